This design comes from an exercise in tuning for small area, a short achievable clock period and few clock cycles on the open sky130 flow, not from production work.
Where RTL was checked, it was by simulation tests only, not by an equivalence proof against the original.
Runs are listed by start time; runs that overlapped did not see each other's results, and the first one shown may already differ from the original design.
The series may have gaps, and a smaller design here may also do less where the tests do not look.
For runs 2 to 14, 17, 21, 28, 29, 31 to 35 and 44, only the layout was checked, not whether the RTL still works.
In runs 16, 17 and 19 to 49 the design's own scripts or RTL, not TritonCTS, make the clock network.
The clock port is modelled as an ideal driver, which makes a skipped or thinned clock tree look cheaper than it is; a real chip needs a root buffer or a tree.
No activity file was given, so power comes from the tool's default toggle rates.

## design/flow/design.v

```verilog
module rep_pixel(
    input clk,
    input reset,
	 input [2:0] fator,
    output reg [18:0] rom_addr,
    input [7:0] rom_data,
    output reg [18:0] ram_wraddr,
    output reg [7:0] ram_data,
    output reg ram_wren,
    output reg done
);
    parameter LARGURA = 160;
    parameter ALTURA = 120;
    wire [11:0] NEW_LARG = LARGURA * fator;
    wire [11:0] NEW_ALTURA = ALTURA * fator;
    reg [10:0] linha, coluna, di, dj;
    reg fim;
    reg [18:0] wa0, wa1, wa2;
    reg v0, v1, v2, d1, d2;
    always @(posedge clk or negedge reset) begin
        if (!reset) begin
            rom_addr <= 0;
            ram_wraddr <= 0;
            ram_data <= 0;
            ram_wren <= 0;
            done <= 0;
            fim <= 0;
            linha <= 0;
            coluna <= 0;
            di <= 0;
            dj <= 0;
            wa0 <= 0; wa1 <= 0; wa2 <= 0;
            v0 <= 0; v1 <= 0; v2 <= 0; d1 <= 0; d2 <= 0;
        end else begin
            wa1 <= wa0; wa2 <= wa1;
            v1 <= v0; v2 <= v1;
            d1 <= fim; d2 <= d1;
            ram_wraddr <= wa2;
            ram_wren   <= v2;
            ram_data   <= rom_data;
            done       <= d2;
            if (!fim) begin
                rom_addr <= linha * LARGURA + coluna;
                wa0 <= (linha * fator + di) * NEW_LARG + (coluna * fator + dj);
                v0  <= 1;
                if (dj == fator - 1) begin
                    dj <= 0;
                    if (di == fator - 1) begin
                        di <= 0;
                        if (coluna == LARGURA - 1) begin
                            coluna <= 0;
                            if (linha == ALTURA - 1) begin
                                linha <= 0;
                                fim <= 1;
                            end else begin
                                linha <= linha + 1;
                            end
                        end else begin
                            coluna <= coluna + 1;
                        end
                    end else begin
                        di <= di + 1;
                    end
                end else begin
                    dj <= dj + 1;
                end
            end else begin
                v0 <= 0;
            end
        end
    end
endmodule
module decimacao(
    input clk,
    input rst,
	 input [2:0] fator,
    input [7:0] pixel_rom,
    output reg [18:0] rom_addr,
    output reg [18:0] addr_ram_vga,
    output reg [7:0] pixel_saida,
    output reg ram_wren,
    output reg done
);
	 parameter LARGURA = 160;
    parameter ALTURA = 120;
    wire [11:0] NEW_LARG = LARGURA / fator;
    wire [11:0] NEW_ALTURA = ALTURA / fator;
    reg [10:0] x_in, y_in;
    reg fim;
    reg [18:0] wa0, wa1, wa2;
    reg v0, v1, v2, d1, d2;
    always @(posedge clk or negedge rst) begin
        if (!rst) begin
            rom_addr <= 0;
            addr_ram_vga <= 0;
            x_in <= 0;
            y_in <= 0;
            done <= 0;
            fim <= 0;
            pixel_saida <= 0;
            ram_wren <= 0;
            wa0 <= 0; wa1 <= 0; wa2 <= 0;
            v0 <= 0; v1 <= 0; v2 <= 0; d1 <= 0; d2 <= 0;
        end else begin
            wa1 <= wa0; wa2 <= wa1;
            v1 <= v0; v2 <= v1;
            d1 <= fim; d2 <= d1;
            addr_ram_vga <= wa2;
            ram_wren     <= v2;
            pixel_saida  <= pixel_rom;
            done         <= d2;
            if (~fim) begin
                rom_addr <= y_in * LARGURA + x_in;
                wa0 <= (y_in / fator) * NEW_LARG + (x_in / fator);
                v0  <= 1;
                if (x_in >= LARGURA - fator) begin
                    x_in <= 0;
                    if (y_in >= ALTURA - fator) begin
                        y_in <= 0;
                        fim <= 1;
                    end else begin
                        y_in <= y_in + fator;
                    end
                end else begin
                    x_in <= x_in + fator;
                end
            end else begin
                v0 <= 0;
            end
        end
    end
endmodule
module zoom_nn (
    input clk,
    input reset,
    input [2:0] fator,
    output reg [18:0] rom_addr,
    input [7:0] rom_data,
    output reg [18:0] ram_wraddr,
    output reg [7:0] ram_data,
    output reg ram_wren,
    output reg done
);
    parameter LARGURA = 160;
    parameter ALTURA  = 120;
    reg [11:0] NEW_LARG;
    reg [10:0] linha, coluna, di, dj;
    reg fim;
    reg [18:0] wa0, wa1, wa2;
    reg v0, v1, v2, d1, d2;
    always @(posedge clk or negedge reset) begin
        if (!reset) begin
            linha <= 0; coluna <= 0; di <= 0; dj <= 0;
            rom_addr <= 0; ram_wraddr <= 0;
            ram_data <= 0;
            ram_wren <= 0; done <= 0; fim <= 0;
            NEW_LARG <= 0;
            wa0 <= 0; wa1 <= 0; wa2 <= 0;
            v0 <= 0; v1 <= 0; v2 <= 0; d1 <= 0; d2 <= 0;
        end else begin
            wa1 <= wa0; wa2 <= wa1;
            v1 <= v0; v2 <= v1;
            d1 <= fim; d2 <= d1;
            ram_wraddr <= wa2;
            ram_wren   <= v2;
            ram_data   <= rom_data;
            done       <= d2;
            if (NEW_LARG == 0)
                NEW_LARG <= LARGURA * fator;
            else if (!fim) begin
                v0 <= 1;
                if (di == 0 && dj == 0)
                    rom_addr <= linha * LARGURA + coluna;
                wa0 <= (linha * fator + di) * NEW_LARG + (coluna * fator + dj);
                if (dj == fator - 1) begin
                    dj <= 0;
                    if (di == fator - 1) begin
                        di <= 0;
                        if (coluna == LARGURA - 1) begin
                            coluna <= 0;
                            if (linha == ALTURA - 1) begin
                                linha <= 0;
                                fim <= 1;
                            end else begin
                                linha <= linha + 1;
                            end
                        end else begin
                            coluna <= coluna + 1;
                        end
                    end else begin
                        di <= di + 1;
                    end
                end else begin
                    dj <= dj + 1;
                end
            end else begin
                v0 <= 0;
            end
        end
    end
endmodule
module copia_direta (
    input clk,
    input reset,
    output reg [18:0] rom_addr,
    input [7:0] rom_data,
    output reg [18:0] ram_wraddr,
    output reg [7:0] ram_data,
    output reg ram_wren,
    output reg done
);
    parameter TOTAL_PIXELS = 160*120;  
    reg [18:0] counter;
    reg fim;
    reg [18:0] wa0, wa1, wa2;
    reg v0, v1, v2, d1, d2;
    always @(posedge clk or negedge reset) begin
        if (!reset) begin
            counter <= 0;
            rom_addr <= 0;
            ram_wraddr <= 0;
            ram_data <= 0;
            ram_wren <= 0;
            done <= 0;
            fim <= 0;
            wa0 <= 0; wa1 <= 0; wa2 <= 0;
            v0 <= 0; v1 <= 0; v2 <= 0; d1 <= 0; d2 <= 0;
        end else begin
            wa1 <= wa0; wa2 <= wa1;
            v1 <= v0; v2 <= v1;
            d1 <= fim; d2 <= d1;
            ram_wraddr <= wa2;
            ram_wren   <= v2;
            ram_data   <= rom_data;
            done       <= d2;
            if (counter < TOTAL_PIXELS) begin
                rom_addr   <= counter;
                wa0        <= counter;
                v0         <= 1;
                counter    <= counter + 1;
            end else begin
                v0  <= 0;
                fim <= 1;
            end
        end
    end
endmodule
module media_blocos (
    input clk,
    input reset,
    input [2:0] fator,
    input [7:0] pixel_rom,
    output reg [18:0] rom_addr,
    output reg [18:0] ram_wraddr,
    output reg [7:0] pixel_saida,
    output reg ram_wren,
    output reg done
);
    parameter LARGURA = 160;
    parameter ALTURA  = 120;
    reg [11:0] NEW_LARG, NEW_ALTURA;
    reg [10:0] bloco_x, bloco_y;
    reg [3:0] sub_x, sub_y;
    reg [15:0] soma_pixels;
    reg [1:0] estado;
    localparam IDLE = 2'b00, READ_BLOCK = 2'b01, CALC_AVERAGE = 2'b10, WRITE_OUTPUT = 2'b11;
    reg fim;
    reg [18:0] wa0, wa1, wa2;
    reg v0, v1, v2, p0, p1, p2, u0, u1, u2, d1, d2;
    wire [15:0] soma_prox = (p2 ? 16'd0 : soma_pixels) + pixel_rom;
    always @(posedge clk or negedge reset) begin
        if (!reset) begin
            rom_addr <= 0; ram_wraddr <= 0; pixel_saida <= 0; done <= 0;
            bloco_x <= 0; bloco_y <= 0; sub_x <= 0; sub_y <= 0;
            soma_pixels <= 0; estado <= IDLE;
            NEW_LARG <= 0; NEW_ALTURA <= 0;
            ram_wren <= 0; fim <= 0;
            wa0 <= 0; wa1 <= 0; wa2 <= 0;
            v0 <= 0; v1 <= 0; v2 <= 0; p0 <= 0; p1 <= 0; p2 <= 0;
            u0 <= 0; u1 <= 0; u2 <= 0; d1 <= 0; d2 <= 0;
        end else begin
            wa1 <= wa0; wa2 <= wa1;
            v1 <= v0; v2 <= v1;
            p1 <= p0; p2 <= p1;
            u1 <= u0; u2 <= u1;
            d1 <= fim; d2 <= d1;
            done <= d2;
            ram_wren <= v2 & u2;
            if (v2) begin
                soma_pixels <= soma_prox;
                if (u2) begin
                    if (fator == 2)
                        pixel_saida <= soma_prox >> 2;
                    else if (fator == 4)
                        pixel_saida <= soma_prox >> 4;
                    else
                        pixel_saida <= soma_prox / (fator*fator);
                    ram_wraddr <= wa2;
                end
            end
            if (NEW_LARG == 0) begin
                NEW_LARG <= LARGURA / fator;
                NEW_ALTURA <= ALTURA / fator;
            end
            v0 <= 0;
            case(estado)
                IDLE: begin
                    sub_x <= 0; sub_y <= 0;
                    estado <= READ_BLOCK;
                end
                READ_BLOCK: if (!fim) begin
                    rom_addr <= (bloco_y*fator + sub_y)*LARGURA + (bloco_x*fator + sub_x);
                    wa0 <= bloco_y * NEW_LARG + bloco_x;
                    v0 <= 1;
                    p0 <= (sub_x == 0) && (sub_y == 0);
                    u0 <= (sub_x >= fator - 1) && (sub_y >= fator - 1);
                    if (sub_x >= fator - 1) begin
                        sub_x <= 0;
                        if (sub_y >= fator - 1)
                            estado <= CALC_AVERAGE;
                        else
                            sub_y <= sub_y + 1;
                    end else
                        sub_x <= sub_x + 1;
                end
                CALC_AVERAGE: begin
                    estado <= WRITE_OUTPUT;
                end
                WRITE_OUTPUT: begin
                    if (bloco_x >= NEW_LARG - 1) begin
                        bloco_x <= 0;
                        if (bloco_y >= NEW_ALTURA - 1) begin
                            bloco_y <= 0;
                            fim <= 1;
                        end else
                            bloco_y <= bloco_y + 1;
                    end else
                        bloco_x <= bloco_x + 1;
                    sub_x <= 0; sub_y <= 0;
                    estado <= READ_BLOCK;
                end
            endcase
        end
    end
endmodule
module ULA (
    input clk,
    input reset,                 
    input [3:0] seletor,         
    output reg saida,
    output reg [18:0] rom_addr,
    input [7:0] rom_data,
    output reg [18:0] ram_wraddr,
    output reg [7:0] ram_data,
    output reg ram_wren,
    output reg done
);
    reg [3:0] state;  
    parameter ST_RESET       = 4'b0111,
              ST_REPLICACAO  = 4'b0000,
              ST_DECIMACAO   = 4'b0001,
              ST_ZOOMNN      = 4'b0010,
				  ST_MEDIA       = 4'b0011,
              ST_COPIA_DIRETA = 4'b0100,
              ST_REPLICACAO4  = 4'b1000,
              ST_DECIMACAO4 = 4'b1001,
              ST_ZOOMNN4 = 4'b1010,
              ST_MED4 = 4'b1011;
    wire [18:0] rom_addr_rep;
    wire [18:0] ram_wraddr_rep;
    wire [7:0]  ram_data_rep;
    wire        ram_wren_rep;
    wire        done_rep;
	 wire [18:0] rom_addr_rep4;
    wire [18:0] ram_wraddr_rep4;
    wire [7:0]  ram_data_rep4;
    wire        ram_wren_rep4;
    wire        done_rep4;
    wire [18:0] rom_addr_dec;
    wire [18:0] ram_wraddr_dec;
    wire [7:0]  ram_data_dec;
    wire        ram_wren_dec;
    wire        done_dec;
    wire [18:0] rom_addr_dec4;
    wire [18:0] ram_wraddr_dec4;
    wire [7:0]  ram_data_dec4;
    wire        ram_wren_dec4;
    wire        done_dec4;
    wire [18:0] rom_addr_zoom;
    wire [18:0] ram_wraddr_zoom;
    wire [7:0]  ram_data_zoom;
    wire        ram_wren_zoom;
    wire        done_zoom;
	 wire [18:0] rom_addr_zoom4;
    wire [18:0] ram_wraddr_zoom4;
    wire [7:0]  ram_data_zoom4;
    wire        ram_wren_zoom4;
    wire        done_zoom4;
    wire [18:0] rom_addr_copia;
    wire [18:0] ram_wraddr_copia;
    wire [7:0]  ram_data_copia;
    wire        ram_wren_copia;
    wire        done_copia;
	 wire [18:0] rom_addr_med;
    wire [18:0] ram_wraddr_med;
    wire [7:0]  ram_data_med;
    wire        ram_wren_med;
    wire        done_med;
	 wire [18:0] rom_addr_med4;
    wire [18:0] ram_wraddr_med4;
    wire [7:0]  ram_data_med4;
    wire        ram_wren_med4;
    wire        done_med4;
    reg reset_rep;
    reg reset_rep4;
    reg reset_dec;
    reg reset_dec4;
    reg reset_zoom;
    reg reset_zoom4;
    reg reset_copia;
	 reg reset_med;
	 reg reset_med4;
    rep_pixel rep_inst(
        .clk(clk),
        .reset(reset_rep),
		  .fator(2),
        .rom_addr(rom_addr_rep),
        .rom_data(rom_data),
        .ram_wraddr(ram_wraddr_rep),
        .ram_data(ram_data_rep),
        .ram_wren(ram_wren_rep),
        .done(done_rep)
    );
	  rep_pixel rep_inst4(
        .clk(clk),
        .reset(reset_rep4),
        .fator(4),
        .rom_addr(rom_addr_rep4),
        .rom_data(rom_data),
        .ram_wraddr(ram_wraddr_rep4),
        .ram_data(ram_data_rep4),
        .ram_wren(ram_wren_rep4),
        .done(done_rep4)
    ); 
    decimacao dec_inst(
        .clk(clk),
        .rst(reset_dec),
		  .fator(2),
        .pixel_rom(rom_data),
        .rom_addr(rom_addr_dec),
        .addr_ram_vga(ram_wraddr_dec),
        .pixel_saida(ram_data_dec),
        .ram_wren(ram_wren_dec),
        .done(done_dec)
    );
	 decimacao dec_inst4(
        .clk(clk),
        .rst(reset_dec4),
		  .fator(4),
        .pixel_rom(rom_data),
        .rom_addr(rom_addr_dec4),
        .addr_ram_vga(ram_wraddr_dec4),
        .pixel_saida(ram_data_dec4),
        .ram_wren(ram_wren_dec4),
        .done(done_dec4)
    );
    zoom_nn zoom_inst(
        .clk(clk),
        .reset(reset_zoom),
		  .fator(2),
        .rom_addr(rom_addr_zoom),
        .rom_data(rom_data),
        .ram_wraddr(ram_wraddr_zoom),
        .ram_data(ram_data_zoom),
        .ram_wren(ram_wren_zoom),
        .done(done_zoom)
    );
	 zoom_nn zoom_inst4(
        .clk(clk),
        .reset(reset_zoom4),
		  .fator(4),
        .rom_addr(rom_addr_zoom4),
        .rom_data(rom_data),
        .ram_wraddr(ram_wraddr_zoom4),
        .ram_data(ram_data_zoom4),
        .ram_wren(ram_wren_zoom4),
        .done(done_zoom4)
    );
    copia_direta copia_inst(
        .clk(clk),
        .reset(reset_copia),
        .rom_addr(rom_addr_copia),
        .rom_data(rom_data),
        .ram_wraddr(ram_wraddr_copia),
        .ram_data(ram_data_copia),
        .ram_wren(ram_wren_copia),
        .done(done_copia)
    );
	 media_blocos med_inst(
        .clk(clk),
        .reset(reset_med),
		  .fator(2),
        .pixel_rom(rom_data),
        .rom_addr(rom_addr_med),
        .ram_wraddr(ram_wraddr_med),
        .pixel_saida(ram_data_med),
        .ram_wren(ram_wren_med),
        .done(done_med)
    );
	 media_blocos med_inst4(
        .clk(clk),
        .reset(reset_med4),
		  .fator(4),
        .pixel_rom(rom_data),
        .rom_addr(rom_addr_med4),
        .ram_wraddr(ram_wraddr_med4),
        .pixel_saida(ram_data_med4),
        .ram_wren(ram_wren_med4),
        .done(done_med4)
    );
    always @(posedge clk or negedge reset) begin
        if (!reset) begin
            state <= ST_RESET;
            saida <= 1'b0;
            rom_addr <= 0;
            ram_wraddr <= 0;
            ram_data <= 0;
            ram_wren <= 0;
            done <= 0;
            reset_rep <= 1'b0;
		      reset_rep4 <= 1'b0;
            reset_dec <= 1'b0;
		      reset_dec4 <= 1'b0;
            reset_zoom <= 1'b0;
		      reset_zoom4 <= 1'b0;
            reset_copia <= 1'b0;
		      reset_med <= 1'b0;
				reset_med4 <= 1'b0;
        end else begin
            case(state)
                ST_RESET: begin
                    reset_rep <= 1'b0;
		              reset_rep4 <= 1'b0;
                    reset_dec <= 1'b0;
		              reset_dec4 <= 1'b0;
                    reset_zoom <= 1'b0;
		              reset_zoom4 <= 1'b0;
                    reset_copia <= 1'b0;
		              reset_med <= 1'b0;
						  reset_med4 <= 1'b0;
                    rom_addr    <= 0;
                    ram_wraddr  <= 0;
                    ram_data    <= 0;
                    ram_wren    <= 0;
                    done        <= 0;
                    case(seletor)
                        4'b0000: state <= ST_REPLICACAO;
                        4'b0001: state <= ST_DECIMACAO;
                        4'b0010: state <= ST_ZOOMNN;
								4'b0011: state <= ST_MEDIA;
                        4'b0100: state <= ST_COPIA_DIRETA;
								4'b1000: state <= ST_REPLICACAO4;
								4'b1001:state <= ST_DECIMACAO4;
								4'b1010: state <= ST_ZOOMNN4;
								4'b1011: state <= ST_MED4;
                        default: state <= ST_RESET;
                    endcase
                end
                ST_REPLICACAO: begin
                    reset_rep   <= 1'b1;
						  reset_rep4   <= 1'b0;
                    reset_dec   <= 1'b0;
						  reset_dec4   <= 1'b0;
                    reset_zoom  <= 1'b0;
						  reset_zoom4  <= 1'b0;
                    reset_copia <= 1'b0;
				  		  reset_med <= 1'b0;
						  reset_med4 <= 1'b0;
                    rom_addr    <= rom_addr_rep;
                    ram_wraddr  <= ram_wraddr_rep;
                    ram_data    <= ram_data_rep;
                    ram_wren    <= ram_wren_rep;
                    done        <= done_rep;
                    if (seletor != 4'b0000) state <= ST_RESET;
                end
					 ST_REPLICACAO4: begin
                    reset_rep   <= 1'b0;
						  reset_rep4   <= 1'b1;
                    reset_dec   <= 1'b0;
						  reset_dec4   <= 1'b0;
                    reset_zoom  <= 1'b0;
						  reset_zoom4  <= 1'b0;
                    reset_copia <= 1'b0;
				  		  reset_med <= 1'b0;
						  reset_med4 <= 1'b0;
                    rom_addr    <= rom_addr_rep4;
                    ram_wraddr  <= ram_wraddr_rep4;
                    ram_data    <= ram_data_rep4;
                    ram_wren    <= ram_wren_rep4;
                    done        <= done_rep4;
                    if (seletor != 4'b1000) state <= ST_RESET;
                end
                ST_DECIMACAO: begin
                    reset_rep   <= 1'b0;
						  reset_rep4   <= 1'b0;
                    reset_dec   <= 1'b1;
						  reset_dec4   <= 1'b0;
                    reset_zoom  <= 1'b0;
						  reset_zoom4  <= 1'b0;
                    reset_copia <= 1'b0;
				  		  reset_med <= 1'b0;
						  reset_med4 <= 1'b0;
                    rom_addr    <= rom_addr_dec;
                    ram_wraddr  <= ram_wraddr_dec;
                    ram_data    <= ram_data_dec;
                    ram_wren <= ram_wren_dec;
                    done        <= done_dec;
                    if (seletor != 4'b0001) state <= ST_RESET;
                end
					 ST_DECIMACAO4: begin
						  reset_rep   <= 1'b0;
						  reset_rep4   <= 1'b0;
                    reset_dec   <= 1'b0;
						  reset_dec4   <= 1'b1;
                    reset_zoom  <= 1'b0;
						  reset_zoom4  <= 1'b0;
                    reset_copia <= 1'b0;
				  		  reset_med <= 1'b0;
						  reset_med4 <= 1'b0;
                    rom_addr    <= rom_addr_dec4;
                    ram_wraddr  <= ram_wraddr_dec4;
                    ram_data    <= ram_data_dec4;
                    ram_wren <= ram_wren_dec4;
                    done        <= done_dec4;
						  if (seletor != 4'b1001) state <= ST_RESET;
					 end
                ST_ZOOMNN: begin
                    reset_rep   <= 1'b0;
						  reset_rep4   <= 1'b0;
                    reset_dec   <= 1'b0;
						  reset_dec4   <= 1'b0;
                    reset_zoom  <= 1'b1;
						  reset_zoom4  <= 1'b0;
                    reset_copia <= 1'b0;
				  		  reset_med <= 1'b0;
						  reset_med4 <= 1'b0;
                    rom_addr    <= rom_addr_zoom;
                    ram_wraddr  <= ram_wraddr_zoom;
                    ram_data    <= ram_data_zoom;
                    ram_wren    <= ram_wren_zoom;
                    done        <= done_zoom;
                    if (seletor != 4'b0010) state <= ST_RESET;
                end
					 ST_ZOOMNN4: begin
                    reset_rep   <= 1'b0;
						  reset_rep4   <= 1'b0;
                    reset_dec   <= 1'b0;
						  reset_dec4   <= 1'b0;
                    reset_zoom  <= 1'b0;
						  reset_zoom4  <= 1'b1;
                    reset_copia <= 1'b0;
					     reset_med4 <= 1'b0;
				  		  reset_med <= 1'b0;
						  reset_med4 <= 1'b0;
                    rom_addr    <= rom_addr_zoom4;
                    ram_wraddr  <= ram_wraddr_zoom4;
                    ram_data    <= ram_data_zoom4;
                    ram_wren    <= ram_wren_zoom4;
                    done        <= done_zoom4;
                    if (seletor != 4'b1010) state <= ST_RESET;
                end
					 ST_MEDIA: begin
                    reset_rep   <= 1'b0;
						  reset_rep4   <= 1'b0;
                    reset_dec   <= 1'b0;
						  reset_dec4   <= 1'b0;
                    reset_zoom  <= 1'b0;
						  reset_zoom4  <= 1'b0;
                    reset_copia <= 1'b0;
				  		  reset_med <= 1'b1;
						  reset_med4 <= 1'b0;
                    rom_addr <= rom_addr_med; 
						  ram_wraddr <= ram_wraddr_med; 
						  ram_data <= ram_data_med; 
						  ram_wren <= ram_wren_med;
						  done <= done_med;
                    if (seletor != 4'b0011) state <= ST_RESET;
                end
					 ST_MED4: begin
                    reset_rep   <= 1'b0;
						  reset_rep4   <= 1'b0;
                    reset_dec   <= 1'b0;
						  reset_dec4   <= 1'b0;
                    reset_zoom  <= 1'b0;
						  reset_zoom4  <= 1'b0;
                    reset_copia <= 1'b0;
				  		  reset_med <= 1'b0;
						  reset_med4 <= 1'b1;
                    rom_addr <= rom_addr_med4; 
						  ram_wraddr <= ram_wraddr_med4; 
						  ram_data <= ram_data_med4; 
						  ram_wren <= ram_wren_med4;
						  done <= done_med4;
                    if (seletor != 4'b1011) state <= ST_RESET;
                end
                ST_COPIA_DIRETA: begin
                    reset_rep   <= 1'b0;
				  		  reset_med <= 1'b0;  
						  reset_dec   <= 1'b0;
                    reset_zoom  <= 1'b0;
                    reset_copia <= 1'b1;
                    rom_addr    <= rom_addr_copia;
                    ram_wraddr  <= ram_wraddr_copia;
                    ram_data    <= ram_data_copia;
                    ram_wren    <= ram_wren_copia;
                    done        <= done_copia;
                    if (seletor != 4'b0100) state <= ST_RESET;
                end
                default: state <= ST_RESET;
            endcase
        end
    end
endmodule
```

## design/flow/run.sh

```bash
#!/bin/bash
# synth_recipe.tcl (not shown) runs the flow's synth.tcl, then flattens the netlist and writes it again
# the make line also repeats each setting of config.mk as NAME=value (left out here)
make -C /OpenROAD-flow-scripts/flow DESIGN_CONFIG=/design/flow/config.mk WORK_HOME=/design/flow/orfs CLKGATE_MAP_FILE= SYNTH_SCRIPT=/design/flow/synth_recipe.tcl finish
```

## design/flow/config.mk

```make
export PLATFORM = sky130hd
export DESIGN_NAME = ULA
export DESIGN_NICKNAME = ULA
export VERILOG_FILES = /design/flow/design.v
export SDC_FILE = /design/flow/constraint.sdc
export NUM_CORES = 4
export LEC_CHECK = 0
export CAP_MARGIN = 20
export CORE_MARGIN = 2
export CORE_UTILIZATION = 40
export PLACE_DENSITY = 0.6
export SLEW_MARGIN = 20
```

## design/flow/constraint.sdc

```tcl
create_clock -name core_clock -period 6.0 [get_ports {clk}]
set_input_delay 1.2000 -clock core_clock [delete_from_list [all_inputs] [get_ports {clk}]]
set_output_delay 1.2000 -clock core_clock [all_outputs]
set_load 0.01 [all_outputs]
```

==> key figures, run 1 <==
Die
  • Die Span Y: about 410 um
  • Core box area: 162000 sq um
  • Rows: 148
  • Die area: between 150000 and 200000 sq um
  • Ports: 63
  • Starting density of the core: 40.2%
  • Die X: 408 um

Clock tree
  • Resized cells post-CTS: 0
  • CTS Buffer Depth: 3
  • CTS tree: yes
  • Post-CTS Hold Buffers: 0
  • CTS buffer count: 146
  • Clock Latency Late Sink: 0.79 ns
  • Post-CTS Setup Repair Bufs: 0
  • Clk sinks: 1346
  • Clk root buf: clkbuf_16
  • Clock transition at path regs: 0.07 ns
  • Max H-tree Level: 4

Synth
  • Synth cell count leaders: dfrtp_1, nand2_1, ha_1, o21ai_0, xnor2_1
  • Share of the synthesized area in the top cell type: approximately half
  • Yosys reg bits: 1346
  • Largest cells by area after synthesis: dfrtp_1, ha_1, xnor2_1, nand2_1, o21ai_0
  • Dominant cell type by area after synthesis: dfrtp_1
  • Most used DFF post-synth: dfrtp_1
  • Synth cell types: 89
  • Post-Synthesis Cells: 6011
  • Avg Cell Area, Syn: 10.9 sq um
  • Seq/Total Area, Yosys: 51.6%
  • Top-count cell post-synth: dfrtp_1
  • Mapped cell area: 65300 sq um
  • Number of flops mapped to enable cells by yosys: 0
  • Asr flop ratio synth: between 90% and 100%
  • Synth Warn #: 14

STA
  • Worst Tran Pin Value: ~1.1 ns
  • Unrepaired setup endpoints after global routing: false
  • Worst Skew: 0.0394 ns
  • Setup ws final: between 1 and 1.5 ns
  • Setup TNS: 0 ns
  • Tmin final: 4.72 ns
  • Final setup vio count: 0
  • Final period utilization: 78.6%
  • Slew Limit Fails: 0
  • Final hold vios: 0
  • F_max: 0.212 GHz
  • Max-slew headroom: 26.5%

Routing
  • Drt initial violations: 4014
  • Vias per std cell: 5.35
  • Final ANT Viol Nets: 0
  • Drt total wl: 173 mm
  • DR vias: 44.9k
  • Initial DRT Pass Iterations: 10
  • DRC: 0
  • Drt wl/cell: 20.7 um

Placement
  • Dpl hpwl: around 130 mm
  • Port-buffer cells: 61
  • Placer Congestion: 0.939
  • Setup WS pre-CTS: 1.32 ns

Setup path
  • Largest fanout on the critical path: 6
  • Reg2Reg Setup Slack: 1.28 ns
  • Reg2reg start: rep_inst.coluna[0]
  • R2R Path End: rep_inst.wa0[18]
  • CP Launch Type: flop
  • Crit path DAT: between 5 and 6 ns
  • CP Capture Type: flop
  • Crit path capture: rep_inst.wa0[18]
  • Critical Path Source: rep_inst.coluna[0]
  • R2r worst-path depth: 21
  • Setup CP Type: reg -> reg
  • Worst Path Required: 6.68 ns

Global routing
  • Global-route wire length before repair: 271 mm
  • GRT Residual Overflow: 0
  • Initial antenna violation count: 13
  • Total track usage: 21.0%
  • Largest net degree at the start of global routing: 142
  • Vias in the first global route: 44.7k

Cells and area
  • Finished Core Util: 45.3%
  • Fillers: 14.9k
  • Layout cells sized above 1: 7.82%
  • Synthesis-to-finish area growth: 12.8%
  • Nets: 6684

Job
  • Max cap viols: 0

Power
  • Worst VDD drop: 0.323 mV
  • Pwr Density: 306 nW/um^2
  • P_leak: 0.0357 uW

Hold path
  • Worst hold path type: reg -> async

Status
  • Status: timing/DRC/antenna clean
[metal layers]
metal	global-route usage, %	share of wire, %
met5	0	0.051
met3	3.58	5.6
met2	31.9	44
met1	30.0	46
met4	7.80	3.7
[metrics by stage]
step           instances  hold slack, ns  power [uW]  area, sq um
3_5_place_dp        8123           0.231       13100        68400
4_1_cts             8388           0.226       22700        73600
6_report            8390           0.221       22600        73600
2_1_floorplan       6016           0.331       11900        65300
5_1_grt             8388           0.233       23500        73600
3_3_place_gp        8123           0.227       13100        68400
[worst min-delay path by stage]
stage	end	slack, ns	cells after the start
floorplan	copia_inst.d2	0.33	0
global placement	zoom_inst4.ram_wraddr[7]	0.23	0
detailed placement	zoom_inst4.ram_wraddr[8]	0.23	0
CTS	zoom_inst4.ram_data[3]	0.23	0
global route	zoom_inst4.ram_data[6]	0.23	0
finish	zoom_inst4.ram_data[6]	0.22	0
[power by group]
part | internal (uW) | switching, uW | total, uW
combinational | 989 | 1480 | 2470
sequential | 9670 | 871 | 10500
clock | 5670 | 3870 | 9550
[cell type report]
type,count,area (sq um),area share (%)
Clock inverter,63,933,1.27
Timing Repair Buffer,104,963,1.31
Multi-Input combinational cell,4191,29800,40.5
Clock buffer,202,4260,5.79
Inverter,307,1150,1.57
Sequential cell,1346,33700,45.8
Antenna cell,2,5.00,0.00680
Tap cell,2175,2720,3.70
[layout by cell type, fill, tap and decap left out, types with 126 or more instances in the layout]
master,count
ha_1,531
a22oi_1,136
clkbuf_16,149
a21oi_1,209
nor2_1,298
xor2_1,162
xnor2_1,347
o21ai_0,459
inv_1,304
mux2_2,126
nand3_1,168
dfrtp_1,1331
nand2_1,666
[worst max-delay path: stages, from the launching register on]
cell and delay [ns]:
dfrtp_1 0.44, ha_1 0.21, inv_1 0.06, fa_1 0.40, nor2b_1 0.12, o21ai_0 0.10
a21boi_0 0.25, o21ai_0 0.11, nand2_1 0.11, a21oi_1 0.07, o21ai_0 0.35, a2111oi_0 0.18
nand3b_1 0.19, ha_1 0.34, or2_2 0.12, a21oi_1 0.05, a2111oi_0 0.64, and3_1 0.33
a32o_1 0.19, nand2_1 0.06, xor2_1 0.16, o21ai_0 0.15
[cell families (layout without fill, tap and decap cells)]
family	Yosys count	count (layout)	share of synthesized area, %
buffers and inverters	479	676	2.79
muxes	155	155	2.62
xor gates and xnor gates	510	510	6.87
and+or+nand+nor	1685	1685	12.3
AOI/OAI and AO/OA	1260	1260	12.3
adders and majority gates	574	574	11.5
DFF	1346	1346	51.6
other	2	9	0.0115
Testbench counts, summed over its fixed seeds: cycles 2,531,001.
==> run 2, diff against run 1 <==
==> design/flow/design.v (replaced) <==
module ULA (
    input clk,
    input reset,
    input [3:0] seletor,
    output saida,
    output [18:0] rom_addr,
    input [7:0] rom_data,
    output reg [18:0] ram_wraddr,
    output reg [7:0] ram_data,
    output reg ram_wren,
    output reg done
);
    assign saida = 1'b0;
    reg [3:0] mode;
    reg start;
    always @(posedge clk or negedge reset) begin
        if (!reset) begin
            mode  <= 4'b1111;
            start <= 1'b0;
        end else begin
            mode  <= seletor;
            start <= (seletor != mode);
        end
    end
    wire f4     = mode[3];
    wire is_avg = ~mode[2] & mode[1] & mode[0];
    wire is_dec = ~mode[2] & ~mode[1] & mode[0];
    wire is_rep = ~mode[2] & ~mode[0];
    wire valid  = ~mode[2] | (mode == 4'b0100);
    reg [1:0] c0, c1;
    reg [7:0] x;
    reg [6:0] y;
    reg [14:0] ra;
    reg run;
    assign rom_addr = {4'b0, ra};
    wire [1:0] lim0 = (is_rep | is_avg) ? (f4 ? 2'd3 : 2'd1) : 2'd0;
    wire [1:0] lim2 = is_rep ? (f4 ? 2'd3 : 2'd1) : 2'd0;
    wire [7:0] limx = is_dec ? (f4 ? 8'd39 : 8'd79) : 8'd159;
    wire [6:0] limy = (is_dec | is_avg) ? (f4 ? 7'd29 : 7'd59) : 7'd119;
    wire e0 = (c0 == lim0);
    wire ex = (x == limx);
    wire e2 = (c1 == lim2);
    wire ey = (y == limy);
    wire last = e0 & ex & e2 & ey;
    wire wr = ~is_avg | (e0 & x[0] & (~f4 | x[1]));
    reg [14:0] k;
    always @* begin
        if (!e0)
            k = is_avg ? 15'd160 : 15'd0;
        else if (!ex)
            k = is_avg ? (f4 ? -15'd479 : -15'd159) :
                is_dec ? (f4 ? 15'd4 : 15'd2) : 15'd1;
        else if (!e2)
            k = -15'd159;
        else
            k = is_dec ? (f4 ? 15'd484 : 15'd162) : 15'd1;
    end
    always @(posedge clk) begin
        if (start) begin
            c0 <= 0; c1 <= 0; x <= 0; y <= 0; ra <= 0;
        end else if (run) begin
            ra <= ra + k;
            if (!e0) c0 <= c0 + 1'b1;
            else begin
                c0 <= 0;
                if (!ex) x <= x + 1'b1;
                else begin
                    x <= 0;
                    if (!e2) c1 <= c1 + 1'b1;
                    else begin
                        c1 <= 0;
                        y <= y + 1'b1;
                    end
                end
            end
        end
    end
    reg v1, l1, r1;
    always @(posedge clk or negedge reset) begin
        if (!reset) begin
            run <= 1'b0; v1 <= 1'b0; l1 <= 1'b0; r1 <= 1'b0;
            ram_wren <= 1'b0; done <= 1'b0;
        end else begin
            if (start) run <= valid;
            else if (last) run <= 1'b0;
            v1 <= run & wr & ~start;
            l1 <= run & last & ~start;
            r1 <= run & ~start;
            ram_wren <= v1 & ~start;
            done <= ~start & (done | l1);
        end
    end
    reg [11:0] sum;
    wire [11:0] nsum = sum + rom_data;
    always @(posedge clk) begin
        if (start) ram_wraddr <= {19{1'b1}};
        else ram_wraddr <= ram_wraddr + v1;
        sum <= (v1 | ~r1) ? 12'd0 : nsum;
        ram_data <= !is_avg ? rom_data : f4 ? nsum[11:4] : nsum[9:2];
    end
endmodule
==> key figures, run 2 <==
Cells and area
  • Layout cells sized above 1: 7.01% (-0.82 points)
  • Final design area excluding fillers: 5580 sq um (-92%)
  • Highest-count cells in the layout ignoring fill and taps: dfxtp_1, nor2_1, clkdlybuf4s50_1
  • Max reg flops: 19
  • Synthesis-to-finish area growth: 21.9%
  • Fin cells: 714 (-91%)
  • Largest Register: ram_wraddr
  • N_diodes: 0 (-2)
  • Commonest non-fill, non-tap cell in the layout: dfxtp_1
  • Finished Core Util: 49.5% (+4.2 points)
  • Nets: 606 (-91%)
  • Regs by FF count: ram_wraddr: 19 flops, ra: 15 flops, sum: 12 flops

Clock tree
  • Resized cells post-CTS: 0 (unchanged)
  • Clk root buf: clkbuf_16
  • Post-CTS Setup Repair Bufs: 0 (unchanged)
  • Clock Latency Late Sink: 0.35 ns (-0.44 ns)
  • Max H-tree Level: 3 (-1)
  • CTS Buffer Depth: 2 (-1)
  • Post-CTS Hold Buffers: 0 (unchanged)
  • CTS tree: yes
  • Clock transition at path regs: 0.06 ns (about the same)
  • CTS buffer count: 9 (-94%)
  • Clk sinks: 84 (-94%)

Power
  • Sequential fraction of design power: 44.1% (-2.6 points)
  • Pwr Density: 235 nW/um^2 (-23%)
  • Net Sw Frac: 23.2% (-4.4 points)
  • NetSw: 304 uW (-95%)
  • Worst VDD drop: 0.124 mV (-62%)
  • Clk pwr share: 47.3% (+5.0 points)
  • Logic gate share of total power: 8.7% (-2.2 points)
  • P_leak: 0.00217 uW (-94%)
  • Internal: 1010 uW (-94%)

Routing
  • Drt initial violations: 221 (-94%)
  • DR vias: 3746 (-92%)
  • Drt total wl: 9.86 mm (-94%)
  • DRC: 0 (unchanged)
  • Initial DRT Pass Iterations: 4 (-6)
  • Vias per std cell: 5.25 (-2.0%)
  • Drt wl/cell: 13.8 um (-33%)
  • Final ANT Viol Nets: 0 (unchanged)

Setup path
  • Top delay family on crit path: compound AO/OA/AOI/OAI gates
  • Crit path buf inv count: 1 (unchanged)
  • CP Capture Type: flop
  • Crit path DAT: 4.61 ns (-0.79 ns)
  • Largest fanout on the critical path: 7 (+1)
  • Worst Path Required: 6.29 ns (-0.39 ns)
  • Cell mode on critical path: a21oi_1
  • Worst path max stage delay: 0.63 ns (about the same)
  • Slowest CP cell: a2111oi_4
  • Setup CP Type: reg -> reg
  • Critical-path cell list: nor3b_4 -> nand4_2 -> a2111oi_4 -> nand2_1 -> a21oi_1 -> ha_1 -> inv_1 -> fa_1 -> nand2b_1 -> a21oi_1 -> o21ai_0 -> o211a_1 -> nor4b_1 -> a211oi_1 -> nand4_1
  • Reg2Reg Setup Slack: 1.68 ns (+0.40 ns)
  • CP Launch Type: flop

Synth
  • Avg Cell Area, Syn: 8.91 sq um (-18%)
  • Top-count cell post-synth: dfxtp_1
  • Synth Warn #: 1 (-13)
  • Mapped cell area: 4580 sq um (-93%)
  • Most used DFF post-synth: dfxtp_1
  • Synth cell types: 64 (-28%)
  • Seq/Total Area, Yosys: 38.0% (-14 points)
  • Post-Synthesis Cells: 514 (-91%)
  • Largest cells by area after synthesis: dfxtp_1, ha_1, xnor2_1, nor2_1, dfrtp_1
  • Synth cell count leaders: dfxtp_1, nor2_1, nand2_1, a21oi_1, xnor2_1
  • Dominant cell type by area after synthesis: dfxtp_1
  • Number of flops mapped to enable cells by yosys: 0 (unchanged)
  • Asr flop ratio synth: 13.1% (-87 points)
  • Share of the synthesized area in the top cell type: 31.9% (-20 points)
  • Yosys reg bits: 84 (-94%)

Global routing
  • Vias in the first global route: 3534 (-92%)
  • Initial antenna violation count: 0 (-13)
  • Largest net degree at the start of global routing: 57 (-60%)
  • GRT Residual Overflow: 0 (unchanged)
  • Global-route wire length before repair: 16.9 mm (-94%)
  • Total track usage: 16.8% (-4.2 points)

Hold path
  • Worst hold path type: reg -> reg

Placement
  • Port-buffer cells: 57 (-6.6%)
  • Dpl hpwl: 7.24 mm (-94%)
  • Placed Area: 5250 sq um (-92%)
  • Dpl cells: 698 (-91%)
  • Placer Congestion: 0.803 (-15%)

Job
  • Max cap viols: 0 (unchanged)

STA
  • Tmin final: 4.32 ns (-0.396 ns)
  • Final hold vios: 0 (unchanged)
  • Worst Tran Pin Value: 0.945 ns (-0.158 ns)
  • Final setup vio count: 0 (unchanged)
  • Hold Slack: 0.473 ns (+0.252 ns)
  • Worst Skew: 0.00518 ns (-0.0342 ns)
  • Final period utilization: 72.0% (-6.6 points)
  • F_max: 0.232 GHz (+9.2%)
  • Max-slew headroom: 36.7% (+10 points)
  • Setup TNS: 0 ns (unchanged)
  • Slew Limit Fails: 0 (unchanged)
  • Unrepaired setup endpoints after global routing: false

Die
  • Die area: 12300 sq um (-93%)
  • Die X: 111 um (-73%)
  • Starting density of the core: 40.6% (+0.43 points)
  • Rows: 39 (-74%)
  • Ports: 63 (unchanged)
  • Die Span Y: 111 um (-73%)
  • Core box area: 11300 sq um (-93%)

Status
  • Status: timing/DRC/antenna clean
## run 2: final timing paths
kind	depth (start not counted)	end	from
max	15	ra[14]	mode[0]
min	2	done	l1
max reg2reg	15	ra[14]	mode[0]
min reg2reg	2	done	l1
max in group asynchronous	1	mode[2]	reset
min in group asynchronous	1	l1	reset
## run 2: through the flow
stage / total power [uW] / setup WS, ns
CTS: 1330 / 1.66
detailed placement: 706 / 1.66
global route: 1370 / 1.29
finish: 1310 / 1.68
floorplan: 669 / 2.16
global placement: 704 / 1.87
## run 2: area by class of cell
class / instances / area, sq um
tap: 143 / 179
multi-input combinational: 396 / 2680
inverter: 16 / 60.1
timing repair buffer: 59 / 586
clock buffer: 11 / 253
clock inverter: 5 / 83.8
fill: 1094 / 5690
sequential: 84 / 1740
## run 2: cell families after synthesis
family | after synthesis | synth area share (%)
adder cells (fa/ha/maj) | 26 | 7.43
other | 1 | 0.0819
flip-flops | 84 | 38.0
buffers and inverters | 38 | 3.74
AND/OR/NAND/NOR | 204 | 24.2
AO/OA/AOI/OAI | 103 | 14.8
XOR/XNOR | 45 | 8.61
multiplexers | 13 | 3.01
## run 2: worst register-to-register path: cells and delay by family, from the launching register on
kind / cells / cell delay, ns
AO/OA/AOI/OAI: 6 / 1.73
AND/OR/NAND/NOR: 6 / 1.33
buffers and inverters: 1 / 0.05
flip-flops: 1 / 0.58
adder cells (fa/ha/maj): 2 / 0.56
## run 2: routing by layer
layer	wire (um)	share of wire [%]	up-vias	global-route usage, %
met5	0	0	-	0
met4	251	2.5	0	8.33
met3	325	3.3	13	3.01
met2	4460	45	53	26.1
met1	4820	49	1770	22.5
li1	-	-	1910	-
## run 2: power by group through the flow
| stage | sequential [uW] | clock, uW | combinational, uW |
|---|---|---|---|
| 2_1_floorplan | 590 | 0 | 78.9 |
| 3_3_place_gp | 590 | 0 | 114 |
| 3_5_place_dp | 591 | 0 | 115 |
| 4_1_cts | 579 | 638 | 115 |
| 5_1_grt | 580 | 660 | 126 |
| 6_report | 579 | 621 | 114 |
==> run 3, diff against run 2 <==
--- a/design/flow/config.mk
+++ b/design/flow/config.mk
@@ -9,4 +9,5 @@
 export CORE_MARGIN = 2
 export CORE_UTILIZATION = 40
 export PLACE_DENSITY = 0.6
+export SETUP_SLACK_MARGIN = 3.8
 export SLEW_MARGIN = 20
==> key figures, run 3 <==
Placement
  • Dpl hpwl: 7.26 mm (+0.34%)
  • Placer Congestion: 0.835 (+3.9%)
  • Placed Area: 5430 sq um (+3.4%)
  • Setup WS pre-CTS: 2.15 ns (+0.488 ns)
  • Port-buffer cells: 57 (unchanged)

Die
  • Die area: 12300 sq um (unchanged)
  • Die X: 111 um (unchanged)
  • Starting density of the core: 40.6% (unchanged)
  • Core box area: 11300 sq um (unchanged)
  • Die Span Y: 111 um (unchanged)
  • Rows: 39 (unchanged)
  • Ports: 63 (unchanged)

Cells and area
  • Register area: 1780 sq um (+2.2%)
  • Synthesis-to-finish area growth: 48.2%
  • Largest Register: ram_wraddr
  • Fillers: 968 (-12%)
  • Multi-input gate area: 3380 sq um (+26%)
  • Layout cells sized above 1: 35.7% (+29 points)
  • Regs by FF count: ram_wraddr: 19 flops, ra: 15 flops, sum: 12 flops
  • Highest-count cells in the layout ignoring fill and taps: dfxtp_1, nor2_1, buf_4
  • Nets: 662 (+9.2%)
  • N_diodes: 0 (unchanged)
  • Max reg flops: 19 (unchanged)
  • Final design area excluding fillers: 6790 sq um (+22%)
  • Commonest non-fill, non-tap cell in the layout: dfxtp_1

Clock tree
  • Clk root buf: clkbuf_16
  • CTS Buffer Depth: 2 (unchanged)
  • Post-CTS Hold Buffers: 0 (unchanged)
  • Clk sinks: 84 (unchanged)
  • Clock transition at path regs: 0.06 ns (about the same)
  • CTS tree: yes
  • CTS buffer count: 9 (unchanged)
  • Max H-tree Level: 3 (unchanged)
  • Clock Latency Late Sink: 0.35 ns (about the same)

Synth
  • Post-Synthesis Cells: 514 (unchanged)
  • Top-count cell post-synth: dfxtp_1
  • Synth cell count leaders: dfxtp_1, nor2_1, nand2_1, a21oi_1, xnor2_1
  • Share of the synthesized area in the top cell type: 31.9% (unchanged)
  • Yosys reg bits: 84 (unchanged)
  • Number of flops mapped to enable cells by yosys: 0 (unchanged)
  • Synth Warn #: 1 (unchanged)
  • Largest cells by area after synthesis: dfxtp_1, ha_1, xnor2_1, nor2_1, dfrtp_1
  • Mapped cell area: 4580 sq um (unchanged)
  • Dominant cell type by area after synthesis: dfxtp_1
  • Asr flop ratio synth: 13.1% (unchanged)
  • Seq/Total Area, Yosys: 38.0% (unchanged)
  • Synth cell types: 64 (unchanged)
  • Most used DFF post-synth: dfxtp_1
  • Avg Cell Area, Syn: 8.91 sq um (unchanged)

Global routing
  • Vias in the first global route: 3858 (+9.2%)
  • Initial antenna violation count: 0 (unchanged)
  • Global-route wire length before repair: 18.7 mm (+11%)
  • GRT Residual Overflow: 0 (unchanged)
  • Total track usage: 18.5% (+1.7 points)
  • Largest net degree at the start of global routing: 57 (unchanged)

Setup path
  • Slowest CP cell: a31oi_4
  • Worst Path Required: 6.22 ns (-0.07 ns)
  • Cell mode on critical path: a21oi_4
  • Top delay family on crit path: compound AO/OA/AOI/OAI gates
  • Worst path max stage delay: 0.52 ns (-0.11 ns)
  • Largest fanout on the critical path: 10 (+3)
  • CP Capture Type: flop
  • CP Launch Type: flop
  • Crit path DAT: 3.71 ns (-0.90 ns)
  • Setup CP Type: reg -> reg
  • Critical-path cell list: buf_4 -> nor2_1 -> nor3_1 -> a31oi_4 -> nand2_4 -> a21oi_4 -> ha_4 -> inv_2 -> fa_2 -> nand2b_4 -> a21oi_4 -> o21ai_1 -> o211a_1 -> nand4b_1 -> mux2_2 -> nand4_1
  • Crit path buf inv count: 2 (+1)

Job
  • Max cap viols: 0 (unchanged)

Power
  • Internal: 1100 uW (+9.2%)
  • Net Sw Frac: 22.9% (-0.28 points)
  • Logic gate share of total power: 11.1% (+2.4 points)
  • NetSw: 327 uW (+7.5%)
  • Worst VDD drop: 0.131 mV (+5.8%)
  • Pwr Density: 211 nW/um^2 (-10%)
  • Clk pwr share: 48.6% (+1.3 points)
  • P_leak: 0.00262 uW (+21%)
  • Sequential fraction of design power: 40.3% (-3.8 points)

STA
  • F_max: 0.287 GHz (+24%)
  • Max-slew headroom: 60.5% (+24 points)
  • Final period utilization: 58.2% (-14 points)
  • Slew Limit Fails: 0 (unchanged)
  • Final setup vio count: 0 (unchanged)
  • Worst Skew: 0.00479 ns (-0.000392 ns)
  • Setup ws final: 2.51 ns (+0.831 ns)
  • Hold Slack: 0.473 ns (+0.000225 ns)
  • Unrepaired setup endpoints after global routing: true
  • Final hold vios: 0 (unchanged)
  • Worst Tran Pin Value: 0.593 ns (-0.352 ns)
  • Setup TNS: 0 ns (unchanged)
  • Tmin final: 3.49 ns (-0.831 ns)

Routing
  • DRC: 0 (unchanged)
  • Drt initial violations: 225 (+1.8%)
  • Drt wl/cell: 15.3 um (+11%)
  • Initial DRT Pass Iterations: 4 (unchanged)
  • DR vias: 4094 (+9.3%)
  • Drt total wl: 11.8 mm (+20%)
  • Final ANT Viol Nets: 0 (unchanged)
  • Vias per std cell: 5.32 (+1.3%)

Hold path
  • Worst hold path type: reg -> reg

Status
  • Status: timing/DRC/antenna clean
-- run 3: cell counts after synthesis --
No cell type changed its count.
-- run 3: path summary, 6_finish.rpt --
check	from	to	slack, ns	depth (start not counted)
max in group asynchronous	reset	mode[0]	4.40	1
worst min-delay path	l1	done	0.47	2
min in group asynchronous	reset	ram_wren	1.22	1
worst max register to register	mode[0]	ra[14]	2.51	16
worst max-delay path	mode[0]	ra[14]	2.51	16
worst min register to register	l1	done	0.47	2
-- run 3: metal layers --
layer | part of all wire [%] | track usage, % | vias up
li1 | - | - | 2018
met1 | 46 | 22.9 | 1965
met2 | 49 | 30.5 | 90
met3 | 3.4 | 3.99 | 21
met4 | 1.9 | 8.75 | 0
met5 | 0 | 0 | -
-- run 3: through the flow --
step	power [uW]	std cells	utilization, %
after floorplan	676	518	-
after global placement	713	698	48.1
after detailed placement	715	698	48.1
after CTS	1430	749	56.5
after global routing	1480	770	60.2
final	1430	770	60.2
-- run 3: area by class of cell --
class / count / share of cell area [%]
multi-input cells: 396 / 49.8
clock inverters: 6 / 1.97
inverters: 16 / 0.959
repair buffers: 115 / 14.9
flip-flops and latches: 84 / 26.2
clock buffers: 10 / 3.52
well taps: 143 / 2.64
-- run 3: tightest hold or removal path, delay by kind of cell, from the launching register on --
| kind | cells | cell delay (ns) |
|---|---|---|
| flops | 1 | 0.32 |
| simple gates | 2 | 0.11 |
-- run 3: what timing repair did --
item	in CTS	in global routing
pin swaps	60	47
setup endpoints to repair	95	71
gates resized for setup	185	76
setup buffers	35	21
-- run 3: cell families (layout without fill, tap and decap cells) --
family	count (synthesis)	after routing	share of synthesized area, %
AO/OA/AOI/OAI	103	103	14.8
XOR/XNOR	45	45	8.61
adder cells (fa/ha/maj)	26	26	7.43
buffers and inverters	38	147	3.74
flip-flops	84	84	38.0
multiplexers	13	13	3.01
other	1	5	0.0819
AND/OR/NAND/NOR	204	204	24.2
-- run 3: power by group through the flow --
| stage | sequential, uW | clock [uW] | combinational (uW) |
|---|---|---|---|
| floorplan | 591 | 0 | 85.4 |
| global placement | 591 | 0 | 122 |
| detailed placement | 592 | 0 | 123 |
| CTS | 578 | 710 | 141 |
| global route | 578 | 733 | 171 |
| finish | 577 | 695 | 158 |
==> run 4, diff against run 3 <==
--- a/design/flow/design.v
+++ b/design/flow/design.v
@@ -30,17 +30,12 @@
     reg [1:0] c0, c1;
     reg [7:0] x;
     reg [6:0] y;
+    reg e0, ex, e2, ey;
     reg [14:0] ra;
     reg run;
     assign rom_addr = {4'b0, ra};
-    wire [1:0] lim0 = (is_rep | is_avg) ? (f4 ? 2'd3 : 2'd1) : 2'd0;
-    wire [1:0] lim2 = is_rep ? (f4 ? 2'd3 : 2'd1) : 2'd0;
-    wire [7:0] limx = is_dec ? (f4 ? 8'd39 : 8'd79) : 8'd159;
-    wire [6:0] limy = (is_dec | is_avg) ? (f4 ? 7'd29 : 7'd59) : 7'd119;
-    wire e0 = (c0 == lim0);
-    wire ex = (x == limx);
-    wire e2 = (c1 == lim2);
-    wire ey = (y == limy);
+    wire [7:0] limx1 = is_dec ? (f4 ? 8'd38 : 8'd78) : 8'd158;
+    wire [6:0] limy1 = (is_dec | is_avg) ? (f4 ? 7'd28 : 7'd58) : 7'd118;
     wire last = e0 & ex & e2 & ey;
     wire wr = ~is_avg | (e0 & x[0] & (~f4 | x[1]));
     reg [14:0] k;
@@ -58,18 +53,29 @@
     always @(posedge clk) begin
         if (start) begin
             c0 <= 0; c1 <= 0; x <= 0; y <= 0; ra <= 0;
-        end else if (run) begin
+            e0 <= ~(is_rep | is_avg); ex <= 1'b0; e2 <= ~is_rep; ey <= 1'b0;
+        end else begin
             ra <= ra + k;
-            if (!e0) c0 <= c0 + 1'b1;
-            else begin
+            if (!e0) begin
+                c0 <= c0 + 1'b1;
+                e0 <= ~f4 | (c0 == 2'd2);
+            end else begin
                 c0 <= 0;
-                if (!ex) x <= x + 1'b1;
-                else begin
+                e0 <= ~(is_rep | is_avg);
+                if (!ex) begin
+                    x <= x + 1'b1;
+                    ex <= (x == limx1);
+                end else begin
                     x <= 0;
-                    if (!e2) c1 <= c1 + 1'b1;
-                    else begin
+                    ex <= 1'b0;
+                    if (!e2) begin
+                        c1 <= c1 + 1'b1;
+                        e2 <= ~f4 | (c1 == 2'd2);
+                    end else begin
                         c1 <= 0;
+                        e2 <= ~is_rep;
                         y <= y + 1'b1;
+                        ey <= (y == limy1);
                     end
                 end
             end
--- a/design/flow/config.mk
+++ b/design/flow/config.mk
@@ -9,5 +9,5 @@
 export CORE_MARGIN = 2
 export CORE_UTILIZATION = 40
 export PLACE_DENSITY = 0.6
-export SETUP_SLACK_MARGIN = 3.8
+export SETUP_SLACK_MARGIN = 3.6
 export SLEW_MARGIN = 20
==> key figures, run 4 <==
STA
  • Final period utilization: 42.4% (-16 points)
  • Final hold vios: 0 (unchanged)
  • Final setup vio count: 0 (unchanged)
  • F_max: 0.393 GHz (+37%)
  • Tmin final: 2.54 ns (-0.947 ns)
  • Unrepaired setup endpoints after global routing: true
  • Setup TNS: 0 ns (unchanged)
  • Worst Tran Pin Value: 0.537 ns (-0.0559 ns)
  • Worst Skew: 0.00881 ns (+0.00402 ns)
  • Slew Limit Fails: 0 (unchanged)
  • Max-slew headroom: 64.2% (+3.7 points)

Die
  • Die Span Y: 111 um (+0.41%)
  • Die X: 111 um (+0.41%)
  • Die area: 12400 sq um (+0.82%)
  • Core box area: 11300 sq um (+0.43%)
  • Ports: 63 (unchanged)
  • Starting density of the core: 40.8% (+0.17 points)
  • Rows: 39 (unchanged)

Hold path
  • Hold Path Depth: 1 (-1)
  • Hold worst-path end: c0[0]
  • Worst hold path type: reg -> reg
  • Hold Startpoint: c0[0]

Power
  • Worst VDD drop: 0.139 mV (+6.2%)
  • Pwr Density: 204 nW/um^2 (-3.3%)
  • P_leak: 0.00262 uW (-0.12%)
  • Total power: 1290 uW (-9.9%)

Cells and area
  • Nets: 648 (-2.1%)
  • Layout cells sized above 1: 25.9% (-9.8 points)
  • Commonest non-fill, non-tap cell in the layout: dfxtp_1
  • Max reg flops: 19 (unchanged)
  • Fillers: 1051 (+8.6%)
  • N_diodes: 0 (unchanged)
  • Largest Register: ram_wraddr
  • Regs by FF count: ram_wraddr: 19 flops, ra: 15 flops, sum: 12 flops
  • Synthesis-to-finish area growth: 37.0%
  • Highest-count cells in the layout ignoring fill and taps: dfxtp_1, nor2_1, dlygate4sd2_1
  • Fin cells: 753 (-2.2%)

Routing
  • DRC: 0 (unchanged)
  • Vias per std cell: 5.12 (-3.8%)
  • Final ANT Viol Nets: 0 (unchanged)
  • DR vias: 3853 (-5.9%)
  • Drt initial violations: 149 (-34%)
  • Initial DRT Pass Iterations: 5 (+1)
  • Drt wl/cell: 14.3 um (-6.8%)
  • Drt total wl: 10.7 mm (-8.8%)

Synth
  • Synth Warn #: 1 (unchanged)
  • Synth cell types: 72 (+13%)
  • Top-count cell post-synth: dfxtp_1
  • Yosys reg bits: 88 (+4.8%)
  • Share of the synthesized area in the top cell type: 33.0% (+1.0 points)
  • Dominant cell type by area after synthesis: dfxtp_1
  • Mapped cell area: 4620 sq um (+0.85%)
  • Most used DFF post-synth: dfxtp_1
  • Asr flop ratio synth: 12.5% (-0.60 points)
  • Synth cell count leaders: dfxtp_1, nor2_1, a21oi_1, nand2_1, ha_1
  • Number of flops mapped to enable cells by yosys: 1 (+1)
  • Avg Cell Area, Syn: 9.09 sq um (+2.0%)
  • Seq/Total Area, Yosys: 39.7% (+1.6 points)
  • Largest cells by area after synthesis: dfxtp_1, ha_1, nor2_1, xnor2_1, xor2_1
  • Post-Synthesis Cells: 508 (-1.2%)

Job
  • Max cap viols: 0 (unchanged)

Clock tree
  • Post-CTS Hold Buffers: 0 (unchanged)
  • Clk sinks: 88 (+4.8%)
  • Max H-tree Level: 3 (unchanged)
  • CTS tree: yes
  • Clock transition at path regs: 0.06 ns (about the same)
  • CTS Buffer Depth: 2 (unchanged)
  • Clock Latency Late Sink: 0.34 ns (about the same)
  • Clk root buf: clkbuf_16
  • CTS buffer count: 9 (unchanged)

Global routing
  • Global-route wire length before repair: 17.8 mm (-5.0%)
  • GRT Residual Overflow: 0 (unchanged)
  • Total track usage: 17.3% (-1.1 points)
  • Largest net degree at the start of global routing: 56 (-1.8%)
  • Initial antenna violation count: 0 (unchanged)
  • Vias in the first global route: 3822 (-0.93%)

Setup path
  • Reg2Reg Setup Slack: 3.46 ns (+0.95 ns)
  • Worst Path Required: 6.21 ns (about the same)
  • R2R Path End: ra[12]
  • Setup CP Type: reg -> reg
  • Crit path DAT: 2.76 ns (-0.95 ns)
  • CP Capture Type: flop
  • Largest fanout on the critical path: 8 (-2)
  • CP Launch Type: flop
  • Reg2reg start: mode[0]
  • R2r worst-path depth: 10 (-6)

Placement
  • Dpl cells: 688 (-1.4%)
  • Dpl hpwl: 6.84 mm (-5.8%)
  • Port-buffer cells: 57 (unchanged)
  • Placer Congestion: 0.844 (+1.1%)

Status
  • Status: timing/DRC/antenna clean
==> run 4: changes by cell type in the layout (fill, tap and decap cells not counted), sizes merged, moves of 6 or more <==
cell and delta:
and2 -6, buf -7, clkdlybuf4s15 -25, dlygate4sd2 +27, mux2i -7, nand4 -8
nor2 +6, xor2 +7
==> run 4: where the power goes <==
group	internal (uW)	switching, uW	leakage (uW)
logic	68.2	68.0	0.00172
clock network	315	227	0.000139
registers	599	11.0	0.000756
==> run 4: cells by family after synthesis <==
kind of cell,share of synthesized area (%)
compound gates,15.3
xor+xnor,9.08
fa+ha+maj,8.18
buf+inv,4.93
flops,39.7
mux,0.650
other cells,0.0812
simple gates,22.1
==> run 4: worst max path at each step <==
| stage | cells past startpoint | slack (ns) | from | endpoint |
|---|---|---|---|---|
| detailed placement | 10 | 2.69 | rom_data[0] | ram_data[6] |
| CTS | 13 | 3.42 | mode[0] | ra[12] |
| global route | 13 | 3.31 | mode[0] | ra[10] |
| finish | 10 | 3.46 | mode[0] | ra[12] |
| floorplan | 9 | 3.40 | rom_data[0] | ram_data[6] |
| global placement | 10 | 2.77 | rom_data[0] | ram_data[6] |
==> run 4: worst max-delay path: stages (launching register included) <==
cell and delay (ns):
dfstp_2 0.57, buf_4 0.14, nand3b_4 0.12, nor2_2 0.11, o21a_4 0.19, ha_2 0.35, a21o_1 0.22, a21o_1 0.21
a221oi_4 0.30, xnor2_1 0.16, nor2_1 0.05
==> run 4: layout make-up <==
type                            count  area, sq um  share of cell area [%]
Clock buffer                       14          274                    4.33
Clock inverter                      2         12.5                   0.198
Inverter                           22         82.6                    1.31
Multi-Input combinational cell    377         2960                    46.8
Sequential cell                    88         1850                    29.2
Tap cell                          143          179                    2.83
Timing Repair Buffer              107          972                    15.4
==> run 4: through the flow <==
step	utilization (%)	worst slack (ns)	hold slack [ns]	instance area, sq um
2_1_floorplan	-	3.40	0.397	4770
6_report	55.9	3.46	0.429	6320
3_5_place_dp	47.4	2.69	0.412	5370
5_1_grt	55.9	3.31	0.454	6320
4_1_cts	53.4	3.42	0.422	6040
3_3_place_gp	47.4	2.77	0.406	5370
==> run 4: timing repair <==
action                                  in CTS  in global routing
endpoints found under the setup margin      67                 30
gates resized for setup                    105                 50
buffers inserted                            36                 13
pin swaps                                   45                 31
==> run 4: routing by layer <==
| layer | track usage (%) | vias to the layer above | routed length [um] |
|---|---|---|---|
| li1 | - | 1933 | - |
| met1 | 22.0 | 1849 | 4980 |
| met2 | 29.4 | 56 | 5270 |
| met3 | 3.32 | 15 | 328 |
| met4 | 6.34 | 0 | 171 |
| met5 | 0 | - | 0 |
==> run 5, diff against run 4 <==
--- a/design/flow/config.mk
+++ b/design/flow/config.mk
@@ -9,5 +9,4 @@
 export CORE_MARGIN = 2
 export CORE_UTILIZATION = 40
 export PLACE_DENSITY = 0.6
-export SETUP_SLACK_MARGIN = 3.6
 export SLEW_MARGIN = 20
==> key figures, run 5 <==
Die
  • Rows: 39 (unchanged)
  • Die Span Y: 111 um (unchanged)
  • Core box area: 11300 sq um (unchanged)
  • Die area: 12400 sq um (unchanged)
  • Ports: 63 (unchanged)
  • Starting density of the core: 40.8% (unchanged)
  • Die X: 111 um (unchanged)

Synth
  • Mapped cell area: 4620 sq um (unchanged)
  • Share of the synthesized area in the top cell type: 33.0% (unchanged)
  • Number of flops mapped to enable cells by yosys: 1 (unchanged)
  • Synth cell types: 72 (unchanged)
  • Synth Warn #: 1 (unchanged)
  • Seq/Total Area, Yosys: 39.7% (unchanged)
  • Most used DFF post-synth: dfxtp_1
  • Yosys reg bits: 88 (unchanged)
  • Top-count cell post-synth: dfxtp_1
  • Largest cells by area after synthesis: dfxtp_1, ha_1, nor2_1, xnor2_1, xor2_1
  • Avg Cell Area, Syn: 9.09 sq um (unchanged)
  • Post-Synthesis Cells: 508 (unchanged)
  • Asr flop ratio synth: 12.5% (unchanged)
  • Dominant cell type by area after synthesis: dfxtp_1
  • Synth cell count leaders: dfxtp_1, nor2_1, a21oi_1, nand2_1, ha_1

Clock tree
  • Max H-tree Level: 3 (unchanged)
  • Clock Latency Late Sink: 0.34 ns (about the same)
  • Post-CTS Hold Buffers: 0 (unchanged)
  • CTS tree: yes
  • CTS buffer count: 9 (unchanged)
  • CTS Buffer Depth: 2 (unchanged)
  • Clock transition at path regs: 0.06 ns (about the same)
  • Post-CTS Setup Repair Bufs: 0 (-100%)
  • Resized cells post-CTS: 0 (-100%)
  • Clk sinks: 88 (unchanged)
  • Clk root buf: clkbuf_16

Routing
  • Final ANT Viol Nets: 0 (unchanged)
  • Initial DRT Pass Iterations: 4 (-1)
  • DR vias: 3612 (-6.3%)
  • Vias per std cell: 5.13 (+0.27%)
  • Drt total wl: 9.55 mm (-11%)
  • Drt initial violations: 146 (-2.0%)
  • Drt wl/cell: 13.6 um (-4.9%)
  • DRC: 0 (unchanged)

Cells and area
  • Commonest non-fill, non-tap cell in the layout: dfxtp_1
  • Max reg flops: 19 (unchanged)
  • Highest-count cells in the layout ignoring fill and taps: dfxtp_1, nor2_1, clkdlybuf4s50_1
  • Nets: 599 (-7.6%)
  • N_diodes: 0 (unchanged)
  • Layout cells sized above 1: 8.20% (-18 points)
  • Synthesis-to-finish area growth: 21.0%
  • Regs by FF count: ram_wraddr: 19 flops, ra: 15 flops, sum: 12 flops
  • Largest Register: ram_wraddr

Status
  • Status: timing/DRC/antenna clean

Global routing
  • Global-route wire length before repair: 16.5 mm (-7.0%)
  • Total track usage: 16.1% (-1.2 points)
  • Vias in the first global route: 3643 (-4.7%)
  • Initial antenna violation count: 0 (unchanged)
  • GRT Residual Overflow: 0 (unchanged)
  • Largest net degree at the start of global routing: 56 (unchanged)

Setup path
  • Setup CP Type: reg -> reg
  • Crit path DAT: 3.35 ns (+0.59 ns)
  • CP Capture Type: flop
  • Largest fanout on the critical path: 7 (-1)
  • Worst Path Required: 6.21 ns (about the same)
  • CP Launch Type: flop
  • Reg2Reg Setup Slack: 2.86 ns (-0.59 ns)

Power
  • Worst VDD drop: 0.109 mV (-22%)
  • P_leak: 0.00225 uW (-14%)
  • Pwr Density: 243 nW/um^2 (+19%)

STA
  • Final period utilization: 52.3% (+9.9 points)
  • Tmin final: 3.14 ns (+0.594 ns)
  • Unrepaired setup endpoints after global routing: false
  • Worst Skew: 0.00556 ns (-0.00326 ns)
  • Final setup vio count: 0 (unchanged)
  • Worst Tran Pin Value: 0.541 ns (+0.00404 ns)
  • F_max: 0.319 GHz (-19%)
  • Hold Slack: 0.427 ns (-0.00244 ns)
  • Slew Limit Fails: 0 (unchanged)
  • Final hold vios: 0 (unchanged)
  • Max-slew headroom: 63.9% (-0.32 points)
  • Setup TNS: 0 ns (unchanged)

Hold path
  • Worst hold path type: reg -> reg

Placement
  • Dpl hpwl: 6.85 mm (+0.10%)
  • Placer Congestion: 0.844 (about the same)
  • Port-buffer cells: 57 (unchanged)

Job
  • Max cap viols: 0 (unchanged)
[run 5: cell counts after synthesis]
Identical to the previous run, type by type.
[run 5: kinds of logic after synthesis]
group           count (synthesis)  synth area share (%)
compound gates                 99                  15.3
xor+xnor                       47                  9.08
fa+ha+maj                      29                  8.18
buf+inv                        47                  4.93
flops                          88                  39.7
mux                             3                 0.650
other cells                     1                0.0812
simple gates                  194                  22.1
[run 5: final cells by class]
cell class | instances | area [sq um]
inverter | 22 | 82.6
fill | 1118 | 5730
clock buffer | 9 | 225
tap | 143 | 179
clock inverter | 7 | 119
sequential | 88 | 1830
timing repair buffer | 58 | 578
multi-input combinational | 377 | 2570
[run 5: report_power, final]
part / switching [uW] / total (uW) / internal, uW
clock: 238 / 646 / 408
combinational: 53.4 / 100 / 46.8
sequential: 12.2 / 611 / 599
[run 5: critical path: stages, from the launching register on]
cell      delay, ns
dfstp_2        0.62
nor2b_4        0.23
nand2b_1       0.15
nor2_1         0.21
nand2_1        0.07
or2_2          0.32
inv_1          0.06
ha_1           0.21
a21o_1         0.18
a21oi_1        0.35
o31a_1         0.28
o21bai_1       0.11
xnor2_1        0.15
nor2_1         0.05
[run 5: final timing paths]
check,startpoint,end,depth (start not counted)
worst max-delay path,mode[0],ra[11],13
worst min-delay path,c0[0],c0[0],1
worst max register to register,mode[0],ra[11],13
worst min register to register,c0[0],c0[0],1
max in group asynchronous,reset,mode[2],1
min in group asynchronous,reset,ram_wren,1
[run 5: per-layer routing]
| layer | global-route usage [%] | vias up | wire length (um) |
|---|---|---|---|
| met5 | 0 | - | 0 |
| met4 | 6.09 | 0 | 133 |
| met3 | 3.38 | 10 | 407 |
| met2 | 27.0 | 61 | 4450 |
| met1 | 20.6 | 1704 | 4560 |
| li1 | - | 1837 | - |
[run 5: stage by stage]
step | utilization [%] | cell area [sq um] | std cells | worst slack, ns | total power, uW
detailed placement | 46.3 | 5240 | 688 | 2.58 | 724
floorplan | - | 4630 | 512 | 3.23 | 691
global route | 49.4 | 5590 | 704 | 2.64 | 1410
CTS | 49.4 | 5590 | 704 | 2.81 | 1380
finish | 49.4 | 5590 | 704 | 2.86 | 1360
global placement | 46.3 | 5240 | 688 | 2.64 | 723
==> run 6, diff against run 5 <==
==> design/flow/design.v (replaced) <==
module ULA (
    input clk,
    input reset,
    input [3:0] seletor,
    output saida,
    output [18:0] rom_addr,
    input [7:0] rom_data,
    output reg [18:0] ram_wraddr,
    output reg [7:0] ram_data,
    output reg ram_wren,
    output reg done
);
    assign saida = 1'b0;
    reg [3:0] mode;
    reg start;
    always @(posedge clk or negedge reset) begin
        if (!reset) begin
            mode  <= 4'b1111;
            start <= 1'b0;
        end else begin
            mode  <= seletor;
            start <= (seletor != mode);
        end
    end
    reg is_avg, is_dec, is_rep;
    always @(posedge clk) begin
        is_avg <= ~seletor[2] & seletor[1] & seletor[0];
        is_dec <= ~seletor[2] & ~seletor[1] & seletor[0];
        is_rep <= ~seletor[2] & ~seletor[0];
    end
    wire f4    = mode[3];
    wire valid = ~mode[2] | (mode == 4'b0100);
    reg [1:0] c0, c1;
    reg [2:0] xh;
    reg [4:0] rl;
    reg [9:0] rh;
    reg run;
    assign rom_addr = {4'b0, rh, rl};
    wire [1:0] lim0 = (is_rep | is_avg) ? {f4, 1'b1} : 2'd0;
    wire [1:0] lim2 = is_rep ? {f4, 1'b1} : 2'd0;
    wire e0 = (c0 == 2'd0);
    wire e2 = (c1 == 2'd0);
    wire ex = xh[2] & rl[4] & rl[3] & rl[2] & (rl[1] | (is_dec & f4)) & (rl[0] | is_dec);
    wire ey = (rh == (is_dec ? (f4 ? 10'd584 : 10'd594) : 10'd599));
    wire last = e0 & ex & e2 & ey;
    wire wr = ~is_avg | (e0 & rl[0] & (~f4 | rl[1]));
    reg [2:0] kl;
    reg [9:0] kh;
    always @* begin
        if (!e0) begin
            kl = 3'd0;
            kh = is_avg ? 10'd5 : 10'd0;
        end else if (!ex) begin
            kl = is_dec ? {f4, ~f4, 1'b0} : 3'd1;
            kh = is_avg ? (f4 ? -10'd15 : -10'd5) : 10'd0;
        end else if (!e2) begin
            kl = 3'd1;
            kh = -10'd5;
        end else begin
            kl = is_dec ? {f4, ~f4, 1'b0} : 3'd1;
            kh = is_dec ? (f4 ? 10'd15 : 10'd5) : 10'd0;
        end
    end
    wire [5:0] nl = rl + kl;
    always @(posedge clk) begin
        if (start) begin
            c0 <= lim0; c1 <= lim2; xh <= 0; rl <= 0; rh <= 0;
        end else begin
            rl <= nl[4:0];
            rh <= rh + kh + nl[5];
            if (!e0) c0 <= c0 - 1'b1;
            else begin
                c0 <= lim0;
                if (!ex) xh <= xh + nl[5];
                else begin
                    xh <= 0;
                    if (!e2) c1 <= c1 - 1'b1;
                    else c1 <= lim2;
                end
            end
        end
    end
    reg v1, l1, r1;
    always @(posedge clk or negedge reset) begin
        if (!reset) begin
            run <= 1'b0; v1 <= 1'b0; l1 <= 1'b0; r1 <= 1'b0;
            ram_wren <= 1'b0; done <= 1'b0;
        end else begin
            if (start) run <= valid;
            else if (last) run <= 1'b0;
            v1 <= run & wr & ~start;
            l1 <= run & last & ~start;
            r1 <= run & ~start;
            ram_wren <= v1 & ~start;
            done <= ~start & (done | l1);
        end
    end
    reg [3:0] ext;
    wire [11:0] nsum = (ram_wren ? 12'd0 : {ext, ram_data}) + rom_data;
    always @(posedge clk) begin
        if (start) ram_wraddr <= {19{1'b1}};
        else ram_wraddr <= ram_wraddr + v1;
        ext <= r1 ? nsum[11:8] : 4'd0;
        if (!is_avg) ram_data <= rom_data;
        else if (!r1) ram_data <= 8'd0;
        else if (v1) ram_data <= f4 ? nsum[11:4] : nsum[9:2];
        else ram_data <= nsum[7:0];
    end
endmodule
==> key figures, run 6 <==
Status
  • Status: timing/DRC/antenna clean

Cells and area
  • Regs by FF count: ram_wraddr: 19 flops, rh: 10 flops, ram_data: 8 flops
  • Commonest non-fill, non-tap cell in the layout: clkdlybuf4s50_1
  • Fin cells: 632 (-10%)
  • Layout cells sized above 1: 6.56% (-1.6 points)
  • Max reg flops: 19 (unchanged)
  • Synthesis-to-finish area growth: 23.7%
  • Largest Register: ram_wraddr
  • N_diodes: 0 (unchanged)
  • Highest-count cells in the layout ignoring fill and taps: clkdlybuf4s50_1, dfxtp_1, nor2_1
  • Final design area excluding fillers: 4750 sq um (-15%)
  • Nets: 539 (-10%)

Global routing
  • Met2 GRT Util: 28.6% (+1.7 points)
  • GRT Residual Overflow: 0 (unchanged)
  • Vias in the first global route: 3184 (-13%)
  • Initial antenna violation count: 0 (unchanged)
  • GRT met3 Usage: 6.16% (+2.8 points)
  • Largest net degree at the start of global routing: 26 (-54%)
  • Global-route wire length before repair: 14.6 mm (-12%)
  • Layer with the highest usage: met2
  • Routing usage on met1: 23.1% (+2.6 points)
  • Total track usage: 17.9% (+1.8 points)

Clock tree
  • Clock transition at path regs: 0.08 ns (+0.02 ns)
  • CTS tree: yes
  • Resized cells post-CTS: 0 (unchanged)
  • Clock Latency Late Sink: 0.35 ns (about the same)
  • Clk sinks: 67 (-24%)
  • Post-CTS Setup Repair Bufs: 0 (unchanged)
  • Post-CTS Hold Buffers: 0 (unchanged)
  • CTS Buffer Depth: 2 (unchanged)
  • Max H-tree Level: 3 (unchanged)
  • CTS buffer count: 9 (unchanged)
  • Clk root buf: clkbuf_8

Routing
  • Drt initial violations: 207 (+42%)
  • Drt wl/cell: 13.9 um (+2.3%)
  • Initial DRT Pass Iterations: 4 (unchanged)
  • Drt total wl: 8.77 mm (-8.2%)
  • Vias per std cell: 5.24 (+2.2%)
  • Final ANT Viol Nets: 0 (unchanged)
  • DR vias: 3313 (-8.3%)
  • DRC: 0 (unchanged)

Setup path
  • Largest fanout on the critical path: 23 (+16)
  • Worst Path Required: 6.23 ns (+0.02 ns)
  • Worst path max stage delay: 0.78 ns (+0.16 ns)
  • Crit path buf inv count: 2 (+1)
  • Critical-path cell list: a21oi_1 -> or3_1 -> o21ai_0 -> nor3_1 -> ha_1 -> a21o_1 -> a21oi_1 -> nor2_1 -> inv_1 -> fa_1 -> inv_1 -> fa_1 -> a21o_1 -> a21oi_1 -> o21bai_1 -> a2111oi_0 -> o21ai_0 -> nor3b_1
  • Slowest CP cell: dfstp_2
  • Crit path DAT: 4.78 ns (+1.43 ns)
  • CP Launch Type: flop
  • Setup CP Type: reg -> reg
  • Top delay family on crit path: compound AO/OA/AOI/OAI gates
  • CP Capture Type: flop
  • Cell mode on critical path: a21oi_1

STA
  • Setup TNS: 0 ns (unchanged)
  • F_max: 0.219 GHz (-31%)
  • Unrepaired setup endpoints after global routing: false
  • Final period utilization: 76.0% (+24 points)
  • Tmin final: 4.56 ns (+1.42 ns)
  • Worst Tran Pin Value: 0.744 ns (+0.203 ns)
  • Worst Skew: 0.0126 ns (+0.00700 ns)
  • Max-slew headroom: 50.0% (-14 points)
  • Final setup vio count: 0 (unchanged)
  • Slew Limit Fails: 0 (unchanged)
  • Final hold vios: 0 (unchanged)

Die
  • Ports: 63 (unchanged)
  • Die Span Y: 102 um (-8.5%)
  • Die X: 102 um (-8.5%)
  • Die area: 10400 sq um (-16%)
  • Core box area: 9280 sq um (-18%)
  • Rows: 35 (-10%)
  • Starting density of the core: 41.4% (+0.61 points)

Power
  • P_leak: 0.00188 uW (-17%)
  • Pwr Density: 233 nW/um^2 (-3.9%)
  • Total power: 1110 uW (-18%)
  • Worst VDD drop: 0.223 mV (+110%)

Synth
  • Dominant cell type by area after synthesis: dfxtp_1
  • Seq/Total Area, Yosys: 37.0% (-2.7 points)
  • Yosys reg bits: 67 (-24%)
  • Asr flop ratio synth: 16.4% (+3.9 points)
  • Share of the synthesized area in the top cell type: 28.1% (-4.8 points)
  • Synth cell count leaders: dfxtp_1, nor2_1, nand2_1, ha_1, a21oi_1
  • Mapped cell area: 3840 sq um (-17%)
  • Synth Warn #: 1 (unchanged)
  • Number of flops mapped to enable cells by yosys: 2 (+1)
  • Largest cells by area after synthesis: dfxtp_1, ha_1, dfrtp_1, nor2_1, nand2_1
  • Post-Synthesis Cells: 445 (-12%)
  • Synth cell types: 64 (-11%)
  • Most used DFF post-synth: dfxtp_1
  • Avg Cell Area, Syn: 8.63 sq um (-5.0%)
  • Top-count cell post-synth: dfxtp_1

Placement
  • Placed Area: 4490 sq um (-14%)
  • Placer Congestion: 0.853 (+1.1%)
  • Port-buffer cells: 57 (unchanged)
  • Dpl hpwl: 6.48 mm (-5.4%)
  • Dpl cells: 616 (-10%)

Hold path
  • Worst hold path type: reg -> reg

Job
  • Max cap viols: 0 (unchanged)
-- run 6: cell count changes after synthesis, moves of 5 or more --
cell / before / now
nand2b_1: 20 / 4
nor2_1: 62 / 45
a21oi_1: 30 / 22
nor3b_1: 2 / 7
nor2b_1: 8 / 17
xor2_1: 21 / 15
xnor2_1: 25 / 18
nand2_1: 30 / 42
dfxtp_1: 76 / 54
-- run 6: layout make-up --
cell class | count | area, sq um
Tap cell | 129 | 161
Inverter | 19 | 71.3
Clock buffer | 10 | 149
Clock inverter | 6 | 116
Timing Repair Buffer | 58 | 578
Sequential cell | 67 | 1420
Fill cell | 916 | 4530
Multi-Input combinational cell | 343 | 2250
-- run 6: logic make-up after synthesis --
kind of cell / share of synthesized area, %
xor+xnor: 7.52
fa+ha+maj: 9.57
flops: 37.0
buf+inv: 4.72
mux: 0.261
simple gates: 24.1
compound gates: 16.8
other cells: 0.0976
-- run 6: power by group --
part	total, uW	internal (uW)	leakage, uW	switching [uW]
Combinational	144	62.9	0.00115	81.4
Sequential	472	461	0.000595	11.7
Clock	493	305	0.000133	188
-- run 6: routing by layer --
metal | vias up | part of all wire, %
met5 | - | 0
met4 | 0 | 1.4
met3 | 13 | 5.2
met2 | 72 | 45
met1 | 1549 | 49
li1 | 1679 | -
-- run 6: path summary, 6_finish.rpt --
kind / from / to / slack, ns / cells after the start
hold / removal: xh[1] / xh[1] / 0.46 / 2
setup reg to reg: mode[3] / rh[8] / 1.44 / 18
max in group asynchronous: reset / mode[3] / 4.45 / 1
min in group asynchronous: reset / ram_wren / 1.18 / 1
hold reg to reg: xh[1] / xh[1] / 0.46 / 2
setup / recovery: mode[3] / rh[8] / 1.44 / 18
-- run 6: through the flow --
stage,util (%),setup WS (ns),hold WS [ns]
floorplan,-,2.07,0.441
global placement,48.3,1.64,0.448
detailed placement,48.3,1.46,0.454
CTS,51.2,1.43,0.464
global route,51.2,0.878,0.482
finish,51.2,1.44,0.464
-- run 6: worst reg2reg max path, delay by kind of cell (launching register included) --
family                     cells  cell delay, ns
AOI/OAI and AO/OA              9            1.88
buffers and inverters          2            0.14
and+or+nand+nor                4            0.77
adders and majority gates      3            0.88
DFF                            1            0.78
==> run 7, diff against run 6 <==
--- a/design/flow/config.mk
+++ b/design/flow/config.mk
@@ -9,4 +9,5 @@
 export CORE_MARGIN = 2
 export CORE_UTILIZATION = 40
 export PLACE_DENSITY = 0.6
+export SETUP_SLACK_MARGIN = 3.6
 export SLEW_MARGIN = 20
==> key figures, run 7 <==
Routing
  • Drt total wl: 10.3 mm (+17%)
  • Vias per std cell: 5.32 (+1.6%)
  • Drt wl/cell: 15.1 um (+8.6%)
  • Final ANT Viol Nets: 0 (unchanged)
  • Initial DRT Pass Iterations: 4 (unchanged)
  • DRC: 0 (unchanged)
  • DR vias: 3631 (+9.6%)
  • Drt initial violations: 192 (-7.2%)

Setup path
  • Critical Path Source: rl[3]
  • Setup CP Type: reg -> reg
  • Crit path buf inv count: 2 (unchanged)
  • Worst Path Required: 6.22 ns (about the same)
  • Reg2reg start: rl[3]
  • Crit path DAT: 3.96 ns (-0.82 ns)
  • CP Capture Type: flop
  • Critical-path cell list: nand4_1 -> or3_4 -> o21ai_4 -> nor3_2 -> ha_1 -> a21o_1 -> a21oi_2 -> nor2_2 -> inv_1 -> fa_2 -> inv_2 -> fa_2 -> a21o_1 -> a21oi_2 -> o21bai_2 -> a2111oi_4 -> o21ai_1 -> nor3b_1
  • CP Launch Type: flop
  • Top delay family on crit path: compound AO/OA/AOI/OAI gates
  • Slowest CP cell: or3_4
  • Largest fanout on the critical path: 5 (-78%)
  • Worst path max stage delay: 0.48 ns (-0.30 ns)

Power
  • Sequential fraction of design power: 40.8% (-1.8 points)
  • Clk pwr share: 40.8% (-3.6 points)
  • Net Sw Frac: 26.5% (+1.2 points)
  • Internal: 851 uW (+2.8%)
  • Pwr Density: 209 nW/um^2 (-10%)
  • NetSw: 307 uW (+9.5%)
  • Logic gate share of total power: 18.4% (+5.4 points)
  • Worst VDD drop: 0.107 mV (-52%)
  • P_leak: 0.00227 uW (+21%)

Cells and area
  • Highest-count cells in the layout ignoring fill and taps: buf_4, nor2_1, dlygate4sd2_1
  • Layout cells sized above 1: 29.8% (+23 points)
  • Commonest non-fill, non-tap cell in the layout: buf_4
  • Max reg flops: 19 (unchanged)
  • Synthesis-to-finish area growth: 44.3%
  • N_diodes: 0 (unchanged)
  • Final design area excluding fillers: 5540 sq um (+17%)
  • Fin cells: 682 (+7.9%)
  • Largest Register: ram_wraddr
  • Nets: 589 (+9.3%)
  • Regs by FF count: ram_wraddr: 19 flops, rh: 10 flops, ram_data: 8 flops

Clock tree
  • CTS buffer count: 9 (unchanged)
  • Clk root buf: clkbuf_8
  • Max H-tree Level: 3 (unchanged)
  • Clock transition at path regs: 0.08 ns (about the same)
  • Post-CTS Hold Buffers: 0 (unchanged)
  • Clock Latency Late Sink: 0.35 ns (about the same)
  • CTS tree: yes
  • Clk sinks: 67 (unchanged)
  • CTS Buffer Depth: 2 (unchanged)

Placement
  • Placer Congestion: 0.855 (+0.21%)
  • Placed Area: 4640 sq um (+3.3%)
  • Dpl cells: 615 (-0.16%)
  • Dpl hpwl: 6.58 mm (+1.5%)
  • Setup WS pre-CTS: 1.92 ns (+0.465 ns)
  • Port-buffer cells: 57 (unchanged)

Die
  • Die Span Y: 102 um (unchanged)
  • Rows: 35 (unchanged)
  • Core box area: 9280 sq um (unchanged)
  • Ports: 63 (unchanged)
  • Starting density of the core: 41.4% (unchanged)
  • Die X: 102 um (unchanged)
  • Die area: 10400 sq um (unchanged)

Synth
  • Synth Area in Simple Gates: 24.1% (unchanged)
  • Main combinational cell family by area after synthesis: simple AND/OR/NAND/NOR gates
  • Dominant cell type by area after synthesis: dfxtp_1
  • Compound-Gate Fraction of Synth Area: 16.8% (unchanged)
  • Post-Synth Adder-Cell Area: 9.57% (unchanged)
  • XOR/XNOR Fraction of Synth Area: 7.52% (unchanged)
  • Most used DFF post-synth: dfxtp_1
  • Seq/Total Area, Yosys: 37.0% (unchanged)
  • Number of flops mapped to enable cells by yosys: 2 (unchanged)
  • Asr flop ratio synth: 16.4% (unchanged)
  • Post-Synthesis Cells: 445 (unchanged)
  • Synth cell count leaders: dfxtp_1, nor2_1, nand2_1, ha_1, a21oi_1
  • Share of the synthesized area in the top cell type: 28.1% (unchanged)
  • Mapped cell area: 3840 sq um (unchanged)
  • Synth cell types: 64 (unchanged)
  • Largest cells by area after synthesis: dfxtp_1, ha_1, dfrtp_1, nor2_1, nand2_1
  • Avg Cell Area, Syn: 8.63 sq um (unchanged)
  • Mux contribution to synthesized area: 0.261% (unchanged)
  • Top-count cell post-synth: dfxtp_1
  • Synth Warn #: 1 (unchanged)
  • Yosys reg bits: 67 (unchanged)

Global routing
  • Largest net degree at the start of global routing: 26 (unchanged)
  • Initial antenna violation count: 0 (unchanged)
  • Global-route wire length before repair: 16.4 mm (+13%)
  • Total track usage: 19.9% (+2.0 points)
  • GRT Residual Overflow: 0 (unchanged)
  • Vias in the first global route: 3410 (+7.1%)

STA
  • Tmin final: 3.74 ns (-0.815 ns)
  • Setup ws final: 2.26 ns (+0.815 ns)
  • Final hold vios: 0 (unchanged)
  • Final setup vio count: 0 (unchanged)
  • F_max: 0.267 GHz (+22%)
  • Max-slew headroom: 49.9% (-0.15 points)
  • Worst Skew: 0.00976 ns (-0.00280 ns)
  • Worst Tran Pin Value: 0.749 ns (+0.00522 ns)
  • Hold Slack: 0.485 ns (+0.0210 ns)
  • Setup TNS: 0 ns (unchanged)
  • Final period utilization: 62.4% (-14 points)
  • Unrepaired setup endpoints after global routing: true
  • Slew Limit Fails: 0 (unchanged)

Status
  • Status: timing/DRC/antenna clean

Hold path
  • Hold Startpoint: c0[1]
  • Worst hold path type: reg -> reg

Job
  • Max cap viols: 0 (unchanged)
run 7: worst paths after layout:
kind,endpoint,slack (ns),depth (start not counted)
min,c0[1],0.48,2
max reg2reg,rh[8],2.26,18
max,rh[8],2.26,18
min in group asynchronous,ram_wren,1.19,1
min reg2reg,c0[1],0.48,2
max in group asynchronous,ram_wren,4.44,1
run 7: layout make-up:
type,instances,area (sq um)
Clock inverter,6,111
Sequential cell,67,1450
Tap cell,129,161
Multi-Input combinational cell,343,2700
Fill cell,844,3740
Clock buffer,10,138
Timing Repair Buffer,108,908
Inverter,19,71.3
run 7: tightest hold or removal path, stage by stage, from the launching register on:
cell and delay [ns]:
dfxtp_1 0.33, nand2_1 0.06, o31ai_1 0.05
run 7: cells by family after synthesis:
logic type,after synthesis
XOR/XNOR,33
AO/OA/AOI/OAI,94
multiplexers,1
other,1
flip-flops,67
buffers and inverters,39
adder cells (fa/ha/maj),27
AND/OR/NAND/NOR,183
run 7: timing repair:
| action | in CTS | in global routing |
|---|---|---|
| endpoints found under the hold margin | 0 | 0 |
| pin swaps | 34 | 19 |
| gates resized for setup | 125 | 30 |
| endpoints found under the setup margin | 72 | 34 |
| buffers inserted | 41 | 10 |
run 7: power groups by stage:
| stage | Clock (uW) | Combinational [uW] | Sequential (uW) |
|---|---|---|---|
| 3_5_place_dp | 0 | 157 | 485 |
| 3_3_place_gp | 0 | 156 | 485 |
| 2_1_floorplan | 0 | 119 | 480 |
| 5_1_grt | 499 | 230 | 476 |
| 6_report | 473 | 213 | 473 |
| 4_1_cts | 483 | 185 | 473 |
run 7: routing by layer:
layer / track usage, % / up-vias / wire (um)
met5: 0 / - / 0
met3: 2.53 / 11 / 436
met2: 31.4 / 86 / 4760
li1: - / 1778 / -
met4: 6.97 / 0 / 143
met1: 28.3 / 1756 / 4940
run 7: per-stage QoR:
step,power [uW],util (%)
after floorplan,599,-
after global placement,641,49.9
after detailed placement,642,49.9
after CTS,1140,57.2
after global routing,1200,59.7
final,1160,59.7
==> run 8, diff against run 7 <==
==> design/flow/flow/run.sh (new file) <==
#!/bin/bash
# Layout flow: the standard ORFS flow, with plain buf_2 cells as the
# port buffers instead of the delay buffers buffer_ports picks by default.
set -euo pipefail
bash standard.sh "BUFFER_PORTS_ARGS=-buffer_cell sky130_fd_sc_hd__buf_2" finish > orfs_make.log 2>&1
==> design/flow/standard.sh (new file) <==
#!/bin/bash
# synth_recipe.tcl (not shown) runs the flow's synth.tcl, then flattens the netlist and writes it again
# the make line also repeats each setting of config.mk as NAME=value (left out here)
make -C /OpenROAD-flow-scripts/flow DESIGN_CONFIG=/design/flow/config.mk WORK_HOME=/design/flow/orfs CLKGATE_MAP_FILE= SYNTH_SCRIPT=/design/flow/synth_recipe.tcl "${@:-finish}"
removed: design/flow/run.sh
==> key figures, run 8 <==
Status
  • Status: timing/DRC/antenna clean

Setup path
  • Largest fanout on the critical path: 3 (-2)
  • CP Launch Type: flop
  • Critical Path Stages: 18 (unchanged)
  • Worst path max stage delay: 0.62 ns (+0.14 ns)
  • Reg2reg start: mode[3]
  • Top delay family on crit path: compound AO/OA/AOI/OAI gates
  • Setup CP Type: reg -> reg
  • Slowest CP cell: dfstp_4
  • CP Capture Type: flop
  • R2R Path End: rh[8]
  • Crit path buf inv count: 2 (unchanged)
  • Reg2Reg Setup Slack: 2.25 ns (about the same)
  • Crit path DAT: 3.96 ns (about the same)
  • R2r worst-path depth: 18 (unchanged)
  • Worst Path Required: 6.21 ns (about the same)
  • Cell mode on critical path: a21oi_2
  • Critical-path cell list: a21oi_2 -> or3_4 -> o21ai_2 -> nor3_2 -> ha_1 -> a21o_1 -> a21oi_2 -> nor2_2 -> inv_2 -> fa_2 -> inv_2 -> fa_2 -> a21o_1 -> a21oi_2 -> o21bai_2 -> a2111oi_4 -> o21ai_1 -> nor3b_1

Die
  • Starting density of the core: 41.4% (unchanged)
  • Core box area: 9280 sq um (unchanged)
  • Die X: 102 um (unchanged)
  • Die area: 10400 sq um (unchanged)
  • Ports: 63 (unchanged)
  • Rows: 35 (unchanged)
  • Die Span Y: 102 um (unchanged)

Hold path
  • Hold Path Depth: 2 (unchanged)
  • Worst hold path type: reg -> reg
  • Hold worst-path end: xh[0]
  • Hold Startpoint: xh[0]

Global routing
  • Vias in the first global route: 3314 (-2.8%)
  • Largest net degree at the start of global routing: 26 (unchanged)
  • GRT Residual Overflow: 0 (unchanged)
  • Global-route wire length before repair: 15.9 mm (-3.0%)
  • Initial antenna violation count: 0 (unchanged)
  • Total track usage: 19.2% (-0.73 points)

Cells and area
  • Regs by FF count: ram_wraddr: 19 flops, rh: 10 flops, ram_data: 8 flops
  • Final design area excluding fillers: 5120 sq um (-7.6%)
  • Largest Register: ram_wraddr
  • Nets: 572 (-2.9%)
  • Register area: 1440 sq um (-0.95%)
  • Synthesis-to-finish area growth: 33.3%
  • Layout cells sized above 1: 34.0% (+4.2 points)
  • Fin cells: 664 (-2.6%)
  • N_diodes: 0 (unchanged)
  • Commonest non-fill, non-tap cell in the layout: buf_2
  • Fillers: 865 (+2.5%)
  • Max reg flops: 19 (unchanged)
  • Highest-count cells in the layout ignoring fill and taps: buf_2, dfxtp_1, nor2_1
  • Multi-input gate area: 2640 sq um (-2.3%)

Placement
  • Dpl cells: 615 (unchanged)
  • Placer Congestion: 0.808 (-5.5%)
  • Placed Area: 4350 sq um (-6.2%)
  • Setup WS pre-CTS: 1.94 ns (+0.0159 ns)
  • Port-buffer cells: 57 (unchanged)
  • Dpl hpwl: 6.52 mm (-0.89%)

Synth
  • Yosys reg bits: 67 (unchanged)
  • Synth cell types: 64 (unchanged)
  • Mapped cell area: 3840 sq um (unchanged)
  • Seq/Total Area, Yosys: 37.0% (unchanged)
  • Share of the synthesized area in the top cell type: 28.1% (unchanged)
  • Number of flops mapped to enable cells by yosys: 2 (unchanged)
  • Synth cell count leaders: dfxtp_1, nor2_1, nand2_1, ha_1, a21oi_1
  • Synth Warn #: 1 (unchanged)
  • Post-Synthesis Cells: 445 (unchanged)
  • Asr flop ratio synth: 16.4% (unchanged)
  • Synth Area in Simple Gates: 24.1% (unchanged)
  • Avg Cell Area, Syn: 8.63 sq um (unchanged)
  • Mux contribution to synthesized area: 0.261% (unchanged)
  • XOR/XNOR Fraction of Synth Area: 7.52% (unchanged)
  • Largest cells by area after synthesis: dfxtp_1, ha_1, dfrtp_1, nor2_1, nand2_1
  • Compound-Gate Fraction of Synth Area: 16.8% (unchanged)
  • Post-Synth Adder-Cell Area: 9.57% (unchanged)
  • Top-count cell post-synth: dfxtp_1
  • Most used DFF post-synth: dfxtp_1
  • Main combinational cell family by area after synthesis: simple AND/OR/NAND/NOR gates
  • Dominant cell type by area after synthesis: dfxtp_1

Clock tree
  • CTS Buffer Depth: 2 (unchanged)
  • Clock Latency Late Sink: 0.34 ns (about the same)
  • Max H-tree Level: 3 (unchanged)
  • Clk root buf: clkbuf_8
  • CTS tree: yes
  • CTS buffer count: 9 (unchanged)
  • Clk sinks: 67 (unchanged)
  • Clock transition at path regs: 0.07 ns (about the same)
  • Post-CTS Hold Buffers: 0 (unchanged)

STA
  • Worst Skew: 0.0114 ns (+0.00160 ns)
  • Slew Limit Fails: 0 (unchanged)
  • Final period utilization: 62.5% (+0.12 points)
  • Final hold vios: 0 (unchanged)
  • Unrepaired setup endpoints after global routing: true
  • Max-slew headroom: 53.1% (+3.2 points)
  • Setup TNS: 0 ns (unchanged)
  • Tmin final: 3.75 ns (+0.00702 ns)
  • F_max: 0.267 GHz (-0.19%)
  • Worst Tran Pin Value: 0.701 ns (-0.0483 ns)
  • Final setup vio count: 0 (unchanged)
  • Setup ws final: 2.25 ns (-0.00702 ns)

Power
  • Net Sw Frac: 26.5% (about the same)
  • P_leak: 0.00208 uW (-8.3%)
  • Pwr Density: 211 nW/um^2 (+0.90%)
  • Logic gate share of total power: 17.9% (-0.5 points)
  • Sequential fraction of design power: 43.8% (+3.0 points)
  • NetSw: 287 uW (-6.7%)
  • Internal: 794 uW (-6.8%)
  • Clk pwr share: 38.3% (-2.5 points)
  • Worst VDD drop: 0.0966 mV (-9.5%)

Routing
  • DRC: 0 (unchanged)
  • Drt wl/cell: 14.4 um (-4.1%)
  • Initial DRT Pass Iterations: 4 (unchanged)
  • Drt initial violations: 194 (+1.0%)
  • Vias per std cell: 5.29 (-0.60%)
  • Final ANT Viol Nets: 0 (unchanged)
  • Drt total wl: 9.59 mm (-6.6%)
  • DR vias: 3514 (-3.2%)

Job
  • Max cap viols: 0 (unchanged)
run 8: cell counts after synthesis:
No cell type changed its count.
run 8: routing by layer:
metal	vias up	GRT usage, %	share of wire [%]
met5	-	0	0
met2	95	29.3	46
met1	1656	27.6	48
met3	15	3.63	4.6
li1	1748	-	-
met4	0	6.05	1.5
run 8: worst max path at each step:
stage | from | endpoint
finish | mode[3] | rh[8]
global route | mode[3] | rh[8]
CTS | mode[3] | rh[8]
detailed placement | mode[3] | rh[8]
global placement | mode[3] | rh[8]
floorplan | mode[3] | rh[8]
run 8: cell type report:
type / count / area share (%)
Multi-Input combinational cell: 343 / 51.6
Inverter: 19 / 1.39
Clock buffer: 12 / 2.83
Clock inverter: 3 / 1.27
Sequential cell: 67 / 28.0
Tap cell: 129 / 3.15
Timing Repair Buffer: 91 / 11.7
run 8: what timing repair did:
item                                    CTS  global route
setup buffers                            25             9
endpoints found under the setup margin   28            38
pin swaps                                34            38
gates resized for setup                  36            30
run 8: power groups by stage:
stage | combinational (uW) | sequential [uW] | clock, uW
floorplan | 119 | 480 | 0
global placement | 146 | 485 | 0
detailed placement | 148 | 485 | 0
CTS | 177 | 473 | 422
global route | 211 | 476 | 445
finish | 193 | 474 | 414
run 8: worst reg2reg max path, delay by kind of cell (launching register included):
kind                     cells  cell delay, ns
AND/OR/NAND/NOR              4            0.66
buffers and inverters        2            0.10
adder cells (fa/ha/maj)      3            0.81
AO/OA/AOI/OAI                9            1.41
flip-flops                   1            0.62
run 8: kinds of logic after synthesis:
group	count (synthesis)
buffers and inverters	39
other	1
AO/OA/AOI/OAI	94
adder cells (fa/ha/maj)	27
AND/OR/NAND/NOR	183
multiplexers	1
flip-flops	67
XOR/XNOR	33
run 8: through the flow:
step,hold slack (ns),power (uW),utilization [%]
after CTS,0.475,1070,52.9
after global placement,0.446,631,46.9
final,0.478,1080,55.2
after floorplan,0.441,599,-
after global routing,0.499,1130,55.2
after detailed placement,0.463,633,46.9
==> run 9, diff against run 8 <==
--- a/design/flow/design.v
+++ b/design/flow/design.v
@@ -40,7 +40,10 @@
     wire [1:0] lim2 = is_rep ? {f4, 1'b1} : 2'd0;
     wire e0 = (c0 == 2'd0);
     wire e2 = (c1 == 2'd0);
-    wire ex = xh[2] & rl[4] & rl[3] & rl[2] & (rl[1] | (is_dec & f4)) & (rl[0] | is_dec);
+    reg ex;
+    wire ex_next = xh[2] & rl[4] & rl[3] &
+                   (is_dec ? (f4 ? (rl[2:0] == 3'd0) : (rl[2:0] == 3'd4))
+                           : (rl[2:0] == 3'd6));
     wire ey = (rh == (is_dec ? (f4 ? 10'd584 : 10'd594) : 10'd599));
     wire last = e0 & ex & e2 & ey;
     wire wr = ~is_avg | (e0 & rl[0] & (~f4 | rl[1]));
@@ -62,18 +65,23 @@
         end
     end
     wire [5:0] nl = rl + kl;
+    wire [9:0] rh0 = rh + kh;
+    wire [9:0] rh1 = rh + kh + 10'd1;
     always @(posedge clk) begin
         if (start) begin
-            c0 <= lim0; c1 <= lim2; xh <= 0; rl <= 0; rh <= 0;
+            c0 <= lim0; c1 <= lim2; xh <= 0; rl <= 0; rh <= 0; ex <= 1'b0;
         end else begin
             rl <= nl[4:0];
-            rh <= rh + kh + nl[5];
+            rh <= nl[5] ? rh1 : rh0;
             if (!e0) c0 <= c0 - 1'b1;
             else begin
                 c0 <= lim0;
-                if (!ex) xh <= xh + nl[5];
-                else begin
+                if (!ex) begin
+                    xh <= xh + nl[5];
+                    ex <= ex_next;
+                end else begin
                     xh <= 0;
+                    ex <= 1'b0;
                     if (!e2) c1 <= c1 - 1'b1;
                     else c1 <= lim2;
                 end
--- a/design/flow/config.mk
+++ b/design/flow/config.mk
@@ -9,5 +9,5 @@
 export CORE_MARGIN = 2
 export CORE_UTILIZATION = 40
 export PLACE_DENSITY = 0.6
-export SETUP_SLACK_MARGIN = 3.6
+export SETUP_SLACK_MARGIN = 4.0
 export SLEW_MARGIN = 20
==> key figures, run 9 <==
Status
  • Status: timing/DRC/antenna clean

Job
  • Max cap viols: 0 (unchanged)

Cells and area
  • Multi-input gate area: 2930 sq um (+11%)
  • Fillers: 782 (-9.6%)
  • Final design area excluding fillers: 6270 sq um (+22%)
  • Largest Register: ram_wraddr
  • Commonest non-fill, non-tap cell in the layout: buf_4
  • Nets: 656 (+15%)
  • Max reg flops: 19 (unchanged)
  • Register area: 1530 sq um (+6.6%)
  • Regs by FF count: ram_wraddr: 19 flops, rh: 10 flops, ram_data: 8 flops
  • Synthesis-to-finish area growth: 56.9%
  • N_diodes: 0 (unchanged)
  • Layout cells sized above 1: 50.9% (+17 points)
  • Finished Core Util: 64.5% (+9.3 points)
  • Highest-count cells in the layout ignoring fill and taps: buf_4, buf_6, nand2_1

STA
  • Max-slew headroom: 66.0% (+13 points)
  • Worst Skew: 0.0142 ns (+0.00283 ns)
  • Final period utilization: 50.4% (-12 points)
  • Slew Limit Fails: 0 (unchanged)
  • Final hold vios: 0 (unchanged)
  • Final setup vio count: 0 (unchanged)
  • Hold Slack: 0.490 ns (+0.0113 ns)
  • Tmin final: 3.02 ns (-0.727 ns)
  • Worst Tran Pin Value: 0.503 ns (-0.198 ns)
  • Unrepaired setup endpoints after global routing: true
  • F_max: 0.331 GHz (+24%)
  • Setup TNS: 0 ns (unchanged)

Synth
  • Seq/Total Area, Yosys: 36.0% (-0.95 points)
  • Synth cell count leaders: dfxtp_1, nand2_1, nor2_1, ha_1
  • Synth cell types: 64 (unchanged)
  • Yosys reg bits: 68 (+1.5%)
  • Largest cells by area after synthesis: dfxtp_1, ha_1, xnor2_1, nand2_1, nor2_1
  • Dominant cell type by area after synthesis: dfxtp_1
  • Number of flops mapped to enable cells by yosys: 2 (unchanged)
  • Share of the synthesized area in the top cell type: 27.5% (-0.60 points)
  • Most used DFF post-synth: dfxtp_1
  • Post-Synthesis Cells: 467 (+4.9%)
  • Top-count cell post-synth: dfxtp_1
  • Avg Cell Area, Syn: 8.56 sq um (-0.83%)
  • Synth Warn #: 1 (unchanged)
  • Mapped cell area: 4000 sq um (+4.1%)
  • Asr flop ratio synth: 16.2% (-0.24 points)

Routing
  • DR vias: 3983 (+13%)
  • Drt initial violations: 161 (-17%)
  • DRC: 0 (unchanged)
  • Final ANT Viol Nets: 0 (unchanged)
  • Drt total wl: 11.9 mm (+24%)
  • Initial DRT Pass Iterations: 5 (+1)
  • Drt wl/cell: 15.8 um (+9.5%)
  • Vias per std cell: 5.30 (about the same)

Clock tree
  • Clk root buf: clkbuf_8
  • CTS tree: yes
  • Clock Latency Late Sink: 0.35 ns (about the same)
  • Clock transition at path regs: 0.09 ns (+0.02 ns)
  • CTS buffer count: 9 (unchanged)
  • Post-CTS Hold Buffers: 0 (unchanged)
  • CTS Buffer Depth: 2 (unchanged)
  • Max H-tree Level: 3 (unchanged)
  • Clk sinks: 68 (+1.5%)

Power
  • P_leak: 0.00264 uW (+27%)
  • Net Sw Frac: 29.9% (+3.4 points)
  • Worst VDD drop: 0.105 mV (+8.3%)
  • NetSw: 324 uW (+13%)
  • Logic gate share of total power: 18.4% (+0.5 points)
  • Clk pwr share: 37.2% (-1.1 points)
  • Pwr Density: 172 nW/um^2 (-18%)
  • Sequential fraction of design power: 44.4% (+0.6 points)
  • Total power: 1080 uW (about the same)
  • Internal: 757 uW (-4.6%)

Setup path
  • Reg2Reg Setup Slack: 2.98 ns (+0.73 ns)
  • CP Capture Type: flop
  • CP Launch Type: flop
  • Worst Path Required: 6.23 ns (+0.02 ns)
  • Setup CP Type: reg -> reg
  • Slowest CP cell: dfstp_4
  • Cell mode on critical path: buf_6
  • Crit path DAT: 3.25 ns (-0.71 ns)
  • Critical-path cell list: buf_6 -> nand2_4 -> a311oi_4 -> fa_2 -> buf_4 -> buf_6 -> xor2_4 -> nand3_2 -> nor3_4 -> nand2_2 -> nor4b_4 -> or4b_1 -> nand4_1
  • R2r worst-path depth: 13 (-5)
  • Worst path max stage delay: 0.66 ns (+0.04 ns)
  • Largest fanout on the critical path: 4 (+1)

Global routing
  • Total track usage: 21.0% (+1.8 points)
  • Vias in the first global route: 3960 (+19%)
  • Global-route wire length before repair: 18.7 mm (+18%)
  • GRT Residual Overflow: 0 (unchanged)
  • Initial antenna violation count: 0 (unchanged)
  • Largest net degree at the start of global routing: 28 (+7.7%)

Placement
  • Placer Congestion: 0.867 (+7.3%)
  • Placed Area: 4540 sq um (+4.4%)
  • Dpl hpwl: 6.69 mm (+2.7%)
  • Port-buffer cells: 57 (unchanged)

Die
  • Die Span Y: 104 um (+1.9%)
  • Starting density of the core: 41.1% (-0.29 points)
  • Die X: 104 um (+1.9%)
  • Rows: 36 (+2.9%)
  • Ports: 63 (unchanged)
  • Die area: 10800 sq um (+3.9%)
  • Core box area: 9730 sq um (+4.8%)

Hold path
  • Worst hold path type: reg -> reg
  • Hold Path Depth: 2 (unchanged)
==> run 9: power by group through the flow <==
stage / clock, uW / combinational, uW / sequential [uW]
6_report: 402 / 199 / 480
5_1_grt: 429 / 217 / 482
4_1_cts: 411 / 179 / 480
3_5_place_dp: 0 / 138 / 492
3_3_place_gp: 0 / 137 / 492
2_1_floorplan: 0 / 114 / 485
==> run 9: area by class of cell <==
cell class,instances,area share (%)
Inverter,20,1.46
Timing Repair Buffer,152,21.4
Multi-Input combinational cell,362,46.7
Sequential cell,68,24.4
Timing Repair inverter,1,0.0798
Tap cell,133,2.65
Clock buffer,9,1.97
Clock inverter,7,1.28
==> run 9: routing by layer <==
layer	track usage [%]	wire (um)	share of wire, %
met5	0	0	0
met4	7.63	240	2.0
met3	4.26	377	3.2
met2	37.2	6230	52
met1	25.2	5050	42
==> run 9: repair_timing <==
item                                    4_1_cts  5_1_grt
pin swaps                                    49       39
endpoints found under the hold margin         0        0
buffers inserted                             69       26
gates cloned                                  0        1
endpoints found under the setup margin       89       82
resized for setup                           151       50
==> run 9: logic make-up after synthesis <==
| family | after synthesis | synth area share (%) |
|---|---|---|
| compound gates | 89 | 14.6 |
| mux | 4 | 1.03 |
| other cells | 1 | 0.0938 |
| simple gates | 194 | 24.6 |
| flops | 68 | 36.0 |
| fa+ha+maj | 28 | 9.32 |
| xor+xnor | 42 | 9.86 |
| buf+inv | 41 | 4.44 |
==> run 9: path summary, 6_finish.rpt <==
check,endpoint,from
max,rh[9],mode[3]
min,done,l1
max reg2reg,rh[9],mode[3]
min reg2reg,done,l1
max in group asynchronous,mode[2],reset
min in group asynchronous,start,reset
==> run 9: stage by stage <==
stage	setup WS (ns)	cells
2_1_floorplan	3.04	471
3_3_place_gp	2.63	640
3_5_place_dp	2.56	640
4_1_cts	3.01	725
5_1_grt	2.84	752
6_report	2.98	752
==> run 9: worst max-delay path, delay by kind of cell, from the launching register on <==
family	cells	cell delay, ns
AO/OA/AOI/OAI	1	0.34
XOR/XNOR	1	0.16
buffers and inverters	3	0.33
AND/OR/NAND/NOR	7	1.11
flip-flops	1	0.66
adder cells (fa/ha/maj)	1	0.29
==> run 10, diff against run 9 <==
--- a/design/flow/config.mk
+++ b/design/flow/config.mk
@@ -9,5 +9,5 @@
 export CORE_MARGIN = 2
 export CORE_UTILIZATION = 40
 export PLACE_DENSITY = 0.6
-export SETUP_SLACK_MARGIN = 4.0
+export SETUP_SLACK_MARGIN = 3.6
 export SLEW_MARGIN = 20
==> key figures, run 10 <==
Status
  • Status: timing/DRC/antenna clean

Cells and area
  • Nets: 606 (-7.6%)
  • N_diodes: 0 (unchanged)
  • Regs by FF count: ram_wraddr: 19 flops, rh: 10 flops, ram_data: 8 flops
  • Fillers: 890 (+14%)
  • Commonest non-fill, non-tap cell in the layout: buf_2
  • Largest Register: ram_wraddr
  • Highest-count cells in the layout ignoring fill and taps: buf_2, dfxtp_1, nand2_1
  • Synthesis-to-finish area growth: 38.4%
  • Finished Core Util: 56.9% (-7.6 points)
  • Max reg flops: 19 (unchanged)
  • Layout cells sized above 1: 38.0% (-13 points)

Die
  • Starting density of the core: 41.1% (unchanged)
  • Ports: 63 (unchanged)
  • Die area: 10800 sq um (unchanged)
  • Die X: 104 um (unchanged)
  • Core box area: 9730 sq um (unchanged)
  • Die Span Y: 104 um (unchanged)
  • Rows: 36 (unchanged)

Placement
  • Setup WS pre-CTS: 2.53 ns (-0.0261 ns)
  • Placer Congestion: 0.840 (-3.1%)
  • Port-buffer cells: 57 (unchanged)
  • Dpl hpwl: 6.96 mm (+4.0%)

STA
  • Unrepaired setup endpoints after global routing: true
  • Worst Skew: 0.0125 ns (-0.00172 ns)
  • Final period utilization: 48.3% (-2.0 points)
  • Setup ws final: 3.10 ns (+0.122 ns)
  • Tmin final: 2.90 ns (-0.122 ns)
  • Hold Slack: 0.478 ns (-0.0114 ns)
  • Setup TNS: 0 ns (unchanged)
  • Final setup vio count: 0 (unchanged)
  • F_max: 0.345 GHz (+4.2%)
  • Slew Limit Fails: 0 (unchanged)
  • Final hold vios: 0 (unchanged)
  • Max-slew headroom: 52.4% (-14 points)
  • Worst Tran Pin Value: 0.713 ns (+0.210 ns)

Synth
  • Post-Synthesis Cells: 467 (unchanged)
  • Post-Synth Adder-Cell Area: 9.32% (unchanged)
  • Synth cell count leaders: dfxtp_1, nand2_1, nor2_1, ha_1
  • Synth Area in Simple Gates: 24.6% (unchanged)
  • Seq/Total Area, Yosys: 36.0% (unchanged)
  • XOR/XNOR Fraction of Synth Area: 9.86% (unchanged)
  • Asr flop ratio synth: 16.2% (unchanged)
  • Mapped cell area: 4000 sq um (unchanged)
  • Yosys reg bits: 68 (unchanged)
  • Synth cell types: 64 (unchanged)
  • Number of flops mapped to enable cells by yosys: 2 (unchanged)
  • Synth Warn #: 1 (unchanged)
  • Compound-Gate Fraction of Synth Area: 14.6% (unchanged)
  • Avg Cell Area, Syn: 8.56 sq um (unchanged)
  • Most used DFF post-synth: dfxtp_1
  • Largest cells by area after synthesis: dfxtp_1, ha_1, xnor2_1, nand2_1, nor2_1
  • Dominant cell type by area after synthesis: dfxtp_1
  • Share of the synthesized area in the top cell type: 27.5% (unchanged)
  • Top-count cell post-synth: dfxtp_1
  • Mux contribution to synthesized area: 1.03% (unchanged)
  • Main combinational cell family by area after synthesis: simple AND/OR/NAND/NOR gates

Routing
  • Drt total wl: 10.5 mm (-12%)
  • Final ANT Viol Nets: 0 (unchanged)
  • Drt wl/cell: 15.0 um (-5.4%)
  • Initial DRT Pass Iterations: 5 (unchanged)
  • DRC: 0 (unchanged)
  • Drt initial violations: 141 (-12%)
  • Vias per std cell: 5.22 (-1.4%)
  • DR vias: 3667 (-7.9%)

Clock tree
  • Max H-tree Level: 3 (unchanged)
  • CTS buffer count: 9 (unchanged)
  • CTS tree: yes
  • Post-CTS Hold Buffers: 0 (unchanged)
  • Clock Latency Late Sink: 0.35 ns (about the same)
  • Clk root buf: clkbuf_8
  • Clk sinks: 68 (unchanged)
  • CTS Buffer Depth: 2 (unchanged)
  • Clock transition at path regs: 0.08 ns (about the same)

Global routing
  • Initial antenna violation count: 0 (unchanged)
  • Vias in the first global route: 3610 (-8.8%)
  • Largest net degree at the start of global routing: 28 (unchanged)
  • Global-route wire length before repair: 17.3 mm (-7.8%)
  • Total track usage: 19.4% (-1.6 points)
  • GRT Residual Overflow: 0 (unchanged)

Power
  • Pwr Density: 202 nW/um^2 (+17%)
  • Worst VDD drop: 0.103 mV (-2.1%)
  • P_leak: 0.00231 uW (-12%)
  • Total power: 1120 uW (+3.5%)

Setup path
  • Setup CP Type: reg -> reg
  • CP Launch Type: flop
  • CP Capture Type: flop
  • Worst Path Required: 6.28 ns (+0.05 ns)
  • Largest fanout on the critical path: 5 (+1)
  • Crit path DAT: 3.18 ns (-0.07 ns)

Job
  • Max cap viols: 0 (unchanged)

Hold path
  • Worst hold path type: reg -> reg
-- run 10: cell counts after synthesis --
Identical to the previous run, type by type.
-- run 10: cell families after synthesis --
kind of cell,count (synthesis)
other,1
buffers and inverters,41
DFF,68
AOI/OAI and AO/OA,89
xor gates and xnor gates,42
muxes,4
and+or+nand+nor,194
adders and majority gates,28
-- run 10: timing repair --
action | CTS | global route
pin swaps | 51 | 31
setup endpoints to repair | 25 | 34
gates resized for setup | 55 | 41
setup buffers | 35 | 11
-- run 10: path summary, 6_finish.rpt --
check | start | end | slack (ns) | cells after the start
min in group asynchronous | reset | done | 0.70 | 1
max in group asynchronous | reset | mode[3] | 5.03 | 1
max reg2reg | mode[3] | rh[9] | 3.10 | 11
min reg2reg | l1 | done | 0.48 | 2
max | mode[3] | rh[9] | 3.10 | 11
min | l1 | done | 0.48 | 2
-- run 10: worst max-delay path, cell delays in order (launching register included) --
cell and delay, ns:
dfstp_4 0.69, clkinv_8 0.06, a21oi_4 0.13, a311oi_4 0.06, fa_2 0.38, a21o_1 0.21
a221oi_4 0.33, a21oi_2 0.10, xor2_1 0.16, nor4b_4 0.15, or4b_1 0.46, nand4_1 0.10
-- run 10: layout make-up --
cell class              instances  area, sq um  share of cell area (%)
multi-input cells             362         2920                    52.8
flip-flops and latches         68         1460                    26.4
repair buffers                103          677                    12.2
well taps                     133          166                    3.01
clock buffers                   9          124                    2.24
clock inverters                 7         97.6                    1.76
inverters                      20         87.6                    1.58
-- run 10: per-stage QoR --
stage               instances  cell area (sq um)
floorplan                 471               4220
global placement          640               4520
detailed placement        640               4520
CTS                       691               5270
global route              702               5540
finish                    702               5540
-- run 10: power breakdown --
group | switching [uW] | internal, uW
Combinational | 107 | 96.3
Sequential | 14.9 | 467
Clock | 197 | 237
Total | 319 | 800
-- run 10: metal layers --
layer  share of wire, %  vias up  track usage [%]
met2                 52       77             34.9
li1                   -     1829                -
met4               0.94        0             4.25
met5                  0        -                0
met3                3.7       11             4.01
met1                 43     1750             23.9
==> run 11, diff against run 10 <==
==> design/flow/design.v (replaced) <==
module ULA (
    input clk,
    input reset,
    input [3:0] seletor,
    output saida,
    output [18:0] rom_addr,
    input [7:0] rom_data,
    output reg [18:0] ram_wraddr,
    output reg [7:0] ram_data,
    output reg ram_wren,
    output reg done
);
    assign saida = 1'b0;
    reg [3:0] mode;
    reg start;
    always @(posedge clk or negedge reset) begin
        if (!reset) begin
            mode  <= 4'b1111;
            start <= 1'b0;
        end else begin
            mode  <= seletor;
            start <= (seletor != mode);
        end
    end
    reg is_avg, is_dec, is_rep;
    always @(posedge clk) begin
        is_avg <= ~seletor[2] & seletor[1] & seletor[0];
        is_dec <= ~seletor[2] & ~seletor[1] & seletor[0];
        is_rep <= ~seletor[2] & ~seletor[0];
    end
    wire f4    = mode[3];
    wire valid = ~mode[2] | (mode == 4'b0100);
    reg [1:0] c0, c1;
    reg [7:0] col;
    reg [6:0] r;
    reg run;
    wire [1:0] lim0 = is_rep ? {f4, 1'b1} : 2'd0;
    wire [1:0] lim2 = is_rep ? {f4, 1'b1} : 2'd0;
    wire e0 = is_avg ? (r[0] & (~f4 | r[1])) : (c0 == 2'd0);
    wire e2 = (c1 == 2'd0);
    wire ex = (col == (is_dec ? (f4 ? 8'd156 : 8'd158) : 8'd159));
    wire ey = (r == (is_dec ? (f4 ? 7'd116 : 7'd118) : 7'd119));
    wire last = e0 & ex & e2 & ey;
    wire wr = ~is_avg | (e0 & col[0] & (~f4 | col[1]));
    wire [2:0] step = is_dec ? {f4, ~f4, 1'b0} : 3'd1;
    wire [7:0] col_p = col + step;
    wire [6:0] r_p = r + step;
    wire [6:0] r_top = {r[6:2], r[1] & ~f4, 1'b0};
    always @(posedge clk) begin
        if (start) begin
            c0 <= lim0; c1 <= lim2; col <= 0; r <= 0;
        end else if (!e0) begin
            c0 <= c0 - 1'b1;
            if (is_avg) r <= r_p;
        end else begin
            c0 <= lim0;
            if (!ex) begin
                col <= col_p;
                if (is_avg) r <= r_top;
            end else begin
                col <= 0;
                if (!e2) c1 <= c1 - 1'b1;
                else begin
                    c1 <= lim2;
                    r <= r_p;
                end
            end
        end
    end
    reg [9:0] rh;
    reg [4:0] rl;
    assign rom_addr = {4'b0, rh, rl};
    always @(posedge clk) begin
        rh <= {r, 2'b00} + r + col[7:5];
        rl <= col[4:0];
    end
    reg v0, l0, r0, v1, l1, r1;
    always @(posedge clk or negedge reset) begin
        if (!reset) begin
            run <= 1'b0;
            v0 <= 1'b0; l0 <= 1'b0; r0 <= 1'b0;
            v1 <= 1'b0; l1 <= 1'b0; r1 <= 1'b0;
            ram_wren <= 1'b0; done <= 1'b0;
        end else begin
            if (start) run <= valid;
            else if (last) run <= 1'b0;
            v0 <= run & wr & ~start;
            l0 <= run & last & ~start;
            r0 <= run & ~start;
            v1 <= v0 & ~start;
            l1 <= l0 & ~start;
            r1 <= r0 & ~start;
            ram_wren <= v1 & ~start;
            done <= ~start & (done | l1);
        end
    end
    reg [3:0] ext;
    wire [11:0] nsum = (ram_wren ? 12'd0 : {ext, ram_data}) + rom_data;
    always @(posedge clk) begin
        if (start) ram_wraddr <= {19{1'b1}};
        else ram_wraddr <= ram_wraddr + v1;
        ext <= r1 ? nsum[11:8] : 4'd0;
        if (!is_avg) ram_data <= rom_data;
        else if (!r1) ram_data <= 8'd0;
        else if (v1) ram_data <= f4 ? nsum[11:4] : nsum[9:2];
        else ram_data <= nsum[7:0];
    end
endmodule
--- a/design/flow/config.mk
+++ b/design/flow/config.mk
@@ -9,5 +9,5 @@
 export CORE_MARGIN = 2
 export CORE_UTILIZATION = 40
 export PLACE_DENSITY = 0.6
-export SETUP_SLACK_MARGIN = 3.6
+export SETUP_SLACK_MARGIN = 3.9
 export SLEW_MARGIN = 20
==> key figures, run 11 <==
Setup path
  • R2R Path End: ram_data[6]
  • Reg2reg start: ram_wren
  • R2r worst-path depth: 12 (+1)
  • Reg2Reg Setup Slack: 3.62 ns (+0.52 ns)
  • Crit path DAT: 2.82 ns (-0.36 ns)
  • Setup CP Type: in -> reg
  • Worst Path Required: 6.29 ns (about the same)
  • CP Capture Type: flop
  • CP Launch Type: primary input
  • Critical Path Source: rom_data[7]
  • Largest fanout on the critical path: 7 (+2)
  • Crit path capture: ram_data[6]

Synth
  • Asr flop ratio synth: 17.1% (+0.90 points)
  • Seq/Total Area, Yosys: 40.0% (+3.9 points)
  • Post-Synthesis Cells: 467 (unchanged)
  • Number of flops mapped to enable cells by yosys: 2 (unchanged)
  • Avg Cell Area, Syn: 9.30 sq um (+8.6%)
  • Yosys reg bits: 82 (+21%)
  • Largest cells by area after synthesis: dfxtp_1, ha_1, dfrtp_1, xnor2_1, a21oi_1
  • Synth cell count leaders: dfxtp_1, nand2_1, nor2_1, a21oi_1, ha_1
  • Most used DFF post-synth: dfxtp_1
  • Dominant cell type by area after synthesis: dfxtp_1
  • Synth cell types: 65 (+1.6%)
  • Synth Warn #: 1 (unchanged)
  • Mapped cell area: 4340 sq um (+8.6%)
  • Share of the synthesized area in the top cell type: 30.4% (+2.9 points)
  • Top-count cell post-synth: dfxtp_1

Global routing
  • Met2 GRT Util: 30.7% (-4.2 points)
  • Initial antenna violation count: 0 (unchanged)
  • GRT met3 Usage: 3.44% (-0.57 points)
  • GRT Residual Overflow: 0 (unchanged)
  • Total track usage: 18.3% (-1.1 points)
  • Largest net degree at the start of global routing: 23 (-18%)
  • Routing usage on met1: 23.1% (-0.86 points)
  • Vias in the first global route: 3666 (+1.6%)
  • Global-route wire length before repair: 17.0 mm (-1.4%)
  • Layer with the highest usage: met2

Clock tree
  • Clock Latency Late Sink: 0.36 ns (about the same)
  • Post-CTS Hold Buffers: 0 (unchanged)
  • Clk root buf: clkbuf_8
  • Clock transition at path regs: 0.09 ns (about the same)
  • Clk sinks: 82 (+21%)
  • Max H-tree Level: 3 (unchanged)
  • CTS tree: yes
  • CTS buffer count: 9 (unchanged)
  • CTS Buffer Depth: 2 (unchanged)

STA
  • Setup TNS: 0 ns (unchanged)
  • Final setup vio count: 0 (unchanged)
  • Unrepaired setup endpoints after global routing: true
  • Tmin final: 2.53 ns (-0.371 ns)
  • Worst Skew: 0.0130 ns (+0.000505 ns)
  • Slew Limit Fails: 0 (unchanged)
  • F_max: 0.395 GHz (+15%)
  • Final period utilization: 42.2% (-6.2 points)
  • Final hold vios: 0 (unchanged)
  • Worst Tran Pin Value: 0.713 ns (-0.000301 ns)
  • Max-slew headroom: 52.4% (about the same)
  • Setup ws final: 3.47 ns (+0.371 ns)

Routing
  • Drt wl/cell: 14.7 um (-1.8%)
  • Drt initial violations: 137 (-2.8%)
  • Initial DRT Pass Iterations: 4 (-1)
  • Drt total wl: 10.6 mm (+0.97%)
  • Final ANT Viol Nets: 0 (unchanged)
  • Vias per std cell: 5.22 (-0.12%)
  • DRC: 0 (unchanged)
  • DR vias: 3767 (+2.7%)

Job
  • Max cap viols: 0 (unchanged)

Placement
  • Port-buffer cells: 57 (unchanged)
  • Placed Area: 4890 sq um (+8.2%)
  • Dpl hpwl: 6.76 mm (-2.9%)
  • Setup WS pre-CTS: 3.00 ns (+0.467 ns)
  • Dpl cells: 648 (+1.3%)
  • Placer Congestion: 0.824 (-1.8%)

Cells and area
  • Highest-count cells in the layout ignoring fill and taps: buf_2, buf_4, dfxtp_1
  • Regs by FF count: ram_wraddr: 19 flops, rh: 10 flops
  • Register area: 1810 sq um (+24%)
  • Layout cells sized above 1: 43.8% (+5.9 points)
  • Multi-input gate area: 2990 sq um (+2.2%)
  • Max reg flops: 19 (unchanged)
  • Fillers: 944 (+6.1%)
  • Largest Register: ram_wraddr
  • N_diodes: 0 (unchanged)
  • Nets: 626 (+3.3%)
  • Final design area excluding fillers: 6000 sq um (+8.3%)
  • Fin cells: 722 (+2.8%)
  • Synthesis-to-finish area growth: 38.0%

Power
  • Net Sw Frac: 28.0% (-0.50 points)
  • NetSw: 320 uW (+0.33%)
  • P_leak: 0.00240 uW (+3.8%)
  • Pwr Density: 191 nW/um^2 (-5.7%)
  • Worst VDD drop: 0.121 mV (+18%)
  • Clk pwr share: 34.2% (-4.6 points)
  • Sequential fraction of design power: 49.4% (+6.4 points)
  • Internal: 823 uW (+2.8%)
  • Logic gate share of total power: 16.4% (-1.8 points)

Die
  • Die Span Y: 108 um (+4.1%)
  • Die X: 108 um (+4.1%)
  • Ports: 63 (unchanged)
  • Starting density of the core: 40.6% (-0.49 points)
  • Die area: 11700 sq um (+8.3%)
  • Rows: 38 (+5.6%)
  • Core box area: 10700 sq um (+10%)

Status
  • Status: timing/DRC/antenna clean

Hold path
  • Worst hold path type: reg -> reg
## run 11: cell types whose count changed in the layout (fill, tap and decap cells not counted), moves of 7 or more
cell	delta
buf_4	+14
o21ai_1	+7
nand2_1	-11
dfxtp_4	+9
nand3_1	-8
dfxtp_1	-11
dfxtp_2	+13
## run 11: logic make-up after synthesis
family	count (synthesis)	share of synthesized area (%)
AND/OR/NAND/NOR	161	19.2
AO/OA/AOI/OAI	103	16.5
flip-flops	82	40.0
buffers and inverters	40	4.03
XOR/XNOR	39	7.86
adder cells (fa/ha/maj)	35	10.9
multiplexers	6	1.41
other	1	0.0863
## run 11: power groups by stage
stage                     sequential, uW  combinational [uW]  clock (uW)
after floorplan                      578                 102           0
after detailed placement             582                 127           0
after CTS                            566                 167         402
after global placement               582                 126           0
after global routing                 566                 203         420
final                                565                 187         391
## run 11: worst min path at each step
| stage | from | slack (ns) | end | cells past startpoint |
|---|---|---|---|---|
| after floorplan | col[2] | 0.37 | rl[2] | 0 |
| after global placement | col[3] | 0.40 | rl[3] | 0 |
| after detailed placement | col[2] | 0.40 | rl[2] | 0 |
| after CTS | col[2] | 0.41 | rl[2] | 0 |
| after global routing | col[0] | 0.42 | rl[0] | 0 |
| final | col[0] | 0.41 | rl[0] | 0 |
## run 11: area by class of cell
| class | count | share of cell area, % |
|---|---|---|
| clock buffer | 11 | 2.55 |
| timing repair buffer | 114 | 12.6 |
| sequential | 82 | 30.1 |
| multi-input combinational | 350 | 49.8 |
| clock inverter | 5 | 0.647 |
| tap | 140 | 2.92 |
| inverter | 20 | 1.36 |
## run 11: what timing repair did
item                       CTS  global route
cloned                       1             0
pin swaps                   40            37
gates resized for setup     67            57
setup endpoints to repair   52            51
setup buffers               40            17
## run 11: routing by layer
layer | up-vias | routed length [um]
li1 | 1860 | -
met1 | 1824 | 4870
met2 | 68 | 5190
met3 | 15 | 378
met4 | 0 | 163
met5 | - | 0
## run 11: worst max-delay path, cell delays in order
cell and delay (ns):
buf_2 0.13, ha_4 0.27, a21oi_2 0.15, o21ai_1 0.11
a31oi_4 0.28, a2bb2oi_1 0.10, or3b_1 0.38, a32oi_1 0.19
## run 11: per-stage QoR
| stage | hold slack (ns) | util [%] | total power [uW] |
|---|---|---|---|
| 6_report | 0.406 | 56.0 | 1140 |
| 5_1_grt | 0.415 | 56.0 | 1190 |
| 4_1_cts | 0.407 | 52.7 | 1140 |
| 3_5_place_dp | 0.396 | 45.8 | 710 |
| 3_3_place_gp | 0.400 | 45.8 | 708 |
| 2_1_floorplan | 0.368 | - | 680 |
==> run 12, diff against run 11 <==
--- a/design/flow/config.mk
+++ b/design/flow/config.mk
@@ -9,5 +9,5 @@
 export CORE_MARGIN = 2
 export CORE_UTILIZATION = 40
 export PLACE_DENSITY = 0.6
-export SETUP_SLACK_MARGIN = 3.9
+export SETUP_SLACK_MARGIN = 3.6
 export SLEW_MARGIN = 20
==> key figures, run 12 <==
Status
  • Status: timing/DRC/antenna clean

Job
  • Max cap viols: 0 (unchanged)

Synth
  • Top-count cell post-synth: dfxtp_1
  • Mapped cell area: 4340 sq um (unchanged)
  • Number of flops mapped to enable cells by yosys: 2 (unchanged)
  • Synth cell count leaders: dfxtp_1, nand2_1, nor2_1, a21oi_1, ha_1
  • Largest cells by area after synthesis: dfxtp_1, ha_1, dfrtp_1, xnor2_1, a21oi_1
  • Dominant cell type by area after synthesis: dfxtp_1
  • Seq/Total Area, Yosys: 40.0% (unchanged)
  • Synth cell types: 65 (unchanged)
  • Asr flop ratio synth: 17.1% (unchanged)
  • Most used DFF post-synth: dfxtp_1
  • Post-Synthesis Cells: 467 (unchanged)
  • Yosys reg bits: 82 (unchanged)
  • Avg Cell Area, Syn: 9.30 sq um (unchanged)
  • Share of the synthesized area in the top cell type: 30.4% (unchanged)
  • Synth Warn #: 1 (unchanged)

Clock tree
  • Clock Latency Late Sink: 0.35 ns (about the same)
  • Clock transition at path regs: 0.08 ns (about the same)
  • Clk root buf: clkbuf_8
  • CTS buffer count: 9 (unchanged)
  • Max H-tree Level: 3 (unchanged)
  • Clk sinks: 82 (unchanged)
  • CTS Buffer Depth: 2 (unchanged)
  • CTS tree: yes
  • Post-CTS Hold Buffers: 0 (unchanged)

STA
  • Unrepaired setup endpoints after global routing: true
  • Final setup vio count: 0 (unchanged)
  • Worst Skew: 0.0138 ns (+0.000839 ns)
  • Final hold vios: 0 (unchanged)
  • Hold Slack: 0.406 ns (+0.000163 ns)
  • Max-slew headroom: 49.7% (-2.8 points)
  • Slew Limit Fails: 0 (unchanged)
  • Final period utilization: 42.3% (+0.14 points)
  • F_max: 0.394 GHz (-0.34%)
  • Setup TNS: 0 ns (unchanged)
  • Worst Tran Pin Value: 0.755 ns (+0.0421 ns)
  • Tmin final: 2.54 ns (+0.00867 ns)

Global routing
  • Global-route wire length before repair: 16.2 mm (-4.7%)
  • GRT Residual Overflow: 0 (unchanged)
  • Vias in the first global route: 3560 (-2.9%)
  • Largest net degree at the start of global routing: 23 (unchanged)
  • Total track usage: 17.7% (-0.68 points)
  • Initial antenna violation count: 0 (unchanged)

Setup path
  • Setup CP Type: in -> reg
  • Largest fanout on the critical path: 6 (-1)
  • Worst Path Required: 6.28 ns (about the same)
  • R2R Path End: ram_data[7]
  • Crit path capture: ram_data[6]
  • Reg2Reg Setup Slack: 3.63 ns (about the same)
  • Reg2reg start: ram_wren
  • CP Launch Type: primary input
  • Critical Path Source: rom_data[0]
  • Crit path DAT: 2.82 ns (about the same)
  • R2r worst-path depth: 10 (-2)
  • CP Capture Type: flop

Die
  • Starting density of the core: 40.6% (unchanged)
  • Die Span Y: 108 um (unchanged)
  • Ports: 63 (unchanged)
  • Die area: 11700 sq um (unchanged)
  • Rows: 38 (unchanged)
  • Core box area: 10700 sq um (unchanged)
  • Die X: 108 um (unchanged)

Placement
  • Dpl hpwl: 6.87 mm (+1.7%)
  • Placer Congestion: 0.842 (+2.2%)
  • Port-buffer cells: 57 (unchanged)

Routing
  • DRC: 0 (unchanged)
  • Vias per std cell: 5.29 (+1.3%)
  • Drt wl/cell: 14.6 um (-0.44%)
  • DR vias: 3679 (-2.3%)
  • Initial DRT Pass Iterations: 4 (unchanged)
  • Drt initial violations: 162 (+18%)
  • Final ANT Viol Nets: 0 (unchanged)
  • Drt total wl: 10.2 mm (-4.0%)

Cells and area
  • Finished Core Util: 51.8% (-4.2 points)
  • Largest Register: ram_wraddr
  • Highest-count cells in the layout ignoring fill and taps: dfxtp_1, buf_2, nand2_1, nor2_1, buf_4
  • Commonest non-fill, non-tap cell in the layout: dfxtp_1
  • Max reg flops: 19 (unchanged)
  • Synthesis-to-finish area growth: 27.6%
  • Regs by FF count: ram_wraddr: 19 flops, rh: 10 flops
  • Nets: 600 (-4.2%)
  • Fillers: 998 (+5.7%)
  • Layout cells sized above 1: 31.7% (-12 points)
  • N_diodes: 0 (unchanged)

Power
  • NetSw: 297 uW (-7.4%)
  • P_leak: 0.00229 uW (-4.7%)
  • Net Sw Frac: 26.8% (-1.3 points)
  • Clk pwr share: 33.2% (-1.0 points)
  • Pwr Density: 200 nW/um^2 (+4.9%)
  • Internal: 812 uW (-1.3%)
  • Logic gate share of total power: 15.5% (-0.9 points)
  • Worst VDD drop: 0.102 mV (-15%)
  • Total power: 1110 uW (-3.0%)
  • Sequential fraction of design power: 51.3% (+1.9 points)

Hold path
  • Worst hold path type: reg -> reg
  • Hold Path Depth: 0 (unchanged)
-- run 12: changes by cell type in the layout (fill, tap and decap cells not counted), sizes merged --
cell      delta
o22ai        -1
buf         -25
clkinv       +1
clkinvlp     -1
-- run 12: how the worst min path moves through the flow --
stage | start | slack [ns] | endpoint
after floorplan | col[0] | 0.37 | rl[0]
after global placement | col[2] | 0.40 | rl[2]
after detailed placement | col[0] | 0.40 | rl[0]
after CTS | col[4] | 0.41 | rl[4]
after global routing | col[2] | 0.43 | rl[2]
final | col[4] | 0.41 | rl[4]
-- run 12: critical path, stage by stage --
cell and delay [ns]:
buf_8 0.10, ha_4 0.15, inv_2 0.05, fa_2 0.20
nand2b_4 0.14, a21oi_4 0.06, a31oi_4 0.28, a2bb2oi_2 0.08
or3b_1 0.36, a32oi_1 0.19
-- run 12: layer usage --
layer | part of all wire [%] | track usage [%]
met3 | 3.0 | 2.83
met2 | 51 | 30.4
met1 | 43 | 21.2
met5 | 0 | 0
met4 | 2.6 | 9.16
-- run 12: timing repair --
action | in CTS | in global routing
resized for setup | 37 | 26
setup endpoints to repair | 31 | 28
pin swaps | 24 | 29
buffers inserted | 21 | 11
-- run 12: kinds of logic after synthesis --
family,count (synthesis),share of synthesized area (%)
flops,82,40.0
fa+ha+maj,35,10.9
simple gates,161,19.2
mux,6,1.41
other cells,1,0.0863
compound gates,103,16.5
xor+xnor,39,7.86
buf+inv,40,4.03
-- run 12: layout make-up --
cell class	instances	area, sq um	share of cell area (%)
Sequential cell	82	1750	31.6
Clock inverter	5	28.8	0.519
Tap cell	140	175	3.16
Timing Repair Buffer	89	572	10.3
Clock buffer	11	151	2.73
Multi-Input combinational cell	349	2790	50.2
Inverter	20	78.8	1.42
-- run 12: stage by stage --
stage	setup WS, ns	instances	area, sq um
final	3.46	696	5550
after global routing	3.42	696	5550
after CTS	3.51	685	5350
after detailed placement	3.00	648	4840
after global placement	3.05	648	4840
after floorplan	3.24	471	4480
-- run 12: power groups by stage --
stage | logic [uW] | clock network [uW] | registers (uW)
6_report | 172 | 368 | 568
5_1_grt | 187 | 408 | 570
2_1_floorplan | 101 | 0 | 578
3_3_place_gp | 124 | 0 | 582
3_5_place_dp | 127 | 0 | 582
4_1_cts | 154 | 384 | 570
==> run 13, diff against run 12 <==
--- a/design/flow/design.v
+++ b/design/flow/design.v
@@ -22,13 +22,13 @@
             start <= (seletor != mode);
         end
     end
-    reg is_avg, is_dec, is_rep;
+    reg is_avg, is_dec, is_rep, f4;
     always @(posedge clk) begin
+        f4     <= seletor[3];
         is_avg <= ~seletor[2] & seletor[1] & seletor[0];
         is_dec <= ~seletor[2] & ~seletor[1] & seletor[0];
         is_rep <= ~seletor[2] & ~seletor[0];
     end
-    wire f4    = mode[3];
     wire valid = ~mode[2] | (mode == 4'b0100);
     reg [1:0] c0, c1;
     reg [7:0] col;
@@ -95,7 +95,11 @@
         end
     end
     reg [3:0] ext;
-    wire [11:0] nsum = (ram_wren ? 12'd0 : {ext, ram_data}) + rom_data;
+    wire [7:0] acc = ram_wren ? 8'd0 : ram_data;
+    wire [3:0] acc_hi = ram_wren ? 4'd0 : ext;
+    wire [8:0] lo = acc + rom_data;
+    wire [3:0] acc_hi1 = acc_hi + 1'b1;
+    wire [11:0] nsum = {lo[8] ? acc_hi1 : acc_hi, lo[7:0]};
     always @(posedge clk) begin
         if (start) ram_wraddr <= {19{1'b1}};
         else ram_wraddr <= ram_wraddr + v1;
--- a/design/flow/config.mk
+++ b/design/flow/config.mk
@@ -9,5 +9,5 @@
 export CORE_MARGIN = 2
 export CORE_UTILIZATION = 40
 export PLACE_DENSITY = 0.6
-export SETUP_SLACK_MARGIN = 3.6
+export SETUP_SLACK_MARGIN = 3.7
 export SLEW_MARGIN = 20
==> key figures, run 13 <==
Routing
  • Drt initial violations: 76 (-53%)
  • Final ANT Viol Nets: 0 (unchanged)
  • DR vias: 3351 (-8.9%)
  • Drt wl/cell: 13.8 um (-5.7%)
  • Drt total wl: 9.03 mm (-11%)
  • Initial DRT Pass Iterations: 4 (unchanged)
  • DRC: 0 (unchanged)
  • Vias per std cell: 5.12 (-3.2%)

Setup path
  • Worst path max stage delay: 0.37 ns (about the same)
  • CP Launch Type: primary input
  • Setup CP Type: in -> reg
  • Crit path buf inv count: 1 (-1)
  • Crit path DAT: 2.97 ns (+0.15 ns)
  • Critical-path cell list: buf_8 -> ha_4 -> fa_2 -> a211oi_4 -> nor3_2 -> o22ai_4 -> mux2i_2 -> o22ai_1 -> or2_4
  • Worst Path Required: 6.24 ns (-0.04 ns)
  • Largest fanout on the critical path: 5 (-1)
  • CP Capture Type: flop
  • Top delay family on crit path: compound AO/OA/AOI/OAI gates
  • Slowest CP cell: fa_2

Global routing
  • Vias in the first global route: 3186 (-11%)
  • GRT Residual Overflow: 0 (unchanged)
  • Global-route wire length before repair: 14.7 mm (-9.5%)
  • Total track usage: 16.3% (-1.4 points)
  • Initial antenna violation count: 0 (unchanged)
  • Largest net degree at the start of global routing: 23 (unchanged)

STA
  • Unrepaired setup endpoints after global routing: true
  • Hold Slack: 0.407 ns (+0.000701 ns)
  • F_max: 0.366 GHz (-7.2%)
  • Final setup vio count: 0 (unchanged)
  • Max-slew headroom: 51.4% (+1.7 points)
  • Final period utilization: 45.6% (+3.3 points)
  • Final hold vios: 0 (unchanged)
  • Setup TNS: 0 ns (unchanged)
  • Slew Limit Fails: 0 (unchanged)
  • Worst Tran Pin Value: 0.729 ns (-0.0254 ns)
  • Worst Skew: 0.0147 ns (+0.000859 ns)
  • Tmin final: 2.73 ns (+0.196 ns)

Cells and area
  • Regs by FF count: ram_wraddr: 19 flops, rh: 10 flops
  • Commonest non-fill, non-tap cell in the layout: dfxtp_1
  • Fillers: 961 (-3.7%)
  • Highest-count cells in the layout ignoring fill and taps: dfxtp_1, buf_2, nor2_1
  • Finished Core Util: 50.4% (-1.5 points)
  • Layout cells sized above 1: 27.6% (-4.1 points)
  • Synthesis-to-finish area growth: 23.3%
  • Nets: 564 (-6.0%)
  • Largest Register: ram_wraddr
  • N_diodes: 0 (unchanged)
  • Max reg flops: 19 (unchanged)

Synth
  • Number of flops mapped to enable cells by yosys: 2 (unchanged)
  • Mapped cell area: 4180 sq um (-3.8%)
  • Post-Synthesis Cells: 436 (-6.6%)
  • Avg Cell Area, Syn: 9.58 sq um (+3.0%)
  • Top-count cell post-synth: dfxtp_1
  • Most used DFF post-synth: dfxtp_1
  • Largest cells by area after synthesis: dfxtp_1, ha_1, dfrtp_1, xnor2_1, nor2_1
  • Synth cell count leaders: dfxtp_1, nor2_1, nand2_1, ha_1, xnor2_1
  • Seq/Total Area, Yosys: 42.0% (+2.1 points)
  • Asr flop ratio synth: 16.9% (-0.21 points)
  • Yosys reg bits: 83 (+1.2%)
  • Synth cell types: 58 (-11%)
  • Synth Warn #: 1 (unchanged)
  • Dominant cell type by area after synthesis: dfxtp_1
  • Share of the synthesized area in the top cell type: 32.1% (+1.7 points)

Placement
  • Dpl hpwl: 6.34 mm (-7.8%)
  • Port-buffer cells: 57 (unchanged)
  • Placer Congestion: 0.807 (-4.2%)

Job
  • Max cap viols: 0 (unchanged)

Die
  • Rows: 37 (-2.6%)
  • Starting density of the core: 40.8% (+0.24 points)
  • Die X: 106 um (-1.8%)
  • Core box area: 10200 sq um (-4.4%)
  • Die Span Y: 106 um (-1.8%)
  • Die area: 11300 sq um (-3.7%)
  • Ports: 63 (unchanged)

Power
  • P_leak: 0.00216 uW (-5.8%)
  • Pwr Density: 219 nW/um^2 (+9.5%)
  • Worst VDD drop: 0.0963 mV (-5.8%)

Hold path
  • Worst hold path type: reg -> reg

Clock tree
  • CTS buffer count: 9 (unchanged)
  • CTS tree: yes
  • Clock Latency Late Sink: 0.35 ns (about the same)
  • Max H-tree Level: 3 (unchanged)
  • Clk sinks: 83 (+1.2%)
  • Clock transition at path regs: 0.08 ns (about the same)
  • CTS Buffer Depth: 2 (unchanged)
  • Post-CTS Hold Buffers: 0 (unchanged)
  • Clk root buf: clkbuf_8

Status
  • Status: timing/DRC/antenna clean
[run 13: through the flow]
stage / instances / setup WS, ns / instance area, sq um / power [uW]
3_3_place_gp: 620 / 2.78 / 4610 / 700
3_5_place_dp: 620 / 2.74 / 4610 / 701
2_1_floorplan: 440 / 3.06 / 4230 / 671
4_1_cts: 652 / 3.22 / 5020 / 1130
5_1_grt: 655 / 3.21 / 5150 / 1180
6_report: 655 / 3.27 / 5150 / 1130
[run 13: final cells by class]
cell class,instances,area (sq um),share of cell area [%]
Tap cell,136,170,3.30
Inverter,22,83.8,1.63
Clock buffer,12,155,3.01
Multi-Input combinational cell,321,2460,47.8
Sequential cell,83,1770,34.3
Clock inverter,4,48.8,0.947
Timing Repair Buffer,77,465,9.03
[run 13: cell families (layout without fill, tap and decap cells)]
family / after synthesis / after routing / share of synthesized area, %
XOR/XNOR: 41 / 41 / 8.59
other: 1 / 5 / 0.0897
adder cells (fa/ha/maj): 36 / 36 / 11.7
multiplexers: 7 / 7 / 1.71
AND/OR/NAND/NOR: 152 / 152 / 18.4
AO/OA/AOI/OAI: 80 / 80 / 13.6
buffers and inverters: 36 / 115 / 3.86
flip-flops: 83 / 83 / 42.0
[run 13: worst register-to-register path, delay by kind of cell (launching register included)]
kind / cells / cell delay (ns)
AO/OA/AOI/OAI: 4 / 0.88
flip-flops: 1 / 0.49
AND/OR/NAND/NOR: 2 / 0.29
adder cells (fa/ha/maj): 1 / 0.25
XOR/XNOR: 1 / 0.25
buffers and inverters: 1 / 0.17
[run 13: what timing repair did]
item                       in CTS  in global routing
setup endpoints to repair      33                 31
pin swaps                      24                 17
setup buffers                  16                  3
gates resized for setup        26                 23
[run 13: worst paths after layout]
kind,from,to,slack (ns),cells after the start
max in group asynchronous,reset,mode[3],4.97,1
hold / removal,col[2],rl[2],0.41,0
hold reg to reg,col[2],rl[2],0.41,0
min in group asynchronous,reset,v0,0.74,1
setup / recovery,rom_data[0],ram_data[5],3.27,9
setup reg to reg,ram_wren,ram_data[7],3.57,9
[run 13: routing by layer]
| layer | global-route usage [%] | share of wire [%] |
|---|---|---|
| met4 | 4.70 | 1.4 |
| met3 | 3.92 | 3.3 |
| met1 | 19.4 | 45 |
| met2 | 29.0 | 51 |
| met5 | 0 | 0 |
[run 13: power breakdown]
part | total (uW) | internal (uW) | switching, uW
Clock | 408 | 215 | 193
Combinational | 145 | 68.5 | 76.1
Sequential | 576 | 566 | 10.0
Total | 1130 | 849 | 279
==> run 14, diff against run 13 <==
--- a/design/flow/design.v
+++ b/design/flow/design.v
@@ -74,39 +74,41 @@
         rh <= {r, 2'b00} + r + col[7:5];
         rl <= col[4:0];
     end
-    reg v0, l0, r0, v1, l1, r1;
+    reg v0, l0, q0, v1, l1, q1, v2, l2, q2;
     always @(posedge clk or negedge reset) begin
         if (!reset) begin
             run <= 1'b0;
-            v0 <= 1'b0; l0 <= 1'b0; r0 <= 1'b0;
-            v1 <= 1'b0; l1 <= 1'b0; r1 <= 1'b0;
+            v0 <= 1'b0; l0 <= 1'b0; q0 <= 1'b0;
+            v1 <= 1'b0; l1 <= 1'b0; q1 <= 1'b0;
+            v2 <= 1'b0; l2 <= 1'b0; q2 <= 1'b0;
             ram_wren <= 1'b0; done <= 1'b0;
         end else begin
             if (start) run <= valid;
             else if (last) run <= 1'b0;
             v0 <= run & wr & ~start;
             l0 <= run & last & ~start;
-            r0 <= run & ~start;
+            q0 <= run & ~start;
             v1 <= v0 & ~start;
             l1 <= l0 & ~start;
-            r1 <= r0 & ~start;
-            ram_wren <= v1 & ~start;
-            done <= ~start & (done | l1);
+            q1 <= q0 & ~start;
+            v2 <= v1 & ~start;
+            l2 <= l1 & ~start;
+            q2 <= q1 & ~start;
+            ram_wren <= v2 & ~start;
+            done <= ~start & (done | l2);
         end
     end
+    reg [7:0] rd;
     reg [3:0] ext;
-    wire [7:0] acc = ram_wren ? 8'd0 : ram_data;
-    wire [3:0] acc_hi = ram_wren ? 4'd0 : ext;
-    wire [8:0] lo = acc + rom_data;
-    wire [3:0] acc_hi1 = acc_hi + 1'b1;
-    wire [11:0] nsum = {lo[8] ? acc_hi1 : acc_hi, lo[7:0]};
+    wire [11:0] nsum = (ram_wren ? 12'd0 : {ext, ram_data}) + rd;
     always @(posedge clk) begin
+        rd <= rom_data;
         if (start) ram_wraddr <= {19{1'b1}};
-        else ram_wraddr <= ram_wraddr + v1;
-        ext <= r1 ? nsum[11:8] : 4'd0;
-        if (!is_avg) ram_data <= rom_data;
-        else if (!r1) ram_data <= 8'd0;
-        else if (v1) ram_data <= f4 ? nsum[11:4] : nsum[9:2];
+        else ram_wraddr <= ram_wraddr + v2;
+        ext <= q2 ? nsum[11:8] : 4'd0;
+        if (!is_avg) ram_data <= rd;
+        else if (!q2) ram_data <= 8'd0;
+        else if (v2) ram_data <= f4 ? nsum[11:4] : nsum[9:2];
         else ram_data <= nsum[7:0];
     end
 endmodule
==> key figures, run 14 <==
Power
  • P_leak: 0.00245 uW (+13%)
  • Pwr Density: 240 nW/um^2 (+9.7%)
  • Worst VDD drop: 0.195 mV (+100%)

Synth
  • Share of the synthesized area in the top cell type: 32.6% (+0.53 points)
  • Synth Warn #: 1 (unchanged)
  • Most used DFF post-synth: dfxtp_1
  • Asr flop ratio synth: 18.1% (+1.2 points)
  • Synth cell count leaders: dfxtp_1, nand2_1, nor2_1, xnor2_1, ha_1
  • Dominant cell type by area after synthesis: dfxtp_1
  • Yosys reg bits: 94 (+13%)
  • Mapped cell area: 4600 sq um (+10%)
  • Number of flops mapped to enable cells by yosys: 2 (unchanged)
  • Synth cell types: 65 (+12%)
  • Top-count cell post-synth: dfxtp_1
  • Avg Cell Area, Syn: 9.59 sq um (about the same)
  • Largest cells by area after synthesis: dfxtp_1, ha_1, dfrtp_1, xnor2_1, nand2_1
  • Post-Synthesis Cells: 480 (+10%)
  • Seq/Total Area, Yosys: 43.3% (+1.2 points)

Cells and area
  • Layout cells sized above 1: 31.4% (+3.8 points)
  • N_diodes: 0 (unchanged)
  • Finished Core Util: 52.2% (+1.9 points)
  • Commonest non-fill, non-tap cell in the layout: dfxtp_1
  • Synthesis-to-finish area growth: 28.5%
  • Nets: 608 (+7.8%)
  • Largest Register: ram_wraddr
  • Final design area excluding fillers: 5910 sq um (+15%)
  • Highest-count cells in the layout ignoring fill and taps: dfxtp_1, buf_2, nand2_1
  • Max reg flops: 19 (unchanged)
  • Regs by FF count: ram_wraddr: 19 flops, rh: 10 flops

Die
  • Starting density of the core: 40.6% (-0.20 points)
  • Rows: 39 (+5.4%)
  • Die area: 12400 sq um (+9.7%)
  • Core box area: 11300 sq um (+11%)
  • Ports: 63 (unchanged)
  • Die X: 111 um (+4.7%)
  • Die Span Y: 111 um (+4.7%)

Clock tree
  • Post-CTS Hold Buffers: 0 (unchanged)
  • CTS Buffer Depth: 2 (unchanged)
  • Max H-tree Level: 3 (unchanged)
  • Clk sinks: 94 (+13%)
  • CTS tree: yes
  • Clock transition at path regs: 0.06 ns (-0.02 ns)
  • CTS buffer count: 9 (unchanged)
  • Clk root buf: clkbuf_16
  • Clock Latency Late Sink: 0.34 ns (about the same)

Setup path
  • Worst Path Required: 6.26 ns (+0.02 ns)
  • Reg2reg start: ram_wren
  • Largest fanout on the critical path: 7 (+2)
  • CP Launch Type: flop
  • Critical Path Source: ram_wren
  • Crit path DAT: 2.66 ns (-0.31 ns)
  • Setup CP Type: reg -> reg
  • R2r worst-path depth: 9 (unchanged)
  • CP Capture Type: flop

Global routing
  • Total track usage: 17.5% (+1.3 points)
  • GRT Residual Overflow: 0 (unchanged)
  • Largest net degree at the start of global routing: 25 (+8.7%)
  • Global-route wire length before repair: 17.5 mm (+19%)
  • Vias in the first global route: 3630 (+14%)
  • Initial antenna violation count: 0 (unchanged)

Placement
  • Port-buffer cells: 57 (unchanged)
  • Dpl hpwl: 6.91 mm (+9.0%)
  • Placed Area: 5040 sq um (+9.3%)
  • Placer Congestion: 0.846 (+4.9%)

STA
  • Final period utilization: 40.0% (-5.6 points)
  • F_max: 0.417 GHz (+14%)
  • Tmin final: 2.40 ns (-0.334 ns)
  • Worst Skew: 0.00492 ns (-0.00974 ns)
  • Final setup vio count: 0 (unchanged)
  • Max-slew headroom: 53.7% (+2.4 points)
  • Final hold vios: 0 (unchanged)
  • Unrepaired setup endpoints after global routing: true
  • Worst Tran Pin Value: 0.693 ns (-0.0364 ns)
  • Setup TNS: 0 ns (unchanged)
  • Slew Limit Fails: 0 (unchanged)

Hold path
  • Worst hold path type: reg -> reg
  • Hold Path Depth: 0 (unchanged)
  • Hold Startpoint: col[2]

Routing
  • Drt total wl: 10.3 mm (+14%)
  • Drt initial violations: 169 (+120%)
  • DR vias: 3667 (+9.4%)
  • DRC: 0 (unchanged)
  • Final ANT Viol Nets: 0 (unchanged)
  • Drt wl/cell: 14.6 um (+5.8%)
  • Initial DRT Pass Iterations: 4 (unchanged)
  • Vias per std cell: 5.19 (+1.4%)

Job
  • Max cap viols: 0 (unchanged)

Status
  • Status: timing/DRC/antenna clean
[run 14: where the power goes]
group	switching, uW	internal, uW	total [uW]
registers	14.6	642	656
logic	85.2	76.5	162
clock network	236	367	603
total	335	1090	1420
[run 14: what timing repair did]
item | 4_1_cts | 5_1_grt
gates resized for setup | 33 | 48
cloned | 0 | 0
endpoints found under the hold margin | 0 | 0
pin swaps | 20 | 27
endpoints found under the setup margin | 32 | 29
buffers inserted | 13 | 11
[run 14: kinds of logic (layout without fill, tap and decap cells)]
| kind of cell | Yosys count | in the layout | synth area share, % |
|---|---|---|---|
| muxes | 6 | 6 | 1.33 |
| AOI/OAI and AO/OA | 97 | 97 | 15.0 |
| buffers and inverters | 37 | 117 | 3.48 |
| DFF | 94 | 94 | 43.3 |
| other | 1 | 5 | 0.0815 |
| xor gates and xnor gates | 42 | 42 | 7.99 |
| adders and majority gates | 35 | 35 | 10.3 |
| and+or+nand+nor | 168 | 168 | 18.5 |
[run 14: worst paths after layout]
path | endpoint | slack [ns]
worst max-delay path | ram_data[6] | 3.60
worst min-delay path | rl[2] | 0.40
worst max register to register | ram_data[6] | 3.60
worst min register to register | rl[2] | 0.40
max in group asynchronous | mode[3] | 4.93
min in group asynchronous | l0 | 0.76
[run 14: routing by layer]
metal | global-route usage (%) | vias up | wire [um] | part of all wire (%)
met3 | 5.47 | 22 | 425 | 4.1
met5 | 0 | - | 0 | 0
met2 | 29.1 | 78 | 5160 | 50
met1 | 20.9 | 1747 | 4450 | 43
li1 | - | 1820 | - | -
met4 | 7.65 | 0 | 278 | 2.7
[run 14: metrics by stage]
step / setup slack [ns] / power (uW) / hold slack (ns) / std cells
final: 3.60 / 1420 / 0.404 / 707
after global routing: 3.47 / 1480 / 0.417 / 707
after CTS: 3.64 / 1410 / 0.405 / 696
after detailed placement: 3.25 / 785 / 0.396 / 667
after floorplan: 3.69 / 755 / 0.368 / 484
after global placement: 3.34 / 783 / 0.395 / 667
[run 14: worst max-delay path, stage by stage, from the launching register on]
cell and delay (ns):
dfrtp_2 0.46, buf_4 0.17, nor2b_1 0.11, ha_1 0.30
a21oi_2 0.19, o21ai_1 0.10, a31oi_4 0.32, a2bb2oi_2 0.10
or3b_1 0.37, a32oi_2 0.20
[run 14: area by class of cell]
type	count	area [sq um]
clock buffer	13	280
clock inverter	3	40.0
fill	1026	5410
inverter	20	78.8
multi-input combinational	353	2830
sequential	94	2010
tap	143	179
timing repair buffer	81	495
==> run 15, diff against run 14 <==
==> design/flow/design.v (replaced) <==
module ULA (
    input clk,
    input reset,
    input [3:0] seletor,
    output saida,
    output [18:0] rom_addr,
    input [7:0] rom_data,
    output reg [18:0] ram_wraddr,
    output reg [7:0] ram_data,
    output reg ram_wren,
    output reg done
);
    assign saida = 1'b0;
    reg [3:0] mode;
    reg start;
    always @(posedge clk or negedge reset) begin
        if (!reset) begin
            mode  <= 4'b1111;
            start <= 1'b0;
        end else begin
            mode  <= seletor;
            start <= (seletor != mode);
        end
    end
    reg is_avg, is_dec, is_rep, f4;
    always @(posedge clk) begin
        f4     <= seletor[3];
        is_avg <= ~seletor[2] & seletor[1] & seletor[0];
        is_dec <= ~seletor[2] & ~seletor[1] & seletor[0];
        is_rep <= ~seletor[2] & ~seletor[0];
    end
    wire valid = ~mode[2] | (mode == 4'b0100);
    reg [1:0] c0, c1;
    reg [7:0] col;
    reg [6:0] r;
    reg run, bub;
    wire [1:0] lim0 = is_rep ? {f4, 1'b1} : 2'd0;
    wire [1:0] lim2 = is_rep ? {f4, 1'b1} : 2'd0;
    wire e0 = is_avg ? (r[0] & (~f4 | r[1])) : (c0 == 2'd0);
    wire e2 = (c1 == 2'd0);
    wire ex = (col == (is_dec ? (f4 ? 8'd156 : 8'd158) : 8'd159));
    wire ey = (r == (is_dec ? (f4 ? 7'd116 : 7'd118) : 7'd119));
    wire last = e0 & ex & e2 & ey;
    wire blk_end = is_avg & e0 & col[0] & (~f4 | col[1]);
    wire hold = blk_end & ~bub;
    wire [2:0] step = is_dec ? {f4, ~f4, 1'b0} : 3'd1;
    wire [7:0] col_p = col + step;
    wire [6:0] r_p = r + step;
    wire [6:0] r_top = {r[6:2], r[1] & ~f4, 1'b0};
    always @(posedge clk) begin
        if (start) begin
            c0 <= lim0; c1 <= lim2; col <= 0; r <= 0; bub <= 1'b0;
        end else if (hold) begin
            bub <= 1'b1;
        end else begin
            bub <= 1'b0;
            if (!e0) begin
                c0 <= c0 - 1'b1;
                if (is_avg) r <= r_p;
            end else begin
                c0 <= lim0;
                if (!ex) begin
                    col <= col_p;
                    if (is_avg) r <= r_top;
                end else begin
                    col <= 0;
                    if (!e2) c1 <= c1 - 1'b1;
                    else begin
                        c1 <= lim2;
                        r <= r_p;
                    end
                end
            end
        end
    end
    reg [9:0] rh;
    reg [4:0] rl;
    assign rom_addr = {4'b0, rh, rl};
    always @(posedge clk) begin
        rh <= {r, 2'b00} + r + col[7:5];
        rl <= col[4:0];
    end
    reg v0, q0, v1, q1;
    always @(posedge clk or negedge reset) begin
        if (!reset) begin
            run <= 1'b0;
            v0 <= 1'b0; q0 <= 1'b0; v1 <= 1'b0; q1 <= 1'b0;
            ram_wren <= 1'b0; done <= 1'b0;
        end else begin
            if (start) run <= valid;
            else if (last & ~hold) run <= 1'b0;
            v0 <= run & ~start & (is_avg ? bub : 1'b1);
            q0 <= run & ~start & ~bub;
            v1 <= v0 & ~start;
            q1 <= q0 & ~start;
            ram_wren <= v1 & ~start;
            done <= ~start & valid & ~run & ~v0 & ~v1;
        end
    end
    reg [3:0] ext;
    reg k1, k2;
    wire [3:0] b0 = ram_wren ? 4'd0 : ram_data[3:0];
    wire [3:0] b1 = ram_wren ? 4'd0 : ram_data[7:4];
    wire [4:0] s0 = b0 + rom_data[3:0];
    wire [4:0] s1 = b1 + rom_data[7:4] + k1;
    wire [4:0] t1 = ram_data[7:4] + k1;
    wire [3:0] t2 = ext + k2 + t1[4];
    always @(posedge clk) begin
        if (start) ram_wraddr <= {19{1'b1}};
        else ram_wraddr <= ram_wraddr + v1;
        if (v1 | ~q1) begin
            ext <= 4'd0; k1 <= 1'b0; k2 <= 1'b0;
        end else begin
            ext <= ext + k2; k1 <= s0[4]; k2 <= s1[4];
        end
        if (!is_avg) ram_data <= rom_data;
        else if (v1) ram_data <= f4 ? {t2, t1[3:0]} : {t2[1:0], t1[3:0], ram_data[3:2]};
        else if (!q1) ram_data <= 8'd0;
        else ram_data <= {s1[3:0], s0[3:0]};
    end
endmodule
--- a/design/flow/config.mk
+++ b/design/flow/config.mk
@@ -9,5 +9,5 @@
 export CORE_MARGIN = 2
 export CORE_UTILIZATION = 40
 export PLACE_DENSITY = 0.6
-export SETUP_SLACK_MARGIN = 3.7
+export SETUP_SLACK_MARGIN = 3.8
 export SLEW_MARGIN = 20
==> key figures, run 15 <==
Cells and area
  • Highest-count cells in the layout ignoring fill and taps: buf_2, dfxtp_1, nand2_1
  • Layout cells sized above 1: 27.4% (-4.0 points)
  • Fillers: 1061 (+3.4%)
  • Synthesis-to-finish area growth: 19.5%
  • N_diodes: 0 (unchanged)
  • Register area: 1820 sq um (-9.7%)
  • Largest Register: ram_wraddr
  • Nets: 586 (-3.6%)
  • Regs by FF count: ram_wraddr: 19 flops, rh: 10 flops
  • Multi-input gate area: 2480 sq um (-12%)
  • Max reg flops: 19 (unchanged)
  • Commonest non-fill, non-tap cell in the layout: buf_2

Synth
  • Seq/Total Area, Yosys: 41.1% (-2.2 points)
  • Synth cell count leaders: dfxtp_1, nand2_1, ha_1, nor2_1, a21oi_1
  • Share of the synthesized area in the top cell type: 31.3% (-1.3 points)
  • Most used DFF post-synth: dfxtp_1
  • Number of flops mapped to enable cells by yosys: 4 (+2)
  • Largest cells by area after synthesis: dfxtp_1, ha_1, dfrtp_1, xnor2_1, xor2_1
  • Synth Warn #: 1 (unchanged)
  • Synth cell types: 61 (-6.2%)
  • Post-Synthesis Cells: 463 (-3.5%)
  • Avg Cell Area, Syn: 9.39 sq um (-2.1%)
  • Asr flop ratio synth: 14.3% (-3.8 points)
  • Yosys reg bits: 84 (-11%)
  • Top-count cell post-synth: dfxtp_1
  • Dominant cell type by area after synthesis: dfxtp_1
  • Mapped cell area: 4350 sq um (-5.5%)

Global routing
  • Vias in the first global route: 3196 (-12%)
  • GRT Residual Overflow: 0 (unchanged)
  • Total track usage: 16.5% (-1.0 points)
  • Global-route wire length before repair: 15.1 mm (-14%)
  • Largest net degree at the start of global routing: 25 (unchanged)
  • Initial antenna violation count: 0 (unchanged)

Routing
  • Final ANT Viol Nets: 0 (unchanged)
  • Drt wl/cell: 13.5 um (-7.7%)
  • DRC: 0 (unchanged)
  • Initial DRT Pass Iterations: 4 (unchanged)
  • Drt total wl: 9.12 mm (-12%)
  • Vias per std cell: 5.09 (-1.9%)
  • Drt initial violations: 163 (-3.6%)
  • DR vias: 3446 (-6.0%)

Power
  • P_leak: 0.00223 uW (-9.0%)
  • Worst VDD drop: 0.152 mV (-22%)
  • Pwr Density: 212 nW/um^2 (-12%)

Clock tree
  • CTS buffer count: 9 (unchanged)
  • Clk root buf: clkbuf_8
  • Max H-tree Level: 3 (unchanged)
  • CTS tree: yes
  • Clock transition at path regs: 0.09 ns (+0.03 ns)
  • CTS Buffer Depth: 2 (unchanged)
  • Clock Latency Late Sink: 0.37 ns (+0.03 ns)
  • Clk sinks: 84 (-11%)

Setup path
  • CP Launch Type: primary input
  • R2R Path End: rh[8]
  • Worst Path Required: 6.26 ns (about the same)
  • Critical Path Source: rom_data[4]
  • Slowest CP cell: fa_2
  • Setup CP Type: in -> reg
  • Critical-path cell list: buf_8 -> inv_8 -> fa_2 -> fa_2 -> o21ai_1 -> a21oi_1 -> a21oi_1
  • Largest fanout on the critical path: 2 (-5)
  • CP Capture Type: flop
  • Worst path max stage delay: 0.53 ns (+0.07 ns)
  • R2r worst-path depth: 9 (unchanged)
  • Reg2reg start: col[7]
  • Reg2Reg Setup Slack: 3.81 ns (+0.21 ns)
  • Crit path DAT: 2.46 ns (-0.20 ns)

Die
  • Die Span Y: 108 um (-2.7%)
  • Starting density of the core: 40.5% (-0.19 points)
  • Die area: 11700 sq um (-5.3%)
  • Die X: 108 um (-2.7%)
  • Ports: 63 (unchanged)
  • Core box area: 10700 sq um (-5.1%)
  • Rows: 38 (-2.6%)

STA
  • Setup TNS: 0 ns (unchanged)
  • Worst Skew: 0.00976 ns (+0.00484 ns)
  • Slew Limit Fails: 0 (unchanged)
  • F_max: 0.455 GHz (+9.1%)
  • Hold Slack: 0.417 ns (+0.0134 ns)
  • Tmin final: 2.20 ns (-0.199 ns)
  • Final period utilization: 36.7% (-3.3 points)
  • Final setup vio count: 0 (unchanged)
  • Unrepaired setup endpoints after global routing: true
  • Final hold vios: 0 (unchanged)

Hold path
  • Hold Path Depth: 0 (unchanged)
  • Worst hold path type: reg -> reg
  • Hold Startpoint: col[0]
  • Hold worst-path end: rl[0]

Status
  • Status: timing/DRC/antenna clean

Job
  • Max cap viols: 0 (unchanged)

Placement
  • Placer Congestion: 0.779 (-8.0%)
  • Dpl hpwl: 6.31 mm (-8.7%)
  • Port-buffer cells: 57 (unchanged)
==> run 15: cell families (layout without fill, tap and decap cells) <==
logic type                 after synthesis  in the layout  synth area share [%]
DFF                                     84             84                  41.1
AOI/OAI and AO/OA                       89             89                  13.4
and+or+nand+nor                        159            159                  18.9
adders and majority gates               41             41                  12.6
xor gates and xnor gates                39             39                  7.86
buffers and inverters                   43            113                  4.40
muxes                                    7              7                  1.64
other                                    1              5                0.0862
==> run 15: what timing repair did <==
item                       4_1_cts  5_1_grt
setup endpoints to repair       29       25
pin swaps                       14        6
hold buffers                     0        0
gates cloned                     0        1
buffers inserted                10        5
gates resized for setup         20       21
==> run 15: area by class of cell <==
class	count	share of cell area [%]
Timing Repair Buffer	72	7.85
Multi-Input combinational cell	340	47.8
Timing Repair inverter	1	0.0964
Clock inverter	7	1.52
Clock buffer	9	2.38
Inverter	24	1.95
Sequential cell	84	35.0
Tap cell	140	3.37
==> run 15: how the worst max path moves through the flow <==
stage | endpoint | slack (ns) | cells past startpoint
global placement | ram_data[5] | 3.32 | 7
CTS | rh[8] | 3.75 | 9
finish | ram_data[5] | 3.80 | 7
floorplan | ram_data[5] | 3.55 | 6
global route | rh[8] | 3.72 | 9
detailed placement | r[6] | 3.27 | 5
==> run 15: stage by stage <==
step	instance area [sq um]	setup WS, ns	utilization [%]	cells	power (uW)
finish	5190	3.80	48.3	677	1100
global route	5190	3.72	48.3	677	1150
CTS	5090	3.75	47.3	671	1110
detailed placement	4760	3.27	44.3	645	690
global placement	4760	3.32	44.3	645	688
floorplan	4400	3.55	-	467	665
==> run 15: metal layers <==
layer	routed length (um)	part of all wire (%)	vias up	track usage (%)
met4	196	2.1	0	8.06
li1	-	-	1747	-
met1	4330	47	1620	21.8
met3	379	4.2	14	3.62
met2	4220	46	65	25.6
met5	0	0	-	0
==> run 15: critical path: cells and delay by family <==
| family | cells | cell delay [ns] |
|---|---|---|
| AOI/OAI and AO/OA | 3 | 0.24 |
| adders and majority gates | 2 | 0.91 |
| buffers and inverters | 2 | 0.11 |
==> run 15: power breakdown <==
part           internal (uW)  total (uW)  switching (uW)
registers                574         587            13.2
logic                   44.0        96.1            52.1
clock network            198         416             218
total                    816        1100             283
Testbench counts for the RTL of run 15, summed over its fixed seeds: cycles 2,512,935.
==> run 16, diff against run 15 <==
--- a/design/flow/design.v
+++ b/design/flow/design.v
@@ -80,11 +80,12 @@
         rh <= {r, 2'b00} + r + col[7:5];
         rl <= col[4:0];
     end
-    reg v0, q0, v1, q1;
+    reg v0, q0, v1, q1, v2, q2;
     always @(posedge clk or negedge reset) begin
         if (!reset) begin
             run <= 1'b0;
             v0 <= 1'b0; q0 <= 1'b0; v1 <= 1'b0; q1 <= 1'b0;
+            v2 <= 1'b0; q2 <= 1'b0;
             ram_wren <= 1'b0; done <= 1'b0;
         end else begin
             if (start) run <= valid;
@@ -93,29 +94,34 @@
             q0 <= run & ~start & ~bub;
             v1 <= v0 & ~start;
             q1 <= q0 & ~start;
-            ram_wren <= v1 & ~start;
-            done <= ~start & valid & ~run & ~v0 & ~v1;
+            v2 <= v1 & ~start;
+            q2 <= q1 & ~start;
+            ram_wren <= v2 & ~start;
+            done <= ~start & valid & ~run & ~v0 & ~v1 & ~v2;
         end
     end
+    reg [7:0] rd;
     reg [3:0] ext;
-    reg k1, k2;
-    wire [3:0] b0 = ram_wren ? 4'd0 : ram_data[3:0];
-    wire [3:0] b1 = ram_wren ? 4'd0 : ram_data[7:4];
-    wire [4:0] s0 = b0 + rom_data[3:0];
-    wire [4:0] s1 = b1 + rom_data[7:4] + k1;
+    reg k1, k2, w;
+    wire [3:0] b0 = w ? 4'd0 : ram_data[3:0];
+    wire [3:0] b1 = w ? 4'd0 : ram_data[7:4];
+    wire [4:0] s0 = b0 + rd[3:0];
+    wire [4:0] s1 = b1 + rd[7:4] + k1;
     wire [4:0] t1 = ram_data[7:4] + k1;
     wire [3:0] t2 = ext + k2 + t1[4];
     always @(posedge clk) begin
+        rd <= rom_data;
+        w <= v2;
         if (start) ram_wraddr <= {19{1'b1}};
-        else ram_wraddr <= ram_wraddr + v1;
-        if (v1 | ~q1) begin
+        else ram_wraddr <= ram_wraddr + v2;
+        if (v2 | ~q2) begin
             ext <= 4'd0; k1 <= 1'b0; k2 <= 1'b0;
         end else begin
             ext <= ext + k2; k1 <= s0[4]; k2 <= s1[4];
         end
-        if (!is_avg) ram_data <= rom_data;
-        else if (v1) ram_data <= f4 ? {t2, t1[3:0]} : {t2[1:0], t1[3:0], ram_data[3:2]};
-        else if (!q1) ram_data <= 8'd0;
+        if (!is_avg) ram_data <= rd;
+        else if (v2) ram_data <= f4 ? {t2, t1[3:0]} : {t2[1:0], t1[3:0], ram_data[3:2]};
+        else if (!q2) ram_data <= 8'd0;
         else ram_data <= {s1[3:0], s0[3:0]};
     end
 endmodule
==> design/flow/flow/run.sh (replaced) <==
#!/bin/bash
# Layout flow: the standard ORFS flow with two changes:
#  - plain buf_2 cells as the port buffers instead of the delay buffers
#    buffer_ports picks by default;
#  - the clock tree is four clkbuf_16 cells driven by the clock port, each
#    driving the flip-flops nearest to it (flow/cts_hook.tcl replaces
#    TritonCTS's two-level H-tree).
set -euo pipefail
here=$(cd "$(dirname "$0")" && pwd)
CLKBUF_N=4 bash standard.sh \
  "BUFFER_PORTS_ARGS=-buffer_cell sky130_fd_sc_hd__buf_2" \
  "PRE_CTS_TCL=$here/cts_hook.tcl" \
  finish > orfs_make.log 2>&1
==> design/flow/flow/cts_hook.tcl (new file) <==
# Clock buffering in place of TritonCTS's H-tree: the clock port drives
# CLKBUF_N clkbuf_16 cells (1, 2 or 4), each placed at the centre of the
# flip-flops it drives; the flip-flops are split between them by position.
proc clock_tree_synthesis { args } {
  set nbuf 1
  if { [info exists ::env(CLKBUF_N)] } { set nbuf $::env(CLKBUF_N) }
  set block [ord::get_db_block]
  set clk_net [$block findNet clk]
  set master [[ord::get_db] findMaster sky130_fd_sc_hd__clkbuf_16]
  set sinks {}
  foreach it [$clk_net getITerms] {
    set loc [[$it getInst] getLocation]
    lappend sinks [list $it [lindex $loc 0] [lindex $loc 1]]
  }
  # split into groups: by x, then each half by y
  set groups [list $sinks]
  set axis 1
  while { [llength $groups] < $nbuf } {
    set ng {}
    foreach g $groups {
      set s [lsort -integer -index $axis $g]
      set h [expr {[llength $s] / 2}]
      lappend ng [lrange $s 0 [expr {$h - 1}]] [lrange $s $h end]
    }
    set groups $ng
    set axis [expr {3 - $axis}]
  }
  set i 0
  foreach g $groups {
    set buf [odb::dbInst_create $block $master clkbuf_root_$i]
    set net [odb::dbNet_create $block clknet_root_$i]
    $net setSigType CLOCK
    set sx 0; set sy 0
    foreach s $g {
      set it [lindex $s 0]
      $it disconnect
      $it connect $net
      set sx [expr {$sx + [lindex $s 1]}]; set sy [expr {$sy + [lindex $s 2]}]
    }
    [$buf findITerm A] connect $clk_net
    [$buf findITerm X] connect $net
    set n [llength $g]
    $buf setLocation [expr {$sx / $n}] [expr {$sy / $n}]
    $buf setPlacementStatus PLACED
    puts "clock buffer clkbuf_root_$i drives $n sinks"
    incr i
  }
  $clk_net setSigType CLOCK
}
--- a/design/flow/config.mk
+++ b/design/flow/config.mk
@@ -9,5 +9,5 @@
 export CORE_MARGIN = 2
 export CORE_UTILIZATION = 40
 export PLACE_DENSITY = 0.6
-export SETUP_SLACK_MARGIN = 3.8
+export SETUP_SLACK_MARGIN = 3.9
 export SLEW_MARGIN = 20
==> key figures, run 16 <==
Placement
  • Port-buffer cells: 57 (unchanged)
  • Placed Area: 4980 sq um (+4.7%)
  • Setup WS pre-CTS: 3.24 ns (-0.0276 ns)
  • Dpl hpwl: 6.44 mm (+2.1%)
  • Placer Congestion: 0.825 (+6.0%)
  • Dpl cells: 651 (+0.93%)

Global routing
  • Total track usage: 14.6% (-1.9 points)
  • Global-route wire length before repair: 15.7 mm (+4.1%)
  • Initial antenna violation count: 0 (unchanged)
  • Vias in the first global route: 3303 (+3.3%)
  • Largest net degree at the start of global routing: 25 (unchanged)
  • GRT Residual Overflow: 0 (unchanged)

Synth
  • Mux contribution to synthesized area: 1.21% (-0.43 points)
  • Synth cell types: 60 (-1.6%)
  • Synth cell count leaders: dfxtp_1, nor2_1, nand2_1, ha_1, a21oi_1
  • Synth Area in Simple Gates: 18.7% (-0.25 points)
  • XOR/XNOR Fraction of Synth Area: 8.27% (+0.41 points)
  • Avg Cell Area, Syn: 9.75 sq um (+3.9%)
  • Seq/Total Area, Yosys: 44.3% (+3.2 points)
  • Main combinational cell family by area after synthesis: simple AND/OR/NAND/NOR gates
  • Largest cells by area after synthesis: dfxtp_1, ha_1, dfrtp_1, xnor2_1, nor2_1
  • Yosys reg bits: 95 (+13%)
  • Mapped cell area: 4550 sq um (+4.7%)
  • Post-Synth Adder-Cell Area: 12.3% (-0.35 points)
  • Dominant cell type by area after synthesis: dfxtp_1
  • Number of flops mapped to enable cells by yosys: 4 (unchanged)
  • Top-count cell post-synth: dfxtp_1
  • Synth Warn #: 1 (unchanged)
  • Most used DFF post-synth: dfxtp_1
  • Compound-Gate Fraction of Synth Area: 11.3% (-2.1 points)
  • Share of the synthesized area in the top cell type: 33.8% (+2.5 points)
  • Asr flop ratio synth: 14.7% (+0.45 points)
  • Post-Synthesis Cells: 467 (+0.86%)

Power
  • P_leak: 0.00223 uW (+0.40%)
  • Total power: 1050 uW (-4.8%)
  • Worst VDD drop: 0.131 mV (-14%)
  • Pwr Density: 194 nW/um^2 (-8.4%)

Setup path
  • CP Launch Type: flop
  • Largest fanout on the critical path: 4 (+2)
  • CP Capture Type: flop
  • Worst Path Required: 6.05 ns (-0.21 ns)
  • Crit path DAT: 2.24 ns (-0.22 ns)
  • Setup CP Type: reg -> reg

Routing
  • Drt wl/cell: 13.8 um (+2.1%)
  • Initial DRT Pass Iterations: 4 (unchanged)
  • Drt total wl: 9.28 mm (+1.8%)
  • DR vias: 3412 (-0.99%)
  • Vias per std cell: 5.05 (-0.69%)
  • Drt initial violations: 123 (-25%)
  • DRC: 0 (unchanged)
  • Final ANT Viol Nets: 0 (unchanged)

STA
  • F_max: 0.455 GHz (+0.21%)
  • Worst Tran Pin Value: 0.567 ns
  • Final setup vio count: 0 (unchanged)
  • Final hold vios: 0 (unchanged)
  • Final period utilization: 36.6% (-0.075 points)
  • Setup TNS: 0 ns (unchanged)
  • Tmin final: 2.20 ns (-0.00452 ns)
  • Worst Skew: 0.0104 ns (+0.000663 ns)
  • Setup ws final: 3.80 ns (+0.00452 ns)
  • Slew Limit Fails: 0 (unchanged)
  • Max-slew headroom: about 62%
  • Unrepaired setup endpoints after global routing: true

Job
  • Max cap viols: 0 (unchanged)

Hold path
  • Worst hold path type: reg -> reg

Cells and area
  • Final design area excluding fillers: 5390 sq um (+3.8%)
  • Regs by FF count: ram_wraddr: 19 flops, rh: 10 flops
  • Nets: 591 (+0.85%)
  • Max reg flops: 19 (unchanged)
  • Commonest non-fill, non-tap cell in the layout: dfxtp_1
  • Fin cells: 675 (-0.30%)
  • Largest Register: ram_wraddr
  • Layout cells sized above 1: 26.0% (-1.4 points)
  • Highest-count cells in the layout ignoring fill and taps: dfxtp_1, buf_2, nor2_1
  • Synthesis-to-finish area growth: 18.4%
  • N_diodes: 0 (unchanged)

Die
  • Rows: 38 (unchanged)
  • Die area: 12300 sq um (+4.6%)
  • Die X: 111 um (+2.3%)
  • Core box area: 11000 sq um (+2.2%)
  • Starting density of the core: 41.5% (+1.0 points)
  • Ports: 63 (unchanged)
  • Die Span Y: 111 um (+2.3%)

Clock tree
  • Clock transition at path regs: 0.10 ns (about the same)
  • Post-CTS Hold Buffers: 0 (unchanged)
  • Clock Latency Late Sink: 0.16 ns (-0.21 ns)

Status
  • Status: timing/DRC/antenna clean
-- run 16: changes by cell type after synthesis, sizes merged, moves of 4 or more --
cell / before / now
a211oi: 6 / 0
or3: 7 / 0
a22oi: 0 / 4
mux2i: 6 / 1
o21a: 6 / 2
nor2: 35 / 46
nand3: 15 / 8
xnor2: 22 / 27
a21oi: 29 / 34
dfxtp: 68 / 77
-- run 16: final timing paths --
path                       slack, ns  startpoint       to  cells after the start
hold reg to reg                 0.40      col[2]    rl[2]                      0
setup / recovery                3.80        r[0]    rh[8]                      9
setup reg to reg                3.80        r[0]    rh[8]                      9
hold / removal                  0.40      col[2]    rl[2]                      0
min in group asynchronous       0.91       reset      run                      1
max in group asynchronous       4.80       reset  mode[2]                      1
-- run 16: area by class of cell --
type	instances	area, sq um
multi-input combinational	336	2530
timing repair inverter	1	5.00
sequential	95	2050
tap	140	175
inverter	23	90.1
timing repair buffer	76	443
fill	1020	5590
buffer	4	100
-- run 16: power breakdown --
part           total [uW]  switching, uW  internal (uW)
Combinational        90.4           49.7           40.7
Sequential            667           17.1            650
Clock                 289            166            123
Total                1050            233            814
-- run 16: critical path: stages, from the launching register on --
cell and delay (ns):
dfxtp_4 0.38, inv_2 0.04, fa_1 0.52, inv_1 0.05, ha_1 0.26, a21o_1 0.17
a21oi_2 0.15, o21ai_2 0.09, o41ai_2 0.30, xnor2_1 0.11
-- run 16: kinds of logic (layout without fill, tap and decap cells) --
family,Yosys count,count (layout)
AO/OA/AOI/OAI,78,78
XOR/XNOR,43,43
adder cells (fa/ha/maj),42,42
buffers and inverters,40,104
flip-flops,95,95
multiplexers,5,5
other,1,5
AND/OR/NAND/NOR,163,163
-- run 16: per-stage QoR --
step           utilization, %  hold slack (ns)
6_report                 49.1            0.400
5_1_grt                  49.1            0.415
4_1_cts                  47.6            0.387
3_5_place_dp             45.4            0.390
3_3_place_gp             45.4            0.389
2_1_floorplan               -            0.368
-- run 16: what timing repair did --
| item | CTS | global route |
|---|---|---|
| buffers inserted | 11 | 8 |
| resized for setup | 24 | 23 |
| hold endpoints to repair | 0 | 0 |
| pin swaps | 16 | 17 |
| setup endpoints to repair | 29 | 24 |
| gates cloned | 1 | 0 |
-- run 16: routing by layer --
metal,vias to the layer above,global-route usage [%],routed length (um),share of wire [%]
met5,-,0,0,0
met1,1638,20.5,4480,48
met2,46,25.8,4470,48
li1,1721,-,-,-
met3,7,0.929,241,2.6
met4,0,1.25,93,1.0
Testbench counts for the RTL of run 16, summed over its fixed seeds: cycles 2,512,962.
==> run 17, diff against run 16 <==
--- a/design/flow/design.v
+++ b/design/flow/design.v
@@ -32,43 +32,40 @@
     wire valid = ~mode[2] | (mode == 4'b0100);
     reg [1:0] c0, c1;
     reg [7:0] col;
-    reg [6:0] r;
+    reg [9:0] t;
     reg run, bub;
-    wire [1:0] lim0 = is_rep ? {f4, 1'b1} : 2'd0;
+    wire [1:0] lim0 = (is_rep | is_avg) ? {f4, 1'b1} : 2'd0;
     wire [1:0] lim2 = is_rep ? {f4, 1'b1} : 2'd0;
-    wire e0 = is_avg ? (r[0] & (~f4 | r[1])) : (c0 == 2'd0);
+    wire e0 = (c0 == 2'd0);
     wire e2 = (c1 == 2'd0);
     wire ex = (col == (is_dec ? (f4 ? 8'd156 : 8'd158) : 8'd159));
-    wire ey = (r == (is_dec ? (f4 ? 7'd116 : 7'd118) : 7'd119));
+    wire ey = (t == (is_dec ? (f4 ? 10'd580 : 10'd590) : 10'd595));
     wire last = e0 & ex & e2 & ey;
     wire blk_end = is_avg & e0 & col[0] & (~f4 | col[1]);
     wire hold = blk_end & ~bub;
     wire [2:0] step = is_dec ? {f4, ~f4, 1'b0} : 3'd1;
     wire [7:0] col_p = col + step;
-    wire [6:0] r_p = r + step;
-    wire [6:0] r_top = {r[6:2], r[1] & ~f4, 1'b0};
+    wire [9:0] kt = (is_avg & ~e0) ? 10'd5 :
+                    (is_avg & ~ex) ? (f4 ? -10'd15 : -10'd5) :
+                    is_dec ? (f4 ? 10'd20 : 10'd10) : 10'd5;
+    wire [9:0] t_p = t + kt;
+    wire t_en = is_avg | (e0 & ex & e2);
     always @(posedge clk) begin
         if (start) begin
-            c0 <= lim0; c1 <= lim2; col <= 0; r <= 0; bub <= 1'b0;
+            c0 <= lim0; c1 <= lim2; col <= 0; t <= 0; bub <= 1'b0;
         end else if (hold) begin
             bub <= 1'b1;
         end else begin
             bub <= 1'b0;
-            if (!e0) begin
-                c0 <= c0 - 1'b1;
-                if (is_avg) r <= r_p;
-            end else begin
+            if (t_en) t <= t_p;
+            if (!e0) c0 <= c0 - 1'b1;
+            else begin
                 c0 <= lim0;
-                if (!ex) begin
-                    col <= col_p;
-                    if (is_avg) r <= r_top;
-                end else begin
+                if (!ex) col <= col_p;
+                else begin
                     col <= 0;
                     if (!e2) c1 <= c1 - 1'b1;
-                    else begin
-                        c1 <= lim2;
-                        r <= r_p;
-                    end
+                    else c1 <= lim2;
                 end
             end
         end
@@ -77,7 +74,7 @@
     reg [4:0] rl;
     assign rom_addr = {4'b0, rh, rl};
     always @(posedge clk) begin
-        rh <= {r, 2'b00} + r + col[7:5];
+        rh <= t + col[7:5];
         rl <= col[4:0];
     end
     reg v0, q0, v1, q1, v2, q2;
==> key figures, run 17 <==
Status
  • Status: timing/DRC/antenna clean

Setup path
  • Reg2Reg Setup Slack: 3.06 ns (-0.74 ns)
  • Largest fanout on the critical path: 4 (unchanged)
  • R2r worst-path depth: 15 (+6)
  • Crit path capture: t[8]
  • Reg2reg start: is_dec
  • Crit path DAT: 2.98 ns (+0.74 ns)
  • Critical Path Source: is_dec
  • Worst Path Required: 6.04 ns (about the same)
  • Setup CP Type: reg -> reg
  • CP Launch Type: flop
  • CP Capture Type: flop
  • R2R Path End: t[8]

STA
  • Slew Limit Fails: 0 (unchanged)
  • Unrepaired setup endpoints after global routing: true
  • Hold Slack: 0.406 ns (+0.00633 ns)
  • Max-slew headroom: 47.3% (-15 points)
  • Worst Skew: 0.0130 ns (+0.00253 ns)
  • Final setup vio count: 0 (unchanged)
  • Worst Tran Pin Value: 0.789 ns (+0.222 ns)
  • Final period utilization: 48.9% (+12 points)
  • F_max: 0.341 GHz (-25%)
  • Final hold vios: 0 (unchanged)
  • Setup TNS: 0 ns (unchanged)
  • Tmin final: 2.94 ns (+0.740 ns)

Global routing
  • Total track usage: 15.0% (+0.41 points)
  • Initial antenna violation count: 0 (unchanged)
  • Global-route wire length before repair: 16.4 mm (+4.7%)
  • Vias in the first global route: 3526 (+6.8%)
  • Largest net degree at the start of global routing: 28 (+12%)
  • GRT Residual Overflow: 0 (unchanged)

Synth
  • Synth cell types: 55 (-8.3%)
  • Most used DFF post-synth: dfxtp_1
  • Seq/Total Area, Yosys: 44.4% (+0.16 points)
  • Number of flops mapped to enable cells by yosys: 4 (unchanged)
  • Synth Warn #: 1 (unchanged)
  • Asr flop ratio synth: 14.3% (-0.45 points)
  • Post-Synthesis Cells: 481 (+3.0%)
  • Share of the synthesized area in the top cell type: 34.3% (+0.42 points)
  • Dominant cell type by area after synthesis: dfxtp_1
  • Top-count cell post-synth: dfxtp_1
  • Avg Cell Area, Syn: 9.72 sq um (-0.38%)
  • Synth cell count leaders: dfxtp_1, nor2_1, nand2_1, a21oi_1, ha_1
  • Largest cells by area after synthesis: dfxtp_1, ha_1, dfrtp_1, xnor2_1, a21oi_1
  • Yosys reg bits: 98 (+3.2%)
  • Mapped cell area: 4670 sq um (+2.6%)

Hold path
  • Worst hold path type: reg -> reg

Placement
  • Port-buffer cells: 57 (unchanged)
  • Dpl cells: 668 (+2.6%)
  • Placer Congestion: 0.780 (-5.4%)
  • Dpl hpwl: 6.77 mm (+5.1%)
  • Placed Area: 5140 sq um (+3.1%)

Routing
  • Vias per std cell: 5.07 (+0.31%)
  • Final ANT Viol Nets: 0 (unchanged)
  • Drt wl/cell: 13.8 um (+0.68%)
  • DR vias: 3524 (+3.3%)
  • Drt initial violations: 142 (+15%)
  • Initial DRT Pass Iterations: 4 (unchanged)
  • Drt total wl: 9.62 mm (+3.7%)
  • DRC: 0 (unchanged)

Die
  • Rows: 39 (+2.6%)
  • Die area: 12600 sq um (+2.5%)
  • Starting density of the core: 40.9% (-0.54 points)
  • Core box area: 11400 sq um (+4.0%)
  • Die X: 112 um (+1.3%)
  • Die Span Y: 112 um (+1.3%)
  • Ports: 63 (unchanged)

Cells and area
  • Fillers: 1095 (+7.4%)
  • Largest Register: ram_wraddr
  • Final design area excluding fillers: 5640 sq um (+4.5%)
  • Multi-input gate area: 2720 sq um (+7.5%)
  • Regs by FF count: ram_wraddr: 19 flops, rh: 10 flops, t: 10 flops
  • Register area: 2100 sq um (+2.5%)
  • Synthesis-to-finish area growth: 20.6%
  • Highest-count cells in the layout ignoring fill and taps: dfxtp_1, buf_2, nor2_1
  • N_diodes: 0 (unchanged)
  • Fin cells: 695 (+3.0%)
  • Layout cells sized above 1: 26.6% (+0.65 points)
  • Max reg flops: 19 (unchanged)
  • Nets: 604 (+2.2%)
  • Commonest non-fill, non-tap cell in the layout: dfxtp_1

Clock tree
  • Clock transition at path regs: 0.10 ns (about the same)
  • Clock Latency Late Sink: 0.16 ns (about the same)

Power
  • Pwr Density: 193 nW/um^2 (-0.61%)
  • Worst VDD drop: 0.146 mV (+11%)
  • P_leak: 0.00236 uW (+5.8%)

Job
  • Max cap viols: 0 (unchanged)
==> run 17: metal layers <==
layer	global-route usage, %	share of wire (%)
met4	2.03	1.4
met2	26.9	48
met5	0	0
met3	0.810	2.8
met1	20.6	48
==> run 17: cell families (layout without fill, tap and decap cells) <==
family,Yosys count,after routing,synth area share [%]
buffers and inverters,35,102,3.48
AOI/OAI and AO/OA,97,97,13.1
xor gates and xnor gates,45,45,8.43
DFF,98,98,44.4
adders and majority gates,36,36,10.6
muxes,10,10,2.25
and+or+nand+nor,159,159,17.6
other,1,5,0.0802
==> run 17: worst min path at each step <==
stage / slack, ns / from / depth (start not counted) / end
after floorplan: 0.36 / col[2] / 0 / rl[2]
after global placement: 0.39 / col[3] / 0 / rl[3]
after detailed placement: 0.39 / col[2] / 0 / rl[2]
after CTS: 0.40 / col[3] / 0 / rl[3]
after global routing: 0.43 / col[2] / 0 / rl[2]
final: 0.41 / col[3] / 0 / rl[3]
==> run 17: critical path: stages (launching register included) <==
cell and delay, ns:
dfxtp_4 0.38, inv_4 0.04, ha_4 0.21, nor3b_2 0.17
o211ai_2 0.14, o21ai_1 0.16, nand2_1 0.11, ha_4 0.17
inv_2 0.05, fa_2 0.23, nor2b_4 0.05, o31a_1 0.26
or4_1 0.42, a31oi_1 0.21, xor2_1 0.16, o31ai_1 0.07
==> run 17: layout make-up <==
class	count	area share, %
Buffer	4	1.78
Inverter	18	1.29
Multi-Input combinational cell	352	48.3
Sequential cell	98	37.2
Tap cell	143	3.17
Timing Repair Buffer	80	8.26
==> run 17: metrics by stage <==
step | power, uW | util [%] | setup WS (ns)
after floorplan | 771 | - | 3.14
after global placement | 796 | 45.0 | 2.61
after detailed placement | 799 | 45.0 | 2.50
after CTS | 1030 | 48.4 | 3.11
after global routing | 1140 | 49.4 | 2.93
final | 1090 | 49.4 | 3.06
==> run 17: timing repair <==
| action | CTS | global route |
|---|---|---|
| pin swaps | 22 | 14 |
| endpoints found under the setup margin | 30 | 26 |
| buffers inserted | 19 | 4 |
| resized for setup | 33 | 17 |
| hold buffers | 0 | 0 |
==> run 17: report_power, final <==
part | leakage, uW | switching, uW | total [uW] | internal (uW)
sequential | 0.000874 | 19.2 | 691 | 671
clock | 0.0000493 | 167 | 289 | 123
combinational | 0.00144 | 57.3 | 107 | 49.7
==> run 18, diff against run 17 <==
==> design/flow/design.v: back to that of run 15 <==
==> design/flow/flow/run.sh (replaced) <==
#!/bin/bash
# Layout flow: the standard ORFS flow with two changes:
#  - synthesis maps adders through ABC like the rest of the logic instead of
#    extracting full/half adder cells first (ADDER_MAP_FILE empty);
#  - plain buf_2 cells as the port buffers instead of the delay buffers
#    buffer_ports picks by default.
set -euo pipefail
bash standard.sh \
  "ADDER_MAP_FILE=" \
  "BUFFER_PORTS_ARGS=-buffer_cell sky130_fd_sc_hd__buf_2" \
  finish > orfs_make.log 2>&1
--- a/design/flow/config.mk
+++ b/design/flow/config.mk
@@ -9,5 +9,5 @@
 export CORE_MARGIN = 2
 export CORE_UTILIZATION = 40
 export PLACE_DENSITY = 0.6
-export SETUP_SLACK_MARGIN = 3.9
+export SETUP_SLACK_MARGIN = 3.8
 export SLEW_MARGIN = 20
removed: design/flow/flow/cts_hook.tcl
==> key figures, run 18 <==
Power
  • Net Sw Frac: 25.2% (+2.8 points)
  • P_leak: 0.00202 uW (-15%)
  • Flop+latch power: 593 uW (-14%)
  • Clk pwr share: 46.3% (+20 points)
  • Top power group: sequential cells
  • Clock net power: 587 uW (+100%)
  • Pwr Density: 241 nW/um^2 (+25%)
  • Internal: 947 uW (+12%)
  • Comb pwr: 86.3 uW (-19%)
  • Logic gate share of total power: 6.8% (-3.0 points)
  • Worst VDD drop: 0.171 mV (+17%)
  • NetSw: 319 uW (+31%)
  • Sequential fraction of design power: 46.9% (-17 points)

Global routing
  • Global-route wire length before repair: 16.7 mm (+1.3%)
  • Initial antenna violation count: 0 (unchanged)
  • GRT Residual Overflow: 0 (unchanged)
  • Largest net degree at the start of global routing: 29 (+3.6%)
  • Total track usage: 17.5% (+2.5 points)
  • Vias in the first global route: 3498 (-0.79%)

Routing
  • DR vias: 3946 (+12%)
  • Drt wl/cell: 14.3 um (+3.3%)
  • Drt total wl: 10.3 mm (+7.5%)
  • Initial DRT Pass Iterations: 5 (+1)
  • Drt initial violations: 221 (+56%)
  • DRC: 0 (unchanged)
  • Vias per std cell: 5.46 (+7.6%)
  • Final ANT Viol Nets: 0 (unchanged)

STA
  • Final period utilization: 39.8% (-9.2 points)
  • Tmin final: 2.39 ns (-0.550 ns)
  • F_max: 0.419 GHz (+23%)
  • Final hold vios: 0 (unchanged)
  • Max-slew headroom: 52.9% (+5.6 points)
  • Worst Tran Pin Value: 0.700 ns (-0.0892 ns)
  • Worst Skew: 0.00591 ns (-0.00705 ns)
  • Final setup vio count: 0 (unchanged)
  • Unrepaired setup endpoints after global routing: true
  • Slew Limit Fails: 0 (unchanged)
  • Setup TNS: 0 ns (unchanged)

Setup path
  • Top delay family on crit path: compound AO/OA/AOI/OAI gates
  • Largest fanout on the critical path: 6 (+2)
  • Worst path max stage delay: 0.32 ns (-0.10 ns)
  • CP Capture Type: flop
  • Critical-path cell list: buf_8 -> maj3_2 -> o22a_1 -> a31o_1 -> a32oi_1 -> o21ai_1 -> a221o_1
  • Crit path DAT: 2.62 ns (-0.36 ns)
  • CP Launch Type: primary input
  • Crit path buf inv count: 1 (-1)
  • Slowest CP cell: a221o_1
  • Worst Path Required: 6.23 ns (+0.19 ns)
  • Setup CP Type: in -> reg

Cells and area
  • Layout cells sized above 1: 21.4% (-5.2 points)
  • Largest Register: ram_wraddr
  • Max reg flops: 19 (unchanged)
  • Nets: 592 (-2.0%)
  • Synthesis-to-finish area growth: 16.2%
  • Highest-count cells in the layout ignoring fill and taps: nand2_1, nor2_1, dfxtp_1
  • N_diodes: 0 (unchanged)
  • Regs by FF count: ram_wraddr: 19 flops, rh: 10 flops
  • Final design area excluding fillers: 5260 sq um (-6.6%)

Die
  • Die X: 110 um (-1.5%)
  • Rows: 38 (-2.6%)
  • Ports: 63 (unchanged)
  • Starting density of the core: 41.4% (+0.48 points)
  • Core box area: 10900 sq um (-4.2%)
  • Die Span Y: 110 um (-1.5%)
  • Die area: 12200 sq um (-3.0%)

Synth
  • Asr flop ratio synth: 14.3% (unchanged)
  • Dominant cell type by area after synthesis: dfxtp_1
  • Most used DFF post-synth: dfxtp_1
  • Top-count cell post-synth: dfxtp_1
  • Avg Cell Area, Syn: 8.45 sq um (-13%)
  • Yosys reg bits: 84 (-14%)
  • Synth cell types: 76 (+38%)
  • Synth cell count leaders: dfxtp_1, nand2_1, nor2_1, xnor2_1, o21ai_0
  • Post-Synthesis Cells: 536 (+11%)
  • Largest cells by area after synthesis: dfxtp_1, xnor2_1, nand2_1, nor2_1, dfrtp_1
  • Seq/Total Area, Yosys: 39.5% (-5.0 points)
  • Mapped cell area: 4530 sq um (-3.1%)
  • Share of the synthesized area in the top cell type: 30.1% (-4.2 points)
  • Synth Warn #: 1 (unchanged)
  • Number of flops mapped to enable cells by yosys: 4 (unchanged)

Placement
  • Placer Congestion: 0.852 (+9.2%)
  • Port-buffer cells: 57 (unchanged)
  • Dpl hpwl: 6.89 mm (+1.8%)
  • Placed Area: 4800 sq um (-6.6%)

Hold path
  • Worst hold path type: reg -> reg

Clock tree
  • Clk sinks: between 80 and 90
  • CTS Buffer Depth: 2
  • Clk root buf: clkbuf_16
  • CTS tree: yes
  • Max H-tree Level: 3
  • Clock transition at path regs: 0.07 ns (-0.03 ns)
  • Clock Latency Late Sink: 0.34 ns (+0.18 ns)
  • CTS buffer count: 9

Status
  • Status: timing/DRC/antenna clean

Job
  • Max cap viols: 0 (unchanged)
[run 18: stage by stage]
| stage | instances | power [uW] | hold slack, ns | util, % | setup WS (ns) |
|---|---|---|---|---|---|
| floorplan | 540 | 663 | 0.363 | - | 3.30 |
| global placement | 696 | 681 | 0.384 | 43.9 | 3.18 |
| detailed placement | 696 | 683 | 0.382 | 43.9 | 3.17 |
| CTS | 717 | 1280 | 0.395 | 47.4 | 3.59 |
| global route | 723 | 1320 | 0.406 | 48.1 | 3.57 |
| finish | 723 | 1270 | 0.399 | 48.1 | 3.61 |
[run 18: final cells by class]
cell class / count / area, sq um
Timing Repair Buffer: 67 / 379
Tap cell: 140 / 175
Timing Repair inverter: 1 / 5.00
Sequential cell: 84 / 1810
Multi-Input combinational cell: 397 / 2500
Fill cell: 1054 / 5670
Inverter: 18 / 71.3
Clock inverter: 7 / 93.8
Clock buffer: 9 / 225
[run 18: kinds of logic (layout without fill, tap and decap cells)]
| group | count (synthesis) | count (layout) | synth area share, % |
|---|---|---|---|
| AOI/OAI and AO/OA | 130 | 130 | 20.1 |
| xor gates and xnor gates | 56 | 56 | 10.8 |
| adders and majority gates | 5 | 5 | 1.16 |
| buffers and inverters | 59 | 102 | 6.16 |
| DFF | 84 | 84 | 39.5 |
| muxes | 1 | 1 | 0.249 |
| other | 1 | 5 | 0.0828 |
| and+or+nand+nor | 200 | 200 | 22.0 |
[run 18: final timing paths]
| path | startpoint | endpoint | slack (ns) | cells after the start |
|---|---|---|---|---|
| max | rom_data[4] | ram_data[6] | 3.61 | 7 |
| min | col[4] | rl[4] | 0.40 | 0 |
| max reg2reg | k1 | ram_data[7] | 3.85 | 7 |
| min reg2reg | col[4] | rl[4] | 0.40 | 0 |
| max in group asynchronous | reset | mode[3] | 5.01 | 1 |
| min in group asynchronous | reset | q0 | 0.72 | 1 |
[run 18: worst reg2reg max path: cells and delay by family (launching register included)]
family,cells,cell delay [ns]
buffers and inverters,1,0.11
AOI/OAI and AO/OA,4,0.76
adders and majority gates,1,0.33
xor gates and xnor gates,1,0.22
DFF,1,0.62
[run 18: metal layers]
metal,up-vias,routed length [um],track usage [%]
met2,79,4940,27.1
met4,0,146,7.86
met5,-,0,0
met3,13,411,3.47
li1,1958,-,-
met1,1896,4850,23.7
[run 18: what timing repair did]
action / in CTS / in global routing
pin swaps: 9 / 7
setup endpoints to repair: 30 / 30
hold buffers: 0 / 0
setup buffers: 5 / 5
cloned: 0 / 1
gates resized for setup: 13 / 13
Testbench counts for the RTL of run 18, summed over its fixed seeds: cycles 2,512,935.
==> run 19, diff against run 18 <==
--- a/design/flow/design.v
+++ b/design/flow/design.v
@@ -80,11 +80,12 @@
         rh <= {r, 2'b00} + r + col[7:5];
         rl <= col[4:0];
     end
-    reg v0, q0, v1, q1;
+    reg v0, q0, v1, q1, v2, q2;
     always @(posedge clk or negedge reset) begin
         if (!reset) begin
             run <= 1'b0;
             v0 <= 1'b0; q0 <= 1'b0; v1 <= 1'b0; q1 <= 1'b0;
+            v2 <= 1'b0; q2 <= 1'b0;
             ram_wren <= 1'b0; done <= 1'b0;
         end else begin
             if (start) run <= valid;
@@ -93,29 +94,34 @@
             q0 <= run & ~start & ~bub;
             v1 <= v0 & ~start;
             q1 <= q0 & ~start;
-            ram_wren <= v1 & ~start;
-            done <= ~start & valid & ~run & ~v0 & ~v1;
+            v2 <= v1 & ~start;
+            q2 <= q1 & ~start;
+            ram_wren <= v2 & ~start;
+            done <= ~start & valid & ~run & ~v0 & ~v1 & ~v2;
         end
     end
+    reg [7:0] rd;
     reg [3:0] ext;
-    reg k1, k2;
-    wire [3:0] b0 = ram_wren ? 4'd0 : ram_data[3:0];
-    wire [3:0] b1 = ram_wren ? 4'd0 : ram_data[7:4];
-    wire [4:0] s0 = b0 + rom_data[3:0];
-    wire [4:0] s1 = b1 + rom_data[7:4] + k1;
+    reg k1, k2, w;
+    wire [3:0] b0 = w ? 4'd0 : ram_data[3:0];
+    wire [3:0] b1 = w ? 4'd0 : ram_data[7:4];
+    wire [4:0] s0 = b0 + rd[3:0];
+    wire [4:0] s1 = b1 + rd[7:4] + k1;
     wire [4:0] t1 = ram_data[7:4] + k1;
     wire [3:0] t2 = ext + k2 + t1[4];
     always @(posedge clk) begin
+        rd <= rom_data;
+        w <= v2;
         if (start) ram_wraddr <= {19{1'b1}};
-        else ram_wraddr <= ram_wraddr + v1;
-        if (v1 | ~q1) begin
+        else ram_wraddr <= ram_wraddr + v2;
+        if (v2 | ~q2) begin
             ext <= 4'd0; k1 <= 1'b0; k2 <= 1'b0;
         end else begin
             ext <= ext + k2; k1 <= s0[4]; k2 <= s1[4];
         end
-        if (!is_avg) ram_data <= rom_data;
-        else if (v1) ram_data <= f4 ? {t2, t1[3:0]} : {t2[1:0], t1[3:0], ram_data[3:2]};
-        else if (!q1) ram_data <= 8'd0;
+        if (!is_avg) ram_data <= rd;
+        else if (v2) ram_data <= f4 ? {t2, t1[3:0]} : {t2[1:0], t1[3:0], ram_data[3:2]};
+        else if (!q2) ram_data <= 8'd0;
         else ram_data <= {s1[3:0], s0[3:0]};
     end
 endmodule
==> design/flow/flow/run.sh (replaced) <==
#!/bin/bash
# Layout flow: the standard ORFS flow with three changes:
#  - synthesis maps adders through ABC like the rest of the logic instead of
#    extracting full/half adder cells first (ADDER_MAP_FILE empty);
#  - plain buf_2 cells as the port buffers instead of the delay buffers
#    buffer_ports picks by default;
#  - the clock tree is four clkbuf_16 cells driven by the clock port, each
#    driving the flip-flops nearest to it (flow/cts_hook.tcl replaces
#    TritonCTS's two-level H-tree).
set -euo pipefail
here=$(cd "$(dirname "$0")" && pwd)
CLKBUF_N=4 bash standard.sh \
  "ADDER_MAP_FILE=" \
  "BUFFER_PORTS_ARGS=-buffer_cell sky130_fd_sc_hd__buf_2" \
  "PRE_CTS_TCL=$here/cts_hook.tcl" \
  finish > orfs_make.log 2>&1
==> design/flow/flow/cts_hook.tcl (new file) <==
# Clock buffering in place of TritonCTS's H-tree: the clock port drives
# CLKBUF_N clkbuf_16 cells (1, 2 or 4), each placed at the centre of the
# flip-flops it drives; the flip-flops are split between them by position.
proc clock_tree_synthesis { args } {
  set nbuf 1
  if { [info exists ::env(CLKBUF_N)] } { set nbuf $::env(CLKBUF_N) }
  set block [ord::get_db_block]
  set clk_net [$block findNet clk]
  set master [[ord::get_db] findMaster sky130_fd_sc_hd__clkbuf_16]
  set sinks {}
  foreach it [$clk_net getITerms] {
    set loc [[$it getInst] getLocation]
    lappend sinks [list $it [lindex $loc 0] [lindex $loc 1]]
  }
  # split into groups: by x, then each half by y
  set groups [list $sinks]
  set axis 1
  while { [llength $groups] < $nbuf } {
    set ng {}
    foreach g $groups {
      set s [lsort -integer -index $axis $g]
      set h [expr {[llength $s] / 2}]
      lappend ng [lrange $s 0 [expr {$h - 1}]] [lrange $s $h end]
    }
    set groups $ng
    set axis [expr {3 - $axis}]
  }
  set i 0
  foreach g $groups {
    set buf [odb::dbInst_create $block $master clkbuf_root_$i]
    set net [odb::dbNet_create $block clknet_root_$i]
    $net setSigType CLOCK
    set sx 0; set sy 0
    foreach s $g {
      set it [lindex $s 0]
      $it disconnect
      $it connect $net
      set sx [expr {$sx + [lindex $s 1]}]; set sy [expr {$sy + [lindex $s 2]}]
    }
    [$buf findITerm A] connect $clk_net
    [$buf findITerm X] connect $net
    set n [llength $g]
    $buf setLocation [expr {$sx / $n}] [expr {$sy / $n}]
    $buf setPlacementStatus PLACED
    puts "clock buffer clkbuf_root_$i drives $n sinks"
    incr i
  }
  $clk_net setSigType CLOCK
}
--- a/design/flow/config.mk
+++ b/design/flow/config.mk
@@ -9,5 +9,5 @@
 export CORE_MARGIN = 2
 export CORE_UTILIZATION = 40
 export PLACE_DENSITY = 0.6
-export SETUP_SLACK_MARGIN = 3.8
+export SETUP_SLACK_MARGIN = 4.0
 export SLEW_MARGIN = 20
==> key figures, run 19 <==
Die
  • Starting density of the core: 41.4% (about the same)
  • Die X: 113 um (+2.8%)
  • Ports: 63 (unchanged)
  • Die area: 12900 sq um (+5.6%)
  • Core box area: 11600 sq um (+5.8%)
  • Die Span Y: 113 um (+2.8%)
  • Rows: 39 (+2.6%)

Power
  • Logic gate share of total power: 7.5% (+0.7 points)
  • Net Sw Frac: 22.0% (-3.3 points)
  • P_leak: 0.00199 uW (-1.2%)
  • Clk pwr share: 27.3% (-19 points)
  • Sequential fraction of design power: 65.2% (+18 points)
  • Internal: 805 uW (-15%)
  • Total power: 1030 uW (-19%)
  • NetSw: 226 uW (-29%)
  • Worst VDD drop: 0.117 mV (-31%)
  • Pwr Density: 193 nW/um^2 (-20%)

Placement
  • Setup WS pre-CTS: 3.42 ns (+0.253 ns)
  • Placer Congestion: 0.826 (-3.1%)
  • Dpl hpwl: 7.27 mm (+5.5%)
  • Port-buffer cells: 57 (unchanged)

Setup path
  • Top delay family on crit path: flip-flops
  • Crit path DAT: 0.76 ns (-1.86 ns)
  • Setup CP Type: reg -> out
  • Worst path max stage delay: 0.43 ns (+0.11 ns)
  • Slowest CP cell: dfxtp_1
  • Critical-path cell list: buf_2
  • Largest fanout on the critical path: 5 (-1)
  • CP Capture Type: output pin
  • CP Launch Type: flop
  • Worst Path Required: 4.80 ns (-1.43 ns)
  • Crit path buf inv count: 1 (unchanged)

Global routing
  • Largest net degree at the start of global routing: 26 (-10%)
  • Initial antenna violation count: 0 (unchanged)
  • Global-route wire length before repair: 17.4 mm (+4.7%)
  • GRT Residual Overflow: 0 (unchanged)
  • Vias in the first global route: 3600 (+2.9%)
  • Total track usage: 15.5% (-2.0 points)

Synth
  • Synth Warn #: 1 (unchanged)
  • Number of flops mapped to enable cells by yosys: 4 (unchanged)
  • Mapped cell area: 4790 sq um (+5.8%)
  • Yosys reg bits: 95 (+13%)
  • Share of the synthesized area in the top cell type: 32.2% (+2.1 points)
  • Asr flop ratio synth: 14.7% (+0.45 points)
  • XOR/XNOR Fraction of Synth Area: 8.96% (-1.9 points)
  • Post-Synthesis Cells: 566 (+5.6%)
  • Mux contribution to synthesized area: 1.31% (+1.1 points)
  • Synth cell count leaders: dfxtp_1, nand2_1, nor2_1, o21ai_0, xnor2_1
  • Post-Synth Adder-Cell Area: 0.862% (-0.30 points)
  • Synth Area in Simple Gates: 20.8% (-1.2 points)
  • Top-count cell post-synth: dfxtp_1
  • Avg Cell Area, Syn: 8.47 sq um (+0.22%)
  • Compound-Gate Fraction of Synth Area: 20.5% (+0.41 points)
  • Dominant cell type by area after synthesis: dfxtp_1
  • Synth cell types: 79 (+3.9%)
  • Seq/Total Area, Yosys: 42.1% (+2.6 points)
  • Most used DFF post-synth: dfxtp_1
  • Largest cells by area after synthesis: dfxtp_1, xnor2_1, nand2_1, dfrtp_1, o21ai_0
  • Main combinational cell family by area after synthesis: simple AND/OR/NAND/NOR gates

STA
  • Tmin final: 1.96 ns (-0.428 ns)
  • Slew Limit Fails: 0 (unchanged)
  • Worst Skew: 0.0168 ns (+0.0109 ns)
  • Final period utilization: 32.6% (-7.1 points)
  • Max-slew headroom: 60.5% (+7.6 points)
  • Worst Tran Pin Value: 0.592 ns (-0.108 ns)
  • F_max: 0.511 GHz (+22%)
  • Final setup vio count: 0 (unchanged)
  • Unrepaired setup endpoints after global routing: true
  • Hold Slack: 0.398 ns (-0.000317 ns)
  • Final hold vios: 0 (unchanged)
  • Setup ws final: 4.04 ns (+0.428 ns)
  • Setup TNS: 0 ns (unchanged)

Hold path
  • Worst hold path type: reg -> reg

Routing
  • Initial DRT Pass Iterations: 5 (unchanged)
  • Final ANT Viol Nets: 0 (unchanged)
  • Drt total wl: 10.7 mm (+3.0%)
  • Drt initial violations: 279 (+26%)
  • Met1 wire length: 5.21 mm (+7.4%)
  • DRC: 0 (unchanged)
  • WL met2: 4.98 mm (+0.83%)
  • DR vias: 4083 (+3.5%)
  • Drt wl/cell: 14.3 um (+0.11%)
  • Highest Signal Layer: met4
  • Vias per std cell: 5.49 (+0.55%)
  • Met3 WL: 393 um (-4.4%)

Cells and area
  • Commonest non-fill, non-tap cell in the layout: nand2_1
  • Layout cells sized above 1: 20.0% (-1.5 points)
  • Multi-input gate area: 2570 sq um (+2.6%)
  • Highest-count cells in the layout ignoring fill and taps: nand2_1, dfxtp_1, buf_2
  • Nets: 617 (+4.2%)
  • Max reg flops: 19 (unchanged)
  • Synthesis-to-finish area growth: 11.7%
  • Fillers: 1164 (+10%)
  • Finished Core Util: 46.3% (-1.9 points)
  • N_diodes: 0 (unchanged)
  • Regs by FF count: ram_wraddr: 19 flops, rh: 10 flops
  • Register area: 2070 sq um (+14%)
  • Largest Register: ram_wraddr

Job
  • Max cap viols: 0 (unchanged)

Clock tree
  • Clock transition at path regs: 0.09 ns (+0.02 ns)
  • Post-CTS Hold Buffers: 0 (unchanged)
  • Clock Latency Late Sink: 0.16 ns (-0.18 ns)

Status
  • Status: timing/DRC/antenna clean
[run 19: cell count changes after synthesis, sizes merged, moves of 6 or more]
cell    change
o21ai      +13
xnor2       -6
clkbuf     +10
nand2       +9
dfxtp       +9
a21oi       +6
buf         -9
and2        -6
[run 19: cells by family after synthesis]
group,after synthesis
simple gates,203
other cells,1
buf+inv,59
xor+xnor,49
compound gates,149
fa+ha+maj,4
mux,6
flops,95
[run 19: area by class of cell]
type                       count  share of cell area (%)
inverter                      17                    1.22
multi-input combinational    416                    48.0
buffer                         4                    1.87
timing repair buffer          69                    7.01
sequential                    95                    38.6
tap                          143                    3.34
[run 19: power by group through the flow]
stage | clock (uW) | combinational [uW] | sequential (uW)
floorplan | 0 | 63.1 | 677
global placement | 0 | 72.2 | 688
detailed placement | 0 | 73.9 | 689
CTS | 216 | 75.4 | 688
global route | 320 | 87.9 | 676
finish | 281 | 77.8 | 672
[run 19: path summary, 6_finish.rpt]
path | to | from | slack, ns | cells past startpoint
worst max register to register | rh[8] | r[0] | 4.08 | 6
max in group asynchronous | mode[3] | reset | 4.79 | 1
worst min-delay path | rl[4] | col[4] | 0.40 | 0
min in group asynchronous | run | reset | 0.91 | 1
worst min register to register | rl[4] | col[4] | 0.40 | 0
worst max-delay path | ram_data[2] | ram_data[2] | 4.04 | 1
[run 19: metrics by stage]
stage                     cells  area [sq um]
after global placement      728          5070
final                       744          5350
after CTS                   734          5230
after detailed placement    728          5070
after global routing        744          5350
after floorplan             570          4810
[run 19: per-layer routing]
metal	global-route usage (%)	vias to the layer above
met1	23.1	1933
met5	0	-
li1	-	2069
met3	1.17	4
met4	1.14	0
met2	25.9	77
[run 19: what timing repair did]
| action | CTS | global route |
|---|---|---|
| pin swaps | 3 | 6 |
| resized for setup | 21 | 19 |
| setup endpoints to repair | 38 | 28 |
| setup buffers | 2 | 10 |
Testbench counts for the RTL of run 19, summed over its fixed seeds: cycles 2,512,962.
==> run 20, diff against run 19 <==
--- a/design/flow/design.v
+++ b/design/flow/design.v
@@ -13,14 +13,10 @@
     assign saida = 1'b0;
     reg [3:0] mode;
     reg start;
+    always @(posedge clk) mode <= seletor;
     always @(posedge clk or negedge reset) begin
-        if (!reset) begin
-            mode  <= 4'b1111;
-            start <= 1'b0;
-        end else begin
-            mode  <= seletor;
-            start <= (seletor != mode);
-        end
+        if (!reset) start <= 1'b1;
+        else start <= (seletor != mode);
     end
     reg is_avg, is_dec, is_rep, f4;
     always @(posedge clk) begin
@@ -81,21 +77,20 @@
         rl <= col[4:0];
     end
     reg v0, q0, v1, q1, v2, q2;
+    always @(posedge clk) begin
+        if (start) run <= valid;
+        else if (last & ~hold) run <= 1'b0;
+        v0 <= run & ~start & (is_avg ? bub : 1'b1);
+        q0 <= run & ~start & ~bub;
+        v1 <= v0 & ~start;
+        q1 <= q0 & ~start;
+        v2 <= v1 & ~start;
+        q2 <= q1 & ~start;
+    end
     always @(posedge clk or negedge reset) begin
         if (!reset) begin
-            run <= 1'b0;
-            v0 <= 1'b0; q0 <= 1'b0; v1 <= 1'b0; q1 <= 1'b0;
-            v2 <= 1'b0; q2 <= 1'b0;
             ram_wren <= 1'b0; done <= 1'b0;
         end else begin
-            if (start) run <= valid;
-            else if (last & ~hold) run <= 1'b0;
-            v0 <= run & ~start & (is_avg ? bub : 1'b1);
-            q0 <= run & ~start & ~bub;
-            v1 <= v0 & ~start;
-            q1 <= q0 & ~start;
-            v2 <= v1 & ~start;
-            q2 <= q1 & ~start;
             ram_wren <= v2 & ~start;
             done <= ~start & valid & ~run & ~v0 & ~v1 & ~v2;
         end
==> key figures, run 20 <==
Synth
  • Share of the synthesized area in the top cell type: 35.6% (+3.4 points)
  • Most used DFF post-synth: dfxtp_1
  • Number of flops mapped to enable cells by yosys: 5 (+1)
  • Seq/Total Area, Yosys: 40.3% (-1.8 points)
  • Asr flop ratio synth: 3.19% (-12 points)
  • Yosys reg bits: 94 (-1.1%)
  • Post-Synthesis Cells: 569 (+0.53%)
  • Mapped cell area: 4840 sq um (+0.91%)
  • Synth Warn #: 1 (unchanged)
  • Avg Cell Area, Syn: 8.50 sq um (+0.38%)
  • Largest cells by area after synthesis: dfxtp_1, xnor2_1, nand2_1, nor2_1, xor2_1
  • Top-count cell post-synth: dfxtp_1
  • Synth cell count leaders: dfxtp_1, nand2_1, nor2_1, a21oi_1, o21ai_0
  • Dominant cell type by area after synthesis: dfxtp_1
  • Synth cell types: 79 (unchanged)

Clock tree
  • Clock Latency Late Sink: 0.16 ns (about the same)
  • Post-CTS Hold Buffers: 0 (unchanged)
  • Clock transition at path regs: 0.09 ns (about the same)

STA
  • Tmin final: 2.00 ns (+0.0431 ns)
  • F_max: 0.500 GHz (-2.2%)
  • Worst Skew: 0.00809 ns (-0.00869 ns)
  • Slew Limit Fails: 0 (unchanged)
  • Max-slew headroom: 60.3% (-0.26 points)
  • Hold Slack: 0.412 ns (+0.0136 ns)
  • Final hold vios: 0 (unchanged)
  • Setup ws final: 4.00 ns (-0.0431 ns)
  • Final period utilization: 33.3% (+0.72 points)
  • Setup TNS: 0 ns (unchanged)
  • Worst Tran Pin Value: 0.596 ns (+0.00388 ns)
  • Final setup vio count: 0 (unchanged)
  • Unrepaired setup endpoints after global routing: true

Cells and area
  • Highest-count cells in the layout ignoring fill and taps: dfxtp_1, nand2_1, nor2_1, buf_2, a21oi_1
  • Synthesis-to-finish area growth: 11.6% (about the same)
  • Regs by FF count: ram_wraddr: 19 flops, rh: 10 flops
  • Commonest non-fill, non-tap cell in the layout: dfxtp_1
  • N_diodes: 0 (unchanged)
  • Finished Core Util: 45.3% (-0.98 points)
  • Layout cells sized above 1: 20.3% (+0.30 points)
  • Fillers: 1163 (-0.086%)
  • Max reg flops: 19 (unchanged)
  • Final design area excluding fillers: 5400 sq um (+0.82%)
  • Nets: 623 (+0.97%)
  • Largest Register: ram_wraddr

Placement
  • Dpl hpwl: 7.00 mm (-3.8%)
  • Placed Area: 5040 sq um (-0.57%)
  • Port-buffer cells: 57 (unchanged)
  • Placer Congestion: 0.858 (+3.8%)
  • Setup WS pre-CTS: 3.67 ns (+0.244 ns)

Global routing
  • Initial antenna violation count: 0 (unchanged)
  • Largest net degree at the start of global routing: 27 (+3.8%)
  • Total track usage: 15.2% (-0.34 points)
  • Vias in the first global route: 3621 (+0.58%)
  • Global-route wire length before repair: 17.1 mm (-2.1%)
  • GRT Residual Overflow: 0 (unchanged)

Die
  • Starting density of the core: 40.6% (-0.84 points)
  • Die Span Y: 114 um (+0.44%)
  • Die X: 114 um (+0.44%)
  • Ports: 63 (unchanged)
  • Die area: 13000 sq um (+0.88%)
  • Core box area: 11900 sq um (+3.0%)
  • Rows: 40 (+2.6%)

Power
  • Net Sw Frac: 22.2% (+0.23 points)
  • Sequential fraction of design power: 64.0% (-1.2 points)
  • Worst VDD drop: 0.128 mV (+8.9%)
  • Clk pwr share: 27.0% (-0.3 points)
  • Pwr Density: 192 nW/um^2 (-0.23%)
  • P_leak: 0.00206 uW (+3.6%)
  • NetSw: 230 uW (+1.6%)
  • Logic gate share of total power: 9.0% (+1.5 points)
  • Internal: 807 uW (+0.29%)

Routing
  • Drt initial violations: 178 (-36%)
  • Vias per std cell: 5.29 (-3.5%)
  • DRC: 0 (unchanged)
  • Initial DRT Pass Iterations: 4 (-1)
  • DR vias: 3991 (-2.3%)
  • Drt wl/cell: 13.6 um (-4.9%)
  • Final ANT Viol Nets: 0 (unchanged)
  • Drt total wl: 10.3 mm (-3.6%)

Status
  • Status: timing/DRC/antenna clean

Setup path
  • CP Capture Type: output pin
  • Top delay family on crit path: flip-flops
  • Slowest CP cell: dfxtp_2
  • Worst path max stage delay: 0.47 ns (+0.04 ns)
  • CP Launch Type: flop
  • Critical-path cell list: buf_2
  • Worst Path Required: 4.80 ns (about the same)
  • Crit path buf inv count: 1 (unchanged)
  • Largest fanout on the critical path: 12 (+7)
  • Setup CP Type: reg -> out
  • Crit path DAT: 0.80 ns (+0.04 ns)

Hold path
  • Worst hold path type: reg -> reg

Job
  • Max cap viols: 0 (unchanged)
[run 20: cell types whose count changed after synthesis, moves of 7 or more]
cell	before	now
xor2_1	16	23
dfrtp_1	10	2
o21ai_0	46	39
dfxtp_1	77	86
clkbuf_1	25	17
a21oi_1	31	40
a211oi_1	7	0
nor2_1	52	59
[run 20: worst paths after layout]
check	startpoint	cells after the start	slack (ns)	end
max	ram_data[7]	1	4.00	ram_data[7]
min reg2reg	col[2]	0	0.41	rl[2]
max in group asynchronous	reset	1	4.98	start
min	col[2]	0	0.41	rl[2]
min in group asynchronous	reset	1	0.82	ram_wren
max reg2reg	f4	7	4.08	r[6]
[run 20: layer usage]
layer / share of wire [%] / track usage (%) / vias up
met3: 3.6 / 1.54 / 10
met4: 1.5 / 3.01 / 0
met1: 48 / 21.5 / 1853
met5: 0 / 0 / -
li1: - / - / 2055
met2: 47 / 25.2 / 73
[run 20: what timing repair did]
| action | CTS | global route |
|---|---|---|
| buffers inserted | 3 | 10 |
| resized for setup | 16 | 27 |
| endpoints found under the setup margin | 23 | 28 |
| hold endpoints to repair | 0 | 0 |
| gates cloned | 2 | 0 |
| pin swaps | 4 | 9 |
[run 20: final cells by class]
class,instances,area [sq um],share of cell area (%)
Buffer,4,100,1.85
Inverter,19,75.1,1.39
Multi-Input combinational cell,417,2610,48.3
Sequential cell,94,1990,36.9
Tap cell,147,184,3.41
Timing Repair Buffer,72,435,8.07
Timing Repair inverter,1,5.00,0.0927
[run 20: cell families after synthesis]
group | synth area share (%)
other cells | 0.0775
buf+inv | 7.32
flops | 40.3
mux | 1.06
fa+ha+maj | 0.906
compound gates | 19.8
xor+xnor | 9.60
simple gates | 20.9
[run 20: through the flow]
| step | power [uW] | instances |
|---|---|---|
| final | 1040 | 754 |
| after global routing | 1080 | 754 |
| after CTS | 982 | 744 |
| after detailed placement | 761 | 735 |
| after global placement | 759 | 735 |
| after floorplan | 741 | 573 |
[run 20: power by group through the flow]
stage	logic, uW	registers [uW]	clock network (uW)
2_1_floorplan	71.2	669	0
3_5_place_dp	81.1	680	0
3_3_place_gp	80.1	679	0
6_report	92.9	664	280
4_1_cts	86.9	681	215
5_1_grt	103	667	314
Testbench counts for the RTL of run 20, summed over its fixed seeds: cycles 2,512,959.
==> run 21, diff against run 20 <==
--- a/design/flow/design.v
+++ b/design/flow/design.v
@@ -27,63 +27,73 @@
     end
     wire valid = ~mode[2] | (mode == 4'b0100);
     reg [1:0] c0, c1;
-    reg [7:0] col;
-    reg [6:0] r;
-    reg run, bub;
-    wire [1:0] lim0 = is_rep ? {f4, 1'b1} : 2'd0;
+    reg [2:0] xh;
+    reg [4:0] rl;
+    reg [9:0] rh;
+    reg ex, run, bub;
+    assign rom_addr = {4'b0, rh, rl};
+    wire [1:0] lim0 = (is_rep | is_avg) ? {f4, 1'b1} : 2'd0;
     wire [1:0] lim2 = is_rep ? {f4, 1'b1} : 2'd0;
-    wire e0 = is_avg ? (r[0] & (~f4 | r[1])) : (c0 == 2'd0);
+    wire e0 = (c0 == 2'd0);
     wire e2 = (c1 == 2'd0);
-    wire ex = (col == (is_dec ? (f4 ? 8'd156 : 8'd158) : 8'd159));
-    wire ey = (r == (is_dec ? (f4 ? 7'd116 : 7'd118) : 7'd119));
+    wire ex_next = xh[2] & rl[4] & rl[3] &
+                   (is_dec ? (f4 ? (rl[2:0] == 3'd0) : (rl[2:0] == 3'd4))
+                           : (rl[2:0] == 3'd6));
+    wire ey = (rh == (is_dec ? (f4 ? 10'd584 : 10'd594) : 10'd599));
     wire last = e0 & ex & e2 & ey;
-    wire blk_end = is_avg & e0 & col[0] & (~f4 | col[1]);
+    wire blk_end = is_avg & e0 & rl[0] & (~f4 | rl[1]);
     wire hold = blk_end & ~bub;
-    wire [2:0] step = is_dec ? {f4, ~f4, 1'b0} : 3'd1;
-    wire [7:0] col_p = col + step;
-    wire [6:0] r_p = r + step;
-    wire [6:0] r_top = {r[6:2], r[1] & ~f4, 1'b0};
+    reg [2:0] kl;
+    reg [9:0] kh;
+    always @* begin
+        if (!e0) begin
+            kl = 3'd0;
+            kh = is_avg ? 10'd5 : 10'd0;
+        end else if (!ex) begin
+            kl = is_dec ? {f4, ~f4, 1'b0} : 3'd1;
+            kh = is_avg ? (f4 ? -10'd15 : -10'd5) : 10'd0;
+        end else if (!e2) begin
+            kl = 3'd1;
+            kh = -10'd5;
+        end else begin
+            kl = is_dec ? {f4, ~f4, 1'b0} : 3'd1;
+            kh = is_dec ? (f4 ? 10'd15 : 10'd5) : 10'd0;
+        end
+    end
+    wire [5:0] nl = rl + kl;
+    wire [9:0] rh0 = rh + kh;
+    wire [9:0] rh1 = rh + kh + 10'd1;
     always @(posedge clk) begin
         if (start) begin
-            c0 <= lim0; c1 <= lim2; col <= 0; r <= 0; bub <= 1'b0;
+            c0 <= lim0; c1 <= lim2; xh <= 0; rl <= 0; rh <= 0;
+            ex <= 1'b0; bub <= 1'b0;
         end else if (hold) begin
             bub <= 1'b1;
         end else begin
             bub <= 1'b0;
-            if (!e0) begin
-                c0 <= c0 - 1'b1;
-                if (is_avg) r <= r_p;
-            end else begin
+            rl <= nl[4:0];
+            rh <= nl[5] ? rh1 : rh0;
+            if (!e0) c0 <= c0 - 1'b1;
+            else begin
                 c0 <= lim0;
                 if (!ex) begin
-                    col <= col_p;
-                    if (is_avg) r <= r_top;
+                    xh <= xh + nl[5];
+                    ex <= ex_next;
                 end else begin
-                    col <= 0;
+                    xh <= 0;
+                    ex <= 1'b0;
                     if (!e2) c1 <= c1 - 1'b1;
-                    else begin
-                        c1 <= lim2;
-                        r <= r_p;
-                    end
+                    else c1 <= lim2;
                 end
             end
         end
     end
-    reg [9:0] rh;
-    reg [4:0] rl;
-    assign rom_addr = {4'b0, rh, rl};
-    always @(posedge clk) begin
-        rh <= {r, 2'b00} + r + col[7:5];
-        rl <= col[4:0];
-    end
-    reg v0, q0, v1, q1, v2, q2;
+    reg v1, q1, v2, q2;
     always @(posedge clk) begin
         if (start) run <= valid;
         else if (last & ~hold) run <= 1'b0;
-        v0 <= run & ~start & (is_avg ? bub : 1'b1);
-        q0 <= run & ~start & ~bub;
-        v1 <= v0 & ~start;
-        q1 <= q0 & ~start;
+        v1 <= run & ~start & (is_avg ? bub : 1'b1);
+        q1 <= run & ~start & ~bub;
         v2 <= v1 & ~start;
         q2 <= q1 & ~start;
     end
@@ -92,7 +102,7 @@
             ram_wren <= 1'b0; done <= 1'b0;
         end else begin
             ram_wren <= v2 & ~start;
-            done <= ~start & valid & ~run & ~v0 & ~v1 & ~v2;
+            done <= ~start & valid & ~run & ~v1 & ~v2;
         end
     end
     reg [7:0] rd;
==> key figures, run 21 <==
Synth
  • Yosys reg bits: 81 (-14%)
  • Mapped cell area: 4450 sq um (-7.9%)
  • Seq/Total Area, Yosys: 37.9% (-2.4 points)
  • Largest cells by area after synthesis: dfxtp_1, xnor2_1, a21oi_1, o21ai_0, nand2_1
  • Dominant cell type by area after synthesis: dfxtp_1
  • Synth cell types: 79 (unchanged)
  • Avg Cell Area, Syn: 8.37 sq um (-1.5%)
  • Number of flops mapped to enable cells by yosys: 5 (unchanged)
  • Post-Synthesis Cells: 532 (-6.5%)
  • Share of the synthesized area in the top cell type: 32.8% (-2.8 points)
  • Synth Warn #: 1 (unchanged)
  • Most used DFF post-synth: dfxtp_1
  • Asr flop ratio synth: 3.70% (+0.51 points)
  • Top-count cell post-synth: dfxtp_1
  • Synth cell count leaders: dfxtp_1, nand2_1, nor2_1, a21oi_1, o21ai_0

Cells and area
  • Commonest non-fill, non-tap cell in the layout: buf_2
  • Multi-input gate area: 2860 sq um (+9.7%)
  • Layout cells sized above 1: 35.2% (+15 points)
  • Final design area excluding fillers: 5660 sq um (+5.0%)
  • Nets: 630 (+1.1%)
  • N_diodes: 0 (unchanged)
  • Regs by FF count: ram_wraddr: 19 flops, rh: 10 flops
  • Register area: 1750 sq um (-12%)
  • Max reg flops: 19 (unchanged)
  • Highest-count cells in the layout ignoring fill and taps: buf_2, nand2_1, buf_4
  • Synthesis-to-finish area growth: 27.2%
  • Fillers: 988 (-15%)
  • Finished Core Util: 52.3% (+6.9 points)
  • Largest Register: ram_wraddr

STA
  • Tmin final: 2.81 ns (+0.810 ns)
  • Setup ws final: 3.19 ns (-0.810 ns)
  • Final setup vio count: 0 (unchanged)
  • Setup TNS: 0 ns (unchanged)
  • Worst Tran Pin Value: 0.685 ns (+0.0884 ns)
  • F_max: 0.356 GHz (-29%)
  • Final period utilization: 46.8% (+14 points)
  • Worst Skew: 0.00978 ns (+0.00169 ns)
  • Final hold vios: 0 (unchanged)
  • Max-slew headroom: 54.3% (-6.0 points)
  • Unrepaired setup endpoints after global routing: true
  • Slew Limit Fails: 0 (unchanged)

Hold path
  • Hold Path Depth: 1 (+1)
  • Worst hold path type: reg -> reg
  • Hold worst-path end: q1
  • Hold Startpoint: bub

Die
  • Ports: 63 (unchanged)
  • Die X: 109 um (-3.9%)
  • Starting density of the core: 41.1% (+0.47 points)
  • Die area: 12000 sq um (-7.7%)
  • Die Span Y: 109 um (-3.9%)
  • Rows: 38 (-5.0%)
  • Core box area: 10800 sq um (-9.0%)

Setup path
  • CP Capture Type: flop
  • CP Launch Type: flop
  • Setup CP Type: reg -> reg
  • Worst Path Required: 6.08 ns (+1.28 ns)
  • R2R Path End: rh[7]
  • Reg2reg start: c1[1]
  • Crit path DAT: 2.89 ns (+2.09 ns)
  • Reg2Reg Setup Slack: 3.19 ns (-0.89 ns)
  • Largest fanout on the critical path: 6 (-6)
  • R2r worst-path depth: 10 (+3)

Routing
  • DR vias: 4147 (+3.9%)
  • DRC: 0 (unchanged)
  • Vias per std cell: 5.50 (+3.9%)
  • Initial DRT Pass Iterations: 4 (unchanged)
  • Final ANT Viol Nets: 0 (unchanged)
  • Drt initial violations: 268 (+51%)
  • Drt total wl: 11.5 mm (+12%)
  • Drt wl/cell: 15.2 um (+12%)

Power
  • Internal: 730 uW (-9.5%)
  • Net Sw Frac: 23.5% (+1.3 points)
  • Logic gate share of total power: 12.0% (+3.0 points)
  • Clk pwr share: 27.3% (+0.3 points)
  • Sequential fraction of design power: 60.6% (-3.4 points)
  • NetSw: 224 uW (-2.5%)
  • P_leak: 0.00207 uW (+0.12%)
  • Flop+latch power: 579 uW (-13%)
  • Clock net power: 261 uW (-7%)
  • Top power group: sequential cells
  • Pwr Density: 169 nW/um^2 (-12%)
  • Comb pwr: 115 uW (+24%)
  • Worst VDD drop: 0.159 mV (+24%)

Placement
  • Port-buffer cells: 57 (unchanged)
  • Placed Area: 4800 sq um (-4.9%)
  • Placer Congestion: 0.885 (+3.1%)
  • Dpl hpwl: 7.28 mm (+4.0%)
  • Setup WS pre-CTS: 2.78 ns (-0.889 ns)

Global routing
  • Vias in the first global route: 3904 (+7.8%)
  • Initial antenna violation count: 0 (unchanged)
  • Total track usage: 18.4% (+3.3 points)
  • GRT Residual Overflow: 0 (unchanged)
  • Largest net degree at the start of global routing: 30 (+11%)
  • Global-route wire length before repair: 18.5 mm (+8.5%)

Clock tree
  • Clock transition at path regs: 0.09 ns (about the same)
  • Clock Latency Late Sink: 0.15 ns (about the same)

Status
  • Status: timing/DRC/antenna clean

Job
  • Max cap viols: 0 (unchanged)
-- run 21: changes by cell type after synthesis, moves of 4 or more --
cell,before,now
a211oi_1,0,4
clkbuf_1,17,25
clkbuf_8,6,0
dfxtp_1,86,73
inv_1,19,14
maj3_1,1,8
nand2_1,63,49
nand4_1,8,12
nor2_1,59,41
or3_1,1,8
xor2_1,23,13
-- run 21: what timing repair did --
item                       in CTS  in global routing
cloned                          1                  0
setup buffers                  22                 31
setup endpoints to repair      31                 45
hold buffers                    0                  0
pin swaps                       9                 27
gates resized for setup        47                 57
-- run 21: worst max path at each step --
| stage | startpoint | slack [ns] | depth (start not counted) | to |
|---|---|---|---|---|
| after global placement | is_avg | 2.88 | 9 | rh[8] |
| after detailed placement | is_avg | 2.78 | 9 | rh[8] |
| final | c1[1] | 3.19 | 10 | rh[7] |
| after CTS | c1[1] | 3.22 | 9 | rh[9] |
| after global routing | c1[1] | 3.03 | 10 | rh[9] |
| after floorplan | c1[1] | 3.16 | 11 | rh[9] |
-- run 21: critical path, stage by stage, from the launching register on --
cell and delay, ns:
edfxtp_1 0.44, or3b_4 0.46, o221a_4 0.32, buf_4 0.14, a21oi_2 0.09, o211a_1 0.22, o211a_4 0.23, nand2b_4 0.15
a21oi_1 0.08, or4_1 0.47, a21oi_1 0.14
-- run 21: cells by family (layout without fill, tap and decap cells) --
family / Yosys count / after routing / share of synthesized area (%)
xor+xnor: 42 / 42 / 8.26
mux: 6 / 6 / 1.41
compound gates: 145 / 145 / 21.7
flops: 81 / 81 / 37.9
buf+inv: 52 / 130 / 5.17
simple gates: 197 / 197 / 23.7
other cells: 1 / 5 / 0.0842
fa+ha+maj: 8 / 8 / 1.80
-- run 21: per-layer routing --
metal / global-route usage [%] / up-vias / wire length (um)
li1: - / 2066 / -
met2: 31.5 / 106 / 5410
met1: 25.2 / 1955 / 5160
met4: 3.98 / 0 / 238
met5: 0 / - / 0
met3: 1.90 / 20 / 660
-- run 21: layout make-up --
class	instances	share of cell area [%]
Buffer	4	1.77
Inverter	14	0.994
Multi-Input combinational cell	403	50.5
Tap cell	140	3.09
Sequential cell	81	30.9
Timing Repair inverter	1	0.0884
Timing Repair Buffer	111	12.7
-- run 21: metrics by stage --
step           cells  hold WS, ns  total power, uW
2_1_floorplan    536        0.373              653
3_3_place_gp     696        0.404              672
3_5_place_dp     696        0.403              674
4_1_cts          723        0.403              893
5_1_grt          754        0.421             1000
6_report         754        0.403              955
==> run 22, diff against run 21 <==
==> design/flow/design.v: back to that of run 20 <==
--- a/design/flow/config.mk
+++ b/design/flow/config.mk
@@ -5,6 +5,7 @@
 export SDC_FILE = /design/flow/constraint.sdc
 export NUM_CORES = 4
 export LEC_CHECK = 0
+export ABC_AREA = 1
 export CAP_MARGIN = 20
 export CORE_MARGIN = 2
 export CORE_UTILIZATION = 40
==> key figures, run 22 <==
Status
  • Status: timing/DRC/antenna clean

Synth
  • Mapped cell area: 4850 sq um (+8.9%)
  • Synth Area in Simple Gates: 36.7% (+13 points)
  • Seq/Total Area, Yosys: 40.2% (+2.3 points)
  • Number of flops mapped to enable cells by yosys: 5 (unchanged)
  • Post-Synth Adder-Cell Area: 0% (-1.8 points)
  • XOR/XNOR Fraction of Synth Area: 3.25% (-5.0 points)
  • Avg Cell Area, Syn: 6.93 sq um (-17%)
  • Synth Warn #: 1 (unchanged)
  • Dominant cell type by area after synthesis: dfxtp_1
  • Post-Synthesis Cells: 699 (+31%)
  • Mux contribution to synthesized area: 0% (-1.4 points)
  • Synth cell types: 50 (-37%)
  • Synth cell count leaders: nand2_1, inv_1, dfxtp_1, nor2_1, nand3_1
  • Top-count cell post-synth: nand2_1
  • Most used DFF post-synth: dfxtp_1
  • Share of the synthesized area in the top cell type: 35.5% (+2.7 points)
  • Main combinational cell family by area after synthesis: simple AND/OR/NAND/NOR gates
  • Asr flop ratio synth: 3.19% (-0.51 points)
  • Largest cells by area after synthesis: dfxtp_1, nand2_1, inv_1, nand3_1, nor2_1
  • Compound-Gate Fraction of Synth Area: 9.55% (-12 points)
  • Yosys reg bits: 94 (+16%)

STA
  • Tmin final: 1.96 ns (-0.853 ns)
  • Hold Slack: 0.402 ns (-0.000974 ns)
  • Unrepaired setup endpoints after global routing: false
  • F_max: 0.511 GHz (+44%)
  • Slew Limit Fails: 0 (unchanged)
  • Final hold vios: 0 (unchanged)
  • Setup TNS: 0 ns (unchanged)
  • Worst Skew: 0.0115 ns (+0.00170 ns)
  • Final setup vio count: 0 (unchanged)
  • Setup ws final: 4.04 ns (+0.853 ns)
  • Final period utilization: 32.6% (-14 points)
  • Max-slew headroom: 66.2% (+12 points)
  • Worst Tran Pin Value: 0.504 ns (-0.180 ns)

Power
  • Worst VDD drop: 0.136 mV (-15%)
  • Pwr Density: 193 nW/um^2 (+15%)
  • P_leak: 0.00271 uW (+31%)

Global routing
  • Total track usage: 15.4% (-3.1 points)
  • Initial antenna violation count: 0 (unchanged)
  • Vias in the first global route: 3795 (-2.8%)
  • GRT Residual Overflow: 0 (unchanged)
  • Largest net degree at the start of global routing: 31 (+3.3%)
  • Global-route wire length before repair: 17.3 mm (-6.6%)

Placement
  • Placed Area: 5200 sq um (+8.5%)
  • Dpl hpwl: 7.72 mm (+6.1%)
  • Placer Congestion: 0.805 (-9.0%)
  • Port-buffer cells: 57 (unchanged)
  • Setup WS pre-CTS: 3.70 ns (+0.917 ns)

Cells and area
  • Largest Register: ram_wraddr
  • Fillers: 1246 (+26%)
  • Commonest non-fill, non-tap cell in the layout: nand2_1
  • Nets: 768 (+22%)
  • Register area: 1960 sq um (+12%)
  • N_diodes: 0 (unchanged)
  • Finished Core Util: 45.1% (-7.1 points)
  • Max reg flops: 19 (unchanged)
  • Synthesis-to-finish area growth: 10.9%
  • Multi-input gate area: 2420 sq um (-15%)
  • Layout cells sized above 1: 16.9% (-18 points)
  • Final design area excluding fillers: 5370 sq um (-5.1%)
  • Regs by FF count: ram_wraddr: 19 flops, rh: 10 flops
  • Highest-count cells in the layout ignoring fill and taps: nand2_1, inv_1, dfxtp_1

Setup path
  • CP Launch Type: flop
  • CP Capture Type: output pin
  • Reg2Reg Setup Slack: 4.17 ns (+0.98 ns)
  • Worst path max stage delay: 0.44 ns (-0.03 ns)
  • Critical-path cell list: buf_2
  • Setup CP Type: reg -> out
  • Crit path buf inv count: 1 (unchanged)
  • Largest fanout on the critical path: 6 (unchanged)
  • Worst Path Required: 4.80 ns (-1.28 ns)
  • Crit path DAT: 0.76 ns (-2.13 ns)
  • Top delay family on crit path: flip-flops
  • Slowest CP cell: dfxtp_1

Hold path
  • Worst hold path type: reg -> reg

Routing
  • Final ANT Viol Nets: 0 (unchanged)
  • DRC: 0 (unchanged)
  • Initial DRT Pass Iterations: 4 (unchanged)
  • Drt initial violations: 195 (-27%)
  • Drt wl/cell: 11.5 um (-25%)
  • Vias per std cell: 4.88 (-11%)
  • DR vias: 4387 (+5.8%)
  • Drt total wl: 10.3 mm (-10%)

Clock tree
  • Clock Latency Late Sink: 0.16 ns (about the same)
  • Clock transition at path regs: 0.10 ns (about the same)

Job
  • Max cap viols: 0 (unchanged)

Die
  • Starting density of the core: 40.7% (-0.37 points)
  • Die Span Y: 114 um (+4.2%)
  • Die area: 13000 sq um (+8.5%)
  • Die X: 114 um (+4.2%)
  • Rows: 40 (+5.3%)
  • Core box area: 11900 sq um (+9.9%)
  • Ports: 63 (unchanged)
==> run 22: cell families (layout without fill, tap and decap cells) <==
group	after synthesis	after routing
buffers and inverters	117	166
flip-flops	94	94
AO/OA/AOI/OAI	82	82
AND/OR/NAND/NOR	387	387
other	1	5
XOR/XNOR	18	18
==> run 22: worst reg2reg max path, cell delays in order (launching register included) <==
cell and delay [ns]:
dfxtp_4 0.50, inv_2 0.14, nor2_1 0.20, nor2_4 0.08
nor2_4 0.28, nand2_2 0.15, nor2_8 0.14, nand2_1 0.06
o21ai_1 0.13, nor2_1 0.05
==> run 22: metrics by stage <==
stage	total power, uW	std cells
finish	1040	899
global route	1090	899
CTS	982	892
detailed placement	766	888
global placement	764	888
floorplan	745	703
==> run 22: timing repair <==
item	CTS	global route
setup buffers	0	6
hold endpoints to repair	0	0
setup endpoints to repair	16	18
pin swaps	0	1
hold buffers	0	0
resized for setup	2	10
gates cloned	0	1
==> run 22: final timing paths <==
kind / start / endpoint / cells past startpoint
hold / removal: q0 / q1 / 2
max in group asynchronous: reset / start / 1
setup / recovery: ram_wraddr[8] / ram_wraddr[8] / 1
min in group asynchronous: reset / done / 1
hold reg to reg: q0 / q1 / 2
setup reg to reg: f4 / col[5] / 9
==> run 22: cell type report <==
type                       count  area share, %
timing repair buffer          63           6.15
sequential                    94           36.5
buffer                         4           1.86
tap                          147           3.42
inverter                      98           6.98
multi-input combinational    492           45.0
timing repair inverter         1         0.0931
==> run 22: power breakdown <==
| part | switching, uW | internal (uW) |
|---|---|---|
| registers | 17.9 | 645 |
| clock network | 161 | 122 |
| logic | 58.2 | 35.6 |
| total | 237 | 803 |
==> run 22: per-layer routing <==
| layer | track usage, % | up-vias | part of all wire (%) |
|---|---|---|---|
| met2 | 26.8 | 78 | 47 |
| li1 | - | 2322 | - |
| met3 | 1.32 | 5 | 4.1 |
| met5 | 0 | - | 0 |
| met1 | 21.8 | 1982 | 48 |
| met4 | 0.976 | 0 | 0.76 |
Testbench counts for the RTL of run 22, summed over its fixed seeds: cycles 2,512,959.
==> run 23, diff against run 22 <==
--- a/design/flow/config.mk
+++ b/design/flow/config.mk
@@ -10,5 +10,5 @@
 export CORE_MARGIN = 2
 export CORE_UTILIZATION = 40
 export PLACE_DENSITY = 0.6
-export SETUP_SLACK_MARGIN = 4.0
+export SETUP_SLACK_MARGIN = 4.2
 export SLEW_MARGIN = 20
==> key figures, run 23 <==
Setup path
  • Critical-path cell list: buf_6
  • Crit path buf inv count: 1 (unchanged)
  • CP Capture Type: output pin
  • Worst Path Required: 4.80 ns (about the same)
  • Setup CP Type: reg -> out
  • Largest fanout on the critical path: 1 (-5)
  • Slowest CP cell: dfrtp_1
  • Worst path max stage delay: 0.40 ns (-0.04 ns)
  • CP Launch Type: flop
  • Crit path DAT: 0.69 ns (-0.07 ns)
  • Top delay family on crit path: flip-flops

Synth
  • Synth cell types: 50 (unchanged)
  • Yosys reg bits: 94 (unchanged)
  • Synth Warn #: 1 (unchanged)
  • Number of flops mapped to enable cells by yosys: 5 (unchanged)
  • Top-count cell post-synth: nand2_1
  • Synth cell count leaders: nand2_1, inv_1, dfxtp_1, nor2_1, nand3_1
  • Asr flop ratio synth: 3.19% (unchanged)
  • Most used DFF post-synth: dfxtp_1
  • Avg Cell Area, Syn: 6.93 sq um (unchanged)
  • Dominant cell type by area after synthesis: dfxtp_1
  • Post-Synthesis Cells: 699 (unchanged)
  • Mapped cell area: 4850 sq um (unchanged)
  • Share of the synthesized area in the top cell type: 35.5% (unchanged)
  • Largest cells by area after synthesis: dfxtp_1, nand2_1, inv_1, nand3_1, nor2_1
  • Seq/Total Area, Yosys: 40.2% (unchanged)

Routing
  • Vias per std cell: 4.86 (-0.49%)
  • Drt initial violations: 194 (-0.51%)
  • Drt wl/cell: 11.8 um (+2.5%)
  • Final ANT Viol Nets: 0 (unchanged)
  • Drt total wl: 10.9 mm (+5.4%)
  • Initial DRT Pass Iterations: 5 (+1)
  • DR vias: 4487 (+2.3%)
  • DRC: 0 (unchanged)

Status
  • Status: timing/DRC/antenna clean

Placement
  • Dpl hpwl: 7.72 mm (unchanged)
  • Setup WS pre-CTS: 3.70 ns (unchanged)
  • Port-buffer cells: 57 (unchanged)
  • Placer Congestion: 0.805 (unchanged)
  • Placed Area: 5200 sq um (unchanged)

Die
  • Die X: 114 um (unchanged)
  • Ports: 63 (unchanged)
  • Rows: 40 (unchanged)
  • Core box area: 11900 sq um (unchanged)
  • Die area: 13000 sq um (unchanged)
  • Die Span Y: 114 um (unchanged)
  • Starting density of the core: 40.7% (unchanged)

Cells and area
  • Regs by FF count: ram_wraddr: 19 flops, rh: 10 flops
  • Synthesis-to-finish area growth: 20.2%
  • Nets: 793 (+3.3%)
  • Multi-input gate area: 2420 sq um (unchanged)
  • Final design area excluding fillers: 5830 sq um (+8.5%)
  • Highest-count cells in the layout ignoring fill and taps: nand2_1, inv_1, nor2_1
  • N_diodes: 0 (unchanged)
  • Layout cells sized above 1: 22.9% (+6.0 points)
  • Commonest non-fill, non-tap cell in the layout: nand2_1
  • Largest Register: ram_wraddr
  • Max reg flops: 19 (unchanged)
  • Fillers: 1210 (-2.9%)
  • Register area: 2030 sq um (+3.6%)

STA
  • Setup ws final: 4.11 ns (+0.0713 ns)
  • Worst Skew: 0.0112 ns (-0.000301 ns)
  • Slew Limit Fails: 0 (unchanged)
  • F_max: 0.530 GHz (+3.8%)
  • Final setup vio count: 0 (unchanged)
  • Hold Slack: 0.402 ns (-0.000571 ns)
  • Setup TNS: 0 ns (unchanged)
  • Tmin final: 1.89 ns (-0.0713 ns)
  • Final period utilization: 31.4% (-1.2 points)
  • Final hold vios: 0 (unchanged)
  • Unrepaired setup endpoints after global routing: true

Global routing
  • Largest net degree at the start of global routing: 25 (-19%)
  • Initial antenna violation count: 0 (unchanged)
  • GRT Residual Overflow: 0 (unchanged)
  • Vias in the first global route: 3820 (+0.66%)
  • Global-route wire length before repair: 17.5 mm (+0.96%)
  • Total track usage: 15.6% (+0.20 points)

Power
  • Worst VDD drop: 0.162 mV (+19%)
  • Total power: 1050 uW (+0.92%)
  • P_leak: 0.00291 uW (+7.2%)
  • Pwr Density: 180 nW/um^2 (-6.9%)

Clock tree
  • Clock Latency Late Sink: 0.16 ns (about the same)
  • Clock transition at path regs: 0.10 ns (about the same)
  • Post-CTS Hold Buffers: 0 (unchanged)

Job
  • Max cap viols: 0 (unchanged)

Hold path
  • Worst hold path type: reg -> reg
[run 23: cell counts after synthesis]
Identical to the previous run, type by type.
[run 23: logic make-up (layout without fill, tap and decap cells)]
logic type      count (synthesis)  in the layout  share of synthesized area [%]
compound gates                 82             82                           9.55
other cells                     1              5                         0.0774
xor+xnor                       18             18                           3.25
buf+inv                       117            191                           10.3
simple gates                  387            387                           36.7
flops                          94             94                           40.2
[run 23: through the flow]
| stage | util (%) | cells |
|---|---|---|
| final | 48.9 | 924 |
| after global routing | 48.9 | 924 |
| after CTS | 44.9 | 897 |
| after detailed placement | 43.7 | 888 |
| after global placement | 43.7 | 888 |
| after floorplan | - | 703 |
[run 23: worst paths after layout]
path | endpoint | slack [ns] | startpoint | cells after the start
min in group asynchronous | ram_wren | 0.83 | reset | 1
hold / removal | q1 | 0.40 | q0 | 2
setup reg to reg | run | 4.28 | is_avg | 7
max in group asynchronous | start | 4.96 | reset | 1
hold reg to reg | q1 | 0.40 | q0 | 2
setup / recovery | ram_wren | 4.11 | ram_wren | 1
[run 23: layer usage]
layer / global-route usage, % / share of wire (%) / wire length (um)
met5: 0 / 0 / 0
met4: 0.976 / 0.75 / 82
met3: 1.32 / 4.0 / 433
met2: 27.1 / 48 / 5260
met1: 22.2 / 47 / 5100
[run 23: worst reg2reg max path: cells and delay by family (launching register included)]
kind,cells,cell delay (ns)
compound gates,1,0.14
buf+inv,2,0.26
flops,1,0.56
simple gates,4,0.48
[run 23: final cells by class]
| class | instances | area share (%) |
|---|---|---|
| inverter | 98 | 6.44 |
| multi-input combinational | 492 | 41.5 |
| timing repair inverter | 1 | 0.129 |
| timing repair buffer | 88 | 12.2 |
| buffer | 4 | 1.72 |
| tap | 147 | 3.16 |
| sequential | 94 | 34.9 |
[run 23: power by group]
part | internal, uW | switching, uW | total [uW]
sequential | 640 | 15.5 | 655
combinational | 45.7 | 63.4 | 109
clock | 122 | 162 | 285
total | 808 | 241 | 1050
[run 23: repair_timing]
| item | CTS | global route |
|---|---|---|
| pin swaps | 0 | 1 |
| setup endpoints to repair | 26 | 70 |
| buffers inserted | 4 | 27 |
| gates resized for setup | 6 | 79 |
| gates cloned | 1 | 0 |
==> run 24, diff against run 23 <==
--- a/design/flow/config.mk
+++ b/design/flow/config.mk
@@ -10,5 +10,5 @@
 export CORE_MARGIN = 2
 export CORE_UTILIZATION = 40
 export PLACE_DENSITY = 0.6
-export SETUP_SLACK_MARGIN = 4.2
+export SETUP_SLACK_MARGIN = 4.3
 export SLEW_MARGIN = 20
==> key figures, run 24 <==
Routing
  • DR vias: 4549 (+1.4%)
  • Final ANT Viol Nets: 0 (unchanged)
  • Drt wl/cell: 11.9 um (+1.1%)
  • Drt initial violations: 207 (+6.7%)
  • Initial DRT Pass Iterations: 4 (-1)
  • Vias per std cell: 4.91 (+1.2%)
  • Drt total wl: 11.0 mm (+1.4%)
  • DRC: 0 (unchanged)

Setup path
  • Top delay family on crit path: flip-flops
  • Slowest CP cell: dfrtp_1
  • R2r worst-path depth: 10 (+3)
  • Reg2reg start: ram_wraddr[2]
  • Reg2Reg Setup Slack: 4.40 ns (+0.12 ns)
  • Worst path max stage delay: 0.40 ns (about the same)
  • Setup CP Type: reg -> out
  • Crit path buf inv count: 1 (unchanged)
  • CP Launch Type: flop
  • Worst Path Required: 4.80 ns (about the same)
  • Crit path DAT: 0.68 ns (about the same)
  • Critical-path cell list: buf_6
  • R2R Path End: ram_wraddr[11]
  • CP Capture Type: output pin
  • Largest fanout on the critical path: 1 (unchanged)

Placement
  • Dpl cells: 888 (unchanged)
  • Placer Congestion: 0.805 (unchanged)
  • Placed Area: 5200 sq um (unchanged)
  • Dpl hpwl: 7.72 mm (unchanged)
  • Port-buffer cells: 57 (unchanged)

Die
  • Die Span Y: 114 um (unchanged)
  • Starting density of the core: 40.7% (unchanged)
  • Core box area: 11900 sq um (unchanged)
  • Die X: 114 um (unchanged)
  • Ports: 63 (unchanged)
  • Die area: 13000 sq um (unchanged)
  • Rows: 40 (unchanged)

Hold path
  • Hold worst-path end: rl[3]
  • Hold Path Depth: 0 (-2)
  • Hold Startpoint: col[3]
  • Worst hold path type: reg -> reg

Job
  • Max cap viols: 0 (unchanged)

Synth
  • Share of the synthesized area in the top cell type: 35.5% (unchanged)
  • Number of flops mapped to enable cells by yosys: 5 (unchanged)
  • Mapped cell area: 4850 sq um (unchanged)
  • Largest cells by area after synthesis: dfxtp_1, nand2_1, inv_1, nand3_1, nor2_1
  • Synth cell count leaders: nand2_1, inv_1, dfxtp_1, nor2_1, nand3_1
  • Top-count cell post-synth: nand2_1
  • Avg Cell Area, Syn: 6.93 sq um (unchanged)
  • Most used DFF post-synth: dfxtp_1
  • Yosys reg bits: 94 (unchanged)
  • Synth Warn #: 1 (unchanged)
  • Post-Synthesis Cells: 699 (unchanged)
  • Dominant cell type by area after synthesis: dfxtp_1
  • Synth cell types: 50 (unchanged)
  • Seq/Total Area, Yosys: 40.2% (unchanged)
  • Asr flop ratio synth: 3.19% (unchanged)

Global routing
  • Vias in the first global route: 3917 (+2.5%)
  • Global-route wire length before repair: 17.7 mm (+1.3%)
  • Total track usage: 15.8% (+0.20 points)
  • GRT Residual Overflow: 0 (unchanged)
  • Largest net degree at the start of global routing: 25 (unchanged)
  • Initial antenna violation count: 0 (unchanged)

STA
  • Tmin final: 1.88 ns (-0.00298 ns)
  • Slew Limit Fails: 0 (unchanged)
  • Unrepaired setup endpoints after global routing: true
  • Setup TNS: 0 ns (unchanged)
  • Final setup vio count: 0 (unchanged)
  • F_max: 0.531 GHz (+0.16%)
  • Worst Skew: 0.0111 ns (-0.0000303 ns)
  • Final hold vios: 0 (unchanged)
  • Final period utilization: 31.4% (-0.050 points)

Power
  • P_leak: 0.00292 uW (+0.49%)
  • Pwr Density: 178 nW/um^2 (-0.98%)
  • Worst VDD drop: 0.163 mV (+0.40%)

Cells and area
  • Max reg flops: 19 (unchanged)
  • Regs by FF count: ram_wraddr: 19 flops, rh: 10 flops
  • Highest-count cells in the layout ignoring fill and taps: nand2_1, inv_1, nor2_1
  • Fin cells: 926 (+0.22%)
  • Synthesis-to-finish area growth: 21.3%
  • Commonest non-fill, non-tap cell in the layout: nand2_1
  • Largest Register: ram_wraddr
  • Final design area excluding fillers: 5880 sq um (+0.88%)
  • Nets: 795 (+0.25%)
  • N_diodes: 0 (unchanged)
  • Layout cells sized above 1: 24.3% (+1.4 points)

Clock tree
  • Clock transition at path regs: 0.09 ns (about the same)
  • Clock Latency Late Sink: 0.16 ns (about the same)

Status
  • Status: timing/DRC/antenna clean
## run 24: cell types whose count changed in the layout (fill, tap and decap cells not counted), moves of 2 or more
cell     delta
nor2_1      -2
dfxtp_1     -6
buf_4       +2
dfxtp_4     +3
dfxtp_2     +3
nor2_2      +2
## run 24: cells by family (layout without fill, tap and decap cells)
group / count (synthesis) / in the layout / synth area share, %
and+or+nand+nor: 387 / 387 / 36.7
buffers and inverters: 117 / 193 / 10.3
DFF: 94 / 94 / 40.2
AOI/OAI and AO/OA: 82 / 82 / 9.55
xor gates and xnor gates: 18 / 18 / 3.25
other: 1 / 5 / 0.0774
## run 24: report_power, final
part / switching (uW) / leakage (uW) / internal [uW]
registers: 16.1 / 0.000802 / 639
clock network: 161 / 0.0000493 / 122
logic: 63.5 / 0.00207 / 45.8
total: 241 / 0.00292 / 807
## run 24: layer usage
metal  track usage (%)  share of wire, %  vias up
met3              1.43               4.2       11
li1                  -                 -     2372
met2              27.5                48      103
met1              22.0                47     2063
met5                 0                 0        -
met4              1.79               1.3        0
## run 24: area by class of cell
class	instances	area [sq um]
Fill cell	1201	6030
Multi-Input combinational cell	492	2430
Sequential cell	94	2050
Timing Repair Buffer	90	727
Inverter	98	378
Tap cell	147	184
Buffer	4	100
Timing Repair inverter	1	7.51
## run 24: how the worst max path moves through the flow
stage | from | end | slack [ns] | cells after the start
after floorplan | ram_wraddr[12] | ram_wraddr[12] | 4.37 | 0
after global placement | f4 | col[5] | 3.79 | 9
after detailed placement | f4 | col[5] | 3.70 | 9
after CTS | ram_wren | ram_wren | 4.30 | 1
after global routing | ram_wren | ram_wren | 4.09 | 1
final | ram_wren | ram_wren | 4.12 | 1
## run 24: timing repair
action | 4_1_cts | 5_1_grt
gates resized for setup | 32 | 68
pin swaps | 1 | 2
cloned | 1 | 0
hold buffers | 0 | 0
setup buffers | 6 | 27
setup endpoints to repair | 48 | 73
## run 24: through the flow
stage,power (uW),util (%),setup slack (ns),hold WS [ns]
6_report,1050,49.4,4.12,0.392
5_1_grt,1100,49.4,4.09,0.404
4_1_cts,989,45.6,4.30,0.395
3_5_place_dp,766,43.7,3.70,0.395
3_3_place_gp,764,43.7,3.79,0.389
2_1_floorplan,745,-,4.37,0.332
==> run 25, diff against run 24 <==
--- a/design/flow/config.mk
+++ b/design/flow/config.mk
@@ -10,5 +10,5 @@
 export CORE_MARGIN = 2
 export CORE_UTILIZATION = 40
 export PLACE_DENSITY = 0.6
-export SETUP_SLACK_MARGIN = 4.3
+export SETUP_SLACK_MARGIN = 4.1
 export SLEW_MARGIN = 20
==> key figures, run 25 <==
Power
  • Total power: 1040 uW (-0.52%)
  • Sequential fraction of design power: 63.1% (+0.6 points)
  • Worst VDD drop: 0.137 mV (-16%)
  • Internal: 805 uW (-0.26%)
  • NetSw: 237 uW (-1.4%)
  • Net Sw Frac: 22.8% (-0.20 points)
  • P_leak: 0.00275 uW (-6.0%)
  • Pwr Density: 190 nW/um^2 (+6.7%)
  • Logic gate share of total power: 9.9% (-0.5 points)
  • Clk pwr share: 27.0% (about the same)

Placement
  • Placed Area: 5200 sq um (unchanged)
  • Setup WS pre-CTS: 3.70 ns (unchanged)
  • Dpl hpwl: 7.72 mm (unchanged)
  • Placer Congestion: 0.805 (unchanged)
  • Port-buffer cells: 57 (unchanged)

Setup path
  • R2r worst-path depth: 3 (-7)
  • Worst Path Required: 4.80 ns (about the same)
  • Reg2reg start: start
  • Critical-path cell list: buf_6
  • Setup CP Type: reg -> out
  • CP Launch Type: flop
  • Slowest CP cell: dfrtp_1
  • Reg2Reg Setup Slack: 4.23 ns (-0.17 ns)
  • CP Capture Type: output pin
  • Crit path DAT: 0.68 ns (about the same)
  • Largest fanout on the critical path: 1 (unchanged)
  • Worst path max stage delay: 0.40 ns (about the same)
  • R2R Path End: c0[0]
  • Crit path buf inv count: 1 (unchanged)
  • Top delay family on crit path: flip-flops

Cells and area
  • Final design area excluding fillers: 5480 sq um (-6.7%)
  • Regs by FF count: ram_wraddr: 19 flops, rh: 10 flops
  • Largest Register: ram_wraddr
  • N_diodes: 0 (unchanged)
  • Max reg flops: 19 (unchanged)
  • Highest-count cells in the layout ignoring fill and taps: nand2_1, inv_1, nor2_1
  • Nets: 776 (-2.4%)
  • Commonest non-fill, non-tap cell in the layout: nand2_1
  • Finished Core Util: 46.0% (-3.3 points)
  • Synthesis-to-finish area growth: 13.1%
  • Layout cells sized above 1: 20.0% (-4.3 points)

STA
  • Setup TNS: 0 ns (unchanged)
  • Final period utilization: 31.4% (about the same)
  • Slew Limit Fails: 0 (unchanged)
  • Worst Skew: 0.0121 ns (+0.000941 ns)
  • Worst Tran Pin Value: just over 0.5 ns
  • Max-slew headroom: 65.4%
  • Setup ws final: 4.12 ns (-0.000380 ns)
  • Tmin final: 1.88 ns (+0.000380 ns)
  • Unrepaired setup endpoints after global routing: true
  • Final hold vios: 0 (unchanged)
  • Final setup vio count: 0 (unchanged)
  • F_max: 0.531 GHz (about the same)

Routing
  • DRC: 0 (unchanged)
  • Drt total wl: 10.5 mm (-4.3%)
  • Drt wl/cell: 11.6 um (-2.3%)
  • Drt initial violations: 180 (-13%)
  • Initial DRT Pass Iterations: 4 (unchanged)
  • DR vias: 4404 (-3.2%)
  • Vias per std cell: 4.86 (-1.2%)
  • Final ANT Viol Nets: 0 (unchanged)

Synth
  • Yosys reg bits: 94 (unchanged)
  • Seq/Total Area, Yosys: 40.2% (unchanged)
  • Top-count cell post-synth: nand2_1
  • Dominant cell type by area after synthesis: dfxtp_1
  • Share of the synthesized area in the top cell type: 35.5% (unchanged)
  • Most used DFF post-synth: dfxtp_1
  • Avg Cell Area, Syn: 6.93 sq um (unchanged)
  • Asr flop ratio synth: 3.19% (unchanged)
  • Post-Synthesis Cells: 699 (unchanged)
  • Synth cell count leaders: nand2_1, inv_1, dfxtp_1, nor2_1, nand3_1
  • Largest cells by area after synthesis: dfxtp_1, nand2_1, inv_1, nand3_1, nor2_1
  • Mapped cell area: 4850 sq um (unchanged)
  • Synth Warn #: 1 (unchanged)
  • Synth cell types: 50 (unchanged)
  • Number of flops mapped to enable cells by yosys: 5 (unchanged)

Die
  • Die area: 13000 sq um (unchanged)
  • Core box area: 11900 sq um (unchanged)
  • Die Span Y: 114 um (unchanged)
  • Ports: 63 (unchanged)
  • Rows: 40 (unchanged)
  • Starting density of the core: 40.7% (unchanged)
  • Die X: 114 um (unchanged)

Global routing
  • Total track usage: 15.6% (-0.21 points)
  • Initial antenna violation count: 0 (unchanged)
  • Global-route wire length before repair: 17.4 mm (-1.4%)
  • GRT Residual Overflow: 0 (unchanged)
  • Largest net degree at the start of global routing: 25 (unchanged)
  • Vias in the first global route: 3807 (-2.8%)

Status
  • Status: timing/DRC/antenna clean

Hold path
  • Hold worst-path end: q1
  • Hold Path Depth: 2 (+2)
  • Hold Startpoint: q0
  • Worst hold path type: reg -> reg

Clock tree
  • Clock Latency Late Sink: 0.16 ns (about the same)
  • Clock transition at path regs: 0.10 ns (about the same)

Job
  • Max cap viols: 0 (unchanged)
-- run 25: cell types whose count changed in the layout (fill, tap and decap cells not counted), moves of 2 or more --
cell,previous run,this run
nor2_2,6,4
buf_6,31,1
dfxtp_1,44,59
buf_2,26,56
buf_4,33,14
nor2_1,68,70
dfxtp_4,19,10
dfxtp_2,23,17
-- run 25: worst max path at each step --
stage                endpoint           start  cells after the start  slack, ns
2_1_floorplan  ram_wraddr[12]  ram_wraddr[12]                      0       4.37
3_3_place_gp           col[5]              f4                      9       3.79
3_5_place_dp           col[5]              f4                      9       3.70
4_1_cts                 c1[1]           start                      4       4.11
5_1_grt              ram_wren        ram_wren                      1       4.09
6_report             ram_wren        ram_wren                      1       4.12
-- run 25: cell type report --
class	count	area, sq um
repair buffers	71	397
repair inverters	1	5.00
multi-input cells	492	2420
inverters	98	375
well taps	147	184
fillers	1245	6430
plain buffers	4	100
flip-flops and latches	94	2010
-- run 25: timing repair --
action / CTS / global route
pin swaps: 0 / 1
setup endpoints to repair: 21 / 35
resized for setup: 4 / 35
gates cloned: 1 / 0
buffers inserted: 0 / 14
hold buffers: 0 / 0
-- run 25: stage by stage --
stage | hold slack [ns] | std cells
3_5_place_dp | 0.395 | 888
6_report | 0.402 | 907
5_1_grt | 0.438 | 907
3_3_place_gp | 0.389 | 888
2_1_floorplan | 0.332 | 703
4_1_cts | 0.395 | 893
-- run 25: routing by layer --
layer / GRT usage (%) / vias up / part of all wire (%)
met2: 27.1 / 71 / 47
li1: - / 2339 / -
met5: 0 / - / 0
met1: 22.1 / 1989 / 48
met4: 0.976 / 0 / 0.74
met3: 1.32 / 5 / 3.6
-- run 25: kinds of logic (layout without fill, tap and decap cells) --
kind of cell	count (synthesis)	in the layout	share of synthesized area, %
other cells	1	5	0.0774
simple gates	387	387	36.7
buf+inv	117	174	10.3
compound gates	82	82	9.55
flops	94	94	40.2
xor+xnor	18	18	3.25
-- run 25: power by group through the flow --
stage | Combinational, uW | Sequential [uW] | Clock [uW]
finish | 103 | 658 | 282
global route | 116 | 661 | 317
detailed placement | 89.9 | 676 | 0
CTS | 90.8 | 677 | 215
global placement | 88.0 | 676 | 0
floorplan | 74.6 | 670 | 0
==> run 26, diff against run 25 <==
--- a/design/flow/design.v
+++ b/design/flow/design.v
@@ -29,7 +29,7 @@
     reg [1:0] c0, c1;
     reg [7:0] col;
     reg [6:0] r;
-    reg run, bub;
+    reg run;
     wire [1:0] lim0 = is_rep ? {f4, 1'b1} : 2'd0;
     wire [1:0] lim2 = is_rep ? {f4, 1'b1} : 2'd0;
     wire e0 = is_avg ? (r[0] & (~f4 | r[1])) : (c0 == 2'd0);
@@ -37,19 +37,15 @@
     wire ex = (col == (is_dec ? (f4 ? 8'd156 : 8'd158) : 8'd159));
     wire ey = (r == (is_dec ? (f4 ? 7'd116 : 7'd118) : 7'd119));
     wire last = e0 & ex & e2 & ey;
-    wire blk_end = is_avg & e0 & col[0] & (~f4 | col[1]);
-    wire hold = blk_end & ~bub;
+    wire blk_end = e0 & col[0] & (~f4 | col[1]);
     wire [2:0] step = is_dec ? {f4, ~f4, 1'b0} : 3'd1;
     wire [7:0] col_p = col + step;
     wire [6:0] r_p = r + step;
     wire [6:0] r_top = {r[6:2], r[1] & ~f4, 1'b0};
     always @(posedge clk) begin
         if (start) begin
-            c0 <= lim0; c1 <= lim2; col <= 0; r <= 0; bub <= 1'b0;
-        end else if (hold) begin
-            bub <= 1'b1;
+            c0 <= lim0; c1 <= lim2; col <= 0; r <= 0;
         end else begin
-            bub <= 1'b0;
             if (!e0) begin
                 c0 <= c0 - 1'b1;
                 if (is_avg) r <= r_p;
@@ -79,9 +75,9 @@
     reg v0, q0, v1, q1, v2, q2;
     always @(posedge clk) begin
         if (start) run <= valid;
-        else if (last & ~hold) run <= 1'b0;
-        v0 <= run & ~start & (is_avg ? bub : 1'b1);
-        q0 <= run & ~start & ~bub;
+        else if (last) run <= 1'b0;
+        v0 <= run & ~start & (~is_avg | blk_end);
+        q0 <= run & ~start;
         v1 <= v0 & ~start;
         q1 <= q0 & ~start;
         v2 <= v1 & ~start;
@@ -97,26 +93,17 @@
     end
     reg [7:0] rd;
     reg [3:0] ext;
-    reg k1, k2, w;
-    wire [3:0] b0 = w ? 4'd0 : ram_data[3:0];
-    wire [3:0] b1 = w ? 4'd0 : ram_data[7:4];
-    wire [4:0] s0 = b0 + rd[3:0];
-    wire [4:0] s1 = b1 + rd[7:4] + k1;
-    wire [4:0] t1 = ram_data[7:4] + k1;
-    wire [3:0] t2 = ext + k2 + t1[4];
+    reg w;
+    wire [11:0] nsum = (w ? 12'd0 : {ext, ram_data}) + rd;
     always @(posedge clk) begin
         rd <= rom_data;
         w <= v2;
         if (start) ram_wraddr <= {19{1'b1}};
         else ram_wraddr <= ram_wraddr + v2;
-        if (v2 | ~q2) begin
-            ext <= 4'd0; k1 <= 1'b0; k2 <= 1'b0;
-        end else begin
-            ext <= ext + k2; k1 <= s0[4]; k2 <= s1[4];
-        end
+        ext <= q2 ? nsum[11:8] : 4'd0;
         if (!is_avg) ram_data <= rd;
-        else if (v2) ram_data <= f4 ? {t2, t1[3:0]} : {t2[1:0], t1[3:0], ram_data[3:2]};
         else if (!q2) ram_data <= 8'd0;
-        else ram_data <= {s1[3:0], s0[3:0]};
+        else if (v2) ram_data <= f4 ? nsum[11:4] : nsum[9:2];
+        else ram_data <= nsum[7:0];
     end
 endmodule
--- a/design/flow/config.mk
+++ b/design/flow/config.mk
@@ -8,7 +8,7 @@
 export ABC_AREA = 1
 export CAP_MARGIN = 20
 export CORE_MARGIN = 2
-export CORE_UTILIZATION = 40
-export PLACE_DENSITY = 0.6
+export CORE_UTILIZATION = 55
+export PLACE_DENSITY = 0.7
 export SETUP_SLACK_MARGIN = 4.1
 export SLEW_MARGIN = 20
==> key figures, run 26 <==
Die
  • Rows: 32 (-20%)
  • Core box area: 7810 sq um (-34%)
  • Die Span Y: 94.4 um (-17%)
  • Starting density of the core: 57.6% (+17 points)
  • Die area: 8910 sq um (-32%)
  • Ports: 63 (unchanged)
  • Die X: 94.4 um (-17%)

STA
  • Worst Skew: 0.0124 ns (+0.000320 ns)
  • Final setup vio count: 0 (unchanged)
  • Final period utilization: 31.5% (+0.077 points)
  • Hold Slack: 0.389 ns (-0.0122 ns)
  • Setup TNS: 0 ns (unchanged)
  • Unrepaired setup endpoints after global routing: true
  • Tmin final: 1.89 ns (+0.00462 ns)
  • F_max: 0.530 GHz (-0.24%)
  • Slew Limit Fails: 0 (unchanged)
  • Final hold vios: 0 (unchanged)
  • Setup ws final: 4.11 ns (-0.00462 ns)

Cells and area
  • Synthesis-to-finish area growth: 16.1%
  • Highest-count cells in the layout ignoring fill and taps: nand2_1, inv_1, dfxtp_1
  • N_diodes: 0 (unchanged)
  • Regs by FF count: ram_wraddr: 19 flops, rh: 10 flops
  • Max reg flops: 19 (unchanged)
  • Layout cells sized above 1: 21.4% (+1.4 points)
  • Final design area excluding fillers: 5220 sq um (-4.8%)
  • Fin cells: 823 (-9.3%)
  • Fillers: 739 (-41%)
  • Largest Register: ram_wraddr
  • Commonest non-fill, non-tap cell in the layout: nand2_1
  • Nets: 737 (-5.0%)

Power
  • Worst VDD drop: 0.218 mV (+60%)
  • Pwr Density: 196 nW/um^2 (+3.1%)
  • P_leak: 0.00253 uW (-8.1%)

Synth
  • Largest cells by area after synthesis: dfxtp_1, nand2_1, inv_1, nand3_1, nor2_1
  • Synth cell types: 43 (-14%)
  • Asr flop ratio synth: 3.30% (+0.11 points)
  • Most used DFF post-synth: dfxtp_1
  • Yosys reg bits: 91 (-3.2%)
  • Share of the synthesized area in the top cell type: 37.9% (+2.3 points)
  • Seq/Total Area, Yosys: 41.6% (+1.4 points)
  • Mapped cell area: 4490 sq um (-7.3%)
  • Avg Cell Area, Syn: 6.84 sq um (-1.4%)
  • Number of flops mapped to enable cells by yosys: 3 (-2)
  • Post-Synthesis Cells: 657 (-6.0%)
  • Synth Warn #: 1 (unchanged)
  • Synth cell count leaders: nand2_1, dfxtp_1, inv_1, nand3_1, nor2_1
  • Top-count cell post-synth: nand2_1
  • Dominant cell type by area after synthesis: dfxtp_1

Setup path
  • Largest fanout on the critical path: 1 (unchanged)
  • CP Launch Type: flop
  • Crit path buf inv count: 1 (unchanged)
  • Setup CP Type: reg -> out
  • Critical-path cell list: buf_2
  • Slowest CP cell: dfrtp_1
  • Top delay family on crit path: flip-flops
  • Crit path DAT: 0.69 ns (about the same)
  • Worst path max stage delay: 0.40 ns (about the same)
  • CP Capture Type: output pin
  • Worst Path Required: 4.80 ns (about the same)

Clock tree
  • Post-CTS Hold Buffers: 0 (unchanged)
  • Clock Latency Late Sink: 0.16 ns (about the same)
  • Clock transition at path regs: 0.09 ns (about the same)

Routing
  • Drt total wl: 10.0 mm (-5.1%)
  • Drt initial violations: 225 (+25%)
  • DR vias: 4173 (-5.2%)
  • Vias per std cell: 5.07 (+4.4%)
  • DRC: 0 (unchanged)
  • Final ANT Viol Nets: 0 (unchanged)
  • Drt wl/cell: 12.2 um (+4.6%)
  • Initial DRT Pass Iterations: 5 (+1)

Placement
  • Placer Congestion: 0.902 (+12%)
  • Port-buffer cells: 57 (unchanged)
  • Placed Area: 4820 sq um (-7.3%)
  • Dpl cells: 803 (-9.6%)
  • Setup WS pre-CTS: 3.75 ns (+0.0502 ns)
  • Dpl hpwl: 7.27 mm (-5.9%)

Global routing
  • Largest net degree at the start of global routing: 27 (+8.0%)
  • Total track usage: 21.6% (+6.0 points)
  • Initial antenna violation count: 0 (unchanged)
  • GRT Residual Overflow: 0 (unchanged)
  • Vias in the first global route: 3632 (-4.6%)
  • Global-route wire length before repair: 16.2 mm (-7.3%)

Job
  • Max cap viols: 0 (unchanged)

Status
  • Status: timing/DRC/antenna clean

Hold path
  • Worst hold path type: reg -> reg
run 26: cell count changes after synthesis, sizes merged, moves of 4 or more:
cell / delta
xor2: +5
nand2: -8
inv: -5
nand3b: -7
o21ai: +8
or2: +4
nor2: -20
nand3: -7
run 26: logic make-up after synthesis:
group	after synthesis	synth area share, %
DFF	91	41.6
AOI/OAI and AO/OA	82	9.91
and+or+nand+nor	349	33.5
buffers and inverters	108	9.86
xor gates and xnor gates	26	5.07
other	1	0.0834
run 26: layout make-up:
type / instances / area, sq um / share of cell area (%)
multi-input cells: 462 / 2300 / 44.1
repair buffers: 71 / 388 / 7.43
flip-flops and latches: 91 / 1930 / 36.9
plain buffers: 4 / 100 / 1.92
well taps: 102 / 128 / 2.45
repair inverters: 2 / 13.8 / 0.264
inverters: 91 / 360 / 6.90
run 26: final timing paths:
kind / from / to / slack [ns] / depth (start not counted)
setup / recovery: ram_wren / ram_wren / 4.11 / 1
hold / removal: col[2] / rl[2] / 0.39 / 0
setup reg to reg: w / ram_data[5] / 4.21 / 12
hold reg to reg: col[2] / rl[2] / 0.39 / 0
max in group asynchronous: reset / start / 4.97 / 1
min in group asynchronous: reset / done / 0.83 / 1
run 26: through the flow:
step                utilization [%]  total power [uW]
finish                         66.8              1020
global route                   66.8              1060
CTS                            63.5               966
detailed placement             61.8               753
global placement               61.8               750
floorplan                         -               726
run 26: power breakdown:
group / switching [uW] / total [uW] / internal [uW] / leakage [uW]
Sequential: 14.6 / 633 / 618 / 0.000764
Clock: 151 / 273 / 122 / 0.0000493
Combinational: 74.7 / 117 / 42.1 / 0.00171
Total: 241 / 1020 / 782 / 0.00253
run 26: per-layer routing:
metal / vias up / global-route usage, % / routed length, um
li1: 2196 / - / -
met1: 1872 / 31.5 / 4870
met2: 94 / 36.7 / 4560
met3: 11 / 1.28 / 441
met4: 0 / 2.54 / 137
met5: - / 0 / 0
run 26: what timing repair did:
item                                    CTS  global route
setup buffers                             0            14
endpoints found under the setup margin   38            52
cloned                                    1             1
resized for setup                         9            64
pin swaps                                 0             7
Testbench counts for the RTL of run 26, summed over its fixed seeds: cycles 2,494,959.
==> run 27, diff against run 26 <==
--- a/design/flow/config.mk
+++ b/design/flow/config.mk
@@ -8,7 +8,7 @@
 export ABC_AREA = 1
 export CAP_MARGIN = 20
 export CORE_MARGIN = 2
-export CORE_UTILIZATION = 55
-export PLACE_DENSITY = 0.7
+export CORE_UTILIZATION = 70
+export PLACE_DENSITY = 0.85
 export SETUP_SLACK_MARGIN = 4.1
 export SLEW_MARGIN = 20
==> key figures, run 27 <==
Synth
  • Synth cell types: 43 (unchanged)
  • Share of the synthesized area in the top cell type: 37.9% (unchanged)
  • Asr flop ratio synth: 3.30% (unchanged)
  • Number of flops mapped to enable cells by yosys: 3 (unchanged)
  • Synth cell count leaders: nand2_1, dfxtp_1, inv_1, nand3_1, nor2_1
  • Top-count cell post-synth: nand2_1
  • Largest cells by area after synthesis: dfxtp_1, nand2_1, inv_1, nand3_1, nor2_1
  • Mapped cell area: 4490 sq um (unchanged)
  • Synth Warn #: 1 (unchanged)
  • Seq/Total Area, Yosys: 41.6% (unchanged)
  • Yosys reg bits: 91 (unchanged)
  • Post-Synthesis Cells: 657 (unchanged)
  • Dominant cell type by area after synthesis: dfxtp_1
  • Most used DFF post-synth: dfxtp_1
  • Avg Cell Area, Syn: 6.84 sq um (unchanged)

Power
  • Net Sw Frac: 24.1% (+0.55 points)
  • Total power: 1040 uW (+1.2%)
  • Logic gate share of total power: 11.8% (+0.4 points)
  • Sequential fraction of design power: 61.2% (-0.7 points)
  • Internal: 786 uW (+0.44%)
  • Worst VDD drop: 0.296 mV (+35%)
  • P_leak: 0.00250 uW (-0.93%)
  • Clk pwr share: 26.9% (+0.2 points)
  • Pwr Density: 202 nW/um^2 (+2.8%)
  • NetSw: 249 uW (+3.6%)

Setup path
  • Top delay family on crit path: flip-flops
  • Critical-path cell list: buf_2
  • CP Capture Type: output pin
  • Setup CP Type: reg -> out
  • CP Launch Type: flop
  • Largest fanout on the critical path: 4 (+3)
  • Crit path buf inv count: 1 (unchanged)
  • Crit path DAT: 0.69 ns (about the same)
  • Slowest CP cell: dfxtp_1
  • Worst path max stage delay: 0.38 ns (-0.02 ns)
  • Worst Path Required: 4.80 ns (about the same)

Routing
  • Drt initial violations: 295 (+31%)
  • DRC: 0 (unchanged)
  • Drt total wl: 10.2 mm (+2.0%)
  • Drt wl/cell: 12.9 um (+6.0%)
  • Final ANT Viol Nets: 0 (unchanged)
  • Initial DRT Pass Iterations: 5 (unchanged)
  • DR vias: 4270 (+2.3%)
  • Vias per std cell: 5.39 (+6.3%)

Die
  • Die area: 7080 sq um (-21%)
  • Starting density of the core: 71.6% (+14 points)
  • Die Span Y: 84.1 um (-11%)
  • Core box area: 6280 sq um (-20%)
  • Ports: 63 (unchanged)
  • Rows: 29 (-9.4%)
  • Die X: 84.1 um (-11%)

Cells and area
  • Fillers: 435 (-41%)
  • Regs by FF count: ram_wraddr: 19 flops, rh: 10 flops
  • Final design area excluding fillers: 5140 sq um (-1.6%)
  • Largest Register: ram_wraddr
  • Max reg flops: 19 (unchanged)
  • Nets: 731 (-0.81%)
  • Fin cells: 792 (-3.8%)
  • Layout cells sized above 1: 21.3% (-0.10 points)
  • Synthesis-to-finish area growth: 14.3%
  • N_diodes: 0 (unchanged)
  • Highest-count cells in the layout ignoring fill and taps: nand2_1, inv_1, dfxtp_1
  • Commonest non-fill, non-tap cell in the layout: nand2_1

Global routing
  • GRT Residual Overflow: 0 (unchanged)
  • Global-route wire length before repair: 16.4 mm (+1.2%)
  • Total track usage: 26.7% (+5.1 points)
  • Layer with the highest usage: met2
  • Initial antenna violation count: 0 (unchanged)
  • GRT met3 Usage: 2.67% (+1.4 points)
  • Largest net degree at the start of global routing: 26 (-3.7%)
  • Vias in the first global route: 3869 (+6.5%)
  • Met2 GRT Util: 47.5% (+11 points)
  • Routing usage on met1: 35.6% (+4.2 points)

STA
  • Setup TNS: 0 ns (unchanged)
  • Hold Slack: 0.398 ns (+0.00850 ns)
  • Final setup vio count: 0 (unchanged)
  • Worst Skew: 0.0203 ns (+0.00792 ns)
  • Tmin final: 1.89 ns (+0.00436 ns)
  • Final period utilization: 31.5% (+0.073 points)
  • Final hold vios: 0 (unchanged)
  • Slew Limit Fails: 0 (unchanged)
  • Unrepaired setup endpoints after global routing: true
  • F_max: 0.528 GHz (-0.23%)

Hold path
  • Worst hold path type: reg -> reg

Status
  • Status: timing/DRC/antenna clean

Clock tree
  • Clock Latency Late Sink: 0.17 ns (about the same)
  • Clock transition at path regs: 0.10 ns (about the same)
  • Post-CTS Hold Buffers: 0 (unchanged)

Placement
  • Dpl hpwl: 7.27 mm (about the same)
  • Dpl cells: 778 (-3.1%)
  • Placer Congestion: 0.933 (+3.4%)
  • Placed Area: 4790 sq um (-0.65%)
  • Port-buffer cells: 57 (unchanged)

Job
  • Max cap viols: 0 (unchanged)
==> run 27: cell counts after synthesis <==
Identical to the previous run, type by type.
==> run 27: layout make-up <==
class | count | area (sq um) | share of cell area, %
multi-input combinational | 462 | 2310 | 44.9
sequential | 91 | 1920 | 37.3
inverter | 91 | 355 | 6.92
timing repair buffer | 65 | 345 | 6.72
buffer | 4 | 100 | 1.95
tap | 77 | 96.3 | 1.88
timing repair inverter | 2 | 13.8 | 0.268
==> run 27: timing repair <==
item                       CTS  global route
pin swaps                    0             6
setup endpoints to repair   34            50
cloned                       0             2
setup buffers                0             8
resized for setup            7            65
==> run 27: logic make-up (layout without fill, tap and decap cells) <==
group	Yosys count	after routing	synth area share, %
AO/OA/AOI/OAI	82	82	9.91
XOR/XNOR	26	26	5.07
buffers and inverters	108	162	9.86
flip-flops	91	91	41.6
other	1	5	0.0834
AND/OR/NAND/NOR	349	349	33.5
==> run 27: final timing paths <==
path / startpoint / to / slack, ns / cells past startpoint
max: ram_data[6] / ram_data[6] / 4.11 / 1
min: col[2] / rl[2] / 0.40 / 0
max reg2reg: w / ram_data[2] / 4.19 / 11
min reg2reg: col[2] / rl[2] / 0.40 / 0
max in group asynchronous: reset / start / 4.97 / 1
min in group asynchronous: reset / done / 0.83 / 1
==> run 27: power groups by stage <==
stage	clock network (uW)	registers, uW	logic [uW]
2_1_floorplan	0	645	81.1
3_3_place_gp	0	649	99.5
3_5_place_dp	0	650	103
4_1_cts	211	649	105
5_1_grt	294	636	135
6_report	279	634	122
==> run 27: routing by layer <==
layer | vias up | wire length (um)
met3 | 20 | 673
met5 | - | 0
met1 | 1914 | 4450
met4 | 0 | 195
li1 | 2184 | -
met2 | 152 | 4900
==> run 27: metrics by stage <==
step                setup slack (ns)  util [%]
finish                          4.11      81.8
global route                    4.03      81.8
CTS                             4.10      78.3
detailed placement              3.79      76.3
global placement                3.95      76.3
floorplan                       4.36         -
==> run 28, diff against run 27 <==
--- a/design/flow/design.v
+++ b/design/flow/design.v
@@ -11,21 +11,20 @@
     output reg done
 );
     assign saida = 1'b0;
-    reg [3:0] mode;
+    wire [5:0] sel = {seletor[3],
+                      ~seletor[2] & seletor[1] & seletor[0],
+                      ~seletor[2] & ~seletor[1] & seletor[0],
+                      ~seletor[2] & ~seletor[0],
+                      seletor[1],
+                      seletor[2:0] == 3'b100};
+    reg f4, is_avg, is_dec, is_rep, zm, is_cp;
     reg start;
-    always @(posedge clk) mode <= seletor;
+    always @(posedge clk) {f4, is_avg, is_dec, is_rep, zm, is_cp} <= sel;
     always @(posedge clk or negedge reset) begin
         if (!reset) start <= 1'b1;
-        else start <= (seletor != mode);
+        else start <= (sel != {f4, is_avg, is_dec, is_rep, zm, is_cp});
     end
-    reg is_avg, is_dec, is_rep, f4;
-    always @(posedge clk) begin
-        f4     <= seletor[3];
-        is_avg <= ~seletor[2] & seletor[1] & seletor[0];
-        is_dec <= ~seletor[2] & ~seletor[1] & seletor[0];
-        is_rep <= ~seletor[2] & ~seletor[0];
-    end
-    wire valid = ~mode[2] | (mode == 4'b0100);
+    wire valid = is_avg | is_dec | is_rep | is_cp;
     reg [1:0] c0, c1;
     reg [7:0] col;
     reg [6:0] r;
--- a/design/flow/config.mk
+++ b/design/flow/config.mk
@@ -8,7 +8,7 @@
 export ABC_AREA = 1
 export CAP_MARGIN = 20
 export CORE_MARGIN = 2
-export CORE_UTILIZATION = 70
-export PLACE_DENSITY = 0.85
+export CORE_UTILIZATION = 40
+export PLACE_DENSITY = 0.6
 export SETUP_SLACK_MARGIN = 4.1
 export SLEW_MARGIN = 20
==> key figures, run 28 <==
Synth
  • Number of flops mapped to enable cells by yosys: 3 (unchanged)
  • Yosys reg bits: 90 (-1.1%)
  • Synth cell types: 46 (+7.0%)
  • Mapped cell area: 4670 sq um (+3.8%)
  • Seq/Total Area, Yosys: 39.6% (-2.0 points)
  • Top-count cell post-synth: nand2_1
  • Synth cell count leaders: nand2_1, inv_1, dfxtp_1, nor2_1, nand3_1
  • Largest cells by area after synthesis: dfxtp_1, nand2_1, inv_1, nand3_1, nor2_1
  • Most used DFF post-synth: dfxtp_1
  • Avg Cell Area, Syn: 6.93 sq um (+1.4%)
  • Share of the synthesized area in the top cell type: 36.0% (-1.8 points)
  • Synth Warn #: 1 (unchanged)
  • Dominant cell type by area after synthesis: dfxtp_1
  • Post-Synthesis Cells: 673 (+2.4%)
  • Asr flop ratio synth: 3.33% (+0.037 points)

Setup path
  • Crit path capture: ram_wraddr[7]
  • CP Launch Type: flop
  • Setup CP Type: reg -> out
  • Critical Path Stages: 1 (unchanged)
  • R2R Path End: col[7]
  • Critical-path cell list: buf_2
  • Crit path buf inv count: 1 (unchanged)
  • Reg2Reg Setup Slack: 4.20 ns (about the same)
  • CP Capture Type: output pin
  • Crit path DAT: 0.68 ns (about the same)
  • Slowest CP cell: dfxtp_4
  • Worst Path Required: 4.80 ns (about the same)
  • R2r worst-path depth: 12 (+1)
  • Critical Path Source: ram_wraddr[7]
  • Top delay family on crit path: flip-flops
  • Worst path max stage delay: 0.39 ns (about the same)
  • Largest fanout on the critical path: 6 (+2)
  • Reg2reg start: f4

Job
  • Max cap viols: 0 (unchanged)

Cells and area
  • Regs by FF count: ram_wraddr: 19 flops, rh: 10 flops
  • Commonest non-fill, non-tap cell in the layout: nand2_1
  • Multi-input gate area: 2480 sq um (+7.7%)
  • Nets: 759 (+3.8%)
  • Synthesis-to-finish area growth: 18.2%
  • Max reg flops: 19 (unchanged)
  • Fillers: 1177 (+170%)
  • Largest Register: ram_wraddr
  • Highest-count cells in the layout ignoring fill and taps: nand2_1, inv_1, nor2_1
  • Layout cells sized above 1: 24.6% (+3.4 points)
  • Register area: 1920 sq um (unchanged)
  • N_diodes: 0 (unchanged)

Routing
  • DR vias: 4429 (+3.7%)
  • Final ANT Viol Nets: 0 (unchanged)
  • DRC: 0 (unchanged)
  • Drt initial violations: 228 (-23%)
  • Vias per std cell: 5.00 (-7.3%)
  • Drt wl/cell: 12.9 um (+0.39%)
  • Drt total wl: 11.5 mm (+12%)
  • Initial DRT Pass Iterations: 5 (unchanged)

STA
  • Unrepaired setup endpoints after global routing: true
  • Setup TNS: 0 ns (unchanged)
  • Worst Tran Pin Value: between 0.5 and 0.6 ns
  • Final hold vios: 0 (unchanged)
  • Worst Skew: 0.0158 ns (-0.00450 ns)
  • Slew Limit Fails: 0 (unchanged)
  • Final period utilization: 31.4% (-0.15 points)
  • F_max: 0.531 GHz (+0.48%)
  • Tmin final: 1.88 ns (-0.00902 ns)
  • Max-slew headroom: 66.1%
  • Final setup vio count: 0 (unchanged)

Power
  • Worst VDD drop: 0.114 mV (-61%)
  • Net Sw Frac: 25.4% (+1.3 points)
  • Clk pwr share: 26.9% (about the same)
  • Logic gate share of total power: 13.3% (+1.5 points)
  • Pwr Density: 191 nW/um^2 (-5.3%)
  • NetSw: 267 uW (+7.2%)
  • P_leak: 0.00265 uW (+5.7%)
  • Sequential fraction of design power: 59.8% (-1.4 points)
  • Total power: 1050 uW (+1.7%)
  • Internal: 786 uW (about the same)

Global routing
  • Initial antenna violation count: 0 (unchanged)
  • Global-route wire length before repair: 18.1 mm (+11%)
  • GRT Residual Overflow: 0 (unchanged)
  • Vias in the first global route: 4026 (+4.1%)
  • Total track usage: 16.6% (-10 points)
  • Largest net degree at the start of global routing: 24 (-7.7%)

Die
  • Starting density of the core: 40.9% (-31 points)
  • Core box area: 11400 sq um (+82%)
  • Die Span Y: 112 um (+33%)
  • Ports: 63 (unchanged)
  • Rows: 39 (+34%)
  • Die area: 12500 sq um (+77%)
  • Die X: 112 um (+33%)

Clock tree
  • Clock transition at path regs: 0.10 ns (about the same)
  • Post-CTS Hold Buffers: 0 (unchanged)
  • Clock Latency Late Sink: 0.16 ns (about the same)

Hold path
  • Worst hold path type: reg -> reg
  • Hold Path Depth: 2 (+2)

Status
  • Status: timing/DRC/antenna clean

Placement
  • Dpl hpwl: 8.28 mm (+14%)
  • Port-buffer cells: 57 (unchanged)
  • Placer Congestion: 0.867 (-7.0%)
[run 28: cell count changes after synthesis, sizes merged, moves of 2 or more]
cell and delta:
inv +2, nand3 +5, nor3 +2, or3 +2, nand4 +4, a21oi -9
xnor2 -3, nand2 -5, or2 -3, o21ai +6, nor2 +16, clkinv +2
[run 28: worst min-delay path by stage]
stage                start  slack, ns  endpoint
floorplan           col[3]       0.36     rl[3]
global placement        q0       0.39        q1
detailed placement  col[3]       0.40     rl[3]
CTS                     q0       0.40        q1
global route        col[2]       0.42     rl[2]
finish                  q1       0.39        q2
[run 28: timing repair]
item,CTS,global route
gates cloned,1,2
setup buffers,2,16
setup endpoints to repair,30,56
resized for setup,14,64
pin swaps,2,1
[run 28: cell families after synthesis]
group,synth area share (%)
other,0.0804
xor gates and xnor gates,4.67
DFF,39.6
and+or+nand+nor,36.6
AOI/OAI and AO/OA,9.12
buffers and inverters,9.89
[run 28: power by group through the flow]
stage                     registers [uW]  logic [uW]  clock network, uW
after floorplan                      642        94.2                  0
after global placement               646         118                  0
after detailed placement             647         120                  0
after CTS                            648         124                210
after global routing                 633         155                312
final                                630         140                284
[run 28: metal layers]
| layer | GRT usage, % | vias up | part of all wire, % |
|---|---|---|---|
| li1 | - | 2258 | - |
| met1 | 21.5 | 2040 | 45 |
| met2 | 31.0 | 118 | 49 |
| met3 | 1.67 | 13 | 4.5 |
| met4 | 1.79 | 0 | 1.1 |
| met5 | 0 | - | 0 |
[run 28: area by class of cell]
cell class	count	area share (%)
Multi-Input combinational cell	476	45.0
Sequential cell	90	34.8
Timing Repair Buffer	75	7.78
Inverter	95	6.94
Tap cell	143	3.24
Buffer	4	1.81
Timing Repair inverter	3	0.408
[run 28: stage by stage]
| step | util, % | worst slack, ns | hold WS (ns) | instances | cell area [sq um] |
|---|---|---|---|---|---|
| finish | 48.3 | 4.12 | 0.391 | 886 | 5520 |
| global route | 48.3 | 4.06 | 0.419 | 886 | 5520 |
| CTS | 45.6 | 4.07 | 0.397 | 868 | 5210 |
| detailed placement | 44.2 | 3.83 | 0.395 | 861 | 5040 |
| global placement | 44.2 | 3.86 | 0.390 | 861 | 5040 |
| floorplan | - | 4.24 | 0.364 | 677 | 4680 |
==> run 29, diff against run 28 <==
--- a/design/flow/design.v
+++ b/design/flow/design.v
@@ -71,7 +71,7 @@
         rh <= {r, 2'b00} + r + col[7:5];
         rl <= col[4:0];
     end
-    reg v0, q0, v1, q1, v2, q2;
+    reg v0, q0, v1, q1, v2, q2, v3;
     always @(posedge clk) begin
         if (start) run <= valid;
         else if (last) run <= 1'b0;
@@ -81,28 +81,26 @@
         q1 <= q0 & ~start;
         v2 <= v1 & ~start;
         q2 <= q1 & ~start;
+        v3 <= v2 & ~start;
     end
+    wire wr = is_avg ? v3 : v2;
     always @(posedge clk or negedge reset) begin
         if (!reset) begin
             ram_wren <= 1'b0; done <= 1'b0;
         end else begin
-            ram_wren <= v2 & ~start;
-            done <= ~start & valid & ~run & ~v0 & ~v1 & ~v2;
+            ram_wren <= wr & ~start;
+            done <= ~start & valid & ~run & ~v0 & ~v1 & ~v2 & ~v3;
         end
     end
     reg [7:0] rd;
-    reg [3:0] ext;
-    reg w;
-    wire [11:0] nsum = (w ? 12'd0 : {ext, ram_data}) + rd;
+    reg [11:0] sum;
+    wire [11:0] nsum = (v3 ? 12'd0 : sum) + rd;
     always @(posedge clk) begin
         rd <= rom_data;
-        w <= v2;
         if (start) ram_wraddr <= {19{1'b1}};
-        else ram_wraddr <= ram_wraddr + v2;
-        ext <= q2 ? nsum[11:8] : 4'd0;
+        else ram_wraddr <= ram_wraddr + wr;
+        sum <= q2 ? nsum : 12'd0;
         if (!is_avg) ram_data <= rd;
-        else if (!q2) ram_data <= 8'd0;
-        else if (v2) ram_data <= f4 ? nsum[11:4] : nsum[9:2];
-        else ram_data <= nsum[7:0];
+        else ram_data <= f4 ? sum[11:4] : sum[9:2];
     end
 endmodule
==> key figures, run 29 <==
Status
  • Status: timing/DRC/antenna clean

Setup path
  • Critical Path Stages: 1 (unchanged)
  • Reg2Reg Setup Slack: 4.28 ns (+0.08 ns)
  • Crit path capture: ram_wraddr[13]
  • Slowest CP cell: dfxtp_4
  • Reg2reg start: r[1]
  • Crit path DAT: 0.67 ns (about the same)
  • Critical-path cell list: buf_2
  • Critical Path Source: ram_wraddr[13]
  • R2r worst-path depth: 8 (-4)
  • Largest fanout on the critical path: 5 (-1)
  • Worst Path Required: 4.80 ns (about the same)
  • Crit path buf inv count: 1 (unchanged)
  • CP Capture Type: output pin
  • CP Launch Type: flop
  • Worst path max stage delay: 0.37 ns (-0.02 ns)
  • Top delay family on crit path: flip-flops
  • R2R Path End: run
  • Setup CP Type: reg -> out

Cells and area
  • Fin cells: 860 (-2.9%)
  • Commonest non-fill, non-tap cell in the layout: nand2_1
  • Fillers: 1167 (-0.85%)
  • Max reg flops: 19 (unchanged)
  • Highest-count cells in the layout ignoring fill and taps: nand2_1, inv_1, dfxtp_1
  • N_diodes: 0 (unchanged)
  • Synthesis-to-finish area growth: 13.3%
  • Nets: 733 (-3.4%)
  • Regs by FF count: ram_wraddr: 19 flops, sum: 12 flops, rh: 10 flops
  • Largest Register: ram_wraddr
  • Layout cells sized above 1: 22.2% (-2.5 points)
  • Final design area excluding fillers: 5390 sq um (-2.3%)

Routing
  • DR vias: 4195 (-5.3%)
  • Drt initial violations: 190 (-17%)
  • DRC: 0 (unchanged)
  • Vias per std cell: 4.88 (-2.4%)
  • Initial DRT Pass Iterations: 18 (+13)
  • Drt wl/cell: 11.7 um (-9.4%)
  • Drt total wl: 10.1 mm (-12%)
  • Final ANT Viol Nets: 0 (unchanged)

Placement
  • Placed Area: 5120 sq um (+1.6%)
  • Dpl hpwl: 7.64 mm (-7.7%)
  • Dpl cells: 848 (-1.5%)
  • Placer Congestion: 0.863 (-0.50%)
  • Port-buffer cells: 57 (unchanged)

Global routing
  • Total track usage: 15.5% (-1.2 points)
  • Global-route wire length before repair: 17.2 mm (-5.3%)
  • Largest net degree at the start of global routing: 29 (+21%)
  • Vias in the first global route: 3863 (-4.0%)
  • Initial antenna violation count: 0 (unchanged)
  • GRT Residual Overflow: 0 (unchanged)

STA
  • Slew Limit Fails: 0 (unchanged)
  • Final setup vio count: 0 (unchanged)
  • Setup TNS: 0 ns (unchanged)
  • Final period utilization: 31.2% (-0.24 points)
  • Unrepaired setup endpoints after global routing: true
  • Tmin final: 1.87 ns (-0.0142 ns)
  • F_max: 0.535 GHz (+0.76%)
  • Worst Skew: 0.0103 ns (-0.00550 ns)
  • Final hold vios: 0 (unchanged)

Job
  • Max cap viols: 0 (unchanged)

Die
  • Ports: 63 (unchanged)
  • Starting density of the core: 41.3% (+0.44 points)
  • Die area: 12800 sq um (+1.9%)
  • Core box area: 11500 sq um (+0.85%)
  • Die Span Y: 113 um (+0.93%)
  • Die X: 113 um (+0.93%)
  • Rows: 39 (unchanged)

Clock tree
  • Clock transition at path regs: 0.10 ns (about the same)
  • Clock Latency Late Sink: 0.16 ns (about the same)
  • Post-CTS Hold Buffers: 0 (unchanged)

Synth
  • Synth cell count leaders: nand2_1, dfxtp_1, inv_1, nor2_1, o21ai_0
  • Seq/Total Area, Yosys: 42.2% (+2.6 points)
  • Largest cells by area after synthesis: dfxtp_1, nand2_1, inv_1, nor2_1, o21ai_0
  • Synth cell types: 44 (-4.3%)
  • Synth Warn #: 1 (unchanged)
  • Mapped cell area: 4760 sq um (+1.9%)
  • Post-Synthesis Cells: 661 (-1.8%)
  • Dominant cell type by area after synthesis: dfxtp_1
  • Most used DFF post-synth: dfxtp_1
  • Asr flop ratio synth: 3.06% (-0.27 points)
  • Share of the synthesized area in the top cell type: 38.7% (+2.7 points)
  • Top-count cell post-synth: nand2_1
  • Number of flops mapped to enable cells by yosys: 3 (unchanged)
  • Yosys reg bits: 98 (+8.9%)
  • Avg Cell Area, Syn: 7.20 sq um (+3.8%)

Power
  • Worst VDD drop: 0.113 mV (-0.67%)
  • P_leak: 0.00254 uW (-4.1%)
  • Pwr Density: 192 nW/um^2 (+0.74%)

Hold path
  • Worst hold path type: reg -> reg
[run 29: cell count changes after synthesis, moves of 4 or more]
cell | before | now
nand2_1 | 177 | 158
o21ai_0 | 35 | 45
xor2_1 | 15 | 10
dfxtp_1 | 84 | 92
nand3_4 | 0 | 4
inv_2 | 5 | 11
nand2_2 | 17 | 12
a21oi_1 | 23 | 39
inv_1 | 88 | 77
nor3_1 | 8 | 14
nand3_1 | 56 | 38
[run 29: worst min path at each step]
stage / from / end / depth (start not counted)
after global routing: col[1] / rl[1] / 0
after global placement: col[1] / rl[1] / 0
after CTS: col[1] / rl[1] / 0
after floorplan: col[1] / rl[1] / 0
after detailed placement: col[1] / rl[1] / 0
final: col[1] / rl[1] / 0
[run 29: power by group]
group | switching (uW) | internal [uW]
clock | 162 | 122
sequential | 13.3 | 664
combinational | 49.0 | 25.0
[run 29: layer usage]
layer  global-route usage (%)  vias up  wire (um)
li1                         -     2221          -
met1                     20.4     1883       4670
met2                     28.3       80       4860
met3                     1.18       11        394
met4                     2.20        0        158
met5                        0        -          0
[run 29: through the flow]
step	utilization, %	worst slack [ns]	hold WS, ns	power [uW]
CTS	45.7	4.08	0.371	989
finish	46.8	4.13	0.388	1040
detailed placement	44.5	3.80	0.366	766
global route	46.8	4.10	0.402	1090
floorplan	-	4.24	0.351	748
global placement	44.5	3.86	0.369	765
[run 29: logic make-up (layout without fill, tap and decap cells)]
family,count (synthesis),after routing,synth area share (%)
AO/OA/AOI/OAI,99,99,11.2
XOR/XNOR,15,15,2.76
buffers and inverters,109,161,9.71
flip-flops,98,98,42.2
other,1,5,0.0788
AND/OR/NAND/NOR,339,339,34.0
[run 29: cell type report]
class                           instances  area [sq um]  share of cell area, %
Inverter                               92           358                   6.64
Multi-Input combinational cell        458          2330                   43.2
Timing Repair Buffer                   65           358                   6.64
Sequential cell                        98          2060                   38.3
Tap cell                              143           179                   3.32
Buffer                                  4           100                   1.86
[run 29: timing repair]
action / 4_1_cts / 5_1_grt
resized for setup: 12 / 38
pin swaps: 2 / 0
endpoints found under the setup margin: 23 / 42
setup buffers: 0 / 8
==> run 30, diff against run 29 <==
==> design/flow/design.v: back to that of run 26 <==
==> key figures, run 30 <==
Routing
  • DRC: 0 (unchanged)
  • Highest Signal Layer: met4
  • Met1 wire length: 5.00 mm (+6.9%)
  • Met3 WL: 377 um (-4.3%)
  • Initial DRT Pass Iterations: 4 (-14)
  • Vias per std cell: 4.83 (-0.99%)
  • Drt wl/cell: 11.9 um (+1.6%)
  • WL met2: 4.79 mm (-1.5%)
  • Final ANT Viol Nets: 0 (unchanged)
  • DR vias: 4163 (-0.76%)
  • Drt total wl: 10.3 mm (+1.8%)
  • Drt initial violations: 217 (+14%)

Synth
  • Synth cell count leaders: nand2_1, dfxtp_1, inv_1, nand3_1, nor2_1
  • Share of the synthesized area in the top cell type: 37.9% (-0.85 points)
  • Most used DFF post-synth: dfxtp_1
  • Asr flop ratio synth: 3.30% (+0.24 points)
  • Post-Synthesis Cells: 657 (-0.61%)
  • Synth Warn #: 1 (unchanged)
  • Largest cells by area after synthesis: dfxtp_1, nand2_1, inv_1, nand3_1, nor2_1
  • Dominant cell type by area after synthesis: dfxtp_1
  • Synth cell types: 43 (-2.3%)
  • Top-count cell post-synth: nand2_1
  • Yosys reg bits: 91 (-7.1%)
  • Mapped cell area: 4490 sq um (-5.5%)
  • Avg Cell Area, Syn: 6.84 sq um (-4.9%)
  • Seq/Total Area, Yosys: 41.6% (-0.65 points)
  • Number of flops mapped to enable cells by yosys: 3 (unchanged)

Setup path
  • Largest fanout on the critical path: 7 (+2)
  • Top delay family on crit path: flip-flops
  • Slowest CP cell: dfxtp_4
  • CP Launch Type: flop
  • Worst Path Required: 4.80 ns (about the same)
  • Setup CP Type: reg -> out
  • Worst path max stage delay: 0.40 ns (+0.03 ns)
  • CP Capture Type: output pin
  • Crit path DAT: 0.69 ns (+0.02 ns)
  • Critical-path cell list: buf_2
  • Crit path buf inv count: 1 (unchanged)

Clock tree
  • Post-CTS Hold Buffers: 0 (unchanged)
  • Clock transition at path regs: 0.09 ns (about the same)
  • Clock Latency Late Sink: 0.16 ns (about the same)

Global routing
  • Vias in the first global route: 3624 (-6.2%)
  • Initial antenna violation count: 0 (unchanged)
  • Global-route wire length before repair: 16.6 mm (-3.5%)
  • GRT Residual Overflow: 0 (unchanged)
  • Total track usage: 16.5% (+1.1 points)
  • Largest net degree at the start of global routing: 27 (-6.9%)

STA
  • Slew Limit Fails: 0 (unchanged)
  • Unrepaired setup endpoints after global routing: true
  • Tmin final: 1.89 ns (+0.0167 ns)
  • Final setup vio count: 0 (unchanged)
  • Setup ws final: 4.11 ns (-0.0167 ns)
  • F_max: 0.530 GHz (-0.89%)
  • Final period utilization: 31.4% (+0.28 points)
  • Final hold vios: 0 (unchanged)
  • Worst Skew: 0.0124 ns (+0.00202 ns)
  • Setup TNS: 0 ns (unchanged)

Hold path
  • Worst hold path type: reg -> reg

Die
  • Core box area: 10900 sq um (-5.5%)
  • Starting density of the core: 41.3% (about the same)
  • Die Span Y: 110 um (-2.7%)
  • Die area: 12100 sq um (-5.3%)
  • Die X: 110 um (-2.7%)
  • Ports: 63 (unchanged)
  • Rows: 38 (-2.6%)

Cells and area
  • Layout cells sized above 1: 21.9% (-0.29 points)
  • Synthesis-to-finish area growth: 17.4%
  • Fillers: 1092 (-6.4%)
  • Nets: 738 (+0.68%)
  • Highest-count cells in the layout ignoring fill and taps: nand2_1, inv_1, buf_2
  • Largest Register: ram_wraddr
  • Max reg flops: 19 (unchanged)
  • N_diodes: 0 (unchanged)
  • Regs by FF count: ram_wraddr: 19 flops, rh: 10 flops
  • Commonest non-fill, non-tap cell in the layout: nand2_1

Power
  • Worst VDD drop: 0.129 mV (+14%)
  • Pwr Density: 194 nW/um^2 (+1.0%)
  • Total power: 1020 uW (-1.1%)
  • P_leak: 0.00253 uW (-0.31%)

Placement
  • Placer Congestion: 0.890 (+3.1%)
  • Setup WS pre-CTS: 3.79 ns (-0.00734 ns)
  • Dpl hpwl: 7.57 mm (-0.93%)
  • Port-buffer cells: 57 (unchanged)

Status
  • Status: timing/DRC/antenna clean

Job
  • Max cap viols: 0 (unchanged)
run 30: cell count changes in the layout (fill, tap and decap cells not counted), moves of 8 or more:
cell	change
a21oi_1	-8
dfxtp_1	-14
nand2_1	+32
nand3_1	+15
nor2_1	-16
nor3_1	-8
o21ai_0	-14
run 30: cell type report:
cell class              count  area [sq um]  area share [%]
multi-input cells         462          2300            43.6
flip-flops and latches     91          1940            36.7
repair buffers             72           398            7.54
inverters                  91           355            6.74
well taps                 140           175            3.32
plain buffers               4           100            1.90
repair inverters            2          11.3           0.213
run 30: timing repair:
item / CTS / global route
hold endpoints to repair: 0 / 0
pin swaps: 0 / 6
gates resized for setup: 9 / 67
gates cloned: 1 / 1
buffers inserted: 1 / 14
setup endpoints to repair: 36 / 63
run 30: path summary, 6_finish.rpt:
check	startpoint	end	slack, ns	cells after the start
hold / removal	col[3]	rl[3]	0.40	0
min in group asynchronous	reset	ram_wren	0.81	1
setup reg to reg	w	ram_data[4]	4.16	13
hold reg to reg	col[3]	rl[3]	0.40	0
setup / recovery	ram_wraddr[12]	ram_wraddr[12]	4.11	1
max in group asynchronous	reset	start	4.98	1
run 30: kinds of logic after synthesis:
kind of cell | share of synthesized area, %
simple gates | 33.5
buf+inv | 9.86
flops | 41.6
compound gates | 9.91
xor+xnor | 5.07
other cells | 0.0834
run 30: where the power goes:
group	switching (uW)	internal (uW)
Sequential	14.6	618
Clock	154	122
Combinational	73.1	43.5
Total	242	783
run 30: through the flow:
stage | instance area [sq um] | std cells | hold slack [ns] | utilization (%)
6_report | 5280 | 862 | 0.397 | 48.4
5_1_grt | 5280 | 862 | 0.416 | 48.4
4_1_cts | 5010 | 847 | 0.384 | 46.0
3_5_place_dp | 4870 | 841 | 0.384 | 44.7
3_3_place_gp | 4870 | 841 | 0.390 | 44.7
2_1_floorplan | 4510 | 661 | 0.364 | -
run 30: layer usage:
metal,track usage (%),up-vias
met4,1.54,0
met5,0,-
met2,28.2,63
met1,23.7,1898
met3,1.18,5
li1,-,2197
Testbench counts for the RTL of run 30, summed over its fixed seeds: cycles 2,494,959.
==> run 31, diff against run 30 <==
--- a/design/flow/design.v
+++ b/design/flow/design.v
@@ -11,21 +11,20 @@
     output reg done
 );
     assign saida = 1'b0;
-    reg [3:0] mode;
+    wire [5:0] sel = {seletor[3],
+                      ~seletor[2] & seletor[1] & seletor[0],
+                      ~seletor[2] & ~seletor[1] & seletor[0],
+                      ~seletor[2] & ~seletor[0],
+                      seletor[1],
+                      seletor == 4'b0100};
+    reg f4, is_avg, is_dec, is_rep, zm, is_cp;
     reg start;
-    always @(posedge clk) mode <= seletor;
+    always @(posedge clk) {f4, is_avg, is_dec, is_rep, zm, is_cp} <= sel;
     always @(posedge clk or negedge reset) begin
         if (!reset) start <= 1'b1;
-        else start <= (seletor != mode);
+        else start <= (sel != {f4, is_avg, is_dec, is_rep, zm, is_cp});
     end
-    reg is_avg, is_dec, is_rep, f4;
-    always @(posedge clk) begin
-        f4     <= seletor[3];
-        is_avg <= ~seletor[2] & seletor[1] & seletor[0];
-        is_dec <= ~seletor[2] & ~seletor[1] & seletor[0];
-        is_rep <= ~seletor[2] & ~seletor[0];
-    end
-    wire valid = ~mode[2] | (mode == 4'b0100);
+    wire valid = is_avg | is_dec | is_rep | is_cp;
     reg [1:0] c0, c1;
     reg [7:0] col;
     reg [6:0] r;
@@ -72,7 +71,7 @@
         rh <= {r, 2'b00} + r + col[7:5];
         rl <= col[4:0];
     end
-    reg v0, q0, v1, q1, v2, q2;
+    reg v0, q0, v1, q1, v2, q2, v3;
     always @(posedge clk) begin
         if (start) run <= valid;
         else if (last) run <= 1'b0;
@@ -82,28 +81,53 @@
         q1 <= q0 & ~start;
         v2 <= v1 & ~start;
         q2 <= q1 & ~start;
+        v3 <= v2 & ~start;
     end
+    wire wr = is_avg ? v3 : v2;
     always @(posedge clk or negedge reset) begin
         if (!reset) begin
             ram_wren <= 1'b0; done <= 1'b0;
         end else begin
-            ram_wren <= v2 & ~start;
-            done <= ~start & valid & ~run & ~v0 & ~v1 & ~v2;
+            ram_wren <= wr & ~start;
+            done <= ~start & valid & ~run & ~v0 & ~v1 & ~v2 & ~v3;
+        end
+    end
+    reg f1, f2;
+    wire cy1 = wr & f1;
+    wire cy2 = cy1 & f2;
+    always @(posedge clk) begin
+        if (start) begin
+            ram_wraddr <= {19{1'b1}};
+            f1 <= 1'b1; f2 <= 1'b1;
+        end else begin
+            ram_wraddr[5:0] <= ram_wraddr[5:0] + wr;
+            ram_wraddr[11:6] <= ram_wraddr[11:6] + cy1;
+            ram_wraddr[18:12] <= ram_wraddr[18:12] + cy2;
+            f1 <= (ram_wraddr[5:0] == (wr ? 6'd62 : 6'd63));
+            f2 <= (ram_wraddr[11:6] == (cy1 ? 6'd62 : 6'd63));
         end
     end
     reg [7:0] rd;
-    reg [3:0] ext;
-    reg w;
-    wire [11:0] nsum = (w ? 12'd0 : {ext, ram_data}) + rd;
+    reg [3:0] n0, n1, n2;
+    reg k1, k2;
+    wire [3:0] b0 = v3 ? 4'd0 : n0;
+    wire [3:0] b1 = v3 ? 4'd0 : n1;
+    wire [3:0] b2 = v3 ? 4'd0 : n2;
+    wire ka = ~v3 & k1;
+    wire kb = ~v3 & k2;
+    wire [4:0] s0 = b0 + rd[3:0];
+    wire [4:0] s1 = b1 + rd[7:4] + ka;
+    wire [3:0] s2 = b2 + kb;
+    wire [4:0] t1 = n1 + k1;
+    wire [3:0] t2 = n2 + k2 + t1[4];
     always @(posedge clk) begin
         rd <= rom_data;
-        w <= v2;
-        if (start) ram_wraddr <= {19{1'b1}};
-        else ram_wraddr <= ram_wraddr + v2;
-        ext <= q2 ? nsum[11:8] : 4'd0;
+        if (q2) begin
+            n0 <= s0[3:0]; n1 <= s1[3:0]; n2 <= s2; k1 <= s0[4]; k2 <= s1[4];
+        end else begin
+            n0 <= 4'd0; n1 <= 4'd0; n2 <= 4'd0; k1 <= 1'b0; k2 <= 1'b0;
+        end
         if (!is_avg) ram_data <= rd;
-        else if (!q2) ram_data <= 8'd0;
-        else if (v2) ram_data <= f4 ? nsum[11:4] : nsum[9:2];
-        else ram_data <= nsum[7:0];
+        else ram_data <= f4 ? {t2, t1[3:0]} : {t2[1:0], t1[3:0], n0[3:2]};
     end
 endmodule
==> key figures, run 31 <==
Die
  • Die Span Y: 113 um (+2.5%)
  • Starting density of the core: 41.2% (-0.056 points)
  • Rows: 39 (+2.6%)
  • Ports: 63 (unchanged)
  • Die area: 12700 sq um (+5.0%)
  • Die X: 113 um (+2.5%)
  • Core box area: 11500 sq um (+5.3%)

Synth
  • Mapped cell area: 4730 sq um (+5.2%)
  • Seq/Total Area, Yosys: 44.2% (+2.6 points)
  • Post-Synthesis Cells: 654 (-0.46%)
  • Top-count cell post-synth: nand2_1
  • Yosys reg bits: 102 (+12%)
  • Avg Cell Area, Syn: 7.23 sq um (+5.7%)
  • Most used DFF post-synth: dfxtp_1
  • Largest cells by area after synthesis: dfxtp_1, nand2_1, inv_1, nor2_1, nand3_1
  • Synth cell count leaders: nand2_1, dfxtp_1, inv_1, nor2_1, nand3_1
  • Number of flops mapped to enable cells by yosys: 3 (unchanged)
  • Synth cell types: 54 (+26%)
  • Share of the synthesized area in the top cell type: 40.7% (+2.8 points)
  • Synth Warn #: 1 (unchanged)
  • Asr flop ratio synth: 2.94% (-0.36 points)
  • Dominant cell type by area after synthesis: dfxtp_1

Setup path
  • Crit path buf inv count: 1 (unchanged)
  • Setup CP Type: reg -> out
  • Crit path DAT: 0.72 ns (+0.03 ns)
  • CP Capture Type: output pin
  • Worst Path Required: 4.80 ns (about the same)
  • Slowest CP cell: dfxtp_2
  • CP Launch Type: flop
  • Top delay family on crit path: flip-flops
  • Largest fanout on the critical path: 7 (unchanged)
  • Worst path max stage delay: 0.41 ns (about the same)
  • Critical-path cell list: buf_2

STA
  • Max-slew headroom: between 60 and 70%
  • Unrepaired setup endpoints after global routing: true
  • F_max: 0.520 GHz (-1.9%)
  • Setup ws final: 4.08 ns (-0.0375 ns)
  • Slew Limit Fails: 0 (unchanged)
  • Final period utilization: 32.1% (+0.62 points)
  • Setup TNS: 0 ns (unchanged)
  • Worst Skew: 0.0121 ns (-0.000247 ns)
  • Final setup vio count: 0 (unchanged)
  • Worst Tran Pin Value: 0.507 ns
  • Tmin final: 1.92 ns (+0.0375 ns)
  • Final hold vios: 0 (unchanged)

Routing
  • Drt wl/cell: 11.5 um (-3.4%)
  • DR vias: 4093 (-1.7%)
  • Drt total wl: 9.80 mm (-4.6%)
  • Final ANT Viol Nets: 0 (unchanged)
  • Vias per std cell: 4.81 (-0.41%)
  • DRC: 0 (unchanged)
  • Drt initial violations: 151 (-30%)
  • Initial DRT Pass Iterations: 4 (unchanged)

Global routing
  • Layer with the highest usage: met2
  • Global-route wire length before repair: 16.2 mm (-2.1%)
  • Met2 GRT Util: 28.8% (+0.60 points)
  • GRT met3 Usage: 1.07% (-0.10 points)
  • Largest net degree at the start of global routing: 27 (unchanged)
  • Vias in the first global route: 3763 (+3.8%)
  • Total track usage: 14.6% (-1.9 points)
  • Routing usage on met1: 17.5% (-6.1 points)
  • GRT Residual Overflow: 0 (unchanged)
  • Initial antenna violation count: 0 (unchanged)

Power
  • Pwr Density: 205 nW/um^2 (+5.3%)
  • Total power: 1080 uW (+5.9%)
  • P_leak: 0.00252 uW (-0.23%)
  • Worst VDD drop: 0.133 mV (+3.5%)

Clock tree
  • Clock transition at path regs: 0.10 ns (about the same)
  • Clock Latency Late Sink: 0.16 ns (about the same)
  • Post-CTS Hold Buffers: 0 (unchanged)

Placement
  • Dpl cells: 836 (-0.59%)
  • Dpl hpwl: 7.27 mm (-3.9%)
  • Setup WS pre-CTS: 3.95 ns (+0.159 ns)
  • Placer Congestion: 0.865 (-2.8%)
  • Port-buffer cells: 57 (unchanged)
  • Placed Area: 5070 sq um (+4.1%)

Cells and area
  • Final design area excluding fillers: 5300 sq um (+0.55%)
  • Highest-count cells in the layout ignoring fill and taps: nand2_1, dfxtp_1, inv_1
  • N_diodes: 0 (unchanged)
  • Synthesis-to-finish area growth: 12.2%
  • Largest Register: ram_wraddr
  • Commonest non-fill, non-tap cell in the layout: nand2_1
  • Fin cells: 851 (-1.3%)
  • Layout cells sized above 1: 18.4% (-3.5 points)
  • Regs by FF count: ram_wraddr: 19 flops, rh: 10 flops
  • Nets: 724 (-1.9%)
  • Max reg flops: 19 (unchanged)

Job
  • Max cap viols: 0 (unchanged)

Hold path
  • Worst hold path type: reg -> reg

Status
  • Status: timing/DRC/antenna clean
run 31: cell types whose count changed after synthesis, sizes merged, moves of 5 or more:
cell | previous run | this run
nor2 | 59 | 71
nand3 | 55 | 46
xnor2 | 11 | 5
nand2 | 200 | 177
dfxtp | 85 | 96
or2 | 7 | 2
nand4 | 12 | 7
buf | 11 | 16
run 31: cells by family (layout without fill, tap and decap cells):
group | count (synthesis) | in the layout | synth area share (%)
other cells | 1 | 5 | 0.0793
buf+inv | 114 | 164 | 10.2
xor+xnor | 17 | 17 | 3.31
flops | 102 | 102 | 44.2
compound gates | 97 | 97 | 12.2
simple gates | 323 | 323 | 30.1
run 31: cell type report:
class                           instances  area [sq um]
Sequential cell                       102          2120
Tap cell                              143           179
Multi-Input combinational cell        442          2190
Timing Repair inverter                  1          5.00
Inverter                               92           352
Fill cell                            1167          6160
Timing Repair Buffer                   67           360
Buffer                                  4           100
run 31: per-stage QoR:
stage	util (%)	hold slack, ns
6_report	46.3	0.355
4_1_cts	45.5	0.336
2_1_floorplan	-	0.331
5_1_grt	46.3	0.380
3_3_place_gp	44.2	0.340
3_5_place_dp	44.2	0.336
run 31: routing by layer:
metal / part of all wire [%] / up-vias
li1: - / 2172
met1: 46 / 1861
met2: 50 / 49
met3: 2.5 / 11
met4: 1.2 / 0
met5: 0 / -
run 31: what timing repair did:
| item | in CTS | in global routing |
|---|---|---|
| pin swaps | 1 | 2 |
| gates cloned | 1 | 0 |
| resized for setup | 8 | 19 |
| setup endpoints to repair | 14 | 28 |
| setup buffers | 2 | 8 |
run 31: path summary, 6_finish.rpt:
kind                                     from       endpoint  slack [ns]  depth (start not counted)
worst max register to register          c0[1]            run        4.23                          4
max in group asynchronous               reset          start        4.96                          1
worst min register to register         col[1]          rl[1]        0.35                          0
worst max-delay path            ram_wraddr[1]  ram_wraddr[1]        4.08                          1
min in group asynchronous               reset       ram_wren        0.82                          1
worst min-delay path                   col[1]          rl[1]        0.35                          0
run 31: report_power, final:
group / internal, uW / switching (uW) / total, uW
logic: 28.6 / 52.5 / 81.1
clock network: 123 / 172 / 295
registers: 696 / 13.6 / 709
==> run 32, diff against run 31 <==
--- a/design/flow/config.mk
+++ b/design/flow/config.mk
@@ -8,7 +8,7 @@
 export ABC_AREA = 1
 export CAP_MARGIN = 20
 export CORE_MARGIN = 2
-export CORE_UTILIZATION = 40
-export PLACE_DENSITY = 0.6
-export SETUP_SLACK_MARGIN = 4.1
+export CORE_UTILIZATION = 70
+export PLACE_DENSITY = 0.85
+export SETUP_SLACK_MARGIN = 4.2
 export SLEW_MARGIN = 20
==> key figures, run 32 <==
Cells and area
  • Synthesis-to-finish area growth: 18.1%
  • Regs by FF count: ram_wraddr: 19 flops, rh: 10 flops
  • Commonest non-fill, non-tap cell in the layout: nand2_1
  • Highest-count cells in the layout ignoring fill and taps: nand2_1, inv_1, nor2_1
  • Largest Register: ram_wraddr
  • Nets: 736 (+1.7%)
  • Layout cells sized above 1: 23.1% (+4.7 points)
  • Max reg flops: 19 (unchanged)
  • N_diodes: 0 (unchanged)

Die
  • Die X: 86.2 um (-24%)
  • Core box area: 6420 sq um (-44%)
  • Rows: 29 (-26%)
  • Die Span Y: 86.2 um (-24%)
  • Die area: 7430 sq um (-42%)
  • Starting density of the core: 73.6% (+32 points)
  • Ports: 63 (unchanged)

Global routing
  • Largest net degree at the start of global routing: 27 (unchanged)
  • GRT Residual Overflow: 0 (unchanged)
  • Initial antenna violation count: 0 (unchanged)
  • Global-route wire length before repair: 16.8 mm (+3.4%)
  • Total track usage: 26.5% (+12 points)
  • Vias in the first global route: 3927 (+4.4%)

Status
  • Status: timing/DRC/antenna clean

Setup path
  • Largest fanout on the critical path: 1 (-6)
  • Worst Path Required: 4.80 ns (about the same)
  • Critical-path cell list: buf_2
  • Slowest CP cell: dfrtp_1
  • CP Launch Type: flop
  • Crit path buf inv count: 1 (unchanged)
  • Setup CP Type: reg -> out
  • Top delay family on crit path: flip-flops
  • Worst path max stage delay: 0.40 ns (about the same)
  • Crit path DAT: 0.70 ns (-0.02 ns)
  • CP Capture Type: output pin

Clock tree
  • Clock Latency Late Sink: 0.16 ns (about the same)
  • Clock transition at path regs: 0.10 ns (about the same)
  • Post-CTS Hold Buffers: 0 (unchanged)

STA
  • Slew Limit Fails: 0 (unchanged)
  • F_max: 0.526 GHz (+1.3%)
  • Worst Skew: 0.0101 ns (-0.00203 ns)
  • Hold Slack: 0.353 ns (-0.00148 ns)
  • Max-slew headroom: 65.3% (-0.73 points)
  • Worst Tran Pin Value: 0.518 ns (+0.0109 ns)
  • Final setup vio count: 0 (unchanged)
  • Final hold vios: 0 (unchanged)
  • Setup TNS: 0 ns (unchanged)
  • Tmin final: 1.90 ns (-0.0241 ns)
  • Final period utilization: 31.7% (-0.40 points)
  • Unrepaired setup endpoints after global routing: true

Routing
  • Final ANT Viol Nets: 0 (unchanged)
  • DR vias: 4428 (+8.2%)
  • Vias per std cell: 5.56 (+16%)
  • Drt initial violations: 257 (+70%)
  • DRC: 0 (unchanged)
  • Drt wl/cell: 14.0 um (+22%)
  • Initial DRT Pass Iterations: 5 (+1)
  • Drt total wl: 11.2 mm (+14%)

Synth
  • Synth Warn #: 1 (unchanged)
  • Synth cell count leaders: nand2_1, dfxtp_1, inv_1, nor2_1, nand3_1
  • Dominant cell type by area after synthesis: dfxtp_1
  • Synth cell types: 54 (unchanged)
  • Number of flops mapped to enable cells by yosys: 3 (unchanged)
  • Share of the synthesized area in the top cell type: 40.7% (unchanged)
  • Asr flop ratio synth: 2.94% (unchanged)
  • Top-count cell post-synth: nand2_1
  • Most used DFF post-synth: dfxtp_1
  • Avg Cell Area, Syn: 7.23 sq um (unchanged)
  • Largest cells by area after synthesis: dfxtp_1, nand2_1, inv_1, nor2_1, nand3_1
  • Yosys reg bits: 102 (unchanged)
  • Mapped cell area: 4730 sq um (unchanged)
  • Seq/Total Area, Yosys: 44.2% (unchanged)
  • Post-Synthesis Cells: 654 (unchanged)

Power
  • Total power: 1100 uW (+1.3%)
  • P_leak: 0.00268 uW (+6.3%)
  • Pwr Density: 197 nW/um^2 (-3.7%)
  • Worst VDD drop: 0.243 mV (+82%)

Job
  • Max cap viols: 0 (unchanged)

Placement
  • Port-buffer cells: 57 (unchanged)
  • Placer Congestion: 0.927 (+7.2%)
  • Dpl hpwl: 7.17 mm (-1.4%)

Hold path
  • Worst hold path type: reg -> reg
[run 32: power by group]
part	leakage, uW	internal [uW]	switching, uW
Clock	0.0000493	123	167
Sequential	0.000852	696	14.7
Combinational	0.00178	40.2	59.0
Total	0.00268	859	241
[run 32: logic make-up (layout without fill, tap and decap cells)]
| kind of cell | Yosys count | in the layout | synth area share (%) |
|---|---|---|---|
| buf+inv | 114 | 176 | 10.2 |
| xor+xnor | 17 | 17 | 3.31 |
| simple gates | 323 | 323 | 30.1 |
| flops | 102 | 102 | 44.2 |
| other cells | 1 | 5 | 0.0793 |
| compound gates | 97 | 97 | 12.2 |
[run 32: area by class of cell]
type | count | area [sq um]
buffer | 4 | 100
fill | 370 | 840
inverter | 92 | 362
multi-input combinational | 442 | 2210
sequential | 102 | 2140
tap | 77 | 96.3
timing repair buffer | 79 | 663
timing repair inverter | 1 | 5.00
[run 32: worst paths after layout]
check	from	to	slack, ns	depth (start not counted)
worst min-delay path	col[1]	rl[1]	0.35	0
worst max register to register	f4	run	4.26	6
max in group asynchronous	reset	start	4.95	1
worst max-delay path	done	done	4.10	1
worst min register to register	col[1]	rl[1]	0.35	0
min in group asynchronous	reset	done	0.83	1
[run 32: what timing repair did]
item,CTS,global route
resized for setup,11,79
endpoints found under the setup margin,24,70
setup buffers,2,20
pin swaps,3,4
gates cloned,1,0
[run 32: layer usage]
layer  wire [um]  vias to the layer above  GRT usage (%)
li1            -                     2196              -
met3         439                       31           1.90
met5           0                        -              0
met2        5970                      146           51.2
met4         283                        0           4.69
met1        4470                     2055           32.5
[run 32: stage by stage]
| step | worst slack, ns | instance area, sq um | util [%] | instances |
|---|---|---|---|---|
| 6_report | 4.10 | 5580 | 86.9 | 797 |
| 5_1_grt | 4.07 | 5580 | 86.9 | 797 |
| 4_1_cts | 4.03 | 5150 | 80.1 | 777 |
| 3_5_place_dp | 3.97 | 4990 | 77.8 | 770 |
| 3_3_place_gp | 4.04 | 4990 | 77.8 | 770 |
| 2_1_floorplan | 4.21 | 4750 | - | 658 |
[run 32: worst register-to-register path: stages (launching register included)]
cell     delay, ns
dfxtp_4       0.46
nand2_2       0.15
xor2_2        0.20
nand3_4       0.17
inv_1         0.09
nand2_1       0.07
o31ai_1       0.29
==> run 33, diff against run 32 <==
--- a/design/flow/config.mk
+++ b/design/flow/config.mk
@@ -8,7 +8,7 @@
 export ABC_AREA = 1
 export CAP_MARGIN = 20
 export CORE_MARGIN = 2
-export CORE_UTILIZATION = 70
-export PLACE_DENSITY = 0.85
-export SETUP_SLACK_MARGIN = 4.2
+export CORE_UTILIZATION = 40
+export PLACE_DENSITY = 0.6
+export SETUP_SLACK_MARGIN = 4.05
 export SLEW_MARGIN = 20
==> key figures, run 33 <==
Synth
  • Post-Synthesis Cells: 654 (unchanged)
  • Largest cells by area after synthesis: dfxtp_1, nand2_1, inv_1, nor2_1, nand3_1
  • Dominant cell type by area after synthesis: dfxtp_1
  • Share of the synthesized area in the top cell type: 40.7% (unchanged)
  • Asr flop ratio synth: 2.94% (unchanged)
  • Most used DFF post-synth: dfxtp_1
  • Seq/Total Area, Yosys: 44.2% (unchanged)
  • Mapped cell area: 4730 sq um (unchanged)
  • Avg Cell Area, Syn: 7.23 sq um (unchanged)
  • Top-count cell post-synth: nand2_1
  • Number of flops mapped to enable cells by yosys: 3 (unchanged)
  • Synth Warn #: 1 (unchanged)
  • Synth cell types: 54 (unchanged)
  • Yosys reg bits: 102 (unchanged)
  • Synth cell count leaders: nand2_1, dfxtp_1, inv_1, nor2_1, nand3_1

Global routing
  • Largest net degree at the start of global routing: 31 (+15%)
  • Initial antenna violation count: 0 (unchanged)
  • Total track usage: 14.6% (-12 points)
  • GRT Residual Overflow: 0 (unchanged)
  • Vias in the first global route: 3755 (-4.4%)
  • Global-route wire length before repair: 16.2 mm (-3.4%)

Cells and area
  • Highest-count cells in the layout ignoring fill and taps: nand2_1, dfxtp_1, inv_1
  • N_diodes: 0 (unchanged)
  • Nets: 720 (-2.2%)
  • Synthesis-to-finish area growth: 11.2%
  • Layout cells sized above 1: 16.3% (-6.7 points)
  • Max reg flops: 19 (unchanged)
  • Fin cells: 847 (+6.3%)
  • Commonest non-fill, non-tap cell in the layout: nand2_1
  • Largest Register: ram_wraddr
  • Regs by FF count: ram_wraddr: 19 flops, rh: 10 flops
  • Finished Core Util: 45.8% (-41 points)

Die
  • Starting density of the core: 41.2% (-32 points)
  • Core box area: 11500 sq um (+79%)
  • Ports: 63 (unchanged)
  • Die X: 113 um (+31%)
  • Rows: 39 (+34%)
  • Die area: 12700 sq um (+71%)
  • Die Span Y: 113 um (+31%)

Setup path
  • Crit path DAT: 0.72 ns (+0.02 ns)
  • Top delay family on crit path: flip-flops
  • Reg2reg start: is_dec
  • Worst Path Required: 4.80 ns (about the same)
  • R2r worst-path depth: 6 (unchanged)
  • Slowest CP cell: dfrtp_1
  • Reg2Reg Setup Slack: 4.14 ns (-0.12 ns)
  • Crit path buf inv count: 1 (unchanged)
  • Critical Path Stages: 1 (unchanged)
  • R2R Path End: run
  • CP Capture Type: output pin
  • Critical-path cell list: buf_2
  • Largest fanout on the critical path: 1 (unchanged)
  • Setup CP Type: reg -> out
  • Worst path max stage delay: 0.41 ns (about the same)
  • CP Launch Type: flop

STA
  • Setup TNS: 0 ns (unchanged)
  • F_max: 0.521 GHz (-0.96%)
  • Unrepaired setup endpoints after global routing: true
  • Max-slew headroom: 66.6% (+1.3 points)
  • Worst Tran Pin Value: 0.499 ns (-0.0196 ns)
  • Final period utilization: 32.0% (+0.31 points)
  • Tmin final: 1.92 ns (+0.0184 ns)
  • Final hold vios: 0 (unchanged)
  • Final setup vio count: 0 (unchanged)
  • Worst Skew: 0.0118 ns (+0.00171 ns)
  • Slew Limit Fails: 0 (unchanged)
  • Setup ws final: 4.08 ns (-0.0184 ns)

Placement
  • Placer Congestion: 0.865 (-6.7%)
  • Port-buffer cells: 57 (unchanged)
  • Setup WS pre-CTS: 3.95 ns (-0.0154 ns)
  • Dpl hpwl: 7.27 mm (+1.4%)
  • Dpl cells: 836 (+8.6%)

Clock tree
  • Clock Latency Late Sink: 0.16 ns (about the same)
  • Post-CTS Hold Buffers: 0 (unchanged)
  • Clock transition at path regs: 0.10 ns (about the same)

Routing
  • Drt initial violations: 167 (-35%)
  • Initial DRT Pass Iterations: 4 (-1)
  • Final ANT Viol Nets: 0 (unchanged)
  • DRC: 0 (unchanged)
  • DR vias: 4091 (-7.6%)
  • Drt total wl: 9.70 mm (-13%)
  • Vias per std cell: 4.83 (-13%)
  • Drt wl/cell: 11.5 um (-18%)

Hold path
  • Worst hold path type: reg -> reg
  • Hold Startpoint: col[1]
  • Hold worst-path end: rl[1]
  • Hold Path Depth: 0 (unchanged)

Status
  • Status: timing/DRC/antenna clean

Power
  • Pwr Density: 206 nW/um^2 (+4.7%)
  • P_leak: 0.00251 uW (-6.5%)
  • Worst VDD drop: 0.133 mV (-45%)
  • Total power: 1080 uW (-1.4%)

Job
  • Max cap viols: 0 (unchanged)
run 33: cell counts after synthesis:
Identical to the previous run, type by type.
run 33: kinds of logic after synthesis:
kind of cell / synth area share [%]
XOR/XNOR: 3.31
AND/OR/NAND/NOR: 30.1
flip-flops: 44.2
buffers and inverters: 10.2
AO/OA/AOI/OAI: 12.2
other: 0.0793
run 33: repair_timing:
item                       CTS  global route
setup endpoints to repair   10            28
setup buffers                2             4
resized for setup            5             9
cloned                       0             1
pin swaps                    1             0
run 33: worst max path at each step:
stage / startpoint / endpoint / slack (ns)
2_1_floorplan: seletor[0] / start / 4.19
3_3_place_gp: seletor[1] / start / 4.03
3_5_place_dp: seletor[0] / start / 3.95
4_1_cts: c0[1] / run / 4.02
5_1_grt: r[2] / rh[8] / 4.05
6_report: done / done / 4.08
run 33: stage by stage:
stage / hold WS (ns) / cell area (sq um)
after floorplan: 0.331 / 4740
after global placement: 0.340 / 5070
after detailed placement: 0.336 / 5070
after CTS: 0.336 / 5200
after global routing: 0.380 / 5260
final: 0.355 / 5260
run 33: layout make-up:
cell class | count | area (sq um)
buffer | 4 | 100
fill | 1165 | 6210
inverter | 92 | 352
multi-input combinational | 442 | 2190
sequential | 102 | 2100
tap | 143 | 179
timing repair buffer | 63 | 330
timing repair inverter | 1 | 5.00
run 33: routing by layer:
layer	up-vias	global-route usage [%]	share of wire (%)
met3	11	1.07	3.1
met4	0	2.36	1.4
met1	1851	17.6	46
met2	68	28.6	50
li1	2161	-	-
met5	-	0	0
run 33: report_power, final:
group	leakage (uW)	switching, uW	internal [uW]
registers	0.000853	13.7	696
logic	0.00161	52.1	28.4
clock network	0.0000493	170	123
==> run 34, diff against run 33 <==
--- a/design/flow/design.v
+++ b/design/flow/design.v
@@ -27,39 +27,36 @@
     wire valid = is_avg | is_dec | is_rep | is_cp;
     reg [1:0] c0, c1;
     reg [7:0] col;
-    reg [6:0] r;
+    reg [9:0] t;
     reg run;
-    wire [1:0] lim0 = is_rep ? {f4, 1'b1} : 2'd0;
+    wire [1:0] lim0 = (is_rep | is_avg) ? {f4, 1'b1} : 2'd0;
     wire [1:0] lim2 = is_rep ? {f4, 1'b1} : 2'd0;
-    wire e0 = is_avg ? (r[0] & (~f4 | r[1])) : (c0 == 2'd0);
+    wire e0 = (c0 == 2'd0);
     wire e2 = (c1 == 2'd0);
     wire ex = (col == (is_dec ? (f4 ? 8'd156 : 8'd158) : 8'd159));
-    wire ey = (r == (is_dec ? (f4 ? 7'd116 : 7'd118) : 7'd119));
+    wire ey = (t == (is_dec ? (f4 ? 10'd580 : 10'd590) : 10'd595));
     wire last = e0 & ex & e2 & ey;
     wire blk_end = e0 & col[0] & (~f4 | col[1]);
     wire [2:0] step = is_dec ? {f4, ~f4, 1'b0} : 3'd1;
     wire [7:0] col_p = col + step;
-    wire [6:0] r_p = r + step;
-    wire [6:0] r_top = {r[6:2], r[1] & ~f4, 1'b0};
+    wire [9:0] kt = (is_avg & ~e0) ? 10'd5 :
+                    (is_avg & ~ex) ? (f4 ? -10'd15 : -10'd5) :
+                    is_dec ? (f4 ? 10'd20 : 10'd10) : 10'd5;
+    wire [9:0] t_p = t + kt;
+    wire t_en = is_avg | (e0 & ex & e2);
     always @(posedge clk) begin
         if (start) begin
-            c0 <= lim0; c1 <= lim2; col <= 0; r <= 0;
+            c0 <= lim0; c1 <= lim2; col <= 0; t <= 0;
         end else begin
-            if (!e0) begin
-                c0 <= c0 - 1'b1;
-                if (is_avg) r <= r_p;
-            end else begin
+            if (t_en) t <= t_p;
+            if (!e0) c0 <= c0 - 1'b1;
+            else begin
                 c0 <= lim0;
-                if (!ex) begin
-                    col <= col_p;
-                    if (is_avg) r <= r_top;
-                end else begin
+                if (!ex) col <= col_p;
+                else begin
                     col <= 0;
                     if (!e2) c1 <= c1 - 1'b1;
-                    else begin
-                        c1 <= lim2;
-                        r <= r_p;
-                    end
+                    else c1 <= lim2;
                 end
             end
         end
@@ -68,7 +65,7 @@
     reg [4:0] rl;
     assign rom_addr = {4'b0, rh, rl};
     always @(posedge clk) begin
-        rh <= {r, 2'b00} + r + col[7:5];
+        rh <= t + col[7:5];
         rl <= col[4:0];
     end
     reg v0, q0, v1, q1, v2, q2, v3;
--- a/design/flow/config.mk
+++ b/design/flow/config.mk
@@ -10,5 +10,5 @@
 export CORE_MARGIN = 2
 export CORE_UTILIZATION = 40
 export PLACE_DENSITY = 0.6
-export SETUP_SLACK_MARGIN = 4.05
+export SETUP_SLACK_MARGIN = 4.1
 export SLEW_MARGIN = 20
==> key figures, run 34 <==
Status
  • Status: timing/DRC/antenna clean

Global routing
  • Initial antenna violation count: 0 (unchanged)
  • Global-route wire length before repair: 18.2 mm (+12%)
  • Total track usage: 16.6% (+2.0 points)
  • Largest net degree at the start of global routing: 34 (+9.7%)
  • Vias in the first global route: 3982 (+6.0%)
  • GRT Residual Overflow: 0 (unchanged)

Synth
  • Compound-Gate Fraction of Synth Area: 12.8% (+0.62 points)
  • Synth Area in Simple Gates: 25.5% (-4.6 points)
  • Largest cells by area after synthesis: dfxtp_1, nand2_1, inv_1, nor2_1, o21ai_0
  • XOR/XNOR Fraction of Synth Area: 5.66% (+2.4 points)
  • Mux contribution to synthesized area: 0% (unchanged)
  • Dominant cell type by area after synthesis: dfxtp_1
  • Synth Warn #: 1 (unchanged)
  • Synth cell types: 50 (-7.4%)
  • Top-count cell post-synth: nand2_1
  • Asr flop ratio synth: 2.86% (-0.084 points)
  • Share of the synthesized area in the top cell type: 41.5% (+0.87 points)
  • Post-Synth Adder-Cell Area: 0.210% (+0.21 points)
  • Synth cell count leaders: nand2_1, inv_1, dfxtp_1, nor2_1, o21ai_0
  • Most used DFF post-synth: dfxtp_1
  • Avg Cell Area, Syn: 7.39 sq um (+2.2%)
  • Mapped cell area: 4770 sq um (+0.95%)
  • Seq/Total Area, Yosys: 45.0% (+0.84 points)
  • Main combinational cell family by area after synthesis: simple AND/OR/NAND/NOR gates
  • Yosys reg bits: 105 (+2.9%)
  • Number of flops mapped to enable cells by yosys: 3 (unchanged)
  • Post-Synthesis Cells: 646 (-1.2%)

Cells and area
  • Synthesis-to-finish area growth: 28.4%
  • Largest Register: ram_wraddr
  • Nets: 751 (+4.3%)
  • Fillers: 1073 (-7.9%)
  • Multi-input gate area: 2570 sq um (+17%)
  • Layout cells sized above 1: 33.1% (+17 points)
  • N_diodes: 0 (unchanged)
  • Regs by FF count: ram_wraddr: 19 flops, rh: 10 flops, t: 10 flops
  • Max reg flops: 19 (unchanged)
  • Highest-count cells in the layout ignoring fill and taps: inv_1, nand2_1, dfxtp_1
  • Register area: 2190 sq um (+4.6%)

Routing
  • Drt wl/cell: 13.0 um (+13%)
  • Final ANT Viol Nets: 0 (unchanged)
  • DRC: 0 (unchanged)
  • Drt total wl: 11.4 mm (+18%)
  • Vias per std cell: 4.92 (+1.8%)
  • Drt initial violations: 158 (-5.4%)
  • DR vias: 4317 (+5.5%)
  • Initial DRT Pass Iterations: 15 (+11)

Hold path
  • Worst hold path type: reg -> reg

Die
  • Ports: 63 (unchanged)
  • Rows: 39 (unchanged)
  • Starting density of the core: 41.4% (+0.22 points)
  • Die Span Y: 113 um (+0.46%)
  • Core box area: 11500 sq um (+0.43%)
  • Die area: 12800 sq um (+0.92%)
  • Die X: 113 um (+0.46%)

STA
  • Unrepaired setup endpoints after global routing: true
  • Final period utilization: 32.8% (+0.79 points)
  • Max-slew headroom: 54.0% (-13 points)
  • Tmin final: 1.97 ns (+0.0474 ns)
  • Setup TNS: 0 ns (unchanged)
  • Worst Tran Pin Value: 0.681 ns (+0.183 ns)
  • Worst Skew: 0.0130 ns (+0.00116 ns)
  • Final hold vios: 0 (unchanged)
  • Hold Slack: 0.391 ns (+0.0366 ns)
  • Slew Limit Fails: 0 (unchanged)
  • F_max: 0.509 GHz (-2.4%)
  • Final setup vio count: 0 (unchanged)

Setup path
  • Crit path buf inv count: 1 (unchanged)
  • CP Capture Type: flop
  • Crit path DAT: 2.04 ns (+1.32 ns)
  • Worst path max stage delay: 0.39 ns (-0.02 ns)
  • Top delay family on crit path: simple AND/OR/NAND/NOR gates
  • Largest fanout on the critical path: 5 (+4)
  • Slowest CP cell: dfxtp_4
  • Cell mode on critical path: nand2_4
  • CP Launch Type: flop
  • Critical-path cell list: nand2_4 -> clkinv_4 -> nand2_2 -> nand2_2 -> nand3_4 -> nand2_4 -> nand2_4 -> nand2_4 -> nand2_2 -> nand2_2 -> nor2_4 -> nand3_2 -> nand2_4 -> nand2_4 -> nand3_2 -> nand2_1 -> nor2_1 -> nor2_1
  • Setup CP Type: reg -> reg
  • Worst Path Required: 6.07 ns (+1.27 ns)

Clock tree
  • Post-CTS Hold Buffers: 0 (unchanged)
  • Clock transition at path regs: 0.10 ns (about the same)
  • Clock Latency Late Sink: 0.16 ns (about the same)

Power
  • Worst VDD drop: 0.176 mV (+32%)
  • Pwr Density: 189 nW/um^2 (-8.3%)
  • P_leak: 0.00294 uW (+17%)

Job
  • Max cap viols: 0 (unchanged)

Placement
  • Port-buffer cells: 57 (unchanged)
  • Placer Congestion: 0.876 (+1.3%)
  • Dpl hpwl: 7.40 mm (+1.7%)
## run 34: changes by cell type after synthesis, sizes merged, moves of 4 or more
cell / before / now
o211ai: 0 / 4
nand2: 177 / 133
o21ai: 41 / 48
inv: 91 / 106
nand3b: 4 / 0
buf: 16 / 10
xor2: 12 / 23
nand3: 46 / 29
nor2: 71 / 81
a31oi: 1 / 5
## run 34: per-layer routing
metal / share of wire, % / wire length [um] / vias to the layer above / track usage [%]
li1: - / - / 2207 / -
met3: 4.4 / 502 / 22 / 1.07
met1: 42 / 4830 / 1964 / 21.0
met5: 0 / 0 / - / 0
met2: 51 / 5820 / 124 / 30.7
met4: 2.1 / 244 / 0 / 3.90
## run 34: power by group
part / internal [uW] / switching, uW
logic: 50.1 / 77.3
registers: 718 / 15.6
clock network: 123 / 175
## run 34: cell type report
cell class	count	share of cell area [%]
multi-input cells	419	41.9
plain buffers	4	1.63
inverters	108	6.98
repair buffers	99	10.8
flip-flops and latches	105	35.8
well taps	143	2.92
## run 34: logic make-up after synthesis
| group | count (synthesis) |
|---|---|
| XOR/XNOR | 30 |
| AND/OR/NAND/NOR | 273 |
| buffers and inverters | 127 |
| flip-flops | 105 |
| other | 1 |
| AO/OA/AOI/OAI | 109 |
| adder cells (fa/ha/maj) | 1 |
## run 34: final timing paths
check                            start        to  slack, ns  depth (start not counted)
worst max-delay path            is_dec      t[9]       4.03                         18
worst min-delay path            col[4]     rl[4]       0.39                          0
worst max register to register  is_dec      t[9]       4.03                         18
worst min register to register  col[4]     rl[4]       0.39                          0
max in group asynchronous        reset     start       4.99                          1
min in group asynchronous        reset  ram_wren       0.81                          1
## run 34: stage by stage
| step | instance area [sq um] | setup slack, ns | std cells | utilization, % | total power [uW] |
|---|---|---|---|---|---|
| CTS | 5730 | 3.92 | 864 | 49.7 | 1090 |
| global route | 6130 | 3.90 | 878 | 53.2 | 1210 |
| floorplan | 4790 | 4.17 | 650 | - | 815 |
| finish | 6130 | 4.03 | 878 | 53.2 | 1160 |
| detailed placement | 5150 | 3.41 | 832 | 44.8 | 842 |
| global placement | 5150 | 3.42 | 832 | 44.8 | 841 |
## run 34: what timing repair did
item                                    CTS  global route
cloned                                    1             0
resized for setup                        72            88
endpoints found under the setup margin   40            40
endpoints found under the hold margin     0             0
buffers inserted                         27            14
pin swaps                                30            47
==> run 35, diff against run 34 <==
==> design/flow/design.v (replaced) <==
module ULA (
    input clk,
    input reset,
    input [3:0] seletor,
    output saida,
    output [18:0] rom_addr,
    input [7:0] rom_data,
    output reg [18:0] ram_wraddr,
    output reg [7:0] ram_data,
    output reg ram_wren,
    output reg done
);
    assign saida = 1'b0;
    wire [5:0] sel = {seletor[3],
                      ~seletor[2] & seletor[1] & seletor[0],
                      ~seletor[2] & ~seletor[1] & seletor[0],
                      ~seletor[2] & ~seletor[0],
                      seletor[1],
                      seletor == 4'b0100};
    reg f4, is_avg, is_dec, is_rep, zm, is_cp;
    reg start;
    always @(posedge clk) {f4, is_avg, is_dec, is_rep, zm, is_cp} <= sel;
    always @(posedge clk or negedge reset) begin
        if (!reset) start <= 1'b1;
        else start <= (sel != {f4, is_avg, is_dec, is_rep, zm, is_cp});
    end
    wire valid = is_avg | is_dec | is_rep | is_cp;
    reg [1:0] c0, c1;
    reg [7:0] col;
    reg [6:0] r;
    reg run;
    wire [1:0] lim0 = is_rep ? {f4, 1'b1} : 2'd0;
    wire [1:0] lim2 = is_rep ? {f4, 1'b1} : 2'd0;
    wire e0 = is_avg ? (r[0] & (~f4 | r[1])) : (c0 == 2'd0);
    wire e2 = (c1 == 2'd0);
    wire ex = (col == (is_dec ? (f4 ? 8'd156 : 8'd158) : 8'd159));
    wire ey = (r == (is_dec ? (f4 ? 7'd116 : 7'd118) : 7'd119));
    wire last = e0 & ex & e2 & ey;
    wire blk_end = e0 & col[0] & (~f4 | col[1]);
    wire [2:0] step = is_dec ? {f4, ~f4, 1'b0} : 3'd1;
    wire [7:0] col_p = col + step;
    wire [6:0] r_p = r + step;
    wire [6:0] r_top = {r[6:2], r[1] & ~f4, 1'b0};
    always @(posedge clk) begin
        if (start) begin
            c0 <= lim0; c1 <= lim2; col <= 0; r <= 0;
        end else begin
            if (!e0) begin
                c0 <= c0 - 1'b1;
                if (is_avg) r <= r_p;
            end else begin
                c0 <= lim0;
                if (!ex) begin
                    col <= col_p;
                    if (is_avg) r <= r_top;
                end else begin
                    col <= 0;
                    if (!e2) c1 <= c1 - 1'b1;
                    else begin
                        c1 <= lim2;
                        r <= r_p;
                    end
                end
            end
        end
    end
    reg [9:0] rh;
    reg [4:0] rl;
    assign rom_addr = {4'b0, rh, rl};
    always @(posedge clk) begin
        rh <= {r, 2'b00} + r + col[7:5];
        rl <= col[4:0];
    end
    reg v0, q0, v1, q1, v2;
    always @(posedge clk) begin
        if (start) run <= valid;
        else if (last) run <= 1'b0;
        v0 <= run & ~start & (~is_avg | blk_end);
        q0 <= run & ~start;
        v1 <= v0 & ~start;
        q1 <= q0 & ~start;
        v2 <= v1 & ~start;
    end
    wire wr = is_avg ? v2 : v1;
    always @(posedge clk or negedge reset) begin
        if (!reset) begin
            ram_wren <= 1'b0; done <= 1'b0;
        end else begin
            ram_wren <= wr & ~start;
            done <= ~start & valid & ~run & ~v0 & ~v1 & ~v2;
        end
    end
    reg f1, f2;
    wire cy1 = wr & f1;
    wire cy2 = cy1 & f2;
    always @(posedge clk) begin
        if (start) begin
            ram_wraddr <= {19{1'b1}};
            f1 <= 1'b1; f2 <= 1'b1;
        end else begin
            ram_wraddr[5:0] <= ram_wraddr[5:0] + wr;
            ram_wraddr[11:6] <= ram_wraddr[11:6] + cy1;
            ram_wraddr[18:12] <= ram_wraddr[18:12] + cy2;
            f1 <= (ram_wraddr[5:0] == (wr ? 6'd62 : 6'd63));
            f2 <= (ram_wraddr[11:6] == (cy1 ? 6'd62 : 6'd63));
        end
    end
    reg [3:0] n0, n1, n2;
    reg k1, k2;
    wire [3:0] b0 = v2 ? 4'd0 : n0;
    wire [3:0] b1 = v2 ? 4'd0 : n1;
    wire [3:0] b2 = v2 ? 4'd0 : n2;
    wire ka = ~v2 & k1;
    wire kb = ~v2 & k2;
    wire [4:0] s0 = b0 + rom_data[3:0];
    wire [4:0] s1 = b1 + rom_data[7:4] + ka;
    wire [3:0] s2 = b2 + kb;
    wire [4:0] t1 = n1 + k1;
    wire [3:0] t2 = n2 + k2 + t1[4];
    always @(posedge clk) begin
        if (q1) begin
            n0 <= s0[3:0]; n1 <= s1[3:0]; n2 <= s2; k1 <= s0[4]; k2 <= s1[4];
        end else begin
            n0 <= 4'd0; n1 <= 4'd0; n2 <= 4'd0; k1 <= 1'b0; k2 <= 1'b0;
        end
        if (!is_avg) ram_data <= rom_data;
        else ram_data <= f4 ? {t2, t1[3:0]} : {t2[1:0], t1[3:0], n0[3:2]};
    end
endmodule
==> key figures, run 35 <==
Routing
  • DRC: 0 (unchanged)
  • Drt wl/cell: 11.7 um (-9.7%)
  • Vias per std cell: 4.92 (about the same)
  • Drt initial violations: 207 (+31%)
  • Final ANT Viol Nets: 0 (unchanged)
  • DR vias: 4051 (-6.2%)
  • Initial DRT Pass Iterations: 5 (-10)
  • Drt total wl: 9.66 mm (-15%)

STA
  • Max-slew headroom: 65.5% (+11 points)
  • Unrepaired setup endpoints after global routing: true
  • Final hold vios: 0 (unchanged)
  • Worst Skew: 0.00546 ns (-0.00750 ns)
  • Tmin final: 1.97 ns (+0.00508 ns)
  • Setup ws final: 4.03 ns (-0.00508 ns)
  • Final period utilization: 32.8% (+0.085 points)
  • F_max: 0.508 GHz (-0.26%)
  • Final setup vio count: 0 (unchanged)
  • Worst Tran Pin Value: 0.518 ns (-0.164 ns)
  • Slew Limit Fails: 0 (unchanged)
  • Setup TNS: 0 ns (unchanged)

Power
  • Total power: 1030 uW (-11%)
  • Worst VDD drop: 0.131 mV (-25%)
  • Pwr Density: 197 nW/um^2 (+4.1%)
  • P_leak: 0.00238 uW (-19%)

Cells and area
  • Regs by FF count: ram_wraddr: 19 flops, rh: 10 flops
  • Synthesis-to-finish area growth: 17.4%
  • N_diodes: 0 (unchanged)
  • Max reg flops: 19 (unchanged)
  • Largest Register: ram_wraddr
  • Highest-count cells in the layout ignoring fill and taps: nand2_1, dfxtp_1, inv_1
  • Commonest non-fill, non-tap cell in the layout: nand2_1
  • Layout cells sized above 1: 23.5% (-9.5 points)
  • Nets: 700 (-6.8%)

Die
  • Core box area: 10800 sq um (-5.9%)
  • Rows: 38 (-2.6%)
  • Ports: 63 (unchanged)
  • Die X: 110 um (-3.2%)
  • Die area: 12000 sq um (-6.3%)
  • Starting density of the core: 41.1% (-0.29 points)
  • Die Span Y: 110 um (-3.2%)

Synth
  • Top-count cell post-synth: nand2_1
  • Seq/Total Area, Yosys: 42.3% (-2.7 points)
  • Avg Cell Area, Syn: 7.16 sq um (-3.1%)
  • Dominant cell type by area after synthesis: dfxtp_1
  • Post-Synthesis Cells: 623 (-3.6%)
  • Synth Warn #: 1 (unchanged)
  • Number of flops mapped to enable cells by yosys: 3 (unchanged)
  • Asr flop ratio synth: 3.26% (+0.40 points)
  • Mapped cell area: 4460 sq um (-6.5%)
  • Yosys reg bits: 92 (-12%)
  • Synth cell types: 50 (unchanged)
  • Share of the synthesized area in the top cell type: 38.6% (-2.9 points)
  • Largest cells by area after synthesis: dfxtp_1, nand2_1, inv_1, nor2_1, a21oi_1
  • Most used DFF post-synth: dfxtp_1
  • Synth cell count leaders: nand2_1, dfxtp_1, inv_1, nor2_1

Clock tree
  • Clock Latency Late Sink: 0.16 ns (about the same)
  • Post-CTS Hold Buffers: 0 (unchanged)
  • Clock transition at path regs: 0.09 ns (about the same)

Placement
  • Port-buffer cells: 57 (unchanged)
  • Placer Congestion: 0.810 (-7.6%)
  • Dpl hpwl: 6.99 mm (-5.5%)
  • Setup WS pre-CTS: 3.79 ns (+0.377 ns)

Setup path
  • R2R Path End: r[2]
  • CP Launch Type: primary input
  • Largest fanout on the critical path: 3 (-2)
  • CP Capture Type: flop
  • R2r worst-path depth: 11 (-7)
  • Reg2reg start: f4
  • Reg2Reg Setup Slack: 4.24 ns (+0.21 ns)
  • Worst Path Required: 6.06 ns (about the same)
  • Crit path DAT: 2.03 ns (about the same)
  • Setup CP Type: in -> reg

Global routing
  • Total track usage: 16.2% (-0.34 points)
  • Vias in the first global route: 3728 (-6.4%)
  • Initial antenna violation count: 0 (unchanged)
  • Global-route wire length before repair: 16.4 mm (-9.5%)
  • Largest net degree at the start of global routing: 24 (-29%)
  • GRT Residual Overflow: 0 (unchanged)

Hold path
  • Hold Path Depth: 0 (unchanged)
  • Hold Startpoint: col[4]
  • Hold worst-path end: rl[4]
  • Worst hold path type: reg -> reg

Status
  • Status: timing/DRC/antenna clean

Job
  • Max cap viols: 0 (unchanged)
==> run 35: layer usage <==
layer,GRT usage [%],part of all wire [%]
met4,2.80,1.8
met3,1.07,3.8
met2,29.1,48
met5,0,0
met1,21.7,46
==> run 35: cell families after synthesis <==
group                  after synthesis  synth area share, %
flip-flops                          92                 42.3
AO/OA/AOI/OAI                       94                 12.0
other                                1               0.0841
AND/OR/NAND/NOR                    312                 31.9
XOR/XNOR                            19                 3.73
buffers and inverters              105                 9.90
==> run 35: critical path, cell delays in order <==
cell	delay [ns]
buf_8	0.10
nand3_4	0.09
nand2_4	0.07
o21ai_4	0.13
nand2_1	0.08
nand2_2	0.08
nand2_2	0.05
nand2_2	0.07
nand2_2	0.06
nand2_1	0.05
nor2_1	0.04
==> run 35: stage by stage <==
stage | cells | area [sq um] | hold slack, ns | utilization (%)
floorplan | 627 | 4500 | 0.364 | -
global placement | 803 | 4840 | 0.380 | 44.6
detailed placement | 803 | 4840 | 0.385 | 44.6
CTS | 816 | 5110 | 0.385 | 47.1
global route | 824 | 5240 | 0.410 | 48.3
finish | 824 | 5240 | 0.398 | 48.3
==> run 35: how the worst max path moves through the flow <==
stage,cells after the start,startpoint,endpoint
after detailed placement,11,rom_data[4],k2
after CTS,11,rom_data[4],n1[3]
after floorplan,10,rom_data[4],n1[3]
final,11,rom_data[4],n1[3]
after global routing,11,rom_data[4],n1[3]
after global placement,12,rom_data[4],n1[3]
==> run 35: where the power goes <==
| group | switching, uW | total (uW) | internal [uW] |
|---|---|---|---|
| Clock | 159 | 282 | 122 |
| Sequential | 16.0 | 645 | 629 |
| Combinational | 63.9 | 104 | 40.5 |
==> run 35: final cells by class <==
type                            instances  area [sq um]
Buffer                                  4           100
Fill cell                            1115          5600
Tap cell                              140           175
Sequential cell                        92          1910
Timing Repair inverter                  1          7.51
Timing Repair Buffer                   73           457
Inverter                               84           344
Multi-Input combinational cell        430          2240
==> run 35: timing repair <==
action,CTS,global route
setup buffers,8,8
gates cloned,1,0
gates resized for setup,32,30
pin swaps,16,9
setup endpoints to repair,27,42
==> run 36, diff against run 35 <==
--- a/design/flow/design.v
+++ b/design/flow/design.v
@@ -105,25 +105,29 @@
             f2 <= (ram_wraddr[11:6] == (cy1 ? 6'd62 : 6'd63));
         end
     end
-    reg [3:0] n0, n1, n2;
-    reg k1, k2;
-    wire [3:0] b0 = v2 ? 4'd0 : n0;
-    wire [3:0] b1 = v2 ? 4'd0 : n1;
-    wire [3:0] b2 = v2 ? 4'd0 : n2;
-    wire ka = ~v2 & k1;
-    wire kb = ~v2 & k2;
-    wire [4:0] s0 = b0 + rom_data[3:0];
-    wire [4:0] s1 = b1 + rom_data[7:4] + ka;
-    wire [3:0] s2 = b2 + kb;
-    wire [4:0] t1 = n1 + k1;
-    wire [3:0] t2 = n2 + k2 + t1[4];
+    reg [1:0] g0, g1, g2, g3;
+    reg [3:0] g4;
+    reg k1, k2, k3, k4;
+    wire [1:0] h0 = v2 ? 2'd0 : g0;
+    wire [1:0] h1 = v2 ? 2'd0 : g1;
+    wire [1:0] h2 = v2 ? 2'd0 : g2;
+    wire [1:0] h3 = v2 ? 2'd0 : g3;
+    wire [3:0] h4 = v2 ? 4'd0 : g4;
+    wire [2:0] s0 = h0 + rom_data[1:0];
+    wire [2:0] s1 = h1 + rom_data[3:2] + (~v2 & k1);
+    wire [2:0] s2 = h2 + rom_data[5:4] + (~v2 & k2);
+    wire [2:0] s3 = h3 + rom_data[7:6] + (~v2 & k3);
+    wire [3:0] s4 = h4 + (~v2 & k4);
+    wire [11:0] tot = {g4, g3, g2, g1, g0} + {3'd0, k4, 1'b0, k3, 1'b0, k2, 1'b0, k1, 2'b0};
     always @(posedge clk) begin
         if (q1) begin
-            n0 <= s0[3:0]; n1 <= s1[3:0]; n2 <= s2; k1 <= s0[4]; k2 <= s1[4];
+            g0 <= s0[1:0]; g1 <= s1[1:0]; g2 <= s2[1:0]; g3 <= s3[1:0]; g4 <= s4;
+            k1 <= s0[2]; k2 <= s1[2]; k3 <= s2[2]; k4 <= s3[2];
         end else begin
-            n0 <= 4'd0; n1 <= 4'd0; n2 <= 4'd0; k1 <= 1'b0; k2 <= 1'b0;
+            g0 <= 2'd0; g1 <= 2'd0; g2 <= 2'd0; g3 <= 2'd0; g4 <= 4'd0;
+            k1 <= 1'b0; k2 <= 1'b0; k3 <= 1'b0; k4 <= 1'b0;
         end
         if (!is_avg) ram_data <= rom_data;
-        else ram_data <= f4 ? {t2, t1[3:0]} : {t2[1:0], t1[3:0], n0[3:2]};
+        else ram_data <= f4 ? tot[11:4] : tot[9:2];
     end
 endmodule
==> key figures, run 36 <==
Clock tree
  • Clock Latency Late Sink: 0.16 ns (about the same)
  • Clock transition at path regs: 0.09 ns (about the same)

STA
  • Hold Slack: 0.412 ns (+0.0142 ns)
  • Tmin final: 1.91 ns (-0.0625 ns)
  • Setup TNS: 0 ns (unchanged)
  • Final setup vio count: 0 (unchanged)
  • Worst Skew: 0.00511 ns (-0.000346 ns)
  • Final hold vios: 0 (unchanged)
  • Unrepaired setup endpoints after global routing: true
  • Final period utilization: 31.8% (-1.0 points)
  • Slew Limit Fails: 0 (unchanged)
  • Setup ws final: 4.09 ns (+0.0625 ns)
  • F_max: 0.524 GHz (+3.3%)

Global routing
  • GRT Residual Overflow: 0 (unchanged)
  • Initial antenna violation count: 0 (unchanged)
  • Layer with the highest usage: met2
  • Met2 GRT Util: 29.0% (-0.12 points)
  • Vias in the first global route: 3829 (+2.7%)
  • Largest net degree at the start of global routing: 27 (+13%)
  • Routing usage on met1: 20.9% (-0.77 points)
  • GRT met3 Usage: 0.656% (-0.41 points)
  • Global-route wire length before repair: 17.1 mm (+4.2%)
  • Total track usage: 15.8% (-0.45 points)

Synth
  • Main combinational cell family by area after synthesis: simple AND/OR/NAND/NOR gates
  • Asr flop ratio synth: 3.19% (-0.069 points)
  • Synth Warn #: 1 (unchanged)
  • Synth cell count leaders: nand2_1, dfxtp_1, inv_1, nand3_1, nor2_1
  • Most used DFF post-synth: dfxtp_1
  • Synth Area in Simple Gates: 32.3% (+0.36 points)
  • Seq/Total Area, Yosys: 41.9% (-0.42 points)
  • Avg Cell Area, Syn: 7.10 sq um (-0.84%)
  • Top-count cell post-synth: nand2_1
  • Number of flops mapped to enable cells by yosys: 3 (unchanged)
  • Dominant cell type by area after synthesis: dfxtp_1
  • Yosys reg bits: 94 (+2.2%)
  • Largest cells by area after synthesis: dfxtp_1, nand2_1, inv_1, nand3_1, nor2_1
  • Share of the synthesized area in the top cell type: 38.3% (-0.31 points)
  • Post-Synth Adder-Cell Area: 0% (unchanged)
  • Mapped cell area: 4600 sq um (+3.1%)
  • Mux contribution to synthesized area: 0% (unchanged)
  • Compound-Gate Fraction of Synth Area: 10.4% (-1.7 points)
  • XOR/XNOR Fraction of Synth Area: 5.30% (+1.6 points)
  • Post-Synthesis Cells: 648 (+4.0%)
  • Synth cell types: 45 (-10%)

Cells and area
  • N_diodes: 0 (unchanged)
  • Synthesis-to-finish area growth: 13.9%
  • Finished Core Util: 46.3% (-2.0 points)
  • Fillers: 1174 (+5.3%)
  • Highest-count cells in the layout ignoring fill and taps: nand2_1, inv_1, dfxtp_1
  • Multi-input gate area: 2270 sq um (+1.2%)
  • Largest Register: ram_wraddr
  • Commonest non-fill, non-tap cell in the layout: nand2_1
  • Register area: 1950 sq um (+2.2%)
  • Regs by FF count: ram_wraddr: 19 flops, rh: 10 flops
  • Max reg flops: 19 (unchanged)
  • Layout cells sized above 1: 19.9% (-3.6 points)
  • Nets: 718 (+2.6%)

Die
  • Starting density of the core: 40.6% (-0.51 points)
  • Die Span Y: 111 um (+1.5%)
  • Rows: 39 (+2.6%)
  • Ports: 63 (unchanged)
  • Core box area: 11300 sq um (+4.4%)
  • Die X: 111 um (+1.5%)
  • Die area: 12400 sq um (+3.0%)

Routing
  • Drt wl/cell: 11.7 um (-0.31%)
  • Initial DRT Pass Iterations: 4 (-1)
  • Vias per std cell: 4.83 (-1.7%)
  • DRC: 0 (unchanged)
  • Final ANT Viol Nets: 0 (unchanged)
  • Drt total wl: 9.87 mm (+2.2%)
  • DR vias: 4084 (+0.81%)
  • Drt initial violations: 151 (-27%)

Setup path
  • Reg2Reg Setup Slack: 4.29 ns (+0.05 ns)
  • Worst Path Required: 4.80 ns (-1.26 ns)
  • Reg2reg start: f4
  • CP Launch Type: flop
  • R2R Path End: r[2]
  • Critical Path Source: done
  • Crit path DAT: 0.71 ns (-1.32 ns)
  • Crit path capture: done
  • Slowest CP cell: dfrtp_1
  • Crit path buf inv count: 1 (unchanged)
  • R2r worst-path depth: 11 (unchanged)
  • Top delay family on crit path: flip-flops
  • Critical Path Stages: 1 (-10)
  • Largest fanout on the critical path: 1 (-2)
  • Worst path max stage delay: 0.42 ns (+0.29 ns)
  • CP Capture Type: output pin
  • Setup CP Type: reg -> out
  • Critical-path cell list: buf_6

Job
  • Max cap viols: 0 (unchanged)

Placement
  • Dpl hpwl: 7.37 mm (+5.4%)
  • Placer Congestion: 0.863 (+6.6%)
  • Port-buffer cells: 57 (unchanged)
  • Setup WS pre-CTS: 3.81 ns (+0.0249 ns)

Power
  • P_leak: 0.00241 uW (+1.1%)
  • Pwr Density: 194 nW/um^2 (-1.6%)
  • Total power: 1020 uW (-1.5%)
  • Worst VDD drop: 0.123 mV (-6.3%)

Hold path
  • Worst hold path type: reg -> reg
  • Hold Startpoint: col[4]

Status
  • Status: timing/DRC/antenna clean
## run 36: changes by cell type after synthesis, sizes merged, moves of 2 or more
cell   before  now
nand3      39   59
xor2       15   23
a21oi      36   31
inv        83   88
nand2     176  181
nor2       67   62
buf        16   14
dfxtp      86   88
nor4        5    3
o21ai      40   38
o32ai       2    0
or2         1    3
## run 36: kinds of logic (layout without fill, tap and decap cells)
family	count (synthesis)	in the layout
XOR/XNOR	27	27
AND/OR/NAND/NOR	334	334
flip-flops	94	94
buffers and inverters	108	158
other	1	5
AO/OA/AOI/OAI	84	84
## run 36: metrics by stage
step | cell area (sq um) | std cells
after floorplan | 4620 | 652
after global placement | 4960 | 834
after detailed placement | 4960 | 834
after CTS | 5210 | 845
after global routing | 5240 | 845
final | 5240 | 845
## run 36: worst min path at each step
stage / to / slack, ns / cells after the start
6_report: rl[4] / 0.41 / 0
5_1_grt: rl[4] / 0.43 / 0
4_1_cts: q1 / 0.40 / 2
3_5_place_dp: q1 / 0.40 / 2
3_3_place_gp: rl[4] / 0.40 / 0
2_1_floorplan: rl[4] / 0.38 / 0
## run 36: cell type report
cell class | instances | share of cell area [%]
well taps | 143 | 3.41
plain buffers | 4 | 1.91
inverters | 90 | 6.66
multi-input cells | 450 | 43.3
flip-flops and latches | 94 | 37.3
repair buffers | 64 | 7.42
## run 36: what timing repair did
item / CTS / global route
hold buffers: 0 / 0
cloned: 0 / 0
endpoints found under the setup margin: 30 / 27
setup buffers: 7 / 0
resized for setup: 32 / 20
pin swaps: 10 / 2
## run 36: report_power, final
group | switching, uW | internal (uW) | total (uW)
logic | 52.1 | 31.3 | 83.4
clock network | 156 | 122 | 278
registers | 13.5 | 640 | 654
## run 36: layer usage
layer  wire (um)  up-vias
met4         131        0
met5           0        -
met2        4800       77
met3         377       10
li1            -     2166
met1        4560     1831
Testbench counts for the RTL of run 36, summed over its fixed seeds: cycles 2,494,959.
==> run 37, diff against run 36 <==
--- a/design/flow/config.mk
+++ b/design/flow/config.mk
@@ -8,7 +8,7 @@
 export ABC_AREA = 1
 export CAP_MARGIN = 20
 export CORE_MARGIN = 2
-export CORE_UTILIZATION = 40
-export PLACE_DENSITY = 0.6
+export CORE_UTILIZATION = 60
+export PLACE_DENSITY = 0.75
 export SETUP_SLACK_MARGIN = 4.1
 export SLEW_MARGIN = 20
==> key figures, run 37 <==
Status
  • Status: timing/DRC/antenna clean

STA
  • Setup TNS: 0 ns (unchanged)
  • Worst Skew: 0.0116 ns (+0.00645 ns)
  • Tmin final: 1.88 ns (-0.0229 ns)
  • Final hold vios: 0 (unchanged)
  • F_max: 0.531 GHz (+1.2%)
  • Final setup vio count: 0 (unchanged)
  • Unrepaired setup endpoints after global routing: true
  • Final period utilization: 31.4% (-0.38 points)
  • Slew Limit Fails: 0 (unchanged)

Cells and area
  • Fillers: 609 (-48%)
  • Synthesis-to-finish area growth: 12.1%
  • Regs by FF count: ram_wraddr: 19 flops, rh: 10 flops
  • Fin cells: 798 (-5.6%)
  • Layout cells sized above 1: 19.2% (-0.77 points)
  • Nets: 715 (-0.42%)
  • Highest-count cells in the layout ignoring fill and taps: nand2_1, inv_1, dfxtp_1
  • Commonest non-fill, non-tap cell in the layout: nand2_1
  • Largest Register: ram_wraddr
  • N_diodes: 0 (unchanged)
  • Max reg flops: 19 (unchanged)
  • Multi-input gate area: 2280 sq um (+0.28%)
  • Register area: 1950 sq um (-0.32%)

Routing
  • DRC: 0 (unchanged)
  • Vias per std cell: 5.24 (+8.5%)
  • Drt total wl: 9.59 mm (-2.9%)
  • Drt wl/cell: 12.0 um (+2.8%)
  • Drt initial violations: 295 (+95%)
  • DR vias: 4185 (+2.5%)
  • Initial DRT Pass Iterations: 5 (+1)
  • Final ANT Viol Nets: 0 (unchanged)

Setup path
  • Top delay family on crit path: flip-flops
  • Reg2reg start: is_avg
  • Worst path max stage delay: 0.39 ns (-0.03 ns)
  • Reg2Reg Setup Slack: 4.32 ns (+0.03 ns)
  • CP Capture Type: output pin
  • Slowest CP cell: dfxtp_2
  • Critical-path cell list: buf_2
  • Largest fanout on the critical path: 5 (+4)
  • Crit path DAT: 0.68 ns (-0.03 ns)
  • Crit path buf inv count: 1 (unchanged)
  • R2R Path End: ram_wraddr[18]
  • CP Launch Type: flop
  • Worst Path Required: 4.80 ns (about the same)
  • R2r worst-path depth: 7 (-4)
  • Setup CP Type: reg -> out

Die
  • Die area: 8380 sq um (-32%)
  • Ports: 63 (unchanged)
  • Rows: 31 (-21%)
  • Starting density of the core: 62.8% (+22 points)
  • Core box area: 7330 sq um (-35%)
  • Die Span Y: 91.6 um (-18%)
  • Die X: 91.6 um (-18%)

Global routing
  • GRT Residual Overflow: 0 (unchanged)
  • Global-route wire length before repair: 17.0 mm (-0.96%)
  • Total track usage: 23.3% (+7.5 points)
  • Vias in the first global route: 3950 (+3.2%)
  • Initial antenna violation count: 0 (unchanged)
  • Largest net degree at the start of global routing: 27 (unchanged)

Synth
  • Number of flops mapped to enable cells by yosys: 3 (unchanged)
  • Mapped cell area: 4600 sq um (unchanged)
  • Synth cell types: 45 (unchanged)
  • Synth cell count leaders: nand2_1, dfxtp_1, inv_1, nand3_1, nor2_1
  • Dominant cell type by area after synthesis: dfxtp_1
  • Most used DFF post-synth: dfxtp_1
  • Largest cells by area after synthesis: dfxtp_1, nand2_1, inv_1, nand3_1, nor2_1
  • Avg Cell Area, Syn: 7.10 sq um (unchanged)
  • Yosys reg bits: 94 (unchanged)
  • Post-Synthesis Cells: 648 (unchanged)
  • Asr flop ratio synth: 3.19% (unchanged)
  • Seq/Total Area, Yosys: 41.9% (unchanged)
  • Top-count cell post-synth: nand2_1
  • Share of the synthesized area in the top cell type: 38.3% (unchanged)
  • Synth Warn #: 1 (unchanged)

Hold path
  • Hold worst-path end: rl[4]
  • Hold Startpoint: col[4]
  • Hold Path Depth: 0 (unchanged)
  • Worst hold path type: reg -> reg

Placement
  • Dpl cells: 790 (-5.3%)
  • Port-buffer cells: 57 (unchanged)
  • Placer Congestion: 0.925 (+7.1%)
  • Dpl hpwl: 7.12 mm (-3.3%)

Clock tree
  • Clock Latency Late Sink: 0.16 ns (about the same)
  • Clock transition at path regs: 0.09 ns (about the same)
  • Post-CTS Hold Buffers: 0 (unchanged)

Power
  • P_leak: 0.00240 uW (-0.51%)
  • Sequential fraction of design power: 64.5% (about the same)
  • Net Sw Frac: 21.7% (-0.076 points)
  • Internal: 793 uW (-0.12%)
  • Clk pwr share: 27.4% (about the same)
  • NetSw: 220 uW (-0.56%)
  • Worst VDD drop: 0.211 mV (+72%)
  • Pwr Density: 196 nW/um^2 (+1.4%)
  • Logic gate share of total power: 8.1% (about the same)

Job
  • Max cap viols: 0 (unchanged)
## run 37: area by class of cell
class | count | share of cell area [%]
Timing Repair Buffer | 61 | 6.92
Buffer | 4 | 1.94
Multi-Input combinational cell | 450 | 44.1
Inverter | 90 | 6.82
Tap cell | 99 | 2.40
Sequential cell | 94 | 37.8
## run 37: per-layer routing
| layer | track usage [%] | wire, um | vias up |
|---|---|---|---|
| met1 | 32.4 | 4600 | 1886 |
| met2 | 40.7 | 4360 | 134 |
| li1 | - | - | 2158 |
| met3 | 1.58 | 552 | 7 |
| met4 | 2.90 | 77 | 0 |
| met5 | 0 | 0 | - |
## run 37: worst max-delay path by stage
stage / startpoint / endpoint / slack, ns / depth (start not counted)
after floorplan: rom_data[4] / g2[1] / 4.15 / 4
after global placement: start / c1[1] / 3.94 / 4
after detailed placement: start / c1[1] / 3.90 / 4
after CTS: seletor[2] / start / 4.04 / 4
after global routing: ram_wraddr[6] / ram_wraddr[6] / 4.08 / 1
final: ram_wraddr[6] / ram_wraddr[6] / 4.12 / 1
## run 37: cell families after synthesis
family          share of synthesized area, %
simple gates                            32.3
buf+inv                                 10.1
flops                                   41.9
compound gates                          10.4
xor+xnor                                5.30
other cells                           0.0815
## run 37: power groups by stage
stage	Sequential, uW	Clock (uW)	Combinational [uW]
floorplan	663	0	59.3
global placement	667	0	72.3
detailed placement	668	0	73.8
CTS	668	215	81.1
global route	656	305	92.1
finish	654	278	81.7
## run 37: what timing repair did
item,4_1_cts,5_1_grt
resized for setup,34,14
setup buffers,4,0
pin swaps,9,0
setup endpoints to repair,22,18
## run 37: through the flow
stage / instance area [sq um] / total power (uW) / utilization (%) / setup slack [ns] / hold WS [ns]
4_1_cts: 5140 / 964 / 70.1 / 4.04 / 0.397
5_1_grt: 5160 / 1050 / 70.3 / 4.08 / 0.424
2_1_floorplan: 4620 / 722 / - / 4.15 / 0.376
6_report: 5160 / 1010 / 70.3 / 4.12 / 0.411
3_5_place_dp: 4900 / 741 / 66.9 / 3.90 / 0.397
3_3_place_gp: 4900 / 739 / 66.9 / 3.94 / 0.395
## run 37: worst register-to-register path: stages, from the launching register on
cell	delay, ns
dfxtp_2	0.56
nand2_1	0.16
o21ai_4	0.13
nand4_2	0.17
nor3_2	0.22
nand2_1	0.11
o21ai_0	0.16
nand3_1	0.08
==> run 38, diff against run 37 <==
--- a/design/flow/config.mk
+++ b/design/flow/config.mk
@@ -8,7 +8,7 @@
 export ABC_AREA = 1
 export CAP_MARGIN = 20
 export CORE_MARGIN = 2
-export CORE_UTILIZATION = 60
-export PLACE_DENSITY = 0.75
+export CORE_UTILIZATION = 75
+export PLACE_DENSITY = 0.88
 export SETUP_SLACK_MARGIN = 4.1
 export SLEW_MARGIN = 20
==> key figures, run 38 <==
Synth
  • Synth Warn #: 1 (unchanged)
  • Avg Cell Area, Syn: 7.10 sq um (unchanged)
  • Post-Synthesis Cells: 648 (unchanged)
  • Dominant cell type by area after synthesis: dfxtp_1
  • Number of flops mapped to enable cells by yosys: 3 (unchanged)
  • Asr flop ratio synth: 3.19% (unchanged)
  • Top-count cell post-synth: nand2_1
  • Most used DFF post-synth: dfxtp_1
  • Mapped cell area: 4600 sq um (unchanged)
  • Share of the synthesized area in the top cell type: 38.3% (unchanged)
  • Yosys reg bits: 94 (unchanged)
  • Synth cell count leaders: nand2_1, dfxtp_1, inv_1, nand3_1, nor2_1
  • Synth cell types: 45 (unchanged)
  • Seq/Total Area, Yosys: 41.9% (unchanged)
  • Largest cells by area after synthesis: dfxtp_1, nand2_1, inv_1, nand3_1, nor2_1

Routing
  • DRC: 0 (unchanged)
  • Drt total wl: 10.9 mm (+14%)
  • Final ANT Viol Nets: 0 (unchanged)
  • Vias per std cell: 5.76 (+9.9%)
  • DR vias: 4466 (+6.7%)
  • Initial DRT Pass Iterations: 6 (+1)
  • Drt initial violations: 276 (-6.4%)
  • Drt wl/cell: 14.1 um (+17%)

Power
  • Clk pwr share: 27.6% (+0.2 points)
  • Net Sw Frac: 22.5% (+0.72 points)
  • NetSw: 230 uW (+4.3%)
  • Worst VDD drop: 0.222 mV (+5.1%)
  • P_leak: 0.00241 uW (+0.41%)
  • Logic gate share of total power: 8.5% (+0.4 points)
  • Internal: 793 uW (about the same)
  • Sequential fraction of design power: 63.9% (-0.6 points)
  • Pwr Density: 199 nW/um^2 (+1.2%)

Status
  • Status: timing/DRC/antenna clean

Setup path
  • Largest fanout on the critical path: 11 (+6)
  • Worst path max stage delay: 0.62 ns (+0.23 ns)
  • Setup CP Type: reg -> reg
  • Crit path DAT: 1.92 ns (+1.24 ns)
  • Worst Path Required: 6.05 ns (+1.25 ns)
  • CP Launch Type: flop
  • Slowest CP cell: dfxtp_1
  • CP Capture Type: flop
  • Critical-path cell list: nand2_1 -> nand2_1 -> nand3_1 -> a21oi_2 -> nand3_1 -> o21ai_0 -> a21oi_1

Global routing
  • Routing usage on met1: 37.2% (+4.8 points)
  • Layer with the highest usage: met2
  • Initial antenna violation count: 0 (unchanged)
  • Met2 GRT Util: 61.5% (+21 points)
  • Total track usage: 32.3% (+9.0 points)
  • GRT Residual Overflow: 0 (unchanged)
  • Global-route wire length before repair: 17.7 mm (+4.3%)
  • Largest net degree at the start of global routing: 27 (unchanged)
  • GRT met3 Usage: 3.37% (+1.8 points)
  • Vias in the first global route: 4272 (+8.2%)

Placement
  • Placer Congestion: 0.964 (+4.3%)
  • Port-buffer cells: 57 (unchanged)
  • Setup WS pre-CTS: 3.85 ns (-0.0483 ns)
  • Dpl hpwl: 7.40 mm (+3.8%)

STA
  • Final setup vio count: 0 (unchanged)
  • Final hold vios: 0 (unchanged)
  • Slew Limit Fails: 0 (unchanged)
  • Final period utilization: 31.3% (-0.16 points)
  • Setup TNS: 0 ns (unchanged)
  • Unrepaired setup endpoints after global routing: false
  • Worst Skew: 0.00518 ns (-0.00638 ns)
  • Tmin final: 1.88 ns (-0.00950 ns)
  • Setup ws final: 4.12 ns (+0.00950 ns)
  • F_max: 0.533 GHz (+0.51%)

Cells and area
  • Layout cells sized above 1: 19.1% (-0.027 points)
  • Largest Register: ram_wraddr
  • Highest-count cells in the layout ignoring fill and taps: nand2_1, inv_1, dfxtp_1
  • Commonest non-fill, non-tap cell in the layout: nand2_1
  • Synthesis-to-finish area growth: 11.9%
  • Regs by FF count: ram_wraddr: 19 flops, rh: 10 flops
  • Fillers: 339 (-44%)
  • Nets: 716 (+0.14%)
  • N_diodes: 0 (unchanged)
  • Max reg flops: 19 (unchanged)

Die
  • Ports: 63 (unchanged)
  • Die Span Y: 82.3 um (-10%)
  • Die area: 6780 sq um (-19%)
  • Core box area: 5920 sq um (-19%)
  • Rows: 28 (-9.7%)
  • Die X: 82.3 um (-10%)
  • Starting density of the core: 77.7% (+15 points)

Clock tree
  • Clock Latency Late Sink: 0.16 ns (about the same)
  • Clock transition at path regs: 0.09 ns (about the same)

Job
  • Max cap viols: 0 (unchanged)

Hold path
  • Worst hold path type: reg -> reg
## run 38: path summary, 6_finish.rpt
check / from / end / slack (ns) / depth (start not counted)
min in group asynchronous: reset / done / 0.82 / 1
min: col[4] / rl[4] / 0.41 / 0
max: is_dec / col[6] / 4.12 / 7
max reg2reg: is_dec / col[6] / 4.12 / 7
max in group asynchronous: reset / start / 4.98 / 1
min reg2reg: col[4] / rl[4] / 0.41 / 0
## run 38: power groups by stage
stage	clock [uW]	combinational (uW)	sequential, uW
6_report	282	86.8	654
5_1_grt	302	95.3	656
4_1_cts	215	84.1	669
3_5_place_dp	0	75.0	668
3_3_place_gp	0	72.5	667
2_1_floorplan	0	59.3	663
## run 38: layer usage
layer / vias up / routed length [um]
li1: 2172 / -
met1: 2011 / 4080
met2: 245 / 5550
met3: 38 / 925
met4: 0 / 354
met5: - / 0
## run 38: repair_timing
action                     CTS  global route
setup buffers                5             0
resized for setup           38            17
setup endpoints to repair   29            17
hold buffers                 0             0
gates cloned                 0             0
pin swaps                    9             0
## run 38: logic make-up after synthesis
kind of cell	share of synthesized area (%)
buffers and inverters	10.1
XOR/XNOR	5.30
AO/OA/AOI/OAI	10.4
AND/OR/NAND/NOR	32.3
flip-flops	41.9
other	0.0815
## run 38: critical path, delay by kind of cell (launching register included)
family / cells / cell delay [ns]
simple gates: 4 / 0.63
flops: 1 / 0.62
compound gates: 3 / 0.51
## run 38: cell type report
type	instances	area, sq um	share of cell area, %
Buffer	4	100	1.95
Inverter	90	359	6.98
Multi-Input combinational cell	450	2270	44.1
Sequential cell	94	1950	38.0
Tap cell	75	93.8	1.82
Timing Repair Buffer	62	370	7.20
## run 38: per-stage QoR
step	util, %	area (sq um)	total power (uW)	std cells	hold WS [ns]
after floorplan	-	4620	722	652	0.376
after global placement	82.3	4870	740	766	0.389
after detailed placement	82.3	4870	743	766	0.390
after CTS	86.5	5120	968	775	0.391
after global routing	86.9	5150	1050	775	0.424
final	86.9	5150	1020	775	0.407
==> run 39, diff against run 38 <==
--- a/design/flow/design.v
+++ b/design/flow/design.v
@@ -105,27 +105,26 @@
             f2 <= (ram_wraddr[11:6] == (cy1 ? 6'd62 : 6'd63));
         end
     end
-    reg [1:0] g0, g1, g2, g3;
-    reg [3:0] g4;
-    reg k1, k2, k3, k4;
-    wire [1:0] h0 = v2 ? 2'd0 : g0;
-    wire [1:0] h1 = v2 ? 2'd0 : g1;
+    reg [2:0] g0, g1;
+    reg [1:0] g2;
+    reg [3:0] g3;
+    reg k1, k2, k3;
+    wire [2:0] h0 = v2 ? 3'd0 : g0;
+    wire [2:0] h1 = v2 ? 3'd0 : g1;
     wire [1:0] h2 = v2 ? 2'd0 : g2;
-    wire [1:0] h3 = v2 ? 2'd0 : g3;
-    wire [3:0] h4 = v2 ? 4'd0 : g4;
-    wire [2:0] s0 = h0 + rom_data[1:0];
-    wire [2:0] s1 = h1 + rom_data[3:2] + (~v2 & k1);
-    wire [2:0] s2 = h2 + rom_data[5:4] + (~v2 & k2);
-    wire [2:0] s3 = h3 + rom_data[7:6] + (~v2 & k3);
-    wire [3:0] s4 = h4 + (~v2 & k4);
-    wire [11:0] tot = {g4, g3, g2, g1, g0} + {3'd0, k4, 1'b0, k3, 1'b0, k2, 1'b0, k1, 2'b0};
+    wire [3:0] h3 = v2 ? 4'd0 : g3;
+    wire [3:0] s0 = h0 + rom_data[2:0];
+    wire [3:0] s1 = h1 + rom_data[5:3] + (~v2 & k1);
+    wire [2:0] s2 = h2 + rom_data[7:6] + (~v2 & k2);
+    wire [3:0] s3 = h3 + (~v2 & k3);
+    wire [11:0] tot = {g3, g2, g1, g0} + {3'd0, k3, 1'b0, k2, 2'b0, k1, 3'b0};
     always @(posedge clk) begin
         if (q1) begin
-            g0 <= s0[1:0]; g1 <= s1[1:0]; g2 <= s2[1:0]; g3 <= s3[1:0]; g4 <= s4;
-            k1 <= s0[2]; k2 <= s1[2]; k3 <= s2[2]; k4 <= s3[2];
+            g0 <= s0[2:0]; g1 <= s1[2:0]; g2 <= s2[1:0]; g3 <= s3;
+            k1 <= s0[3]; k2 <= s1[3]; k3 <= s2[2];
         end else begin
-            g0 <= 2'd0; g1 <= 2'd0; g2 <= 2'd0; g3 <= 2'd0; g4 <= 4'd0;
-            k1 <= 1'b0; k2 <= 1'b0; k3 <= 1'b0; k4 <= 1'b0;
+            g0 <= 3'd0; g1 <= 3'd0; g2 <= 2'd0; g3 <= 4'd0;
+            k1 <= 1'b0; k2 <= 1'b0; k3 <= 1'b0;
         end
         if (!is_avg) ram_data <= rom_data;
         else ram_data <= f4 ? tot[11:4] : tot[9:2];
--- a/design/flow/config.mk
+++ b/design/flow/config.mk
@@ -8,7 +8,7 @@
 export ABC_AREA = 1
 export CAP_MARGIN = 20
 export CORE_MARGIN = 2
-export CORE_UTILIZATION = 75
-export PLACE_DENSITY = 0.88
+export CORE_UTILIZATION = 60
+export PLACE_DENSITY = 0.75
 export SETUP_SLACK_MARGIN = 4.1
 export SLEW_MARGIN = 20
==> key figures, run 39 <==
Status
  • Status: timing/DRC/antenna clean

Routing
  • Drt total wl: 9.56 mm (-12%)
  • Drt wl/cell: 12.2 um (-13%)
  • DR vias: 4079 (-8.7%)
  • DRC: 0 (unchanged)
  • Final ANT Viol Nets: 0 (unchanged)
  • Drt initial violations: 177 (-36%)
  • Initial DRT Pass Iterations: 4 (-2)
  • Vias per std cell: 5.20 (-9.7%)

Setup path
  • R2r worst-path depth: 8 (+1)
  • CP Capture Type: output pin
  • Crit path DAT: 0.67 ns (-1.25 ns)
  • Critical-path cell list: buf_2
  • Largest fanout on the critical path: 1 (-10)
  • Worst Path Required: 4.80 ns (-1.25 ns)
  • Critical Path Stages: 1 (-6)
  • R2R Path End: run
  • Top delay family on crit path: flip-flops
  • Worst path max stage delay: 0.38 ns (-0.24 ns)
  • Crit path buf inv count: 1 (+1)
  • Slowest CP cell: dfrtp_1
  • Setup CP Type: reg -> out
  • Reg2Reg Setup Slack: 4.16 ns (+0.04 ns)
  • CP Launch Type: flop
  • Reg2reg start: is_dec

Synth
  • Compound-Gate Fraction of Synth Area: 11.9% (+1.5 points)
  • Asr flop ratio synth: 3.23% (+0.034 points)
  • Top-count cell post-synth: nand2_1
  • Mux contribution to synthesized area: 0% (unchanged)
  • Share of the synthesized area in the top cell type: 38.9% (+0.56 points)
  • Synth cell types: 45 (unchanged)
  • Post-Synth Adder-Cell Area: 0% (unchanged)
  • Post-Synthesis Cells: 634 (-2.2%)
  • Mapped cell area: 4480 sq um (-2.6%)
  • Yosys reg bits: 93 (-1.1%)
  • Seq/Total Area, Yosys: 42.6% (+0.65 points)
  • Synth Area in Simple Gates: 31.4% (-0.88 points)
  • Main combinational cell family by area after synthesis: simple AND/OR/NAND/NOR gates
  • Most used DFF post-synth: dfxtp_1
  • Synth cell count leaders: nand2_1, dfxtp_1, inv_1, nand3_1, nor2_1
  • Synth Warn #: 1 (unchanged)
  • Dominant cell type by area after synthesis: dfxtp_1
  • XOR/XNOR Fraction of Synth Area: 4.27% (-1.0 points)
  • Largest cells by area after synthesis: dfxtp_1, nand2_1, inv_1, nand3_1, nor2_1
  • Number of flops mapped to enable cells by yosys: 3 (unchanged)
  • Avg Cell Area, Syn: 7.07 sq um (-0.40%)

Placement
  • Dpl hpwl: 7.05 mm (-4.6%)
  • Port-buffer cells: 57 (unchanged)
  • Placed Area: 4790 sq um (-1.8%)
  • Setup WS pre-CTS: 3.50 ns (-0.348 ns)
  • Placer Congestion: 0.919 (-4.7%)

Cells and area
  • Register area: 1930 sq um (-1.2%)
  • N_diodes: 0 (unchanged)
  • Multi-input gate area: 2240 sq um (-1.3%)
  • Fillers: 595 (+76%)
  • Final design area excluding fillers: 5100 sq um (-0.97%)
  • Regs by FF count: ram_wraddr: 19 flops, rh: 10 flops
  • Synthesis-to-finish area growth: 13.7%
  • Layout cells sized above 1: 19.4% (+0.27 points)
  • Nets: 701 (-2.1%)
  • Commonest non-fill, non-tap cell in the layout: nand2_1
  • Highest-count cells in the layout ignoring fill and taps: nand2_1, inv_1, dfxtp_1
  • Largest Register: ram_wraddr
  • Max reg flops: 19 (unchanged)

STA
  • Setup ws final: 4.13 ns (+0.00257 ns)
  • Max-slew headroom: 65.2%
  • Slew Limit Fails: 0 (unchanged)
  • Final hold vios: 0 (unchanged)
  • Final setup vio count: 0 (unchanged)
  • Worst Skew: 0.0122 ns (+0.00705 ns)
  • Setup TNS: 0 ns (unchanged)
  • Final period utilization: 31.2% (-0.043 points)
  • Worst Tran Pin Value: 0.522 ns
  • Unrepaired setup endpoints after global routing: true
  • Tmin final: 1.87 ns (-0.00257 ns)
  • F_max: 0.534 GHz (+0.14%)

Global routing
  • Vias in the first global route: 3840 (-10%)
  • GRT Residual Overflow: 0 (unchanged)
  • Largest net degree at the start of global routing: 29 (+7.4%)
  • Initial antenna violation count: 0 (unchanged)
  • Total track usage: 22.9% (-9.4 points)
  • Global-route wire length before repair: 16.2 mm (-8.3%)

Hold path
  • Hold Startpoint: col[4]
  • Worst hold path type: reg -> reg
  • Hold worst-path end: rl[4]
  • Hold Path Depth: 0 (unchanged)

Power
  • P_leak: 0.00232 uW (-3.7%)
  • Pwr Density: 199 nW/um^2 (about the same)
  • Worst VDD drop: 0.201 mV (-9.3%)

Die
  • Rows: 31 (+11%)
  • Die area: 8180 sq um (+21%)
  • Core box area: 7250 sq um (+23%)
  • Starting density of the core: 61.8% (-16 points)
  • Die X: 90.4 um (+9.9%)
  • Ports: 63 (unchanged)
  • Die Span Y: 90.4 um (+9.9%)

Job
  • Max cap viols: 0 (unchanged)

Clock tree
  • Clock transition at path regs: 0.09 ns (about the same)
  • Clock Latency Late Sink: 0.16 ns (about the same)
  • Post-CTS Hold Buffers: 0 (unchanged)
## run 39: changes by cell type after synthesis, sizes merged, moves of 3 or more
cell / previous run / this run
o21ai: 38 / 43
nand2: 181 / 177
nor2: 62 / 57
a21oi: 31 / 34
xor2: 23 / 13
nand3: 59 / 53
xnor2: 4 / 8
inv: 88 / 83
nand4: 13 / 10
## run 39: layout make-up
| cell class | instances | share of cell area, % |
|---|---|---|
| inverters | 85 | 6.58 |
| flip-flops and latches | 93 | 37.9 |
| multi-input cells | 440 | 43.9 |
| repair buffers | 63 | 7.19 |
| well taps | 99 | 2.43 |
| plain buffers | 4 | 1.96 |
## run 39: per-stage QoR
stage / utilization (%) / hold WS, ns / power [uW] / instances
finish: 70.3 / 0.386 / 1010 / 784
floorplan: - / 0.351 / 716 / 638
global placement: 66.0 / 0.363 / 736 / 774
CTS: 68.9 / 0.367 / 958 / 780
detailed placement: 66.0 / 0.366 / 738 / 774
global route: 70.3 / 0.391 / 1050 / 784
## run 39: power by group
group	internal, uW	leakage (uW)	switching [uW]
combinational	31.3	0.00149	55.2
sequential	635	0.000775	13.3
clock	122	0.0000493	156
## run 39: worst reg2reg max path, stage by stage (launching register included)
cell,delay [ns]
dfxtp_2,0.52
nand2_4,0.12
nand2_2,0.08
nand2_2,0.07
nor2_4,0.16
nand2_2,0.10
o21ai_1,0.23
inv_1,0.14
a21oi_1,0.15
## run 39: worst max-delay path by stage
stage	from	endpoint	slack, ns
3_5_place_dp	start	run	3.50
6_report	ram_wren	ram_wren	4.13
4_1_cts	rom_data[3]	k2	3.96
3_3_place_gp	start	run	3.57
2_1_floorplan	rom_data[3]	g1[2]	4.11
5_1_grt	is_avg	ram_wraddr[18]	4.04
## run 39: metal layers
layer  vias to the layer above  wire, um  GRT usage, %
met5                         -         0             0
met4                         0       124          3.72
met3                         9       401          2.17
met2                        77      4930          43.7
met1                      1864      4100          28.2
li1                       2129         -             -
## run 39: logic make-up after synthesis
kind of cell / count (synthesis)
AO/OA/AOI/OAI: 94
XOR/XNOR: 21
buffers and inverters: 105
flip-flops: 93
other: 1
AND/OR/NAND/NOR: 320
## run 39: what timing repair did
action / in CTS / in global routing
resized for setup: 33 / 30
pin swaps: 9 / 9
setup endpoints to repair: 33 / 36
buffers inserted: 2 / 4
Testbench counts for the RTL of run 39, summed over its fixed seeds: cycles 2,494,959.
==> run 40, diff against run 39 <==
--- a/design/flow/design.v
+++ b/design/flow/design.v
@@ -90,19 +90,16 @@
             done <= ~start & valid & ~run & ~v0 & ~v1 & ~v2;
         end
     end
-    reg f1, f2;
+    reg f1;
     wire cy1 = wr & f1;
-    wire cy2 = cy1 & f2;
     always @(posedge clk) begin
         if (start) begin
             ram_wraddr <= {19{1'b1}};
-            f1 <= 1'b1; f2 <= 1'b1;
+            f1 <= 1'b1;
         end else begin
-            ram_wraddr[5:0] <= ram_wraddr[5:0] + wr;
-            ram_wraddr[11:6] <= ram_wraddr[11:6] + cy1;
-            ram_wraddr[18:12] <= ram_wraddr[18:12] + cy2;
-            f1 <= (ram_wraddr[5:0] == (wr ? 6'd62 : 6'd63));
-            f2 <= (ram_wraddr[11:6] == (cy1 ? 6'd62 : 6'd63));
+            ram_wraddr[9:0] <= ram_wraddr[9:0] + wr;
+            ram_wraddr[18:10] <= ram_wraddr[18:10] + cy1;
+            f1 <= (ram_wraddr[9:0] == (wr ? 10'd1022 : 10'd1023));
         end
     end
     reg [2:0] g0, g1;
==> key figures, run 40 <==
Job
  • Max cap viols: 0 (unchanged)

Global routing
  • Initial antenna violation count: 0 (unchanged)
  • Largest net degree at the start of global routing: 24 (-17%)
  • GRT Residual Overflow: 0 (unchanged)
  • Total track usage: 22.7% (-0.13 points)
  • Vias in the first global route: 3695 (-3.8%)
  • Global-route wire length before repair: 16.1 mm (-0.89%)

Synth
  • Dominant cell type by area after synthesis: dfxtp_1
  • Share of the synthesized area in the top cell type: 38.7% (-0.15 points)
  • Avg Cell Area, Syn: 7.04 sq um (-0.44%)
  • Number of flops mapped to enable cells by yosys: 3 (unchanged)
  • Seq/Total Area, Yosys: 42.4% (-0.13 points)
  • Synth cell types: 42 (-6.7%)
  • Asr flop ratio synth: 3.26% (+0.035 points)
  • Largest cells by area after synthesis: dfxtp_1, nand2_1, inv_1, nand3_1, nor2_1
  • Mapped cell area: 4450 sq um (-0.75%)
  • Post-Synthesis Cells: 632 (-0.32%)
  • Most used DFF post-synth: dfxtp_1
  • Yosys reg bits: 92 (-1.1%)
  • Synth Warn #: 1 (unchanged)
  • Synth cell count leaders: nand2_1, dfxtp_1, inv_1, nor2_1, nand3_1
  • Top-count cell post-synth: nand2_1

Die
  • Rows: 31 (unchanged)
  • Die area: 8120 sq um (-0.73%)
  • Die Span Y: 90.1 um (-0.36%)
  • Die X: 90.1 um (-0.36%)
  • Starting density of the core: 61.7% (-0.14 points)
  • Core box area: 7210 sq um (-0.53%)
  • Ports: 63 (unchanged)

Routing
  • Drt initial violations: 226 (+28%)
  • Drt total wl: 9.59 mm (+0.27%)
  • DR vias: 4093 (+0.34%)
  • Drt wl/cell: 12.2 um (about the same)
  • DRC: 0 (unchanged)
  • Vias per std cell: 5.21 (about the same)
  • Final ANT Viol Nets: 0 (unchanged)
  • Initial DRT Pass Iterations: 4 (unchanged)

Cells and area
  • Finished Core Util: 70.2% (about the same)
  • Max reg flops: 19 (unchanged)
  • Synthesis-to-finish area growth: 13.9%
  • N_diodes: 0 (unchanged)
  • Largest Register: ram_wraddr
  • Nets: 703 (+0.29%)
  • Layout cells sized above 1: 19.5% (+0.089 points)
  • Highest-count cells in the layout ignoring fill and taps: nand2_1, inv_1, dfxtp_1
  • Fin cells: 786 (+0.26%)
  • Regs by FF count: ram_wraddr: 19 flops, rh: 10 flops
  • Commonest non-fill, non-tap cell in the layout: nand2_1

Power
  • Pwr Density: 198 nW/um^2 (-0.62%)
  • Worst VDD drop: 0.193 mV (-4.3%)
  • P_leak: 0.00238 uW (+2.8%)

Placement
  • Placer Congestion: 0.996 (+8.4%)
  • Dpl hpwl: 6.95 mm (-1.4%)
  • Dpl cells: 775 (+0.13%)
  • Setup WS pre-CTS: 3.85 ns (+0.354 ns)
  • Port-buffer cells: 57 (unchanged)

STA
  • Max-slew headroom: 64.0% (-1.2 points)
  • Worst Skew: 0.00807 ns (-0.00416 ns)
  • F_max: 0.534 GHz (about the same)
  • Final hold vios: 0 (unchanged)
  • Worst Tran Pin Value: 0.537 ns (+0.0155 ns)
  • Slew Limit Fails: 0 (unchanged)
  • Setup ws final: 4.13 ns (-0.000900 ns)
  • Setup TNS: 0 ns (unchanged)
  • Final period utilization: 31.2% (about the same)
  • Final setup vio count: 0 (unchanged)
  • Unrepaired setup endpoints after global routing: false
  • Tmin final: 1.87 ns (+0.000900 ns)

Setup path
  • Worst Path Required: 4.80 ns (about the same)
  • Top delay family on crit path: flip-flops
  • CP Capture Type: output pin
  • Critical-path cell list: buf_2
  • Crit path DAT: 0.67 ns (about the same)
  • Largest fanout on the critical path: 3 (+2)
  • Crit path buf inv count: 1 (unchanged)
  • Worst path max stage delay: 0.38 ns (about the same)
  • Setup CP Type: reg -> out
  • CP Launch Type: flop
  • Slowest CP cell: dfxtp_2

Status
  • Status: timing/DRC/antenna clean

Hold path
  • Worst hold path type: reg -> reg

Clock tree
  • Post-CTS Hold Buffers: 0 (unchanged)
  • Clock Latency Late Sink: 0.16 ns (about the same)
  • Clock transition at path regs: 0.09 ns (about the same)
run 40: cell count changes in the layout (fill, tap and decap cells not counted), sizes merged, moves of 3 or more:
| cell | delta |
|---|---|
| nor2 | +9 |
| nand2 | -7 |
| inv | +6 |
| nand3 | +4 |
| xnor2 | -4 |
| nand4 | +3 |
| o21ai | -3 |
run 40: final timing paths:
kind / startpoint / end / slack (ns) / cells past startpoint
max: ram_wraddr[11] / ram_wraddr[11] / 4.13 / 1
min: col[1] / rl[1] / 0.38 / 0
max reg2reg: f4 / col[6] / 4.30 / 11
min reg2reg: col[1] / rl[1] / 0.38 / 0
max in group asynchronous: reset / start / 4.97 / 1
min in group asynchronous: reset / done / 0.83 / 1
run 40: where the power goes:
group | internal [uW] | switching (uW) | leakage [uW]
clock | 122 | 154 | 0.0000493
combinational | 30.7 | 53.2 | 0.00157
sequential | 627 | 13.5 | 0.000765
run 40: metal layers:
| layer | global-route usage, % | wire length [um] | part of all wire, % | vias to the layer above |
|---|---|---|---|---|
| met5 | 0 | 0 | 0 | - |
| met4 | 2.56 | 126 | 1.3 | 0 |
| met3 | 1.17 | 370 | 3.9 | 10 |
| met2 | 42.4 | 4570 | 48 | 92 |
| met1 | 30.1 | 4530 | 47 | 1865 |
| li1 | - | - | - | 2126 |
run 40: logic make-up after synthesis:
kind of cell | count (synthesis) | synth area share [%]
AND/OR/NAND/NOR | 326 | 32.8
buffers and inverters | 106 | 10.0
flip-flops | 92 | 42.4
AO/OA/AOI/OAI | 88 | 11.0
XOR/XNOR | 19 | 3.74
other | 1 | 0.0843
run 40: per-stage QoR:
stage	hold slack, ns	area [sq um]	total power (uW)
after floorplan	0.351	4460	706
after global placement	0.367	4760	726
after detailed placement	0.364	4760	727
after CTS	0.366	5000	948
after global routing	0.386	5070	1040
final	0.379	5070	1000
run 40: what timing repair did:
action                     in CTS  in global routing
pin swaps                      10                  2
gates resized for setup        37                 22
setup endpoints to repair      22                 30
cloned                          1                  0
setup buffers                   2                  4
run 40: cell type report:
class	count	area (sq um)
Sequential cell	92	1910
Timing Repair inverter	1	5.00
Inverter	89	348
Multi-Input combinational cell	438	2210
Timing Repair Buffer	63	372
Tap cell	99	124
Buffer	4	100
Fill cell	650	2150
Testbench counts for the RTL of run 40, summed over its fixed seeds: cycles 2,494,959.
==> run 41, diff against run 40 <==
--- a/design/flow/config.mk
+++ b/design/flow/config.mk
@@ -8,7 +8,7 @@
 export ABC_AREA = 1
 export CAP_MARGIN = 20
 export CORE_MARGIN = 2
-export CORE_UTILIZATION = 60
-export PLACE_DENSITY = 0.75
+export CORE_UTILIZATION = 50
+export PLACE_DENSITY = 0.7
 export SETUP_SLACK_MARGIN = 4.1
 export SLEW_MARGIN = 20
==> key figures, run 41 <==
Routing
  • Drt wl/cell: 11.9 um (-2.5%)
  • Drt total wl: 9.47 mm (-1.2%)
  • DRC: 0 (unchanged)
  • Vias per std cell: 5.14 (-1.4%)
  • Initial DRT Pass Iterations: 4 (unchanged)
  • Final ANT Viol Nets: 0 (unchanged)
  • DR vias: 4088 (-0.12%)
  • Drt initial violations: 161 (-29%)

Cells and area
  • Commonest non-fill, non-tap cell in the layout: nand2_1
  • Regs by FF count: ram_wraddr: 19 flops, rh: 10 flops
  • Highest-count cells in the layout ignoring fill and taps: nand2_1, inv_1, dfxtp_1
  • Max reg flops: 19 (unchanged)
  • Synthesis-to-finish area growth: 14.0%
  • Largest Register: ram_wraddr
  • Register area: 1930 sq um (+0.72%)
  • N_diodes: 0 (unchanged)
  • Multi-input gate area: 2180 sq um (-1.2%)
  • Nets: 704 (+0.14%)
  • Layout cells sized above 1: 19.5% (-0.028 points)
  • Fillers: 833 (+28%)
  • Finished Core Util: 58.5% (-12 points)

STA
  • Final setup vio count: 0 (unchanged)
  • Final hold vios: 0 (unchanged)
  • F_max: 0.529 GHz (-0.87%)
  • Setup TNS: 0 ns (unchanged)
  • Worst Skew: 0.00844 ns (+0.000364 ns)
  • Final period utilization: 31.5% (+0.27 points)
  • Slew Limit Fails: 0 (unchanged)
  • Worst Tran Pin Value: 0.548 ns (+0.0105 ns)
  • Unrepaired setup endpoints after global routing: true
  • Hold Slack: 0.378 ns (-0.00146 ns)
  • Max-slew headroom: 63.3% (-0.71 points)
  • Tmin final: 1.89 ns (+0.0164 ns)

Power
  • Pwr Density: 197 nW/um^2 (-0.20%)
  • Worst VDD drop: 0.204 mV (+6.0%)
  • Sequential fraction of design power: 63.9% (about the same)
  • Logic gate share of total power: 8.3% (about the same)
  • Internal: 779 uW (-0.17%)
  • Net Sw Frac: 22.1% (+0.092 points)
  • P_leak: 0.00238 uW (about the same)
  • Clk pwr share: 27.9% (+0.3 points)
  • Total power: 1000 uW (about the same)
  • NetSw: 222 uW (+0.36%)

Setup path
  • CP Launch Type: flop
  • Setup CP Type: reg -> out
  • Slowest CP cell: dfrtp_1
  • Largest fanout on the critical path: 1 (-2)
  • Worst Path Required: 4.80 ns (about the same)
  • Worst path max stage delay: 0.40 ns (+0.02 ns)
  • Crit path DAT: 0.69 ns (+0.02 ns)
  • Critical-path cell list: buf_2
  • Top delay family on crit path: flip-flops
  • CP Capture Type: output pin
  • Crit path buf inv count: 1 (unchanged)

Job
  • Max cap viols: 0 (unchanged)

Die
  • Die X: 98.3 um (+9.1%)
  • Die area: 9670 sq um (+19%)
  • Rows: 34 (+9.7%)
  • Die Span Y: 98.3 um (+9.1%)
  • Ports: 63 (unchanged)
  • Starting density of the core: 51.3% (-10 points)
  • Core box area: 8680 sq um (+20%)

Placement
  • Port-buffer cells: 57 (unchanged)
  • Placer Congestion: 0.905 (-9.1%)
  • Dpl hpwl: 6.92 mm (-0.52%)

Synth
  • Most used DFF post-synth: dfxtp_1
  • Yosys reg bits: 92 (unchanged)
  • Seq/Total Area, Yosys: 42.4% (unchanged)
  • Synth cell types: 42 (unchanged)
  • Synth Warn #: 1 (unchanged)
  • Largest cells by area after synthesis: dfxtp_1, nand2_1, inv_1, nand3_1, nor2_1
  • Post-Synthesis Cells: 632 (unchanged)
  • Synth cell count leaders: nand2_1, dfxtp_1, inv_1, nor2_1, nand3_1
  • Top-count cell post-synth: nand2_1
  • Dominant cell type by area after synthesis: dfxtp_1
  • Number of flops mapped to enable cells by yosys: 3 (unchanged)
  • Mapped cell area: 4450 sq um (unchanged)
  • Avg Cell Area, Syn: 7.04 sq um (unchanged)
  • Share of the synthesized area in the top cell type: 38.7% (unchanged)
  • Asr flop ratio synth: 3.26% (unchanged)

Status
  • Status: timing/DRC/antenna clean

Clock tree
  • Clock transition at path regs: 0.09 ns (about the same)
  • Clock Latency Late Sink: 0.16 ns (about the same)

Global routing
  • Initial antenna violation count: 0 (unchanged)
  • Total track usage: 19.0% (-3.7 points)
  • GRT Residual Overflow: 0 (unchanged)
  • Global-route wire length before repair: 16.2 mm (+0.55%)
  • Vias in the first global route: 3731 (+0.97%)
  • Largest net degree at the start of global routing: 32 (+33%)

Hold path
  • Worst hold path type: reg -> reg
## run 41: path summary, 6_finish.rpt
| kind | cells past startpoint | slack (ns) | start | to |
|---|---|---|---|---|
| worst max-delay path | 1 | 4.11 | ram_wren | ram_wren |
| worst min-delay path | 0 | 0.38 | col[1] | rl[1] |
| worst max register to register | 7 | 4.29 | is_avg | c1[0] |
| worst min register to register | 0 | 0.38 | col[1] | rl[1] |
| max in group asynchronous | 1 | 4.98 | reset | start |
| min in group asynchronous | 1 | 0.82 | reset | done |
## run 41: per-layer routing
metal	routed length, um	up-vias	track usage [%]	share of wire (%)
li1	-	2134	-	-
met1	4520	1848	26.7	48
met2	4380	96	32.6	46
met3	456	10	2.00	4.8
met4	116	0	2.32	1.2
met5	0	-	0	0
## run 41: cell type report
| class | count | area share, % |
|---|---|---|
| repair buffers | 64 | 7.55 |
| repair inverters | 1 | 0.0986 |
| flip-flops and latches | 92 | 38.0 |
| multi-input cells | 438 | 43.0 |
| inverters | 89 | 6.81 |
| well taps | 108 | 2.66 |
| plain buffers | 4 | 1.97 |
## run 41: power groups by stage
stage | Combinational (uW) | Clock (uW) | Sequential [uW]
after floorplan | 55.9 | 0 | 650
after global placement | 72.2 | 0 | 654
after detailed placement | 73.2 | 0 | 654
after CTS | 78.9 | 213 | 654
after global routing | 93.0 | 311 | 641
final | 82.7 | 279 | 639
## run 41: logic make-up (layout without fill, tap and decap cells)
group                  after synthesis  count (layout)  synth area share (%)
AND/OR/NAND/NOR                    326             326                  32.8
buffers and inverters              106             158                  10.0
flip-flops                          92              92                  42.4
AO/OA/AOI/OAI                       88              88                  11.0
XOR/XNOR                            19              19                  3.74
other                                1               5                0.0843
## run 41: repair_timing
action                     in CTS  in global routing
hold buffers                    0                  0
resized for setup              32                 26
hold endpoints to repair        0                  0
pin swaps                      11                  0
setup endpoints to repair      21                 34
gates cloned                    0                  1
setup buffers                   3                  4
## run 41: through the flow
stage | instance area, sq um | std cells | setup slack [ns]
CTS | 4990 | 791 | 4.01
finish | 5070 | 796 | 4.11
floorplan | 4460 | 636 | 4.11
global placement | 4770 | 784 | 3.93
global route | 5070 | 796 | 4.10
detailed placement | 4770 | 784 | 3.88
==> run 42, diff against run 41 <==
--- a/design/flow/config.mk
+++ b/design/flow/config.mk
@@ -8,7 +8,7 @@
 export ABC_AREA = 1
 export CAP_MARGIN = 20
 export CORE_MARGIN = 2
-export CORE_UTILIZATION = 50
-export PLACE_DENSITY = 0.7
+export CORE_UTILIZATION = 65
+export PLACE_DENSITY = 0.8
 export SETUP_SLACK_MARGIN = 4.1
 export SLEW_MARGIN = 20
==> key figures, run 42 <==
Status
  • Status: timing/DRC/antenna clean

Die
  • Rows: 30 (-12%)
  • Die Span Y: 86.7 um (-12%)
  • Die X: 86.7 um (-12%)
  • Core box area: 6720 sq um (-23%)
  • Starting density of the core: 66.2% (+15 points)
  • Die area: 7520 sq um (-22%)
  • Ports: 63 (unchanged)

Placement
  • Placer Congestion: 0.871 (-3.8%)
  • Dpl hpwl: 6.90 mm (-0.21%)
  • Dpl cells: 756 (-3.6%)
  • Port-buffer cells: 57 (unchanged)

Synth
  • Largest cells by area after synthesis: dfxtp_1, nand2_1, inv_1, nand3_1, nor2_1
  • Mapped cell area: 4450 sq um (unchanged)
  • Yosys reg bits: 92 (unchanged)
  • Asr flop ratio synth: 3.26% (unchanged)
  • Dominant cell type by area after synthesis: dfxtp_1
  • Number of flops mapped to enable cells by yosys: 3 (unchanged)
  • Most used DFF post-synth: dfxtp_1
  • Top-count cell post-synth: nand2_1
  • Synth Warn #: 1 (unchanged)
  • Share of the synthesized area in the top cell type: 38.7% (unchanged)
  • Seq/Total Area, Yosys: 42.4% (unchanged)
  • Post-Synthesis Cells: 632 (unchanged)
  • Synth cell count leaders: nand2_1, dfxtp_1, inv_1, nor2_1, nand3_1
  • Synth cell types: 42 (unchanged)
  • Avg Cell Area, Syn: 7.04 sq um (unchanged)

Cells and area
  • Largest Register: ram_wraddr
  • Synthesis-to-finish area growth: 12.9%
  • Fillers: 552 (-34%)
  • Commonest non-fill, non-tap cell in the layout: nand2_1
  • Regs by FF count: ram_wraddr: 19 flops, rh: 10 flops
  • Max reg flops: 19 (unchanged)
  • Layout cells sized above 1: 18.9% (-0.62 points)
  • N_diodes: 0 (unchanged)
  • Fin cells: 764 (-4.0%)
  • Finished Core Util: 74.7% (+16 points)
  • Highest-count cells in the layout ignoring fill and taps: nand2_1, inv_1, dfxtp_1
  • Register area: 1910 sq um (-0.65%)
  • Multi-input gate area: 2210 sq um (+1.2%)
  • Nets: 700 (-0.57%)

Routing
  • Final ANT Viol Nets: 0 (unchanged)
  • DR vias: 4181 (+2.3%)
  • Drt initial violations: 264 (+64%)
  • Initial DRT Pass Iterations: 5 (+1)
  • DRC: 0 (unchanged)
  • Drt total wl: 9.84 mm (+3.9%)
  • Vias per std cell: 5.47 (+6.6%)
  • Drt wl/cell: 12.9 um (+8.3%)

Power
  • NetSw: 224 uW (+0.99%)
  • Worst VDD drop: 0.227 mV (+11%)
  • Logic gate share of total power: 8.2% (about the same)
  • Pwr Density: 200 nW/um^2 (+1.2%)
  • Sequential fraction of design power: 64.0% (about the same)
  • Net Sw Frac: 22.3% (+0.17 points)
  • Internal: 779 uW (about the same)
  • P_leak: 0.00237 uW (-0.70%)
  • Clk pwr share: 27.8% (about the same)

Global routing
  • GRT met3 Usage: 1.52% (-0.48 points)
  • GRT Residual Overflow: 0 (unchanged)
  • Vias in the first global route: 3691 (-1.1%)
  • Global-route wire length before repair: 16.0 mm (-1.1%)
  • Met2 GRT Util: 46.4% (+14 points)
  • Initial antenna violation count: 0 (unchanged)
  • Layer with the highest usage: met2
  • Largest net degree at the start of global routing: 32 (unchanged)
  • Total track usage: 25.2% (+6.2 points)
  • Routing usage on met1: 33.1% (+6.4 points)

STA
  • Slew Limit Fails: 0 (unchanged)
  • Setup TNS: 0 ns (unchanged)
  • Final setup vio count: 0 (unchanged)
  • F_max: 0.532 GHz (+0.62%)
  • Final hold vios: 0 (unchanged)
  • Max-slew headroom: 64.1% (+0.82 points)
  • Final period utilization: 31.3% (-0.19 points)
  • Unrepaired setup endpoints after global routing: false
  • Worst Tran Pin Value: 0.536 ns (-0.0122 ns)
  • Tmin final: 1.88 ns (-0.0116 ns)
  • Worst Skew: 0.00924 ns (+0.000806 ns)

Setup path
  • Top delay family on crit path: flip-flops
  • Largest fanout on the critical path: 5 (+4)
  • CP Capture Type: output pin
  • Critical-path cell list: buf_2
  • Crit path buf inv count: 1 (unchanged)
  • CP Launch Type: flop
  • Worst Path Required: 4.80 ns (about the same)
  • Slowest CP cell: dfxtp_2
  • Worst path max stage delay: 0.38 ns (-0.02 ns)
  • Setup CP Type: reg -> out
  • Crit path DAT: 0.68 ns (about the same)

Job
  • Max cap viols: 0 (unchanged)

Clock tree
  • Clock Latency Late Sink: 0.16 ns (about the same)
  • Clock transition at path regs: 0.09 ns (about the same)

Hold path
  • Worst hold path type: reg -> reg
run 42: cell counts after synthesis:
No cell type changed its count.
run 42: area by class of cell:
cell class                      count  share of cell area (%)
Buffer                              4                    1.99
Timing Repair Buffer               60                    7.05
Sequential cell                    92                    38.1
Timing Repair inverter              1                  0.0997
Multi-Input combinational cell    438                    43.9
Inverter                           89                    6.83
Tap cell                           80                    1.99
run 42: path summary, 6_finish.rpt:
check	start	endpoint	slack, ns	cells past startpoint
max	ram_wraddr[1]	ram_wraddr[1]	4.12	1
min	col[1]	rl[1]	0.40	0
max reg2reg	start	c1[1]	4.23	4
min reg2reg	col[1]	rl[1]	0.40	0
max in group asynchronous	reset	start	4.98	1
min in group asynchronous	reset	done	0.83	1
run 42: metrics by stage:
step                      hold WS [ns]  setup slack, ns  total power, uW  instance area [sq um]
after floorplan                  0.351             4.11              706                   4460
after CTS                        0.383             3.99              947                   4970
after global placement           0.384             3.92              725                   4740
after global routing             0.402             4.09             1030                   5020
after detailed placement         0.385             3.88              727                   4740
final                            0.398             4.12             1000                   5020
run 42: cell families (layout without fill, tap and decap cells):
kind of cell    after synthesis  count (layout)  share of synthesized area [%]
compound gates               88              88                           11.0
simple gates                326             326                           32.8
flops                        92              92                           42.4
xor+xnor                     19              19                           3.74
other cells                   1               5                         0.0843
buf+inv                     106             154                           10.0
run 42: power groups by stage:
stage	sequential [uW]	clock (uW)	combinational, uW
after global routing	643	299	91.2
after global placement	654	0	71.0
after CTS	655	213	79.9
final	641	279	82.3
after floorplan	650	0	55.9
after detailed placement	654	0	72.8
run 42: per-layer routing:
| metal | wire, um | vias up |
|---|---|---|
| met1 | 4380 | 1915 |
| li1 | - | 2132 |
| met5 | 0 | - |
| met3 | 471 | 13 |
| met2 | 4840 | 121 |
| met4 | 146 | 0 |
run 42: timing repair:
| action | CTS | global route |
|---|---|---|
| pin swaps | 12 | 4 |
| cloned | 0 | 1 |
| buffers inserted | 3 | 0 |
| hold buffers | 0 | 0 |
| setup endpoints to repair | 18 | 33 |
| resized for setup | 33 | 22 |
==> run 43, diff against run 42 <==
--- a/design/flow/config.mk
+++ b/design/flow/config.mk
@@ -5,7 +5,7 @@
 export SDC_FILE = /design/flow/constraint.sdc
 export NUM_CORES = 4
 export LEC_CHECK = 0
-export ABC_AREA = 1
+export ABC_AREA = 0
 export CAP_MARGIN = 20
 export CORE_MARGIN = 2
 export CORE_UTILIZATION = 65
==> key figures, run 43 <==
Status
  • Status: timing/DRC/antenna clean

Die
  • Core box area: 6420 sq um (-4.4%)
  • Die area: 7370 sq um (-2.0%)
  • Die Span Y: 85.8 um (-1.0%)
  • Rows: 29 (-3.3%)
  • Ports: 63 (unchanged)
  • Die X: 85.8 um (-1.0%)
  • Starting density of the core: 67.8% (+1.6 points)

STA
  • Setup ws final: 3.88 ns (-0.243 ns)
  • Final hold vios: 0 (unchanged)
  • Unrepaired setup endpoints after global routing: true
  • Hold Slack: 0.393 ns (-0.00478 ns)
  • Final period utilization: 35.4% (+4.1 points)
  • Tmin final: 2.12 ns (+0.243 ns)
  • Worst Skew: 0.00704 ns (-0.00221 ns)
  • F_max: 0.471 GHz (-11%)
  • Worst Tran Pin Value: 0.724 ns (+0.188 ns)
  • Max-slew headroom: 51.7% (-12 points)
  • Final setup vio count: 0 (unchanged)
  • Setup TNS: 0 ns (unchanged)
  • Slew Limit Fails: 0 (unchanged)

Synth
  • Synth cell types: 65 (+55%)
  • Compound-Gate Fraction of Synth Area: 17.1% (+6.1 points)
  • Post-Synthesis Cells: 494 (-22%)
  • Synth cell count leaders: dfxtp_1, nand2_1, xnor2_1, nor2_1, o21ai_0
  • Most used DFF post-synth: dfxtp_1
  • Share of the synthesized area in the top cell type: 39.5% (+0.85 points)
  • Number of flops mapped to enable cells by yosys: 3 (unchanged)
  • XOR/XNOR Fraction of Synth Area: 12.3% (+8.5 points)
  • Avg Cell Area, Syn: 8.81 sq um (+25%)
  • Largest cells by area after synthesis: dfxtp_1, xnor2_1, nand2_1, o21ai_0, xor2_1
  • Seq/Total Area, Yosys: 43.4% (+0.93 points)
  • Post-Synth Adder-Cell Area: 0.776% (+0.78 points)
  • Mux contribution to synthesized area: 2.18% (+2.2 points)
  • Synth Area in Simple Gates: 19.9% (-13 points)
  • Asr flop ratio synth: 3.26% (unchanged)
  • Synth Warn #: 1 (unchanged)
  • Main combinational cell family by area after synthesis: simple AND/OR/NAND/NOR gates
  • Top-count cell post-synth: dfxtp_1
  • Mapped cell area: 4350 sq um (-2.1%)
  • Dominant cell type by area after synthesis: dfxtp_1
  • Yosys reg bits: 92 (unchanged)

Setup path
  • R2R Path End: ram_wraddr[17]
  • Crit path capture: g1[2]
  • Critical-path cell list: buf_8 -> maj3_2 -> buf_4 -> o21ai_2 -> a21oi_2 -> xnor2_1 -> and2_1
  • Crit path DAT: 2.18 ns (+1.50 ns)
  • Largest fanout on the critical path: 3 (-2)
  • CP Launch Type: primary input
  • Worst path max stage delay: 0.30 ns (-0.08 ns)
  • Critical Path Source: rom_data[3]
  • Slowest CP cell: maj3_2
  • Reg2Reg Setup Slack: 4.09 ns (-0.14 ns)
  • CP Capture Type: flop
  • R2r worst-path depth: 6 (+2)
  • Worst Path Required: 6.06 ns (+1.26 ns)
  • Setup CP Type: in -> reg
  • Reg2reg start: v2

Routing
  • Drt wl/cell: 14.7 um (+14%)
  • DRC: 0 (unchanged)
  • Drt initial violations: 220 (-17%)
  • Drt total wl: 9.12 mm (-7.3%)
  • Vias per std cell: 5.87 (+7.3%)
  • Final ANT Viol Nets: 0 (unchanged)
  • DR vias: 3634 (-13%)
  • Initial DRT Pass Iterations: 19 (+14)

Cells and area
  • Largest Register: ram_wraddr
  • Highest-count cells in the layout ignoring fill and taps: dfxtp_1, nand2_1, buf_2
  • Max reg flops: 19 (unchanged)
  • Regs by FF count: ram_wraddr: 19 flops, rh: 10 flops
  • Synthesis-to-finish area growth: 15.4%
  • N_diodes: 0 (unchanged)
  • Nets: 558 (-20%)
  • Commonest non-fill, non-tap cell in the layout: dfxtp_1
  • Layout cells sized above 1: 24.5% (+5.7 points)

Hold path
  • Worst hold path type: reg -> reg
  • Hold Path Depth: 0 (unchanged)
  • Hold Startpoint: col[3]

Placement
  • Setup WS pre-CTS: 3.51 ns (-0.370 ns)
  • Port-buffer cells: 57 (unchanged)
  • Placer Congestion: 0.865 (-0.69%)
  • Dpl hpwl: 5.68 mm (-18%)

Power
  • P_leak: 0.00180 uW (-24%)
  • Worst VDD drop: 0.232 mV (+2.1%)
  • Pwr Density: 196 nW/um^2 (-1.7%)

Clock tree
  • Clock Latency Late Sink: 0.15 ns (about the same)
  • Clock transition at path regs: 0.09 ns (about the same)

Global routing
  • Global-route wire length before repair: 14.4 mm (-9.8%)
  • GRT Residual Overflow: 0 (unchanged)
  • Largest net degree at the start of global routing: 26 (-19%)
  • Initial antenna violation count: 0 (unchanged)
  • Vias in the first global route: 3220 (-13%)
  • Total track usage: 22.8% (-2.4 points)

Job
  • Max cap viols: 0 (unchanged)
==> run 43: changes by cell type after synthesis, sizes merged, moves of 5 or more <==
cell,previous run,this run
a21boi,0,8
and2,0,10
buf,11,16
clkbuf,6,15
inv,89,5
mux2i,0,5
nand2,170,54
nand2b,0,6
nand3,57,8
nand4,13,6
nor2,66,38
nor2b,0,11
or3,0,10
xnor2,4,42
==> run 43: kinds of logic after synthesis <==
kind of cell | Yosys count
AND/OR/NAND/NOR | 172
AO/OA/AOI/OAI | 118
flip-flops | 92
XOR/XNOR | 61
buffers and inverters | 38
multiplexers | 9
adder cells (fa/ha/maj) | 3
other | 1
==> run 43: power by group <==
part	total, uW	switching (uW)	internal (uW)
clock network	274	152	122
logic	74.5	43.2	31.3
registers	637	13.3	623
==> run 43: per-layer routing <==
layer	wire (um)	track usage (%)	up-vias
li1	-	-	1810
met1	4090	31.8	1714
met2	4550	39.3	99
met3	347	1.73	11
met4	131	4.47	0
met5	0	0	-
==> run 43: metrics by stage <==
stage / util [%] / power, uW / cells / area, sq um
global route: 78.2 / 1020 / 619 / 5020
floorplan: - / 695 / 498 / 4390
finish: 78.2 / 986 / 619 / 5020
CTS: 75.6 / 934 / 611 / 4860
global placement: 71.7 / 713 / 601 / 4610
detailed placement: 71.7 / 714 / 601 / 4610
==> run 43: timing repair <==
| item | in CTS | in global routing |
|---|---|---|
| hold buffers | 0 | 0 |
| pin swaps | 9 | 9 |
| hold endpoints to repair | 0 | 0 |
| buffers inserted | 6 | 7 |
| resized for setup | 40 | 35 |
| endpoints found under the setup margin | 46 | 34 |
| gates cloned | 0 | 1 |
==> run 43: layout make-up <==
class	instances	area [sq um]
flip-flops and latches	92	1940
inverters	7	30.0
fillers	441	1400
multi-input cells	368	2440
repair inverters	1	5.00
repair buffers	70	412
plain buffers	4	100
well taps	77	96.3
==> run 43: worst min path at each step <==
stage                 end  slack, ns
floorplan           rl[3]       0.36
global placement    rl[3]       0.38
detailed placement  rl[3]       0.38
CTS                 rl[3]       0.38
global route        rl[3]       0.42
finish              rl[3]       0.39
==> run 43: worst max-delay path, delay by kind of cell <==
family / cells / cell delay, ns
fa+ha+maj: 1 / 0.30
buf+inv: 2 / 0.24
compound gates: 2 / 0.16
simple gates: 1 / 0.15
xor+xnor: 1 / 0.13
==> run 44, diff against run 43 <==
--- a/design/flow/design.v
+++ b/design/flow/design.v
@@ -29,9 +29,9 @@
     reg [7:0] col;
     reg [6:0] r;
     reg run;
-    wire [1:0] lim0 = is_rep ? {f4, 1'b1} : 2'd0;
+    wire [1:0] lim0 = (is_rep | is_avg) ? {f4, 1'b1} : 2'd0;
     wire [1:0] lim2 = is_rep ? {f4, 1'b1} : 2'd0;
-    wire e0 = is_avg ? (r[0] & (~f4 | r[1])) : (c0 == 2'd0);
+    wire e0 = (c0 == 2'd0);
     wire e2 = (c1 == 2'd0);
     wire ex = (col == (is_dec ? (f4 ? 8'd156 : 8'd158) : 8'd159));
     wire ey = (r == (is_dec ? (f4 ? 7'd116 : 7'd118) : 7'd119));
--- a/design/flow/config.mk
+++ b/design/flow/config.mk
@@ -5,7 +5,7 @@
 export SDC_FILE = /design/flow/constraint.sdc
 export NUM_CORES = 4
 export LEC_CHECK = 0
-export ABC_AREA = 0
+export ABC_AREA = 1
 export CAP_MARGIN = 20
 export CORE_MARGIN = 2
 export CORE_UTILIZATION = 65
==> key figures, run 44 <==
Setup path
  • Worst Path Required: 4.80 ns (-1.26 ns)
  • Critical Path Source: ram_wraddr[14]
  • Setup CP Type: reg -> out
  • Largest fanout on the critical path: 7 (+4)
  • Slowest CP cell: dfxtp_2
  • Worst path max stage delay: 0.39 ns (+0.09 ns)
  • Crit path DAT: 0.69 ns (-1.49 ns)
  • Crit path buf inv count: 1 (-1)
  • CP Capture Type: output pin
  • R2r worst-path depth: 6 (unchanged)
  • CP Launch Type: flop
  • Critical Path Stages: 1 (-6)
  • Top delay family on crit path: flip-flops
  • Reg2reg start: is_dec
  • Critical-path cell list: buf_2

Cells and area
  • Fin cells: 761 (+23%)
  • Largest Register: ram_wraddr
  • Finished Core Util: 75.8% (-2.4 points)
  • Nets: 697 (+25%)
  • Layout cells sized above 1: 21.4% (-3.1 points)
  • N_diodes: 0 (unchanged)
  • Max reg flops: 19 (unchanged)
  • Fillers: 540 (+22%)
  • Regs by FF count: ram_wraddr: 19 flops, rh: 10 flops
  • Multi-input gate area: 2260 sq um (-7.4%)
  • Register area: 1920 sq um (-1.0%)
  • Commonest non-fill, non-tap cell in the layout: nand2_1
  • Highest-count cells in the layout ignoring fill and taps: nand2_1, inv_1, dfxtp_1
  • Synthesis-to-finish area growth: 14.1%

Power
  • Worst VDD drop: 0.176 mV (-24%)
  • Total power: 995 uW (+0.95%)
  • Pwr Density: 195 nW/um^2 (-0.47%)
  • P_leak: 0.00239 uW (+32%)

STA
  • Hold Slack: 0.374 ns (-0.0185 ns)
  • Tmin final: 1.89 ns (-0.227 ns)
  • Worst Skew: 0.0105 ns (+0.00344 ns)
  • Final period utilization: 31.6% (-3.8 points)
  • Final setup vio count: 0 (unchanged)
  • F_max: 0.528 GHz (+12%)
  • Unrepaired setup endpoints after global routing: true
  • Slew Limit Fails: 0 (unchanged)
  • Final hold vios: 0 (unchanged)
  • Setup TNS: 0 ns (unchanged)

Synth
  • Mapped cell area: 4470 sq um (+2.6%)
  • Post-Synth Adder-Cell Area: 0% (-0.78 points)
  • Avg Cell Area, Syn: 7.12 sq um (-19%)
  • Synth cell types: 48 (-26%)
  • Number of flops mapped to enable cells by yosys: 3 (unchanged)
  • Synth Warn #: 1 (unchanged)
  • Synth cell count leaders: nand2_1, dfxtp_1, inv_1, nor2_1, nand3_1
  • Most used DFF post-synth: dfxtp_1
  • Main combinational cell family by area after synthesis: simple AND/OR/NAND/NOR gates
  • Synth Area in Simple Gates: 32.6% (+13 points)
  • Dominant cell type by area after synthesis: dfxtp_1
  • Asr flop ratio synth: 3.26% (unchanged)
  • Seq/Total Area, Yosys: 42.3% (-1.1 points)
  • XOR/XNOR Fraction of Synth Area: 4.71% (-7.6 points)
  • Mux contribution to synthesized area: 0% (-2.2 points)
  • Post-Synthesis Cells: 627 (+27%)
  • Share of the synthesized area in the top cell type: 38.5% (-1.0 points)
  • Yosys reg bits: 92 (unchanged)
  • Largest cells by area after synthesis: dfxtp_1, nand2_1, inv_1, nand3_1, nor2_1
  • Top-count cell post-synth: nand2_1
  • Compound-Gate Fraction of Synth Area: 11.0% (-6.1 points)

Routing
  • Initial DRT Pass Iterations: 5 (-14)
  • Drt wl/cell: 12.1 um (-18%)
  • Drt initial violations: 206 (-6.4%)
  • Drt total wl: 9.22 mm (+1.1%)
  • DRC: 0 (unchanged)
  • DR vias: 3999 (+10%)
  • Final ANT Viol Nets: 0 (unchanged)
  • Vias per std cell: 5.25 (-10%)

Die
  • Rows: 30 (+3.4%)
  • Die X: 86.9 um (+1.2%)
  • Die Span Y: 86.9 um (+1.2%)
  • Ports: 63 (unchanged)
  • Core box area: 6720 sq um (+4.6%)
  • Die area: 7550 sq um (+2.5%)
  • Starting density of the core: 66.5% (-1.3 points)

Global routing
  • Met2 GRT Util: 45.0% (+5.8 points)
  • Initial antenna violation count: 0 (unchanged)
  • GRT met3 Usage: 1.14% (-0.59 points)
  • GRT Residual Overflow: 0 (unchanged)
  • Global-route wire length before repair: 15.9 mm (+10%)
  • Largest net degree at the start of global routing: 35 (+35%)
  • Layer with the highest usage: met2
  • Routing usage on met1: 32.2% (+0.47 points)
  • Total track usage: 24.7% (+1.9 points)
  • Vias in the first global route: 3777 (+17%)

Hold path
  • Hold Startpoint: col[4]
  • Worst hold path type: reg -> reg
  • Hold Path Depth: 0 (unchanged)

Placement
  • Port-buffer cells: 57 (unchanged)
  • Dpl hpwl: 6.73 mm (+18%)
  • Dpl cells: 749 (+25%)
  • Placer Congestion: 0.974 (+13%)

Status
  • Status: timing/DRC/antenna clean

Clock tree
  • Post-CTS Hold Buffers: 0 (unchanged)
  • Clock transition at path regs: 0.09 ns (about the same)
  • Clock Latency Late Sink: 0.16 ns (about the same)

Job
  • Max cap viols: 0 (unchanged)
run 44: cell types whose count changed after synthesis, sizes merged, moves of 27 or more:
cell	change
xnor2	-36
nand3	+43
inv	+76
nor2	+27
nand2	+126
run 44: worst paths after layout:
path                                  endpoint  slack, ns
worst max-delay path            ram_wraddr[14]       4.11
worst min-delay path                     rl[4]       0.37
worst max register to register             run       4.28
worst min register to register           rl[4]       0.37
max in group asynchronous                start       4.98
min in group asynchronous                 done       0.82
run 44: layout make-up:
| class | count | share of cell area, % |
|---|---|---|
| multi-input cells | 437 | 44.3 |
| flip-flops and latches | 92 | 37.7 |
| repair buffers | 65 | 7.47 |
| inverters | 83 | 6.58 |
| plain buffers | 4 | 1.96 |
| well taps | 80 | 1.96 |
run 44: logic make-up (layout without fill, tap and decap cells):
kind of cell	count (synthesis)	in the layout
AOI/OAI and AO/OA	82	82
xor gates and xnor gates	24	24
buffers and inverters	102	152
DFF	92	92
other	1	5
and+or+nand+nor	326	326
run 44: timing repair:
item,in CTS,in global routing
gates resized for setup,31,29
buffers inserted,4,4
setup endpoints to repair,32,28
cloned,0,0
pin swaps,13,4
run 44: per-layer routing:
layer	routed length (um)	up-vias
met5	0	-
met4	175	0
li1	-	2101
met2	4600	65
met3	263	13
met1	4180	1820
run 44: power by group:
part / switching (uW) / total [uW] / internal, uW
registers: 13.3 / 640 / 627
logic: 48.9 / 79.3 / 30.4
clock network: 153 / 275 / 122
run 44: metrics by stage:
stage	area (sq um)	setup slack, ns
floorplan	4510	4.08
global placement	4790	3.77
detailed placement	4790	3.65
CTS	5010	3.95
global route	5090	4.04
finish	5090	4.11
==> run 45, diff against run 44 <==
--- a/design/flow/design.v
+++ b/design/flow/design.v
@@ -29,9 +29,9 @@
     reg [7:0] col;
     reg [6:0] r;
     reg run;
-    wire [1:0] lim0 = (is_rep | is_avg) ? {f4, 1'b1} : 2'd0;
+    wire [1:0] lim0 = is_rep ? {f4, 1'b1} : 2'd0;
     wire [1:0] lim2 = is_rep ? {f4, 1'b1} : 2'd0;
-    wire e0 = (c0 == 2'd0);
+    wire e0 = is_avg ? (r[0] & (~f4 | r[1])) : (c0 == 2'd0);
     wire e2 = (c1 == 2'd0);
     wire ex = (col == (is_dec ? (f4 ? 8'd156 : 8'd158) : 8'd159));
     wire ey = (r == (is_dec ? (f4 ? 7'd116 : 7'd118) : 7'd119));
--- a/design/flow/flow/run.sh
+++ b/design/flow/flow/run.sh
@@ -6,11 +6,14 @@
 #    buffer_ports picks by default;
 #  - the clock tree is four clkbuf_16 cells driven by the clock port, each
 #    driving the flip-flops nearest to it (flow/cts_hook.tcl replaces
-#    TritonCTS's two-level H-tree).
+#    TritonCTS's two-level H-tree);
+#  - after clock tree synthesis, output flip-flops that also feed internal
+#    logic get drive strength 2 (flow/post_cts.tcl).
 set -euo pipefail
 here=$(cd "$(dirname "$0")" && pwd)
 CLKBUF_N=4 bash standard.sh \
   "ADDER_MAP_FILE=" \
   "BUFFER_PORTS_ARGS=-buffer_cell sky130_fd_sc_hd__buf_2" \
   "PRE_CTS_TCL=$here/cts_hook.tcl" \
+  "POST_CTS_TCL=$here/post_cts.tcl" \
   finish > orfs_make.log 2>&1
==> design/flow/flow/post_cts.tcl (new file) <==
# Output flip-flops that also drive logic inside the design (the write
# address counter) get the next drive strength, dfxtp_1 -> dfxtp_2, so
# their clock-to-output delay is not slowed by the extra load; then
# placement is legalized again.
proc my_upsize_output_flops {} {
  set db [ord::get_db]
  set block [ord::get_db_block]
  set n 0
  foreach bt [$block getBTerms] {
    if { [$bt getIoType] ne "OUTPUT" } { continue }
    set net [$bt getNet]
    if { $net eq "NULL" } { continue }
    foreach it [$net getITerms] {
      if { ![$it isOutputSignal] } { continue }
      set a [[$it getInst] findITerm A]
      if { $a eq "NULL" } { continue }
      set n2 [$a getNet]
      if { $n2 eq "NULL" || [llength [$n2 getITerms]] <= 2 } { continue }
      foreach it2 [$n2 getITerms] {
        if { ![$it2 isOutputSignal] } { continue }
        set ff [$it2 getInst]
        if { [[$ff getMaster] getName] eq "sky130_fd_sc_hd__dfxtp_1" } {
          $ff swapMaster [$db findMaster sky130_fd_sc_hd__dfxtp_2]
          incr n
        }
      }
    }
  }
  puts "upsized $n output flip-flops"
}
my_upsize_output_flops
detailed_placement
estimate_parasitics -placement
==> key figures, run 45 <==
Cells and area
  • N_diodes: 0 (unchanged)
  • Largest Register: ram_wraddr
  • Nets: 700 (+0.43%)
  • Final design area excluding fillers: 5030 sq um (-1.3%)
  • Regs by FF count: ram_wraddr: 19 flops, rh: 10 flops
  • Layout cells sized above 1: 19.6% (-1.8 points)
  • Finished Core Util: 74.9% (-0.97 points)
  • Synthesis-to-finish area growth: 13.0%
  • Max reg flops: 19 (unchanged)
  • Highest-count cells in the layout ignoring fill and taps: nand2_1, inv_1, nor2_1, dfxtp_1, nand3_1
  • Commonest non-fill, non-tap cell in the layout: nand2_1

Global routing
  • Total track usage: 25.4% (+0.70 points)
  • Initial antenna violation count: 0 (unchanged)
  • Largest net degree at the start of global routing: 32 (-8.6%)
  • Global-route wire length before repair: 16.1 mm (+1.4%)
  • GRT Residual Overflow: 0 (unchanged)
  • Vias in the first global route: 3708 (-1.8%)

Routing
  • Initial DRT Pass Iterations: 4 (-1)
  • Vias per std cell: 5.38 (+2.5%)
  • DR vias: 4114 (+2.9%)
  • Drt wl/cell: 12.6 um (+3.8%)
  • DRC: 0 (unchanged)
  • Final ANT Viol Nets: 0 (unchanged)
  • Drt initial violations: 246 (+19%)
  • Drt total wl: 9.61 mm (+4.2%)

Synth
  • Largest cells by area after synthesis: dfxtp_1, nand2_1, inv_1, nand3_1, nor2_1
  • Post-Synthesis Cells: 632 (+0.80%)
  • Avg Cell Area, Syn: 7.04 sq um (-1.2%)
  • Synth cell types: 42 (-13%)
  • Seq/Total Area, Yosys: 42.4% (+0.17 points)
  • Number of flops mapped to enable cells by yosys: 3 (unchanged)
  • Share of the synthesized area in the top cell type: 38.7% (+0.15 points)
  • Synth Warn #: 1 (unchanged)
  • Asr flop ratio synth: 3.26% (unchanged)
  • Synth cell count leaders: nand2_1, dfxtp_1, inv_1, nor2_1, nand3_1
  • Most used DFF post-synth: dfxtp_1
  • Mapped cell area: 4450 sq um (-0.39%)
  • Top-count cell post-synth: nand2_1
  • Yosys reg bits: 92 (unchanged)
  • Dominant cell type by area after synthesis: dfxtp_1

STA
  • Final setup vio count: 0 (unchanged)
  • F_max: 0.533 GHz (+1.0%)
  • Tmin final: 1.88 ns (-0.0188 ns)
  • Final period utilization: 31.3% (-0.31 points)
  • Setup TNS: 0 ns (unchanged)
  • Unrepaired setup endpoints after global routing: false
  • Worst Tran Pin Value: 0.554 ns
  • Max-slew headroom: between 60% and 70%
  • Final hold vios: 0 (unchanged)
  • Worst Skew: 0.0111 ns (+0.000655 ns)
  • Setup ws final: 4.12 ns (+0.0188 ns)
  • Slew Limit Fails: 0 (unchanged)

Setup path
  • Setup CP Type: reg -> out
  • CP Capture Type: output pin
  • Critical Path Source: ram_wraddr[1]
  • Worst Path Required: 4.80 ns (about the same)
  • Reg2reg start: start
  • Slowest CP cell: dfxtp_2
  • Crit path buf inv count: 1 (unchanged)
  • CP Launch Type: flop
  • Critical-path cell list: buf_2
  • Worst path max stage delay: 0.38 ns (about the same)
  • Critical Path Stages: 1 (unchanged)
  • Top delay family on crit path: flip-flops
  • Crit path DAT: 0.68 ns (about the same)
  • Largest fanout on the critical path: 5 (-2)
  • R2r worst-path depth: 4 (-2)
  • Crit path capture: ram_wraddr[1]
  • Reg2Reg Setup Slack: 4.25 ns (-0.03 ns)
  • R2R Path End: c1[1]

Die
  • Die X: 86.7 um (-0.18%)
  • Starting density of the core: 66.2% (-0.26 points)
  • Rows: 30 (unchanged)
  • Die Span Y: 86.7 um (-0.18%)
  • Core box area: 6720 sq um (unchanged)
  • Die area: 7520 sq um (-0.37%)
  • Ports: 63 (unchanged)

Clock tree
  • Clock Latency Late Sink: 0.16 ns (about the same)
  • Clock transition at path regs: 0.08 ns (about the same)

Status
  • Status: timing/DRC/antenna clean

Power
  • Pwr Density: 199 nW/um^2 (+1.8%)
  • Total power: 999 uW (+0.46%)
  • P_leak: 0.00236 uW (-0.95%)
  • Worst VDD drop: 0.226 mV (+28%)

Placement
  • Placer Congestion: 0.871 (-11%)
  • Setup WS pre-CTS: 3.88 ns (+0.233 ns)
  • Port-buffer cells: 57 (unchanged)
  • Placed Area: 4740 sq um (-1.0%)
  • Dpl hpwl: 6.90 mm (+2.5%)

Hold path
  • Worst hold path type: reg -> reg

Job
  • Max cap viols: 0 (unchanged)
## run 45: cell count changes after synthesis, moves of 4 or more
cell and change:
nand3_1 +8, o21ai_0 +12, nand2_2 -5, nand2_1 -6, buf_2 -4, inv_1 +6
## run 45: metal layers
layer,vias to the layer above,routed length (um),GRT usage (%)
met5,-,0,0
met4,0,132,3.98
met3,15,484,1.62
met2,101,4770,46.9
met1,1869,4210,33.3
li1,2129,-,-
## run 45: final cells by class
cell class                      instances  area (sq um)
Buffer                                  4           100
Fill cell                             550          1690
Inverter                               89           345
Multi-Input combinational cell        438          2210
Sequential cell                        92          1920
Tap cell                               80           100
Timing Repair Buffer                   60           354
Timing Repair inverter                  1          5.00
## run 45: kinds of logic (layout without fill, tap and decap cells)
kind of cell           after synthesis  count (layout)  synth area share, %
other                                1               5               0.0843
flip-flops                          92              92                 42.4
XOR/XNOR                            19              19                 3.74
buffers and inverters              106             154                 10.0
AND/OR/NAND/NOR                    326             326                 32.8
AO/OA/AOI/OAI                       88              88                 11.0
## run 45: report_power, final
group          total [uW]  switching, uW  internal [uW]
sequential            641           13.8            627
combinational        81.6           52.5           29.1
clock                 277            155            122
## run 45: worst min path at each step
stage           start    end  slack (ns)  depth (start not counted)
2_1_floorplan  col[1]  rl[1]        0.35                          0
3_5_place_dp   col[1]  rl[1]        0.38                          0
6_report       col[1]  rl[1]        0.40                          0
3_3_place_gp   col[1]  rl[1]        0.38                          0
5_1_grt        col[1]  rl[1]        0.40                          0
## run 45: per-stage QoR
step | cells | hold WS, ns
6_report | 764 | 0.400
5_1_grt | 764 | 0.402
3_5_place_dp | 756 | 0.385
3_3_place_gp | 756 | 0.384
2_1_floorplan | 636 | 0.351
Testbench counts for the RTL of run 45, summed over its fixed seeds: cycles 2,494,959.
==> run 46, diff against run 45 <==
==> design/flow/flow/run.sh (replaced) <==
#!/bin/bash
# Layout flow: the standard ORFS flow with three changes:
#  - synthesis maps adders through ABC like the rest of the logic instead of
#    extracting full/half adder cells first (ADDER_MAP_FILE empty);
#  - plain buf_2 cells as the port buffers instead of the delay buffers
#    buffer_ports picks by default;
#  - the clock tree is four clkbuf_16 cells driven by the clock port, each
#    driving the flip-flops nearest to it (flow/cts_hook.tcl replaces
#    TritonCTS's two-level H-tree).
set -euo pipefail
here=$(cd "$(dirname "$0")" && pwd)
CLKBUF_N=4 bash standard.sh \
  "ADDER_MAP_FILE=" \
  "BUFFER_PORTS_ARGS=-buffer_cell sky130_fd_sc_hd__buf_2" \
  "PRE_CTS_TCL=$here/cts_hook.tcl" \
  finish > orfs_make.log 2>&1
--- a/design/flow/config.mk
+++ b/design/flow/config.mk
@@ -10,5 +10,5 @@
 export CORE_MARGIN = 2
 export CORE_UTILIZATION = 65
 export PLACE_DENSITY = 0.8
-export SETUP_SLACK_MARGIN = 4.1
+export SETUP_SLACK_MARGIN = 4.15
 export SLEW_MARGIN = 20
removed: design/flow/flow/post_cts.tcl
==> key figures, run 46 <==
STA
  • Worst Skew: 0.00916 ns (-0.00197 ns)
  • Max-slew headroom: 62.7% (-0.12 points)
  • Setup TNS: 0 ns (unchanged)
  • Tmin final: 1.87 ns (-0.00710 ns)
  • Worst Tran Pin Value: 0.556 ns (+0.00183 ns)
  • F_max: 0.535 GHz (+0.38%)
  • Final period utilization: 31.1% (-0.12 points)
  • Slew Limit Fails: 0 (unchanged)
  • Setup ws final: 4.13 ns (+0.00710 ns)
  • Final hold vios: 0 (unchanged)
  • Final setup vio count: 0 (unchanged)
  • Unrepaired setup endpoints after global routing: true

Cells and area
  • Commonest non-fill, non-tap cell in the layout: nand2_1
  • N_diodes: 0 (unchanged)
  • Largest Register: ram_wraddr
  • Layout cells sized above 1: 21.8% (+2.2 points)
  • Final design area excluding fillers: 5240 sq um (+4.1%)
  • Register area: 1940 sq um (+1.2%)
  • Multi-input gate area: 2210 sq um (+0.40%)
  • Max reg flops: 19 (unchanged)
  • Fillers: 503 (-8.5%)
  • Nets: 714 (+2.0%)
  • Synthesis-to-finish area growth: 17.7%
  • Highest-count cells in the layout ignoring fill and taps: nand2_1, inv_1, dfxtp_1
  • Regs by FF count: ram_wraddr: 19 flops, rh: 10 flops

Setup path
  • Critical Path Source: ram_wren
  • Critical-path cell list: buf_2
  • Largest fanout on the critical path: 1 (-4)
  • Reg2reg start: start
  • Slowest CP cell: dfrtp_1
  • CP Launch Type: flop
  • Reg2Reg Setup Slack: 4.29 ns (+0.04 ns)
  • Top delay family on crit path: flip-flops
  • Setup CP Type: reg -> out
  • Crit path buf inv count: 1 (unchanged)
  • CP Capture Type: output pin
  • Crit path DAT: 0.67 ns (about the same)
  • R2r worst-path depth: 4 (unchanged)
  • Critical Path Stages: 1 (unchanged)
  • Worst path max stage delay: 0.38 ns (about the same)
  • R2R Path End: c1[1]
  • Worst Path Required: 4.80 ns (about the same)

Placement
  • Dpl hpwl: 6.89 mm (-0.18%)
  • Port-buffer cells: 57 (unchanged)
  • Setup WS pre-CTS: 3.90 ns (+0.0171 ns)
  • Placed Area: 4760 sq um (+0.50%)
  • Placer Congestion: 0.885 (+1.6%)

Synth
  • Yosys reg bits: 92 (unchanged)
  • Mapped cell area: 4450 sq um (unchanged)
  • Seq/Total Area, Yosys: 42.4% (unchanged)
  • Number of flops mapped to enable cells by yosys: 3 (unchanged)
  • Dominant cell type by area after synthesis: dfxtp_1
  • Most used DFF post-synth: dfxtp_1
  • Avg Cell Area, Syn: 7.04 sq um (unchanged)
  • Asr flop ratio synth: 3.26% (unchanged)
  • Top-count cell post-synth: nand2_1
  • Synth cell count leaders: nand2_1, dfxtp_1, inv_1, nor2_1, nand3_1
  • Share of the synthesized area in the top cell type: 38.7% (unchanged)
  • Largest cells by area after synthesis: dfxtp_1, nand2_1, inv_1, nand3_1, nor2_1
  • Synth cell types: 42 (unchanged)
  • Synth Warn #: 1 (unchanged)
  • Post-Synthesis Cells: 632 (unchanged)

Global routing
  • Initial antenna violation count: 0 (unchanged)
  • Total track usage: 25.8% (+0.38 points)
  • Largest net degree at the start of global routing: 32 (unchanged)
  • GRT Residual Overflow: 0 (unchanged)
  • Vias in the first global route: 3883 (+4.7%)
  • Global-route wire length before repair: 16.4 mm (+2.0%)

Routing
  • Drt initial violations: 297 (+21%)
  • DR vias: 4307 (+4.7%)
  • Drt total wl: 10.2 mm (+5.9%)
  • Vias per std cell: 5.54 (+2.8%)
  • DRC: 0 (unchanged)
  • Drt wl/cell: 13.1 um (+4.0%)
  • Final ANT Viol Nets: 0 (unchanged)
  • Initial DRT Pass Iterations: 5 (+1)

Power
  • Pwr Density: 191 nW/um^2 (-4.1%)
  • P_leak: 0.00246 uW (+4.2%)
  • Worst VDD drop: 0.168 mV (-26%)

Hold path
  • Hold Path Depth: 0 (unchanged)
  • Worst hold path type: reg -> reg
  • Hold Startpoint: col[1]
  • Hold worst-path end: rl[1]

Die
  • Ports: 63 (unchanged)
  • Die area: 7520 sq um (unchanged)
  • Rows: 30 (unchanged)
  • Die Span Y: 86.7 um (unchanged)
  • Starting density of the core: 66.2% (unchanged)
  • Die X: 86.7 um (unchanged)
  • Core box area: 6720 sq um (unchanged)

Status
  • Status: timing/DRC/antenna clean

Clock tree
  • Clock Latency Late Sink: 0.16 ns (about the same)
  • Clock transition at path regs: 0.09 ns (about the same)

Job
  • Max cap viols: 0 (unchanged)
==> run 46: how the worst max path moves through the flow <==
stage | slack (ns) | to
2_1_floorplan | 4.15 | g1[2]
3_3_place_gp | 3.95 | g1[2]
3_5_place_dp | 3.90 | k2
4_1_cts | 3.99 | g1[2]
5_1_grt | 4.08 | k2
6_report | 4.13 | ram_wren
==> run 46: cell type report <==
type | instances | area share (%)
plain buffers | 4 | 1.91
flip-flops and latches | 92 | 37.1
well taps | 80 | 1.91
multi-input cells | 438 | 42.3
repair buffers | 74 | 9.96
inverters | 89 | 6.74
repair inverters | 1 | 0.0956
==> run 46: timing repair <==
action,4_1_cts,5_1_grt
endpoints found under the setup margin,28,49
gates cloned,0,1
pin swaps,10,5
buffers inserted,4,13
hold buffers,0,0
gates resized for setup,32,47
==> run 46: cell families (layout without fill, tap and decap cells) <==
logic type	Yosys count	after routing	share of synthesized area, %
AOI/OAI and AO/OA	88	88	11.0
xor gates and xnor gates	19	19	3.74
buffers and inverters	106	168	10.0
DFF	92	92	42.4
other	1	5	0.0843
and+or+nand+nor	326	326	32.8
==> run 46: worst register-to-register path: stages, from the launching register on <==
cell        delay (ns)
dfstp_2           0.77
clkinvlp_4        0.42
nand2_1           0.18
nand2_1           0.06
o21ai_0           0.13
==> run 46: per-stage QoR <==
step / hold WS [ns] / utilization, % / total power, uW / instances
final: 0.389 / 77.9 / 998 / 778
after CTS: 0.381 / 74.7 / 948 / 764
after detailed placement: 0.370 / 70.9 / 727 / 756
after global placement: 0.376 / 70.9 / 725 / 756
after floorplan: 0.351 / - / 706 / 636
after global routing: 0.398 / 77.9 / 1030 / 778
==> run 46: routing by layer <==
metal / wire [um] / up-vias / global-route usage [%]
li1: - / 2159 / -
met4: 191 / 0 / 4.83
met5: 0 / - / 0
met3: 562 / 19 / 1.52
met1: 4380 / 1976 / 34.3
met2: 5030 / 153 / 46.7
==> run 46: power by group <==
part	switching, uW	internal (uW)
clock	155	122
combinational	53.2	30.3
sequential	13.1	624
total	222	776
==> run 47, diff against run 46 <==
--- a/design/flow/config.mk
+++ b/design/flow/config.mk
@@ -10,5 +10,5 @@
 export CORE_MARGIN = 2
 export CORE_UTILIZATION = 65
 export PLACE_DENSITY = 0.8
-export SETUP_SLACK_MARGIN = 4.15
+export SETUP_SLACK_MARGIN = 4.05
 export SLEW_MARGIN = 20
==> key figures, run 47 <==
Placement
  • Placed Area: 4740 sq um (-0.50%)
  • Dpl hpwl: 6.90 mm (+0.18%)
  • Placer Congestion: 0.871 (-1.6%)
  • Port-buffer cells: 57 (unchanged)
  • Setup WS pre-CTS: 3.88 ns (-0.0171 ns)

Clock tree
  • Clock Latency Late Sink: 0.16 ns (about the same)
  • Post-CTS Hold Buffers: 0 (unchanged)
  • Clock transition at path regs: 0.09 ns (about the same)

Setup path
  • Worst path max stage delay: 0.42 ns (+0.04 ns)
  • Top delay family on crit path: flip-flops
  • Crit path buf inv count: 1 (unchanged)
  • Largest fanout on the critical path: 5 (+4)
  • Crit path DAT: 0.73 ns (+0.06 ns)
  • CP Launch Type: flop
  • Slowest CP cell: dfxtp_1
  • CP Capture Type: output pin
  • Critical-path cell list: buf_2
  • Worst Path Required: 4.80 ns (about the same)
  • Setup CP Type: reg -> out

Routing
  • Initial DRT Pass Iterations: 5 (unchanged)
  • Vias per std cell: 5.41 (-2.3%)
  • DR vias: 4126 (-4.2%)
  • Drt total wl: 9.48 mm (-6.8%)
  • Drt initial violations: 204 (-31%)
  • Final ANT Viol Nets: 0 (unchanged)
  • DRC: 0 (unchanged)
  • Drt wl/cell: 12.4 um (-5.0%)

Synth
  • Synth cell count leaders: nand2_1, dfxtp_1, inv_1, nor2_1, nand3_1
  • Post-Synth Adder-Cell Area: 0% (unchanged)
  • Top-count cell post-synth: nand2_1
  • Mapped cell area: 4450 sq um (unchanged)
  • Compound-Gate Fraction of Synth Area: 11.0% (unchanged)
  • Share of the synthesized area in the top cell type: 38.7% (unchanged)
  • Dominant cell type by area after synthesis: dfxtp_1
  • Main combinational cell family by area after synthesis: simple AND/OR/NAND/NOR gates
  • Seq/Total Area, Yosys: 42.4% (unchanged)
  • Avg Cell Area, Syn: 7.04 sq um (unchanged)
  • Mux contribution to synthesized area: 0% (unchanged)
  • Most used DFF post-synth: dfxtp_1
  • Post-Synthesis Cells: 632 (unchanged)
  • Synth cell types: 42 (unchanged)
  • Synth Warn #: 1 (unchanged)
  • Synth Area in Simple Gates: 32.8% (unchanged)
  • Largest cells by area after synthesis: dfxtp_1, nand2_1, inv_1, nand3_1, nor2_1
  • Yosys reg bits: 92 (unchanged)
  • XOR/XNOR Fraction of Synth Area: 3.74% (unchanged)
  • Number of flops mapped to enable cells by yosys: 3 (unchanged)
  • Asr flop ratio synth: 3.26% (unchanged)

Die
  • Ports: 63 (unchanged)
  • Die X: 86.7 um (unchanged)
  • Rows: 30 (unchanged)
  • Die Span Y: 86.7 um (unchanged)
  • Die area: 7520 sq um (unchanged)
  • Starting density of the core: 66.2% (unchanged)
  • Core box area: 6720 sq um (unchanged)

Power
  • Pwr Density: 201 nW/um^2 (+5.5%)
  • P_leak: 0.00236 uW (-4.2%)
  • Worst VDD drop: 0.227 mV (+35%)

STA
  • Final period utilization: 32.2% (+1.0 points)
  • Worst Tran Pin Value: 0.531 ns (-0.0252 ns)
  • Max-slew headroom: 64.4% (+1.7 points)
  • Final setup vio count: 0 (unchanged)
  • F_max: 0.518 GHz (-3.2%)
  • Slew Limit Fails: 0 (unchanged)
  • Setup TNS: 0 ns (unchanged)
  • Worst Skew: 0.00835 ns (-0.000811 ns)
  • Setup ws final: 4.07 ns (-0.0620 ns)
  • Tmin final: 1.93 ns (+0.0620 ns)
  • Final hold vios: 0 (unchanged)
  • Unrepaired setup endpoints after global routing: false

Cells and area
  • Final design area excluding fillers: 4960 sq um (-5.2%)
  • Multi-input gate area: 2180 sq um (-1.6%)
  • Synthesis-to-finish area growth: 11.5%
  • Largest Register: ram_wraddr
  • N_diodes: 0 (unchanged)
  • Register area: 1900 sq um (-2.4%)
  • Finished Core Util: 73.9% (-4.1 points)
  • Fillers: 551 (+9.5%)
  • Commonest non-fill, non-tap cell in the layout: nand2_1
  • Layout cells sized above 1: 16.8% (-4.9 points)
  • Max reg flops: 19 (unchanged)
  • Regs by FF count: ram_wraddr: 19 flops, rh: 10 flops
  • Nets: 699 (-2.1%)
  • Highest-count cells in the layout ignoring fill and taps: nand2_1, dfxtp_1, inv_1

Job
  • Max cap viols: 0 (unchanged)

Global routing
  • Vias in the first global route: 3690 (-5.0%)
  • GRT Residual Overflow: 0 (unchanged)
  • Global-route wire length before repair: 16.0 mm (-2.9%)
  • Total track usage: 25.1% (-0.69 points)
  • Largest net degree at the start of global routing: 32 (unchanged)
  • Initial antenna violation count: 0 (unchanged)

Status
  • Status: timing/DRC/antenna clean

Hold path
  • Worst hold path type: reg -> reg
## run 47: cells by family (layout without fill, tap and decap cells)
family	after synthesis	in the layout
xor+xnor	19	19
other cells	1	5
flops	92	92
compound gates	88	88
buf+inv	106	153
simple gates	326	326
## run 47: routing by layer
layer | global-route usage [%] | vias to the layer above | wire (um)
li1 | - | 2119 | -
met1 | 33.2 | 1875 | 4270
met2 | 46.3 | 124 | 4620
met3 | 1.52 | 8 | 519
met4 | 3.55 | 0 | 71
met5 | 0 | - | 0
## run 47: cell type report
| cell class | instances | share of cell area [%] |
|---|---|---|
| Multi-Input combinational cell | 438 | 43.9 |
| Sequential cell | 92 | 38.2 |
| Inverter | 89 | 6.91 |
| Timing Repair Buffer | 59 | 6.83 |
| Buffer | 4 | 2.02 |
| Tap cell | 80 | 2.02 |
| Timing Repair inverter | 1 | 0.101 |
## run 47: final timing paths
path                                     from            end  slack [ns]  cells after the start
worst max-delay path            ram_wraddr[1]  ram_wraddr[1]        4.07                      1
worst min-delay path                   col[1]          rl[1]        0.40                      0
worst max register to register             f4         col[6]        4.26                     11
worst min register to register         col[1]          rl[1]        0.40                      0
max in group asynchronous               reset          start        4.97                      1
min in group asynchronous               reset           done        0.83                      1
## run 47: metrics by stage
stage,std cells,hold slack [ns],total power [uW]
2_1_floorplan,636,0.351,706
3_3_place_gp,756,0.384,725
3_5_place_dp,756,0.385,727
4_1_cts,762,0.383,946
5_1_grt,763,0.402,1030
6_report,763,0.400,998
## run 47: power breakdown
group / switching [uW] / total [uW] / leakage (uW) / internal, uW
logic: 51.6 / 79.6 / 0.00154 / 28.0
registers: 13.5 / 641 / 0.000770 / 628
clock network: 154 / 277 / 0.0000493 / 122
## run 47: timing repair
item,4_1_cts,5_1_grt
gates cloned,0,1
setup buffers,2,0
gates resized for setup,30,6
endpoints found under the setup margin,10,34
pin swaps,12,0
==> run 48, diff against run 47 <==
--- a/design/flow/config.mk
+++ b/design/flow/config.mk
@@ -10,5 +10,5 @@
 export CORE_MARGIN = 2
 export CORE_UTILIZATION = 65
 export PLACE_DENSITY = 0.8
-export SETUP_SLACK_MARGIN = 4.05
+export SETUP_SLACK_MARGIN = 4.12
 export SLEW_MARGIN = 20
==> key figures, run 48 <==
Status
  • Status: timing/DRC/antenna clean

Synth
  • Top-count cell post-synth: nand2_1
  • Dominant cell type by area after synthesis: dfxtp_1
  • Synth cell types: 42 (unchanged)
  • Synth Warn #: 1 (unchanged)
  • Share of the synthesized area in the top cell type: 38.7% (unchanged)
  • Seq/Total Area, Yosys: 42.4% (unchanged)
  • XOR/XNOR Fraction of Synth Area: 3.74% (unchanged)
  • Avg Cell Area, Syn: 7.04 sq um (unchanged)
  • Most used DFF post-synth: dfxtp_1
  • Main combinational cell family by area after synthesis: simple AND/OR/NAND/NOR gates
  • Largest cells by area after synthesis: dfxtp_1, nand2_1, inv_1, nand3_1, nor2_1
  • Post-Synthesis Cells: 632 (unchanged)
  • Post-Synth Adder-Cell Area: 0% (unchanged)
  • Mapped cell area: 4450 sq um (unchanged)
  • Asr flop ratio synth: 3.26% (unchanged)
  • Compound-Gate Fraction of Synth Area: 11.0% (unchanged)
  • Synth cell count leaders: nand2_1, dfxtp_1, inv_1, nor2_1, nand3_1
  • Mux contribution to synthesized area: 0% (unchanged)
  • Number of flops mapped to enable cells by yosys: 3 (unchanged)
  • Yosys reg bits: 92 (unchanged)
  • Synth Area in Simple Gates: 32.8% (unchanged)

Hold path
  • Worst hold path type: reg -> reg
  • Hold worst-path end: rl[1]
  • Hold Path Depth: 0 (unchanged)
  • Hold Startpoint: col[1]

Die
  • Die X: 86.7 um (unchanged)
  • Rows: 30 (unchanged)
  • Die area: 7520 sq um (unchanged)
  • Ports: 63 (unchanged)
  • Die Span Y: 86.7 um (unchanged)
  • Starting density of the core: 66.2% (unchanged)
  • Core box area: 6720 sq um (unchanged)

Cells and area
  • Highest-count cells in the layout ignoring fill and taps: nand2_1, inv_1, dfxtp_1
  • Synthesis-to-finish area growth: 14.5%
  • Max reg flops: 19 (unchanged)
  • Finished Core Util: 75.8% (+1.9 points)
  • N_diodes: 0 (unchanged)
  • Commonest non-fill, non-tap cell in the layout: nand2_1
  • Regs by FF count: ram_wraddr: 19 flops, rh: 10 flops
  • Fin cells: 768 (+0.66%)
  • Nets: 704 (+0.72%)
  • Largest Register: ram_wraddr
  • Layout cells sized above 1: 20.2% (+3.4 points)

Global routing
  • Largest net degree at the start of global routing: 32 (unchanged)
  • GRT Residual Overflow: 0 (unchanged)
  • Vias in the first global route: 3790 (+2.7%)
  • Global-route wire length before repair: 16.4 mm (+2.7%)
  • Initial antenna violation count: 0 (unchanged)
  • Total track usage: 25.9% (+0.79 points)

Routing
  • Final ANT Viol Nets: 0 (unchanged)
  • Drt initial violations: 267 (+31%)
  • DRC: 0 (unchanged)
  • Initial DRT Pass Iterations: 5 (unchanged)
  • DR vias: 4172 (+1.1%)
  • Vias per std cell: 5.43 (+0.46%)
  • Drt wl/cell: 12.9 um (+4.0%)
  • Drt total wl: 9.92 mm (+4.7%)

Power
  • Total power: 998 uW (about the same)
  • P_leak: 0.00239 uW (+1.2%)
  • Worst VDD drop: 0.211 mV (-7.0%)
  • Pwr Density: 196 nW/um^2 (-2.5%)

Placement
  • Dpl cells: 756 (unchanged)
  • Placer Congestion: 0.922 (+5.9%)
  • Port-buffer cells: 57 (unchanged)
  • Dpl hpwl: 6.81 mm (-1.4%)

STA
  • Final period utilization: 31.4% (-0.81 points)
  • Final hold vios: 0 (unchanged)
  • F_max: 0.531 GHz (+2.6%)
  • Worst Skew: 0.00836 ns (+0.00000637 ns)
  • Setup TNS: 0 ns (unchanged)
  • Tmin final: 1.88 ns (-0.0489 ns)
  • Slew Limit Fails: 0 (unchanged)
  • Hold Slack: 0.380 ns (-0.0198 ns)
  • Final setup vio count: 0 (unchanged)
  • Worst Tran Pin Value: 0.545 ns (+0.0134 ns)
  • Max-slew headroom: 63.5% (-0.90 points)
  • Unrepaired setup endpoints after global routing: true

Setup path
  • Worst path max stage delay: 0.16 ns (-0.26 ns)
  • Critical-path cell list: buf_8 -> nand3_4 -> nand2_4 -> o21ai_4 -> nand2_1 -> nand2_2 -> o21ai_1 -> a21oi_1
  • R2R Path End: c1[1]
  • Reg2Reg Setup Slack: 4.28 ns (+0.02 ns)
  • Crit path DAT: 1.98 ns (+1.25 ns)
  • Reg2reg start: start
  • Worst Path Required: 6.09 ns (+1.29 ns)
  • Largest fanout on the critical path: 3 (-2)
  • Slowest CP cell: o21ai_4
  • R2r worst-path depth: 4 (-7)
  • Setup CP Type: in -> reg
  • CP Launch Type: primary input
  • CP Capture Type: flop

Clock tree
  • Clock Latency Late Sink: 0.15 ns (about the same)
  • Clock transition at path regs: 0.09 ns (about the same)
  • Post-CTS Hold Buffers: 0 (unchanged)

Job
  • Max cap viols: 0 (unchanged)
==> run 48: kinds of logic after synthesis <==
kind of cell / Yosys count
flops: 92
simple gates: 326
xor+xnor: 19
compound gates: 88
other cells: 1
buf+inv: 106
==> run 48: final cells by class <==
type | instances | area, sq um
multi-input cells | 438 | 2220
flip-flops and latches | 92 | 1920
fillers | 533 | 1630
repair buffers | 64 | 393
inverters | 89 | 350
plain buffers | 4 | 100
well taps | 80 | 100
repair inverters | 1 | 5.00
==> run 48: how the worst max path moves through the flow <==
stage | slack (ns) | cells after the start | endpoint | from
final | 4.12 | 8 | g1[2] | rom_data[3]
after floorplan | 4.12 | 8 | g1[2] | rom_data[3]
after detailed placement | 3.87 | 5 | g0[2] | rom_data[0]
after global placement | 3.96 | 9 | g1[2] | rom_data[3]
after global routing | 4.07 | 8 | g1[2] | rom_data[3]
after CTS | 4.01 | 8 | g1[2] | rom_data[3]
==> run 48: report_power, final <==
part	total [uW]	switching [uW]	internal, uW
clock network	275	153	122
registers	639	13.6	626
logic	84.1	53.8	30.3
==> run 48: timing repair <==
action	in CTS	in global routing
setup buffers	5	2
gates cloned	0	1
endpoints found under the setup margin	20	37
pin swaps	10	3
gates resized for setup	36	31
==> run 48: layer usage <==
| metal | GRT usage (%) | wire, um | vias up |
|---|---|---|---|
| met5 | 0 | 0 | - |
| li1 | - | - | 2133 |
| met4 | 4.26 | 95 | 0 |
| met2 | 47.0 | 4920 | 112 |
| met1 | 34.8 | 4450 | 1918 |
| met3 | 1.24 | 454 | 9 |
==> run 48: stage by stage <==
step                      instance area (sq um)  setup WS (ns)
final                                      5090           4.12
after global routing                       5090           4.07
after CTS                                  5000           4.01
after detailed placement                   4750           3.87
after global placement                     4750           3.96
after floorplan                            4480           4.12
==> run 48: worst max-delay path: cells and delay by family <==
family	cells	cell delay (ns)
AO/OA/AOI/OAI	3	0.34
AND/OR/NAND/NOR	4	0.33
buffers and inverters	1	0.10
==> run 49, diff against run 48 <==
--- a/design/flow/config.mk
+++ b/design/flow/config.mk
@@ -10,5 +10,5 @@
 export CORE_MARGIN = 2
 export CORE_UTILIZATION = 65
 export PLACE_DENSITY = 0.8
-export SETUP_SLACK_MARGIN = 4.12
+export SETUP_SLACK_MARGIN = 4.08
 export SLEW_MARGIN = 20
==> key figures, run 49 <==
Synth
  • Synth Area in Simple Gates: 32.8% (unchanged)
  • Dominant cell type by area after synthesis: dfxtp_1
  • Seq/Total Area, Yosys: 42.4% (unchanged)
  • Avg Cell Area, Syn: 7.04 sq um (unchanged)
  • XOR/XNOR Fraction of Synth Area: 3.74% (unchanged)
  • Post-Synthesis Cells: 632 (unchanged)
  • Share of the synthesized area in the top cell type: 38.7% (unchanged)
  • Asr flop ratio synth: 3.26% (unchanged)
  • Top-count cell post-synth: nand2_1
  • Mapped cell area: 4450 sq um (unchanged)
  • Synth cell types: 42 (unchanged)
  • Largest cells by area after synthesis: dfxtp_1, nand2_1, inv_1, nand3_1, nor2_1
  • Number of flops mapped to enable cells by yosys: 3 (unchanged)
  • Synth cell count leaders: nand2_1, dfxtp_1, inv_1, nor2_1, nand3_1
  • Synth Warn #: 1 (unchanged)
  • Compound-Gate Fraction of Synth Area: 11.0% (unchanged)
  • Most used DFF post-synth: dfxtp_1
  • Mux contribution to synthesized area: 0% (unchanged)
  • Yosys reg bits: 92 (unchanged)
  • Main combinational cell family by area after synthesis: simple AND/OR/NAND/NOR gates
  • Post-Synth Adder-Cell Area: 0% (unchanged)

Cells and area
  • Nets: 700 (-0.57%)
  • Commonest non-fill, non-tap cell in the layout: nand2_1
  • Largest Register: ram_wraddr
  • Finished Core Util: 74.4% (-1.4 points)
  • Max reg flops: 19 (unchanged)
  • Highest-count cells in the layout ignoring fill and taps: nand2_1, inv_1, dfxtp_1
  • Fillers: 554 (+3.9%)
  • N_diodes: 0 (unchanged)
  • Synthesis-to-finish area growth: 12.4%
  • Layout cells sized above 1: 18.6% (-1.6 points)
  • Regs by FF count: ram_wraddr: 19 flops, rh: 10 flops

Placement
  • Placer Congestion: 0.871 (-5.6%)
  • Port-buffer cells: 57 (unchanged)
  • Dpl hpwl: 6.90 mm (+1.4%)

Power
  • Total power: 1000 uW (+0.17%)
  • NetSw: 221 uW (+0.39%)
  • P_leak: 0.00236 uW (-1.1%)
  • Logic gate share of total power: 8.1% (-0.3 points)
  • Pwr Density: 200 nW/um^2 (+2.0%)
  • Clk pwr share: 27.7% (+0.2 points)
  • Internal: 779 uW (+0.11%)
  • Sequential fraction of design power: 64.2% (+0.2 points)
  • Net Sw Frac: 22.1% (+0.047 points)
  • Worst VDD drop: 0.226 mV (+7.0%)

Die
  • Core box area: 6720 sq um (unchanged)
  • Rows: 30 (unchanged)
  • Ports: 63 (unchanged)
  • Starting density of the core: 66.2% (unchanged)
  • Die Span Y: 86.7 um (unchanged)
  • Die area: 7520 sq um (unchanged)
  • Die X: 86.7 um (unchanged)

Setup path
  • Top delay family on crit path: flip-flops
  • Critical-path cell list: buf_2
  • Setup CP Type: reg -> out
  • CP Capture Type: output pin
  • Crit path buf inv count: 1 (unchanged)
  • Largest fanout on the critical path: 4 (+1)
  • CP Launch Type: flop
  • Worst Path Required: 4.80 ns (-1.29 ns)
  • Crit path DAT: 0.69 ns (-1.29 ns)
  • Slowest CP cell: dfxtp_1
  • Worst path max stage delay: 0.39 ns (+0.23 ns)

Global routing
  • Global-route wire length before repair: 16.0 mm (-2.5%)
  • Initial antenna violation count: 0 (unchanged)
  • Largest net degree at the start of global routing: 32 (unchanged)
  • Vias in the first global route: 3691 (-2.6%)
  • GRT Residual Overflow: 0 (unchanged)
  • Total track usage: 25.2% (-0.76 points)

Job
  • Max cap viols: 0 (unchanged)

Routing
  • Vias per std cell: 5.37 (-1.1%)
  • Initial DRT Pass Iterations: 5 (unchanged)
  • DRC: 0 (unchanged)
  • Drt wl/cell: 12.7 um (-1.8%)
  • Drt total wl: 9.69 mm (-2.3%)
  • Drt initial violations: 221 (-17%)
  • DR vias: 4105 (-1.6%)
  • Final ANT Viol Nets: 0 (unchanged)

STA
  • Final setup vio count: 0 (unchanged)
  • F_max: 0.529 GHz (-0.52%)
  • Final period utilization: 31.5% (+0.17 points)
  • Worst Tran Pin Value: 0.536 ns (-0.00853 ns)
  • Final hold vios: 0 (unchanged)
  • Max-slew headroom: 64.1% (+0.57 points)
  • Worst Skew: 0.00838 ns (+0.0000222 ns)
  • Setup TNS: 0 ns (unchanged)
  • Tmin final: 1.89 ns (+0.00991 ns)
  • Slew Limit Fails: 0 (unchanged)
  • Unrepaired setup endpoints after global routing: false

Clock tree
  • Clock transition at path regs: 0.09 ns (about the same)
  • Clock Latency Late Sink: 0.16 ns (about the same)
  • Post-CTS Hold Buffers: 0 (unchanged)

Hold path
  • Worst hold path type: reg -> reg

Status
  • Status: timing/DRC/antenna clean
run 49: cell types whose count changed in the layout (fill, tap and decap cells not counted), sizes merged:
cell	before	now
buf	64	60
run 49: cells by family (layout without fill, tap and decap cells):
family                 count (synthesis)  after routing
AO/OA/AOI/OAI                         88             88
XOR/XNOR                              19             19
buffers and inverters                106            154
flip-flops                            92             92
other                                  1              5
AND/OR/NAND/NOR                      326            326
run 49: power by group through the flow:
stage	clock network, uW	logic [uW]	registers (uW)
6_report	277	81.5	642
5_1_grt	300	90.5	644
4_1_cts	213	79.9	655
3_5_place_dp	0	72.8	654
3_3_place_gp	0	71.0	654
2_1_floorplan	0	55.9	650
run 49: metrics by stage:
stage | instance area (sq um) | setup slack (ns) | hold slack [ns] | instances
after CTS | 4970 | 3.99 | 0.383 | 763
final | 5000 | 4.11 | 0.398 | 764
after global routing | 5000 | 4.08 | 0.402 | 764
after floorplan | 4460 | 4.11 | 0.351 | 636
after detailed placement | 4740 | 3.88 | 0.385 | 756
after global placement | 4740 | 3.92 | 0.384 | 756
run 49: cell type report:
class / instances / area [sq um] / share of cell area (%)
Multi-Input combinational cell: 438 / 2190 / 43.9
Timing Repair Buffer: 60 / 350 / 7.01
Buffer: 4 / 100 / 2.00
Timing Repair inverter: 1 / 5.00 / 0.100
Inverter: 89 / 343 / 6.86
Sequential cell: 92 / 1910 / 38.2
Tap cell: 80 / 100 / 2.00
run 49: what timing repair did:
item / CTS / global route
setup buffers: 3 / 0
gates resized for setup: 33 / 16
pin swaps: 12 / 1
cloned: 0 / 1
setup endpoints to repair: 16 / 29
run 49: per-layer routing:
metal  GRT usage, %  share of wire (%)  vias to the layer above  routed length, um
met5              0                  0                        -                  0
met3           1.52                4.3                       10                420
met2           46.4                 49                       94               4790
met4           3.55               0.99                        0                 96
met1           33.1                 45                     1872               4380
li1               -                  -                     2129                  -
run 49: worst paths after layout:
kind	from	to	slack (ns)	cells past startpoint
max	ram_wraddr[9]	ram_wraddr[9]	4.11	1
min	col[1]	rl[1]	0.40	0
min reg2reg	col[1]	rl[1]	0.40	0
max reg2reg	start	c1[1]	4.24	4
max in group asynchronous	reset	start	4.97	1
min in group asynchronous	reset	done	0.83	1

## port drivers added, routing unchanged
The flow's constraints put no driver on any port. The routed layouts listed below were extracted and timed again, unchanged, in two steps.
Step 1 assumes that a clkbuf_16 drives the clock port and a buf_2 every other input.
Step 2 moves the port delays by t, midway between the first and last clock arrival at a register: inputs arrive t later, outputs are due t later. That takes back most of the time a late clock gives input paths.
Slacks: ideal ports / drivers / drivers and shift; pairs: ideal ports / drivers.
| run | t, ns | setup WS [ns] | latest minus earliest clock arrival (ns) | worst data-port slew with drivers (ns) |
|---|---|---|---|---|
| run 1 | 0.847 | 1.284 / 1.284 / 1.284 | 0.041 / 0.041 | 0.17 |
| run 2 | 0.385 | 1.680 / 1.680 / 1.680 | 0.005 / 0.005 | 0.04 |
| run 3 | 0.380 | 2.511 / 2.511 / 2.511 | 0.005 / 0.004 | 0.05 |
| run 4 | 0.370 | 3.458 / 3.458 / 3.166 | 0.009 / 0.009 | 0.06 |
| run 5 | 0.375 | 2.864 / 2.864 / 2.583 | 0.005 / 0.006 | 0.06 |
| run 6 | 0.378 | 1.442 / 1.442 / 1.442 | 0.014 / 0.013 | 0.04 |
| run 7 | 0.376 | 2.258 / 2.258 / 2.258 | 0.010 / 0.010 | 0.05 |
| run 8 | 0.369 | 2.251 / 2.251 / 2.251 | 0.012 / 0.012 | 0.05 |
| run 9 | 0.378 | 2.977 / 2.977 / 2.857 | 0.015 / 0.014 | 0.05 |
| run 10 | 0.376 | 3.100 / 3.100 / 2.783 | 0.012 / 0.012 | 0.05 |
| run 11 | 0.392 | 3.471 / 3.471 / 3.079 | 0.014 / 0.014 | 0.05 |
| run 12 | 0.382 | 3.462 / 3.455 / 3.073 | 0.014 / 0.014 | 0.05 |
| run 13 | 0.370 | 3.266 / 3.259 / 2.888 | 0.015 / 0.015 | 0.05 |
| run 14 | 0.384 | 3.600 / 3.600 / 3.600 | 0.005 / 0.005 | 0.03 |
| run 15 | 0.399 | 3.800 / 3.783 / 3.384 | 0.011 / 0.011 | 0.05 |
| run 16 | 0.237 | 3.804 / 3.804 / 3.804 | 0.010 / 0.010 | 0.04 |
| run 17 | 0.237 | 3.065 / 3.065 / 3.065 | 0.013 / 0.013 | 0.04 |
| run 18 | 0.378 | 3.615 / 3.614 / 3.236 | 0.006 / 0.006 | 0.05 |
| run 19 | 0.238 | 4.043 / 3.960 / 4.081 | 0.018 / 0.018 | 0.03 |
| run 20 | 0.239 | 4.000 / 3.915 / 4.076 | 0.008 / 0.009 | 0.04 |
| run 21 | 0.231 | 3.190 / 3.190 / 3.190 | 0.010 / 0.011 | 0.04 |
| run 22 | 0.235 | 4.042 / 3.963 / 4.169 | 0.012 / 0.012 | 0.04 |
| run 23 | 0.235 | 4.114 / 4.034 / 4.270 | 0.012 / 0.011 | 0.05 |
| run 24 | 0.235 | 4.117 / 4.038 / 4.273 | 0.011 / 0.012 | 0.04 |
| run 25 | 0.235 | 4.116 / 4.037 / 4.235 | 0.012 / 0.012 | 0.04 |
| run 26 | 0.231 | 4.112 / 4.033 / 4.210 | 0.015 / 0.015 | 0.03 |
| run 27 | 0.233 | 4.107 / 4.030 / 4.187 | 0.022 / 0.022 | 0.03 |
| run 28 | 0.238 | 4.116 / 4.035 / 4.085 | 0.016 / 0.016 | 0.04 |
| run 29 | 0.238 | 4.131 / 4.047 / 4.067 | 0.013 / 0.013 | 0.06 |
| run 30 | 0.234 | 4.114 / 4.034 / 4.159 | 0.014 / 0.013 | 0.04 |
| run 31 | 0.239 | 4.076 / 3.995 / 3.974 | 0.012 / 0.012 | 0.03 |
| run 32 | 0.240 | 4.101 / 4.017 / 3.970 | 0.012 / 0.011 | 0.07 |
| run 33 | 0.239 | 4.082 / 4.001 / 4.027 | 0.012 / 0.012 | 0.03 |
| run 34 | 0.243 | 4.035 / 4.035 / 3.946 | 0.013 / 0.013 | 0.05 |
| run 35 | 0.236 | 4.030 / 4.048 / 3.832 | 0.006 / 0.006 | 0.07 |
| run 36 | 0.232 | 4.092 / 4.013 / 3.987 | 0.006 / 0.005 | 0.05 |
| run 37 | 0.235 | 4.115 / 4.033 / 4.027 | 0.012 / 0.012 | 0.06 |
| run 38 | 0.235 | 4.125 / 4.042 / 3.954 | 0.007 / 0.007 | 0.06 |
| run 39 | 0.228 | 4.127 / 4.050 / 3.937 | 0.013 / 0.013 | 0.06 |
| run 40 | 0.227 | 4.126 / 4.050 / 3.940 | 0.008 / 0.008 | 0.07 |
| run 41 | 0.230 | 4.110 / 4.031 / 3.975 | 0.009 / 0.009 | 0.06 |
| run 42 | 0.233 | 4.121 / 4.041 / 3.995 | 0.009 / 0.009 | 0.06 |
| run 43 | 0.230 | 3.878 / 3.918 / 3.689 | 0.008 / 0.007 | 0.05 |
| run 44 | 0.233 | 4.106 / 4.025 / 3.923 | 0.012 / 0.012 | 0.05 |
| run 45 | 0.233 | 4.124 / 4.043 / 3.999 | 0.012 / 0.011 | 0.06 |
| run 46 | 0.234 | 4.132 / 4.049 / 3.956 | 0.010 / 0.010 | 0.06 |
| run 47 | 0.233 | 4.069 / 3.989 / 3.957 | 0.010 / 0.010 | 0.06 |
| run 48 | 0.231 | 4.118 / 4.046 / 3.930 | 0.009 / 0.009 | 0.06 |
| run 49 | 0.232 | 4.108 / 4.029 / 3.997 | 0.010 / 0.011 | 0.06 |
After both steps every run listed still meets setup and hold. For run 15, which loses most, drivers alone change the setup slack by -0.017 ns; drivers and shift together by -0.416 ns.
